Context: an optimization exercise on an open-source flow, tuned for small area. The choices shown serve that exercise and are no tape-out recipe.
Where RTL was checked, it was by simulation tests only, not by an equivalence proof against the original.
The runs stand in the order in which they began. Some may have run side by side, so a run need not build on the results above it, and the first need not be the original design.
The series may have gaps, and a smaller design here may also do less where the tests do not look.
Only the layout flow was run in runs 8, 9, 12, 14 to 18, 22 and 26; the RTL was not checked for function there.
Power is estimated from default activity; no workload was simulated.

[run.sh]
#!/bin/bash
# synth_recipe.tcl (not shown) runs the flow's synth.tcl, then flattens the netlist and writes it again
# the make line also repeats each setting of config.mk as NAME=value (left out here)
make -C /OpenROAD-flow-scripts/flow DESIGN_CONFIG=/design/flow/config.mk WORK_HOME=/design/flow/orfs CLKGATE_MAP_FILE= SYNTH_SCRIPT=/design/flow/synth_recipe.tcl finish
[config.mk]
export PLATFORM = sky130hd
export DESIGN_NAME = FIR_filter
export DESIGN_NICKNAME = FIR_filter
export VERILOG_FILES = /design/flow/design.v
export SDC_FILE = /design/flow/constraint.sdc
export NUM_CORES = 4
export LEC_CHECK = 0
export CAP_MARGIN = 20
export CORE_MARGIN = 2
export CORE_UTILIZATION = 40
export SLEW_MARGIN = 20
[constraint.sdc]
create_clock -name core_clock -period 10.0 [get_ports {clk}]
set_input_delay 2.0000 -clock core_clock [delete_from_list [all_inputs] [get_ports {clk}]]
set_output_delay 2.0000 -clock core_clock [all_outputs]
set_load 0.01 [all_outputs]
[design.v]
`timescale 1ns/1ps
module mac_mult (
	input logic signed [15:0] a,
	input logic signed [23:0] b,
	output logic signed [39:0] p
);
	assign p = a * b;
endmodule
`timescale 1ns/1ps
`timescale 1ns/1ps
module FIR_filter #(parameter order = 10)(
	input logic clk,
	input logic reset,
	input logic x_valid,
	input logic signed [23:0] x,
	input logic [16*order - 1:0] h,
	output logic signed [39:0] y
);
	logic [23:0] ring [0:order - 1];	 
	logic [23:0] hold;			 
	logic [3:0] age;			 
	logic pend;				 
	logic [3:0] left;			 
	logic [3:0] nvalid;			 
	logic signed [39:0] acc;
	wire accept = x_valid & ~reset;
	wire ins = pend & (age == order - 1);
	wire [23:0] smp = ins ? hold : ring[order - 1];
	wire [3:0] k = ins ? 4'd0 : pend ? age + 4'd1 : age;
	wire use_k = (left != 0) & (k < nvalid);
	logic [15:0] tap;
	always_comb begin
		tap = '0;
		for (int j = 0; j < order; j++)
			if (use_k && k == j) tap = tap | h[16*j +: 16];
	end
	logic signed [39:0] prod;
	mac_mult u_mult (.a(tap), .b(smp), .p(prod));
	always_ff @(posedge clk) begin
		ring[0] <= smp;
		for (int i = 1; i < order; i++) ring[i] <= ring[i - 1];
		if (x_valid) hold <= x;
		acc <= x_valid ? 40'sd0 : acc + prod;
		if (reset) begin
			pend <= 1'b0;
			left <= '0;
			nvalid <= '0;
			age <= order - 1;
		end else begin
			age <= (ins || age == 0) ? order - 1 : age - 4'd1;
			if (accept) begin
				pend <= 1'b1;
				left <= order;
				nvalid <= (nvalid == order) ? nvalid : nvalid + 4'd1;
			end else begin
				if (ins) pend <= 1'b0;
				if (left != 0) left <= left - 4'd1;
			end
		end
	end
	assign y = acc;
endmodule
==> insert_results.sql, run 1 <==
INSERT INTO impl_metrics (metric_group, metric, value, unit) VALUES
('outcome', 'outcome', 'finished clean', ''),
('pwr', 'total_power_density_per_cell_area', '282', 'nW/um2'),
('route', 'post_drt_wl_per_cell', '19.0', 'um'),
('timing', 'final.setup_skew', '0.0237', 'ns'),
('grt', 'global_route_wire_length_before_repair', '101', 'mm'),
('grt', 'globalRouteOverflowTotal', '0', ''),
('floorplan', 'total_die_area', '61100', 'um2'),
('cts', 'cts_tree', 'done', ''),
('layout', 'fillCellCount', '5543', ''),
('timing', 'setup_violation_total_in_the_final_timing_report', '0', ''),
('timing', 'maxSlewHeadroom', '0.382', ''),
('cts', 'path_clk_slew', '0.07', 'ns'),
('yosys', 'netlist_area_before_placement', '23700', 'um2'),
('placement', 'port-buffer-count', '226', ''),
('worst_setup_path', 'worstSetupStartpointType', 'flip-flop', ''),
('timing', 'rsz_0062_raised_after_global_routing', 'no', ''),
('yosys', 'synth_area_per_cell', '10.1', 'um2'),
('layout', 'design_area', '28200', 'um2'),
('layout', 'syn_to_layout_area_delta', '19.2', '%'),
('yosys', 'cell_type_with_the_highest_aggregate_area_in_the_netlist', 'sky130_fd_sc_hd__fa_1', ''),
('timing', 'timing.setup.tns', '0', 'ns'),
('timing', 'post-route-period-util', '0.953', ''),
('yosys', 'yosysTopAreaCellShare', '0.349', ''),
('pwr', 'power.static_leakage', '13.4', 'nW'),
('cts', 'cts_sinks', '317', ''),
('flow_run', 'max-cap-violations', '0', ''),
('grt', 'grt_start_max_net_pins', '39', ''),
('route', 'detail_route.iter0.violations', '951', ''),
('placement', 'detailed_place.area', '27100', 'um2'),
('placement', 'finalWeightedCongestion', '0.952', ''),
('worst_hold_path', 'timing.hold.worst.class', 'flip-flop to flip-flop', ''),
('worst_setup_path', 'worst-setup-path-type', 'flip-flop to flip-flop', ''),
('route', 'routed_wl', '64.4', 'mm'),
('cts', 'cts-root-to-sink-buffers', '3', ''),
('floorplan', 'floorplan.core_area', '58800', 'um2'),
('floorplan', 'die_extent_in_x', '247', 'um'),
('pwr', 'vdd.ir_drop.worst', '0.191', 'mV'),
('yosys', 'synth_top_cells_by_area', 'sky130_fd_sc_hd__fa_1 35%, sky130_fd_sc_hd__dfxtp_1 25%, sky130_fd_sc_hd__inv_1 7.7%', ''),
('route', 'ant_nets', '0', ''),
('worst_setup_path', 'crit_required', '10.47', 'ns'),
('floorplan', 'pin_count', '227', ''),
('timing', 'worst_hold_slack', '0.300', 'ns'),
('worst_setup_path', 'max_stage_delay', '0.84', 'ns'),
('placement', 'dpl.hpwl', '52.1', 'mm'),
('layout', 'num-nets-final', '3315', ''),
('yosys', 'synth_cell_type_count', '77', ''),
('cts', 'ctsHtreeMaxLevel', '1', ''),
('yosys', 'ys_seq_elements', '317', ''),
('worst_setup_path', 'crit_path_top_delay_cell', 'sky130_fd_sc_hd__and4_1', ''),
('pwr', 'total_power', '7.94', 'mW'),
('worst_setup_path', 'cp_max_fo', '16', ''),
('cts', 'cts_made_buffers', '31', ''),
('timing', 'achievable-frequency', '105', 'MHz'),
('worst_setup_path', 'crit_top_cell', 'sky130_fd_sc_hd__fa_1', ''),
('worst_setup_path', 'timing.reg2reg.setup_slack', '0.47', 'ns'),
('yosys', 'synth_edf_count', '24', ''),
('cts', 'clock_insertion_delay_worst_skew', '0.60', 'ns'),
('yosys', 'ys_seq_area_frac', '0.278', ''),
('route', 'vias', '17000', ''),
('grt', 'first_global_vias', '18100', ''),
('floorplan', 'initial_core_utilization', '0.402', ''),
('yosys', 'async_reset_ff_frac', '0', ''),
('timing', 'min_period', '9.53', 'ns'),
('yosys', 'synthFlopType', 'sky130_fd_sc_hd__dfxtp_1', ''),
('timing', 'finalMaxSlewViolations', '0', ''),
('route', 'avgViaCountPerCell', '5.01', ''),
('grt', 'groute.usage.overall', '0.217', ''),
('floorplan', 'die_height', '247', 'um'),
('route', 'detail_route.first_pass.iterations', '8', ''),
('timing', 'worst_pin_slew', '0.902', 'ns'),
('layout', 'final_layout_size_suffix_gt1_frac', '0.0611', ''),
('route', 'drc', '0', ''),
('yosys', 'ys_warn_count', '2', ''),
('timing', 'hold_violations', '0', ''),
('grt', 'antenna_found_initial', '3', ''),
('floorplan', 'site_rows', '89', ''),
('cts', 'clockRootBuffer', 'sky130_fd_sc_hd__clkbuf_16', ''),
('yosys', 'netlist_instances', '2336', ''),
('worst_setup_path', 'worstSetupEndpointType', 'flip-flop', ''),
('worst_setup_path', 'arrival', '10.00', 'ns'),
('cts', 'cts_hold_buffers', '0', '');
## path summary, 6_finish.rpt
check                                         start                   to  depth (start not counted)
worst max-delay path              age[1]$_SDFF_PP0_   acc[37]$_SDFF_PP0_                         31
worst min-delay path            ring[1][13]$_DFF_P_  ring[2][13]$_DFF_P_                          0
worst max register to register    age[1]$_SDFF_PP0_   acc[37]$_SDFF_PP0_                         31
worst min register to register  ring[1][13]$_DFF_P_  ring[2][13]$_DFF_P_                          0
## Yosys cell counts, types with 14 or more instances
| library cell | count |
|---|---|
| sky130_fd_sc_hd__a21oi_1 | 44 |
| sky130_fd_sc_hd__a22o_1 | 14 |
| sky130_fd_sc_hd__a22oi_1 | 32 |
| sky130_fd_sc_hd__and2_1 | 18 |
| sky130_fd_sc_hd__and3_1 | 17 |
| sky130_fd_sc_hd__buf_2 | 38 |
| sky130_fd_sc_hd__clkbuf_1 | 24 |
| sky130_fd_sc_hd__clkinv_1 | 18 |
| sky130_fd_sc_hd__dfxtp_1 | 293 |
| sky130_fd_sc_hd__edfxtp_1 | 24 |
| sky130_fd_sc_hd__fa_1 | 412 |
| sky130_fd_sc_hd__ha_1 | 122 |
| sky130_fd_sc_hd__inv_1 | 485 |
| sky130_fd_sc_hd__mux2i_1 | 37 |
| sky130_fd_sc_hd__nand2_1 | 217 |
| sky130_fd_sc_hd__nand2b_1 | 21 |
| sky130_fd_sc_hd__nor2_1 | 236 |
| sky130_fd_sc_hd__nor3_1 | 20 |
| sky130_fd_sc_hd__o21ai_0 | 31 |
| sky130_fd_sc_hd__xnor2_1 | 30 |
## final cells by class
class	count	area (um2)	area share
well taps	773	967	0.0343
clock buffers	45	921	0.0327
inverters	503	1890	0.0670
clock inverters	12	141	0.00501
multi-input cells	1439	14800	0.526
flip-flops and latches	317	6590	0.234
repair buffers	302	2850	0.101
diodes	3	7.51	0.000266
## kinds of logic after synthesis
family	count (synthesis)	share of synthesized area
AND/OR/NAND/NOR	595	0.110
AO/OA/AOI/OAI	230	0.0702
multiplexers	39	0.0166
flip-flops	317	0.278
XOR/XNOR	41	0.0152
adder cells (fa/ha/maj)	534	0.413
buffers and inverters	580	0.0963
## state kept, by name, indices dropped and copies added (netlist names)
| register | cells |
|---|---|
| acc | 40 |
| age | 4 |
| hold | 24 |
| left | 4 |
| nvalid | 4 |
| pend | 1 |
| ring | 240 |
## critical path, delay by kind of cell, from the launching register on
family,cells,cell delay [ns]
AO/OA/AOI/OAI,9,2.21
multiplexers,1,0.35
AND/OR/NAND/NOR,7,2.00
adder cells (fa/ha/maj),9,3.84
buffers and inverters,5,0.64
flip-flops,1,0.37
## routing by layer
metal | vias up | GRT usage | wire length [um]
li1 | 7693 | - | -
met1 | 8656 | 0.280 | 26800
met2 | 537 | 0.366 | 31300
met3 | 104 | 0.0442 | 4210
met4 | 0 | 0.0682 | 2160
met5 | - | 0 | 0
## through the flow
stage	cells	util	worst slack (ns)
6_report	3394	0.480	0.472
5_1_grt	3394	0.480	0.0136
4_1_cts	3388	0.478	0.127
3_5_place_dp	3331	0.460	0.0693
3_3_place_gp	3331	0.460	0.128
2_1_floorplan	2336	-	1.31
## timing repair
item / 4_1_cts / 5_1_grt
endpoints found under the setup margin: 1 / 13
buffers inserted: 0 / 3
pin swaps: 0 / 2
resized for setup: 1 / 16
hold endpoints to repair: 0 / 0
## power by group
group	leakage [nW]	switching, mW	internal, mW
clock network	0.518	0.501	0.695
registers	2.67	0.164	1.84
logic	10.3	2.90	1.84
## layout by cell type, fill, tap and decap left out, types with 17 or more instances in the layout
cell	netlist	layout
sky130_fd_sc_hd__mux2i_1	37	37
sky130_fd_sc_hd__fa_1	412	412
sky130_fd_sc_hd__nand2b_1	21	21
sky130_fd_sc_hd__and2_1	18	17
sky130_fd_sc_hd__clkbuf_16	0	33
sky130_fd_sc_hd__a21oi_1	44	44
sky130_fd_sc_hd__dfxtp_1	293	293
sky130_fd_sc_hd__buf_4	8	74
sky130_fd_sc_hd__nand2_1	217	217
sky130_fd_sc_hd__edfxtp_1	24	24
sky130_fd_sc_hd__clkinv_1	18	18
sky130_fd_sc_hd__a22oi_1	32	32
sky130_fd_sc_hd__o21ai_0	31	31
sky130_fd_sc_hd__ha_1	122	122
sky130_fd_sc_hd__nor3_1	20	20
sky130_fd_sc_hd__xnor2_1	30	30
sky130_fd_sc_hd__clkdlybuf4s50_1	0	225
sky130_fd_sc_hd__nor2_1	236	236
sky130_fd_sc_hd__inv_1	485	485
==> run 2, diff against run 1 <==
==> design.v (replaced) <==
`timescale 1ns/1ps
module mac_mult (
	input logic [15:0] a,
	input logic [23:0] b,
	input logic [39:0] acc,
	output logic [39:0] p
);
	wire one0 = a[0] ^ 1'b0;
	wire two0 = (a[1] & ~a[0] & ~1'b0) | (~a[1] & a[0] & 1'b0);
	wire neg0 = a[1];
	wire pp0_0;
	booth_sel u_pp0_0 (one0, two0, neg0, b[0], 1'b0, pp0_0);
	wire pp0_1;
	booth_sel u_pp0_1 (one0, two0, neg0, b[1], b[0], pp0_1);
	wire pp0_2;
	booth_sel u_pp0_2 (one0, two0, neg0, b[2], b[1], pp0_2);
	wire pp0_3;
	booth_sel u_pp0_3 (one0, two0, neg0, b[3], b[2], pp0_3);
	wire pp0_4;
	booth_sel u_pp0_4 (one0, two0, neg0, b[4], b[3], pp0_4);
	wire pp0_5;
	booth_sel u_pp0_5 (one0, two0, neg0, b[5], b[4], pp0_5);
	wire pp0_6;
	booth_sel u_pp0_6 (one0, two0, neg0, b[6], b[5], pp0_6);
	wire pp0_7;
	booth_sel u_pp0_7 (one0, two0, neg0, b[7], b[6], pp0_7);
	wire pp0_8;
	booth_sel u_pp0_8 (one0, two0, neg0, b[8], b[7], pp0_8);
	wire pp0_9;
	booth_sel u_pp0_9 (one0, two0, neg0, b[9], b[8], pp0_9);
	wire pp0_10;
	booth_sel u_pp0_10 (one0, two0, neg0, b[10], b[9], pp0_10);
	wire pp0_11;
	booth_sel u_pp0_11 (one0, two0, neg0, b[11], b[10], pp0_11);
	wire pp0_12;
	booth_sel u_pp0_12 (one0, two0, neg0, b[12], b[11], pp0_12);
	wire pp0_13;
	booth_sel u_pp0_13 (one0, two0, neg0, b[13], b[12], pp0_13);
	wire pp0_14;
	booth_sel u_pp0_14 (one0, two0, neg0, b[14], b[13], pp0_14);
	wire pp0_15;
	booth_sel u_pp0_15 (one0, two0, neg0, b[15], b[14], pp0_15);
	wire pp0_16;
	booth_sel u_pp0_16 (one0, two0, neg0, b[16], b[15], pp0_16);
	wire pp0_17;
	booth_sel u_pp0_17 (one0, two0, neg0, b[17], b[16], pp0_17);
	wire pp0_18;
	booth_sel u_pp0_18 (one0, two0, neg0, b[18], b[17], pp0_18);
	wire pp0_19;
	booth_sel u_pp0_19 (one0, two0, neg0, b[19], b[18], pp0_19);
	wire pp0_20;
	booth_sel u_pp0_20 (one0, two0, neg0, b[20], b[19], pp0_20);
	wire pp0_21;
	booth_sel u_pp0_21 (one0, two0, neg0, b[21], b[20], pp0_21);
	wire pp0_22;
	booth_sel u_pp0_22 (one0, two0, neg0, b[22], b[21], pp0_22);
	wire pp0_23;
	booth_sel u_pp0_23 (one0, two0, neg0, b[23], b[22], pp0_23);
	wire pp0_24;
	booth_sel_n u_pp0_24 (one0, two0, neg0, b[23], b[23], pp0_24);
	wire one1 = a[2] ^ a[1];
	wire two1 = (a[3] & ~a[2] & ~a[1]) | (~a[3] & a[2] & a[1]);
	wire neg1 = a[3];
	wire pp1_0;
	booth_sel u_pp1_0 (one1, two1, neg1, b[0], 1'b0, pp1_0);
	wire pp1_1;
	booth_sel u_pp1_1 (one1, two1, neg1, b[1], b[0], pp1_1);
	wire pp1_2;
	booth_sel u_pp1_2 (one1, two1, neg1, b[2], b[1], pp1_2);
	wire pp1_3;
	booth_sel u_pp1_3 (one1, two1, neg1, b[3], b[2], pp1_3);
	wire pp1_4;
	booth_sel u_pp1_4 (one1, two1, neg1, b[4], b[3], pp1_4);
	wire pp1_5;
	booth_sel u_pp1_5 (one1, two1, neg1, b[5], b[4], pp1_5);
	wire pp1_6;
	booth_sel u_pp1_6 (one1, two1, neg1, b[6], b[5], pp1_6);
	wire pp1_7;
	booth_sel u_pp1_7 (one1, two1, neg1, b[7], b[6], pp1_7);
	wire pp1_8;
	booth_sel u_pp1_8 (one1, two1, neg1, b[8], b[7], pp1_8);
	wire pp1_9;
	booth_sel u_pp1_9 (one1, two1, neg1, b[9], b[8], pp1_9);
	wire pp1_10;
	booth_sel u_pp1_10 (one1, two1, neg1, b[10], b[9], pp1_10);
	wire pp1_11;
	booth_sel u_pp1_11 (one1, two1, neg1, b[11], b[10], pp1_11);
	wire pp1_12;
	booth_sel u_pp1_12 (one1, two1, neg1, b[12], b[11], pp1_12);
	wire pp1_13;
	booth_sel u_pp1_13 (one1, two1, neg1, b[13], b[12], pp1_13);
	wire pp1_14;
	booth_sel u_pp1_14 (one1, two1, neg1, b[14], b[13], pp1_14);
	wire pp1_15;
	booth_sel u_pp1_15 (one1, two1, neg1, b[15], b[14], pp1_15);
	wire pp1_16;
	booth_sel u_pp1_16 (one1, two1, neg1, b[16], b[15], pp1_16);
	wire pp1_17;
	booth_sel u_pp1_17 (one1, two1, neg1, b[17], b[16], pp1_17);
	wire pp1_18;
	booth_sel u_pp1_18 (one1, two1, neg1, b[18], b[17], pp1_18);
	wire pp1_19;
	booth_sel u_pp1_19 (one1, two1, neg1, b[19], b[18], pp1_19);
	wire pp1_20;
	booth_sel u_pp1_20 (one1, two1, neg1, b[20], b[19], pp1_20);
	wire pp1_21;
	booth_sel u_pp1_21 (one1, two1, neg1, b[21], b[20], pp1_21);
	wire pp1_22;
	booth_sel u_pp1_22 (one1, two1, neg1, b[22], b[21], pp1_22);
	wire pp1_23;
	booth_sel u_pp1_23 (one1, two1, neg1, b[23], b[22], pp1_23);
	wire pp1_24;
	booth_sel_n u_pp1_24 (one1, two1, neg1, b[23], b[23], pp1_24);
	wire one2 = a[4] ^ a[3];
	wire two2 = (a[5] & ~a[4] & ~a[3]) | (~a[5] & a[4] & a[3]);
	wire neg2 = a[5];
	wire pp2_0;
	booth_sel u_pp2_0 (one2, two2, neg2, b[0], 1'b0, pp2_0);
	wire pp2_1;
	booth_sel u_pp2_1 (one2, two2, neg2, b[1], b[0], pp2_1);
	wire pp2_2;
	booth_sel u_pp2_2 (one2, two2, neg2, b[2], b[1], pp2_2);
	wire pp2_3;
	booth_sel u_pp2_3 (one2, two2, neg2, b[3], b[2], pp2_3);
	wire pp2_4;
	booth_sel u_pp2_4 (one2, two2, neg2, b[4], b[3], pp2_4);
	wire pp2_5;
	booth_sel u_pp2_5 (one2, two2, neg2, b[5], b[4], pp2_5);
	wire pp2_6;
	booth_sel u_pp2_6 (one2, two2, neg2, b[6], b[5], pp2_6);
	wire pp2_7;
	booth_sel u_pp2_7 (one2, two2, neg2, b[7], b[6], pp2_7);
	wire pp2_8;
	booth_sel u_pp2_8 (one2, two2, neg2, b[8], b[7], pp2_8);
	wire pp2_9;
	booth_sel u_pp2_9 (one2, two2, neg2, b[9], b[8], pp2_9);
	wire pp2_10;
	booth_sel u_pp2_10 (one2, two2, neg2, b[10], b[9], pp2_10);
	wire pp2_11;
	booth_sel u_pp2_11 (one2, two2, neg2, b[11], b[10], pp2_11);
	wire pp2_12;
	booth_sel u_pp2_12 (one2, two2, neg2, b[12], b[11], pp2_12);
	wire pp2_13;
	booth_sel u_pp2_13 (one2, two2, neg2, b[13], b[12], pp2_13);
	wire pp2_14;
	booth_sel u_pp2_14 (one2, two2, neg2, b[14], b[13], pp2_14);
	wire pp2_15;
	booth_sel u_pp2_15 (one2, two2, neg2, b[15], b[14], pp2_15);
	wire pp2_16;
	booth_sel u_pp2_16 (one2, two2, neg2, b[16], b[15], pp2_16);
	wire pp2_17;
	booth_sel u_pp2_17 (one2, two2, neg2, b[17], b[16], pp2_17);
	wire pp2_18;
	booth_sel u_pp2_18 (one2, two2, neg2, b[18], b[17], pp2_18);
	wire pp2_19;
	booth_sel u_pp2_19 (one2, two2, neg2, b[19], b[18], pp2_19);
	wire pp2_20;
	booth_sel u_pp2_20 (one2, two2, neg2, b[20], b[19], pp2_20);
	wire pp2_21;
	booth_sel u_pp2_21 (one2, two2, neg2, b[21], b[20], pp2_21);
	wire pp2_22;
	booth_sel u_pp2_22 (one2, two2, neg2, b[22], b[21], pp2_22);
	wire pp2_23;
	booth_sel u_pp2_23 (one2, two2, neg2, b[23], b[22], pp2_23);
	wire pp2_24;
	booth_sel_n u_pp2_24 (one2, two2, neg2, b[23], b[23], pp2_24);
	wire one3 = a[6] ^ a[5];
	wire two3 = (a[7] & ~a[6] & ~a[5]) | (~a[7] & a[6] & a[5]);
	wire neg3 = a[7];
	wire pp3_0;
	booth_sel u_pp3_0 (one3, two3, neg3, b[0], 1'b0, pp3_0);
	wire pp3_1;
	booth_sel u_pp3_1 (one3, two3, neg3, b[1], b[0], pp3_1);
	wire pp3_2;
	booth_sel u_pp3_2 (one3, two3, neg3, b[2], b[1], pp3_2);
	wire pp3_3;
	booth_sel u_pp3_3 (one3, two3, neg3, b[3], b[2], pp3_3);
	wire pp3_4;
	booth_sel u_pp3_4 (one3, two3, neg3, b[4], b[3], pp3_4);
	wire pp3_5;
	booth_sel u_pp3_5 (one3, two3, neg3, b[5], b[4], pp3_5);
	wire pp3_6;
	booth_sel u_pp3_6 (one3, two3, neg3, b[6], b[5], pp3_6);
	wire pp3_7;
	booth_sel u_pp3_7 (one3, two3, neg3, b[7], b[6], pp3_7);
	wire pp3_8;
	booth_sel u_pp3_8 (one3, two3, neg3, b[8], b[7], pp3_8);
	wire pp3_9;
	booth_sel u_pp3_9 (one3, two3, neg3, b[9], b[8], pp3_9);
	wire pp3_10;
	booth_sel u_pp3_10 (one3, two3, neg3, b[10], b[9], pp3_10);
	wire pp3_11;
	booth_sel u_pp3_11 (one3, two3, neg3, b[11], b[10], pp3_11);
	wire pp3_12;
	booth_sel u_pp3_12 (one3, two3, neg3, b[12], b[11], pp3_12);
	wire pp3_13;
	booth_sel u_pp3_13 (one3, two3, neg3, b[13], b[12], pp3_13);
	wire pp3_14;
	booth_sel u_pp3_14 (one3, two3, neg3, b[14], b[13], pp3_14);
	wire pp3_15;
	booth_sel u_pp3_15 (one3, two3, neg3, b[15], b[14], pp3_15);
	wire pp3_16;
	booth_sel u_pp3_16 (one3, two3, neg3, b[16], b[15], pp3_16);
	wire pp3_17;
	booth_sel u_pp3_17 (one3, two3, neg3, b[17], b[16], pp3_17);
	wire pp3_18;
	booth_sel u_pp3_18 (one3, two3, neg3, b[18], b[17], pp3_18);
	wire pp3_19;
	booth_sel u_pp3_19 (one3, two3, neg3, b[19], b[18], pp3_19);
	wire pp3_20;
	booth_sel u_pp3_20 (one3, two3, neg3, b[20], b[19], pp3_20);
	wire pp3_21;
	booth_sel u_pp3_21 (one3, two3, neg3, b[21], b[20], pp3_21);
	wire pp3_22;
	booth_sel u_pp3_22 (one3, two3, neg3, b[22], b[21], pp3_22);
	wire pp3_23;
	booth_sel u_pp3_23 (one3, two3, neg3, b[23], b[22], pp3_23);
	wire pp3_24;
	booth_sel_n u_pp3_24 (one3, two3, neg3, b[23], b[23], pp3_24);
	wire one4 = a[8] ^ a[7];
	wire two4 = (a[9] & ~a[8] & ~a[7]) | (~a[9] & a[8] & a[7]);
	wire neg4 = a[9];
	wire pp4_0;
	booth_sel u_pp4_0 (one4, two4, neg4, b[0], 1'b0, pp4_0);
	wire pp4_1;
	booth_sel u_pp4_1 (one4, two4, neg4, b[1], b[0], pp4_1);
	wire pp4_2;
	booth_sel u_pp4_2 (one4, two4, neg4, b[2], b[1], pp4_2);
	wire pp4_3;
	booth_sel u_pp4_3 (one4, two4, neg4, b[3], b[2], pp4_3);
	wire pp4_4;
	booth_sel u_pp4_4 (one4, two4, neg4, b[4], b[3], pp4_4);
	wire pp4_5;
	booth_sel u_pp4_5 (one4, two4, neg4, b[5], b[4], pp4_5);
	wire pp4_6;
	booth_sel u_pp4_6 (one4, two4, neg4, b[6], b[5], pp4_6);
	wire pp4_7;
	booth_sel u_pp4_7 (one4, two4, neg4, b[7], b[6], pp4_7);
	wire pp4_8;
	booth_sel u_pp4_8 (one4, two4, neg4, b[8], b[7], pp4_8);
	wire pp4_9;
	booth_sel u_pp4_9 (one4, two4, neg4, b[9], b[8], pp4_9);
	wire pp4_10;
	booth_sel u_pp4_10 (one4, two4, neg4, b[10], b[9], pp4_10);
	wire pp4_11;
	booth_sel u_pp4_11 (one4, two4, neg4, b[11], b[10], pp4_11);
	wire pp4_12;
	booth_sel u_pp4_12 (one4, two4, neg4, b[12], b[11], pp4_12);
	wire pp4_13;
	booth_sel u_pp4_13 (one4, two4, neg4, b[13], b[12], pp4_13);
	wire pp4_14;
	booth_sel u_pp4_14 (one4, two4, neg4, b[14], b[13], pp4_14);
	wire pp4_15;
	booth_sel u_pp4_15 (one4, two4, neg4, b[15], b[14], pp4_15);
	wire pp4_16;
	booth_sel u_pp4_16 (one4, two4, neg4, b[16], b[15], pp4_16);
	wire pp4_17;
	booth_sel u_pp4_17 (one4, two4, neg4, b[17], b[16], pp4_17);
	wire pp4_18;
	booth_sel u_pp4_18 (one4, two4, neg4, b[18], b[17], pp4_18);
	wire pp4_19;
	booth_sel u_pp4_19 (one4, two4, neg4, b[19], b[18], pp4_19);
	wire pp4_20;
	booth_sel u_pp4_20 (one4, two4, neg4, b[20], b[19], pp4_20);
	wire pp4_21;
	booth_sel u_pp4_21 (one4, two4, neg4, b[21], b[20], pp4_21);
	wire pp4_22;
	booth_sel u_pp4_22 (one4, two4, neg4, b[22], b[21], pp4_22);
	wire pp4_23;
	booth_sel u_pp4_23 (one4, two4, neg4, b[23], b[22], pp4_23);
	wire pp4_24;
	booth_sel_n u_pp4_24 (one4, two4, neg4, b[23], b[23], pp4_24);
	wire one5 = a[10] ^ a[9];
	wire two5 = (a[11] & ~a[10] & ~a[9]) | (~a[11] & a[10] & a[9]);
	wire neg5 = a[11];
	wire pp5_0;
	booth_sel u_pp5_0 (one5, two5, neg5, b[0], 1'b0, pp5_0);
	wire pp5_1;
	booth_sel u_pp5_1 (one5, two5, neg5, b[1], b[0], pp5_1);
	wire pp5_2;
	booth_sel u_pp5_2 (one5, two5, neg5, b[2], b[1], pp5_2);
	wire pp5_3;
	booth_sel u_pp5_3 (one5, two5, neg5, b[3], b[2], pp5_3);
	wire pp5_4;
	booth_sel u_pp5_4 (one5, two5, neg5, b[4], b[3], pp5_4);
	wire pp5_5;
	booth_sel u_pp5_5 (one5, two5, neg5, b[5], b[4], pp5_5);
	wire pp5_6;
	booth_sel u_pp5_6 (one5, two5, neg5, b[6], b[5], pp5_6);
	wire pp5_7;
	booth_sel u_pp5_7 (one5, two5, neg5, b[7], b[6], pp5_7);
	wire pp5_8;
	booth_sel u_pp5_8 (one5, two5, neg5, b[8], b[7], pp5_8);
	wire pp5_9;
	booth_sel u_pp5_9 (one5, two5, neg5, b[9], b[8], pp5_9);
	wire pp5_10;
	booth_sel u_pp5_10 (one5, two5, neg5, b[10], b[9], pp5_10);
	wire pp5_11;
	booth_sel u_pp5_11 (one5, two5, neg5, b[11], b[10], pp5_11);
	wire pp5_12;
	booth_sel u_pp5_12 (one5, two5, neg5, b[12], b[11], pp5_12);
	wire pp5_13;
	booth_sel u_pp5_13 (one5, two5, neg5, b[13], b[12], pp5_13);
	wire pp5_14;
	booth_sel u_pp5_14 (one5, two5, neg5, b[14], b[13], pp5_14);
	wire pp5_15;
	booth_sel u_pp5_15 (one5, two5, neg5, b[15], b[14], pp5_15);
	wire pp5_16;
	booth_sel u_pp5_16 (one5, two5, neg5, b[16], b[15], pp5_16);
	wire pp5_17;
	booth_sel u_pp5_17 (one5, two5, neg5, b[17], b[16], pp5_17);
	wire pp5_18;
	booth_sel u_pp5_18 (one5, two5, neg5, b[18], b[17], pp5_18);
	wire pp5_19;
	booth_sel u_pp5_19 (one5, two5, neg5, b[19], b[18], pp5_19);
	wire pp5_20;
	booth_sel u_pp5_20 (one5, two5, neg5, b[20], b[19], pp5_20);
	wire pp5_21;
	booth_sel u_pp5_21 (one5, two5, neg5, b[21], b[20], pp5_21);
	wire pp5_22;
	booth_sel u_pp5_22 (one5, two5, neg5, b[22], b[21], pp5_22);
	wire pp5_23;
	booth_sel u_pp5_23 (one5, two5, neg5, b[23], b[22], pp5_23);
	wire pp5_24;
	booth_sel_n u_pp5_24 (one5, two5, neg5, b[23], b[23], pp5_24);
	wire one6 = a[12] ^ a[11];
	wire two6 = (a[13] & ~a[12] & ~a[11]) | (~a[13] & a[12] & a[11]);
	wire neg6 = a[13];
	wire pp6_0;
	booth_sel u_pp6_0 (one6, two6, neg6, b[0], 1'b0, pp6_0);
	wire pp6_1;
	booth_sel u_pp6_1 (one6, two6, neg6, b[1], b[0], pp6_1);
	wire pp6_2;
	booth_sel u_pp6_2 (one6, two6, neg6, b[2], b[1], pp6_2);
	wire pp6_3;
	booth_sel u_pp6_3 (one6, two6, neg6, b[3], b[2], pp6_3);
	wire pp6_4;
	booth_sel u_pp6_4 (one6, two6, neg6, b[4], b[3], pp6_4);
	wire pp6_5;
	booth_sel u_pp6_5 (one6, two6, neg6, b[5], b[4], pp6_5);
	wire pp6_6;
	booth_sel u_pp6_6 (one6, two6, neg6, b[6], b[5], pp6_6);
	wire pp6_7;
	booth_sel u_pp6_7 (one6, two6, neg6, b[7], b[6], pp6_7);
	wire pp6_8;
	booth_sel u_pp6_8 (one6, two6, neg6, b[8], b[7], pp6_8);
	wire pp6_9;
	booth_sel u_pp6_9 (one6, two6, neg6, b[9], b[8], pp6_9);
	wire pp6_10;
	booth_sel u_pp6_10 (one6, two6, neg6, b[10], b[9], pp6_10);
	wire pp6_11;
	booth_sel u_pp6_11 (one6, two6, neg6, b[11], b[10], pp6_11);
	wire pp6_12;
	booth_sel u_pp6_12 (one6, two6, neg6, b[12], b[11], pp6_12);
	wire pp6_13;
	booth_sel u_pp6_13 (one6, two6, neg6, b[13], b[12], pp6_13);
	wire pp6_14;
	booth_sel u_pp6_14 (one6, two6, neg6, b[14], b[13], pp6_14);
	wire pp6_15;
	booth_sel u_pp6_15 (one6, two6, neg6, b[15], b[14], pp6_15);
	wire pp6_16;
	booth_sel u_pp6_16 (one6, two6, neg6, b[16], b[15], pp6_16);
	wire pp6_17;
	booth_sel u_pp6_17 (one6, two6, neg6, b[17], b[16], pp6_17);
	wire pp6_18;
	booth_sel u_pp6_18 (one6, two6, neg6, b[18], b[17], pp6_18);
	wire pp6_19;
	booth_sel u_pp6_19 (one6, two6, neg6, b[19], b[18], pp6_19);
	wire pp6_20;
	booth_sel u_pp6_20 (one6, two6, neg6, b[20], b[19], pp6_20);
	wire pp6_21;
	booth_sel u_pp6_21 (one6, two6, neg6, b[21], b[20], pp6_21);
	wire pp6_22;
	booth_sel u_pp6_22 (one6, two6, neg6, b[22], b[21], pp6_22);
	wire pp6_23;
	booth_sel u_pp6_23 (one6, two6, neg6, b[23], b[22], pp6_23);
	wire pp6_24;
	booth_sel_n u_pp6_24 (one6, two6, neg6, b[23], b[23], pp6_24);
	wire one7 = a[14] ^ a[13];
	wire two7 = (a[15] & ~a[14] & ~a[13]) | (~a[15] & a[14] & a[13]);
	wire neg7 = a[15];
	wire pp7_0;
	booth_sel u_pp7_0 (one7, two7, neg7, b[0], 1'b0, pp7_0);
	wire pp7_1;
	booth_sel u_pp7_1 (one7, two7, neg7, b[1], b[0], pp7_1);
	wire pp7_2;
	booth_sel u_pp7_2 (one7, two7, neg7, b[2], b[1], pp7_2);
	wire pp7_3;
	booth_sel u_pp7_3 (one7, two7, neg7, b[3], b[2], pp7_3);
	wire pp7_4;
	booth_sel u_pp7_4 (one7, two7, neg7, b[4], b[3], pp7_4);
	wire pp7_5;
	booth_sel u_pp7_5 (one7, two7, neg7, b[5], b[4], pp7_5);
	wire pp7_6;
	booth_sel u_pp7_6 (one7, two7, neg7, b[6], b[5], pp7_6);
	wire pp7_7;
	booth_sel u_pp7_7 (one7, two7, neg7, b[7], b[6], pp7_7);
	wire pp7_8;
	booth_sel u_pp7_8 (one7, two7, neg7, b[8], b[7], pp7_8);
	wire pp7_9;
	booth_sel u_pp7_9 (one7, two7, neg7, b[9], b[8], pp7_9);
	wire pp7_10;
	booth_sel u_pp7_10 (one7, two7, neg7, b[10], b[9], pp7_10);
	wire pp7_11;
	booth_sel u_pp7_11 (one7, two7, neg7, b[11], b[10], pp7_11);
	wire pp7_12;
	booth_sel u_pp7_12 (one7, two7, neg7, b[12], b[11], pp7_12);
	wire pp7_13;
	booth_sel u_pp7_13 (one7, two7, neg7, b[13], b[12], pp7_13);
	wire pp7_14;
	booth_sel u_pp7_14 (one7, two7, neg7, b[14], b[13], pp7_14);
	wire pp7_15;
	booth_sel u_pp7_15 (one7, two7, neg7, b[15], b[14], pp7_15);
	wire pp7_16;
	booth_sel u_pp7_16 (one7, two7, neg7, b[16], b[15], pp7_16);
	wire pp7_17;
	booth_sel u_pp7_17 (one7, two7, neg7, b[17], b[16], pp7_17);
	wire pp7_18;
	booth_sel u_pp7_18 (one7, two7, neg7, b[18], b[17], pp7_18);
	wire pp7_19;
	booth_sel u_pp7_19 (one7, two7, neg7, b[19], b[18], pp7_19);
	wire pp7_20;
	booth_sel u_pp7_20 (one7, two7, neg7, b[20], b[19], pp7_20);
	wire pp7_21;
	booth_sel u_pp7_21 (one7, two7, neg7, b[21], b[20], pp7_21);
	wire pp7_22;
	booth_sel u_pp7_22 (one7, two7, neg7, b[22], b[21], pp7_22);
	wire pp7_23;
	booth_sel u_pp7_23 (one7, two7, neg7, b[23], b[22], pp7_23);
	wire pp7_24;
	booth_sel_n u_pp7_24 (one7, two7, neg7, b[23], b[23], pp7_24);
	wire hs0, hc0;
	ha_cell u_hs0 (acc[14], neg7, hs0, hc0);
	wire hs1, hc1;
	ha_cell u_hs1 (acc[15], pp0_15, hs1, hc1);
	wire hs2, hc2;
	ha_cell u_hs2 (acc[16], pp0_16, hs2, hc2);
	wire hs3, hc3;
	ha_cell u_hs3 (acc[17], pp0_17, hs3, hc3);
	wire hs4, hc4;
	ha_cell u_hs4 (acc[18], pp0_18, hs4, hc4);
	wire hs5, hc5;
	ha_cell u_hs5 (acc[19], pp0_19, hs5, hc5);
	wire hs6, hc6;
	ha_cell u_hs6 (acc[20], pp0_20, hs6, hc6);
	wire hs7, hc7;
	ha_cell u_hs7 (acc[21], pp0_21, hs7, hc7);
	wire hs8, hc8;
	ha_cell u_hs8 (acc[22], pp0_22, hs8, hc8);
	wire hs9, hc9;
	ha_cell u_hs9 (acc[23], pp0_23, hs9, hc9);
	wire s0, c0;
	fa_cell u_s0 (acc[24], 1'b1, pp0_24, s0, c0);
	wire hs10, hc10;
	ha_cell u_hs10 (acc[25], 1'b1, hs10, hc10);
	wire hs11, hc11;
	ha_cell u_hs11 (acc[8], neg4, hs11, hc11);
	wire hs12, hc12;
	ha_cell u_hs12 (acc[9], pp0_9, hs12, hc12);
	wire s1, c1;
	fa_cell u_s1 (acc[10], neg5, pp0_10, s1, c1);
	wire hs13, hc13;
	ha_cell u_hs13 (pp1_8, pp2_6, hs13, hc13);
	wire s2, c2;
	fa_cell u_s2 (acc[11], pp0_11, pp1_9, s2, c2);
	wire hs14, hc14;
	ha_cell u_hs14 (pp2_7, pp3_5, hs14, hc14);
	wire s3, c3;
	fa_cell u_s3 (acc[12], neg6, pp0_12, s3, c3);
	wire s4, c4;
	fa_cell u_s4 (pp1_10, pp2_8, pp3_6, s4, c4);
	wire hs15, hc15;
	ha_cell u_hs15 (pp4_4, pp5_2, hs15, hc15);
	wire s5, c5;
	fa_cell u_s5 (acc[13], pp0_13, pp1_11, s5, c5);
	wire s6, c6;
	fa_cell u_s6 (pp2_9, pp3_7, pp4_5, s6, c6);
	wire hs16, hc16;
	ha_cell u_hs16 (pp5_3, pp6_1, hs16, hc16);
	wire s7, c7;
	fa_cell u_s7 (pp0_14, pp1_12, pp2_10, s7, c7);
	wire s8, c8;
	fa_cell u_s8 (pp3_8, pp4_6, pp5_4, s8, c8);
	wire s9, c9;
	fa_cell u_s9 (pp6_2, pp7_0, hs0, s9, c9);
	wire s10, c10;
	fa_cell u_s10 (pp1_13, pp2_11, pp3_9, s10, c10);
	wire s11, c11;
	fa_cell u_s11 (pp4_7, pp5_5, pp6_3, s11, c11);
	wire s12, c12;
	fa_cell u_s12 (pp7_1, hc0, hs1, s12, c12);
	wire s13, c13;
	fa_cell u_s13 (pp1_14, pp2_12, pp3_10, s13, c13);
	wire s14, c14;
	fa_cell u_s14 (pp4_8, pp5_6, pp6_4, s14, c14);
	wire s15, c15;
	fa_cell u_s15 (pp7_2, hc1, hs2, s15, c15);
	wire s16, c16;
	fa_cell u_s16 (pp1_15, pp2_13, pp3_11, s16, c16);
	wire s17, c17;
	fa_cell u_s17 (pp4_9, pp5_7, pp6_5, s17, c17);
	wire s18, c18;
	fa_cell u_s18 (pp7_3, hc2, hs3, s18, c18);
	wire s19, c19;
	fa_cell u_s19 (pp1_16, pp2_14, pp3_12, s19, c19);
	wire s20, c20;
	fa_cell u_s20 (pp4_10, pp5_8, pp6_6, s20, c20);
	wire s21, c21;
	fa_cell u_s21 (pp7_4, hc3, hs4, s21, c21);
	wire s22, c22;
	fa_cell u_s22 (pp1_17, pp2_15, pp3_13, s22, c22);
	wire s23, c23;
	fa_cell u_s23 (pp4_11, pp5_9, pp6_7, s23, c23);
	wire s24, c24;
	fa_cell u_s24 (pp7_5, hc4, hs5, s24, c24);
	wire s25, c25;
	fa_cell u_s25 (pp1_18, pp2_16, pp3_14, s25, c25);
	wire s26, c26;
	fa_cell u_s26 (pp4_12, pp5_10, pp6_8, s26, c26);
	wire s27, c27;
	fa_cell u_s27 (pp7_6, hc5, hs6, s27, c27);
	wire s28, c28;
	fa_cell u_s28 (pp1_19, pp2_17, pp3_15, s28, c28);
	wire s29, c29;
	fa_cell u_s29 (pp4_13, pp5_11, pp6_9, s29, c29);
	wire s30, c30;
	fa_cell u_s30 (pp7_7, hc6, hs7, s30, c30);
	wire s31, c31;
	fa_cell u_s31 (pp1_20, pp2_18, pp3_16, s31, c31);
	wire s32, c32;
	fa_cell u_s32 (pp4_14, pp5_12, pp6_10, s32, c32);
	wire s33, c33;
	fa_cell u_s33 (pp7_8, hc7, hs8, s33, c33);
	wire s34, c34;
	fa_cell u_s34 (pp1_21, pp2_19, pp3_17, s34, c34);
	wire s35, c35;
	fa_cell u_s35 (pp4_15, pp5_13, pp6_11, s35, c35);
	wire s36, c36;
	fa_cell u_s36 (pp7_9, hc8, hs9, s36, c36);
	wire s37, c37;
	fa_cell u_s37 (pp1_22, pp2_20, pp3_18, s37, c37);
	wire s38, c38;
	fa_cell u_s38 (pp4_16, pp5_14, pp6_12, s38, c38);
	wire s39, c39;
	fa_cell u_s39 (pp7_10, hc9, s0, s39, c39);
	wire s40, c40;
	fa_cell u_s40 (hs10, pp1_23, pp2_21, s40, c40);
	wire s41, c41;
	fa_cell u_s41 (pp3_19, pp4_17, pp5_15, s41, c41);
	wire s42, c42;
	fa_cell u_s42 (pp6_13, pp7_11, c0, s42, c42);
	wire s43, c43;
	fa_cell u_s43 (acc[26], hc10, pp1_24, s43, c43);
	wire s44, c44;
	fa_cell u_s44 (pp2_22, pp3_20, pp4_18, s44, c44);
	wire s45, c45;
	fa_cell u_s45 (pp5_16, pp6_14, pp7_12, s45, c45);
	wire s46, c46;
	fa_cell u_s46 (acc[27], 1'b1, pp2_23, s46, c46);
	wire s47, c47;
	fa_cell u_s47 (pp3_21, pp4_19, pp5_17, s47, c47);
	wire hs17, hc17;
	ha_cell u_hs17 (pp6_15, pp7_13, hs17, hc17);
	wire s48, c48;
	fa_cell u_s48 (acc[28], pp2_24, pp3_22, s48, c48);
	wire s49, c49;
	fa_cell u_s49 (pp4_20, pp5_18, pp6_16, s49, c49);
	wire s50, c50;
	fa_cell u_s50 (acc[29], 1'b1, pp3_23, s50, c50);
	wire hs18, hc18;
	ha_cell u_hs18 (pp4_21, pp5_19, hs18, hc18);
	wire s51, c51;
	fa_cell u_s51 (acc[30], pp3_24, pp4_22, s51, c51);
	wire hs19, hc19;
	ha_cell u_hs19 (acc[31], 1'b1, hs19, hc19);
	wire hs20, hc20;
	ha_cell u_hs20 (acc[4], neg2, hs20, hc20);
	wire hs21, hc21;
	ha_cell u_hs21 (acc[5], pp0_5, hs21, hc21);
	wire s52, c52;
	fa_cell u_s52 (acc[6], neg3, pp0_6, s52, c52);
	wire hs22, hc22;
	ha_cell u_hs22 (pp1_4, pp2_2, hs22, hc22);
	wire s53, c53;
	fa_cell u_s53 (acc[7], pp0_7, pp1_5, s53, c53);
	wire hs23, hc23;
	ha_cell u_hs23 (pp2_3, pp3_1, hs23, hc23);
	wire s54, c54;
	fa_cell u_s54 (pp0_8, pp1_6, pp2_4, s54, c54);
	wire s55, c55;
	fa_cell u_s55 (pp3_2, pp4_0, hs11, s55, c55);
	wire s56, c56;
	fa_cell u_s56 (pp1_7, pp2_5, pp3_3, s56, c56);
	wire s57, c57;
	fa_cell u_s57 (pp4_1, hc11, hs12, s57, c57);
	wire s58, c58;
	fa_cell u_s58 (pp3_4, pp4_2, pp5_0, s58, c58);
	wire s59, c59;
	fa_cell u_s59 (hc12, hs13, s1, s59, c59);
	wire s60, c60;
	fa_cell u_s60 (pp4_3, pp5_1, hc13, s60, c60);
	wire s61, c61;
	fa_cell u_s61 (hs14, c1, s2, s61, c61);
	wire s62, c62;
	fa_cell u_s62 (pp6_0, hc14, hs15, s62, c62);
	wire s63, c63;
	fa_cell u_s63 (c2, s3, s4, s63, c63);
	wire s64, c64;
	fa_cell u_s64 (hc15, hs16, c3, s64, c64);
	wire s65, c65;
	fa_cell u_s65 (c4, s5, s6, s65, c65);
	wire s66, c66;
	fa_cell u_s66 (hc16, c5, c6, s66, c66);
	wire s67, c67;
	fa_cell u_s67 (s7, s8, s9, s67, c67);
	wire s68, c68;
	fa_cell u_s68 (c7, c8, c9, s68, c68);
	wire s69, c69;
	fa_cell u_s69 (s10, s11, s12, s69, c69);
	wire s70, c70;
	fa_cell u_s70 (c10, c11, s13, s70, c70);
	wire s71, c71;
	fa_cell u_s71 (s14, c12, s15, s71, c71);
	wire s72, c72;
	fa_cell u_s72 (c13, c14, s16, s72, c72);
	wire s73, c73;
	fa_cell u_s73 (s17, c15, s18, s73, c73);
	wire s74, c74;
	fa_cell u_s74 (c16, c17, s19, s74, c74);
	wire s75, c75;
	fa_cell u_s75 (s20, c18, s21, s75, c75);
	wire s76, c76;
	fa_cell u_s76 (c19, c20, s22, s76, c76);
	wire s77, c77;
	fa_cell u_s77 (s23, c21, s24, s77, c77);
	wire s78, c78;
	fa_cell u_s78 (c22, c23, s25, s78, c78);
	wire s79, c79;
	fa_cell u_s79 (s26, c24, s27, s79, c79);
	wire s80, c80;
	fa_cell u_s80 (c25, c26, s28, s80, c80);
	wire s81, c81;
	fa_cell u_s81 (s29, c27, s30, s81, c81);
	wire s82, c82;
	fa_cell u_s82 (c28, c29, s31, s82, c82);
	wire s83, c83;
	fa_cell u_s83 (s32, c30, s33, s83, c83);
	wire s84, c84;
	fa_cell u_s84 (c31, c32, s34, s84, c84);
	wire s85, c85;
	fa_cell u_s85 (s35, c33, s36, s85, c85);
	wire s86, c86;
	fa_cell u_s86 (c34, c35, s37, s86, c86);
	wire s87, c87;
	fa_cell u_s87 (s38, c36, s39, s87, c87);
	wire s88, c88;
	fa_cell u_s88 (c37, c38, s40, s88, c88);
	wire s89, c89;
	fa_cell u_s89 (s41, c39, s42, s89, c89);
	wire s90, c90;
	fa_cell u_s90 (c40, c41, s43, s90, c90);
	wire s91, c91;
	fa_cell u_s91 (s44, s45, c42, s91, c91);
	wire s92, c92;
	fa_cell u_s92 (hs17, c43, c44, s92, c92);
	wire s93, c93;
	fa_cell u_s93 (c45, s46, s47, s93, c93);
	wire s94, c94;
	fa_cell u_s94 (pp7_14, hc17, c46, s94, c94);
	wire s95, c95;
	fa_cell u_s95 (c47, s48, s49, s95, c95);
	wire s96, c96;
	fa_cell u_s96 (pp6_17, pp7_15, hs18, s96, c96);
	wire s97, c97;
	fa_cell u_s97 (c48, c49, s50, s97, c97);
	wire s98, c98;
	fa_cell u_s98 (pp5_20, pp6_18, pp7_16, s98, c98);
	wire s99, c99;
	fa_cell u_s99 (hc18, c50, s51, s99, c99);
	wire s100, c100;
	fa_cell u_s100 (hs19, pp4_23, pp5_21, s100, c100);
	wire s101, c101;
	fa_cell u_s101 (pp6_19, pp7_17, c51, s101, c101);
	wire s102, c102;
	fa_cell u_s102 (acc[32], hc19, pp4_24, s102, c102);
	wire s103, c103;
	fa_cell u_s103 (pp5_22, pp6_20, pp7_18, s103, c103);
	wire s104, c104;
	fa_cell u_s104 (acc[33], 1'b1, pp5_23, s104, c104);
	wire hs24, hc24;
	ha_cell u_hs24 (pp6_21, pp7_19, hs24, hc24);
	wire s105, c105;
	fa_cell u_s105 (acc[34], pp5_24, pp6_22, s105, c105);
	wire hs25, hc25;
	ha_cell u_hs25 (acc[35], 1'b1, hs25, hc25);
	wire hs26, hc26;
	ha_cell u_hs26 (acc[2], neg1, hs26, hc26);
	wire hs27, hc27;
	ha_cell u_hs27 (acc[3], pp0_3, hs27, hc27);
	wire s106, c106;
	fa_cell u_s106 (pp0_4, pp1_2, pp2_0, s106, c106);
	wire s107, c107;
	fa_cell u_s107 (pp1_3, pp2_1, hc20, s107, c107);
	wire s108, c108;
	fa_cell u_s108 (pp3_0, hc21, hs22, s108, c108);
	wire s109, c109;
	fa_cell u_s109 (hc22, hs23, c52, s109, c109);
	wire s110, c110;
	fa_cell u_s110 (hc23, c53, s54, s110, c110);
	wire s111, c111;
	fa_cell u_s111 (c54, c55, s56, s111, c111);
	wire s112, c112;
	fa_cell u_s112 (c56, s58, c57, s112, c112);
	wire s113, c113;
	fa_cell u_s113 (c58, s60, c59, s113, c113);
	wire s114, c114;
	fa_cell u_s114 (c60, s62, c61, s114, c114);
	wire s115, c115;
	fa_cell u_s115 (c62, c63, s64, s115, c115);
	wire s116, c116;
	fa_cell u_s116 (c64, c65, s66, s116, c116);
	wire s117, c117;
	fa_cell u_s117 (c66, c67, s68, s117, c117);
	wire s118, c118;
	fa_cell u_s118 (c68, s70, c69, s118, c118);
	wire s119, c119;
	fa_cell u_s119 (c70, s72, c71, s119, c119);
	wire s120, c120;
	fa_cell u_s120 (c72, s74, c73, s120, c120);
	wire s121, c121;
	fa_cell u_s121 (c74, s76, c75, s121, c121);
	wire s122, c122;
	fa_cell u_s122 (c76, s78, c77, s122, c122);
	wire s123, c123;
	fa_cell u_s123 (c78, s80, c79, s123, c123);
	wire s124, c124;
	fa_cell u_s124 (c80, s82, c81, s124, c124);
	wire s125, c125;
	fa_cell u_s125 (c82, s84, c83, s125, c125);
	wire s126, c126;
	fa_cell u_s126 (c84, s86, c85, s126, c126);
	wire s127, c127;
	fa_cell u_s127 (c86, s88, s89, s127, c127);
	wire s128, c128;
	fa_cell u_s128 (c88, s90, c89, s128, c128);
	wire s129, c129;
	fa_cell u_s129 (c90, s92, s93, s129, c129);
	wire s130, c130;
	fa_cell u_s130 (c92, c93, s94, s130, c130);
	wire s131, c131;
	fa_cell u_s131 (c94, s96, c95, s131, c131);
	wire s132, c132;
	fa_cell u_s132 (s98, c96, c97, s132, c132);
	wire s133, c133;
	fa_cell u_s133 (c98, s100, c99, s133, c133);
	wire s134, c134;
	fa_cell u_s134 (c100, s102, s103, s134, c134);
	wire s135, c135;
	fa_cell u_s135 (hs24, c102, c103, s135, c135);
	wire s136, c136;
	fa_cell u_s136 (pp7_20, hc24, c104, s136, c136);
	wire s137, c137;
	fa_cell u_s137 (hs25, pp6_23, pp7_21, s137, c137);
	wire s138, c138;
	fa_cell u_s138 (acc[36], hc25, pp6_24, s138, c138);
	wire hs28, hc28;
	ha_cell u_hs28 (acc[37], 1'b1, hs28, hc28);
	wire hs29, hc29;
	ha_cell u_hs29 (acc[0], neg0, hs29, hc29);
	wire hs30, hc30;
	ha_cell u_hs30 (acc[1], pp0_1, hs30, hc30);
	wire s139, c139;
	fa_cell u_s139 (pp0_2, pp1_0, hs26, s139, c139);
	wire s140, c140;
	fa_cell u_s140 (pp1_1, hc26, hs27, s140, c140);
	wire s141, c141;
	fa_cell u_s141 (hs20, hc27, s106, s141, c141);
	wire s142, c142;
	fa_cell u_s142 (hs21, c106, s107, s142, c142);
	wire s143, c143;
	fa_cell u_s143 (c107, s52, s108, s143, c143);
	wire s144, c144;
	fa_cell u_s144 (s53, c108, s109, s144, c144);
	wire s145, c145;
	fa_cell u_s145 (s55, c109, s110, s145, c145);
	wire s146, c146;
	fa_cell u_s146 (s57, c110, s111, s146, c146);
	wire s147, c147;
	fa_cell u_s147 (c111, s59, s112, s147, c147);
	wire s148, c148;
	fa_cell u_s148 (s61, c112, s113, s148, c148);
	wire s149, c149;
	fa_cell u_s149 (s63, c113, s114, s149, c149);
	wire s150, c150;
	fa_cell u_s150 (s65, c114, s115, s150, c150);
	wire s151, c151;
	fa_cell u_s151 (s67, c115, s116, s151, c151);
	wire s152, c152;
	fa_cell u_s152 (c116, s69, s117, s152, c152);
	wire s153, c153;
	fa_cell u_s153 (s71, c117, s118, s153, c153);
	wire s154, c154;
	fa_cell u_s154 (s73, c118, s119, s154, c154);
	wire s155, c155;
	fa_cell u_s155 (s75, c119, s120, s155, c155);
	wire s156, c156;
	fa_cell u_s156 (s77, c120, s121, s156, c156);
	wire s157, c157;
	fa_cell u_s157 (s79, c121, s122, s157, c157);
	wire s158, c158;
	fa_cell u_s158 (s81, c122, s123, s158, c158);
	wire s159, c159;
	fa_cell u_s159 (s83, c123, s124, s159, c159);
	wire s160, c160;
	fa_cell u_s160 (s85, c124, s125, s160, c160);
	wire s161, c161;
	fa_cell u_s161 (s87, c125, s126, s161, c161);
	wire s162, c162;
	fa_cell u_s162 (c87, c126, s127, s162, c162);
	wire s163, c163;
	fa_cell u_s163 (s91, c127, s128, s163, c163);
	wire s164, c164;
	fa_cell u_s164 (c91, s129, c128, s164, c164);
	wire s165, c165;
	fa_cell u_s165 (s95, s130, c129, s165, c165);
	wire s166, c166;
	fa_cell u_s166 (s97, c130, s131, s166, c166);
	wire s167, c167;
	fa_cell u_s167 (s99, c131, s132, s167, c167);
	wire s168, c168;
	fa_cell u_s168 (s101, c132, s133, s168, c168);
	wire s169, c169;
	fa_cell u_s169 (c101, s134, c133, s169, c169);
	wire s170, c170;
	fa_cell u_s170 (s104, c134, s135, s170, c170);
	wire s171, c171;
	fa_cell u_s171 (s105, c135, s136, s171, c171);
	wire s172, c172;
	fa_cell u_s172 (c105, s137, c136, s172, c172);
	wire s173, c173;
	fa_cell u_s173 (pp7_22, c137, s138, s173, c173);
	wire s174, c174;
	fa_cell u_s174 (hs28, pp7_23, c138, s174, c174);
	wire s175, c175;
	fa_cell u_s175 (acc[38], hc28, pp7_24, s175, c175);
	wire hs31, hc31;
	ha_cell u_hs31 (acc[39], 1'b1, hs31, hc31);
	wire hs32, hc32;
	ha_cell u_hs32 (pp0_0, hs29, hs32, hc32);
	assign p[0] = hs32;
	wire s176, c176;
	fa_cell u_s176 (hc29, hs30, hc32, s176, c176);
	assign p[1] = s176;
	wire s177, c177;
	fa_cell u_s177 (hc30, s139, c176, s177, c177);
	assign p[2] = s177;
	wire s178, c178;
	fa_cell u_s178 (c139, s140, c177, s178, c178);
	assign p[3] = s178;
	wire s179, c179;
	fa_cell u_s179 (c140, s141, c178, s179, c179);
	assign p[4] = s179;
	wire s180, c180;
	fa_cell u_s180 (c141, s142, c179, s180, c180);
	assign p[5] = s180;
	wire s181, c181;
	fa_cell u_s181 (c142, s143, c180, s181, c181);
	assign p[6] = s181;
	wire s182, c182;
	fa_cell u_s182 (c143, s144, c181, s182, c182);
	assign p[7] = s182;
	wire g8, p8;
	assign {g8, p8} = c144 + s145;
	wire g9, p9;
	assign {g9, p9} = c145 + s146;
	wire g10, p10;
	assign {g10, p10} = c146 + s147;
	wire g11, p11;
	assign {g11, p11} = c147 + s148;
	wire g12, p12;
	assign {g12, p12} = c148 + s149;
	wire g13, p13;
	assign {g13, p13} = c149 + s150;
	wire g14, p14;
	assign {g14, p14} = c150 + s151;
	wire g15, p15;
	assign {g15, p15} = c151 + s152;
	wire g16, p16;
	assign {g16, p16} = c152 + s153;
	wire g17, p17;
	assign {g17, p17} = c153 + s154;
	wire g18, p18;
	assign {g18, p18} = c154 + s155;
	wire g19, p19;
	assign {g19, p19} = c155 + s156;
	wire g20, p20;
	assign {g20, p20} = c156 + s157;
	wire g21, p21;
	assign {g21, p21} = c157 + s158;
	wire g22, p22;
	assign {g22, p22} = c158 + s159;
	wire g23, p23;
	assign {g23, p23} = c159 + s160;
	wire g24, p24;
	assign {g24, p24} = c160 + s161;
	wire g25, p25;
	assign {g25, p25} = c161 + s162;
	wire g26, p26;
	assign {g26, p26} = c162 + s163;
	wire g27, p27;
	assign {g27, p27} = c163 + s164;
	wire g28, p28;
	assign {g28, p28} = s165 + c164;
	wire g29, p29;
	assign {g29, p29} = c165 + s166;
	wire g30, p30;
	assign {g30, p30} = c166 + s167;
	wire g31, p31;
	assign {g31, p31} = c167 + s168;
	wire g32, p32;
	assign {g32, p32} = c168 + s169;
	wire g33, p33;
	assign {g33, p33} = s170 + c169;
	wire g34, p34;
	assign {g34, p34} = c170 + s171;
	wire g35, p35;
	assign {g35, p35} = c171 + s172;
	wire g36, p36;
	assign {g36, p36} = s173 + c172;
	wire g37, p37;
	assign {g37, p37} = c173 + s174;
	wire g38, p38;
	assign {g38, p38} = s175 + c174;
	wire g39, p39;
	assign {g39, p39} = hs31 + c175;
	wire G0 = g8 | (p8 & c182);
	wire P0 = p8 & 1'b0;
	wire G1 = g10 | (p10 & g9);
	wire P1 = p10 & p9;
	wire G2 = g12 | (p12 & g11);
	wire P2 = p12 & p11;
	wire G3 = g14 | (p14 & g13);
	wire P3 = p14 & p13;
	wire G4 = g16 | (p16 & g15);
	wire P4 = p16 & p15;
	wire G5 = g18 | (p18 & g17);
	wire P5 = p18 & p17;
	wire G6 = g20 | (p20 & g19);
	wire P6 = p20 & p19;
	wire G7 = g22 | (p22 & g21);
	wire P7 = p22 & p21;
	wire G8 = g24 | (p24 & g23);
	wire P8 = p24 & p23;
	wire G9 = g26 | (p26 & g25);
	wire P9 = p26 & p25;
	wire G10 = g28 | (p28 & g27);
	wire P10 = p28 & p27;
	wire G11 = g30 | (p30 & g29);
	wire P11 = p30 & p29;
	wire G12 = g32 | (p32 & g31);
	wire P12 = p32 & p31;
	wire G13 = g34 | (p34 & g33);
	wire P13 = p34 & p33;
	wire G14 = g36 | (p36 & g35);
	wire P14 = p36 & p35;
	wire G15 = g38 | (p38 & g37);
	wire P15 = p38 & p37;
	wire G16 = G1 | (P1 & G0);
	wire P16 = P1 & P0;
	wire G17 = G3 | (P3 & G2);
	wire P17 = P3 & P2;
	wire G18 = G5 | (P5 & G4);
	wire P18 = P5 & P4;
	wire G19 = G7 | (P7 & G6);
	wire P19 = P7 & P6;
	wire G20 = G9 | (P9 & G8);
	wire P20 = P9 & P8;
	wire G21 = G11 | (P11 & G10);
	wire P21 = P11 & P10;
	wire G22 = G13 | (P13 & G12);
	wire P22 = P13 & P12;
	wire G23 = G15 | (P15 & G14);
	wire P23 = P15 & P14;
	wire G24 = G17 | (P17 & G16);
	wire P24 = P17 & P16;
	wire G25 = G19 | (P19 & G18);
	wire P25 = P19 & P18;
	wire G26 = G21 | (P21 & G20);
	wire P26 = P21 & P20;
	wire G27 = G23 | (P23 & G22);
	wire P27 = P23 & P22;
	wire G28 = G25 | (P25 & G24);
	wire P28 = P25 & P24;
	wire G29 = G27 | (P27 & G26);
	wire P29 = P27 & P26;
	wire G30 = G29 | (P29 & G28);
	wire P30 = P29 & P28;
	wire G31 = G26 | (P26 & G28);
	wire P31 = P26 & P28;
	wire G32 = G18 | (P18 & G24);
	wire P32 = P18 & P24;
	wire G33 = G20 | (P20 & G28);
	wire P33 = P20 & P28;
	wire G34 = G22 | (P22 & G31);
	wire P34 = P22 & P31;
	wire G35 = G2 | (P2 & G16);
	wire P35 = P2 & P16;
	wire G36 = G4 | (P4 & G24);
	wire P36 = P4 & P24;
	wire G37 = G6 | (P6 & G32);
	wire P37 = P6 & P32;
	wire G38 = G8 | (P8 & G28);
	wire P38 = P8 & P28;
	wire G39 = G10 | (P10 & G33);
	wire P39 = P10 & P33;
	wire G40 = G12 | (P12 & G31);
	wire P40 = P12 & P31;
	wire G41 = G14 | (P14 & G34);
	wire P41 = P14 & P34;
	wire G42 = g9 | (p9 & G0);
	wire P42 = p9 & P0;
	wire G43 = g11 | (p11 & G16);
	wire P43 = p11 & P16;
	wire G44 = g13 | (p13 & G35);
	wire P44 = p13 & P35;
	wire G45 = g15 | (p15 & G24);
	wire P45 = p15 & P24;
	wire G46 = g17 | (p17 & G36);
	wire P46 = p17 & P36;
	wire G47 = g19 | (p19 & G32);
	wire P47 = p19 & P32;
	wire G48 = g21 | (p21 & G37);
	wire P48 = p21 & P37;
	wire G49 = g23 | (p23 & G28);
	wire P49 = p23 & P28;
	wire G50 = g25 | (p25 & G38);
	wire P50 = p25 & P38;
	wire G51 = g27 | (p27 & G33);
	wire P51 = p27 & P33;
	wire G52 = g29 | (p29 & G39);
	wire P52 = p29 & P39;
	wire G53 = g31 | (p31 & G31);
	wire P53 = p31 & P31;
	wire G54 = g33 | (p33 & G40);
	wire P54 = p33 & P40;
	wire G55 = g35 | (p35 & G34);
	wire P55 = p35 & P34;
	wire G56 = g37 | (p37 & G41);
	wire P56 = p37 & P41;
	wire G57 = g39 | (p39 & G30);
	wire P57 = p39 & P30;
	assign p[8] = p8 ^ c182;
	assign p[9] = p9 ^ G0;
	assign p[10] = p10 ^ G42;
	assign p[11] = p11 ^ G16;
	assign p[12] = p12 ^ G43;
	assign p[13] = p13 ^ G35;
	assign p[14] = p14 ^ G44;
	assign p[15] = p15 ^ G24;
	assign p[16] = p16 ^ G45;
	assign p[17] = p17 ^ G36;
	assign p[18] = p18 ^ G46;
	assign p[19] = p19 ^ G32;
	assign p[20] = p20 ^ G47;
	assign p[21] = p21 ^ G37;
	assign p[22] = p22 ^ G48;
	assign p[23] = p23 ^ G28;
	assign p[24] = p24 ^ G49;
	assign p[25] = p25 ^ G38;
	assign p[26] = p26 ^ G50;
	assign p[27] = p27 ^ G33;
	assign p[28] = p28 ^ G51;
	assign p[29] = p29 ^ G39;
	assign p[30] = p30 ^ G52;
	assign p[31] = p31 ^ G31;
	assign p[32] = p32 ^ G53;
	assign p[33] = p33 ^ G40;
	assign p[34] = p34 ^ G54;
	assign p[35] = p35 ^ G34;
	assign p[36] = p36 ^ G55;
	assign p[37] = p37 ^ G41;
	assign p[38] = p38 ^ G56;
	assign p[39] = p39 ^ G30;
endmodule
`timescale 1ns/1ps
module fa_cell (
	input logic a,
	input logic b,
	input logic c,
	output logic s,
	output logic co
);
	assign {co, s} = a + b + c;
endmodule
module ha_cell (
	input logic a,
	input logic b,
	output logic s,
	output logic co
);
	assign {co, s} = a + b;
endmodule
module booth_sel (
	input logic one,
	input logic two,
	input logic neg,
	input logic b0,
	input logic b1,
	output logic p
);
	assign p = ((one & b0) | (two & b1)) ^ neg;
endmodule
module booth_sel_n (
	input logic one,
	input logic two,
	input logic neg,
	input logic b0,
	input logic b1,
	output logic p
);
	assign p = ~(((one & b0) | (two & b1)) ^ neg);
endmodule
`timescale 1ns/1ps
module FIR_filter #(parameter order = 10)(
	input logic clk,
	input logic reset,
	input logic x_valid,
	input logic signed [23:0] x,
	input logic [16*order - 1:0] h,
	output logic signed [39:0] y
);
	logic [23:0] ring [0:order - 1];	 
	logic [23:0] hold;			 
	logic [3:0] age;			 
	logic pend;				 
	logic [3:0] left;			 
	logic [3:0] nvalid;			 
	logic [15:0] tap;			 
	logic [39:0] acc;
	wire ins = pend & (age == order - 1);
	wire [23:0] smp = ins ? hold : ring[order - 1];
	logic [3:0] age_n, left_n, nvalid_n, k_n;
	logic pend_n, use_n;
	always_comb begin
		if (reset) begin
			pend_n = 1'b0;
			left_n = '0;
			nvalid_n = '0;
			age_n = order - 1;
		end else begin
			age_n = (ins || age == 0) ? order - 1 : age - 4'd1;
			if (x_valid) begin
				pend_n = 1'b1;
				left_n = order;
				nvalid_n = (nvalid == order) ? nvalid : nvalid + 4'd1;
			end else begin
				pend_n = pend & ~ins;
				left_n = (left != 0) ? left - 4'd1 : left;
				nvalid_n = nvalid;
			end
		end
		k_n = (pend_n && age_n == order - 1) ? 4'd0 : pend_n ? age_n + 4'd1 : age_n;
		use_n = (left_n != 0) && (k_n < nvalid_n);
	end
	logic [15:0] tap_n;
	always_comb begin
		tap_n = '0;
		for (int j = 0; j < order; j++)
			if (use_n && k_n == j) tap_n = tap_n | h[16*j +: 16];
	end
	logic [39:0] sum;
	mac_mult u_mult (.a(tap), .b(smp), .acc(acc), .p(sum));
	always_ff @(posedge clk) begin
		ring[0] <= smp;
		for (int i = 1; i < order; i++) ring[i] <= ring[i - 1];
		if (x_valid) hold <= x;
		acc <= x_valid ? 40'd0 : sum;
		tap <= tap_n;
		pend <= pend_n;
		left <= left_n;
		nvalid <= nvalid_n;
		age <= age_n;
	end
	assign y = acc;
endmodule
--- a/config.mk
+++ b/config.mk
@@ -10,2 +10,3 @@
 export CORE_UTILIZATION = 40
 export SLEW_MARGIN = 20
+export SYNTH_HIERARCHICAL = 1
==> insert_results.sql, run 2 <==
INSERT INTO impl_metrics (metric_group, metric, value, unit) VALUES
('outcome', 'outcome', 'finished clean', ''),
('layout', 'syn_to_layout_area_delta', '24.2', '%'),
('timing', 'achievable-frequency', '120', 'MHz'),
('yosys', 'ys_seq_elements', '333', ''),
('worst_hold_path', 'hold-path-cell-count', '0', ''),
('cts', 'clock_insertion_delay_worst_skew', '0.57', 'ns'),
('timing', 'rsz_0062_raised_after_global_routing', 'no', ''),
('layout', 'largest_reg_flops', '240', ''),
('floorplan', 'initial_core_utilization', '0.406', ''),
('cts', 'path_clk_slew', '0.06', 'ns'),
('route', 'avgViaCountPerCell', '5.32', ''),
('worst_setup_path', 'worstSetupStartpointType', 'flip-flop', ''),
('placement', 'finalWeightedCongestion', '0.877', ''),
('worst_setup_path', 'worstSetupEndpointType', 'flip-flop', ''),
('timing', 'setup_violation_total_in_the_final_timing_report', '0', ''),
('timing', 'timing.final.ws_setup', '1.67', 'ns'),
('cts', 'cts_made_buffers', '36', ''),
('yosys', 'synth_edf_count', '24', ''),
('timing', 'worst_pin_slew', '1.11', 'ns'),
('pwr', 'power.static_leakage', '9.51', 'nW'),
('floorplan', 'pin_count', '227', ''),
('route', 'drc', '0', ''),
('layout', 'registers.top_by_ff_count', 'ring', ''),
('layout', 'mostFrequentLayoutCell', 'sky130_fd_sc_hd__dfxtp_1', ''),
('yosys', 'netlist_area_before_placement', '19500', 'um2'),
('timing', 'finalMaxSlewViolations', '0', ''),
('cts', 'cts_sinks', '333', ''),
('pwr', 'vdd.ir_drop.worst', '0.300', 'mV'),
('cts', 'post_cts.resized_instances', '0', ''),
('flow_run', 'max-cap-violations', '0', ''),
('layout', 'final_layout_size_suffix_gt1_frac', '0.194', ''),
('worst_setup_path', 'worst_r2r_path_depth', '24', ''),
('worst_setup_path', 'reg2reg_from', 'age[0]$_DFF_P_', ''),
('cts', 'cts_tree', 'done', ''),
('timing', 'maxSlewHeadroom', '0.260', ''),
('timing', 'final.setup_skew', '0.0319', 'ns'),
('placement', 'dpl.hpwl', '40.4', 'mm'),
('yosys', 'netlist_instances', '1590', ''),
('grt', 'groute.usage.overall', '0.224', ''),
('route', 'ant_nets', '0', ''),
('yosys', 'synth.most_common_cell', 'sky130_fd_sc_hd__dfxtp_1', ''),
('floorplan', 'site_rows', '80', ''),
('yosys', 'synth.top_cells.by_count', '309 x sky130_fd_sc_hd__dfxtp_1, 203 x sky130_fd_sc_hd__xnor2_1, 200 x sky130_fd_sc_hd__a22oi_2, 199 x sky130_fd_sc_hd__fa_1, 139 x sky130_fd_sc_hd__nand2_1', ''),
('cts', 'cts_hold_buffers', '0', ''),
('worst_setup_path', 'worst-setup-path-type', 'flip-flop to flip-flop', ''),
('layout', 'top_library_cells_by_usage_in_the_layout_fill_and_taps_aside', '302 x sky130_fd_sc_hd__dfxtp_1, 225 x sky130_fd_sc_hd__clkdlybuf4s50_1, 203 x sky130_fd_sc_hd__xnor2_1, 200 x sky130_fd_sc_hd__a22oi_2, 199 x sky130_fd_sc_hd__fa_1', ''),
('worst_hold_path', 'hold_path_end', 'ring[8][11]$_DFF_P_', ''),
('timing', 'timing.setup.tns', '0', 'ns'),
('worst_setup_path', 'cp_max_fo', '17', ''),
('worst_hold_path', 'worst_hold_startpoint', 'ring[7][11]$_DFF_P_', ''),
('floorplan', 'die_extent_in_x', '225', 'um'),
('layout', 'num-nets-final', '2346', ''),
('yosys', 'synth_top_cells_by_area', 'sky130_fd_sc_hd__dfxtp_1 32%, sky130_fd_sc_hd__fa_1 20%, sky130_fd_sc_hd__a22oi_2 13%', ''),
('yosys', 'yosysTopAreaCellShare', '0.317', ''),
('route', 'detail_route.first_pass.iterations', '5', ''),
('floorplan', 'die_height', '225', 'um'),
('worst_hold_path', 'timing.hold.worst.class', 'flip-flop to flip-flop', ''),
('grt', 'antenna_found_initial', '0', ''),
('worst_setup_path', 'setup.worst_path.start', 'age[0]$_DFF_P_', ''),
('floorplan', 'floorplan.core_area', '47900', 'um2'),
('grt', 'first_global_vias', '14700', ''),
('placement', 'preCtsSetupSlack', '1.71', 'ns'),
('yosys', 'ys_warn_count', '8', ''),
('cts', 'post_cts.repair.setup_buffers', '0', ''),
('worst_setup_path', 'timing.reg2reg.setup_slack', '1.67', 'ns'),
('timing', 'hold_violations', '0', ''),
('cts', 'ctsHtreeMaxLevel', '2', ''),
('grt', 'global_route_wire_length_before_repair', '85.3', 'mm'),
('yosys', 'synth_cell_type_count', '73', ''),
('placement', 'port-buffer-count', '226', ''),
('route', 'post_drt_wl_per_cell', '21.8', 'um'),
('grt', 'globalRouteOverflowTotal', '0', ''),
('route', 'routed_wl', '55.1', 'mm'),
('layout', 'antenna_cells', '0', ''),
('layout', 'fillCellCount', '4213', ''),
('cts', 'clockRootBuffer', 'sky130_fd_sc_hd__clkbuf_16', ''),
('pwr', 'total_power_density_per_cell_area', '421', 'nW/um2'),
('cts', 'cts-root-to-sink-buffers', '3', ''),
('timing', 'min_period', '8.33', 'ns'),
('route', 'vias', '13500', ''),
('yosys', 'ys_seq_area_frac', '0.354', ''),
('yosys', 'cell_type_with_the_highest_aggregate_area_in_the_netlist', 'sky130_fd_sc_hd__dfxtp_1', ''),
('worst_setup_path', 'crit_required', '10.43', 'ns'),
('worst_setup_path', 'arrival', '8.75', 'ns'),
('grt', 'grt_start_max_net_pins', '59', ''),
('yosys', 'async_reset_ff_frac', '0', ''),
('timing', 'post-route-period-util', '0.833', ''),
('layout', 'largest_registers', 'ring x240, acc x40, hold x24', ''),
('route', 'detail_route.iter0.violations', '545', ''),
('floorplan', 'total_die_area', '50500', 'um2'),
('yosys', 'synthFlopType', 'sky130_fd_sc_hd__dfxtp_1', ''),
('worst_setup_path', 'r2r_path_end', 'acc[38]$_SDFF_PP0_', ''),
('yosys', 'synth_area_per_cell', '12.3', 'um2');
[run 2: worst max-delay path by stage]
stage,endpoint,cells after the start,slack [ns]
6_report,acc[38]$_SDFF_PP0_,24,1.67
2_1_floorplan,acc[26]$_SDFF_PP0_,20,1.26
3_3_place_gp,acc[38]$_SDFF_PP0_,25,1.86
3_5_place_dp,acc[38]$_SDFF_PP0_,24,1.71
4_1_cts,acc[38]$_SDFF_PP0_,24,1.69
5_1_grt,acc[38]$_SDFF_PP0_,25,1.11
[run 2: final cells by class]
cell class | instances | area, um2 | share of cell area
Multi-Input combinational cell | 1198 | 12400 | 0.513
Clock buffer | 41 | 971 | 0.0401
Inverter | 38 | 143 | 0.00590
Tap cell | 615 | 769 | 0.0318
Timing Repair Buffer | 279 | 2680 | 0.111
Sequential cell | 333 | 6920 | 0.286
Clock inverter | 24 | 293 | 0.0121
[run 2: per-module statistics from Yosys, one instance, submodules excluded]
module	flip-flops and latches	times used	cell area, um2
booth_sel	0	192	21.3
FIR_filter	333	1	9600
mac_mult	0	1	1560
ha_cell	0	33	12.5
booth_sel_n	0	8	21.3
fa_cell	0	183	20.0
[run 2: routing by layer]
layer / GRT usage / up-vias / wire length, um
met1: 0.263 / 6712 / 21900
met3: 0.0387 / 104 / 2910
met4: 0.104 / 0 / 2490
met2: 0.397 / 450 / 27800
met5: 0 / - / 0
li1: - / 6195 / -
[run 2: power by group]
part           internal (mW)  leakage (nW)  switching [mW]  total [mW]
clock                  0.798         0.623           0.588        1.39
sequential              1.82          2.80           0.167        1.99
combinational           2.92          6.09            3.89        6.81
total                   5.54          9.51            4.65        10.2
[run 2: logic make-up (layout without fill, tap and decap cells)]
| logic type | after synthesis | in the layout | share of synthesized area |
|---|---|---|---|
| AO/OA/AOI/OAI | 365 | 365 | 0.187 |
| XOR/XNOR | 230 | 230 | 0.103 |
| adder cells (fa/ha/maj) | 273 | 273 | 0.252 |
| buffers and inverters | 74 | 382 | 0.0171 |
| flip-flops | 333 | 333 | 0.354 |
| multiplexers | 15 | 15 | 0.00816 |
| other | 2 | 17 | 0.000385 |
| AND/OR/NAND/NOR | 298 | 298 | 0.0771 |
[run 2: worst max-delay path, cell delays in order (launching register included)]
cell                       delay [ns]
sky130_fd_sc_hd__dfxtp_1         0.39
sky130_fd_sc_hd__ha_1            0.23
sky130_fd_sc_hd__and4b_1         0.61
sky130_fd_sc_hd__nand2_1         0.11
sky130_fd_sc_hd__nand2_1         0.65
sky130_fd_sc_hd__a22oi_2         0.18
sky130_fd_sc_hd__xnor2_1         0.17
sky130_fd_sc_hd__ha_1            0.31
sky130_fd_sc_hd__fa_1            0.41
sky130_fd_sc_hd__fa_1            0.39
sky130_fd_sc_hd__fa_1            0.42
sky130_fd_sc_hd__fa_1            0.43
sky130_fd_sc_hd__fa_1            0.41
sky130_fd_sc_hd__fa_1            0.40
sky130_fd_sc_hd__fa_1            0.39
sky130_fd_sc_hd__fa_1            0.43
sky130_fd_sc_hd__a211oi_1        0.24
sky130_fd_sc_hd__o21ai_1         0.23
sky130_fd_sc_hd__o211ai_1        0.40
sky130_fd_sc_hd__a21oi_1         0.24
sky130_fd_sc_hd__o21ai_0         0.32
sky130_fd_sc_hd__a32oi_1         0.17
sky130_fd_sc_hd__fa_1            0.40
sky130_fd_sc_hd__xor2_1          0.14
sky130_fd_sc_hd__nor2b_1         0.12
[run 2: per-stage QoR]
step,area (um2),total power [mW],util,hold slack [ns],std cells
after global placement,22900,8.69,0.477,0.310,2458
after CTS,24100,10.3,0.504,0.301,2524
after floorplan,19500,7.05,-,0.310,1605
final,24200,10.2,0.505,0.301,2528
after detailed placement,22900,8.85,0.477,0.312,2459
after global routing,24200,11.2,0.505,0.310,2528
==> run 3, diff against run 2 <==
--- a/config.mk
+++ b/config.mk
@@ -9,4 +9,5 @@
 export CORE_MARGIN = 2
 export CORE_UTILIZATION = 40
+export CTS_BUF_LIST = sky130_fd_sc_hd__clkbuf_4
 export SLEW_MARGIN = 20
 export SYNTH_HIERARCHICAL = 1
==> insert_results.sql, run 3 <==
INSERT INTO impl_metrics (metric_group, metric, value, unit) VALUES
('yosys', 'synth.most_common_cell', 'sky130_fd_sc_hd__dfxtp_1', ''),
('worst_hold_path', 'timing.hold.worst.class', 'flip-flop to flip-flop', ''),
('layout', 'registers.top_by_ff_count', 'ring', ''),
('yosys', 'async_reset_ff_frac', '0', ''),
('route', 'post_drt_wl_per_cell', '21.1', 'um'),
('worst_setup_path', 'setup.worst_path.start', 'age[0]$_DFF_P_', ''),
('timing', 'timing.setup.tns', '0', 'ns'),
('placement', 'dpl.hpwl', '40.4', 'mm'),
('layout', 'finalCoreUtilization', '0.501', ''),
('yosys', 'synth_top_cells_by_area', 'sky130_fd_sc_hd__dfxtp_1 32%, sky130_fd_sc_hd__fa_1 20%, sky130_fd_sc_hd__a22oi_2 13%', ''),
('worst_setup_path', 'reg2reg_from', 'age[0]$_DFF_P_', ''),
('worst_setup_path', 'cp.buffers_inverters', '0', ''),
('cts', 'post_cts.repair.setup_buffers', '0', ''),
('layout', 'largest_registers', 'ring x240, acc x40, hold x24', ''),
('worst_setup_path', 'family_with_the_most_delay_on_the_worst_path', 'adder cells', ''),
('yosys', 'netlist_instances', '1590', ''),
('pwr', 'vdd.ir_drop.worst', '0.301', 'mV'),
('grt', 'groute.usage.overall', '0.226', ''),
('cts', 'clock_insertion_delay_worst_skew', '0.83', 'ns'),
('yosys', 'synth.top_cells.by_count', '309 x sky130_fd_sc_hd__dfxtp_1, 203 x sky130_fd_sc_hd__xnor2_1, 200 x sky130_fd_sc_hd__a22oi_2, 199 x sky130_fd_sc_hd__fa_1, 139 x sky130_fd_sc_hd__nand2_1', ''),
('yosys', 'netlist_area_before_placement', '19500', 'um2'),
('timing', 'hold_violations', '0', ''),
('timing', 'finalMaxSlewViolations', '0', ''),
('yosys', 'cell_type_with_the_highest_aggregate_area_in_the_netlist', 'sky130_fd_sc_hd__dfxtp_1', ''),
('route', 'route.top_layer_used', 'met4', ''),
('worst_setup_path', 'timing.reg2reg.setup_slack', '1.69', 'ns'),
('route', 'met2_length', '28.2', 'mm'),
('yosys', 'ys_warn_count', '8', ''),
('pwr', 'power.static_leakage', '9.53', 'nW'),
('cts', 'path_clk_slew', '0.07', 'ns'),
('cts', 'cts_hold_buffers', '0', ''),
('cts', 'cts_sinks', '333', ''),
('timing', 'rsz_0062_raised_after_global_routing', 'no', ''),
('worst_setup_path', 'max_stage_delay', '0.65', 'ns'),
('grt', 'globalRouteOverflowTotal', '0', ''),
('timing', 'achievable-frequency', '120', 'MHz'),
('worst_setup_path', 'cp_max_fo', '17', ''),
('worst_hold_path', 'worst_hold_startpoint', 'ring[7][19]$_DFF_P_', ''),
('floorplan', 'floorplan.core_area', '47900', 'um2'),
('cts', 'cts-root-to-sink-buffers', '3', ''),
('timing', 'min_period', '8.31', 'ns'),
('worst_setup_path', 'worstSetupStartpointType', 'flip-flop', ''),
('layout', 'syn_to_layout_area_delta', '23.4', '%'),
('cts', 'clockRootBuffer', 'sky130_fd_sc_hd__clkbuf_4', ''),
('yosys', 'synthFlopType', 'sky130_fd_sc_hd__dfxtp_1', ''),
('worst_hold_path', 'hold-path-cell-count', '0', ''),
('floorplan', 'die_extent_in_x', '225', 'um'),
('layout', 'num-nets-final', '2394', ''),
('placement', 'port-buffer-count', '226', ''),
('worst_setup_path', 'crit_top_cell', 'sky130_fd_sc_hd__fa_1', ''),
('worst_setup_path', 'worst-setup-path-type', 'flip-flop to flip-flop', ''),
('worst_setup_path', 'worstPathCellList', 'ha_1, and4b_1, nand2_1, nand2_1, a22oi_2, xnor2_1, ha_1, fa_1, fa_1, fa_1, fa_1, fa_1, fa_1, fa_1, fa_1, a211oi_1, o21ai_1, o211ai_1, a21oi_1, o21ai_0, a32oi_1, fa_1, xor2_1, nor2b_1', ''),
('placement', 'preCtsSetupSlack', '1.71', 'ns'),
('grt', 'global_route_wire_length_before_repair', '86.2', 'mm'),
('cts', 'ctsHtreeMaxLevel', '3', ''),
('yosys', 'ys_seq_area_frac', '0.354', ''),
('placement', 'detailed_place.area', '22900', 'um2'),
('worst_setup_path', 'arrival', '8.97', 'ns'),
('cts', 'cts_tree', 'done', ''),
('yosys', 'ys_seq_elements', '333', ''),
('grt', 'antenna_found_initial', '2', ''),
('route', 'detail_route.first_pass.iterations', '5', ''),
('route', 'routed_wl', '55.4', 'mm'),
('cts', 'cts_made_buffers', '85', ''),
('layout', 'largest_reg_flops', '240', ''),
('worst_setup_path', 'worstSetupEndpointType', 'flip-flop', ''),
('timing', 'final.setup_skew', '0.0868', 'ns'),
('layout', 'fillCellCount', '4310', ''),
('floorplan', 'die_height', '225', 'um'),
('layout', 'top_library_cells_by_usage_in_the_layout_fill_and_taps_aside', '302 x sky130_fd_sc_hd__dfxtp_1, 225 x sky130_fd_sc_hd__clkdlybuf4s50_1, 203 x sky130_fd_sc_hd__xnor2_1, 200 x sky130_fd_sc_hd__a22oi_2, 199 x sky130_fd_sc_hd__fa_1', ''),
('route', 'detailroute.wirelength.met3', '2.87', 'mm'),
('route', 'drc', '0', ''),
('worst_setup_path', 'crit_path_top_delay_cell', 'sky130_fd_sc_hd__nand2_1', ''),
('route', 'vias', '13800', ''),
('cts', 'post_cts.resized_instances', '0', ''),
('pwr', 'total_power_density_per_cell_area', '414', 'nW/um2'),
('timing', 'worst_pin_slew', '1.08', 'ns'),
('worst_setup_path', 'crit_required', '10.66', 'ns'),
('outcome', 'outcome', 'finished clean', ''),
('yosys', 'synth_area_per_cell', '12.3', 'um2'),
('grt', 'first_global_vias', '15200', ''),
('layout', 'mostFrequentLayoutCell', 'sky130_fd_sc_hd__dfxtp_1', ''),
('timing', 'maxSlewHeadroom', '0.278', ''),
('grt', 'grt_start_max_net_pins', '59', ''),
('yosys', 'yosysTopAreaCellShare', '0.317', ''),
('timing', 'timing.final.ws_setup', '1.69', 'ns'),
('timing', 'post-route-period-util', '0.831', ''),
('layout', 'design_area', '24000', 'um2'),
('floorplan', 'total_die_area', '50500', 'um2'),
('route', 'detail_route.iter0.violations', '605', ''),
('floorplan', 'pin_count', '227', ''),
('route', 'routedLengthMet1', '22.0', 'mm'),
('route', 'avgViaCountPerCell', '5.26', ''),
('floorplan', 'site_rows', '80', ''),
('layout', 'final_layout_size_suffix_gt1_frac', '0.220', ''),
('placement', 'finalWeightedCongestion', '0.877', ''),
('timing', 'setup_violation_total_in_the_final_timing_report', '0', ''),
('floorplan', 'initial_core_utilization', '0.406', ''),
('yosys', 'synth_cell_type_count', '73', ''),
('worst_setup_path', 'worst_r2r_path_depth', '24', ''),
('flow_run', 'max-cap-violations', '0', ''),
('pwr', 'total_power', '9.96', 'mW'),
('yosys', 'synth_edf_count', '24', ''),
('route', 'ant_nets', '0', ''),
('worst_setup_path', 'cp.depth', '24', '');
run 3: cell counts after synthesis:
Identical to the previous run, type by type.
run 3: final timing paths:
kind / end
worst min-delay path: ring[8][19]$_DFF_P_
worst max register to register: acc[38]$_SDFF_PP0_
worst min register to register: ring[8][19]$_DFF_P_
worst max-delay path: acc[38]$_SDFF_PP0_
run 3: cells by family (layout without fill, tap and decap cells):
logic type | Yosys count | after routing | synth area share
mux | 15 | 15 | 0.00816
fa+ha+maj | 273 | 273 | 0.252
flops | 333 | 333 | 0.354
xor+xnor | 230 | 230 | 0.103
other cells | 2 | 20 | 0.000385
buf+inv | 74 | 472 | 0.0171
simple gates | 298 | 298 | 0.0771
compound gates | 365 | 365 | 0.187
run 3: per-stage QoR:
| step | hold slack [ns] | cells |
|---|---|---|
| 2_1_floorplan | 0.310 | 1605 |
| 3_3_place_gp | 0.310 | 2458 |
| 3_5_place_dp | 0.312 | 2459 |
| 4_1_cts | 0.283 | 2615 |
| 5_1_grt | 0.303 | 2620 |
| 6_report | 0.276 | 2621 |
run 3: area by class of cell:
| type | count | area, um2 | share of cell area |
|---|---|---|---|
| clock buffers | 122 | 916 | 0.0381 |
| clock inverters | 34 | 190 | 0.00791 |
| flip-flops and latches | 333 | 6920 | 0.288 |
| repair buffers | 278 | 2680 | 0.111 |
| well taps | 615 | 769 | 0.0320 |
| inverters | 38 | 143 | 0.00593 |
| diodes | 3 | 7.51 | 0.000312 |
| multi-input cells | 1198 | 12400 | 0.517 |
run 3: Yosys stat by module (local to each module, per instance):
module | cells inside | flip-flops and latches
mac_mult | 192 | 0
fa_cell | 1 | 0
booth_sel_n | 2 | 0
ha_cell | 1 | 0
FIR_filter | 782 | 333
booth_sel | 2 | 0
run 3: power by group:
group / switching, mW / leakage, nW / internal [mW]
Clock: 0.565 / 0.653 / 0.597
Sequential: 0.166 / 2.80 / 1.82
Combinational: 3.90 / 6.08 / 2.91
Total: 4.63 / 9.53 / 5.34
run 3: routing by layer:
layer / global-route usage / vias up
met5: 0 / -
met4: 0.121 / 0
met3: 0.0419 / 110
met2: 0.400 / 452
met1: 0.259 / 6861
li1: - / 6368
==> run 4, diff against run 3 <==
==> flow/run.sh (new file) <==
#!/bin/bash
# The standard layout, with two changes to how it is made:
#  - ports are buffered with the smallest buffer (buf_1) instead of the default choice;
#  - before floorplanning, combinational cells that synthesis upsized are set back to their
#    smallest size (downsize.tcl); the flow's timing repair upsizes again where needed.
# make's full output goes to flow_make.log; each step's log is under orfs/logs/.
set -euo pipefail
here=$(pwd)
bash standard.sh \
  "BUFFER_PORTS_ARGS=-buffer_cell sky130_fd_sc_hd__buf_1" \
  "PRE_FLOORPLAN_TCL=$here/flow/downsize.tcl" \
  finish > "$here/flow_make.log" 2>&1
==> flow/downsize.tcl (new file) <==
# Set every combinational cell that is not a buffer, delay or clock cell to the smallest
# size of its kind (for example a22oi_2 -> a22oi_1). Sequential cells are left alone.
set db [ord::get_db]
set n 0
foreach inst [[ord::get_db_block] getInsts] {
  set master [$inst getMaster]
  set name [$master getName]
  if { ![regexp {^sky130_fd_sc_hd__([a-z0-9]+)_([0-9]+)$} $name -> base drive] } { continue }
  if { [regexp {^(df|edf|sdf|sedf|dl|clk|buf|dly|conb|tap|fill|decap|diode|probe|lpflow)} $base] } { continue }
  set best $master
  foreach d {0 1 2} {
    set cand [$db findMaster "sky130_fd_sc_hd__${base}_$d"]
    if { $cand ne "NULL" && [$cand getWidth] < [[set best] getWidth] } { set best $cand }
  }
  if { $best ne $master } {
    replace_cell [$inst getName] [$best getName]
    incr n
  }
}
puts "downsize.tcl: resized $n instances"
==> standard.sh (new file) <==
#!/bin/bash
# synth_recipe.tcl (not shown) runs the flow's synth.tcl, then flattens the netlist and writes it again
# the make line also repeats each setting of config.mk as NAME=value (left out here)
make -C /OpenROAD-flow-scripts/flow DESIGN_CONFIG=/design/flow/config.mk WORK_HOME=/design/flow/orfs CLKGATE_MAP_FILE= SYNTH_SCRIPT=/design/flow/synth_recipe.tcl "${@:-finish}"
--- a/config.mk
+++ b/config.mk
@@ -9,5 +9,4 @@
 export CORE_MARGIN = 2
 export CORE_UTILIZATION = 40
-export CTS_BUF_LIST = sky130_fd_sc_hd__clkbuf_4
 export SLEW_MARGIN = 20
 export SYNTH_HIERARCHICAL = 1
removed: run.sh
==> insert_results.sql, run 4 <==
INSERT INTO impl_metrics (metric_group, metric, value, unit) VALUES
('outcome', 'outcome', 'finished clean', ''),
('layout', 'largest_registers', 'ring x240, acc x40, hold x24', ''),
('grt', 'global_route_wire_length_before_repair', '83.7', 'mm'),
('cts', 'clock_insertion_delay_worst_skew', '0.56', 'ns'),
('route', 'drc', '0', ''),
('cts', 'ctsHtreeMaxLevel', '2', ''),
('timing', 'worst_pin_slew', '1.09', 'ns'),
('cts', 'cts_tree', 'done', ''),
('worst_setup_path', 'arrival', '8.56', 'ns'),
('route', 'routed_wl', '54.0', 'mm'),
('route', 'detail_route.iter0.violations', '1023', ''),
('timing', 'achievable-frequency', '123', 'MHz'),
('pwr', 'power.static_leakage', '8.72', 'nW'),
('timing', 'min_period', '8.13', 'ns'),
('pwr', 'vdd.ir_drop.worst', '0.252', 'mV'),
('timing', 'rsz_0062_raised_after_global_routing', 'no', ''),
('route', 'ant_nets', '0', ''),
('placement', 'port-buffer-count', '226', ''),
('worst_setup_path', 'worstSetupStartpointType', 'flip-flop', ''),
('floorplan', 'pin_count', '227', ''),
('worst_setup_path', 'worstSetupEndpointType', 'flip-flop', ''),
('grt', 'globalRouteOverflowTotal', '0', ''),
('route', 'avgViaCountPerCell', '5.44', ''),
('timing', 'timing.setup.tns', '0', 'ns'),
('floorplan', 'die_extent_in_x', '218', 'um'),
('worst_hold_path', 'timing.hold.worst.class', 'flip-flop to flip-flop', ''),
('layout', 'largest_reg_flops', '240', ''),
('floorplan', 'initial_core_utilization', '0.405', ''),
('yosys', 'ys_warn_count', '8', ''),
('worst_setup_path', 'worst-setup-path-type', 'flip-flop to flip-flop', ''),
('layout', 'registers.top_by_ff_count', 'ring', ''),
('grt', 'grt_start_max_net_pins', '58', ''),
('cts', 'post_cts.resized_instances', '0', ''),
('floorplan', 'site_rows', '78', ''),
('route', 'post_drt_wl_per_cell', '21.6', 'um'),
('grt', 'groute.usage.overall', '0.232', ''),
('placement', 'dpl.hpwl', '39.1', 'mm'),
('timing', 'setup_violation_total_in_the_final_timing_report', '0', ''),
('timing', 'post-route-period-util', '0.813', ''),
('floorplan', 'total_die_area', '47700', 'um2'),
('layout', 'antenna_cells', '0', ''),
('flow_run', 'max-cap-violations', '0', ''),
('cts', 'cts_hold_buffers', '0', ''),
('timing', 'worst_hold_slack', '0.320', 'ns'),
('cts', 'path_clk_slew', '0.07', 'ns'),
('floorplan', 'die_height', '218', 'um'),
('cts', 'post_cts.repair.setup_buffers', '0', ''),
('cts', 'cts_sinks', '333', ''),
('layout', 'final_layout_size_suffix_gt1_frac', '0.0618', ''),
('worst_setup_path', 'crit_required', '10.44', 'ns'),
('floorplan', 'floorplan.core_area', '45400', 'um2'),
('layout', 'mostFrequentLayoutCell', 'sky130_fd_sc_hd__dfxtp_1', ''),
('grt', 'first_global_vias', '14600', ''),
('grt', 'antenna_found_initial', '0', ''),
('timing', 'final.setup_skew', '0.0159', 'ns'),
('placement', 'finalWeightedCongestion', '0.896', ''),
('cts', 'clockRootBuffer', 'sky130_fd_sc_hd__clkbuf_16', ''),
('worst_setup_path', 'cp_max_fo', '17', ''),
('yosys', 'netlist_instances', '1590', ''),
('timing', 'finalMaxSlewViolations', '0', ''),
('pwr', 'total_power_density_per_cell_area', '448', 'nW/um2'),
('cts', 'cts-root-to-sink-buffers', '3', ''),
('layout', 'top_library_cells_by_usage_in_the_layout_fill_and_taps_aside', '302 x sky130_fd_sc_hd__dfxtp_1, 235 x sky130_fd_sc_hd__a22oi_1, 225 x sky130_fd_sc_hd__buf_1, 203 x sky130_fd_sc_hd__xnor2_1, 199 x sky130_fd_sc_hd__fa_1', ''),
('timing', 'maxSlewHeadroom', '0.271', ''),
('layout', 'num-nets-final', '2324', ''),
('timing', 'hold_violations', '0', ''),
('route', 'vias', '13600', ''),
('cts', 'cts_made_buffers', '37', ''),
('route', 'detail_route.first_pass.iterations', '6', '');
## run 4: layout make-up
class / instances / area [um2]
clock buffer: 53 / 1090
tap: 600 / 751
sequential: 333 / 6920
multi-input combinational: 1198 / 11200
timing repair buffer: 256 / 1080
fill: 4263 / 23900
clock inverter: 15 / 225
inverter: 38 / 143
## run 4: power by group
part	leakage, nW	switching, mW	internal [mW]
Clock	0.636	0.576	0.852
Combinational	5.29	3.55	2.62
Sequential	2.80	0.195	1.82
Total	8.72	4.32	5.29
## run 4: per-layer routing
metal	routed length [um]	part of all wire	track usage
met5	0	0	0
met4	2880	0.053	0.125
met1	20600	0.38	0.274
met2	26600	0.49	0.400
met3	3880	0.072	0.0412
## run 4: worst paths after layout
check	cells after the start	start	end	slack (ns)
worst min register to register	0	ring[8][6]$_DFF_P_	ring[9][6]$_DFF_P_	0.32
worst max register to register	24	age[0]$_DFF_P_	acc[38]$_SDFF_PP0_	1.87
worst min-delay path	0	ring[8][6]$_DFF_P_	ring[9][6]$_DFF_P_	0.32
worst max-delay path	24	age[0]$_DFF_P_	acc[38]$_SDFF_PP0_	1.87
## run 4: metrics by stage
| stage | cell area (um2) | util | setup slack [ns] | power, mW | std cells |
|---|---|---|---|---|---|
| finish | 21400 | 0.473 | 1.87 | 9.61 | 2493 |
| global route | 21400 | 0.473 | 1.35 | 10.6 | 2493 |
| CTS | 21400 | 0.472 | 1.84 | 9.72 | 2493 |
| detailed placement | 20100 | 0.444 | 1.88 | 8.25 | 2425 |
| global placement | 20100 | 0.444 | 1.97 | 8.05 | 2425 |
| floorplan | 18500 | - | 2.27 | 6.67 | 1605 |
## run 4: critical path, cell delays in order (launching register included)
cell	delay, ns
sky130_fd_sc_hd__dfxtp_1	0.40
sky130_fd_sc_hd__ha_1	0.24
sky130_fd_sc_hd__nand4b_1	0.55
sky130_fd_sc_hd__nand2_1	0.24
sky130_fd_sc_hd__nand2_1	0.39
sky130_fd_sc_hd__a22oi_1	0.32
sky130_fd_sc_hd__xnor2_1	0.15
sky130_fd_sc_hd__ha_1	0.26
sky130_fd_sc_hd__fa_1	0.43
sky130_fd_sc_hd__fa_1	0.40
sky130_fd_sc_hd__fa_1	0.41
sky130_fd_sc_hd__fa_1	0.44
sky130_fd_sc_hd__fa_1	0.41
sky130_fd_sc_hd__fa_1	0.41
sky130_fd_sc_hd__fa_1	0.39
sky130_fd_sc_hd__fa_1	0.42
sky130_fd_sc_hd__a211oi_1	0.24
sky130_fd_sc_hd__o21ai_1	0.22
sky130_fd_sc_hd__o211ai_1	0.38
sky130_fd_sc_hd__a21oi_1	0.20
sky130_fd_sc_hd__o21ai_0	0.28
sky130_fd_sc_hd__a32oi_1	0.16
sky130_fd_sc_hd__fa_1	0.39
sky130_fd_sc_hd__xor2_1	0.14
sky130_fd_sc_hd__nor2b_1	0.12
==> run 5, diff against run 4 <==
--- a/config.mk
+++ b/config.mk
@@ -9,4 +9,7 @@
 export CORE_MARGIN = 2
 export CORE_UTILIZATION = 40
+export CTS_BUF_LIST = sky130_fd_sc_hd__clkbuf_8
+export CTS_CLUSTER_DIAMETER = 50
+export CTS_CLUSTER_SIZE = 16
 export SLEW_MARGIN = 20
 export SYNTH_HIERARCHICAL = 1
==> insert_results.sql, run 5 <==
INSERT INTO impl_metrics (metric_group, metric, value, unit) VALUES
('timing', 'timing.setup.tns', '0', 'ns'),
('route', 'post_drt_wl_per_cell', '21.6', 'um'),
('layout', 'registers.top_by_ff_count', 'ring', ''),
('placement', 'dpl.hpwl', '39.1', 'mm'),
('timing', 'rsz_0062_raised_after_global_routing', 'no', ''),
('cts', 'clockRootBuffer', 'sky130_fd_sc_hd__clkbuf_8', ''),
('pwr', 'vdd.ir_drop.worst', '0.259', 'mV'),
('route', 'detail_route.iter0.violations', '1090', ''),
('route', 'detail_route.first_pass.iterations', '6', ''),
('timing', 'maxSlewHeadroom', '0.269', ''),
('worst_setup_path', 'worstSetupStartpointType', 'flip-flop', ''),
('worst_setup_path', 'r2r_path_end', 'acc[38]$_SDFF_PP0_', ''),
('outcome', 'outcome', 'finished clean', ''),
('route', 'avgViaCountPerCell', '5.43', ''),
('worst_setup_path', 'worst_r2r_path_depth', '24', ''),
('layout', 'final_layout_size_suffix_gt1_frac', '0.0604', ''),
('pwr', 'total_power_density_per_cell_area', '437', 'nW/um2'),
('yosys', 'ys_warn_count', '8', ''),
('worst_hold_path', 'hold_path_end', 'ring[3][14]$_DFF_P_', ''),
('worst_setup_path', 'cp.buffers_inverters', '0', ''),
('timing', 'setup_violation_total_in_the_final_timing_report', '0', ''),
('timing', 'hold_violations', '0', ''),
('cts', 'path_clk_slew', '0.09', 'ns'),
('worst_hold_path', 'worst_hold_startpoint', 'ring[2][14]$_DFF_P_', ''),
('floorplan', 'floorplan.core_area', '45400', 'um2'),
('worst_setup_path', 'reg2reg_from', 'age[0]$_DFF_P_', ''),
('timing', 'final.setup_skew', '0.0206', 'ns'),
('worst_setup_path', 'crit_required', '10.47', 'ns'),
('floorplan', 'pin_count', '227', ''),
('flow_run', 'max-cap-violations', '0', ''),
('cts', 'cts_sinks', '333', ''),
('cts', 'post_cts.resized_instances', '0', ''),
('grt', 'first_global_vias', '14400', ''),
('timing', 'worst_pin_slew', '1.10', 'ns'),
('floorplan', 'initial_core_utilization', '0.405', ''),
('placement', 'finalWeightedCongestion', '0.896', ''),
('cts', 'cts_hold_buffers', '0', ''),
('timing', 'min_period', '8.25', 'ns'),
('worst_setup_path', 'arrival', '8.72', 'ns'),
('cts', 'cts-root-to-sink-buffers', '3', ''),
('cts', 'clock_insertion_delay_worst_skew', '0.60', 'ns'),
('worst_setup_path', 'crit_top_cell', 'sky130_fd_sc_hd__fa_1', ''),
('cts', 'cts_tree', 'done', ''),
('route', 'ant_nets', '0', ''),
('worst_hold_path', 'hold-path-cell-count', '0', ''),
('pwr', 'power.static_leakage', '8.48', 'nW'),
('grt', 'groute.usage.overall', '0.230', ''),
('route', 'routed_wl', '53.8', 'mm'),
('layout', 'mostFrequentLayoutCell', 'sky130_fd_sc_hd__dfxtp_1', ''),
('worst_hold_path', 'timing.hold.worst.class', 'flip-flop to flip-flop', ''),
('grt', 'grt_start_max_net_pins', '58', ''),
('worst_setup_path', 'family_with_the_most_delay_on_the_worst_path', 'adder cells', ''),
('yosys', 'netlist_instances', '1590', ''),
('route', 'drc', '0', ''),
('layout', 'largest_registers', 'ring x240, acc x40, hold x24', ''),
('floorplan', 'die_extent_in_x', '218', 'um'),
('worst_setup_path', 'crit_path_top_delay_cell', 'sky130_fd_sc_hd__nand4b_1', ''),
('placement', 'place_inst', '2425', ''),
('layout', 'num-nets-final', '2324', ''),
('worst_setup_path', 'worstPathCellList', 'ha_1, nand4b_1, nand2_1, nand2_1, a22oi_1, xnor2_1, ha_1, fa_1, fa_1, fa_1, fa_1, fa_1, fa_1, fa_1, fa_1, a211oi_1, o21ai_1, o211ai_1, a21oi_1, o21ai_0, a32oi_1, fa_1, xor2_1, nor2b_1', ''),
('grt', 'antenna_found_initial', '0', ''),
('floorplan', 'site_rows', '78', ''),
('layout', 'top_library_cells_by_usage_in_the_layout_fill_and_taps_aside', '302 x sky130_fd_sc_hd__dfxtp_1, 235 x sky130_fd_sc_hd__a22oi_1, 225 x sky130_fd_sc_hd__buf_1, 203 x sky130_fd_sc_hd__xnor2_1, 199 x sky130_fd_sc_hd__fa_1', ''),
('worst_setup_path', 'worst-setup-path-type', 'flip-flop to flip-flop', ''),
('cts', 'cts_made_buffers', '37', ''),
('placement', 'port-buffer-count', '226', ''),
('worst_setup_path', 'cp_max_fo', '17', ''),
('timing', 'finalMaxSlewViolations', '0', ''),
('worst_setup_path', 'timing.reg2reg.setup_slack', '1.75', 'ns'),
('worst_setup_path', 'worstSetupEndpointType', 'flip-flop', ''),
('timing', 'achievable-frequency', '121', 'MHz'),
('grt', 'globalRouteOverflowTotal', '0', ''),
('timing', 'post-route-period-util', '0.825', ''),
('route', 'vias', '13500', ''),
('grt', 'global_route_wire_length_before_repair', '83.0', 'mm'),
('layout', 'final_cell_count_no_fill', '2486', ''),
('layout', 'antenna_cells', '0', ''),
('floorplan', 'total_die_area', '47700', 'um2'),
('cts', 'post_cts.repair.setup_buffers', '0', ''),
('layout', 'largest_reg_flops', '240', ''),
('worst_setup_path', 'max_stage_delay', '0.57', 'ns'),
('cts', 'ctsHtreeMaxLevel', '2', ''),
('floorplan', 'die_height', '218', 'um');
run 5: worst register-to-register path: cells and delay by family, from the launching register on:
kind	cells	cell delay (ns)
xor+xnor	2	0.30
compound gates	7	1.82
fa+ha+maj	11	4.24
flops	1	0.42
simple gates	4	1.33
run 5: power breakdown:
group | total, mW | internal, mW | switching, mW
logic | 6.17 | 2.62 | 3.55
clock network | 0.942 | 0.425 | 0.517
registers | 2.01 | 1.82 | 0.194
run 5: worst max-delay path by stage:
stage                   start                 end  cells after the start
2_1_floorplan  tap[3]$_DFF_P_  acc[26]$_SDFF_PP0_                     20
3_3_place_gp   age[0]$_DFF_P_  acc[38]$_SDFF_PP0_                     24
3_5_place_dp   age[0]$_DFF_P_  acc[38]$_SDFF_PP0_                     24
4_1_cts        age[0]$_DFF_P_  acc[38]$_SDFF_PP0_                     24
5_1_grt        age[0]$_DFF_P_  acc[38]$_SDFF_PP0_                     24
6_report       age[0]$_DFF_P_  acc[38]$_SDFF_PP0_                     24
run 5: area by class of cell:
cell class	count	area, um2
clock buffer	37	509
clock inverter	24	246
fill	4307	24500
inverter	38	143
multi-input combinational	1198	11200
sequential	333	6920
tap	600	751
timing repair buffer	256	1080
run 5: routing by layer:
metal	part of all wire	track usage	vias up
met5	0	0	-
met3	0.075	0.0450	129
met2	0.49	0.399	661
li1	-	-	6146
met4	0.048	0.110	0
met1	0.38	0.273	6573
run 5: stage by stage:
stage | hold slack [ns] | area, um2 | setup WS, ns | total power, mW | util
final | 0.325 | 20900 | 1.75 | 9.13 | 0.460
after global routing | 0.322 | 20900 | 1.30 | 10.1 | 0.460
after CTS | 0.323 | 20900 | 1.77 | 9.23 | 0.460
after detailed placement | 0.312 | 20100 | 1.88 | 8.25 | 0.444
after global placement | 0.310 | 20100 | 1.97 | 8.05 | 0.444
after floorplan | 0.310 | 18500 | 2.27 | 6.67 | -
==> run 6, diff against run 5 <==
--- a/config.mk
+++ b/config.mk
@@ -9,7 +9,7 @@
 export CORE_MARGIN = 2
 export CORE_UTILIZATION = 40
-export CTS_BUF_LIST = sky130_fd_sc_hd__clkbuf_8
-export CTS_CLUSTER_DIAMETER = 50
-export CTS_CLUSTER_SIZE = 16
+export CTS_BUF_LIST = sky130_fd_sc_hd__clkbuf_4
+export CTS_CLUSTER_DIAMETER = 40
+export CTS_CLUSTER_SIZE = 10
 export SLEW_MARGIN = 20
 export SYNTH_HIERARCHICAL = 1
==> insert_results.sql, run 6 <==
INSERT INTO impl_metrics (metric_group, metric, value, unit) VALUES
('layout', 'largest_registers', 'ring x240, acc x40, hold x24', ''),
('floorplan', 'pin_count', '227', ''),
('floorplan', 'floorplan.core_area', '45400', 'um2'),
('layout', 'num-nets-final', '2340', ''),
('pwr', 'power_switching_share', '0.469', ''),
('grt', 'grt_start_max_net_pins', '58', ''),
('timing', 'finalMaxSlewViolations', '0', ''),
('worst_setup_path', 'arrival', '8.84', 'ns'),
('layout', 'top_library_cells_by_usage_in_the_layout_fill_and_taps_aside', '302 x sky130_fd_sc_hd__dfxtp_1, 235 x sky130_fd_sc_hd__a22oi_1, 225 x sky130_fd_sc_hd__buf_1, 203 x sky130_fd_sc_hd__xnor2_1, 199 x sky130_fd_sc_hd__fa_1', ''),
('timing', 'final.setup_skew', '0.0576', 'ns'),
('cts', 'cts-root-to-sink-buffers', '3', ''),
('floorplan', 'die_extent_in_x', '218', 'um'),
('grt', 'groute.usage.overall', '0.231', ''),
('cts', 'cts_tree', 'done', ''),
('worst_setup_path', 'worst_r2r_path_depth', '24', ''),
('route', 'detail_route.first_pass.iterations', '5', ''),
('grt', 'gr-usage-met3', '0.0468', ''),
('placement', 'place_inst', '2425', ''),
('cts', 'ctsHtreeMaxLevel', '2', ''),
('route', 'drc', '0', ''),
('pwr', 'total_power_density_per_cell_area', '436', 'nW/um2'),
('layout', 'final_layout_size_suffix_gt1_frac', '0.0747', ''),
('pwr', 'internal-power', '4.83', 'mW'),
('yosys', 'netlist_instances', '1590', ''),
('pwr', 'power.static_leakage', '8.49', 'nW'),
('worst_setup_path', 'cp_max_fo', '17', ''),
('outcome', 'outcome', 'finished clean', ''),
('layout', 'multiInputGateArea', '11200', 'um2'),
('cts', 'post_cts.resized_instances', '0', ''),
('layout', 'mostFrequentLayoutCell', 'sky130_fd_sc_hd__dfxtp_1', ''),
('grt', 'globalRoute.busiestLayer', 'met2', ''),
('worst_setup_path', 'reg2reg_from', 'age[0]$_DFF_P_', ''),
('worst_setup_path', 'worstSetupStartpointType', 'flip-flop', ''),
('pwr', 'power_switching', '4.28', 'mW'),
('worst_setup_path', 'worstSetupEndpointType', 'flip-flop', ''),
('worst_setup_path', 'worst-setup-path-type', 'flip-flop to flip-flop', ''),
('route', 'avgViaCountPerCell', '5.41', ''),
('worst_setup_path', 'timing.reg2reg.setup_slack', '1.85', 'ns'),
('layout', 'fillCellCount', '4329', ''),
('floorplan', 'site_rows', '78', ''),
('grt', 'global_route_wire_length_before_repair', '83.3', 'mm'),
('timing', 'timing.setup.tns', '0', 'ns'),
('timing', 'rsz_0062_raised_after_global_routing', 'no', ''),
('worst_setup_path', 'setup.worst_path.start', 'age[0]$_DFF_P_', ''),
('timing', 'hold_violations', '0', ''),
('timing', 'setup_violation_total_in_the_final_timing_report', '0', ''),
('cts', 'cts_hold_buffers', '0', ''),
('route', 'ant_nets', '0', ''),
('cts', 'clock_insertion_delay_worst_skew', '0.81', 'ns'),
('cts', 'cts_made_buffers', '53', ''),
('grt', 'groute.layer.met1.usage', '0.271', ''),
('worst_setup_path', 'crit_required', '10.69', 'ns'),
('worst_setup_path', 'r2r_path_end', 'acc[38]$_SDFF_PP0_', ''),
('timing', 'worst_pin_slew', '1.10', 'ns'),
('flow_run', 'max-cap-violations', '0', ''),
('grt', 'antenna_found_initial', '2', ''),
('timing', 'achievable-frequency', '123', 'MHz'),
('cts', 'clockRootBuffer', 'sky130_fd_sc_hd__clkbuf_4', ''),
('timing', 'min_period', '8.15', 'ns'),
('route', 'vias', '13600', ''),
('layout', 'final_cell_count_no_fill', '2516', ''),
('cts', 'cts_sinks', '333', ''),
('timing', 'maxSlewHeadroom', '0.265', ''),
('grt', 'first_global_vias', '14700', ''),
('placement', 'detailed_place.area', '20100', 'um2'),
('placement', 'port-buffer-count', '226', ''),
('route', 'detail_route.iter0.violations', '1059', ''),
('pwr', 'power_frac_clock', '0.101', ''),
('timing', 'worst_hold_slack', '0.292', 'ns'),
('cts', 'path_clk_slew', '0.10', 'ns'),
('layout', 'design_area', '20900', 'um2'),
('route', 'routed_wl', '53.8', 'mm'),
('pwr', 'vdd.ir_drop.worst', '0.260', 'mV'),
('placement', 'dpl.hpwl', '39.1', 'mm'),
('cts', 'post_cts.repair.setup_buffers', '0', ''),
('pwr', 'pwr-share-seq', '0.221', ''),
('grt', 'grt_util_met2', '0.402', ''),
('worst_setup_path', 'critPathCapture', 'acc[38]$_SDFF_PP0_', ''),
('pwr', 'total_power', '9.11', 'mW'),
('yosys', 'ys_warn_count', '8', ''),
('pwr', 'comb_pwr_share', '0.678', ''),
('floorplan', 'initial_core_utilization', '0.405', ''),
('floorplan', 'die_height', '218', 'um'),
('worst_hold_path', 'timing.hold.worst.class', 'flip-flop to flip-flop', ''),
('grt', 'globalRouteOverflowTotal', '0', ''),
('layout', 'largest_reg_flops', '240', ''),
('layout', 'register_area', '6920', 'um2'),
('floorplan', 'total_die_area', '47700', 'um2'),
('layout', 'registers.top_by_ff_count', 'ring', ''),
('timing', 'post-route-period-util', '0.815', ''),
('placement', 'finalWeightedCongestion', '0.896', ''),
('route', 'post_drt_wl_per_cell', '21.4', 'um');
## run 6: cell type report
class,count,share of cell area
clock buffer,61,0.0219
sequential,333,0.331
antenna,2,0.000240
timing repair buffer,256,0.0516
multi-input combinational,1198,0.539
tap,600,0.0360
inverter,38,0.00683
clock inverter,28,0.0132
## run 6: per-stage QoR
stage / utilization / worst slack [ns]
6_report: 0.460 / 1.85
2_1_floorplan: - / 2.27
4_1_cts: 0.460 / 1.83
5_1_grt: 0.460 / 1.32
3_5_place_dp: 0.444 / 1.88
3_3_place_gp: 0.444 / 1.97
## run 6: power groups by stage
stage	Combinational (mW)	Clock, mW	Sequential, mW
5_1_grt	6.99	1.02	2.06
2_1_floorplan	4.62	0	2.05
6_report	6.17	0.923	2.01
4_1_cts	6.22	0.965	2.02
3_5_place_dp	6.19	0	2.05
3_3_place_gp	6.01	0	2.04
## run 6: worst max-delay path, stage by stage, from the launching register on
cell and delay [ns]:
sky130_fd_sc_hd__dfxtp_1 0.42, sky130_fd_sc_hd__ha_1 0.24, sky130_fd_sc_hd__nand4b_1 0.56, sky130_fd_sc_hd__nand2_1 0.24, sky130_fd_sc_hd__nand2_1 0.39, sky130_fd_sc_hd__a22oi_1 0.32
sky130_fd_sc_hd__xnor2_1 0.15, sky130_fd_sc_hd__ha_1 0.26, sky130_fd_sc_hd__fa_1 0.43, sky130_fd_sc_hd__fa_1 0.40, sky130_fd_sc_hd__fa_1 0.41, sky130_fd_sc_hd__fa_1 0.44
sky130_fd_sc_hd__fa_1 0.41, sky130_fd_sc_hd__fa_1 0.41, sky130_fd_sc_hd__fa_1 0.39, sky130_fd_sc_hd__fa_1 0.42, sky130_fd_sc_hd__a211oi_1 0.24, sky130_fd_sc_hd__o21ai_1 0.22
sky130_fd_sc_hd__o211ai_1 0.39, sky130_fd_sc_hd__a21oi_1 0.20, sky130_fd_sc_hd__o21ai_0 0.28, sky130_fd_sc_hd__a32oi_1 0.16, sky130_fd_sc_hd__fa_1 0.39, sky130_fd_sc_hd__xor2_1 0.14
sky130_fd_sc_hd__nor2b_1 0.12
## run 6: how the worst min path moves through the flow
stage                     cells after the start                  end           startpoint
after floorplan                               0   ring[1][0]$_DFF_P_   ring[0][0]$_DFF_P_
after global placement                        0   ring[5][5]$_DFF_P_   ring[4][5]$_DFF_P_
after detailed placement                      0  ring[1][12]$_DFF_P_  ring[0][12]$_DFF_P_
after CTS                                     0   ring[6][2]$_DFF_P_   ring[5][2]$_DFF_P_
after global routing                          0   ring[3][0]$_DFF_P_   ring[2][0]$_DFF_P_
final                                         0   ring[6][2]$_DFF_P_   ring[5][2]$_DFF_P_
## run 6: per-layer routing
layer	vias up	part of all wire
met5	-	0
met4	0	0.049
met3	142	0.073
met2	671	0.50
met1	6604	0.38
li1	6201	-
==> run 7, diff against run 6 <==
--- a/config.mk
+++ b/config.mk
@@ -9,7 +9,7 @@
 export CORE_MARGIN = 2
 export CORE_UTILIZATION = 40
-export CTS_BUF_LIST = sky130_fd_sc_hd__clkbuf_4
-export CTS_CLUSTER_DIAMETER = 40
-export CTS_CLUSTER_SIZE = 10
+export CTS_BUF_LIST = sky130_fd_sc_hd__clkbuf_16 sky130_fd_sc_hd__clkbuf_8 sky130_fd_sc_hd__clkbuf_4
+export CTS_CLUSTER_DIAMETER = 60
+export CTS_CLUSTER_SIZE = 24
 export SLEW_MARGIN = 20
 export SYNTH_HIERARCHICAL = 1
==> insert_results.sql, run 7 <==
INSERT INTO impl_metrics (metric_group, metric, value, unit) VALUES
('worst_setup_path', 'cp_max_fo', '17', ''),
('cts', 'cts_hold_buffers', '0', ''),
('worst_setup_path', 'max_stage_delay', '0.57', 'ns'),
('timing', 'worst_pin_slew', '1.09', 'ns'),
('worst_setup_path', 'arrival', '8.63', 'ns'),
('layout', 'finalCoreUtilization', '0.468', ''),
('route', 'post_drt_wl_per_cell', '21.6', 'um'),
('grt', 'first_global_vias', '14400', ''),
('route', 'detail_route.iter0.violations', '1005', ''),
('cts', 'ctsHtreeMaxLevel', '1', ''),
('worst_hold_path', 'timing.hold.worst.class', 'flip-flop to flip-flop', ''),
('grt', 'grt_start_max_net_pins', '58', ''),
('grt', 'globalRouteOverflowTotal', '0', ''),
('placement', 'dpl.hpwl', '39.1', 'mm'),
('cts', 'clock_insertion_delay_worst_skew', '0.59', 'ns'),
('pwr', 'vdd.ir_drop.worst', '0.253', 'mV'),
('worst_setup_path', 'crit_path_top_delay_cell', 'sky130_fd_sc_hd__nand4b_1', ''),
('worst_setup_path', 'worstPathCellList', 'ha_1, nand4b_1, nand2_1, nand2_1, a22oi_1, xnor2_1, ha_1, fa_1, fa_1, fa_1, fa_1, fa_1, fa_1, fa_1, fa_1, a211oi_1, o21ai_1, o211ai_1, a21oi_1, o21ai_0, a32oi_1, fa_1, xor2_1, nor2b_1', ''),
('timing', 'post-route-period-util', '0.816', ''),
('cts', 'path_clk_slew', '0.08', 'ns'),
('timing', 'worst_hold_slack', '0.308', 'ns'),
('cts', 'cts_tree', 'done', ''),
('floorplan', 'site_rows', '78', ''),
('yosys', 'netlist_instances', '1590', ''),
('timing', 'final.setup_skew', '0.0283', 'ns'),
('layout', 'registers.top_by_ff_count', 'ring', ''),
('cts', 'clockRootBuffer', 'sky130_fd_sc_hd__clkbuf_16', ''),
('route', 'ant_nets', '0', ''),
('cts', 'cts-root-to-sink-buffers', '3', ''),
('pwr', 'total_power_density_per_cell_area', '444', 'nW/um2'),
('timing', 'achievable-frequency', '123', 'MHz'),
('grt', 'global_route_wire_length_before_repair', '82.9', 'mm'),
('route', 'detail_route.first_pass.iterations', '6', ''),
('cts', 'post_cts.repair.setup_buffers', '0', ''),
('pwr', 'total_power', '9.44', 'mW'),
('route', 'avgViaCountPerCell', '5.40', ''),
('outcome', 'outcome', 'finished clean', ''),
('flow_run', 'max-cap-violations', '0', ''),
('grt', 'antenna_found_initial', '0', ''),
('layout', 'mostFrequentLayoutCell', 'sky130_fd_sc_hd__dfxtp_1', ''),
('layout', 'largest_registers', 'ring x240, acc x40, hold x24', ''),
('layout', 'antenna_cells', '0', ''),
('floorplan', 'floorplan.core_area', '45400', 'um2'),
('floorplan', 'initial_core_utilization', '0.405', ''),
('timing', 'rsz_0062_raised_after_global_routing', 'no', ''),
('worst_setup_path', 'timing.reg2reg.setup_slack', '1.84', 'ns'),
('route', 'drc', '0', ''),
('floorplan', 'total_die_area', '47700', 'um2'),
('placement', 'finalWeightedCongestion', '0.896', ''),
('timing', 'hold_violations', '0', ''),
('route', 'routed_wl', '53.6', 'mm'),
('layout', 'final_layout_size_suffix_gt1_frac', '0.0581', ''),
('cts', 'cts_made_buffers', '29', ''),
('grt', 'groute.usage.overall', '0.228', ''),
('layout', 'num-nets-final', '2316', ''),
('floorplan', 'pin_count', '227', ''),
('yosys', 'ys_warn_count', '8', ''),
('worst_setup_path', 'worstSetupStartpointType', 'flip-flop', ''),
('cts', 'post_cts.resized_instances', '0', ''),
('worst_setup_path', 'worst-setup-path-type', 'flip-flop to flip-flop', ''),
('cts', 'cts_sinks', '333', ''),
('timing', 'maxSlewHeadroom', '0.275', ''),
('pwr', 'power.static_leakage', '8.61', 'nW'),
('timing', 'min_period', '8.16', 'ns'),
('layout', 'top_library_cells_by_usage_in_the_layout_fill_and_taps_aside', '302 x sky130_fd_sc_hd__dfxtp_1, 235 x sky130_fd_sc_hd__a22oi_1, 225 x sky130_fd_sc_hd__buf_1, 203 x sky130_fd_sc_hd__xnor2_1, 199 x sky130_fd_sc_hd__fa_1', ''),
('timing', 'finalMaxSlewViolations', '0', ''),
('worst_setup_path', 'worstSetupEndpointType', 'flip-flop', ''),
('worst_setup_path', 'family_with_the_most_delay_on_the_worst_path', 'adder cells', ''),
('timing', 'timing.setup.tns', '0', 'ns'),
('floorplan', 'die_height', '218', 'um'),
('floorplan', 'die_extent_in_x', '218', 'um'),
('timing', 'setup_violation_total_in_the_final_timing_report', '0', ''),
('worst_setup_path', 'crit_required', '10.47', 'ns'),
('worst_setup_path', 'crit_top_cell', 'sky130_fd_sc_hd__fa_1', ''),
('placement', 'port-buffer-count', '226', ''),
('worst_setup_path', 'cp.buffers_inverters', '0', ''),
('layout', 'largest_reg_flops', '240', ''),
('route', 'vias', '13400', '');
==> run 7: cell count changes in the layout (fill, tap and decap cells not counted), sizes merged <==
cell	delta
bufinv	-3
clkbuf	-28
clkinv	-2
clkinvlp	-2
diode	-2
inv	-2
==> run 7: worst paths after layout <==
path,from,to,cells after the start
min,ring[8][20]$_DFF_P_,ring[9][20]$_DFF_P_,0
min reg2reg,ring[8][20]$_DFF_P_,ring[9][20]$_DFF_P_,0
max reg2reg,age[0]$_DFF_P_,acc[38]$_SDFF_PP0_,24
max,age[0]$_DFF_P_,acc[38]$_SDFF_PP0_,24
==> run 7: layout make-up <==
class / instances / area, um2
inverters: 38 / 143
well taps: 600 / 751
repair buffers: 256 / 1080
clock inverters: 19 / 345
multi-input cells: 1198 / 11200
fillers: 4267 / 24100
flip-flops and latches: 333 / 6920
clock buffers: 33 / 762
==> run 7: power by group <==
group / total (mW) / internal, mW / switching, mW
combinational: 6.17 / 2.62 / 3.55
clock: 1.25 / 0.619 / 0.630
sequential: 2.02 / 1.82 / 0.195
==> run 7: per-layer routing <==
layer | GRT usage | part of all wire | vias to the layer above
met3 | 0.0379 | 0.068 | 122
li1 | - | - | 6129
met1 | 0.273 | 0.39 | 6520
met5 | 0 | 0 | -
met4 | 0.105 | 0.047 | 0
met2 | 0.399 | 0.50 | 612
==> run 7: through the flow <==
step	area [um2]	std cells	worst slack (ns)
after floorplan	18500	1605	2.27
after global placement	20100	2425	1.97
after detailed placement	20100	2425	1.88
after CTS	21200	2477	1.83
after global routing	21200	2477	1.34
final	21200	2477	1.84
==> run 8, diff against run 7 <==
--- a/design.v
+++ b/design.v
@@ -451,7 +451,9 @@
 	ha_cell u_hs9 (acc[23], pp0_23, hs9, hc9);
 	wire s0, c0;
-	fa_cell u_s0 (acc[24], 1'b1, pp0_24, s0, c0);
+	assign s0 = ~(acc[24] ^ pp0_24);
+	assign c0 = acc[24] | pp0_24;
 	wire hs10, hc10;
-	ha_cell u_hs10 (acc[25], 1'b1, hs10, hc10);
+	assign hs10 = ~acc[25];
+	assign hc10 = acc[25];
 	wire hs11, hc11;
 	ha_cell u_hs11 (acc[8], neg4, hs11, hc11);
@@ -557,5 +559,6 @@
 	fa_cell u_s45 (pp5_16, pp6_14, pp7_12, s45, c45);
 	wire s46, c46;
-	fa_cell u_s46 (acc[27], 1'b1, pp2_23, s46, c46);
+	assign s46 = ~(acc[27] ^ pp2_23);
+	assign c46 = acc[27] | pp2_23;
 	wire s47, c47;
 	fa_cell u_s47 (pp3_21, pp4_19, pp5_17, s47, c47);
@@ -567,5 +570,6 @@
 	fa_cell u_s49 (pp4_20, pp5_18, pp6_16, s49, c49);
 	wire s50, c50;
-	fa_cell u_s50 (acc[29], 1'b1, pp3_23, s50, c50);
+	assign s50 = ~(acc[29] ^ pp3_23);
+	assign c50 = acc[29] | pp3_23;
 	wire hs18, hc18;
 	ha_cell u_hs18 (pp4_21, pp5_19, hs18, hc18);
@@ -573,5 +577,6 @@
 	fa_cell u_s51 (acc[30], pp3_24, pp4_22, s51, c51);
 	wire hs19, hc19;
-	ha_cell u_hs19 (acc[31], 1'b1, hs19, hc19);
+	assign hs19 = ~acc[31];
+	assign hc19 = acc[31];
 	wire hs20, hc20;
 	ha_cell u_hs20 (acc[4], neg2, hs20, hc20);
@@ -687,5 +692,6 @@
 	fa_cell u_s103 (pp5_22, pp6_20, pp7_18, s103, c103);
 	wire s104, c104;
-	fa_cell u_s104 (acc[33], 1'b1, pp5_23, s104, c104);
+	assign s104 = ~(acc[33] ^ pp5_23);
+	assign c104 = acc[33] | pp5_23;
 	wire hs24, hc24;
 	ha_cell u_hs24 (pp6_21, pp7_19, hs24, hc24);
@@ -693,5 +699,6 @@
 	fa_cell u_s105 (acc[34], pp5_24, pp6_22, s105, c105);
 	wire hs25, hc25;
-	ha_cell u_hs25 (acc[35], 1'b1, hs25, hc25);
+	assign hs25 = ~acc[35];
+	assign hc25 = acc[35];
 	wire hs26, hc26;
 	ha_cell u_hs26 (acc[2], neg1, hs26, hc26);
@@ -765,5 +772,6 @@
 	fa_cell u_s138 (acc[36], hc25, pp6_24, s138, c138);
 	wire hs28, hc28;
-	ha_cell u_hs28 (acc[37], 1'b1, hs28, hc28);
+	assign hs28 = ~acc[37];
+	assign hc28 = acc[37];
 	wire hs29, hc29;
 	ha_cell u_hs29 (acc[0], neg0, hs29, hc29);
@@ -845,5 +853,6 @@
 	fa_cell u_s175 (acc[38], hc28, pp7_24, s175, c175);
 	wire hs31, hc31;
-	ha_cell u_hs31 (acc[39], 1'b1, hs31, hc31);
+	assign hs31 = ~acc[39];
+	assign hc31 = acc[39];
 	wire hs32, hc32;
 	ha_cell u_hs32 (pp0_0, hs29, hs32, hc32);
@@ -1130,14 +1139,17 @@
 	output logic signed [39:0] y
 );
-	logic [23:0] ring [0:order - 1];	 
+	localparam int R = order - 1;		 
+	logic [23:0] ring [0:R - 1];		 
 	logic [23:0] hold;			 
 	logic [3:0] age;			 
 	logic pend;				 
+	logic ins;				 
+	logic last;				 
 	logic [3:0] left;			 
 	logic [3:0] nvalid;			 
 	logic [15:0] tap;			 
 	logic [39:0] acc;
-	wire ins = pend & (age == order - 1);
-	wire [23:0] smp = ins ? hold : ring[order - 1];
+	wire [23:0] tail = ring[R - 1];
+	wire [23:0] smp = last ? hold : tail;
 	logic [3:0] age_n, left_n, nvalid_n, k_n;
 	logic pend_n, use_n;
@@ -1147,18 +1159,20 @@
 			left_n = '0;
 			nvalid_n = '0;
-			age_n = order - 1;
+			age_n = R - 1;
+		end else if (x_valid) begin
+			pend_n = 1'b1;
+			left_n = order;
+			nvalid_n = (nvalid == order) ? nvalid : nvalid + 4'd1;
+			age_n = (age == 0) ? R : age;
 		end else begin
-			age_n = (ins || age == 0) ? order - 1 : age - 4'd1;
-			if (x_valid) begin
-				pend_n = 1'b1;
-				left_n = order;
-				nvalid_n = (nvalid == order) ? nvalid : nvalid + 4'd1;
-			end else begin
-				pend_n = pend & ~ins;
-				left_n = (left != 0) ? left - 4'd1 : left;
-				nvalid_n = nvalid;
-			end
+			pend_n = pend & ~ins;
+			left_n = (left != 0) ? left - 4'd1 : left;
+			nvalid_n = nvalid;
+			if (pend && !ins)
+				age_n = (age == 1) ? R : age - 4'd1;	 
+			else
+				age_n = (age == 0) ? R - 1 : age - 4'd1;	 
 		end
-		k_n = (pend_n && age_n == order - 1) ? 4'd0 : pend_n ? age_n + 4'd1 : age_n;
+		k_n = (left_n == 1) ? 4'd0 : age_n;
 		use_n = (left_n != 0) && (k_n < nvalid_n);
 	end
@@ -1172,10 +1186,12 @@
 	mac_mult u_mult (.a(tap), .b(smp), .acc(acc), .p(sum));
 	always_ff @(posedge clk) begin
-		ring[0] <= smp;
-		for (int i = 1; i < order; i++) ring[i] <= ring[i - 1];
+		ring[0] <= ins ? hold : tail;
+		for (int i = 1; i < R; i++) ring[i] <= ring[i - 1];
 		if (x_valid) hold <= x;
 		acc <= x_valid ? 40'd0 : sum;
 		tap <= tap_n;
 		pend <= pend_n;
+		ins <= pend_n && age_n == R;
+		last <= left_n == 1;
 		left <= left_n;
 		nvalid <= nvalid_n;
--- a/config.mk
+++ b/config.mk
@@ -9,7 +9,7 @@
 export CORE_MARGIN = 2
 export CORE_UTILIZATION = 40
-export CTS_BUF_LIST = sky130_fd_sc_hd__clkbuf_16 sky130_fd_sc_hd__clkbuf_8 sky130_fd_sc_hd__clkbuf_4
-export CTS_CLUSTER_DIAMETER = 60
-export CTS_CLUSTER_SIZE = 24
+export CTS_BUF_LIST = sky130_fd_sc_hd__clkbuf_8
+export CTS_CLUSTER_DIAMETER = 50
+export CTS_CLUSTER_SIZE = 16
 export SLEW_MARGIN = 20
 export SYNTH_HIERARCHICAL = 1
==> insert_results.sql, run 8 <==
INSERT INTO impl_metrics (metric_group, metric, value, unit) VALUES
('flow_run', 'max-cap-violations', '0', ''),
('layout', 'register_area', '6470', 'um2'),
('placement', 'dpl.hpwl', '38.5', 'mm'),
('worst_setup_path', 'cp_max_fo', '24', ''),
('worst_setup_path', 'arrival', '8.18', 'ns'),
('pwr', 'power_switching', '2.05', 'mW'),
('cts', 'clockRootBuffer', 'sky130_fd_sc_hd__clkbuf_8', ''),
('cts', 'clock_insertion_delay_worst_skew', '0.63', 'ns'),
('cts', 'cts-root-to-sink-buffers', '3', ''),
('timing', 'timing.setup.tns', '0', 'ns'),
('route', 'detail_route.iter0.violations', '967', ''),
('layout', 'fillCellCount', '4314', ''),
('placement', 'finalWeightedCongestion', '0.936', ''),
('grt', 'first_global_vias', '14200', ''),
('cts', 'cts_sinks', '311', ''),
('worst_hold_path', 'hold_path_end', 'ring[7][2]$_DFF_P_', ''),
('route', 'detail_route.first_pass.iterations', '6', ''),
('grt', 'globalRouteOverflowTotal', '0', ''),
('layout', 'top_library_cells_by_usage_in_the_layout_fill_and_taps_aside', '280 x sky130_fd_sc_hd__dfxtp_1, 232 x sky130_fd_sc_hd__a22oi_1, 225 x sky130_fd_sc_hd__buf_1, 202 x sky130_fd_sc_hd__xnor2_1, 195 x sky130_fd_sc_hd__fa_1', ''),
('floorplan', 'initial_core_utilization', '0.404', ''),
('cts', 'post_cts.repair.setup_buffers', '0', ''),
('worst_setup_path', 'cp.buffers_inverters', '2', ''),
('yosys', 'netlist_instances', '1567', ''),
('pwr', 'total_power_density_per_cell_area', '243', 'nW/um2'),
('route', 'met2_length', '24.6', 'mm'),
('outcome', 'outcome', 'finished clean', ''),
('grt', 'grt_start_max_net_pins', '48', ''),
('timing', 'post-route-period-util', '0.768', ''),
('route', 'vias', '13300', ''),
('worst_setup_path', 'worst_r2r_path_depth', '23', ''),
('route', 'route.top_layer_used', 'met4', ''),
('yosys', 'ys_warn_count', '8', ''),
('layout', 'registers.top_by_ff_count', 'ring', ''),
('cts', 'ctsHtreeMaxLevel', '2', ''),
('pwr', 'power_frac_clock', '0.200', ''),
('timing', 'worst_hold_slack', '0.299', 'ns'),
('route', 'avgViaCountPerCell', '5.41', ''),
('layout', 'num-nets-final', '2281', ''),
('worst_setup_path', 'worstSetupEndpointType', 'flip-flop', ''),
('grt', 'groute.usage.overall', '0.221', ''),
('grt', 'antenna_found_initial', '0', ''),
('floorplan', 'die_height', '218', 'um'),
('cts', 'cts_hold_buffers', '0', ''),
('pwr', 'pwr-share-seq', '0.312', ''),
('worst_setup_path', 'worstPathCellList', 'buf_4, mux2_2, a22oi_1, xnor2_1, ha_1, fa_1, fa_1, fa_1, fa_1, fa_1, fa_1, fa_1, fa_1, a211oi_1, o21ai_0, buf_4, o211ai_1, nand2_1, a21oi_1, o21ai_0, fa_1, xor2_1, nor2b_1', ''),
('worst_setup_path', 'crit_required', '10.50', 'ns'),
('layout', 'largest_registers', 'ring x216, acc x40, hold x24', ''),
('worst_hold_path', 'worst_hold_startpoint', 'ring[6][2]$_DFF_P_', ''),
('worst_setup_path', 'r2r_path_end', 'acc[30]$_SDFF_PP0_', ''),
('cts', 'cts_tree', 'done', ''),
('grt', 'global_route_wire_length_before_repair', '80.4', 'mm'),
('worst_setup_path', 'crit_top_cell', 'sky130_fd_sc_hd__fa_1', ''),
('worst_setup_path', 'worstSetupStartpointType', 'flip-flop', ''),
('pwr', 'power.static_leakage', '8.28', 'nW'),
('layout', 'mostFrequentLayoutCell', 'sky130_fd_sc_hd__dfxtp_1', ''),
('pwr', 'total_power', '5.06', 'mW'),
('timing', 'timing.final.ws_setup', '2.32', 'ns'),
('layout', 'final_layout_size_suffix_gt1_frac', '0.0920', ''),
('layout', 'final_cell_count_no_fill', '2458', ''),
('worst_setup_path', 'family_with_the_most_delay_on_the_worst_path', 'adder cells', ''),
('placement', 'detailed_place.area', '20000', 'um2'),
('timing', 'achievable-frequency', '130', 'MHz'),
('route', 'routed_wl', '51.3', 'mm'),
('floorplan', 'total_die_area', '47400', 'um2'),
('route', 'drc', '0', ''),
('route', 'ant_nets', '0', ''),
('pwr', 'comb_pwr_share', '0.489', ''),
('timing', 'worst_pin_slew', '1.15', 'ns'),
('worst_hold_path', 'timing.hold.worst.class', 'flip-flop to flip-flop', ''),
('timing', 'setup_violation_total_in_the_final_timing_report', '0', ''),
('layout', 'multiInputGateArea', '11400', 'um2'),
('placement', 'preCtsSetupSlack', '2.42', 'ns'),
('timing', 'hold_violations', '0', ''),
('pwr', 'internal-power', '3.01', 'mW'),
('worst_setup_path', 'worst-setup-path-type', 'flip-flop to flip-flop', ''),
('route', 'post_drt_wl_per_cell', '20.9', 'um'),
('worst_setup_path', 'crit_path_top_delay_cell', 'sky130_fd_sc_hd__mux2_2', ''),
('placement', 'place_inst', '2389', ''),
('layout', 'antenna_cells', '0', ''),
('worst_hold_path', 'hold-path-cell-count', '0', ''),
('route', 'detailroute.wirelength.met3', '3.48', 'mm'),
('worst_setup_path', 'reg2reg_from', 'last$_DFF_P_', ''),
('worst_setup_path', 'max_stage_delay', '0.54', 'ns'),
('timing', 'final.setup_skew', '0.0524', 'ns'),
('pwr', 'power_switching_share', '0.406', ''),
('placement', 'port-buffer-count', '226', ''),
('timing', 'min_period', '7.68', 'ns'),
('layout', 'design_area', '20800', 'um2'),
('floorplan', 'pin_count', '227', ''),
('worst_setup_path', 'timing.reg2reg.setup_slack', '2.32', 'ns'),
('cts', 'post_cts.resized_instances', '0', ''),
('floorplan', 'floorplan.core_area', '45300', 'um2'),
('timing', 'finalMaxSlewViolations', '0', ''),
('layout', 'finalCoreUtilization', '0.460', ''),
('floorplan', 'die_extent_in_x', '218', 'um'),
('layout', 'largest_reg_flops', '216', ''),
('cts', 'cts_made_buffers', '38', ''),
('cts', 'path_clk_slew', '0.09', 'ns'),
('route', 'routedLengthMet1', '20.8', 'mm'),
('timing', 'maxSlewHeadroom', '0.229', ''),
('floorplan', 'site_rows', '78', ''),
('timing', 'rsz_0062_raised_after_global_routing', 'no', ''),
('pwr', 'vdd.ir_drop.worst', '0.124', 'mV');
## run 8: worst max-delay path by stage
stage                    from                 end  slack, ns  cells past startpoint
2_1_floorplan  tap[3]$_DFF_P_  acc[26]$_SDFF_PP0_       2.15                     20
3_3_place_gp     last$_DFF_P_  acc[30]$_SDFF_PP0_       2.48                     23
3_5_place_dp     last$_DFF_P_  acc[30]$_SDFF_PP0_       2.42                     23
4_1_cts          last$_DFF_P_  acc[30]$_SDFF_PP0_       2.37                     23
5_1_grt          last$_DFF_P_  acc[30]$_SDFF_PP0_       2.08                     23
6_report         last$_DFF_P_  acc[30]$_SDFF_PP0_       2.32                     23
## run 8: power groups by stage
stage	Combinational [mW]	Clock [mW]	Sequential, mW
2_1_floorplan	1.84	0	1.60
3_3_place_gp	2.40	0	1.61
3_5_place_dp	2.47	0	1.61
4_1_cts	2.49	1.05	1.58
5_1_grt	2.81	1.10	1.60
6_report	2.47	1.01	1.58
## run 8: area by class of cell
type | count | area share
clock buffers | 38 | 0.0251
clock inverters | 31 | 0.0169
inverters | 54 | 0.00973
multi-input cells | 1165 | 0.549
flip-flops and latches | 311 | 0.311
well taps | 600 | 0.0360
repair buffers | 259 | 0.0528
## run 8: per-layer routing
layer / vias to the layer above / track usage
li1: 6094 / -
met1: 6516 / 0.271
met2: 565 / 0.376
met3: 128 / 0.0384
met4: 0 / 0.107
met5: - / 0
==> run 9, diff against run 8 <==
--- a/config.mk
+++ b/config.mk
@@ -6,5 +6,5 @@
 export NUM_CORES = 4
 export LEC_CHECK = 0
-export CAP_MARGIN = 20
+export CAP_MARGIN = 0
 export CORE_MARGIN = 2
 export CORE_UTILIZATION = 40
@@ -12,4 +12,4 @@
 export CTS_CLUSTER_DIAMETER = 50
 export CTS_CLUSTER_SIZE = 16
-export SLEW_MARGIN = 20
+export SLEW_MARGIN = 0
 export SYNTH_HIERARCHICAL = 1
==> insert_results.sql, run 9 <==
INSERT INTO impl_metrics (metric_group, metric, value, unit) VALUES
('outcome', 'outcome', 'finished clean', ''),
('worst_setup_path', 'reg2reg_from', 'tap[0]$_DFF_P_', ''),
('grt', 'first_global_vias', '14100', ''),
('worst_hold_path', 'hold-path-cell-count', '0', ''),
('flow_run', 'max-cap-violations', '0', ''),
('cts', 'path_clk_slew', '0.10', 'ns'),
('layout', 'antenna_cells', '0', ''),
('worst_setup_path', 'max_stage_delay', '0.91', 'ns'),
('yosys', 'netlist_instances', '1567', ''),
('floorplan', 'pin_count', '227', ''),
('cts', 'cts_tree', 'done', ''),
('layout', 'largest_reg_flops', '216', ''),
('cts', 'clock_insertion_delay_worst_skew', '0.62', 'ns'),
('pwr', 'total_power_density_per_cell_area', '241', 'nW/um2'),
('timing', 'min_period', '7.65', 'ns'),
('placement', 'finalWeightedCongestion', '0.936', ''),
('timing', 'setup_violation_total_in_the_final_timing_report', '0', ''),
('cts', 'cts_sinks', '311', ''),
('worst_setup_path', 'worst-setup-path-type', 'flip-flop to flip-flop', ''),
('layout', 'largest_registers', 'ring x216, acc x40, hold x24', ''),
('worst_setup_path', 'crit_path_top_delay_cell', 'sky130_fd_sc_hd__dfxtp_1', ''),
('worst_setup_path', 'worstSetupStartpointType', 'flip-flop', ''),
('grt', 'grt_start_max_net_pins', '48', ''),
('floorplan', 'die_extent_in_x', '218', 'um'),
('worst_hold_path', 'timing.hold.worst.class', 'flip-flop to flip-flop', ''),
('layout', 'design_area', '20800', 'um2'),
('grt', 'groute.usage.overall', '0.220', ''),
('route', 'vias', '13200', ''),
('grt', 'antenna_found_initial', '0', ''),
('timing', 'achievable-frequency', '131', 'MHz'),
('placement', 'port-buffer-count', '226', ''),
('worst_setup_path', 'crit_required', '10.47', 'ns'),
('cts', 'cts-root-to-sink-buffers', '3', ''),
('route', 'avgViaCountPerCell', '5.38', ''),
('layout', 'registers.top_by_ff_count', 'ring', ''),
('route', 'post_drt_wl_per_cell', '20.9', 'um'),
('cts', 'ctsHtreeMaxLevel', '2', ''),
('timing', 'worst_hold_slack', '0.306', 'ns'),
('placement', 'detailed_place.area', '19900', 'um2'),
('worst_setup_path', 'r2r_path_end', 'acc[30]$_SDFF_PP0_', ''),
('layout', 'top_library_cells_by_usage_in_the_layout_fill_and_taps_aside', '280 x sky130_fd_sc_hd__dfxtp_1, 232 x sky130_fd_sc_hd__a22oi_1, 225 x sky130_fd_sc_hd__buf_1, 202 x sky130_fd_sc_hd__xnor2_1, 195 x sky130_fd_sc_hd__fa_1', ''),
('cts', 'post_cts.repair.setup_buffers', '0', ''),
('route', 'ant_nets', '0', ''),
('worst_setup_path', 'cp_max_fo', '26', ''),
('worst_setup_path', 'timing.reg2reg.setup_slack', '2.35', 'ns'),
('timing', 'timing.setup.tns', '0', 'ns'),
('layout', 'finalCoreUtilization', '0.459', ''),
('pwr', 'vdd.ir_drop.worst', '0.123', 'mV'),
('timing', 'finalMaxSlewViolations', '0', ''),
('placement', 'dpl.hpwl', '38.5', 'mm'),
('pwr', 'total_power', '5.01', 'mW'),
('timing', 'post-route-period-util', '0.765', ''),
('floorplan', 'site_rows', '78', ''),
('worst_setup_path', 'crit_top_cell', 'sky130_fd_sc_hd__fa_1', ''),
('timing', 'worst_pin_slew', '1.19', 'ns'),
('cts', 'cts_made_buffers', '37', ''),
('timing', 'rsz_0062_raised_after_global_routing', 'no', ''),
('worst_setup_path', 'worstSetupEndpointType', 'flip-flop', ''),
('layout', 'num-nets-final', '2280', ''),
('floorplan', 'initial_core_utilization', '0.404', ''),
('pwr', 'power.static_leakage', '8.26', 'nW'),
('worst_hold_path', 'worst_hold_startpoint', 'ring[3][3]$_DFF_P_', ''),
('worst_setup_path', 'worst_r2r_path_depth', '22', ''),
('grt', 'globalRouteOverflowTotal', '0', ''),
('yosys', 'ys_warn_count', '8', ''),
('floorplan', 'floorplan.core_area', '45300', 'um2'),
('timing', 'maxSlewHeadroom', '0.206', ''),
('worst_setup_path', 'arrival', '8.12', 'ns'),
('route', 'detail_route.iter0.violations', '963', ''),
('worst_setup_path', 'worstPathCellList', 'nor2b_1, buf_4, a22oi_1, xnor2_1, fa_1, fa_1, fa_1, fa_1, fa_1, fa_1, fa_1, fa_1, a211oi_1, o21ai_0, buf_4, o211ai_1, nand2_1, a21oi_1, o21ai_0, fa_1, xor2_1, nor2b_1', ''),
('route', 'drc', '0', ''),
('timing', 'final.setup_skew', '0.0469', 'ns'),
('cts', 'clockRootBuffer', 'sky130_fd_sc_hd__clkbuf_8', ''),
('timing', 'hold_violations', '0', ''),
('layout', 'final_layout_size_suffix_gt1_frac', '0.0899', ''),
('floorplan', 'total_die_area', '47400', 'um2'),
('grt', 'global_route_wire_length_before_repair', '80.3', 'mm'),
('worst_hold_path', 'hold_path_end', 'ring[4][3]$_DFF_P_', ''),
('layout', 'mostFrequentLayoutCell', 'sky130_fd_sc_hd__dfxtp_1', ''),
('cts', 'post_cts.resized_instances', '0', ''),
('cts', 'cts_hold_buffers', '0', ''),
('floorplan', 'die_height', '218', 'um'),
('route', 'routed_wl', '51.4', 'mm'),
('route', 'detail_route.first_pass.iterations', '6', '');
## run 9: cell type report
type	count	area, um2
Clock buffer	41	564
Tap cell	600	751
Timing Repair Buffer	259	1100
Inverter	54	203
Clock inverter	27	259
Fill cell	4269	24500
Multi-Input combinational cell	1165	11400
Sequential cell	311	6470
## run 9: through the flow
stage                     worst slack [ns]  instances
final                                 2.35       2457
after detailed placement              2.43       2389
after floorplan                       2.15       1574
after CTS                             2.39       2457
after global routing                  2.07       2457
after global placement                2.48       2389
## run 9: worst max path at each step
| stage | start | end | cells after the start |
|---|---|---|---|
| floorplan | tap[3]$_DFF_P_ | acc[26]$_SDFF_PP0_ | 20 |
| detailed placement | tap[0]$_DFF_P_ | acc[30]$_SDFF_PP0_ | 22 |
| finish | tap[0]$_DFF_P_ | acc[30]$_SDFF_PP0_ | 22 |
| CTS | last$_DFF_P_ | acc[30]$_SDFF_PP0_ | 23 |
| global route | tap[0]$_DFF_P_ | acc[30]$_SDFF_PP0_ | 22 |
| global placement | last$_DFF_P_ | acc[30]$_SDFF_PP0_ | 23 |
## run 9: power breakdown
part	internal (mW)	leakage, nW	switching [mW]
Combinational	1.11	5.24	1.37
Clock	0.439	0.443	0.523
Sequential	1.46	2.58	0.117
## run 9: critical path, delay by kind of cell, from the launching register on
family	cells	cell delay, ns
buf+inv	2	0.43
fa+ha+maj	9	3.91
simple gates	3	0.51
flops	1	0.91
compound gates	6	1.45
xor+xnor	2	0.30
## run 9: layer usage
metal	part of all wire	track usage	up-vias
li1	-	-	6085
met2	0.49	0.383	564
met5	0	0	-
met4	0.035	0.0828	0
met1	0.41	0.273	6467
met3	0.065	0.0391	96
==> run 10, diff against run 9 <==
--- a/design.v
+++ b/design.v
@@ -1148,5 +1148,6 @@
 	logic [3:0] left;			 
 	logic [3:0] nvalid;			 
-	logic [15:0] tap;			 
+	logic [3:0] k;				 
+	logic use_k;				 
 	logic [39:0] acc;
 	wire [23:0] tail = ring[R - 1];
@@ -1177,9 +1178,9 @@
 		use_n = (left_n != 0) && (k_n < nvalid_n);
 	end
-	logic [15:0] tap_n;
+	logic [15:0] tap;
 	always_comb begin
-		tap_n = '0;
+		tap = '0;
 		for (int j = 0; j < order; j++)
-			if (use_n && k_n == j) tap_n = tap_n | h[16*j +: 16];
+			if (use_k && k == j) tap = tap | h[16*j +: 16];
 	end
 	logic [39:0] sum;
@@ -1190,5 +1191,6 @@
 		if (x_valid) hold <= x;
 		acc <= x_valid ? 40'd0 : sum;
-		tap <= tap_n;
+		k <= k_n;
+		use_k <= use_n;
 		pend <= pend_n;
 		ins <= pend_n && age_n == R;
--- a/config.mk
+++ b/config.mk
@@ -6,5 +6,5 @@
 export NUM_CORES = 4
 export LEC_CHECK = 0
-export CAP_MARGIN = 0
+export CAP_MARGIN = 20
 export CORE_MARGIN = 2
 export CORE_UTILIZATION = 40
@@ -12,4 +12,4 @@
 export CTS_CLUSTER_DIAMETER = 50
 export CTS_CLUSTER_SIZE = 16
-export SLEW_MARGIN = 0
+export SLEW_MARGIN = 20
 export SYNTH_HIERARCHICAL = 1
==> insert_results.sql, run 10 <==
INSERT INTO impl_metrics (metric_group, metric, value, unit) VALUES
('outcome', 'outcome', 'finished clean', ''),
('route', 'avgViaCountPerCell', '5.37', ''),
('grt', 'global_route_wire_length_before_repair', '75.6', 'mm'),
('grt', 'grt_util_met2', '0.375', ''),
('pwr', 'power_switching_share', '0.394', ''),
('cts', 'clock_insertion_delay_worst_skew', '0.66', 'ns'),
('pwr', 'power_frac_clock', '0.182', ''),
('grt', 'groute.layer.met1.usage', '0.287', ''),
('timing', 'min_period', '8.57', 'ns'),
('route', 'post_drt_wl_per_cell', '20.7', 'um'),
('floorplan', 'pin_count', '227', ''),
('cts', 'cts_made_buffers', '31', ''),
('worst_setup_path', 'crit_top_cell', 'sky130_fd_sc_hd__fa_2', ''),
('route', 'vias', '12500', ''),
('timing', 'worst_pin_slew', '1.09', 'ns'),
('pwr', 'power.static_leakage', '7.94', 'nW'),
('cts', 'cts_hold_buffers', '0', ''),
('pwr', 'pwr-share-seq', '0.332', ''),
('placement', 'finalWeightedCongestion', '0.914', ''),
('worst_setup_path', 'cp.buffers_inverters', '2', ''),
('worst_setup_path', 'crit_path_top_delay_cell', 'sky130_fd_sc_hd__o211ai_1', ''),
('grt', 'groute.usage.overall', '0.217', ''),
('worst_setup_path', 'cp_max_fo', '15', ''),
('floorplan', 'die_extent_in_x', '213', 'um'),
('timing', 'timing.setup.tns', '0', 'ns'),
('cts', 'post_cts.resized_instances', '0', ''),
('route', 'drc', '0', ''),
('pwr', 'internal-power', '2.86', 'mW'),
('pwr', 'total_power', '4.73', 'mW'),
('worst_setup_path', 'worstSetupStartpointType', 'input pin', ''),
('floorplan', 'site_rows', '76', ''),
('route', 'ant_nets', '0', ''),
('route', 'detail_route.first_pass.iterations', '8', ''),
('route', 'routed_wl', '48.2', 'mm'),
('layout', 'multiInputGateArea', '11000', 'um2'),
('timing', 'hold_violations', '0', ''),
('placement', 'port-buffer-count', '226', ''),
('layout', 'largest_registers', 'ring x216, acc x40, hold x24', ''),
('grt', 'gr-usage-met3', '0.0279', ''),
('floorplan', 'floorplan.core_area', '43100', 'um2'),
('layout', 'num-nets-final', '2173', ''),
('cts', 'ctsHtreeMaxLevel', '1', ''),
('pwr', 'vdd.ir_drop.worst', '0.136', 'mV'),
('floorplan', 'initial_core_utilization', '0.405', ''),
('layout', 'largest_reg_flops', '216', ''),
('route', 'detail_route.iter0.violations', '920', ''),
('grt', 'antenna_found_initial', '0', ''),
('grt', 'first_global_vias', '13200', ''),
('floorplan', 'total_die_area', '45300', 'um2'),
('layout', 'registers.top_by_ff_count', 'ring', ''),
('layout', 'fillCellCount', '3957', ''),
('worst_hold_path', 'timing.hold.worst.class', 'flip-flop to flip-flop', ''),
('grt', 'grt_start_max_net_pins', '46', ''),
('worst_setup_path', 'family_with_the_most_delay_on_the_worst_path', 'adder cells', ''),
('timing', 'setup_violation_total_in_the_final_timing_report', '0', ''),
('worst_setup_path', 'worst-setup-path-type', 'input pin to flip-flop', ''),
('cts', 'clockRootBuffer', 'sky130_fd_sc_hd__clkbuf_8', ''),
('layout', 'register_area', '6250', 'um2'),
('floorplan', 'die_height', '213', 'um'),
('worst_setup_path', 'max_stage_delay', '0.51', 'ns'),
('placement', 'dpl.hpwl', '36.3', 'mm'),
('cts', 'cts_sinks', '300', ''),
('timing', 'finalMaxSlewViolations', '0', ''),
('worst_setup_path', 'arrival', '9.11', 'ns'),
('flow_run', 'max-cap-violations', '0', ''),
('pwr', 'total_power_density_per_cell_area', '235', 'nW/um2'),
('timing', 'maxSlewHeadroom', '0.266', ''),
('timing', 'rsz_0062_raised_after_global_routing', 'no', ''),
('worst_setup_path', 'worstSetupEndpointType', 'flip-flop', ''),
('pwr', 'power_switching', '1.86', 'mW'),
('grt', 'globalRouteOverflowTotal', '0', ''),
('timing', 'final.setup_skew', '0.0698', 'ns'),
('cts', 'cts_tree', 'done', ''),
('pwr', 'comb_pwr_share', '0.486', ''),
('yosys', 'netlist_instances', '1441', ''),
('cts', 'path_clk_slew', '0.10', 'ns'),
('layout', 'final_layout_size_suffix_gt1_frac', '0.104', ''),
('layout', 'top_library_cells_by_usage_in_the_layout_fill_and_taps_aside', '276 x sky130_fd_sc_hd__dfxtp_1, 244 x sky130_fd_sc_hd__a22oi_1, 225 x sky130_fd_sc_hd__buf_1, 202 x sky130_fd_sc_hd__xnor2_1, 186 x sky130_fd_sc_hd__fa_1', ''),
('cts', 'cts-root-to-sink-buffers', '3', ''),
('timing', 'post-route-period-util', '0.857', ''),
('grt', 'globalRoute.busiestLayer', 'met2', ''),
('timing', 'achievable-frequency', '117', 'MHz'),
('cts', 'post_cts.repair.setup_buffers', '0', ''),
('layout', 'antenna_cells', '0', ''),
('yosys', 'ys_warn_count', '8', ''),
('worst_setup_path', 'crit_required', '10.53', 'ns'),
('layout', 'mostFrequentLayoutCell', 'sky130_fd_sc_hd__dfxtp_1', '');
==> run 10: path summary, 6_finish.rpt <==
path                    endpoint                start  cells after the start  slack [ns]
min          ring[4][16]$_DFF_P_  ring[3][16]$_DFF_P_                      0        0.27
min reg2reg  ring[4][16]$_DFF_P_  ring[3][16]$_DFF_P_                      0        0.27
max           acc[26]$_SDFF_PP0_               h[128]                     26        1.43
max reg2reg   acc[26]$_SDFF_PP0_         k[1]$_DFF_P_                     28        1.73
==> run 10: layer usage <==
| layer | vias to the layer above | wire length, um |
|---|---|---|
| met3 | 77 | 2770 |
| li1 | 5728 | - |
| met2 | 436 | 23900 |
| met5 | - | 0 |
| met4 | 0 | 1100 |
| met1 | 6276 | 20400 |
==> run 10: layout make-up <==
type / instances / share of cell area
inverter: 53 / 0.00990
timing repair buffer: 273 / 0.0600
sequential: 300 / 0.311
clock buffer: 31 / 0.0212
clock inverter: 26 / 0.0141
tap: 585 / 0.0364
multi-input combinational: 1062 / 0.548
==> run 10: per-stage QoR <==
step                 util  instances  hold WS (ns)  area (um2)  setup slack [ns]
floorplan               -       1448         0.310       17500            -0.362
global placement    0.450       2273         0.310       19400             0.885
detailed placement  0.450       2273         0.312       19400             0.758
CTS                 0.467       2330         0.287       20100              1.43
global route        0.467       2330         0.313       20100              1.12
finish              0.467       2330         0.274       20100              1.43
==> run 10: worst register-to-register path, delay by kind of cell, from the launching register on <==
family | cells | cell delay (ns)
compound gates | 8 | 2.16
xor+xnor | 2 | 0.32
fa+ha+maj | 10 | 3.74
buf+inv | 2 | 0.45
flops | 1 | 0.56
simple gates | 6 | 0.90
==> run 10: power by group through the flow <==
| stage | Clock [mW] | Sequential [mW] | Combinational (mW) |
|---|---|---|---|
| after floorplan | 0 | 1.57 | 1.76 |
| after global placement | 0 | 1.60 | 2.25 |
| after detailed placement | 0 | 1.60 | 2.31 |
| after CTS | 0.887 | 1.58 | 2.32 |
| after global routing | 0.934 | 1.60 | 2.63 |
| final | 0.861 | 1.57 | 2.30 |
==> run 11, diff against run 10 <==
--- a/design.v
+++ b/design.v
@@ -10,5 +10,5 @@
 	wire neg0 = a[1];
 	wire pp0_0;
-	booth_sel u_pp0_0 (one0, two0, neg0, b[0], 1'b0, pp0_0);
+	booth_sel0 u_pp0_0 (one0, neg0, b[0], pp0_0);
 	wire pp0_1;
 	booth_sel u_pp0_1 (one0, two0, neg0, b[1], b[0], pp0_1);
@@ -63,5 +63,5 @@
 	wire neg1 = a[3];
 	wire pp1_0;
-	booth_sel u_pp1_0 (one1, two1, neg1, b[0], 1'b0, pp1_0);
+	booth_sel0 u_pp1_0 (one1, neg1, b[0], pp1_0);
 	wire pp1_1;
 	booth_sel u_pp1_1 (one1, two1, neg1, b[1], b[0], pp1_1);
@@ -116,5 +116,5 @@
 	wire neg2 = a[5];
 	wire pp2_0;
-	booth_sel u_pp2_0 (one2, two2, neg2, b[0], 1'b0, pp2_0);
+	booth_sel0 u_pp2_0 (one2, neg2, b[0], pp2_0);
 	wire pp2_1;
 	booth_sel u_pp2_1 (one2, two2, neg2, b[1], b[0], pp2_1);
@@ -169,5 +169,5 @@
 	wire neg3 = a[7];
 	wire pp3_0;
-	booth_sel u_pp3_0 (one3, two3, neg3, b[0], 1'b0, pp3_0);
+	booth_sel0 u_pp3_0 (one3, neg3, b[0], pp3_0);
 	wire pp3_1;
 	booth_sel u_pp3_1 (one3, two3, neg3, b[1], b[0], pp3_1);
@@ -222,5 +222,5 @@
 	wire neg4 = a[9];
 	wire pp4_0;
-	booth_sel u_pp4_0 (one4, two4, neg4, b[0], 1'b0, pp4_0);
+	booth_sel0 u_pp4_0 (one4, neg4, b[0], pp4_0);
 	wire pp4_1;
 	booth_sel u_pp4_1 (one4, two4, neg4, b[1], b[0], pp4_1);
@@ -275,5 +275,5 @@
 	wire neg5 = a[11];
 	wire pp5_0;
-	booth_sel u_pp5_0 (one5, two5, neg5, b[0], 1'b0, pp5_0);
+	booth_sel0 u_pp5_0 (one5, neg5, b[0], pp5_0);
 	wire pp5_1;
 	booth_sel u_pp5_1 (one5, two5, neg5, b[1], b[0], pp5_1);
@@ -328,5 +328,5 @@
 	wire neg6 = a[13];
 	wire pp6_0;
-	booth_sel u_pp6_0 (one6, two6, neg6, b[0], 1'b0, pp6_0);
+	booth_sel0 u_pp6_0 (one6, neg6, b[0], pp6_0);
 	wire pp6_1;
 	booth_sel u_pp6_1 (one6, two6, neg6, b[1], b[0], pp6_1);
@@ -381,5 +381,5 @@
 	wire neg7 = a[15];
 	wire pp7_0;
-	booth_sel u_pp7_0 (one7, two7, neg7, b[0], 1'b0, pp7_0);
+	booth_sel0 u_pp7_0 (one7, neg7, b[0], pp7_0);
 	wire pp7_1;
 	booth_sel u_pp7_1 (one7, two7, neg7, b[1], b[0], pp7_1);
@@ -1130,4 +1130,12 @@
 	assign p = ~(((one & b0) | (two & b1)) ^ neg);
 endmodule
+module booth_sel0 (
+	input logic one,
+	input logic neg,
+	input logic b0,
+	output logic p
+);
+	assign p = (one & b0) ^ neg;
+endmodule
 `timescale 1ns/1ps
 module FIR_filter #(parameter order = 10)(
--- a/config.mk
+++ b/config.mk
@@ -6,5 +6,5 @@
 export NUM_CORES = 4
 export LEC_CHECK = 0
-export CAP_MARGIN = 20
+export CAP_MARGIN = 0
 export CORE_MARGIN = 2
 export CORE_UTILIZATION = 40
@@ -12,4 +12,4 @@
 export CTS_CLUSTER_DIAMETER = 50
 export CTS_CLUSTER_SIZE = 16
-export SLEW_MARGIN = 20
+export SLEW_MARGIN = 0
 export SYNTH_HIERARCHICAL = 1
==> insert_results.sql, run 11 <==
INSERT INTO impl_metrics (metric_group, metric, value, unit) VALUES
('pwr', 'total_power_density_per_cell_area', '231', 'nW/um2'),
('cts', 'cts_tree', 'done', ''),
('layout', 'largest_registers', 'ring x216, acc x40, hold x24', ''),
('cts', 'post_cts.repair.setup_buffers', '0', ''),
('timing', 'achievable-frequency', '117', 'MHz'),
('pwr', 'power.static_leakage', '7.85', 'nW'),
('cts', 'clockRootBuffer', 'sky130_fd_sc_hd__clkbuf_8', ''),
('floorplan', 'initial_core_utilization', '0.405', ''),
('cts', 'cts-root-to-sink-buffers', '3', ''),
('timing', 'rsz_0062_raised_after_global_routing', 'no', ''),
('placement', 'preCtsSetupSlack', '0.826', 'ns'),
('cts', 'cts_sinks', '300', ''),
('layout', 'top_library_cells_by_usage_in_the_layout_fill_and_taps_aside', '275 x sky130_fd_sc_hd__dfxtp_1, 236 x sky130_fd_sc_hd__a22oi_1, 225 x sky130_fd_sc_hd__buf_1, 202 x sky130_fd_sc_hd__xnor2_1, 186 x sky130_fd_sc_hd__fa_1', ''),
('worst_setup_path', 'arrival', '9.06', 'ns'),
('grt', 'global_route_wire_length_before_repair', '73.1', 'mm'),
('layout', 'mostFrequentLayoutCell', 'sky130_fd_sc_hd__dfxtp_1', ''),
('worst_setup_path', 'worstSetupStartpointType', 'input pin', ''),
('route', 'post_drt_wl_per_cell', '20.3', 'um'),
('floorplan', 'pin_count', '227', ''),
('timing', 'timing.final.ws_setup', '1.42', 'ns'),
('timing', 'setup_violation_total_in_the_final_timing_report', '0', ''),
('worst_hold_path', 'timing.hold.worst.class', 'flip-flop to flip-flop', ''),
('cts', 'path_clk_slew', '0.10', 'ns'),
('route', 'drc', '0', ''),
('timing', 'timing.setup.tns', '0', 'ns'),
('pwr', 'total_power', '4.59', 'mW'),
('worst_setup_path', 'crit_required', '10.48', 'ns'),
('timing', 'min_period', '8.58', 'ns'),
('route', 'ant_nets', '0', ''),
('cts', 'cts_made_buffers', '28', ''),
('placement', 'port-buffer-count', '226', ''),
('grt', 'globalRouteOverflowTotal', '0', ''),
('grt', 'grt_start_max_net_pins', '72', ''),
('timing', 'worst_pin_slew', '1.33', 'ns'),
('route', 'detail_route.first_pass.iterations', '6', ''),
('layout', 'registers.top_by_ff_count', 'ring', ''),
('floorplan', 'site_rows', '76', ''),
('floorplan', 'total_die_area', '45200', 'um2'),
('floorplan', 'die_height', '213', 'um'),
('cts', 'ctsHtreeMaxLevel', '1', ''),
('cts', 'cts_hold_buffers', '0', ''),
('grt', 'first_global_vias', '13000', ''),
('layout', 'num-nets-final', '2156', ''),
('timing', 'final.setup_skew', '0.0488', 'ns'),
('outcome', 'outcome', 'finished clean', ''),
('yosys', 'ys_warn_count', '8', ''),
('placement', 'dpl.hpwl', '35.5', 'mm'),
('floorplan', 'floorplan.core_area', '43000', 'um2'),
('yosys', 'netlist_instances', '1438', ''),
('floorplan', 'die_extent_in_x', '213', 'um'),
('route', 'vias', '12400', ''),
('layout', 'largest_reg_flops', '216', ''),
('cts', 'clock_insertion_delay_worst_skew', '0.64', 'ns'),
('worst_setup_path', 'cp_max_fo', '25', ''),
('timing', 'maxSlewHeadroom', '0.109', ''),
('route', 'routed_wl', '46.9', 'mm'),
('timing', 'hold_violations', '0', ''),
('route', 'detail_route.iter0.violations', '903', ''),
('layout', 'final_layout_size_suffix_gt1_frac', '0.0963', ''),
('timing', 'post-route-period-util', '0.858', ''),
('timing', 'finalMaxSlewViolations', '0', ''),
('worst_setup_path', 'worst-setup-path-type', 'input pin to flip-flop', ''),
('flow_run', 'max-cap-violations', '0', ''),
('route', 'avgViaCountPerCell', '5.36', ''),
('pwr', 'vdd.ir_drop.worst', '0.121', 'mV'),
('grt', 'antenna_found_initial', '0', ''),
('cts', 'post_cts.resized_instances', '0', ''),
('worst_setup_path', 'worstSetupEndpointType', 'flip-flop', ''),
('placement', 'finalWeightedCongestion', '0.911', ''),
('grt', 'groute.usage.overall', '0.211', '');
## run 11: layout make-up
class | count | area (um2)
fill | 4059 | 23100
multi-input combinational | 1053 | 10900
sequential | 300 | 6250
timing repair buffer | 269 | 1170
tap | 585 | 732
clock buffer | 30 | 413
inverter | 52 | 195
clock inverter | 20 | 178
antenna | 1 | 2.50
## run 11: per-stage QoR
step                      instances  area (um2)  hold WS [ns]   util
after CTS                      2309       19900         0.326  0.462
final                          2310       19900         0.326  0.462
after global placement         2259       19300         0.311  0.449
after global routing           2309       19900         0.334  0.462
after detailed placement       2259       19300         0.312  0.449
after floorplan                1438       17500         0.310      -
## run 11: worst paths after layout
path,start,to,slack [ns],depth (start not counted)
setup / recovery,h[32],acc[36]$_SDFF_PP0_,1.42,27
hold / removal,ring[2][21]$_DFF_P_,ring[3][21]$_DFF_P_,0.33,0
setup reg to reg,k[1]$_DFF_P_,acc[36]$_SDFF_PP0_,1.77,27
hold reg to reg,ring[2][21]$_DFF_P_,ring[3][21]$_DFF_P_,0.33,0
## run 11: layer usage
metal	wire [um]	GRT usage
met5	0	0
met2	23000	0.368
met3	2660	0.0287
met1	20000	0.277
met4	1140	0.0559
## run 11: where the power goes
part | internal [mW] | total, mW | switching [mW]
Clock | 0.300 | 0.742 | 0.442
Combinational | 1.03 | 2.27 | 1.24
Sequential | 1.45 | 1.58 | 0.125
Total | 2.78 | 4.59 | 1.81
## run 11: critical path: stages
cell and delay (ns):
sky130_fd_sc_hd__buf_1 0.09, sky130_fd_sc_hd__mux2i_1 0.13, sky130_fd_sc_hd__nor4_1 0.06, sky130_fd_sc_hd__a21oi_1 0.13, sky130_fd_sc_hd__nand3_1 0.10, sky130_fd_sc_hd__a221o_1 0.40
sky130_fd_sc_hd__buf_4 0.27, sky130_fd_sc_hd__a22oi_1 0.23, sky130_fd_sc_hd__xnor2_1 0.15, sky130_fd_sc_hd__ha_1 0.26, sky130_fd_sc_hd__fa_1 0.43, sky130_fd_sc_hd__fa_1 0.41
sky130_fd_sc_hd__fa_1 0.41, sky130_fd_sc_hd__fa_2 0.38, sky130_fd_sc_hd__fa_2 0.38, sky130_fd_sc_hd__fa_2 0.39, sky130_fd_sc_hd__fa_2 0.41, sky130_fd_sc_hd__fa_2 0.41
sky130_fd_sc_hd__a211oi_2 0.26, sky130_fd_sc_hd__o21ai_2 0.15, sky130_fd_sc_hd__o2111ai_2 0.45, sky130_fd_sc_hd__a21oi_1 0.16, sky130_fd_sc_hd__o21ai_1 0.21, sky130_fd_sc_hd__nand2b_1 0.10
sky130_fd_sc_hd__fa_1 0.38, sky130_fd_sc_hd__xor2_1 0.17, sky130_fd_sc_hd__nor2b_1 0.13
==> run 12, diff against run 11 <==
--- a/design.v
+++ b/design.v
@@ -1156,11 +1156,9 @@
 	logic [3:0] left;			 
 	logic [3:0] nvalid;			 
-	logic [3:0] k;				 
-	logic use_k;				 
 	logic [39:0] acc;
 	wire [23:0] tail = ring[R - 1];
 	wire [23:0] smp = last ? hold : tail;
-	logic [3:0] age_n, left_n, nvalid_n, k_n;
-	logic pend_n, use_n;
+	logic [3:0] age_n, left_n, nvalid_n;
+	logic pend_n;
 	always_comb begin
 		if (reset) begin
@@ -1183,7 +1181,7 @@
 				age_n = (age == 0) ? R - 1 : age - 4'd1;	 
 		end
-		k_n = (left_n == 1) ? 4'd0 : age_n;
-		use_n = (left_n != 0) && (k_n < nvalid_n);
 	end
+	wire [3:0] k = last ? 4'd0 : age;
+	wire use_k = (left != 0) && (k < nvalid);
 	logic [15:0] tap;
 	always_comb begin
@@ -1199,6 +1197,4 @@
 		if (x_valid) hold <= x;
 		acc <= x_valid ? 40'd0 : sum;
-		k <= k_n;
-		use_k <= use_n;
 		pend <= pend_n;
 		ins <= pend_n && age_n == R;
==> flow/run.sh (replaced) <==
#!/bin/bash
# The standard layout, with three changes to how it is made:
#  - ports are buffered with the smallest buffer (buf_1) instead of the default choice;
#  - before floorplanning, combinational cells that synthesis upsized are set back to their
#    smallest size (downsize.tcl); the flow's timing repair upsizes again where needed;
#  - clock tree synthesis adds no dummy load cells.
# make's full output goes to flow_make.log; each step's log is under orfs/logs/.
set -euo pipefail
here=$(pwd)
bash standard.sh \
  "BUFFER_PORTS_ARGS=-buffer_cell sky130_fd_sc_hd__buf_1" \
  "PRE_FLOORPLAN_TCL=$here/flow/downsize.tcl" \
  "CTS_ARGS=-sink_clustering_enable -repair_clock_nets -sink_clustering_size 16 -sink_clustering_max_diameter 50 -buf_list sky130_fd_sc_hd__clkbuf_8 -dont_use_dummy_load" \
  finish > "$here/flow_make.log" 2>&1
==> insert_results.sql, run 12 <==
INSERT INTO impl_metrics (metric_group, metric, value, unit) VALUES
('outcome', 'outcome', 'finished clean', ''),
('grt', 'grt_util_met2', '0.361', ''),
('cts', 'clockRootBuffer', 'sky130_fd_sc_hd__clkbuf_8', ''),
('cts', 'post_cts.repair.setup_buffers', '0', ''),
('pwr', 'power_switching', '2.28', 'mW'),
('grt', 'groute.usage.overall', '0.223', ''),
('worst_setup_path', 'crit_top_cell', 'sky130_fd_sc_hd__fa_2', ''),
('floorplan', 'die_height', '215', 'um'),
('cts', 'cts_hold_buffers', '0', ''),
('pwr', 'vdd.ir_drop.worst', '0.178', 'mV'),
('layout', 'final_cell_count_no_fill', '2385', ''),
('layout', 'largest_registers', 'ring x216, acc x40, hold x24', ''),
('floorplan', 'total_die_area', '46400', 'um2'),
('grt', 'first_global_vias', '13500', ''),
('layout', 'design_area', '20200', 'um2'),
('timing', 'min_period', '8.86', 'ns'),
('yosys', 'ys_warn_count', '8', ''),
('grt', 'globalRouteOverflowTotal', '0', ''),
('worst_hold_path', 'timing.hold.worst.class', 'flip-flop to flip-flop', ''),
('timing', 'setup_violation_total_in_the_final_timing_report', '0', ''),
('floorplan', 'pin_count', '227', ''),
('worst_setup_path', 'cp_max_fo', '29', ''),
('route', 'detail_route.first_pass.iterations', '7', ''),
('layout', 'largest_reg_flops', '216', ''),
('worst_setup_path', 'arrival', '9.32', 'ns'),
('placement', 'detailed_place.area', '19700', 'um2'),
('pwr', 'total_power_density_per_cell_area', '271', 'nW/um2'),
('floorplan', 'floorplan.core_area', '44100', 'um2'),
('route', 'post_drt_wl_per_cell', '21.6', 'um'),
('pwr', 'power.static_leakage', '7.84', 'nW'),
('timing', 'achievable-frequency', '113', 'MHz'),
('route', 'drc', '0', ''),
('placement', 'port-buffer-count', '226', ''),
('cts', 'cts_sinks', '295', ''),
('flow_run', 'max-cap-violations', '0', ''),
('placement', 'finalWeightedCongestion', '0.937', ''),
('worst_setup_path', 'crit_required', '10.47', 'ns'),
('pwr', 'pwr-share-seq', '0.282', ''),
('cts', 'cts_tree', 'done', ''),
('grt', 'gr-usage-met3', '0.0397', ''),
('grt', 'antenna_found_initial', '2', ''),
('route', 'ant_nets', '0', ''),
('pwr', 'internal-power', '3.19', 'mW'),
('cts', 'clock_insertion_delay_worst_skew', '0.64', 'ns'),
('yosys', 'netlist_instances', '1525', ''),
('layout', 'num-nets-final', '2244', ''),
('layout', 'top_library_cells_by_usage_in_the_layout_fill_and_taps_aside', '269 x sky130_fd_sc_hd__dfxtp_1, 225 x sky130_fd_sc_hd__buf_1, 204 x sky130_fd_sc_hd__a22oi_1, 203 x sky130_fd_sc_hd__xnor2_1, 188 x sky130_fd_sc_hd__fa_1', ''),
('timing', 'worst_pin_slew', '1.21', 'ns'),
('layout', 'registers.top_by_ff_count', 'ring', ''),
('grt', 'global_route_wire_length_before_repair', '80.4', 'mm'),
('route', 'vias', '13100', ''),
('worst_setup_path', 'worst-setup-path-type', 'flip-flop to flip-flop', ''),
('cts', 'cts_made_buffers', '31', ''),
('floorplan', 'die_extent_in_x', '215', 'um'),
('worst_setup_path', 'worstSetupEndpointType', 'flip-flop', ''),
('worst_setup_path', 'crit_path_top_delay_cell', 'sky130_fd_sc_hd__or4b_1', ''),
('floorplan', 'site_rows', '77', ''),
('placement', 'place_inst', '2352', ''),
('layout', 'mostFrequentLayoutCell', 'sky130_fd_sc_hd__dfxtp_1', ''),
('timing', 'maxSlewHeadroom', '0.193', ''),
('grt', 'globalRoute.busiestLayer', 'met2', ''),
('timing', 'rsz_0062_raised_after_global_routing', 'no', ''),
('cts', 'cts-root-to-sink-buffers', '3', ''),
('cts', 'path_clk_slew', '0.09', 'ns'),
('cts', 'ctsHtreeMaxLevel', '1', ''),
('layout', 'final_layout_size_suffix_gt1_frac', '0.0893', ''),
('placement', 'dpl.hpwl', '38.8', 'mm'),
('route', 'avgViaCountPerCell', '5.49', ''),
('floorplan', 'initial_core_utilization', '0.405', ''),
('layout', 'finalCoreUtilization', '0.457', ''),
('pwr', 'power_switching_share', '0.417', ''),
('pwr', 'comb_pwr_share', '0.600', ''),
('timing', 'worst_hold_slack', '0.297', 'ns'),
('grt', 'grt_start_max_net_pins', '59', ''),
('timing', 'finalMaxSlewViolations', '0', ''),
('pwr', 'power_frac_clock', '0.118', ''),
('timing', 'hold_violations', '0', ''),
('grt', 'groute.layer.met1.usage', '0.311', ''),
('route', 'detail_route.iter0.violations', '981', ''),
('worst_setup_path', 'worstSetupStartpointType', 'flip-flop', ''),
('timing', 'final.setup_skew', '0.0633', 'ns'),
('timing', 'post-route-period-util', '0.886', ''),
('route', 'routed_wl', '51.5', 'mm'),
('worst_setup_path', 'max_stage_delay', '0.60', 'ns'),
('cts', 'post_cts.resized_instances', '0', '');
==> run 12: metal layers <==
metal / share of wire / vias to the layer above
met5: 0 / -
met4: 0.021 / 0
met3: 0.067 / 89
met2: 0.47 / 456
met1: 0.44 / 6596
li1: - / 5956
==> run 12: through the flow <==
| stage | setup TNS [ns] | total power [mW] | worst slack, ns |
|---|---|---|---|
| 5_1_grt | 0 | 6.05 | 0.662 |
| 3_5_place_dp | 0 | 4.86 | 0.983 |
| 2_1_floorplan | -2.82 | 4.07 | -0.362 |
| 4_1_cts | 0 | 5.54 | 1.14 |
| 3_3_place_gp | 0 | 4.80 | 1.08 |
| 6_report | 0 | 5.46 | 1.14 |
==> run 12: area by class of cell <==
cell class | instances | area (um2)
multi-input combinational | 1135 | 11400
inverter | 53 | 199
fill | 4300 | 24000
timing repair buffer | 277 | 1230
antenna | 2 | 5.00
tap | 592 | 741
clock buffer | 31 | 427
sequential | 295 | 6150
==> run 12: power by group through the flow <==
stage / logic (mW) / clock network [mW] / registers, mW
2_1_floorplan: 2.52 / 0 / 1.55
3_3_place_gp: 3.23 / 0 / 1.57
3_5_place_dp: 3.28 / 0 / 1.57
4_1_cts: 3.31 / 0.678 / 1.55
5_1_grt: 3.76 / 0.717 / 1.57
6_report: 3.28 / 0.644 / 1.54
==> run 12: final timing paths <==
kind | from | end | slack (ns) | cells after the start
worst max-delay path | age[3]$_DFF_P_ | acc[30]$_SDFF_PP0_ | 1.14 | 29
worst min-delay path | ring[4][17]$_DFF_P_ | ring[5][17]$_DFF_P_ | 0.30 | 0
worst max register to register | age[3]$_DFF_P_ | acc[30]$_SDFF_PP0_ | 1.14 | 29
worst min register to register | ring[4][17]$_DFF_P_ | ring[5][17]$_DFF_P_ | 0.30 | 0
==> run 12: critical path, delay by kind of cell, from the launching register on <==
| kind | cells | cell delay, ns |
|---|---|---|
| AOI/OAI and AO/OA | 6 | 1.35 |
| adders and majority gates | 10 | 3.85 |
| buffers and inverters | 2 | 0.59 |
| DFF | 1 | 0.45 |
| xor gates and xnor gates | 3 | 0.58 |
| and+or+nand+nor | 8 | 1.88 |
==> run 13, diff against run 12 <==
--- a/design.v
+++ b/design.v
@@ -1156,9 +1156,11 @@
 	logic [3:0] left;			 
 	logic [3:0] nvalid;			 
+	logic [3:0] k;				 
+	logic use_k;				 
 	logic [39:0] acc;
 	wire [23:0] tail = ring[R - 1];
 	wire [23:0] smp = last ? hold : tail;
-	logic [3:0] age_n, left_n, nvalid_n;
-	logic pend_n;
+	logic [3:0] age_n, left_n, nvalid_n, k_n;
+	logic pend_n, use_n;
 	always_comb begin
 		if (reset) begin
@@ -1181,7 +1183,7 @@
 				age_n = (age == 0) ? R - 1 : age - 4'd1;	 
 		end
+		k_n = (left_n == 1) ? 4'd0 : age_n;
+		use_n = (left_n != 0) && (k_n < nvalid_n);
 	end
-	wire [3:0] k = last ? 4'd0 : age;
-	wire use_k = (left != 0) && (k < nvalid);
 	logic [15:0] tap;
 	always_comb begin
@@ -1197,4 +1199,6 @@
 		if (x_valid) hold <= x;
 		acc <= x_valid ? 40'd0 : sum;
+		k <= k_n;
+		use_k <= use_n;
 		pend <= pend_n;
 		ins <= pend_n && age_n == R;
==> insert_results.sql, run 13 <==
INSERT INTO impl_metrics (metric_group, metric, value, unit) VALUES
('outcome', 'outcome', 'finished clean', ''),
('cts', 'cts_tree', 'done', ''),
('layout', 'mostFrequentLayoutCell', 'sky130_fd_sc_hd__dfxtp_1', ''),
('worst_hold_path', 'hold_path_end', 'ring[3][21]$_DFF_P_', ''),
('pwr', 'vdd.ir_drop.worst', '0.123', 'mV'),
('timing', 'worst_hold_slack', '0.292', 'ns'),
('route', 'detail_route.iter0.violations', '893', ''),
('layout', 'largest_registers', 'ring x216, acc x40, hold x24', ''),
('cts', 'cts_made_buffers', '28', ''),
('placement', 'finalWeightedCongestion', '0.911', ''),
('timing', 'timing.final.ws_setup', '1.38', 'ns'),
('yosys', 'ys_warn_count', '8', ''),
('worst_setup_path', 'max_stage_delay', '0.45', 'ns'),
('layout', 'largest_reg_flops', '216', ''),
('route', 'detail_route.first_pass.iterations', '8', ''),
('worst_setup_path', 'worstSetupEndpointType', 'flip-flop', ''),
('floorplan', 'pin_count', '227', ''),
('grt', 'groute.usage.overall', '0.212', ''),
('grt', 'grt_start_max_net_pins', '72', ''),
('yosys', 'netlist_instances', '1438', ''),
('timing', 'worst_pin_slew', '1.31', 'ns'),
('pwr', 'power.static_leakage', '7.72', 'nW'),
('worst_setup_path', 'arrival', '9.06', 'ns'),
('worst_hold_path', 'timing.hold.worst.class', 'flip-flop to flip-flop', ''),
('cts', 'cts-root-to-sink-buffers', '3', ''),
('cts', 'cts_hold_buffers', '0', ''),
('timing', 'hold_violations', '0', ''),
('cts', 'clockRootBuffer', 'sky130_fd_sc_hd__clkbuf_8', ''),
('worst_setup_path', 'cp_max_fo', '25', ''),
('placement', 'place_inst', '2259', ''),
('placement', 'preCtsSetupSlack', '0.826', 'ns'),
('layout', 'num-nets-final', '2156', ''),
('worst_setup_path', 'crit_required', '10.44', 'ns'),
('timing', 'finalMaxSlewViolations', '0', ''),
('grt', 'globalRouteOverflowTotal', '0', ''),
('pwr', 'total_power', '4.46', 'mW'),
('worst_setup_path', 'crit_path_top_delay_cell', 'sky130_fd_sc_hd__o2111ai_2', ''),
('layout', 'top_library_cells_by_usage_in_the_layout_fill_and_taps_aside', '275 x sky130_fd_sc_hd__dfxtp_1, 236 x sky130_fd_sc_hd__a22oi_1, 225 x sky130_fd_sc_hd__buf_1, 202 x sky130_fd_sc_hd__xnor2_1, 186 x sky130_fd_sc_hd__fa_1', ''),
('worst_setup_path', 'worstSetupStartpointType', 'input pin', ''),
('layout', 'final_layout_size_suffix_gt1_frac', '0.0905', ''),
('worst_hold_path', 'worst_hold_startpoint', 'ring[2][21]$_DFF_P_', ''),
('route', 'routed_wl', '46.8', 'mm'),
('timing', 'rsz_0062_raised_after_global_routing', 'no', ''),
('floorplan', 'floorplan.core_area', '43000', 'um2'),
('floorplan', 'total_die_area', '45200', 'um2'),
('worst_setup_path', 'crit_top_cell', 'sky130_fd_sc_hd__fa_2', ''),
('route', 'vias', '12300', ''),
('route', 'drc', '0', ''),
('floorplan', 'die_extent_in_x', '213', 'um'),
('floorplan', 'initial_core_utilization', '0.405', ''),
('route', 'ant_nets', '0', ''),
('layout', 'final_cell_count_no_fill', '2288', ''),
('placement', 'dpl.hpwl', '35.5', 'mm'),
('timing', 'final.setup_skew', '0.115', 'ns'),
('route', 'avgViaCountPerCell', '5.39', ''),
('cts', 'clock_insertion_delay_worst_skew', '0.63', 'ns'),
('floorplan', 'die_height', '213', 'um'),
('layout', 'registers.top_by_ff_count', 'ring', ''),
('grt', 'global_route_wire_length_before_repair', '73.1', 'mm'),
('timing', 'maxSlewHeadroom', '0.119', ''),
('cts', 'post_cts.repair.setup_buffers', '0', ''),
('cts', 'post_cts.resized_instances', '0', ''),
('layout', 'fillCellCount', '4086', ''),
('worst_hold_path', 'hold-path-cell-count', '0', ''),
('grt', 'antenna_found_initial', '0', ''),
('worst_setup_path', 'timing.reg2reg.setup_slack', '1.75', 'ns'),
('timing', 'min_period', '8.62', 'ns'),
('worst_setup_path', 'reg2reg_from', 'k[1]$_DFF_P_', ''),
('cts', 'cts_sinks', '300', ''),
('grt', 'first_global_vias', '13000', ''),
('floorplan', 'site_rows', '76', ''),
('cts', 'ctsHtreeMaxLevel', '1', ''),
('placement', 'port-buffer-count', '226', ''),
('pwr', 'total_power_density_per_cell_area', '227', 'nW/um2'),
('worst_setup_path', 'worst-setup-path-type', 'input pin to flip-flop', ''),
('timing', 'achievable-frequency', '116', 'MHz'),
('worst_setup_path', 'r2r_path_end', 'acc[36]$_SDFF_PP0_', ''),
('timing', 'post-route-period-util', '0.862', ''),
('route', 'post_drt_wl_per_cell', '20.5', 'um'),
('worst_setup_path', 'worst_r2r_path_depth', '27', ''),
('worst_setup_path', 'setup.worst_path.start', 'h[32]', ''),
('timing', 'timing.setup.tns', '0', 'ns'),
('timing', 'setup_violation_total_in_the_final_timing_report', '0', ''),
('flow_run', 'max-cap-violations', '0', ''),
('cts', 'path_clk_slew', '0.09', 'ns');
[run 13: report_power, final]
part / switching (mW) / leakage (nW) / internal [mW]
sequential: 0.125 / 2.51 / 1.45
combinational: 1.24 / 5.02 / 1.03
clock: 0.366 / 0.201 / 0.247
[run 13: worst max-delay path, delay by kind of cell]
family | cells | cell delay [ns]
multiplexers | 1 | 0.13
AO/OA/AOI/OAI | 8 | 2.00
AND/OR/NAND/NOR | 4 | 0.39
adder cells (fa/ha/maj) | 10 | 3.86
buffers and inverters | 2 | 0.35
XOR/XNOR | 2 | 0.32
[run 13: layout make-up]
class                      instances  area (um2)  area share
multi-input combinational       1053       10900       0.556
tap                              585         732      0.0372
timing repair buffer             269        1170      0.0597
antenna                            1        2.50    0.000127
sequential                       300        6250       0.318
clock buffer                      28         385      0.0196
inverter                          52         195     0.00992
[run 13: routing by layer]
| metal | vias to the layer above | share of wire | track usage |
|---|---|---|---|
| met5 | - | 0 | 0 |
| li1 | 5652 | - | - |
| met2 | 428 | 0.49 | 0.367 |
| met1 | 6189 | 0.43 | 0.277 |
| met4 | 0 | 0.026 | 0.0552 |
| met3 | 68 | 0.055 | 0.0287 |
[run 13: metrics by stage]
stage          area [um2]  utilization
3_3_place_gp        19300        0.449
3_5_place_dp        19300        0.449
2_1_floorplan       17500            -
5_1_grt             19700        0.458
4_1_cts             19700        0.458
6_report            19700        0.458
[run 13: worst max path at each step]
stage and end:
2_1_floorplan acc[26]$_SDFF_PP0_, 3_3_place_gp acc[26]$_SDFF_PP0_, 3_5_place_dp acc[38]$_SDFF_PP0_, 4_1_cts acc[36]$_SDFF_PP0_
5_1_grt acc[36]$_SDFF_PP0_, 6_report acc[36]$_SDFF_PP0_
==> run 14, diff against run 13 <==
--- a/design.v
+++ b/design.v
@@ -2,432 +2,432 @@
 module mac_mult (
 	input logic [15:0] a,
-	input logic [23:0] b,
+	input logic [23:0] bn,
 	input logic [39:0] acc,
 	output logic [39:0] p
 );
-	wire one0 = a[0] ^ 1'b0;
-	wire two0 = (a[1] & ~a[0] & ~1'b0) | (~a[1] & a[0] & 1'b0);
+	wire one0 = ~(a[0] ^ 1'b0);
+	wire two0 = ~((a[1] & ~a[0] & ~1'b0) | (~a[1] & a[0] & 1'b0));
 	wire neg0 = a[1];
 	wire pp0_0;
-	booth_sel0 u_pp0_0 (one0, neg0, b[0], pp0_0);
+	booth_sel0 u_pp0_0 (one0, neg0, bn[0], pp0_0);
 	wire pp0_1;
-	booth_sel u_pp0_1 (one0, two0, neg0, b[1], b[0], pp0_1);
+	booth_sel u_pp0_1 (one0, two0, neg0, bn[1], bn[0], pp0_1);
 	wire pp0_2;
-	booth_sel u_pp0_2 (one0, two0, neg0, b[2], b[1], pp0_2);
+	booth_sel u_pp0_2 (one0, two0, neg0, bn[2], bn[1], pp0_2);
 	wire pp0_3;
-	booth_sel u_pp0_3 (one0, two0, neg0, b[3], b[2], pp0_3);
+	booth_sel u_pp0_3 (one0, two0, neg0, bn[3], bn[2], pp0_3);
 	wire pp0_4;
-	booth_sel u_pp0_4 (one0, two0, neg0, b[4], b[3], pp0_4);
+	booth_sel u_pp0_4 (one0, two0, neg0, bn[4], bn[3], pp0_4);
 	wire pp0_5;
-	booth_sel u_pp0_5 (one0, two0, neg0, b[5], b[4], pp0_5);
+	booth_sel u_pp0_5 (one0, two0, neg0, bn[5], bn[4], pp0_5);
 	wire pp0_6;
-	booth_sel u_pp0_6 (one0, two0, neg0, b[6], b[5], pp0_6);
+	booth_sel u_pp0_6 (one0, two0, neg0, bn[6], bn[5], pp0_6);
 	wire pp0_7;
-	booth_sel u_pp0_7 (one0, two0, neg0, b[7], b[6], pp0_7);
+	booth_sel u_pp0_7 (one0, two0, neg0, bn[7], bn[6], pp0_7);
 	wire pp0_8;
-	booth_sel u_pp0_8 (one0, two0, neg0, b[8], b[7], pp0_8);
+	booth_sel u_pp0_8 (one0, two0, neg0, bn[8], bn[7], pp0_8);
 	wire pp0_9;
-	booth_sel u_pp0_9 (one0, two0, neg0, b[9], b[8], pp0_9);
+	booth_sel u_pp0_9 (one0, two0, neg0, bn[9], bn[8], pp0_9);
 	wire pp0_10;
-	booth_sel u_pp0_10 (one0, two0, neg0, b[10], b[9], pp0_10);
+	booth_sel u_pp0_10 (one0, two0, neg0, bn[10], bn[9], pp0_10);
 	wire pp0_11;
-	booth_sel u_pp0_11 (one0, two0, neg0, b[11], b[10], pp0_11);
+	booth_sel u_pp0_11 (one0, two0, neg0, bn[11], bn[10], pp0_11);
 	wire pp0_12;
-	booth_sel u_pp0_12 (one0, two0, neg0, b[12], b[11], pp0_12);
+	booth_sel u_pp0_12 (one0, two0, neg0, bn[12], bn[11], pp0_12);
 	wire pp0_13;
-	booth_sel u_pp0_13 (one0, two0, neg0, b[13], b[12], pp0_13);
+	booth_sel u_pp0_13 (one0, two0, neg0, bn[13], bn[12], pp0_13);
 	wire pp0_14;
-	booth_sel u_pp0_14 (one0, two0, neg0, b[14], b[13], pp0_14);
+	booth_sel u_pp0_14 (one0, two0, neg0, bn[14], bn[13], pp0_14);
 	wire pp0_15;
-	booth_sel u_pp0_15 (one0, two0, neg0, b[15], b[14], pp0_15);
+	booth_sel u_pp0_15 (one0, two0, neg0, bn[15], bn[14], pp0_15);
 	wire pp0_16;
-	booth_sel u_pp0_16 (one0, two0, neg0, b[16], b[15], pp0_16);
+	booth_sel u_pp0_16 (one0, two0, neg0, bn[16], bn[15], pp0_16);
 	wire pp0_17;
-	booth_sel u_pp0_17 (one0, two0, neg0, b[17], b[16], pp0_17);
+	booth_sel u_pp0_17 (one0, two0, neg0, bn[17], bn[16], pp0_17);
 	wire pp0_18;
-	booth_sel u_pp0_18 (one0, two0, neg0, b[18], b[17], pp0_18);
+	booth_sel u_pp0_18 (one0, two0, neg0, bn[18], bn[17], pp0_18);
 	wire pp0_19;
-	booth_sel u_pp0_19 (one0, two0, neg0, b[19], b[18], pp0_19);
+	booth_sel u_pp0_19 (one0, two0, neg0, bn[19], bn[18], pp0_19);
 	wire pp0_20;
-	booth_sel u_pp0_20 (one0, two0, neg0, b[20], b[19], pp0_20);
+	booth_sel u_pp0_20 (one0, two0, neg0, bn[20], bn[19], pp0_20);
 	wire pp0_21;
-	booth_sel u_pp0_21 (one0, two0, neg0, b[21], b[20], pp0_21);
+	booth_sel u_pp0_21 (one0, two0, neg0, bn[21], bn[20], pp0_21);
 	wire pp0_22;
-	booth_sel u_pp0_22 (one0, two0, neg0, b[22], b[21], pp0_22);
+	booth_sel u_pp0_22 (one0, two0, neg0, bn[22], bn[21], pp0_22);
 	wire pp0_23;
-	booth_sel u_pp0_23 (one0, two0, neg0, b[23], b[22], pp0_23);
+	booth_sel u_pp0_23 (one0, two0, neg0, bn[23], bn[22], pp0_23);
 	wire pp0_24;
-	booth_sel_n u_pp0_24 (one0, two0, neg0, b[23], b[23], pp0_24);
-	wire one1 = a[2] ^ a[1];
-	wire two1 = (a[3] & ~a[2] & ~a[1]) | (~a[3] & a[2] & a[1]);
+	booth_sel_n u_pp0_24 (one0, two0, neg0, bn[23], bn[23], pp0_24);
+	wire one1 = ~(a[2] ^ a[1]);
+	wire two1 = ~((a[3] & ~a[2] & ~a[1]) | (~a[3] & a[2] & a[1]));
 	wire neg1 = a[3];
 	wire pp1_0;
-	booth_sel0 u_pp1_0 (one1, neg1, b[0], pp1_0);
+	booth_sel0 u_pp1_0 (one1, neg1, bn[0], pp1_0);
 	wire pp1_1;
-	booth_sel u_pp1_1 (one1, two1, neg1, b[1], b[0], pp1_1);
+	booth_sel u_pp1_1 (one1, two1, neg1, bn[1], bn[0], pp1_1);
 	wire pp1_2;
-	booth_sel u_pp1_2 (one1, two1, neg1, b[2], b[1], pp1_2);
+	booth_sel u_pp1_2 (one1, two1, neg1, bn[2], bn[1], pp1_2);
 	wire pp1_3;
-	booth_sel u_pp1_3 (one1, two1, neg1, b[3], b[2], pp1_3);
+	booth_sel u_pp1_3 (one1, two1, neg1, bn[3], bn[2], pp1_3);
 	wire pp1_4;
-	booth_sel u_pp1_4 (one1, two1, neg1, b[4], b[3], pp1_4);
+	booth_sel u_pp1_4 (one1, two1, neg1, bn[4], bn[3], pp1_4);
 	wire pp1_5;
-	booth_sel u_pp1_5 (one1, two1, neg1, b[5], b[4], pp1_5);
+	booth_sel u_pp1_5 (one1, two1, neg1, bn[5], bn[4], pp1_5);
 	wire pp1_6;
-	booth_sel u_pp1_6 (one1, two1, neg1, b[6], b[5], pp1_6);
+	booth_sel u_pp1_6 (one1, two1, neg1, bn[6], bn[5], pp1_6);
 	wire pp1_7;
-	booth_sel u_pp1_7 (one1, two1, neg1, b[7], b[6], pp1_7);
+	booth_sel u_pp1_7 (one1, two1, neg1, bn[7], bn[6], pp1_7);
 	wire pp1_8;
-	booth_sel u_pp1_8 (one1, two1, neg1, b[8], b[7], pp1_8);
+	booth_sel u_pp1_8 (one1, two1, neg1, bn[8], bn[7], pp1_8);
 	wire pp1_9;
-	booth_sel u_pp1_9 (one1, two1, neg1, b[9], b[8], pp1_9);
+	booth_sel u_pp1_9 (one1, two1, neg1, bn[9], bn[8], pp1_9);
 	wire pp1_10;
-	booth_sel u_pp1_10 (one1, two1, neg1, b[10], b[9], pp1_10);
+	booth_sel u_pp1_10 (one1, two1, neg1, bn[10], bn[9], pp1_10);
 	wire pp1_11;
-	booth_sel u_pp1_11 (one1, two1, neg1, b[11], b[10], pp1_11);
+	booth_sel u_pp1_11 (one1, two1, neg1, bn[11], bn[10], pp1_11);
 	wire pp1_12;
-	booth_sel u_pp1_12 (one1, two1, neg1, b[12], b[11], pp1_12);
+	booth_sel u_pp1_12 (one1, two1, neg1, bn[12], bn[11], pp1_12);
 	wire pp1_13;
-	booth_sel u_pp1_13 (one1, two1, neg1, b[13], b[12], pp1_13);
+	booth_sel u_pp1_13 (one1, two1, neg1, bn[13], bn[12], pp1_13);
 	wire pp1_14;
-	booth_sel u_pp1_14 (one1, two1, neg1, b[14], b[13], pp1_14);
+	booth_sel u_pp1_14 (one1, two1, neg1, bn[14], bn[13], pp1_14);
 	wire pp1_15;
-	booth_sel u_pp1_15 (one1, two1, neg1, b[15], b[14], pp1_15);
+	booth_sel u_pp1_15 (one1, two1, neg1, bn[15], bn[14], pp1_15);
 	wire pp1_16;
-	booth_sel u_pp1_16 (one1, two1, neg1, b[16], b[15], pp1_16);
+	booth_sel u_pp1_16 (one1, two1, neg1, bn[16], bn[15], pp1_16);
 	wire pp1_17;
-	booth_sel u_pp1_17 (one1, two1, neg1, b[17], b[16], pp1_17);
+	booth_sel u_pp1_17 (one1, two1, neg1, bn[17], bn[16], pp1_17);
 	wire pp1_18;
-	booth_sel u_pp1_18 (one1, two1, neg1, b[18], b[17], pp1_18);
+	booth_sel u_pp1_18 (one1, two1, neg1, bn[18], bn[17], pp1_18);
 	wire pp1_19;
-	booth_sel u_pp1_19 (one1, two1, neg1, b[19], b[18], pp1_19);
+	booth_sel u_pp1_19 (one1, two1, neg1, bn[19], bn[18], pp1_19);
 	wire pp1_20;
-	booth_sel u_pp1_20 (one1, two1, neg1, b[20], b[19], pp1_20);
+	booth_sel u_pp1_20 (one1, two1, neg1, bn[20], bn[19], pp1_20);
 	wire pp1_21;
-	booth_sel u_pp1_21 (one1, two1, neg1, b[21], b[20], pp1_21);
+	booth_sel u_pp1_21 (one1, two1, neg1, bn[21], bn[20], pp1_21);
 	wire pp1_22;
-	booth_sel u_pp1_22 (one1, two1, neg1, b[22], b[21], pp1_22);
+	booth_sel u_pp1_22 (one1, two1, neg1, bn[22], bn[21], pp1_22);
 	wire pp1_23;
-	booth_sel u_pp1_23 (one1, two1, neg1, b[23], b[22], pp1_23);
+	booth_sel u_pp1_23 (one1, two1, neg1, bn[23], bn[22], pp1_23);
 	wire pp1_24;
-	booth_sel_n u_pp1_24 (one1, two1, neg1, b[23], b[23], pp1_24);
-	wire one2 = a[4] ^ a[3];
-	wire two2 = (a[5] & ~a[4] & ~a[3]) | (~a[5] & a[4] & a[3]);
+	booth_sel_n u_pp1_24 (one1, two1, neg1, bn[23], bn[23], pp1_24);
+	wire one2 = ~(a[4] ^ a[3]);
+	wire two2 = ~((a[5] & ~a[4] & ~a[3]) | (~a[5] & a[4] & a[3]));
 	wire neg2 = a[5];
 	wire pp2_0;
-	booth_sel0 u_pp2_0 (one2, neg2, b[0], pp2_0);
+	booth_sel0 u_pp2_0 (one2, neg2, bn[0], pp2_0);
 	wire pp2_1;
-	booth_sel u_pp2_1 (one2, two2, neg2, b[1], b[0], pp2_1);
+	booth_sel u_pp2_1 (one2, two2, neg2, bn[1], bn[0], pp2_1);
 	wire pp2_2;
-	booth_sel u_pp2_2 (one2, two2, neg2, b[2], b[1], pp2_2);
+	booth_sel u_pp2_2 (one2, two2, neg2, bn[2], bn[1], pp2_2);
 	wire pp2_3;
-	booth_sel u_pp2_3 (one2, two2, neg2, b[3], b[2], pp2_3);
+	booth_sel u_pp2_3 (one2, two2, neg2, bn[3], bn[2], pp2_3);
 	wire pp2_4;
-	booth_sel u_pp2_4 (one2, two2, neg2, b[4], b[3], pp2_4);
+	booth_sel u_pp2_4 (one2, two2, neg2, bn[4], bn[3], pp2_4);
 	wire pp2_5;
-	booth_sel u_pp2_5 (one2, two2, neg2, b[5], b[4], pp2_5);
+	booth_sel u_pp2_5 (one2, two2, neg2, bn[5], bn[4], pp2_5);
 	wire pp2_6;
-	booth_sel u_pp2_6 (one2, two2, neg2, b[6], b[5], pp2_6);
+	booth_sel u_pp2_6 (one2, two2, neg2, bn[6], bn[5], pp2_6);
 	wire pp2_7;
-	booth_sel u_pp2_7 (one2, two2, neg2, b[7], b[6], pp2_7);
+	booth_sel u_pp2_7 (one2, two2, neg2, bn[7], bn[6], pp2_7);
 	wire pp2_8;
-	booth_sel u_pp2_8 (one2, two2, neg2, b[8], b[7], pp2_8);
+	booth_sel u_pp2_8 (one2, two2, neg2, bn[8], bn[7], pp2_8);
 	wire pp2_9;
-	booth_sel u_pp2_9 (one2, two2, neg2, b[9], b[8], pp2_9);
+	booth_sel u_pp2_9 (one2, two2, neg2, bn[9], bn[8], pp2_9);
 	wire pp2_10;
-	booth_sel u_pp2_10 (one2, two2, neg2, b[10], b[9], pp2_10);
+	booth_sel u_pp2_10 (one2, two2, neg2, bn[10], bn[9], pp2_10);
 	wire pp2_11;
-	booth_sel u_pp2_11 (one2, two2, neg2, b[11], b[10], pp2_11);
+	booth_sel u_pp2_11 (one2, two2, neg2, bn[11], bn[10], pp2_11);
 	wire pp2_12;
-	booth_sel u_pp2_12 (one2, two2, neg2, b[12], b[11], pp2_12);
+	booth_sel u_pp2_12 (one2, two2, neg2, bn[12], bn[11], pp2_12);
 	wire pp2_13;
-	booth_sel u_pp2_13 (one2, two2, neg2, b[13], b[12], pp2_13);
+	booth_sel u_pp2_13 (one2, two2, neg2, bn[13], bn[12], pp2_13);
 	wire pp2_14;
-	booth_sel u_pp2_14 (one2, two2, neg2, b[14], b[13], pp2_14);
+	booth_sel u_pp2_14 (one2, two2, neg2, bn[14], bn[13], pp2_14);
 	wire pp2_15;
-	booth_sel u_pp2_15 (one2, two2, neg2, b[15], b[14], pp2_15);
+	booth_sel u_pp2_15 (one2, two2, neg2, bn[15], bn[14], pp2_15);
 	wire pp2_16;
-	booth_sel u_pp2_16 (one2, two2, neg2, b[16], b[15], pp2_16);
+	booth_sel u_pp2_16 (one2, two2, neg2, bn[16], bn[15], pp2_16);
 	wire pp2_17;
-	booth_sel u_pp2_17 (one2, two2, neg2, b[17], b[16], pp2_17);
+	booth_sel u_pp2_17 (one2, two2, neg2, bn[17], bn[16], pp2_17);
 	wire pp2_18;
-	booth_sel u_pp2_18 (one2, two2, neg2, b[18], b[17], pp2_18);
+	booth_sel u_pp2_18 (one2, two2, neg2, bn[18], bn[17], pp2_18);
 	wire pp2_19;
-	booth_sel u_pp2_19 (one2, two2, neg2, b[19], b[18], pp2_19);
+	booth_sel u_pp2_19 (one2, two2, neg2, bn[19], bn[18], pp2_19);
 	wire pp2_20;
-	booth_sel u_pp2_20 (one2, two2, neg2, b[20], b[19], pp2_20);
+	booth_sel u_pp2_20 (one2, two2, neg2, bn[20], bn[19], pp2_20);
 	wire pp2_21;
-	booth_sel u_pp2_21 (one2, two2, neg2, b[21], b[20], pp2_21);
+	booth_sel u_pp2_21 (one2, two2, neg2, bn[21], bn[20], pp2_21);
 	wire pp2_22;
-	booth_sel u_pp2_22 (one2, two2, neg2, b[22], b[21], pp2_22);
+	booth_sel u_pp2_22 (one2, two2, neg2, bn[22], bn[21], pp2_22);
 	wire pp2_23;
-	booth_sel u_pp2_23 (one2, two2, neg2, b[23], b[22], pp2_23);
+	booth_sel u_pp2_23 (one2, two2, neg2, bn[23], bn[22], pp2_23);
 	wire pp2_24;
-	booth_sel_n u_pp2_24 (one2, two2, neg2, b[23], b[23], pp2_24);
-	wire one3 = a[6] ^ a[5];
-	wire two3 = (a[7] & ~a[6] & ~a[5]) | (~a[7] & a[6] & a[5]);
+	booth_sel_n u_pp2_24 (one2, two2, neg2, bn[23], bn[23], pp2_24);
+	wire one3 = ~(a[6] ^ a[5]);
+	wire two3 = ~((a[7] & ~a[6] & ~a[5]) | (~a[7] & a[6] & a[5]));
 	wire neg3 = a[7];
 	wire pp3_0;
-	booth_sel0 u_pp3_0 (one3, neg3, b[0], pp3_0);
+	booth_sel0 u_pp3_0 (one3, neg3, bn[0], pp3_0);
 	wire pp3_1;
-	booth_sel u_pp3_1 (one3, two3, neg3, b[1], b[0], pp3_1);
+	booth_sel u_pp3_1 (one3, two3, neg3, bn[1], bn[0], pp3_1);
 	wire pp3_2;
-	booth_sel u_pp3_2 (one3, two3, neg3, b[2], b[1], pp3_2);
+	booth_sel u_pp3_2 (one3, two3, neg3, bn[2], bn[1], pp3_2);
 	wire pp3_3;
-	booth_sel u_pp3_3 (one3, two3, neg3, b[3], b[2], pp3_3);
+	booth_sel u_pp3_3 (one3, two3, neg3, bn[3], bn[2], pp3_3);
 	wire pp3_4;
-	booth_sel u_pp3_4 (one3, two3, neg3, b[4], b[3], pp3_4);
+	booth_sel u_pp3_4 (one3, two3, neg3, bn[4], bn[3], pp3_4);
 	wire pp3_5;
-	booth_sel u_pp3_5 (one3, two3, neg3, b[5], b[4], pp3_5);
+	booth_sel u_pp3_5 (one3, two3, neg3, bn[5], bn[4], pp3_5);
 	wire pp3_6;
-	booth_sel u_pp3_6 (one3, two3, neg3, b[6], b[5], pp3_6);
+	booth_sel u_pp3_6 (one3, two3, neg3, bn[6], bn[5], pp3_6);
 	wire pp3_7;
-	booth_sel u_pp3_7 (one3, two3, neg3, b[7], b[6], pp3_7);
+	booth_sel u_pp3_7 (one3, two3, neg3, bn[7], bn[6], pp3_7);
 	wire pp3_8;
-	booth_sel u_pp3_8 (one3, two3, neg3, b[8], b[7], pp3_8);
+	booth_sel u_pp3_8 (one3, two3, neg3, bn[8], bn[7], pp3_8);
 	wire pp3_9;
-	booth_sel u_pp3_9 (one3, two3, neg3, b[9], b[8], pp3_9);
+	booth_sel u_pp3_9 (one3, two3, neg3, bn[9], bn[8], pp3_9);
 	wire pp3_10;
-	booth_sel u_pp3_10 (one3, two3, neg3, b[10], b[9], pp3_10);
+	booth_sel u_pp3_10 (one3, two3, neg3, bn[10], bn[9], pp3_10);
 	wire pp3_11;
-	booth_sel u_pp3_11 (one3, two3, neg3, b[11], b[10], pp3_11);
+	booth_sel u_pp3_11 (one3, two3, neg3, bn[11], bn[10], pp3_11);
 	wire pp3_12;
-	booth_sel u_pp3_12 (one3, two3, neg3, b[12], b[11], pp3_12);
+	booth_sel u_pp3_12 (one3, two3, neg3, bn[12], bn[11], pp3_12);
 	wire pp3_13;
-	booth_sel u_pp3_13 (one3, two3, neg3, b[13], b[12], pp3_13);
+	booth_sel u_pp3_13 (one3, two3, neg3, bn[13], bn[12], pp3_13);
 	wire pp3_14;
-	booth_sel u_pp3_14 (one3, two3, neg3, b[14], b[13], pp3_14);
+	booth_sel u_pp3_14 (one3, two3, neg3, bn[14], bn[13], pp3_14);
 	wire pp3_15;
-	booth_sel u_pp3_15 (one3, two3, neg3, b[15], b[14], pp3_15);
+	booth_sel u_pp3_15 (one3, two3, neg3, bn[15], bn[14], pp3_15);
 	wire pp3_16;
-	booth_sel u_pp3_16 (one3, two3, neg3, b[16], b[15], pp3_16);
+	booth_sel u_pp3_16 (one3, two3, neg3, bn[16], bn[15], pp3_16);
 	wire pp3_17;
-	booth_sel u_pp3_17 (one3, two3, neg3, b[17], b[16], pp3_17);
+	booth_sel u_pp3_17 (one3, two3, neg3, bn[17], bn[16], pp3_17);
 	wire pp3_18;
-	booth_sel u_pp3_18 (one3, two3, neg3, b[18], b[17], pp3_18);
+	booth_sel u_pp3_18 (one3, two3, neg3, bn[18], bn[17], pp3_18);
 	wire pp3_19;
-	booth_sel u_pp3_19 (one3, two3, neg3, b[19], b[18], pp3_19);
+	booth_sel u_pp3_19 (one3, two3, neg3, bn[19], bn[18], pp3_19);
 	wire pp3_20;
-	booth_sel u_pp3_20 (one3, two3, neg3, b[20], b[19], pp3_20);
+	booth_sel u_pp3_20 (one3, two3, neg3, bn[20], bn[19], pp3_20);
 	wire pp3_21;
-	booth_sel u_pp3_21 (one3, two3, neg3, b[21], b[20], pp3_21);
+	booth_sel u_pp3_21 (one3, two3, neg3, bn[21], bn[20], pp3_21);
 	wire pp3_22;
-	booth_sel u_pp3_22 (one3, two3, neg3, b[22], b[21], pp3_22);
+	booth_sel u_pp3_22 (one3, two3, neg3, bn[22], bn[21], pp3_22);
 	wire pp3_23;
-	booth_sel u_pp3_23 (one3, two3, neg3, b[23], b[22], pp3_23);
+	booth_sel u_pp3_23 (one3, two3, neg3, bn[23], bn[22], pp3_23);
 	wire pp3_24;
-	booth_sel_n u_pp3_24 (one3, two3, neg3, b[23], b[23], pp3_24);
-	wire one4 = a[8] ^ a[7];
-	wire two4 = (a[9] & ~a[8] & ~a[7]) | (~a[9] & a[8] & a[7]);
+	booth_sel_n u_pp3_24 (one3, two3, neg3, bn[23], bn[23], pp3_24);
+	wire one4 = ~(a[8] ^ a[7]);
+	wire two4 = ~((a[9] & ~a[8] & ~a[7]) | (~a[9] & a[8] & a[7]));
 	wire neg4 = a[9];
 	wire pp4_0;
-	booth_sel0 u_pp4_0 (one4, neg4, b[0], pp4_0);
+	booth_sel0 u_pp4_0 (one4, neg4, bn[0], pp4_0);
 	wire pp4_1;
-	booth_sel u_pp4_1 (one4, two4, neg4, b[1], b[0], pp4_1);
+	booth_sel u_pp4_1 (one4, two4, neg4, bn[1], bn[0], pp4_1);
 	wire pp4_2;
-	booth_sel u_pp4_2 (one4, two4, neg4, b[2], b[1], pp4_2);
+	booth_sel u_pp4_2 (one4, two4, neg4, bn[2], bn[1], pp4_2);
 	wire pp4_3;
-	booth_sel u_pp4_3 (one4, two4, neg4, b[3], b[2], pp4_3);
+	booth_sel u_pp4_3 (one4, two4, neg4, bn[3], bn[2], pp4_3);
 	wire pp4_4;
-	booth_sel u_pp4_4 (one4, two4, neg4, b[4], b[3], pp4_4);
+	booth_sel u_pp4_4 (one4, two4, neg4, bn[4], bn[3], pp4_4);
 	wire pp4_5;
-	booth_sel u_pp4_5 (one4, two4, neg4, b[5], b[4], pp4_5);
+	booth_sel u_pp4_5 (one4, two4, neg4, bn[5], bn[4], pp4_5);
 	wire pp4_6;
-	booth_sel u_pp4_6 (one4, two4, neg4, b[6], b[5], pp4_6);
+	booth_sel u_pp4_6 (one4, two4, neg4, bn[6], bn[5], pp4_6);
 	wire pp4_7;
-	booth_sel u_pp4_7 (one4, two4, neg4, b[7], b[6], pp4_7);
+	booth_sel u_pp4_7 (one4, two4, neg4, bn[7], bn[6], pp4_7);
 	wire pp4_8;
-	booth_sel u_pp4_8 (one4, two4, neg4, b[8], b[7], pp4_8);
+	booth_sel u_pp4_8 (one4, two4, neg4, bn[8], bn[7], pp4_8);
 	wire pp4_9;
-	booth_sel u_pp4_9 (one4, two4, neg4, b[9], b[8], pp4_9);
+	booth_sel u_pp4_9 (one4, two4, neg4, bn[9], bn[8], pp4_9);
 	wire pp4_10;
-	booth_sel u_pp4_10 (one4, two4, neg4, b[10], b[9], pp4_10);
+	booth_sel u_pp4_10 (one4, two4, neg4, bn[10], bn[9], pp4_10);
 	wire pp4_11;
-	booth_sel u_pp4_11 (one4, two4, neg4, b[11], b[10], pp4_11);
+	booth_sel u_pp4_11 (one4, two4, neg4, bn[11], bn[10], pp4_11);
 	wire pp4_12;
-	booth_sel u_pp4_12 (one4, two4, neg4, b[12], b[11], pp4_12);
+	booth_sel u_pp4_12 (one4, two4, neg4, bn[12], bn[11], pp4_12);
 	wire pp4_13;
-	booth_sel u_pp4_13 (one4, two4, neg4, b[13], b[12], pp4_13);
+	booth_sel u_pp4_13 (one4, two4, neg4, bn[13], bn[12], pp4_13);
 	wire pp4_14;
-	booth_sel u_pp4_14 (one4, two4, neg4, b[14], b[13], pp4_14);
+	booth_sel u_pp4_14 (one4, two4, neg4, bn[14], bn[13], pp4_14);
 	wire pp4_15;
-	booth_sel u_pp4_15 (one4, two4, neg4, b[15], b[14], pp4_15);
+	booth_sel u_pp4_15 (one4, two4, neg4, bn[15], bn[14], pp4_15);
 	wire pp4_16;
-	booth_sel u_pp4_16 (one4, two4, neg4, b[16], b[15], pp4_16);
+	booth_sel u_pp4_16 (one4, two4, neg4, bn[16], bn[15], pp4_16);
 	wire pp4_17;
-	booth_sel u_pp4_17 (one4, two4, neg4, b[17], b[16], pp4_17);
+	booth_sel u_pp4_17 (one4, two4, neg4, bn[17], bn[16], pp4_17);
 	wire pp4_18;
-	booth_sel u_pp4_18 (one4, two4, neg4, b[18], b[17], pp4_18);
+	booth_sel u_pp4_18 (one4, two4, neg4, bn[18], bn[17], pp4_18);
 	wire pp4_19;
-	booth_sel u_pp4_19 (one4, two4, neg4, b[19], b[18], pp4_19);
+	booth_sel u_pp4_19 (one4, two4, neg4, bn[19], bn[18], pp4_19);
 	wire pp4_20;
-	booth_sel u_pp4_20 (one4, two4, neg4, b[20], b[19], pp4_20);
+	booth_sel u_pp4_20 (one4, two4, neg4, bn[20], bn[19], pp4_20);
 	wire pp4_21;
-	booth_sel u_pp4_21 (one4, two4, neg4, b[21], b[20], pp4_21);
+	booth_sel u_pp4_21 (one4, two4, neg4, bn[21], bn[20], pp4_21);
 	wire pp4_22;
-	booth_sel u_pp4_22 (one4, two4, neg4, b[22], b[21], pp4_22);
+	booth_sel u_pp4_22 (one4, two4, neg4, bn[22], bn[21], pp4_22);
 	wire pp4_23;
-	booth_sel u_pp4_23 (one4, two4, neg4, b[23], b[22], pp4_23);
+	booth_sel u_pp4_23 (one4, two4, neg4, bn[23], bn[22], pp4_23);
 	wire pp4_24;
-	booth_sel_n u_pp4_24 (one4, two4, neg4, b[23], b[23], pp4_24);
-	wire one5 = a[10] ^ a[9];
-	wire two5 = (a[11] & ~a[10] & ~a[9]) | (~a[11] & a[10] & a[9]);
+	booth_sel_n u_pp4_24 (one4, two4, neg4, bn[23], bn[23], pp4_24);
+	wire one5 = ~(a[10] ^ a[9]);
+	wire two5 = ~((a[11] & ~a[10] & ~a[9]) | (~a[11] & a[10] & a[9]));
 	wire neg5 = a[11];
 	wire pp5_0;
-	booth_sel0 u_pp5_0 (one5, neg5, b[0], pp5_0);
+	booth_sel0 u_pp5_0 (one5, neg5, bn[0], pp5_0);
 	wire pp5_1;
-	booth_sel u_pp5_1 (one5, two5, neg5, b[1], b[0], pp5_1);
+	booth_sel u_pp5_1 (one5, two5, neg5, bn[1], bn[0], pp5_1);
 	wire pp5_2;
-	booth_sel u_pp5_2 (one5, two5, neg5, b[2], b[1], pp5_2);
+	booth_sel u_pp5_2 (one5, two5, neg5, bn[2], bn[1], pp5_2);
 	wire pp5_3;
-	booth_sel u_pp5_3 (one5, two5, neg5, b[3], b[2], pp5_3);
+	booth_sel u_pp5_3 (one5, two5, neg5, bn[3], bn[2], pp5_3);
 	wire pp5_4;
-	booth_sel u_pp5_4 (one5, two5, neg5, b[4], b[3], pp5_4);
+	booth_sel u_pp5_4 (one5, two5, neg5, bn[4], bn[3], pp5_4);
 	wire pp5_5;
-	booth_sel u_pp5_5 (one5, two5, neg5, b[5], b[4], pp5_5);
+	booth_sel u_pp5_5 (one5, two5, neg5, bn[5], bn[4], pp5_5);
 	wire pp5_6;
-	booth_sel u_pp5_6 (one5, two5, neg5, b[6], b[5], pp5_6);
+	booth_sel u_pp5_6 (one5, two5, neg5, bn[6], bn[5], pp5_6);
 	wire pp5_7;
-	booth_sel u_pp5_7 (one5, two5, neg5, b[7], b[6], pp5_7);
+	booth_sel u_pp5_7 (one5, two5, neg5, bn[7], bn[6], pp5_7);
 	wire pp5_8;
-	booth_sel u_pp5_8 (one5, two5, neg5, b[8], b[7], pp5_8);
+	booth_sel u_pp5_8 (one5, two5, neg5, bn[8], bn[7], pp5_8);
 	wire pp5_9;
-	booth_sel u_pp5_9 (one5, two5, neg5, b[9], b[8], pp5_9);
+	booth_sel u_pp5_9 (one5, two5, neg5, bn[9], bn[8], pp5_9);
 	wire pp5_10;
-	booth_sel u_pp5_10 (one5, two5, neg5, b[10], b[9], pp5_10);
+	booth_sel u_pp5_10 (one5, two5, neg5, bn[10], bn[9], pp5_10);
 	wire pp5_11;
-	booth_sel u_pp5_11 (one5, two5, neg5, b[11], b[10], pp5_11);
+	booth_sel u_pp5_11 (one5, two5, neg5, bn[11], bn[10], pp5_11);
 	wire pp5_12;
-	booth_sel u_pp5_12 (one5, two5, neg5, b[12], b[11], pp5_12);
+	booth_sel u_pp5_12 (one5, two5, neg5, bn[12], bn[11], pp5_12);
 	wire pp5_13;
-	booth_sel u_pp5_13 (one5, two5, neg5, b[13], b[12], pp5_13);
+	booth_sel u_pp5_13 (one5, two5, neg5, bn[13], bn[12], pp5_13);
 	wire pp5_14;
-	booth_sel u_pp5_14 (one5, two5, neg5, b[14], b[13], pp5_14);
+	booth_sel u_pp5_14 (one5, two5, neg5, bn[14], bn[13], pp5_14);
 	wire pp5_15;
-	booth_sel u_pp5_15 (one5, two5, neg5, b[15], b[14], pp5_15);
+	booth_sel u_pp5_15 (one5, two5, neg5, bn[15], bn[14], pp5_15);
 	wire pp5_16;
-	booth_sel u_pp5_16 (one5, two5, neg5, b[16], b[15], pp5_16);
+	booth_sel u_pp5_16 (one5, two5, neg5, bn[16], bn[15], pp5_16);
 	wire pp5_17;
-	booth_sel u_pp5_17 (one5, two5, neg5, b[17], b[16], pp5_17);
+	booth_sel u_pp5_17 (one5, two5, neg5, bn[17], bn[16], pp5_17);
 	wire pp5_18;
-	booth_sel u_pp5_18 (one5, two5, neg5, b[18], b[17], pp5_18);
+	booth_sel u_pp5_18 (one5, two5, neg5, bn[18], bn[17], pp5_18);
 	wire pp5_19;
-	booth_sel u_pp5_19 (one5, two5, neg5, b[19], b[18], pp5_19);
+	booth_sel u_pp5_19 (one5, two5, neg5, bn[19], bn[18], pp5_19);
 	wire pp5_20;
-	booth_sel u_pp5_20 (one5, two5, neg5, b[20], b[19], pp5_20);
+	booth_sel u_pp5_20 (one5, two5, neg5, bn[20], bn[19], pp5_20);
 	wire pp5_21;
-	booth_sel u_pp5_21 (one5, two5, neg5, b[21], b[20], pp5_21);
+	booth_sel u_pp5_21 (one5, two5, neg5, bn[21], bn[20], pp5_21);
 	wire pp5_22;
-	booth_sel u_pp5_22 (one5, two5, neg5, b[22], b[21], pp5_22);
+	booth_sel u_pp5_22 (one5, two5, neg5, bn[22], bn[21], pp5_22);
 	wire pp5_23;
-	booth_sel u_pp5_23 (one5, two5, neg5, b[23], b[22], pp5_23);
+	booth_sel u_pp5_23 (one5, two5, neg5, bn[23], bn[22], pp5_23);
 	wire pp5_24;
-	booth_sel_n u_pp5_24 (one5, two5, neg5, b[23], b[23], pp5_24);
-	wire one6 = a[12] ^ a[11];
-	wire two6 = (a[13] & ~a[12] & ~a[11]) | (~a[13] & a[12] & a[11]);
+	booth_sel_n u_pp5_24 (one5, two5, neg5, bn[23], bn[23], pp5_24);
+	wire one6 = ~(a[12] ^ a[11]);
+	wire two6 = ~((a[13] & ~a[12] & ~a[11]) | (~a[13] & a[12] & a[11]));
 	wire neg6 = a[13];
 	wire pp6_0;
-	booth_sel0 u_pp6_0 (one6, neg6, b[0], pp6_0);
+	booth_sel0 u_pp6_0 (one6, neg6, bn[0], pp6_0);
 	wire pp6_1;
-	booth_sel u_pp6_1 (one6, two6, neg6, b[1], b[0], pp6_1);
+	booth_sel u_pp6_1 (one6, two6, neg6, bn[1], bn[0], pp6_1);
 	wire pp6_2;
-	booth_sel u_pp6_2 (one6, two6, neg6, b[2], b[1], pp6_2);
+	booth_sel u_pp6_2 (one6, two6, neg6, bn[2], bn[1], pp6_2);
 	wire pp6_3;
-	booth_sel u_pp6_3 (one6, two6, neg6, b[3], b[2], pp6_3);
+	booth_sel u_pp6_3 (one6, two6, neg6, bn[3], bn[2], pp6_3);
 	wire pp6_4;
-	booth_sel u_pp6_4 (one6, two6, neg6, b[4], b[3], pp6_4);
+	booth_sel u_pp6_4 (one6, two6, neg6, bn[4], bn[3], pp6_4);
 	wire pp6_5;
-	booth_sel u_pp6_5 (one6, two6, neg6, b[5], b[4], pp6_5);
+	booth_sel u_pp6_5 (one6, two6, neg6, bn[5], bn[4], pp6_5);
 	wire pp6_6;
-	booth_sel u_pp6_6 (one6, two6, neg6, b[6], b[5], pp6_6);
+	booth_sel u_pp6_6 (one6, two6, neg6, bn[6], bn[5], pp6_6);
 	wire pp6_7;
-	booth_sel u_pp6_7 (one6, two6, neg6, b[7], b[6], pp6_7);
+	booth_sel u_pp6_7 (one6, two6, neg6, bn[7], bn[6], pp6_7);
 	wire pp6_8;
-	booth_sel u_pp6_8 (one6, two6, neg6, b[8], b[7], pp6_8);
+	booth_sel u_pp6_8 (one6, two6, neg6, bn[8], bn[7], pp6_8);
 	wire pp6_9;
-	booth_sel u_pp6_9 (one6, two6, neg6, b[9], b[8], pp6_9);
+	booth_sel u_pp6_9 (one6, two6, neg6, bn[9], bn[8], pp6_9);
 	wire pp6_10;
-	booth_sel u_pp6_10 (one6, two6, neg6, b[10], b[9], pp6_10);
+	booth_sel u_pp6_10 (one6, two6, neg6, bn[10], bn[9], pp6_10);
 	wire pp6_11;
-	booth_sel u_pp6_11 (one6, two6, neg6, b[11], b[10], pp6_11);
+	booth_sel u_pp6_11 (one6, two6, neg6, bn[11], bn[10], pp6_11);
 	wire pp6_12;
-	booth_sel u_pp6_12 (one6, two6, neg6, b[12], b[11], pp6_12);
+	booth_sel u_pp6_12 (one6, two6, neg6, bn[12], bn[11], pp6_12);
 	wire pp6_13;
-	booth_sel u_pp6_13 (one6, two6, neg6, b[13], b[12], pp6_13);
+	booth_sel u_pp6_13 (one6, two6, neg6, bn[13], bn[12], pp6_13);
 	wire pp6_14;
-	booth_sel u_pp6_14 (one6, two6, neg6, b[14], b[13], pp6_14);
+	booth_sel u_pp6_14 (one6, two6, neg6, bn[14], bn[13], pp6_14);
 	wire pp6_15;
-	booth_sel u_pp6_15 (one6, two6, neg6, b[15], b[14], pp6_15);
+	booth_sel u_pp6_15 (one6, two6, neg6, bn[15], bn[14], pp6_15);
 	wire pp6_16;
-	booth_sel u_pp6_16 (one6, two6, neg6, b[16], b[15], pp6_16);
+	booth_sel u_pp6_16 (one6, two6, neg6, bn[16], bn[15], pp6_16);
 	wire pp6_17;
-	booth_sel u_pp6_17 (one6, two6, neg6, b[17], b[16], pp6_17);
+	booth_sel u_pp6_17 (one6, two6, neg6, bn[17], bn[16], pp6_17);
 	wire pp6_18;
-	booth_sel u_pp6_18 (one6, two6, neg6, b[18], b[17], pp6_18);
+	booth_sel u_pp6_18 (one6, two6, neg6, bn[18], bn[17], pp6_18);
 	wire pp6_19;
-	booth_sel u_pp6_19 (one6, two6, neg6, b[19], b[18], pp6_19);
+	booth_sel u_pp6_19 (one6, two6, neg6, bn[19], bn[18], pp6_19);
 	wire pp6_20;
-	booth_sel u_pp6_20 (one6, two6, neg6, b[20], b[19], pp6_20);
+	booth_sel u_pp6_20 (one6, two6, neg6, bn[20], bn[19], pp6_20);
 	wire pp6_21;
-	booth_sel u_pp6_21 (one6, two6, neg6, b[21], b[20], pp6_21);
+	booth_sel u_pp6_21 (one6, two6, neg6, bn[21], bn[20], pp6_21);
 	wire pp6_22;
-	booth_sel u_pp6_22 (one6, two6, neg6, b[22], b[21], pp6_22);
+	booth_sel u_pp6_22 (one6, two6, neg6, bn[22], bn[21], pp6_22);
 	wire pp6_23;
-	booth_sel u_pp6_23 (one6, two6, neg6, b[23], b[22], pp6_23);
+	booth_sel u_pp6_23 (one6, two6, neg6, bn[23], bn[22], pp6_23);
 	wire pp6_24;
-	booth_sel_n u_pp6_24 (one6, two6, neg6, b[23], b[23], pp6_24);
-	wire one7 = a[14] ^ a[13];
-	wire two7 = (a[15] & ~a[14] & ~a[13]) | (~a[15] & a[14] & a[13]);
+	booth_sel_n u_pp6_24 (one6, two6, neg6, bn[23], bn[23], pp6_24);
+	wire one7 = ~(a[14] ^ a[13]);
+	wire two7 = ~((a[15] & ~a[14] & ~a[13]) | (~a[15] & a[14] & a[13]));
 	wire neg7 = a[15];
 	wire pp7_0;
-	booth_sel0 u_pp7_0 (one7, neg7, b[0], pp7_0);
+	booth_sel0 u_pp7_0 (one7, neg7, bn[0], pp7_0);
 	wire pp7_1;
-	booth_sel u_pp7_1 (one7, two7, neg7, b[1], b[0], pp7_1);
+	booth_sel u_pp7_1 (one7, two7, neg7, bn[1], bn[0], pp7_1);
 	wire pp7_2;
-	booth_sel u_pp7_2 (one7, two7, neg7, b[2], b[1], pp7_2);
+	booth_sel u_pp7_2 (one7, two7, neg7, bn[2], bn[1], pp7_2);
 	wire pp7_3;
-	booth_sel u_pp7_3 (one7, two7, neg7, b[3], b[2], pp7_3);
+	booth_sel u_pp7_3 (one7, two7, neg7, bn[3], bn[2], pp7_3);
 	wire pp7_4;
-	booth_sel u_pp7_4 (one7, two7, neg7, b[4], b[3], pp7_4);
+	booth_sel u_pp7_4 (one7, two7, neg7, bn[4], bn[3], pp7_4);
 	wire pp7_5;
-	booth_sel u_pp7_5 (one7, two7, neg7, b[5], b[4], pp7_5);
+	booth_sel u_pp7_5 (one7, two7, neg7, bn[5], bn[4], pp7_5);
 	wire pp7_6;
-	booth_sel u_pp7_6 (one7, two7, neg7, b[6], b[5], pp7_6);
+	booth_sel u_pp7_6 (one7, two7, neg7, bn[6], bn[5], pp7_6);
 	wire pp7_7;
-	booth_sel u_pp7_7 (one7, two7, neg7, b[7], b[6], pp7_7);
+	booth_sel u_pp7_7 (one7, two7, neg7, bn[7], bn[6], pp7_7);
 	wire pp7_8;
-	booth_sel u_pp7_8 (one7, two7, neg7, b[8], b[7], pp7_8);
+	booth_sel u_pp7_8 (one7, two7, neg7, bn[8], bn[7], pp7_8);
 	wire pp7_9;
-	booth_sel u_pp7_9 (one7, two7, neg7, b[9], b[8], pp7_9);
+	booth_sel u_pp7_9 (one7, two7, neg7, bn[9], bn[8], pp7_9);
 	wire pp7_10;
-	booth_sel u_pp7_10 (one7, two7, neg7, b[10], b[9], pp7_10);
+	booth_sel u_pp7_10 (one7, two7, neg7, bn[10], bn[9], pp7_10);
 	wire pp7_11;
-	booth_sel u_pp7_11 (one7, two7, neg7, b[11], b[10], pp7_11);
+	booth_sel u_pp7_11 (one7, two7, neg7, bn[11], bn[10], pp7_11);
 	wire pp7_12;
-	booth_sel u_pp7_12 (one7, two7, neg7, b[12], b[11], pp7_12);
+	booth_sel u_pp7_12 (one7, two7, neg7, bn[12], bn[11], pp7_12);
 	wire pp7_13;
-	booth_sel u_pp7_13 (one7, two7, neg7, b[13], b[12], pp7_13);
+	booth_sel u_pp7_13 (one7, two7, neg7, bn[13], bn[12], pp7_13);
 	wire pp7_14;
-	booth_sel u_pp7_14 (one7, two7, neg7, b[14], b[13], pp7_14);
+	booth_sel u_pp7_14 (one7, two7, neg7, bn[14], bn[13], pp7_14);
 	wire pp7_15;
-	booth_sel u_pp7_15 (one7, two7, neg7, b[15], b[14], pp7_15);
+	booth_sel u_pp7_15 (one7, two7, neg7, bn[15], bn[14], pp7_15);
 	wire pp7_16;
-	booth_sel u_pp7_16 (one7, two7, neg7, b[16], b[15], pp7_16);
+	booth_sel u_pp7_16 (one7, two7, neg7, bn[16], bn[15], pp7_16);
 	wire pp7_17;
-	booth_sel u_pp7_17 (one7, two7, neg7, b[17], b[16], pp7_17);
+	booth_sel u_pp7_17 (one7, two7, neg7, bn[17], bn[16], pp7_17);
 	wire pp7_18;
-	booth_sel u_pp7_18 (one7, two7, neg7, b[18], b[17], pp7_18);
+	booth_sel u_pp7_18 (one7, two7, neg7, bn[18], bn[17], pp7_18);
 	wire pp7_19;
-	booth_sel u_pp7_19 (one7, two7, neg7, b[19], b[18], pp7_19);
+	booth_sel u_pp7_19 (one7, two7, neg7, bn[19], bn[18], pp7_19);
 	wire pp7_20;
-	booth_sel u_pp7_20 (one7, two7, neg7, b[20], b[19], pp7_20);
+	booth_sel u_pp7_20 (one7, two7, neg7, bn[20], bn[19], pp7_20);
 	wire pp7_21;
-	booth_sel u_pp7_21 (one7, two7, neg7, b[21], b[20], pp7_21);
+	booth_sel u_pp7_21 (one7, two7, neg7, bn[21], bn[20], pp7_21);
 	wire pp7_22;
-	booth_sel u_pp7_22 (one7, two7, neg7, b[22], b[21], pp7_22);
+	booth_sel u_pp7_22 (one7, two7, neg7, bn[22], bn[21], pp7_22);
 	wire pp7_23;
-	booth_sel u_pp7_23 (one7, two7, neg7, b[23], b[22], pp7_23);
+	booth_sel u_pp7_23 (one7, two7, neg7, bn[23], bn[22], pp7_23);
 	wire pp7_24;
-	booth_sel_n u_pp7_24 (one7, two7, neg7, b[23], b[23], pp7_24);
+	booth_sel_n u_pp7_24 (one7, two7, neg7, bn[23], bn[23], pp7_24);
 	wire hs0, hc0;
 	ha_cell u_hs0 (acc[14], neg7, hs0, hc0);
@@ -1111,30 +1111,30 @@
 endmodule
 module booth_sel (
-	input logic one,
-	input logic two,
+	input logic one_n,
+	input logic two_n,
 	input logic neg,
-	input logic b0,
-	input logic b1,
+	input logic b0_n,
+	input logic b1_n,
 	output logic p
 );
-	assign p = ((one & b0) | (two & b1)) ^ neg;
+	assign p = ((~one_n & ~b0_n) | (~two_n & ~b1_n)) ^ neg;
 endmodule
 module booth_sel_n (
-	input logic one,
-	input logic two,
+	input logic one_n,
+	input logic two_n,
 	input logic neg,
-	input logic b0,
-	input logic b1,
+	input logic b0_n,
+	input logic b1_n,
 	output logic p
 );
-	assign p = ~(((one & b0) | (two & b1)) ^ neg);
+	assign p = ~(((~one_n & ~b0_n) | (~two_n & ~b1_n)) ^ neg);
 endmodule
 module booth_sel0 (
-	input logic one,
+	input logic one_n,
 	input logic neg,
-	input logic b0,
+	input logic b0_n,
 	output logic p
 );
-	assign p = (one & b0) ^ neg;
+	assign p = (~one_n & ~b0_n) ^ neg;
 endmodule
 `timescale 1ns/1ps
@@ -1160,5 +1160,5 @@
 	logic [39:0] acc;
 	wire [23:0] tail = ring[R - 1];
-	wire [23:0] smp = last ? hold : tail;
+	wire [23:0] smp_n = ~(last ? hold : tail);	 
 	logic [3:0] age_n, left_n, nvalid_n, k_n;
 	logic pend_n, use_n;
@@ -1193,5 +1193,5 @@
 	end
 	logic [39:0] sum;
-	mac_mult u_mult (.a(tap), .b(smp), .acc(acc), .p(sum));
+	mac_mult u_mult (.a(tap), .bn(smp_n), .acc(acc), .p(sum));
 	always_ff @(posedge clk) begin
 		ring[0] <= ins ? hold : tail;
==> insert_results.sql, run 14 <==
INSERT INTO impl_metrics (metric_group, metric, value, unit) VALUES
('cts', 'clock_insertion_delay_worst_skew', '0.62', 'ns'),
('worst_setup_path', 'crit_required', '10.49', 'ns'),
('flow_run', 'max-cap-violations', '0', ''),
('layout', 'final_layout_size_suffix_gt1_frac', '0.0874', ''),
('timing', 'finalMaxSlewViolations', '0', ''),
('cts', 'post_cts.resized_instances', '0', ''),
('cts', 'post_cts.repair.setup_buffers', '0', ''),
('cts', 'cts_sinks', '300', ''),
('worst_setup_path', 'worst-setup-path-type', 'input pin to flip-flop', ''),
('worst_setup_path', 'crit_top_cell', 'sky130_fd_sc_hd__fa_2', ''),
('route', 'detail_route.iter0.violations', '818', ''),
('worst_setup_path', 'arrival', '9.33', 'ns'),
('cts', 'cts_tree', 'done', ''),
('route', 'ant_nets', '0', ''),
('worst_setup_path', 'cp.buffers_inverters', '2', ''),
('layout', 'design_area', '19500', 'um2'),
('worst_setup_path', 'crit_path_top_delay_cell', 'sky130_fd_sc_hd__nand4_1', ''),
('layout', 'finalCoreUtilization', '0.464', ''),
('worst_setup_path', 'timing.reg2reg.setup_slack', '1.57', 'ns'),
('grt', 'gr-usage-met3', '0.0569', ''),
('worst_setup_path', 'worst_r2r_path_depth', '27', ''),
('layout', 'top_library_cells_by_usage_in_the_layout_fill_and_taps_aside', '276 x sky130_fd_sc_hd__dfxtp_1, 225 x sky130_fd_sc_hd__buf_1, 204 x sky130_fd_sc_hd__xor2_1, 192 x sky130_fd_sc_hd__o22ai_1, 188 x sky130_fd_sc_hd__fa_1', ''),
('worst_setup_path', 'r2r_path_end', 'acc[38]$_SDFF_PP0_', ''),
('layout', 'num-nets-final', '2194', ''),
('layout', 'largest_registers', 'ring x216, acc x40, hold x24', ''),
('pwr', 'power.static_leakage', '9.02', 'nW'),
('grt', 'global_route_wire_length_before_repair', '77.0', 'mm'),
('placement', 'place_inst', '2251', ''),
('floorplan', 'floorplan.core_area', '42100', 'um2'),
('worst_setup_path', 'family_with_the_most_delay_on_the_worst_path', 'adder cells', ''),
('floorplan', 'initial_core_utilization', '0.408', ''),
('layout', 'mostFrequentLayoutCell', 'sky130_fd_sc_hd__dfxtp_1', ''),
('pwr', 'total_power', '4.40', 'mW'),
('layout', 'final_cell_count_no_fill', '2282', ''),
('worst_setup_path', 'max_stage_delay', '0.54', 'ns'),
('cts', 'cts_hold_buffers', '0', ''),
('timing', 'rsz_0062_raised_after_global_routing', 'no', ''),
('grt', 'globalRouteOverflowTotal', '0', ''),
('cts', 'path_clk_slew', '0.09', 'ns'),
('cts', 'ctsHtreeMaxLevel', '1', ''),
('grt', 'first_global_vias', '13100', ''),
('placement', 'port-buffer-count', '226', ''),
('worst_setup_path', 'worstSetupEndpointType', 'flip-flop', ''),
('route', 'post_drt_wl_per_cell', '21.7', 'um'),
('grt', 'antenna_found_initial', '3', ''),
('placement', 'dpl.hpwl', '38.0', 'mm'),
('outcome', 'outcome', 'finished clean', ''),
('placement', 'finalWeightedCongestion', '0.974', ''),
('placement', 'detailed_place.area', '19200', 'um2'),
('timing', 'hold_violations', '0', ''),
('grt', 'groute.layer.met1.usage', '0.314', ''),
('route', 'vias', '12700', ''),
('yosys', 'ys_warn_count', '8', ''),
('cts', 'cts-root-to-sink-buffers', '3', ''),
('yosys', 'netlist_instances', '1454', ''),
('cts', 'cts_made_buffers', '28', ''),
('floorplan', 'site_rows', '75', ''),
('timing', 'timing.setup.tns', '0', 'ns'),
('timing', 'worst_hold_slack', '0.278', 'ns'),
('cts', 'clockRootBuffer', 'sky130_fd_sc_hd__clkbuf_8', ''),
('floorplan', 'die_extent_in_x', '211', 'um'),
('timing', 'setup_violation_total_in_the_final_timing_report', '0', ''),
('route', 'detail_route.first_pass.iterations', '6', ''),
('placement', 'preCtsSetupSlack', '0.646', 'ns'),
('worst_setup_path', 'reg2reg_from', 'k[3]$_DFF_P_', ''),
('worst_hold_path', 'hold_path_end', 'ring[8][1]$_DFF_P_', ''),
('timing', 'achievable-frequency', '113', 'MHz'),
('route', 'routed_wl', '49.6', 'mm'),
('worst_setup_path', 'cp_max_fo', '23', ''),
('worst_hold_path', 'hold-path-cell-count', '0', ''),
('route', 'drc', '0', ''),
('floorplan', 'total_die_area', '44600', 'um2'),
('timing', 'post-route-period-util', '0.884', ''),
('worst_hold_path', 'timing.hold.worst.class', 'flip-flop to flip-flop', ''),
('grt', 'groute.usage.overall', '0.225', ''),
('pwr', 'vdd.ir_drop.worst', '0.164', 'mV'),
('grt', 'grt_util_met2', '0.342', ''),
('floorplan', 'pin_count', '227', ''),
('grt', 'grt_start_max_net_pins', '61', ''),
('layout', 'registers.top_by_ff_count', 'ring', ''),
('worst_hold_path', 'worst_hold_startpoint', 'ring[7][1]$_DFF_P_', ''),
('timing', 'timing.final.ws_setup', '1.16', 'ns'),
('pwr', 'total_power_density_per_cell_area', '225', 'nW/um2'),
('layout', 'largest_reg_flops', '216', ''),
('timing', 'final.setup_skew', '0.0903', 'ns'),
('timing', 'maxSlewHeadroom', '0.298', ''),
('floorplan', 'die_height', '211', 'um'),
('timing', 'worst_pin_slew', '1.05', 'ns'),
('route', 'avgViaCountPerCell', '5.55', ''),
('timing', 'min_period', '8.84', 'ns'),
('worst_setup_path', 'worstSetupStartpointType', 'input pin', ''),
('grt', 'globalRoute.busiestLayer', 'met2', '');
## run 14: how the worst max path moves through the flow
| stage | start | slack (ns) | cells after the start | endpoint |
|---|---|---|---|---|
| 2_1_floorplan | h[81] | -0.05 | 23 | acc[26]$_SDFF_PP0_ |
| 3_3_place_gp | h[81] | 0.70 | 25 | acc[38]$_SDFF_PP0_ |
| 3_5_place_dp | h[81] | 0.65 | 25 | acc[38]$_SDFF_PP0_ |
| 4_1_cts | h[81] | 1.29 | 25 | acc[38]$_SDFF_PP0_ |
| 5_1_grt | h[113] | 0.79 | 25 | acc[38]$_SDFF_PP0_ |
| 6_report | h[81] | 1.16 | 25 | acc[38]$_SDFF_PP0_ |
## run 14: worst reg2reg max path, stage by stage (launching register included)
cell and delay [ns]:
sky130_fd_sc_hd__dfxtp_1 0.48, sky130_fd_sc_hd__nand2b_1 0.28, sky130_fd_sc_hd__nor2_1 0.08, sky130_fd_sc_hd__buf_4 0.21, sky130_fd_sc_hd__a22o_1 0.22, sky130_fd_sc_hd__a221oi_1 0.36, sky130_fd_sc_hd__nand4_1 0.54, sky130_fd_sc_hd__nand2_1 0.27
sky130_fd_sc_hd__buf_4 0.28, sky130_fd_sc_hd__o22ai_1 0.12, sky130_fd_sc_hd__xor2_1 0.17, sky130_fd_sc_hd__fa_1 0.53, sky130_fd_sc_hd__fa_2 0.38, sky130_fd_sc_hd__fa_2 0.36, sky130_fd_sc_hd__fa_2 0.35, sky130_fd_sc_hd__fa_2 0.37
sky130_fd_sc_hd__fa_2 0.36, sky130_fd_sc_hd__fa_2 0.36, sky130_fd_sc_hd__fa_2 0.40, sky130_fd_sc_hd__a211oi_2 0.22, sky130_fd_sc_hd__o211ai_1 0.22, sky130_fd_sc_hd__nand4b_1 0.47, sky130_fd_sc_hd__a21boi_0 0.25, sky130_fd_sc_hd__o21ai_1 0.24
sky130_fd_sc_hd__a21oi_1 0.11, sky130_fd_sc_hd__fa_1 0.39, sky130_fd_sc_hd__xor2_1 0.17, sky130_fd_sc_hd__nor2b_1 0.13
## run 14: area by class of cell
cell class | count | area (um2)
diodes | 3 | 7.51
clock buffers | 28 | 385
fillers | 3923 | 22600
inverters | 54 | 203
multi-input cells | 1065 | 10700
flip-flops and latches | 300 | 6250
well taps | 539 | 674
repair buffers | 293 | 1360
## run 14: power breakdown
| part | leakage [nW] | internal (mW) | total, mW | switching, mW |
|---|---|---|---|---|
| logic | 6.31 | 0.993 | 2.24 | 1.24 |
| clock network | 0.201 | 0.247 | 0.614 | 0.366 |
| registers | 2.50 | 1.44 | 1.55 | 0.107 |
## run 14: routing by layer
metal,up-vias,part of all wire
met5,-,0
met4,0,0.032
met3,94,0.077
met2,421,0.45
met1,6372,0.45
li1,5782,-
==> run 15, diff against run 14 <==
--- a/config.mk
+++ b/config.mk
@@ -12,4 +12,5 @@
 export CTS_CLUSTER_DIAMETER = 50
 export CTS_CLUSTER_SIZE = 16
+export GPL_TIMING_DRIVEN = 0
 export SLEW_MARGIN = 0
 export SYNTH_HIERARCHICAL = 1
==> insert_results.sql, run 15 <==
INSERT INTO impl_metrics (metric_group, metric, value, unit) VALUES
('outcome', 'outcome', 'finished clean', ''),
('layout', 'final_cell_count_no_fill', '2307', ''),
('route', 'drc', '0', ''),
('pwr', 'power.static_leakage', '9.27', 'nW'),
('cts', 'clock_insertion_delay_worst_skew', '0.64', 'ns'),
('layout', 'finalCoreUtilization', '0.478', ''),
('layout', 'mostFrequentLayoutCell', 'sky130_fd_sc_hd__dfxtp_1', ''),
('timing', 'hold_violations', '0', ''),
('worst_setup_path', 'cp.buffers_inverters', '2', ''),
('cts', 'cts-root-to-sink-buffers', '3', ''),
('timing', 'finalMaxSlewViolations', '0', ''),
('worst_setup_path', 'worst-setup-path-type', 'input pin to flip-flop', ''),
('timing', 'achievable-frequency', '102', 'MHz'),
('cts', 'cts_sinks', '300', ''),
('grt', 'globalRouteOverflowTotal', '0', ''),
('layout', 'final_layout_size_suffix_gt1_frac', '0.102', ''),
('layout', 'design_area', '20100', 'um2'),
('floorplan', 'total_die_area', '44600', 'um2'),
('timing', 'rsz_0062_raised_after_global_routing', 'no', ''),
('floorplan', 'die_height', '211', 'um'),
('worst_setup_path', 'critPathCapture', 'acc[34]$_SDFF_PP0_', ''),
('worst_hold_path', 'hold-path-cell-count', '0', ''),
('worst_setup_path', 'crit_required', '10.48', 'ns'),
('worst_setup_path', 'crit_path_top_delay_cell', 'sky130_fd_sc_hd__nand2_1', ''),
('timing', 'final.setup_skew', '0.0934', 'ns'),
('grt', 'global_route_wire_length_before_repair', '80.7', 'mm'),
('worst_setup_path', 'worst_r2r_path_depth', '26', ''),
('route', 'avgViaCountPerCell', '5.57', ''),
('timing', 'setup_violation_total_in_the_final_timing_report', '0', ''),
('yosys', 'ys_warn_count', '8', ''),
('placement', 'preCtsSetupSlack', '-0.306', 'ns'),
('worst_setup_path', 'setup.worst_path.start', 'h[81]', ''),
('placement', 'detailed_place.area', '19700', 'um2'),
('worst_setup_path', 'cp_max_fo', '24', ''),
('cts', 'cts_tree', 'done', ''),
('layout', 'registers.top_by_ff_count', 'ring', ''),
('grt', 'first_global_vias', '13300', ''),
('cts', 'cts_made_buffers', '30', ''),
('yosys', 'netlist_instances', '1454', ''),
('route', 'detail_route.first_pass.iterations', '5', ''),
('placement', 'place_inst', '2275', ''),
('layout', 'largest_reg_flops', '216', ''),
('route', 'ant_nets', '0', ''),
('cts', 'cts_hold_buffers', '0', ''),
('placement', 'port-buffer-count', '225', ''),
('worst_setup_path', 'worstSetupStartpointType', 'input pin', ''),
('layout', 'multiInputGateArea', '10700', 'um2'),
('worst_setup_path', 'reg2reg_from', 'k[2]$_DFF_P_', ''),
('layout', 'register_area', '6250', 'um2'),
('cts', 'path_clk_slew', '0.07', 'ns'),
('pwr', 'total_power', '4.52', 'mW'),
('timing', 'post-route-period-util', '0.978', ''),
('floorplan', 'initial_core_utilization', '0.408', ''),
('timing', 'worst_pin_slew', '1.32', 'ns'),
('layout', 'top_library_cells_by_usage_in_the_layout_fill_and_taps_aside', '276 x sky130_fd_sc_hd__dfxtp_1, 226 x sky130_fd_sc_hd__buf_1, 204 x sky130_fd_sc_hd__xor2_1, 192 x sky130_fd_sc_hd__o22ai_1, 188 x sky130_fd_sc_hd__fa_1', ''),
('route', 'routed_wl', '52.1', 'mm'),
('timing', 'timing.final.ws_setup', '0.218', 'ns'),
('route', 'post_drt_wl_per_cell', '22.6', 'um'),
('worst_setup_path', 'arrival', '10.26', 'ns'),
('placement', 'finalWeightedCongestion', '0.950', ''),
('layout', 'fillCellCount', '3845', ''),
('grt', 'antenna_found_initial', '1', ''),
('pwr', 'total_power_density_per_cell_area', '224', 'nW/um2'),
('layout', 'num-nets-final', '2220', ''),
('worst_setup_path', 'timing.reg2reg.setup_slack', '0.65', 'ns'),
('placement', 'dpl.hpwl', '40.7', 'mm'),
('route', 'vias', '12800', ''),
('grt', 'groute.usage.overall', '0.236', ''),
('timing', 'min_period', '9.78', 'ns'),
('worst_setup_path', 'crit_top_cell', 'sky130_fd_sc_hd__fa_2', ''),
('worst_setup_path', 'cp.depth', '26', ''),
('worst_setup_path', 'family_with_the_most_delay_on_the_worst_path', 'adder cells', ''),
('worst_setup_path', 'max_stage_delay', '0.74', 'ns'),
('floorplan', 'pin_count', '227', ''),
('layout', 'largest_registers', 'ring x216, acc x40, hold x24', ''),
('floorplan', 'site_rows', '75', ''),
('cts', 'ctsHtreeMaxLevel', '1', ''),
('flow_run', 'max-cap-violations', '0', ''),
('cts', 'clockRootBuffer', 'sky130_fd_sc_hd__clkbuf_8', ''),
('floorplan', 'floorplan.core_area', '42100', 'um2'),
('worst_setup_path', 'worstSetupEndpointType', 'flip-flop', ''),
('worst_setup_path', 'r2r_path_end', 'acc[34]$_SDFF_PP0_', ''),
('grt', 'grt_start_max_net_pins', '30', ''),
('timing', 'maxSlewHeadroom', '0.112', ''),
('floorplan', 'die_extent_in_x', '211', 'um'),
('cts', 'post_cts.resized_instances', '0', ''),
('cts', 'post_cts.repair.setup_buffers', '0', ''),
('pwr', 'vdd.ir_drop.worst', '0.124', 'mV'),
('route', 'detail_route.iter0.violations', '1127', ''),
('worst_hold_path', 'timing.hold.worst.class', 'flip-flop to flip-flop', '');
==> run 15: cell count changes in the layout (fill, tap and decap cells not counted), sizes merged <==
cell / change
buf: +10
clkbuf: +16
diode: -1
==> run 15: metal layers <==
metal  share of wire  track usage
met4           0.024       0.0566
met1            0.46        0.339
met3           0.067       0.0480
met2            0.45        0.367
met5               0            0
==> run 15: worst min-delay path by stage <==
stage	startpoint	end
after global placement	ring[0][4]$_DFF_P_	ring[1][4]$_DFF_P_
after floorplan	ring[0][0]$_DFF_P_	ring[1][0]$_DFF_P_
after global routing	ring[3][1]$_DFF_P_	ring[4][1]$_DFF_P_
final	ring[3][1]$_DFF_P_	ring[4][1]$_DFF_P_
after CTS	ring[3][1]$_DFF_P_	ring[4][1]$_DFF_P_
after detailed placement	ring[2][21]$_DFF_P_	ring[3][21]$_DFF_P_
==> run 15: cell type report <==
class                   count  share of cell area
multi-input cells        1065               0.533
flip-flops and latches    300               0.310
repair buffers            282              0.0833
well taps                 539              0.0335
clock buffers              30              0.0205
inverters                  54              0.0101
plain buffers              35             0.00938
diodes                      2            0.000248
==> run 15: per-stage QoR <==
step,TNS [ns],hold slack [ns]
after floorplan,-0.0485,0.310
after global placement,-70.25,0.310
after detailed placement,-2.28,0.312
after CTS,0,0.245
after global routing,0,0.243
final,0,0.258
==> run 15: power breakdown <==
part	switching, mW	internal [mW]
clock	0.368	0.264
combinational	1.27	1.06
sequential	0.107	1.44
==> run 16, diff against run 15 <==
--- a/config.mk
+++ b/config.mk
@@ -8,9 +8,8 @@
 export CAP_MARGIN = 0
 export CORE_MARGIN = 2
-export CORE_UTILIZATION = 40
+export CORE_UTILIZATION = 60
 export CTS_BUF_LIST = sky130_fd_sc_hd__clkbuf_8
 export CTS_CLUSTER_DIAMETER = 50
 export CTS_CLUSTER_SIZE = 16
-export GPL_TIMING_DRIVEN = 0
 export SLEW_MARGIN = 0
 export SYNTH_HIERARCHICAL = 1
==> insert_results.sql, run 16 <==
INSERT INTO impl_metrics (metric_group, metric, value, unit) VALUES
('yosys', 'netlist_instances', '1454', ''),
('grt', 'globalRouteOverflowTotal', '0', ''),
('worst_setup_path', 'cp.buffers_inverters', '2', ''),
('layout', 'largest_registers', 'ring x216, acc x40, hold x24', ''),
('worst_setup_path', 'timing.reg2reg.setup_slack', '1.64', 'ns'),
('route', 'drc', '0', ''),
('flow_run', 'max-cap-violations', '0', ''),
('worst_setup_path', 'crit_path_top_delay_cell', 'sky130_fd_sc_hd__fa_1', ''),
('worst_setup_path', 'cp_max_fo', '24', ''),
('layout', 'finalCoreUtilization', '0.688', ''),
('layout', 'antenna_cells', '0', ''),
('floorplan', 'floorplan.core_area', '28000', 'um2'),
('floorplan', 'total_die_area', '30000', 'um2'),
('timing', 'maxSlewHeadroom', '0.190', ''),
('timing', 'rsz_0062_raised_after_global_routing', 'no', ''),
('yosys', 'ys_warn_count', '8', ''),
('floorplan', 'die_extent_in_x', '173', 'um'),
('layout', 'fillCellCount', '2177', ''),
('layout', 'largest_reg_flops', '216', ''),
('route', 'detail_route.iter0.violations', '1190', ''),
('worst_setup_path', 'arrival', '8.84', 'ns'),
('worst_setup_path', 'worst-setup-path-type', 'input pin to flip-flop', ''),
('route', 'vias', '12700', ''),
('timing', 'setup_violation_total_in_the_final_timing_report', '0', ''),
('cts', 'post_cts.repair.setup_buffers', '0', ''),
('timing', 'worst_pin_slew', '1.21', 'ns'),
('cts', 'ctsHtreeMaxLevel', '1', ''),
('grt', 'grt_util_met2', '0.460', ''),
('route', 'post_drt_wl_per_cell', '21.4', 'um'),
('worst_setup_path', 'worstSetupStartpointType', 'input pin', ''),
('placement', 'dpl.hpwl', '33.2', 'mm'),
('grt', 'first_global_vias', '13200', ''),
('worst_hold_path', 'timing.hold.worst.class', 'flip-flop to flip-flop', ''),
('timing', 'final.setup_skew', '0.105', 'ns'),
('route', 'detail_route.first_pass.iterations', '6', ''),
('grt', 'antenna_found_initial', '0', ''),
('worst_setup_path', 'crit_top_cell', 'sky130_fd_sc_hd__fa_2', ''),
('layout', 'registers.top_by_ff_count', 'ring', ''),
('worst_setup_path', 'worstSetupEndpointType', 'flip-flop', ''),
('worst_setup_path', 'crit_required', '10.42', 'ns'),
('floorplan', 'die_height', '173', 'um'),
('grt', 'groute.layer.met1.usage', '0.425', ''),
('outcome', 'outcome', 'finished clean', ''),
('cts', 'cts-root-to-sink-buffers', '3', ''),
('worst_setup_path', 'max_stage_delay', '0.42', 'ns'),
('grt', 'globalRoute.busiestLayer', 'met2', ''),
('pwr', 'power.static_leakage', '8.98', 'nW'),
('layout', 'num-nets-final', '2186', ''),
('grt', 'global_route_wire_length_before_repair', '71.9', 'mm'),
('timing', 'min_period', '8.42', 'ns'),
('timing', 'worst_hold_slack', '0.273', 'ns'),
('placement', 'port-buffer-count', '226', ''),
('cts', 'cts_sinks', '300', ''),
('grt', 'groute.usage.overall', '0.304', ''),
('cts', 'cts_made_buffers', '28', ''),
('cts', 'clockRootBuffer', 'sky130_fd_sc_hd__clkbuf_8', ''),
('cts', 'clock_insertion_delay_worst_skew', '0.63', 'ns'),
('worst_setup_path', 'family_with_the_most_delay_on_the_worst_path', 'adder cells', ''),
('cts', 'post_cts.resized_instances', '0', ''),
('floorplan', 'initial_core_utilization', '0.613', ''),
('route', 'routed_wl', '45.1', 'mm'),
('route', 'avgViaCountPerCell', '6.02', ''),
('placement', 'finalWeightedCongestion', '1.07', ''),
('timing', 'finalMaxSlewViolations', '0', ''),
('pwr', 'vdd.ir_drop.worst', '0.189', 'mV'),
('layout', 'top_library_cells_by_usage_in_the_layout_fill_and_taps_aside', '276 x sky130_fd_sc_hd__dfxtp_1, 225 x sky130_fd_sc_hd__buf_1, 204 x sky130_fd_sc_hd__xor2_1, 192 x sky130_fd_sc_hd__o22ai_1, 188 x sky130_fd_sc_hd__fa_1', ''),
('cts', 'path_clk_slew', '0.09', 'ns'),
('timing', 'hold_violations', '0', ''),
('timing', 'post-route-period-util', '0.842', ''),
('pwr', 'total_power_density_per_cell_area', '228', 'nW/um2'),
('grt', 'grt_start_max_net_pins', '84', ''),
('floorplan', 'site_rows', '61', ''),
('layout', 'mostFrequentLayoutCell', 'sky130_fd_sc_hd__dfxtp_1', ''),
('layout', 'final_layout_size_suffix_gt1_frac', '0.0837', ''),
('cts', 'cts_tree', 'done', ''),
('timing', 'achievable-frequency', '119', 'MHz'),
('route', 'ant_nets', '0', ''),
('cts', 'cts_hold_buffers', '0', ''),
('floorplan', 'pin_count', '227', ''),
('grt', 'gr-usage-met3', '0.0844', '');
run 16: per-layer routing:
layer | up-vias | share of wire
li1 | 5754 | -
met1 | 6222 | 0.42
met2 | 614 | 0.45
met3 | 118 | 0.093
met4 | 2 | 0.034
met5 | - | 0.0014
run 16: final cells by class:
type | instances | area [um2] | area share
flip-flops and latches | 300 | 6250 | 0.324
well taps | 378 | 473 | 0.0245
clock buffers | 28 | 385 | 0.0200
multi-input cells | 1065 | 10700 | 0.554
repair buffers | 285 | 1290 | 0.0672
inverters | 54 | 203 | 0.0105
run 16: worst paths after layout:
check,from,end,cells after the start
hold reg to reg,ring[6][15]$_DFF_P_,ring[7][15]$_DFF_P_,0
hold / removal,ring[6][15]$_DFF_P_,ring[7][15]$_DFF_P_,0
setup / recovery,h[81],acc[34]$_SDFF_PP0_,26
setup reg to reg,k[2]$_DFF_P_,acc[34]$_SDFF_PP0_,26
run 16: stage by stage:
| stage | instances | cell area (um2) | setup WS, ns | power, mW | setup TNS [ns] |
|---|---|---|---|---|---|
| after floorplan | 1454 | 17200 | -0.0485 | 3.20 | -0.0485 |
| after global placement | 2082 | 18900 | 1.16 | 3.74 | 0 |
| after detailed placement | 2082 | 18900 | 1.08 | 3.79 | 0 |
| after CTS | 2110 | 19300 | 1.67 | 4.42 | 0 |
| after global routing | 2110 | 19300 | 1.17 | 4.78 | 0 |
| final | 2110 | 19300 | 1.58 | 4.39 | 0 |
run 16: report_power, final:
part / internal (mW) / switching [mW] / total (mW)
Clock: 0.247 / 0.358 / 0.604
Sequential: 1.44 / 0.102 / 1.55
Combinational: 0.995 / 1.25 / 2.24
==> run 17, diff against run 16 <==
--- a/flow/run.sh
+++ b/flow/run.sh
@@ -11,4 +11,4 @@
   "BUFFER_PORTS_ARGS=-buffer_cell sky130_fd_sc_hd__buf_1" \
   "PRE_FLOORPLAN_TCL=$here/flow/downsize.tcl" \
-  "CTS_ARGS=-sink_clustering_enable -repair_clock_nets -sink_clustering_size 16 -sink_clustering_max_diameter 50 -buf_list sky130_fd_sc_hd__clkbuf_8 -dont_use_dummy_load" \
+  "CTS_ARGS=-sink_clustering_enable -repair_clock_nets -sink_clustering_size 20 -sink_clustering_max_diameter 70 -buf_list sky130_fd_sc_hd__clkbuf_8 -dont_use_dummy_load" \
   finish > "$here/flow_make.log" 2>&1
==> insert_results.sql, run 17 <==
INSERT INTO impl_metrics (metric_group, metric, value, unit) VALUES
('outcome', 'outcome', 'finished clean', ''),
('timing', 'final.setup_skew', '0.0960', 'ns'),
('cts', 'post_cts.repair.setup_buffers', '0', ''),
('worst_setup_path', 'max_stage_delay', '0.63', 'ns'),
('cts', 'cts_made_buffers', '22', ''),
('layout', 'top_library_cells_by_usage_in_the_layout_fill_and_taps_aside', '276 x sky130_fd_sc_hd__dfxtp_1, 225 x sky130_fd_sc_hd__buf_1, 204 x sky130_fd_sc_hd__xor2_1, 192 x sky130_fd_sc_hd__o22ai_1, 188 x sky130_fd_sc_hd__fa_1', ''),
('floorplan', 'total_die_area', '30000', 'um2'),
('timing', 'timing.setup.tns', '0', 'ns'),
('timing', 'hold_violations', '0', ''),
('worst_setup_path', 'worst-setup-path-type', 'input pin to flip-flop', ''),
('pwr', 'comb_pwr_share', '0.518', ''),
('timing', 'maxSlewHeadroom', '0.166', ''),
('cts', 'cts_tree', 'done', ''),
('pwr', 'internal-power', '2.63', 'mW'),
('cts', 'clockRootBuffer', 'sky130_fd_sc_hd__clkbuf_8', ''),
('worst_setup_path', 'reg2reg_from', 'k[2]$_DFF_P_', ''),
('layout', 'antenna_cells', '0', ''),
('layout', 'design_area', '19200', 'um2'),
('pwr', 'power_frac_clock', '0.126', ''),
('cts', 'clock_insertion_delay_worst_skew', '0.59', 'ns'),
('grt', 'grt_start_max_net_pins', '84', ''),
('worst_hold_path', 'hold_path_end', 'ring[7][1]$_DFF_P_', ''),
('layout', 'registers.top_by_ff_count', 'ring', ''),
('worst_setup_path', 'worstPathCellList', 'buf_1, a22o_1, a221oi_1, nand4_1, nor3b_1, a21oi_1, buf_4, o22ai_1, xor2_1, fa_1, fa_1, fa_2, fa_2, fa_2, fa_2, a211oi_2, o211ai_1, nand4b_1, a21boi_0, nor2_1, o21ai_1, fa_1, xor2_1, nor2b_1', ''),
('route', 'avgViaCountPerCell', '6.05', ''),
('route', 'routed_wl', '45.3', 'mm'),
('pwr', 'power.static_leakage', '8.94', 'nW'),
('route', 'ant_nets', '0', ''),
('timing', 'worst_hold_slack', '0.283', 'ns'),
('worst_hold_path', 'timing.hold.worst.class', 'flip-flop to flip-flop', ''),
('cts', 'path_clk_slew', '0.11', 'ns'),
('flow_run', 'max-cap-violations', '0', ''),
('grt', 'groute.usage.overall', '0.303', ''),
('worst_setup_path', 'family_with_the_most_delay_on_the_worst_path', 'adder cells', ''),
('route', 'detail_route.first_pass.iterations', '5', ''),
('yosys', 'netlist_instances', '1454', ''),
('timing', 'finalMaxSlewViolations', '0', ''),
('worst_setup_path', 'cp.buffers_inverters', '2', ''),
('timing', 'achievable-frequency', '118', 'MHz'),
('worst_setup_path', 'setup.worst_path.start', 'h[85]', ''),
('pwr', 'total_power', '4.34', 'mW'),
('worst_setup_path', 'arrival', '8.86', 'ns'),
('placement', 'dpl.hpwl', '33.2', 'mm'),
('pwr', 'power_switching', '1.70', 'mW'),
('placement', 'detailed_place.area', '18900', 'um2'),
('route', 'post_drt_wl_per_cell', '21.5', 'um'),
('route', 'vias', '12700', ''),
('worst_setup_path', 'crit_path_top_delay_cell', 'sky130_fd_sc_hd__nand4_1', ''),
('layout', 'finalCoreUtilization', '0.685', ''),
('layout', 'largest_registers', 'ring x216, acc x40, hold x24', ''),
('timing', 'post-route-period-util', '0.846', ''),
('floorplan', 'initial_core_utilization', '0.613', ''),
('pwr', 'vdd.ir_drop.worst', '0.183', 'mV'),
('worst_setup_path', 'timing.reg2reg.setup_slack', '1.55', 'ns'),
('grt', 'first_global_vias', '13100', ''),
('worst_setup_path', 'worstSetupEndpointType', 'flip-flop', ''),
('floorplan', 'floorplan.core_area', '28000', 'um2'),
('placement', 'finalWeightedCongestion', '1.07', ''),
('grt', 'antenna_found_initial', '0', ''),
('placement', 'preCtsSetupSlack', '1.08', 'ns'),
('route', 'drc', '0', ''),
('layout', 'num-nets-final', '2180', ''),
('layout', 'final_cell_count_no_fill', '2104', ''),
('cts', 'cts_sinks', '300', ''),
('worst_setup_path', 'worstSetupStartpointType', 'input pin', ''),
('worst_hold_path', 'hold-path-cell-count', '0', ''),
('worst_hold_path', 'worst_hold_startpoint', 'ring[6][1]$_DFF_P_', ''),
('pwr', 'pwr-share-seq', '0.357', ''),
('timing', 'setup_violation_total_in_the_final_timing_report', '0', ''),
('worst_setup_path', 'r2r_path_end', 'acc[34]$_SDFF_PP0_', ''),
('timing', 'min_period', '8.46', 'ns'),
('grt', 'globalRouteOverflowTotal', '0', ''),
('worst_setup_path', 'worst_r2r_path_depth', '26', ''),
('cts', 'post_cts.resized_instances', '0', ''),
('layout', 'final_layout_size_suffix_gt1_frac', '0.0805', ''),
('grt', 'global_route_wire_length_before_repair', '72.0', 'mm'),
('floorplan', 'site_rows', '61', ''),
('layout', 'mostFrequentLayoutCell', 'sky130_fd_sc_hd__dfxtp_1', ''),
('pwr', 'power_switching_share', '0.392', ''),
('yosys', 'ys_warn_count', '8', ''),
('timing', 'worst_pin_slew', '1.24', 'ns'),
('floorplan', 'pin_count', '227', ''),
('placement', 'port-buffer-count', '226', ''),
('pwr', 'total_power_density_per_cell_area', '226', 'nW/um2'),
('placement', 'place_inst', '2082', ''),
('worst_setup_path', 'cp_max_fo', '24', ''),
('floorplan', 'die_height', '173', 'um'),
('timing', 'timing.final.ws_setup', '1.54', 'ns'),
('cts', 'cts-root-to-sink-buffers', '3', ''),
('worst_setup_path', 'crit_required', '10.40', 'ns'),
('timing', 'rsz_0062_raised_after_global_routing', 'no', ''),
('cts', 'ctsHtreeMaxLevel', '1', ''),
('worst_setup_path', 'crit_top_cell', 'sky130_fd_sc_hd__fa_2', ''),
('floorplan', 'die_extent_in_x', '173', 'um'),
('layout', 'largest_reg_flops', '216', ''),
('route', 'detail_route.iter0.violations', '1107', ''),
('cts', 'cts_hold_buffers', '0', '');
==> run 17: cell type report <==
class / instances / area [um2]
Multi-Input combinational cell: 1065 / 10700
Timing Repair Buffer: 285 / 1290
Sequential cell: 300 / 6250
Fill cell: 2174 / 8810
Inverter: 54 / 203
Clock buffer: 22 / 303
Tap cell: 378 / 473
==> run 17: power by group through the flow <==
| stage | logic (mW) | registers [mW] | clock network [mW] |
|---|---|---|---|
| 3_5_place_dp | 2.22 | 1.58 | 0 |
| 3_3_place_gp | 2.18 | 1.56 | 0 |
| 6_report | 2.25 | 1.55 | 0.546 |
| 2_1_floorplan | 1.64 | 1.56 | 0 |
| 4_1_cts | 2.24 | 1.55 | 0.564 |
| 5_1_grt | 2.54 | 1.57 | 0.601 |
==> run 17: how the worst max path moves through the flow <==
stage	endpoint	cells past startpoint
after global routing	acc[34]$_SDFF_PP0_	26
after CTS	acc[34]$_SDFF_PP0_	26
final	acc[34]$_SDFF_PP0_	24
after global placement	acc[34]$_SDFF_PP0_	26
after detailed placement	acc[34]$_SDFF_PP0_	26
after floorplan	acc[26]$_SDFF_PP0_	23
==> run 17: routing by layer <==
| metal | wire (um) | global-route usage | up-vias |
|---|---|---|---|
| met5 | 63 | 0.0160 | - |
| met3 | 3840 | 0.0655 | 108 |
| met4 | 1330 | 0.0865 | 2 |
| met1 | 19400 | 0.434 | 6291 |
| met2 | 20600 | 0.466 | 580 |
| li1 | - | - | 5738 |
==> run 18, diff against run 17 <==
--- a/flow/run.sh
+++ b/flow/run.sh
@@ -11,4 +11,4 @@
   "BUFFER_PORTS_ARGS=-buffer_cell sky130_fd_sc_hd__buf_1" \
   "PRE_FLOORPLAN_TCL=$here/flow/downsize.tcl" \
-  "CTS_ARGS=-sink_clustering_enable -repair_clock_nets -sink_clustering_size 20 -sink_clustering_max_diameter 70 -buf_list sky130_fd_sc_hd__clkbuf_8 -dont_use_dummy_load" \
+  "CTS_ARGS=-sink_clustering_enable -repair_clock_nets -sink_clustering_size 16 -sink_clustering_max_diameter 50 -buf_list sky130_fd_sc_hd__clkbuf_8 -dont_use_dummy_load" \
   finish > "$here/flow_make.log" 2>&1
--- a/config.mk
+++ b/config.mk
@@ -8,5 +8,5 @@
 export CAP_MARGIN = 0
 export CORE_MARGIN = 2
-export CORE_UTILIZATION = 60
+export CORE_UTILIZATION = 75
 export CTS_BUF_LIST = sky130_fd_sc_hd__clkbuf_8
 export CTS_CLUSTER_DIAMETER = 50
==> insert_results.sql, run 18 <==
INSERT INTO impl_metrics (metric_group, metric, value, unit) VALUES
('grt', 'globalRouteOverflowTotal', '0', ''),
('floorplan', 'site_rows', '55', ''),
('layout', 'num-nets-final', '2189', ''),
('cts', 'clock_insertion_delay_worst_skew', '0.62', 'ns'),
('timing', 'timing.final.ws_setup', '-0.0192', 'ns'),
('layout', 'mostFrequentLayoutCell', 'sky130_fd_sc_hd__dfxtp_1', ''),
('worst_setup_path', 'worstPathCellList', 'buf_1, a22o_1, a221oi_1, nand4_1, nor2_1, a21oi_1, buf_4, o22ai_1, xor2_1, fa_1, fa_1, fa_1, fa_1, ha_1, nand4_1, nor2_1, a21boi_1, nor2_1, fa_1, xnor2_1, nor2b_1', ''),
('yosys', 'ys_warn_count', '8', ''),
('pwr', 'total_power_density_per_cell_area', '265', 'nW/um2'),
('worst_setup_path', 'crit_top_cell', 'sky130_fd_sc_hd__fa_1', ''),
('route', 'ant_nets', '0', ''),
('worst_setup_path', 'reg2reg_from', 'k[3]$_DFF_P_', ''),
('layout', 'registers.top_by_ff_count', 'ring', ''),
('placement', 'port-buffer-count', '226', ''),
('layout', 'largest_registers', 'ring x216, acc x40, hold x24', ''),
('route', 'detail_route.first_pass.iterations', '14', ''),
('route', 'post_drt_wl_per_cell', '30.8', 'um'),
('grt', 'global_route_wire_length_before_repair', '93.2', 'mm'),
('floorplan', 'pin_count', '227', ''),
('layout', 'fillCellCount', '1037', ''),
('timing', 'rsz_0062_raised_after_global_routing', 'no', ''),
('placement', 'dpl.hpwl', '42.6', 'mm'),
('cts', 'cts-root-to-sink-buffers', '3', ''),
('route', 'detailroute.wirelength.met3', '8.31', 'mm'),
('pwr', 'vdd.ir_drop.worst', '0.267', 'mV'),
('floorplan', 'initial_core_utilization', '0.761', ''),
('yosys', 'netlist_instances', '1454', ''),
('worst_setup_path', 'max_stage_delay', '0.80', 'ns'),
('worst_setup_path', 'r2r_path_end', 'acc[32]$_SDFF_PP0_', ''),
('pwr', 'power.static_leakage', '8.98', 'nW'),
('worst_setup_path', 'crit_path_top_delay_cell', 'sky130_fd_sc_hd__a21boi_1', ''),
('layout', 'final_layout_size_suffix_gt1_frac', '0.0813', ''),
('worst_setup_path', 'cp.buffers_inverters', '2', ''),
('route', 'drc', '0', ''),
('cts', 'path_clk_slew', '0.10', 'ns'),
('timing', 'hold_violations', '0', ''),
('timing', 'post-route-period-util', '1.00', ''),
('worst_setup_path', 'worstSetupStartpointType', 'input pin', ''),
('grt', 'first_global_vias', '15800', ''),
('timing', 'final.setup_skew', '0.0887', 'ns'),
('timing', 'setup_violation_total_in_the_final_timing_report', '1', ''),
('worst_setup_path', 'critPathCapture', 'acc[32]$_SDFF_PP0_', ''),
('route', 'met2_length', '27.6', 'mm'),
('timing', 'achievable-frequency', '99.8', 'MHz'),
('worst_setup_path', 'setup.worst_path.start', 'h[89]', ''),
('grt', 'groute.usage.overall', '0.521', ''),
('worst_setup_path', 'family_with_the_most_delay_on_the_worst_path', 'adder cells', ''),
('worst_hold_path', 'worst_hold_startpoint', 'ring[6][18]$_DFF_P_', ''),
('worst_setup_path', 'worst_r2r_path_depth', '23', ''),
('worst_setup_path', 'timing.reg2reg.setup_slack', '0.30', 'ns'),
('grt', 'grt_start_max_net_pins', '84', ''),
('layout', 'finalCoreUtilization', '0.849', ''),
('timing', 'min_period', '10.02', 'ns'),
('floorplan', 'total_die_area', '24100', 'um2'),
('route', 'vias', '15000', ''),
('timing', 'maxSlewHeadroom', '0.182', ''),
('cts', 'clockRootBuffer', 'sky130_fd_sc_hd__clkbuf_8', ''),
('floorplan', 'die_height', '155', 'um'),
('layout', 'largest_reg_flops', '216', ''),
('route', 'routed_wl', '62.3', 'mm'),
('timing', 'finalMaxSlewViolations', '0', ''),
('route', 'detail_route.iter0.violations', '2483', ''),
('worst_setup_path', 'crit_required', '10.46', 'ns'),
('worst_setup_path', 'worstSetupEndpointType', 'flip-flop', ''),
('placement', 'detailed_place.area', '18800', 'um2'),
('placement', 'finalWeightedCongestion', '0.970', ''),
('layout', 'design_area', '19200', 'um2'),
('route', 'routedLengthMet1', '20.7', 'mm'),
('worst_setup_path', 'worst-setup-path-type', 'input pin to flip-flop', ''),
('worst_setup_path', 'cp_max_fo', '24', ''),
('outcome', 'so.violations', 'negative setup slack', ''),
('flow_run', 'max-cap-violations', '0', ''),
('timing', 'worst_pin_slew', '1.22', 'ns'),
('cts', 'post_cts.repair.setup_buffers', '0', ''),
('cts', 'cts_sinks', '300', ''),
('outcome', 'outcome', 'complete, but fails checks', ''),
('worst_hold_path', 'timing.hold.worst.class', 'flip-flop to flip-flop', ''),
('floorplan', 'floorplan.core_area', '22600', 'um2'),
('worst_setup_path', 'cp.depth', '21', ''),
('route', 'route.top_layer_used', 'met5', ''),
('cts', 'ctsHtreeMaxLevel', '1', ''),
('layout', 'top_library_cells_by_usage_in_the_layout_fill_and_taps_aside', '276 x sky130_fd_sc_hd__dfxtp_1, 225 x sky130_fd_sc_hd__buf_1, 204 x sky130_fd_sc_hd__xor2_1, 192 x sky130_fd_sc_hd__o22ai_1, 188 x sky130_fd_sc_hd__fa_1', ''),
('floorplan', 'die_extent_in_x', '155', 'um'),
('cts', 'cts_tree', 'done', ''),
('worst_setup_path', 'arrival', '10.48', 'ns'),
('cts', 'cts_made_buffers', '26', ''),
('route', 'avgViaCountPerCell', '7.44', ''),
('grt', 'antenna_found_initial', '3', '');
[run 18: layer usage]
layer	vias to the layer above	global-route usage
li1	5759	-
met1	7099	0.617
met2	1575	0.800
met3	609	0.190
met4	4	0.356
met5	-	0
[run 18: layout make-up]
type | instances | area, um2 | area share
Multi-Input combinational cell | 1065 | 10700 | 0.556
Timing Repair Buffer | 290 | 1330 | 0.0696
Tap cell | 285 | 357 | 0.0186
Clock buffer | 26 | 358 | 0.0187
Inverter | 54 | 203 | 0.0106
Antenna cell | 3 | 7.51 | 0.000392
Sequential cell | 300 | 6250 | 0.326
[run 18: worst min path at each step]
stage                                     end  slack (ns)  depth (start not counted)
after global routing       ring[6][3]$_DFF_P_        0.28                          0
final                     ring[7][18]$_DFF_P_        0.29                          0
after detailed placement  ring[3][16]$_DFF_P_        0.31                          0
after floorplan            ring[1][0]$_DFF_P_        0.31                          0
after global placement    ring[7][17]$_DFF_P_        0.31                          0
after CTS                 ring[7][18]$_DFF_P_        0.29                          0
[run 18: metrics by stage]
step           TNS, ns  instances  power (mW)  setup WS, ns  hold WS (ns)
3_5_place_dp         0       1994        4.09         0.590         0.312
4_1_cts              0       2020        4.82          1.09         0.286
3_3_place_gp         0       1994        3.67          1.07         0.310
5_1_grt              0       2020        5.20        0.0318         0.283
6_report       -0.0192       2023        5.09       -0.0192         0.286
2_1_floorplan  -0.0485       1454        3.20       -0.0485         0.310
[run 18: repair_timing]
action	CTS	global route
resized for setup	0	1
hold buffers	0	0
endpoints found under the setup margin	0	4
[run 18: where the power goes]
group	leakage, nW	internal [mW]	total, mW	switching [mW]
combinational	6.29	1.10	2.88	1.77
sequential	2.50	1.44	1.59	0.144
clock	0.187	0.231	0.618	0.387
total	8.98	2.78	5.09	2.31
==> run 19, diff against run 18 <==
--- a/design.v
+++ b/design.v
@@ -1,4 +1,5 @@
 `timescale 1ns/1ps
 module mac_mult (
+	input logic act,
 	input logic [15:0] a,
 	input logic [23:0] bn,
@@ -58,5 +59,5 @@
 	booth_sel u_pp0_23 (one0, two0, neg0, bn[23], bn[22], pp0_23);
 	wire pp0_24;
-	booth_sel_n u_pp0_24 (one0, two0, neg0, bn[23], bn[23], pp0_24);
+	booth_sel_n u_pp0_24 (act, one0, two0, neg0, bn[23], bn[23], pp0_24);
 	wire one1 = ~(a[2] ^ a[1]);
 	wire two1 = ~((a[3] & ~a[2] & ~a[1]) | (~a[3] & a[2] & a[1]));
@@ -111,5 +112,5 @@
 	booth_sel u_pp1_23 (one1, two1, neg1, bn[23], bn[22], pp1_23);
 	wire pp1_24;
-	booth_sel_n u_pp1_24 (one1, two1, neg1, bn[23], bn[23], pp1_24);
+	booth_sel_n u_pp1_24 (act, one1, two1, neg1, bn[23], bn[23], pp1_24);
 	wire one2 = ~(a[4] ^ a[3]);
 	wire two2 = ~((a[5] & ~a[4] & ~a[3]) | (~a[5] & a[4] & a[3]));
@@ -164,5 +165,5 @@
 	booth_sel u_pp2_23 (one2, two2, neg2, bn[23], bn[22], pp2_23);
 	wire pp2_24;
-	booth_sel_n u_pp2_24 (one2, two2, neg2, bn[23], bn[23], pp2_24);
+	booth_sel_n u_pp2_24 (act, one2, two2, neg2, bn[23], bn[23], pp2_24);
 	wire one3 = ~(a[6] ^ a[5]);
 	wire two3 = ~((a[7] & ~a[6] & ~a[5]) | (~a[7] & a[6] & a[5]));
@@ -217,5 +218,5 @@
 	booth_sel u_pp3_23 (one3, two3, neg3, bn[23], bn[22], pp3_23);
 	wire pp3_24;
-	booth_sel_n u_pp3_24 (one3, two3, neg3, bn[23], bn[23], pp3_24);
+	booth_sel_n u_pp3_24 (act, one3, two3, neg3, bn[23], bn[23], pp3_24);
 	wire one4 = ~(a[8] ^ a[7]);
 	wire two4 = ~((a[9] & ~a[8] & ~a[7]) | (~a[9] & a[8] & a[7]));
@@ -270,5 +271,5 @@
 	booth_sel u_pp4_23 (one4, two4, neg4, bn[23], bn[22], pp4_23);
 	wire pp4_24;
-	booth_sel_n u_pp4_24 (one4, two4, neg4, bn[23], bn[23], pp4_24);
+	booth_sel_n u_pp4_24 (act, one4, two4, neg4, bn[23], bn[23], pp4_24);
 	wire one5 = ~(a[10] ^ a[9]);
 	wire two5 = ~((a[11] & ~a[10] & ~a[9]) | (~a[11] & a[10] & a[9]));
@@ -323,5 +324,5 @@
 	booth_sel u_pp5_23 (one5, two5, neg5, bn[23], bn[22], pp5_23);
 	wire pp5_24;
-	booth_sel_n u_pp5_24 (one5, two5, neg5, bn[23], bn[23], pp5_24);
+	booth_sel_n u_pp5_24 (act, one5, two5, neg5, bn[23], bn[23], pp5_24);
 	wire one6 = ~(a[12] ^ a[11]);
 	wire two6 = ~((a[13] & ~a[12] & ~a[11]) | (~a[13] & a[12] & a[11]));
@@ -376,5 +377,5 @@
 	booth_sel u_pp6_23 (one6, two6, neg6, bn[23], bn[22], pp6_23);
 	wire pp6_24;
-	booth_sel_n u_pp6_24 (one6, two6, neg6, bn[23], bn[23], pp6_24);
+	booth_sel_n u_pp6_24 (act, one6, two6, neg6, bn[23], bn[23], pp6_24);
 	wire one7 = ~(a[14] ^ a[13]);
 	wire two7 = ~((a[15] & ~a[14] & ~a[13]) | (~a[15] & a[14] & a[13]));
@@ -429,5 +430,5 @@
 	booth_sel u_pp7_23 (one7, two7, neg7, bn[23], bn[22], pp7_23);
 	wire pp7_24;
-	booth_sel_n u_pp7_24 (one7, two7, neg7, bn[23], bn[23], pp7_24);
+	booth_sel_n u_pp7_24 (act, one7, two7, neg7, bn[23], bn[23], pp7_24);
 	wire hs0, hc0;
 	ha_cell u_hs0 (acc[14], neg7, hs0, hc0);
@@ -450,498 +451,473 @@
 	wire hs9, hc9;
 	ha_cell u_hs9 (acc[23], pp0_23, hs9, hc9);
-	wire s0, c0;
-	assign s0 = ~(acc[24] ^ pp0_24);
-	assign c0 = acc[24] | pp0_24;
 	wire hs10, hc10;
-	assign hs10 = ~acc[25];
-	assign hc10 = acc[25];
+	ha_cell u_hs10 (acc[24], pp0_24, hs10, hc10);
 	wire hs11, hc11;
 	ha_cell u_hs11 (acc[8], neg4, hs11, hc11);
 	wire hs12, hc12;
 	ha_cell u_hs12 (acc[9], pp0_9, hs12, hc12);
-	wire s1, c1;
-	fa_cell u_s1 (acc[10], neg5, pp0_10, s1, c1);
+	wire s0, c0;
+	fa_cell u_s0 (acc[10], neg5, pp0_10, s0, c0);
 	wire hs13, hc13;
 	ha_cell u_hs13 (pp1_8, pp2_6, hs13, hc13);
-	wire s2, c2;
-	fa_cell u_s2 (acc[11], pp0_11, pp1_9, s2, c2);
+	wire s1, c1;
+	fa_cell u_s1 (acc[11], pp0_11, pp1_9, s1, c1);
 	wire hs14, hc14;
 	ha_cell u_hs14 (pp2_7, pp3_5, hs14, hc14);
+	wire s2, c2;
+	fa_cell u_s2 (acc[12], neg6, pp0_12, s2, c2);
 	wire s3, c3;
-	fa_cell u_s3 (acc[12], neg6, pp0_12, s3, c3);
-	wire s4, c4;
-	fa_cell u_s4 (pp1_10, pp2_8, pp3_6, s4, c4);
+	fa_cell u_s3 (pp1_10, pp2_8, pp3_6, s3, c3);
 	wire hs15, hc15;
 	ha_cell u_hs15 (pp4_4, pp5_2, hs15, hc15);
+	wire s4, c4;
+	fa_cell u_s4 (acc[13], pp0_13, pp1_11, s4, c4);
 	wire s5, c5;
-	fa_cell u_s5 (acc[13], pp0_13, pp1_11, s5, c5);
-	wire s6, c6;
-	fa_cell u_s6 (pp2_9, pp3_7, pp4_5, s6, c6);
+	fa_cell u_s5 (pp2_9, pp3_7, pp4_5, s5, c5);
 	wire hs16, hc16;
 	ha_cell u_hs16 (pp5_3, pp6_1, hs16, hc16);
+	wire s6, c6;
+	fa_cell u_s6 (pp0_14, pp1_12, pp2_10, s6, c6);
 	wire s7, c7;
-	fa_cell u_s7 (pp0_14, pp1_12, pp2_10, s7, c7);
+	fa_cell u_s7 (pp3_8, pp4_6, pp5_4, s7, c7);
 	wire s8, c8;
-	fa_cell u_s8 (pp3_8, pp4_6, pp5_4, s8, c8);
+	fa_cell u_s8 (pp6_2, pp7_0, hs0, s8, c8);
 	wire s9, c9;
-	fa_cell u_s9 (pp6_2, pp7_0, hs0, s9, c9);
+	fa_cell u_s9 (pp1_13, pp2_11, pp3_9, s9, c9);
 	wire s10, c10;
-	fa_cell u_s10 (pp1_13, pp2_11, pp3_9, s10, c10);
+	fa_cell u_s10 (pp4_7, pp5_5, pp6_3, s10, c10);
 	wire s11, c11;
-	fa_cell u_s11 (pp4_7, pp5_5, pp6_3, s11, c11);
+	fa_cell u_s11 (pp7_1, hc0, hs1, s11, c11);
 	wire s12, c12;
-	fa_cell u_s12 (pp7_1, hc0, hs1, s12, c12);
+	fa_cell u_s12 (pp1_14, pp2_12, pp3_10, s12, c12);
 	wire s13, c13;
-	fa_cell u_s13 (pp1_14, pp2_12, pp3_10, s13, c13);
+	fa_cell u_s13 (pp4_8, pp5_6, pp6_4, s13, c13);
 	wire s14, c14;
-	fa_cell u_s14 (pp4_8, pp5_6, pp6_4, s14, c14);
+	fa_cell u_s14 (pp7_2, hc1, hs2, s14, c14);
 	wire s15, c15;
-	fa_cell u_s15 (pp7_2, hc1, hs2, s15, c15);
+	fa_cell u_s15 (pp1_15, pp2_13, pp3_11, s15, c15);
 	wire s16, c16;
-	fa_cell u_s16 (pp1_15, pp2_13, pp3_11, s16, c16);
+	fa_cell u_s16 (pp4_9, pp5_7, pp6_5, s16, c16);
 	wire s17, c17;
-	fa_cell u_s17 (pp4_9, pp5_7, pp6_5, s17, c17);
+	fa_cell u_s17 (pp7_3, hc2, hs3, s17, c17);
 	wire s18, c18;
-	fa_cell u_s18 (pp7_3, hc2, hs3, s18, c18);
+	fa_cell u_s18 (pp1_16, pp2_14, pp3_12, s18, c18);
 	wire s19, c19;
-	fa_cell u_s19 (pp1_16, pp2_14, pp3_12, s19, c19);
+	fa_cell u_s19 (pp4_10, pp5_8, pp6_6, s19, c19);
 	wire s20, c20;
-	fa_cell u_s20 (pp4_10, pp5_8, pp6_6, s20, c20);
+	fa_cell u_s20 (pp7_4, hc3, hs4, s20, c20);
 	wire s21, c21;
-	fa_cell u_s21 (pp7_4, hc3, hs4, s21, c21);
+	fa_cell u_s21 (pp1_17, pp2_15, pp3_13, s21, c21);
 	wire s22, c22;
-	fa_cell u_s22 (pp1_17, pp2_15, pp3_13, s22, c22);
+	fa_cell u_s22 (pp4_11, pp5_9, pp6_7, s22, c22);
 	wire s23, c23;
-	fa_cell u_s23 (pp4_11, pp5_9, pp6_7, s23, c23);
+	fa_cell u_s23 (pp7_5, hc4, hs5, s23, c23);
 	wire s24, c24;
-	fa_cell u_s24 (pp7_5, hc4, hs5, s24, c24);
+	fa_cell u_s24 (pp1_18, pp2_16, pp3_14, s24, c24);
 	wire s25, c25;
-	fa_cell u_s25 (pp1_18, pp2_16, pp3_14, s25, c25);
+	fa_cell u_s25 (pp4_12, pp5_10, pp6_8, s25, c25);
 	wire s26, c26;
-	fa_cell u_s26 (pp4_12, pp5_10, pp6_8, s26, c26);
+	fa_cell u_s26 (pp7_6, hc5, hs6, s26, c26);
 	wire s27, c27;
-	fa_cell u_s27 (pp7_6, hc5, hs6, s27, c27);
+	fa_cell u_s27 (pp1_19, pp2_17, pp3_15, s27, c27);
 	wire s28, c28;
-	fa_cell u_s28 (pp1_19, pp2_17, pp3_15, s28, c28);
+	fa_cell u_s28 (pp4_13, pp5_11, pp6_9, s28, c28);
 	wire s29, c29;
-	fa_cell u_s29 (pp4_13, pp5_11, pp6_9, s29, c29);
+	fa_cell u_s29 (pp7_7, hc6, hs7, s29, c29);
 	wire s30, c30;
-	fa_cell u_s30 (pp7_7, hc6, hs7, s30, c30);
+	fa_cell u_s30 (pp1_20, pp2_18, pp3_16, s30, c30);
 	wire s31, c31;
-	fa_cell u_s31 (pp1_20, pp2_18, pp3_16, s31, c31);
+	fa_cell u_s31 (pp4_14, pp5_12, pp6_10, s31, c31);
 	wire s32, c32;
-	fa_cell u_s32 (pp4_14, pp5_12, pp6_10, s32, c32);
+	fa_cell u_s32 (pp7_8, hc7, hs8, s32, c32);
 	wire s33, c33;
-	fa_cell u_s33 (pp7_8, hc7, hs8, s33, c33);
+	fa_cell u_s33 (pp1_21, pp2_19, pp3_17, s33, c33);
 	wire s34, c34;
-	fa_cell u_s34 (pp1_21, pp2_19, pp3_17, s34, c34);
+	fa_cell u_s34 (pp4_15, pp5_13, pp6_11, s34, c34);
 	wire s35, c35;
-	fa_cell u_s35 (pp4_15, pp5_13, pp6_11, s35, c35);
+	fa_cell u_s35 (pp7_9, hc8, hs9, s35, c35);
 	wire s36, c36;
-	fa_cell u_s36 (pp7_9, hc8, hs9, s36, c36);
+	fa_cell u_s36 (pp1_22, pp2_20, pp3_18, s36, c36);
 	wire s37, c37;
-	fa_cell u_s37 (pp1_22, pp2_20, pp3_18, s37, c37);
+	fa_cell u_s37 (pp4_16, pp5_14, pp6_12, s37, c37);
 	wire s38, c38;
-	fa_cell u_s38 (pp4_16, pp5_14, pp6_12, s38, c38);
+	fa_cell u_s38 (pp7_10, hc9, hs10, s38, c38);
 	wire s39, c39;
-	fa_cell u_s39 (pp7_10, hc9, s0, s39, c39);
+	fa_cell u_s39 (acc[25], pp1_23, pp2_21, s39, c39);
 	wire s40, c40;
-	fa_cell u_s40 (hs10, pp1_23, pp2_21, s40, c40);
+	fa_cell u_s40 (pp3_19, pp4_17, pp5_15, s40, c40);
 	wire s41, c41;
-	fa_cell u_s41 (pp3_19, pp4_17, pp5_15, s41, c41);
+	fa_cell u_s41 (pp6_13, pp7_11, hc10, s41, c41);
 	wire s42, c42;
-	fa_cell u_s42 (pp6_13, pp7_11, c0, s42, c42);
+	fa_cell u_s42 (acc[26], pp1_24, pp2_22, s42, c42);
 	wire s43, c43;
-	fa_cell u_s43 (acc[26], hc10, pp1_24, s43, c43);
+	fa_cell u_s43 (pp3_20, pp4_18, pp5_16, s43, c43);
+	wire hs17, hc17;
+	ha_cell u_hs17 (pp6_14, pp7_12, hs17, hc17);
 	wire s44, c44;
-	fa_cell u_s44 (pp2_22, pp3_20, pp4_18, s44, c44);
+	fa_cell u_s44 (acc[27], pp2_23, pp3_21, s44, c44);
 	wire s45, c45;
-	fa_cell u_s45 (pp5_16, pp6_14, pp7_12, s45, c45);
+	fa_cell u_s45 (pp4_19, pp5_17, pp6_15, s45, c45);
 	wire s46, c46;
-	assign s46 = ~(acc[27] ^ pp2_23);
-	assign c46 = acc[27] | pp2_23;
-	wire s47, c47;
-	fa_cell u_s47 (pp3_21, pp4_19, pp5_17, s47, c47);
-	wire hs17, hc17;
-	ha_cell u_hs17 (pp6_15, pp7_13, hs17, hc17);
-	wire s48, c48;
-	fa_cell u_s48 (acc[28], pp2_24, pp3_22, s48, c48);
-	wire s49, c49;
-	fa_cell u_s49 (pp4_20, pp5_18, pp6_16, s49, c49);
-	wire s50, c50;
-	assign s50 = ~(acc[29] ^ pp3_23);
-	assign c50 = acc[29] | pp3_23;
+	fa_cell u_s46 (acc[28], pp2_24, pp3_22, s46, c46);
 	wire hs18, hc18;
-	ha_cell u_hs18 (pp4_21, pp5_19, hs18, hc18);
-	wire s51, c51;
-	fa_cell u_s51 (acc[30], pp3_24, pp4_22, s51, c51);
+	ha_cell u_hs18 (pp4_20, pp5_18, hs18, hc18);
+	wire s47, c47;
+	fa_cell u_s47 (acc[29], pp3_23, pp4_21, s47, c47);
 	wire hs19, hc19;
-	assign hs19 = ~acc[31];
-	assign hc19 = acc[31];
+	ha_cell u_hs19 (acc[30], pp3_24, hs19, hc19);
 	wire hs20, hc20;
 	ha_cell u_hs20 (acc[4], neg2, hs20, hc20);
 	wire hs21, hc21;
 	ha_cell u_hs21 (acc[5], pp0_5, hs21, hc21);
-	wire s52, c52;
-	fa_cell u_s52 (acc[6], neg3, pp0_6, s52, c52);
+	wire s48, c48;
+	fa_cell u_s48 (acc[6], neg3, pp0_6, s48, c48);
 	wire hs22, hc22;
 	ha_cell u_hs22 (pp1_4, pp2_2, hs22, hc22);
-	wire s53, c53;
-	fa_cell u_s53 (acc[7], pp0_7, pp1_5, s53, c53);
+	wire s49, c49;
+	fa_cell u_s49 (acc[7], pp0_7, pp1_5, s49, c49);
 	wire hs23, hc23;
 	ha_cell u_hs23 (pp2_3, pp3_1, hs23, hc23);
+	wire s50, c50;
+	fa_cell u_s50 (pp0_8, pp1_6, pp2_4, s50, c50);
+	wire s51, c51;
+	fa_cell u_s51 (pp3_2, pp4_0, hs11, s51, c51);
+	wire s52, c52;
+	fa_cell u_s52 (pp1_7, pp2_5, pp3_3, s52, c52);
+	wire s53, c53;
+	fa_cell u_s53 (pp4_1, hc11, hs12, s53, c53);
 	wire s54, c54;
-	fa_cell u_s54 (pp0_8, pp1_6, pp2_4, s54, c54);
+	fa_cell u_s54 (pp3_4, pp4_2, pp5_0, s54, c54);
 	wire s55, c55;
-	fa_cell u_s55 (pp3_2, pp4_0, hs11, s55, c55);
+	fa_cell u_s55 (hc12, hs13, s0, s55, c55);
 	wire s56, c56;
-	fa_cell u_s56 (pp1_7, pp2_5, pp3_3, s56, c56);
+	fa_cell u_s56 (pp4_3, pp5_1, hc13, s56, c56);
 	wire s57, c57;
-	fa_cell u_s57 (pp4_1, hc11, hs12, s57, c57);
+	fa_cell u_s57 (hs14, c0, s1, s57, c57);
 	wire s58, c58;
-	fa_cell u_s58 (pp3_4, pp4_2, pp5_0, s58, c58);
+	fa_cell u_s58 (pp6_0, hc14, hs15, s58, c58);
 	wire s59, c59;
-	fa_cell u_s59 (hc12, hs13, s1, s59, c59);
+	fa_cell u_s59 (c1, s2, s3, s59, c59);
 	wire s60, c60;
-	fa_cell u_s60 (pp4_3, pp5_1, hc13, s60, c60);
+	fa_cell u_s60 (hc15, hs16, c2, s60, c60);
 	wire s61, c61;
-	fa_cell u_s61 (hs14, c1, s2, s61, c61);
+	fa_cell u_s61 (c3, s4, s5, s61, c61);
 	wire s62, c62;
-	fa_cell u_s62 (pp6_0, hc14, hs15, s62, c62);
+	fa_cell u_s62 (hc16, c4, c5, s62, c62);
 	wire s63, c63;
-	fa_cell u_s63 (c2, s3, s4, s63, c63);
+	fa_cell u_s63 (s6, s7, s8, s63, c63);
 	wire s64, c64;
-	fa_cell u_s64 (hc15, hs16, c3, s64, c64);
+	fa_cell u_s64 (c6, c7, c8, s64, c64);
 	wire s65, c65;
-	fa_cell u_s65 (c4, s5, s6, s65, c65);
+	fa_cell u_s65 (s9, s10, s11, s65, c65);
 	wire s66, c66;
-	fa_cell u_s66 (hc16, c5, c6, s66, c66);
+	fa_cell u_s66 (c9, c10, s12, s66, c66);
 	wire s67, c67;
-	fa_cell u_s67 (s7, s8, s9, s67, c67);
+	fa_cell u_s67 (s13, c11, s14, s67, c67);
 	wire s68, c68;
-	fa_cell u_s68 (c7, c8, c9, s68, c68);
+	fa_cell u_s68 (c12, c13, s15, s68, c68);
 	wire s69, c69;
-	fa_cell u_s69 (s10, s11, s12, s69, c69);
+	fa_cell u_s69 (s16, c14, s17, s69, c69);
 	wire s70, c70;
-	fa_cell u_s70 (c10, c11, s13, s70, c70);
+	fa_cell u_s70 (c15, c16, s18, s70, c70);
 	wire s71, c71;
-	fa_cell u_s71 (s14, c12, s15, s71, c71);
+	fa_cell u_s71 (s19, c17, s20, s71, c71);
 	wire s72, c72;
-	fa_cell u_s72 (c13, c14, s16, s72, c72);
+	fa_cell u_s72 (c18, c19, s21, s72, c72);
 	wire s73, c73;
-	fa_cell u_s73 (s17, c15, s18, s73, c73);
+	fa_cell u_s73 (s22, c20, s23, s73, c73);
 	wire s74, c74;
-	fa_cell u_s74 (c16, c17, s19, s74, c74);
+	fa_cell u_s74 (c21, c22, s24, s74, c74);
 	wire s75, c75;
-	fa_cell u_s75 (s20, c18, s21, s75, c75);
+	fa_cell u_s75 (s25, c23, s26, s75, c75);
 	wire s76, c76;
-	fa_cell u_s76 (c19, c20, s22, s76, c76);
+	fa_cell u_s76 (c24, c25, s27, s76, c76);
 	wire s77, c77;
-	fa_cell u_s77 (s23, c21, s24, s77, c77);
+	fa_cell u_s77 (s28, c26, s29, s77, c77);
 	wire s78, c78;
-	fa_cell u_s78 (c22, c23, s25, s78, c78);
+	fa_cell u_s78 (c27, c28, s30, s78, c78);
 	wire s79, c79;
-	fa_cell u_s79 (s26, c24, s27, s79, c79);
+	fa_cell u_s79 (s31, c29, s32, s79, c79);
 	wire s80, c80;
-	fa_cell u_s80 (c25, c26, s28, s80, c80);
+	fa_cell u_s80 (c30, c31, s33, s80, c80);
 	wire s81, c81;
-	fa_cell u_s81 (s29, c27, s30, s81, c81);
+	fa_cell u_s81 (s34, c32, s35, s81, c81);
 	wire s82, c82;
-	fa_cell u_s82 (c28, c29, s31, s82, c82);
+	fa_cell u_s82 (c33, c34, s36, s82, c82);
 	wire s83, c83;
-	fa_cell u_s83 (s32, c30, s33, s83, c83);
+	fa_cell u_s83 (s37, c35, s38, s83, c83);
 	wire s84, c84;
-	fa_cell u_s84 (c31, c32, s34, s84, c84);
+	fa_cell u_s84 (c36, c37, s39, s84, c84);
 	wire s85, c85;
-	fa_cell u_s85 (s35, c33, s36, s85, c85);
+	fa_cell u_s85 (s40, c38, s41, s85, c85);
 	wire s86, c86;
-	fa_cell u_s86 (c34, c35, s37, s86, c86);
+	fa_cell u_s86 (hs17, c39, c40, s86, c86);
 	wire s87, c87;
-	fa_cell u_s87 (s38, c36, s39, s87, c87);
+	fa_cell u_s87 (s42, s43, c41, s87, c87);
 	wire s88, c88;
-	fa_cell u_s88 (c37, c38, s40, s88, c88);
+	fa_cell u_s88 (pp7_13, hc17, c42, s88, c88);
 	wire s89, c89;
-	fa_cell u_s89 (s41, c39, s42, s89, c89);
+	fa_cell u_s89 (c43, s44, s45, s89, c89);
 	wire s90, c90;
-	fa_cell u_s90 (c40, c41, s43, s90, c90);
+	fa_cell u_s90 (pp6_16, pp7_14, hs18, s90, c90);
 	wire s91, c91;
-	fa_cell u_s91 (s44, s45, c42, s91, c91);
+	fa_cell u_s91 (c44, c45, s46, s91, c91);
 	wire s92, c92;
-	fa_cell u_s92 (hs17, c43, c44, s92, c92);
+	fa_cell u_s92 (pp5_19, pp6_17, pp7_15, s92, c92);
 	wire s93, c93;
-	fa_cell u_s93 (c45, s46, s47, s93, c93);
+	fa_cell u_s93 (hc18, c46, s47, s93, c93);
 	wire s94, c94;
-	fa_cell u_s94 (pp7_14, hc17, c46, s94, c94);
+	fa_cell u_s94 (pp4_22, pp5_20, pp6_18, s94, c94);
 	wire s95, c95;
-	fa_cell u_s95 (c47, s48, s49, s95, c95);
+	fa_cell u_s95 (pp7_16, hs19, c47, s95, c95);
 	wire s96, c96;
-	fa_cell u_s96 (pp6_17, pp7_15, hs18, s96, c96);
+	fa_cell u_s96 (acc[31], pp4_23, pp5_21, s96, c96);
 	wire s97, c97;
-	fa_cell u_s97 (c48, c49, s50, s97, c97);
+	fa_cell u_s97 (pp6_19, pp7_17, hc19, s97, c97);
 	wire s98, c98;
-	fa_cell u_s98 (pp5_20, pp6_18, pp7_16, s98, c98);
+	fa_cell u_s98 (acc[32], pp4_24, pp5_22, s98, c98);
+	wire hs24, hc24;
+	ha_cell u_hs24 (pp6_20, pp7_18, hs24, hc24);
 	wire s99, c99;
-	fa_cell u_s99 (hc18, c50, s51, s99, c99);
+	fa_cell u_s99 (acc[33], pp5_23, pp6_21, s99, c99);
+	wire hs25, hc25;
+	ha_cell u_hs25 (acc[34], pp5_24, hs25, hc25);
+	wire hs26, hc26;
+	ha_cell u_hs26 (acc[2], neg1, hs26, hc26);
+	wire hs27, hc27;
+	ha_cell u_hs27 (acc[3], pp0_3, hs27, hc27);
 	wire s100, c100;
-	fa_cell u_s100 (hs19, pp4_23, pp5_21, s100, c100);
+	fa_cell u_s100 (pp0_4, pp1_2, pp2_0, s100, c100);
 	wire s101, c101;
-	fa_cell u_s101 (pp6_19, pp7_17, c51, s101, c101);
+	fa_cell u_s101 (pp1_3, pp2_1, hc20, s101, c101);
 	wire s102, c102;
-	fa_cell u_s102 (acc[32], hc19, pp4_24, s102, c102);
+	fa_cell u_s102 (pp3_0, hc21, hs22, s102, c102);
 	wire s103, c103;
-	fa_cell u_s103 (pp5_22, pp6_20, pp7_18, s103, c103);
+	fa_cell u_s103 (hc22, hs23, c48, s103, c103);
 	wire s104, c104;
-	assign s104 = ~(acc[33] ^ pp5_23);
-	assign c104 = acc[33] | pp5_23;
-	wire hs24, hc24;
-	ha_cell u_hs24 (pp6_21, pp7_19, hs24, hc24);
+	fa_cell u_s104 (hc23, c49, s50, s104, c104);
 	wire s105, c105;
-	fa_cell u_s105 (acc[34], pp5_24, pp6_22, s105, c105);
-	wire hs25, hc25;
-	assign hs25 = ~acc[35];
-	assign hc25 = acc[35];
-	wire hs26, hc26;
-	ha_cell u_hs26 (acc[2], neg1, hs26, hc26);
-	wire hs27, hc27;
-	ha_cell u_hs27 (acc[3], pp0_3, hs27, hc27);
+	fa_cell u_s105 (c50, c51, s52, s105, c105);
 	wire s106, c106;
-	fa_cell u_s106 (pp0_4, pp1_2, pp2_0, s106, c106);
+	fa_cell u_s106 (c52, s54, c53, s106, c106);
 	wire s107, c107;
-	fa_cell u_s107 (pp1_3, pp2_1, hc20, s107, c107);
+	fa_cell u_s107 (c54, s56, c55, s107, c107);
 	wire s108, c108;
-	fa_cell u_s108 (pp3_0, hc21, hs22, s108, c108);
+	fa_cell u_s108 (c56, s58, c57, s108, c108);
 	wire s109, c109;
-	fa_cell u_s109 (hc22, hs23, c52, s109, c109);
+	fa_cell u_s109 (c58, c59, s60, s109, c109);
 	wire s110, c110;
-	fa_cell u_s110 (hc23, c53, s54, s110, c110);
+	fa_cell u_s110 (c60, c61, s62, s110, c110);
 	wire s111, c111;
-	fa_cell u_s111 (c54, c55, s56, s111, c111);
+	fa_cell u_s111 (c62, c63, s64, s111, c111);
 	wire s112, c112;
-	fa_cell u_s112 (c56, s58, c57, s112, c112);
+	fa_cell u_s112 (c64, s66, c65, s112, c112);
 	wire s113, c113;
-	fa_cell u_s113 (c58, s60, c59, s113, c113);
+	fa_cell u_s113 (c66, s68, c67, s113, c113);
 	wire s114, c114;
-	fa_cell u_s114 (c60, s62, c61, s114, c114);
+	fa_cell u_s114 (c68, s70, c69, s114, c114);
 	wire s115, c115;
-	fa_cell u_s115 (c62, c63, s64, s115, c115);
+	fa_cell u_s115 (c70, s72, c71, s115, c115);
 	wire s116, c116;
-	fa_cell u_s116 (c64, c65, s66, s116, c116);
+	fa_cell u_s116 (c72, s74, c73, s116, c116);
 	wire s117, c117;
-	fa_cell u_s117 (c66, c67, s68, s117, c117);
+	fa_cell u_s117 (c74, s76, c75, s117, c117);
 	wire s118, c118;
-	fa_cell u_s118 (c68, s70, c69, s118, c118);
+	fa_cell u_s118 (c76, s78, c77, s118, c118);
 	wire s119, c119;
-	fa_cell u_s119 (c70, s72, c71, s119, c119);
+	fa_cell u_s119 (c78, s80, c79, s119, c119);
 	wire s120, c120;
-	fa_cell u_s120 (c72, s74, c73, s120, c120);
+	fa_cell u_s120 (c80, s82, c81, s120, c120);
 	wire s121, c121;
-	fa_cell u_s121 (c74, s76, c75, s121, c121);
+	fa_cell u_s121 (c82, s84, c83, s121, c121);
 	wire s122, c122;
-	fa_cell u_s122 (c76, s78, c77, s122, c122);
+	fa_cell u_s122 (c84, s86, c85, s122, c122);
 	wire s123, c123;
-	fa_cell u_s123 (c78, s80, c79, s123, c123);
+	fa_cell u_s123 (c86, s88, s89, s123, c123);
 	wire s124, c124;
-	fa_cell u_s124 (c80, s82, c81, s124, c124);
+	fa_cell u_s124 (c88, s90, c89, s124, c124);
 	wire s125, c125;
-	fa_cell u_s125 (c82, s84, c83, s125, c125);
+	fa_cell u_s125 (s92, c90, c91, s125, c125);
 	wire s126, c126;
-	fa_cell u_s126 (c84, s86, c85, s126, c126);
+	fa_cell u_s126 (c92, s94, c93, s126, c126);
 	wire s127, c127;
-	fa_cell u_s127 (c86, s88, s89, s127, c127);
+	fa_cell u_s127 (c94, s96, s97, s127, c127);
 	wire s128, c128;
-	fa_cell u_s128 (c88, s90, c89, s128, c128);
+	fa_cell u_s128 (hs24, c96, s98, s128, c128);
 	wire s129, c129;
-	fa_cell u_s129 (c90, s92, s93, s129, c129);
+	fa_cell u_s129 (pp7_19, hc24, c98, s129, c129);
 	wire s130, c130;
-	fa_cell u_s130 (c92, c93, s94, s130, c130);
+	fa_cell u_s130 (pp6_22, pp7_20, hs25, s130, c130);
 	wire s131, c131;
-	fa_cell u_s131 (c94, s96, c95, s131, c131);
+	fa_cell u_s131 (acc[35], pp6_23, pp7_21, s131, c131);
+	wire hs28, hc28;
+	ha_cell u_hs28 (acc[36], pp6_24, hs28, hc28);
+	wire hs29, hc29;
+	ha_cell u_hs29 (acc[0], neg0, hs29, hc29);
+	wire hs30, hc30;
+	ha_cell u_hs30 (acc[1], pp0_1, hs30, hc30);
 	wire s132, c132;
-	fa_cell u_s132 (s98, c96, c97, s132, c132);
+	fa_cell u_s132 (pp0_2, pp1_0, hs26, s132, c132);
 	wire s133, c133;
-	fa_cell u_s133 (c98, s100, c99, s133, c133);
+	fa_cell u_s133 (pp1_1, hc26, hs27, s133, c133);
 	wire s134, c134;
-	fa_cell u_s134 (c100, s102, s103, s134, c134);
+	fa_cell u_s134 (hs20, hc27, s100, s134, c134);
 	wire s135, c135;
-	fa_cell u_s135 (hs24, c102, c103, s135, c135);
+	fa_cell u_s135 (hs21, c100, s101, s135, c135);
 	wire s136, c136;
-	fa_cell u_s136 (pp7_20, hc24, c104, s136, c136);
+	fa_cell u_s136 (c101, s48, s102, s136, c136);
 	wire s137, c137;
-	fa_cell u_s137 (hs25, pp6_23, pp7_21, s137, c137);
+	fa_cell u_s137 (s49, c102, s103, s137, c137);
 	wire s138, c138;
-	fa_cell u_s138 (acc[36], hc25, pp6_24, s138, c138);
-	wire hs28, hc28;
-	assign hs28 = ~acc[37];
-	assign hc28 = acc[37];
-	wire hs29, hc29;
-	ha_cell u_hs29 (acc[0], neg0, hs29, hc29);
-	wire hs30, hc30;
-	ha_cell u_hs30 (acc[1], pp0_1, hs30, hc30);
+	fa_cell u_s138 (s51, c103, s104, s138, c138);
 	wire s139, c139;
-	fa_cell u_s139 (pp0_2, pp1_0, hs26, s139, c139);
+	fa_cell u_s139 (s53, c104, s105, s139, c139);
 	wire s140, c140;
-	fa_cell u_s140 (pp1_1, hc26, hs27, s140, c140);
+	fa_cell u_s140 (c105, s55, s106, s140, c140);
 	wire s141, c141;
-	fa_cell u_s141 (hs20, hc27, s106, s141, c141);
+	fa_cell u_s141 (s57, c106, s107, s141, c141);
 	wire s142, c142;
-	fa_cell u_s142 (hs21, c106, s107, s142, c142);
+	fa_cell u_s142 (s59, c107, s108, s142, c142);
 	wire s143, c143;
-	fa_cell u_s143 (c107, s52, s108, s143, c143);
+	fa_cell u_s143 (s61, c108, s109, s143, c143);
 	wire s144, c144;
-	fa_cell u_s144 (s53, c108, s109, s144, c144);
+	fa_cell u_s144 (s63, c109, s110, s144, c144);
 	wire s145, c145;
-	fa_cell u_s145 (s55, c109, s110, s145, c145);
+	fa_cell u_s145 (c110, s65, s111, s145, c145);
 	wire s146, c146;
-	fa_cell u_s146 (s57, c110, s111, s146, c146);
+	fa_cell u_s146 (s67, c111, s112, s146, c146);
 	wire s147, c147;
-	fa_cell u_s147 (c111, s59, s112, s147, c147);
+	fa_cell u_s147 (s69, c112, s113, s147, c147);
 	wire s148, c148;
-	fa_cell u_s148 (s61, c112, s113, s148, c148);
+	fa_cell u_s148 (s71, c113, s114, s148, c148);
 	wire s149, c149;
-	fa_cell u_s149 (s63, c113, s114, s149, c149);
+	fa_cell u_s149 (s73, c114, s115, s149, c149);
 	wire s150, c150;
-	fa_cell u_s150 (s65, c114, s115, s150, c150);
+	fa_cell u_s150 (s75, c115, s116, s150, c150);
 	wire s151, c151;
-	fa_cell u_s151 (s67, c115, s116, s151, c151);
+	fa_cell u_s151 (s77, c116, s117, s151, c151);
 	wire s152, c152;
-	fa_cell u_s152 (c116, s69, s117, s152, c152);
+	fa_cell u_s152 (s79, c117, s118, s152, c152);
 	wire s153, c153;
-	fa_cell u_s153 (s71, c117, s118, s153, c153);
+	fa_cell u_s153 (s81, c118, s119, s153, c153);
 	wire s154, c154;
-	fa_cell u_s154 (s73, c118, s119, s154, c154);
+	fa_cell u_s154 (s83, c119, s120, s154, c154);
 	wire s155, c155;
-	fa_cell u_s155 (s75, c119, s120, s155, c155);
+	fa_cell u_s155 (s85, c120, s121, s155, c155);
 	wire s156, c156;
-	fa_cell u_s156 (s77, c120, s121, s156, c156);
+	fa_cell u_s156 (s87, c121, s122, s156, c156);
 	wire s157, c157;
-	fa_cell u_s157 (s79, c121, s122, s157, c157);
+	fa_cell u_s157 (c87, s123, c122, s157, c157);
 	wire s158, c158;
-	fa_cell u_s158 (s81, c122, s123, s158, c158);
+	fa_cell u_s158 (s91, s124, c123, s158, c158);
 	wire s159, c159;
-	fa_cell u_s159 (s83, c123, s124, s159, c159);
+	fa_cell u_s159 (s93, c124, s125, s159, c159);
 	wire s160, c160;
-	fa_cell u_s160 (s85, c124, s125, s160, c160);
+	fa_cell u_s160 (s95, c125, s126, s160, c160);
 	wire s161, c161;
-	fa_cell u_s161 (s87, c125, s126, s161, c161);
+	fa_cell u_s161 (c95, s127, c126, s161, c161);
 	wire s162, c162;
-	fa_cell u_s162 (c87, c126, s127, s162, c162);
+	fa_cell u_s162 (c97, s128, c127, s162, c162);
 	wire s163, c163;
-	fa_cell u_s163 (s91, c127, s128, s163, c163);
+	fa_cell u_s163 (s99, c128, s129, s163, c163);
 	wire s164, c164;
-	fa_cell u_s164 (c91, s129, c128, s164, c164);
+	fa_cell u_s164 (c99, c129, s130, s164, c164);
 	wire s165, c165;
-	fa_cell u_s165 (s95, s130, c129, s165, c165);
+	fa_cell u_s165 (hc25, s131, c130, s165, c165);
 	wire s166, c166;
-	fa_cell u_s166 (s97, c130, s131, s166, c166);
+	fa_cell u_s166 (pp7_22, hs28, c131, s166, c166);
 	wire s167, c167;
-	fa_cell u_s167 (s99, c131, s132, s167, c167);
+	fa_cell u_s167 (acc[37], pp7_23, hc28, s167, c167);
+	wire hs31, hc31;
+	ha_cell u_hs31 (acc[38], pp7_24, hs31, hc31);
+	wire hs32, hc32;
+	ha_cell u_hs32 (pp0_0, hs29, hs32, hc32);
+	assign p[0] = hs32;
 	wire s168, c168;
-	fa_cell u_s168 (s101, c132, s133, s168, c168);
+	fa_cell u_s168 (hc29, hs30, hc32, s168, c168);
+	assign p[1] = s168;
 	wire s169, c169;
-	fa_cell u_s169 (c101, s134, c133, s169, c169);
+	fa_cell u_s169 (hc30, s132, c168, s169, c169);
+	assign p[2] = s169;
 	wire s170, c170;
-	fa_cell u_s170 (s104, c134, s135, s170, c170);
+	fa_cell u_s170 (c132, s133, c169, s170, c170);
+	assign p[3] = s170;
 	wire s171, c171;
-	fa_cell u_s171 (s105, c135, s136, s171, c171);
+	fa_cell u_s171 (c133, s134, c170, s171, c171);
+	assign p[4] = s171;
 	wire s172, c172;
-	fa_cell u_s172 (c105, s137, c136, s172, c172);
+	fa_cell u_s172 (c134, s135, c171, s172, c172);
+	assign p[5] = s172;
 	wire s173, c173;
-	fa_cell u_s173 (pp7_22, c137, s138, s173, c173);
+	fa_cell u_s173 (c135, s136, c172, s173, c173);
+	assign p[6] = s173;
 	wire s174, c174;
-	fa_cell u_s174 (hs28, pp7_23, c138, s174, c174);
-	wire s175, c175;
-	fa_cell u_s175 (acc[38], hc28, pp7_24, s175, c175);
-	wire hs31, hc31;
-	assign hs31 = ~acc[39];
-	assign hc31 = acc[39];
-	wire hs32, hc32;
-	ha_cell u_hs32 (pp0_0, hs29, hs32, hc32);
-	assign p[0] = hs32;
-	wire s176, c176;
-	fa_cell u_s176 (hc29, hs30, hc32, s176, c176);
-	assign p[1] = s176;
-	wire s177, c177;
-	fa_cell u_s177 (hc30, s139, c176, s177, c177);
-	assign p[2] = s177;
-	wire s178, c178;
-	fa_cell u_s178 (c139, s140, c177, s178, c178);
-	assign p[3] = s178;
-	wire s179, c179;
-	fa_cell u_s179 (c140, s141, c178, s179, c179);
-	assign p[4] = s179;
-	wire s180, c180;
-	fa_cell u_s180 (c141, s142, c179, s180, c180);
-	assign p[5] = s180;
-	wire s181, c181;
-	fa_cell u_s181 (c142, s143, c180, s181, c181);
-	assign p[6] = s181;
-	wire s182, c182;
-	fa_cell u_s182 (c143, s144, c181, s182, c182);
-	assign p[7] = s182;
+	fa_cell u_s174 (c136, s137, c173, s174, c174);
+	assign p[7] = s174;
 	wire g8, p8;
-	assign {g8, p8} = c144 + s145;
+	assign {g8, p8} = c137 + s138;
 	wire g9, p9;
-	assign {g9, p9} = c145 + s146;
+	assign {g9, p9} = c138 + s139;
 	wire g10, p10;
-	assign {g10, p10} = c146 + s147;
+	assign {g10, p10} = c139 + s140;
 	wire g11, p11;
-	assign {g11, p11} = c147 + s148;
+	assign {g11, p11} = c140 + s141;
 	wire g12, p12;
-	assign {g12, p12} = c148 + s149;
+	assign {g12, p12} = c141 + s142;
 	wire g13, p13;
-	assign {g13, p13} = c149 + s150;
+	assign {g13, p13} = c142 + s143;
 	wire g14, p14;
-	assign {g14, p14} = c150 + s151;
+	assign {g14, p14} = c143 + s144;
 	wire g15, p15;
-	assign {g15, p15} = c151 + s152;
+	assign {g15, p15} = c144 + s145;
 	wire g16, p16;
-	assign {g16, p16} = c152 + s153;
+	assign {g16, p16} = c145 + s146;
 	wire g17, p17;
-	assign {g17, p17} = c153 + s154;
+	assign {g17, p17} = c146 + s147;
 	wire g18, p18;
-	assign {g18, p18} = c154 + s155;
+	assign {g18, p18} = c147 + s148;
 	wire g19, p19;
-	assign {g19, p19} = c155 + s156;
+	assign {g19, p19} = c148 + s149;
 	wire g20, p20;
-	assign {g20, p20} = c156 + s157;
+	assign {g20, p20} = c149 + s150;
 	wire g21, p21;
-	assign {g21, p21} = c157 + s158;
+	assign {g21, p21} = c150 + s151;
 	wire g22, p22;
-	assign {g22, p22} = c158 + s159;
+	assign {g22, p22} = c151 + s152;
 	wire g23, p23;
-	assign {g23, p23} = c159 + s160;
+	assign {g23, p23} = c152 + s153;
 	wire g24, p24;
-	assign {g24, p24} = c160 + s161;
+	assign {g24, p24} = c153 + s154;
 	wire g25, p25;
-	assign {g25, p25} = c161 + s162;
+	assign {g25, p25} = c154 + s155;
 	wire g26, p26;
-	assign {g26, p26} = c162 + s163;
+	assign {g26, p26} = c155 + s156;
 	wire g27, p27;
-	assign {g27, p27} = c163 + s164;
+	assign {g27, p27} = s157 + c156;
 	wire g28, p28;
-	assign {g28, p28} = s165 + c164;
+	assign {g28, p28} = s158 + c157;
 	wire g29, p29;
-	assign {g29, p29} = c165 + s166;
+	assign {g29, p29} = c158 + s159;
 	wire g30, p30;
-	assign {g30, p30} = c166 + s167;
+	assign {g30, p30} = c159 + s160;
 	wire g31, p31;
-	assign {g31, p31} = c167 + s168;
+	assign {g31, p31} = c160 + s161;
 	wire g32, p32;
-	assign {g32, p32} = c168 + s169;
+	assign {g32, p32} = s162 + c161;
 	wire g33, p33;
-	assign {g33, p33} = s170 + c169;
+	assign {g33, p33} = s163 + c162;
 	wire g34, p34;
-	assign {g34, p34} = c170 + s171;
+	assign {g34, p34} = c163 + s164;
 	wire g35, p35;
-	assign {g35, p35} = c171 + s172;
+	assign {g35, p35} = c164 + s165;
 	wire g36, p36;
-	assign {g36, p36} = s173 + c172;
+	assign {g36, p36} = s166 + c165;
 	wire g37, p37;
-	assign {g37, p37} = c173 + s174;
+	assign {g37, p37} = s167 + c166;
 	wire g38, p38;
-	assign {g38, p38} = s175 + c174;
+	assign {g38, p38} = hs31 + c167;
 	wire g39, p39;
-	assign {g39, p39} = hs31 + c175;
-	wire G0 = g8 | (p8 & c182);
+	assign {g39, p39} = acc[39] + hc31;
+	wire G0 = g8 | (p8 & c174);
 	wire P0 = p8 & 1'b0;
 	wire G1 = g10 | (p10 & g9);
@@ -1059,5 +1035,5 @@
 	wire G57 = g39 | (p39 & G30);
 	wire P57 = p39 & P30;
-	assign p[8] = p8 ^ c182;
+	assign p[8] = p8 ^ c174;
 	assign p[9] = p9 ^ G0;
 	assign p[10] = p10 ^ G42;
@@ -1121,4 +1097,5 @@
 endmodule
 module booth_sel_n (
+	input logic act,
 	input logic one_n,
 	input logic two_n,
@@ -1128,5 +1105,5 @@
 	output logic p
 );
-	assign p = ~(((~one_n & ~b0_n) | (~two_n & ~b1_n)) ^ neg);
+	assign p = act & ~(((~one_n & ~b0_n) | (~two_n & ~b1_n)) ^ neg);
 endmodule
 module booth_sel0 (
@@ -1193,10 +1170,10 @@
 	end
 	logic [39:0] sum;
-	mac_mult u_mult (.a(tap), .bn(smp_n), .acc(acc), .p(sum));
+	mac_mult u_mult (.act(left != 0), .a(tap), .bn(smp_n), .acc(acc), .p(sum));
 	always_ff @(posedge clk) begin
 		ring[0] <= ins ? hold : tail;
 		for (int i = 1; i < R; i++) ring[i] <= ring[i - 1];
 		if (x_valid) hold <= x;
-		acc <= x_valid ? 40'd0 : sum;
+		acc <= x_valid ? 40'hAAAE000000 : sum;
 		k <= k_n;
 		use_k <= use_n;
--- a/flow/run.sh
+++ b/flow/run.sh
@@ -11,4 +11,4 @@
   "BUFFER_PORTS_ARGS=-buffer_cell sky130_fd_sc_hd__buf_1" \
   "PRE_FLOORPLAN_TCL=$here/flow/downsize.tcl" \
-  "CTS_ARGS=-sink_clustering_enable -repair_clock_nets -sink_clustering_size 16 -sink_clustering_max_diameter 50 -buf_list sky130_fd_sc_hd__clkbuf_8 -dont_use_dummy_load" \
+  "CTS_ARGS=-sink_clustering_enable -repair_clock_nets -sink_clustering_size 20 -sink_clustering_max_diameter 70 -buf_list sky130_fd_sc_hd__clkbuf_8 -dont_use_dummy_load" \
   finish > "$here/flow_make.log" 2>&1
--- a/config.mk
+++ b/config.mk
@@ -8,5 +8,5 @@
 export CAP_MARGIN = 0
 export CORE_MARGIN = 2
-export CORE_UTILIZATION = 75
+export CORE_UTILIZATION = 60
 export CTS_BUF_LIST = sky130_fd_sc_hd__clkbuf_8
 export CTS_CLUSTER_DIAMETER = 50
==> insert_results.sql, run 19 <==
INSERT INTO impl_metrics (metric_group, metric, value, unit) VALUES
('route', 'post_drt_wl_per_cell', '21.2', 'um'),
('pwr', 'power_frac_clock', '0.143', ''),
('worst_setup_path', 'max_stage_delay', '0.53', 'ns'),
('worst_setup_path', 'crit_path_top_delay_cell', 'sky130_fd_sc_hd__o211ai_1', ''),
('flow_run', 'max-cap-violations', '0', ''),
('layout', 'registers.top_by_ff_count', 'ring', ''),
('floorplan', 'initial_core_utilization', '0.611', ''),
('outcome', 'outcome', 'finished clean', ''),
('route', 'avgViaCountPerCell', '6.08', ''),
('route', 'drc', '0', ''),
('pwr', 'power_switching', '1.45', 'mW'),
('floorplan', 'floorplan.core_area', '27900', 'um2'),
('layout', 'mostFrequentLayoutCell', 'sky130_fd_sc_hd__dfxtp_1', ''),
('worst_hold_path', 'timing.hold.worst.class', 'flip-flop to flip-flop', ''),
('cts', 'post_cts.repair.setup_buffers', '0', ''),
('placement', 'port-buffer-count', '226', ''),
('worst_setup_path', 'family_with_the_most_delay_on_the_worst_path', 'adder cells', ''),
('cts', 'ctsHtreeMaxLevel', '1', ''),
('timing', 'setup_violation_total_in_the_final_timing_report', '0', ''),
('timing', 'final.setup_skew', '0.103', 'ns'),
('timing', 'rsz_0062_raised_after_global_routing', 'no', ''),
('cts', 'clock_insertion_delay_worst_skew', '0.59', 'ns'),
('timing', 'timing.setup.tns', '0', 'ns'),
('placement', 'detailed_place.area', '18900', 'um2'),
('timing', 'timing.final.ws_setup', '1.23', 'ns'),
('grt', 'groute.usage.overall', '0.302', ''),
('pwr', 'total_power_density_per_cell_area', '201', 'nW/um2'),
('pwr', 'power.static_leakage', '8.96', 'nW'),
('grt', 'antenna_found_initial', '0', ''),
('floorplan', 'die_height', '173', 'um'),
('cts', 'path_clk_slew', '0.12', 'ns'),
('pwr', 'power_switching_share', '0.376', ''),
('floorplan', 'site_rows', '61', ''),
('layout', 'antenna_cells', '0', ''),
('worst_setup_path', 'cp.buffers_inverters', '2', ''),
('timing', 'post-route-period-util', '0.877', ''),
('pwr', 'comb_pwr_share', '0.458', ''),
('placement', 'place_inst', '2079', ''),
('cts', 'post_cts.resized_instances', '0', ''),
('placement', 'finalWeightedCongestion', '1.03', ''),
('layout', 'num-nets-final', '2174', ''),
('cts', 'cts_made_buffers', '22', ''),
('grt', 'globalRouteOverflowTotal', '0', ''),
('pwr', 'pwr-share-seq', '0.399', ''),
('floorplan', 'total_die_area', '29800', 'um2'),
('layout', 'largest_reg_flops', '216', ''),
('placement', 'preCtsSetupSlack', '0.766', 'ns'),
('layout', 'largest_registers', 'ring x216, acc x40, hold x24', ''),
('grt', 'grt_start_max_net_pins', '82', ''),
('floorplan', 'pin_count', '227', ''),
('layout', 'final_cell_count_no_fill', '2101', ''),
('placement', 'dpl.hpwl', '33.0', 'mm'),
('worst_setup_path', 'worstSetupEndpointType', 'flip-flop', ''),
('cts', 'cts_sinks', '300', ''),
('cts', 'cts_tree', 'done', ''),
('timing', 'maxSlewHeadroom', '0.202', ''),
('layout', 'top_library_cells_by_usage_in_the_layout_fill_and_taps_aside', '276 x sky130_fd_sc_hd__dfxtp_1, 225 x sky130_fd_sc_hd__buf_1, 204 x sky130_fd_sc_hd__xor2_1, 192 x sky130_fd_sc_hd__o22ai_1, 184 x sky130_fd_sc_hd__fa_1', ''),
('pwr', 'vdd.ir_drop.worst', '0.184', 'mV'),
('cts', 'clockRootBuffer', 'sky130_fd_sc_hd__clkbuf_8', ''),
('pwr', 'total_power', '3.85', 'mW'),
('timing', 'finalMaxSlewViolations', '0', ''),
('floorplan', 'die_extent_in_x', '173', 'um'),
('grt', 'global_route_wire_length_before_repair', '71.7', 'mm'),
('timing', 'min_period', '8.77', 'ns'),
('route', 'detail_route.first_pass.iterations', '6', ''),
('worst_setup_path', 'crit_top_cell', 'sky130_fd_sc_hd__fa_2', ''),
('route', 'ant_nets', '0', ''),
('worst_setup_path', 'arrival', '9.22', 'ns'),
('layout', 'final_layout_size_suffix_gt1_frac', '0.0894', ''),
('worst_setup_path', 'crit_required', '10.45', 'ns'),
('worst_setup_path', 'worst-setup-path-type', 'input pin to flip-flop', ''),
('layout', 'design_area', '19200', 'um2'),
('worst_setup_path', 'cp_max_fo', '24', ''),
('grt', 'first_global_vias', '13100', ''),
('yosys', 'ys_warn_count', '8', ''),
('pwr', 'internal-power', '2.40', 'mW'),
('worst_setup_path', 'worstSetupStartpointType', 'input pin', ''),
('yosys', 'netlist_instances', '1443', ''),
('layout', 'fillCellCount', '2234', ''),
('cts', 'cts_hold_buffers', '0', ''),
('timing', 'achievable-frequency', '114', 'MHz'),
('route', 'vias', '12800', ''),
('route', 'detail_route.iter0.violations', '1115', ''),
('timing', 'worst_pin_slew', '1.17', 'ns'),
('worst_setup_path', 'timing.reg2reg.setup_slack', '1.73', 'ns'),
('cts', 'cts-root-to-sink-buffers', '3', ''),
('route', 'routed_wl', '44.6', 'mm'),
('timing', 'hold_violations', '0', '');
run 19: changes by cell type in the layout (fill, tap and decap cells not counted), sizes merged, moves of 5 or more:
cell,previous run,this run
or2,2,11
nand2,25,35
o21ai,13,20
mux2i,24,35
nor2b,45,32
xnor2,25,15
a211oi,2,7
inv,54,37
nand4,22,17
nand2b,6,14
run 19: worst paths after layout:
kind,startpoint,endpoint,depth (start not counted)
max,h[17],acc[26]$_SDFF_PP1_,26
min,ring[5][20]$_DFF_P_,ring[6][20]$_DFF_P_,0
min reg2reg,ring[5][20]$_DFF_P_,ring[6][20]$_DFF_P_,0
max reg2reg,k[3]$_DFF_P_,acc[26]$_SDFF_PP1_,27
run 19: metal layers:
layer / track usage / share of wire
met1: 0.442 / 0.44
met2: 0.470 / 0.46
met3: 0.0512 / 0.081
met4: 0.0780 / 0.023
met5: 0 / 0
run 19: power groups by stage:
stage	Clock, mW	Sequential, mW	Combinational (mW)
2_1_floorplan	0	1.54	1.27
3_3_place_gp	0	1.56	1.67
3_5_place_dp	0	1.56	1.74
4_1_cts	0.569	1.54	1.76
5_1_grt	0.610	1.56	1.97
6_report	0.551	1.53	1.76
run 19: layout make-up:
class	count	area, um2	area share
repair buffers	290	1330	0.0695
multi-input cells	1074	10700	0.557
inverters	37	139	0.00725
well taps	378	473	0.0247
flip-flops and latches	300	6250	0.326
clock buffers	22	303	0.0158
run 19: through the flow:
step	util	hold slack, ns
detailed placement	0.675	0.312
CTS	0.686	0.306
finish	0.686	0.303
global route	0.686	0.316
global placement	0.675	0.310
floorplan	-	0.310
==> run 20, diff against run 19 <==
--- a/config.mk
+++ b/config.mk
@@ -9,7 +9,4 @@
 export CORE_MARGIN = 2
 export CORE_UTILIZATION = 60
-export CTS_BUF_LIST = sky130_fd_sc_hd__clkbuf_8
-export CTS_CLUSTER_DIAMETER = 50
-export CTS_CLUSTER_SIZE = 16
 export SLEW_MARGIN = 0
 export SYNTH_HIERARCHICAL = 1
==> insert_results.sql, run 20 <==
INSERT INTO impl_metrics (metric_group, metric, value, unit) VALUES
('flow_run', 'max-cap-violations', '0', ''),
('cts', 'path_clk_slew', '0.12', 'ns'),
('grt', 'groute.usage.overall', '0.302', ''),
('timing', 'post-route-period-util', '0.877', ''),
('layout', 'multiInputGateArea', '10700', 'um2'),
('placement', 'place_inst', '2079', ''),
('pwr', 'total_power_density_per_cell_area', '201', 'nW/um2'),
('cts', 'cts-root-to-sink-buffers', '3', ''),
('route', 'detail_route.first_pass.iterations', '6', ''),
('timing', 'worst_hold_slack', '0.303', 'ns'),
('pwr', 'power.static_leakage', '8.96', 'nW'),
('grt', 'globalRouteOverflowTotal', '0', ''),
('grt', 'antenna_found_initial', '0', ''),
('cts', 'cts_made_buffers', '22', ''),
('cts', 'clock_insertion_delay_worst_skew', '0.59', 'ns'),
('layout', 'fillCellCount', '2234', ''),
('grt', 'first_global_vias', '13100', ''),
('placement', 'dpl.hpwl', '33.0', 'mm'),
('layout', 'top_library_cells_by_usage_in_the_layout_fill_and_taps_aside', '276 x sky130_fd_sc_hd__dfxtp_1, 225 x sky130_fd_sc_hd__buf_1, 204 x sky130_fd_sc_hd__xor2_1, 192 x sky130_fd_sc_hd__o22ai_1, 184 x sky130_fd_sc_hd__fa_1', ''),
('route', 'ant_nets', '0', ''),
('yosys', 'netlist_instances', '1443', ''),
('timing', 'finalMaxSlewViolations', '0', ''),
('layout', 'registers.top_by_ff_count', 'ring', ''),
('floorplan', 'die_height', '173', 'um'),
('timing', 'setup_violation_total_in_the_final_timing_report', '0', ''),
('cts', 'post_cts.repair.setup_buffers', '0', ''),
('outcome', 'outcome', 'finished clean', ''),
('grt', 'grt_start_max_net_pins', '82', ''),
('layout', 'register_area', '6250', 'um2'),
('worst_setup_path', 'arrival', '9.22', 'ns'),
('route', 'detail_route.iter0.violations', '1115', ''),
('pwr', 'vdd.ir_drop.worst', '0.184', 'mV'),
('floorplan', 'site_rows', '61', ''),
('layout', 'mostFrequentLayoutCell', 'sky130_fd_sc_hd__dfxtp_1', ''),
('layout', 'num-nets-final', '2174', ''),
('cts', 'post_cts.resized_instances', '0', ''),
('cts', 'cts_sinks', '300', ''),
('route', 'vias', '12800', ''),
('cts', 'cts_hold_buffers', '0', ''),
('route', 'post_drt_wl_per_cell', '21.2', 'um'),
('worst_setup_path', 'worstSetupEndpointType', 'flip-flop', ''),
('worst_setup_path', 'crit_required', '10.45', 'ns'),
('timing', 'rsz_0062_raised_after_global_routing', 'no', ''),
('worst_hold_path', 'timing.hold.worst.class', 'flip-flop to flip-flop', ''),
('layout', 'largest_registers', 'ring x216, acc x40, hold x24', ''),
('timing', 'achievable-frequency', '114', 'MHz'),
('floorplan', 'floorplan.core_area', '27900', 'um2'),
('placement', 'finalWeightedCongestion', '1.03', ''),
('layout', 'final_cell_count_no_fill', '2101', ''),
('timing', 'maxSlewHeadroom', '0.202', ''),
('worst_setup_path', 'worstSetupStartpointType', 'input pin', ''),
('cts', 'ctsHtreeMaxLevel', '1', ''),
('timing', 'hold_violations', '0', ''),
('placement', 'port-buffer-count', '226', ''),
('yosys', 'ys_warn_count', '8', ''),
('worst_setup_path', 'worst-setup-path-type', 'input pin to flip-flop', ''),
('route', 'avgViaCountPerCell', '6.08', ''),
('route', 'routed_wl', '44.6', 'mm'),
('worst_setup_path', 'cp_max_fo', '24', ''),
('floorplan', 'die_extent_in_x', '173', 'um'),
('floorplan', 'total_die_area', '29800', 'um2'),
('cts', 'clockRootBuffer', 'sky130_fd_sc_hd__clkbuf_8', ''),
('grt', 'global_route_wire_length_before_repair', '71.7', 'mm'),
('timing', 'final.setup_skew', '0.103', 'ns'),
('layout', 'final_layout_size_suffix_gt1_frac', '0.0894', ''),
('layout', 'antenna_cells', '0', ''),
('timing', 'worst_pin_slew', '1.17', 'ns'),
('timing', 'min_period', '8.77', 'ns'),
('floorplan', 'initial_core_utilization', '0.611', ''),
('floorplan', 'pin_count', '227', ''),
('route', 'drc', '0', ''),
('layout', 'largest_reg_flops', '216', ''),
('cts', 'cts_tree', 'done', '');
==> run 20: area by class of cell <==
cell class | count | area share
Inverter | 37 | 0.00725
Multi-Input combinational cell | 1074 | 0.557
Timing Repair Buffer | 290 | 0.0695
Sequential cell | 300 | 0.326
Tap cell | 378 | 0.0247
Clock buffer | 22 | 0.0158
==> run 20: where the power goes <==
part / internal [mW] / leakage [nW] / switching (mW)
sequential: 1.43 / 2.51 / 0.105
clock: 0.197 / 0.158 / 0.354
combinational: 0.775 / 6.30 / 0.986
total: 2.40 / 8.96 / 1.45
==> run 20: per-layer routing <==
metal  track usage  wire length (um)  up-vias  part of all wire
li1              -                 -     5749                 -
met1         0.442             19500     6369              0.44
met2         0.470             20400      572              0.46
met3        0.0512              3620       89             0.081
met4        0.0780              1010        0             0.023
met5             0                 0        -                 0
==> run 20: worst max-delay path, cell delays in order <==
cell	delay [ns]
sky130_fd_sc_hd__buf_1	0.07
sky130_fd_sc_hd__a22o_1	0.21
sky130_fd_sc_hd__a221oi_2	0.19
sky130_fd_sc_hd__nand4_1	0.41
sky130_fd_sc_hd__nand2_1	0.19
sky130_fd_sc_hd__buf_4	0.27
sky130_fd_sc_hd__o22ai_1	0.12
sky130_fd_sc_hd__xor2_1	0.17
sky130_fd_sc_hd__ha_1	0.31
sky130_fd_sc_hd__fa_1	0.43
sky130_fd_sc_hd__fa_2	0.36
sky130_fd_sc_hd__fa_2	0.36
sky130_fd_sc_hd__fa_2	0.35
sky130_fd_sc_hd__fa_2	0.37
sky130_fd_sc_hd__fa_2	0.35
sky130_fd_sc_hd__fa_2	0.36
sky130_fd_sc_hd__fa_2	0.37
sky130_fd_sc_hd__a211oi_2	0.22
sky130_fd_sc_hd__o21ai_2	0.14
sky130_fd_sc_hd__o211ai_1	0.53
sky130_fd_sc_hd__nand2_1	0.22
sky130_fd_sc_hd__a21o_1	0.22
sky130_fd_sc_hd__a21o_1	0.18
sky130_fd_sc_hd__fa_1	0.37
sky130_fd_sc_hd__xor2_1	0.16
sky130_fd_sc_hd__or2_2	0.27
==> run 20: path summary, 6_finish.rpt <==
path	start	cells past startpoint	endpoint	slack, ns
hold / removal	ring[5][20]$_DFF_P_	0	ring[6][20]$_DFF_P_	0.30
hold reg to reg	ring[5][20]$_DFF_P_	0	ring[6][20]$_DFF_P_	0.30
setup / recovery	h[17]	26	acc[26]$_SDFF_PP1_	1.23
setup reg to reg	k[3]$_DFF_P_	27	acc[26]$_SDFF_PP1_	1.73
==> run 20: metrics by stage <==
| step | utilization | TNS [ns] | power, mW | setup WS (ns) | area [um2] |
|---|---|---|---|---|---|
| after floorplan | - | -0.372 | 2.81 | -0.203 | 17100 |
| after global placement | 0.675 | 0 | 3.23 | 0.833 | 18900 |
| after detailed placement | 0.675 | 0 | 3.30 | 0.766 | 18900 |
| after CTS | 0.686 | 0 | 3.86 | 1.34 | 19200 |
| after global routing | 0.686 | 0 | 4.14 | 0.934 | 19200 |
| final | 0.686 | 0 | 3.85 | 1.23 | 19200 |
==> run 21, diff against run 20 <==
--- a/flow/run.sh
+++ b/flow/run.sh
@@ -3,5 +3,5 @@
 #  - ports are buffered with the smallest buffer (buf_1) instead of the default choice;
 #  - before floorplanning, combinational cells that synthesis upsized are set back to their
-#    smallest size (downsize.tcl); the flow's timing repair upsizes again where needed;
+#    smallest size, or size 2 for high fanout (downsize.tcl); timing repair resizes again as needed;
 #  - clock tree synthesis adds no dummy load cells.
 # make's full output goes to flow_make.log; each step's log is under orfs/logs/.
==> flow/downsize.tcl (replaced) <==
# Size every combinational cell that is not a buffer, delay or clock cell by its fanout: the
# smallest size of its kind (for example a22oi_2 -> a22oi_1), or size 2 when its output drives
# FANOUT_BIG or more pins. Sequential cells are left alone. The flow's timing repair resizes
# again where needed.
set FANOUT_BIG 10
set db [ord::get_db]
set n 0
foreach inst [[ord::get_db_block] getInsts] {
  set master [$inst getMaster]
  set name [$master getName]
  if { ![regexp {^sky130_fd_sc_hd__([a-z0-9]+)_([0-9]+)$} $name -> base drive] } { continue }
  if { [regexp {^(df|edf|sdf|sedf|dl|clk|buf|dly|conb|tap|fill|decap|diode|probe|lpflow)} $base] } { continue }
  set fanout 0
  foreach it [$inst getITerms] {
    if { [$it isOutputSignal] && [$it getNet] ne "NULL" } {
      set fanout [expr { $fanout + [llength [[$it getNet] getITerms]] - 1 + [llength [[$it getNet] getBTerms]] }]
    }
  }
  set best $master
  if { $fanout >= $FANOUT_BIG } {
    set cand [$db findMaster "sky130_fd_sc_hd__${base}_2"]
    if { $cand ne "NULL" } { set best $cand }
  } else {
    foreach d {0 1 2} {
      set cand [$db findMaster "sky130_fd_sc_hd__${base}_$d"]
      if { $cand ne "NULL" && [$cand getWidth] < [[set best] getWidth] } { set best $cand }
    }
  }
  if { $best ne $master } {
    replace_cell [$inst getName] [$best getName]
    incr n
  }
}
puts "downsize.tcl: resized $n instances"
==> insert_results.sql, run 21 <==
INSERT INTO impl_metrics (metric_group, metric, value, unit) VALUES
('pwr', 'power.static_leakage', '8.99', 'nW'),
('yosys', 'netlist_instances', '1443', ''),
('pwr', 'vdd.ir_drop.worst', '0.188', 'mV'),
('layout', 'design_area', '19300', 'um2'),
('placement', 'dpl.hpwl', '34.0', 'mm'),
('route', 'routedLengthMet1', '19.3', 'mm'),
('floorplan', 'site_rows', '62', ''),
('timing', 'timing.setup.tns', '0', 'ns'),
('route', 'avgViaCountPerCell', '6.00', ''),
('worst_setup_path', 'worstSetupStartpointType', 'input pin', ''),
('worst_setup_path', 'arrival', '9.56', 'ns'),
('timing', 'worst_hold_slack', '0.302', 'ns'),
('placement', 'finalWeightedCongestion', '0.994', ''),
('route', 'detailroute.wirelength.met3', '3.24', 'mm'),
('worst_setup_path', 'crit_top_cell', 'sky130_fd_sc_hd__fa_1', ''),
('worst_setup_path', 'max_stage_delay', '0.62', 'ns'),
('layout', 'final_layout_size_suffix_gt1_frac', '0.105', ''),
('outcome', 'outcome', 'finished clean', ''),
('timing', 'final.setup_skew', '0.117', 'ns'),
('layout', 'top_library_cells_by_usage_in_the_layout_fill_and_taps_aside', '275 x sky130_fd_sc_hd__dfxtp_1, 225 x sky130_fd_sc_hd__buf_1, 204 x sky130_fd_sc_hd__xor2_1, 192 x sky130_fd_sc_hd__o22ai_1, 191 x sky130_fd_sc_hd__fa_1', ''),
('worst_hold_path', 'timing.hold.worst.class', 'flip-flop to flip-flop', ''),
('layout', 'antenna_cells', '0', ''),
('route', 'route.top_layer_used', 'met4', ''),
('floorplan', 'total_die_area', '30200', 'um2'),
('route', 'ant_nets', '0', ''),
('cts', 'clock_insertion_delay_worst_skew', '0.59', 'ns'),
('placement', 'detailed_place.area', '19000', 'um2'),
('grt', 'global_route_wire_length_before_repair', '71.7', 'mm'),
('grt', 'antenna_found_initial', '0', ''),
('cts', 'clockRootBuffer', 'sky130_fd_sc_hd__clkbuf_8', ''),
('timing', 'achievable-frequency', '110', 'MHz'),
('route', 'detail_route.iter0.violations', '1024', ''),
('timing', 'post-route-period-util', '0.911', ''),
('timing', 'finalMaxSlewViolations', '0', ''),
('layout', 'num-nets-final', '2171', ''),
('cts', 'post_cts.repair.setup_buffers', '0', ''),
('timing', 'rsz_0062_raised_after_global_routing', 'no', ''),
('cts', 'path_clk_slew', '0.11', 'ns'),
('cts', 'cts_tree', 'done', ''),
('cts', 'cts_made_buffers', '22', ''),
('timing', 'worst_pin_slew', '1.08', 'ns'),
('layout', 'registers.top_by_ff_count', 'ring', ''),
('layout', 'largest_registers', 'ring x216, acc x40, hold x24', ''),
('grt', 'globalRouteOverflowTotal', '0', ''),
('layout', 'multiInputGateArea', '10800', 'um2'),
('grt', 'grt_start_max_net_pins', '55', ''),
('worst_setup_path', 'crit_path_top_delay_cell', 'sky130_fd_sc_hd__o211ai_1', ''),
('route', 'vias', '12600', ''),
('cts', 'cts_hold_buffers', '0', ''),
('pwr', 'total_power_density_per_cell_area', '199', 'nW/um2'),
('timing', 'min_period', '9.11', 'ns'),
('grt', 'groute.usage.overall', '0.302', ''),
('route', 'routed_wl', '44.8', 'mm'),
('route', 'post_drt_wl_per_cell', '21.3', 'um'),
('timing', 'hold_violations', '0', ''),
('layout', 'register_area', '6250', 'um2'),
('route', 'met2_length', '20.7', 'mm'),
('floorplan', 'die_height', '174', 'um'),
('floorplan', 'pin_count', '227', ''),
('placement', 'port-buffer-count', '226', ''),
('route', 'drc', '0', ''),
('layout', 'mostFrequentLayoutCell', 'sky130_fd_sc_hd__dfxtp_1', ''),
('floorplan', 'die_extent_in_x', '174', 'um'),
('worst_setup_path', 'worst-setup-path-type', 'input pin to flip-flop', ''),
('timing', 'setup_violation_total_in_the_final_timing_report', '0', ''),
('cts', 'ctsHtreeMaxLevel', '1', ''),
('layout', 'fillCellCount', '2284', ''),
('route', 'detail_route.first_pass.iterations', '5', ''),
('layout', 'largest_reg_flops', '216', ''),
('grt', 'first_global_vias', '13200', ''),
('cts', 'cts-root-to-sink-buffers', '3', ''),
('cts', 'post_cts.resized_instances', '0', ''),
('worst_setup_path', 'worstSetupEndpointType', 'flip-flop', ''),
('cts', 'cts_sinks', '300', ''),
('yosys', 'ys_warn_count', '8', ''),
('worst_setup_path', 'cp_max_fo', '30', ''),
('layout', 'finalCoreUtilization', '0.675', ''),
('timing', 'maxSlewHeadroom', '0.266', ''),
('worst_setup_path', 'crit_required', '10.45', 'ns'),
('flow_run', 'max-cap-violations', '0', ''),
('worst_setup_path', 'timing.reg2reg.setup_slack', '1.29', 'ns'),
('floorplan', 'initial_core_utilization', '0.606', ''),
('floorplan', 'floorplan.core_area', '28500', 'um2');
==> run 21: changes by cell type in the layout (fill, tap and decap cells not counted), sizes merged <==
| cell | delta |
|---|---|
| buf | -3 |
==> run 21: cell type report <==
type,instances,area share
Clock buffer,22,0.0157
Inverter,37,0.00721
Multi-Input combinational cell,1074,0.560
Sequential cell,300,0.324
Tap cell,384,0.0249
Timing Repair Buffer,287,0.0680
==> run 21: through the flow <==
stage                     total power, mW  instances  setup slack (ns)
after floorplan                      2.82       1443             0.342
after global placement               3.24       2082             0.605
after detailed placement             3.30       2082             0.469
after CTS                            3.86       2104              1.09
after global routing                 4.13       2104             0.631
final                                3.83       2104             0.888
==> run 21: where the power goes <==
part,internal [mW],leakage [nW],switching (mW)
logic,0.769,6.32,0.974
clock network,0.197,0.158,0.345
registers,1.43,2.51,0.112
total,2.39,8.99,1.43
==> run 21: final timing paths <==
path	startpoint	to	cells after the start
max	h[17]	acc[26]$_SDFF_PP1_	25
min	ring[5][6]$_DFF_P_	ring[6][6]$_DFF_P_	0
max reg2reg	k[2]$_DFF_P_	acc[26]$_SDFF_PP1_	26
min reg2reg	ring[5][6]$_DFF_P_	ring[6][6]$_DFF_P_	0
==> run 21: routing by layer <==
layer  up-vias  track usage
met5         -            0
met4         0       0.0984
met3        95       0.0476
met2       499        0.482
met1      6294        0.425
li1       5744            -
==> run 21: worst max-delay path, delay by kind of cell <==
family	cells	cell delay (ns)
adders and majority gates	9	3.78
buffers and inverters	2	0.37
AOI/OAI and AO/OA	7	2.02
xor gates and xnor gates	3	0.58
and+or+nand+nor	4	0.79
==> run 22, diff against run 21 <==
--- a/design.v
+++ b/design.v
@@ -1115,4 +1115,27 @@
 	assign p = (~one_n & ~b0_n) ^ neg;
 endmodule
+module sel_or10 (
+	input logic [9:0] sel,
+	input logic [9:0] d,
+	output logic y
+);
+	logic n0, n1, n2, n3;
+	aoi222_cell u_a0 (sel[0], d[0], sel[1], d[1], sel[2], d[2], n0);
+	aoi222_cell u_a1 (sel[3], d[3], sel[4], d[4], sel[5], d[5], n1);
+	aoi222_cell u_a2 (sel[6], d[6], sel[7], d[7], sel[8], d[8], n2);
+	assign n3 = ~(sel[9] & d[9]);
+	assign y = ~(n0 & n1 & n2 & n3);
+endmodule
+module aoi222_cell (
+	input logic a1,
+	input logic a2,
+	input logic b1,
+	input logic b2,
+	input logic c1,
+	input logic c2,
+	output logic y
+);
+	assign y = ~((a1 & a2) | (b1 & b2) | (c1 & c2));
+endmodule
 `timescale 1ns/1ps
 module FIR_filter #(parameter order = 10)(
@@ -1163,10 +1186,15 @@
 		use_n = (left_n != 0) && (k_n < nvalid_n);
 	end
+	logic [order - 1:0] sel;		 
+	always_comb
+		for (int j = 0; j < order; j++) sel[j] = use_k && k == j;
 	logic [15:0] tap;
-	always_comb begin
-		tap = '0;
-		for (int j = 0; j < order; j++)
-			if (use_k && k == j) tap = tap | h[16*j +: 16];
+	genvar b;
+	generate
+	for (b = 0; b < 16; b++) begin : tap_mux
+		sel_or10 u_mux (.sel(sel), .d({h[144 + b], h[128 + b], h[112 + b], h[96 + b], h[80 + b],
+			h[64 + b], h[48 + b], h[32 + b], h[16 + b], h[b]}), .y(tap[b]));
 	end
+	endgenerate
 	logic [39:0] sum;
 	mac_mult u_mult (.act(left != 0), .a(tap), .bn(smp_n), .acc(acc), .p(sum));
--- a/flow/run.sh
+++ b/flow/run.sh
@@ -3,5 +3,5 @@
 #  - ports are buffered with the smallest buffer (buf_1) instead of the default choice;
 #  - before floorplanning, combinational cells that synthesis upsized are set back to their
-#    smallest size, or size 2 for high fanout (downsize.tcl); timing repair resizes again as needed;
+#    smallest size (downsize.tcl); the flow's timing repair upsizes again where needed;
 #  - clock tree synthesis adds no dummy load cells.
 # make's full output goes to flow_make.log; each step's log is under orfs/logs/.
==> flow/downsize.tcl (replaced) <==
# Set every combinational cell that is not a buffer, delay or clock cell to the smallest
# size of its kind (for example a22oi_2 -> a22oi_1). Sequential cells are left alone.
set db [ord::get_db]
set n 0
foreach inst [[ord::get_db_block] getInsts] {
  set master [$inst getMaster]
  set name [$master getName]
  if { ![regexp {^sky130_fd_sc_hd__([a-z0-9]+)_([0-9]+)$} $name -> base drive] } { continue }
  if { [regexp {^(df|edf|sdf|sedf|dl|clk|buf|dly|conb|tap|fill|decap|diode|probe|lpflow)} $base] } { continue }
  set best $master
  foreach d {0 1 2} {
    set cand [$db findMaster "sky130_fd_sc_hd__${base}_$d"]
    if { $cand ne "NULL" && [$cand getWidth] < [[set best] getWidth] } { set best $cand }
  }
  if { $best ne $master } {
    replace_cell [$inst getName] [$best getName]
    incr n
  }
}
puts "downsize.tcl: resized $n instances"
==> insert_results.sql, run 22 <==
INSERT INTO impl_metrics (metric_group, metric, value, unit) VALUES
('outcome', 'outcome', 'finished clean', ''),
('layout', 'final_layout_size_suffix_gt1_frac', '0.0882', ''),
('cts', 'clock_insertion_delay_worst_skew', '0.55', 'ns'),
('pwr', 'total_power', '4.21', 'mW'),
('cts', 'path_clk_slew', '0.11', 'ns'),
('timing', 'post-route-period-util', '0.850', ''),
('cts', 'ctsHtreeMaxLevel', '1', ''),
('worst_setup_path', 'crit_required', '10.45', 'ns'),
('route', 'drc', '0', ''),
('cts', 'cts_sinks', '300', ''),
('layout', 'largest_reg_flops', '216', ''),
('worst_hold_path', 'timing.hold.worst.class', 'flip-flop to flip-flop', ''),
('route', 'routed_wl', '44.3', 'mm'),
('cts', 'clockRootBuffer', 'sky130_fd_sc_hd__clkbuf_8', ''),
('grt', 'globalRouteOverflowTotal', '0', ''),
('layout', 'largest_registers', 'ring x216, acc x40, hold x24', ''),
('pwr', 'total_power_density_per_cell_area', '222', 'nW/um2'),
('worst_setup_path', 'max_stage_delay', '0.48', 'ns'),
('layout', 'register_area', '6250', 'um2'),
('cts', 'cts_tree', 'done', ''),
('timing', 'finalMaxSlewViolations', '0', ''),
('timing', 'min_period', '8.50', 'ns'),
('timing', 'hold_violations', '0', ''),
('placement', 'finalWeightedCongestion', '0.998', ''),
('cts', 'post_cts.resized_instances', '0', ''),
('floorplan', 'die_height', '172', 'um'),
('layout', 'fillCellCount', '2161', ''),
('flow_run', 'max-cap-violations', '0', ''),
('route', 'avgViaCountPerCell', '6.04', ''),
('layout', 'antenna_cells', '0', ''),
('route', 'ant_nets', '0', ''),
('worst_setup_path', 'family_with_the_most_delay_on_the_worst_path', 'adder cells', ''),
('worst_setup_path', 'cp.buffers_inverters', '3', ''),
('yosys', 'ys_warn_count', '8', ''),
('timing', 'timing.final.ws_setup', '1.50', 'ns'),
('timing', 'final.setup_skew', '0.0616', 'ns'),
('grt', 'groute.usage.overall', '0.303', ''),
('timing', 'achievable-frequency', '118', 'MHz'),
('route', 'vias', '12500', ''),
('layout', 'mostFrequentLayoutCell', 'sky130_fd_sc_hd__dfxtp_1', ''),
('worst_setup_path', 'worst-setup-path-type', 'input pin to flip-flop', ''),
('floorplan', 'die_extent_in_x', '172', 'um'),
('route', 'detail_route.iter0.violations', '1283', ''),
('floorplan', 'total_die_area', '29600', 'um2'),
('floorplan', 'initial_core_utilization', '0.610', ''),
('pwr', 'power.static_leakage', '8.90', 'nW'),
('worst_setup_path', 'worstSetupEndpointType', 'flip-flop', ''),
('timing', 'worst_pin_slew', '1.07', 'ns'),
('placement', 'preCtsSetupSlack', '0.977', 'ns'),
('worst_setup_path', 'arrival', '8.95', 'ns'),
('layout', 'registers.top_by_ff_count', 'ring', ''),
('pwr', 'vdd.ir_drop.worst', '0.193', 'mV'),
('grt', 'antenna_found_initial', '0', ''),
('placement', 'dpl.hpwl', '32.2', 'mm'),
('route', 'post_drt_wl_per_cell', '21.4', 'um'),
('grt', 'first_global_vias', '12500', ''),
('worst_setup_path', 'worstPathCellList', 'buf_1, a222oi_1, nand4_1, buf_4, nor2_1, a21oi_1, buf_4, o22ai_1, xor2_1, fa_1, fa_1, fa_2, fa_2, fa_2, fa_2, fa_2, a211oi_2, o211a_1, nor3_1, nor3_2, o21ai_1, a21o_1, fa_1, or2_2', ''),
('layout', 'top_library_cells_by_usage_in_the_layout_fill_and_taps_aside', '275 x sky130_fd_sc_hd__dfxtp_1, 225 x sky130_fd_sc_hd__buf_1, 204 x sky130_fd_sc_hd__xor2_1, 193 x sky130_fd_sc_hd__o22ai_1, 182 x sky130_fd_sc_hd__fa_1', ''),
('timing', 'setup_violation_total_in_the_final_timing_report', '0', ''),
('layout', 'num-nets-final', '2141', ''),
('cts', 'cts_hold_buffers', '0', ''),
('placement', 'port-buffer-count', '226', ''),
('timing', 'worst_hold_slack', '0.253', 'ns'),
('cts', 'post_cts.repair.setup_buffers', '0', ''),
('worst_setup_path', 'crit_path_top_delay_cell', 'sky130_fd_sc_hd__fa_1', ''),
('timing', 'rsz_0062_raised_after_global_routing', 'no', ''),
('cts', 'cts_made_buffers', '21', ''),
('layout', 'finalCoreUtilization', '0.685', ''),
('yosys', 'netlist_instances', '1406', ''),
('layout', 'final_cell_count_no_fill', '2068', ''),
('worst_setup_path', 'crit_top_cell', 'sky130_fd_sc_hd__fa_2', ''),
('timing', 'maxSlewHeadroom', '0.274', ''),
('floorplan', 'site_rows', '61', ''),
('cts', 'cts-root-to-sink-buffers', '3', ''),
('worst_setup_path', 'worstSetupStartpointType', 'input pin', ''),
('layout', 'multiInputGateArea', '10600', 'um2'),
('route', 'detail_route.first_pass.iterations', '8', ''),
('grt', 'global_route_wire_length_before_repair', '69.2', 'mm'),
('placement', 'place_inst', '2047', ''),
('grt', 'grt_start_max_net_pins', '54', ''),
('worst_setup_path', 'cp_max_fo', '29', ''),
('floorplan', 'pin_count', '227', ''),
('floorplan', 'floorplan.core_area', '27800', 'um2');
==> run 22: where the power goes <==
group | internal (mW) | switching, mW | total [mW]
clock network | 0.189 | 0.347 | 0.535
logic | 0.935 | 1.19 | 2.12
registers | 1.44 | 0.111 | 1.56
==> run 22: path summary, 6_finish.rpt <==
check,endpoint,slack [ns],cells after the start,startpoint
worst max-delay path,acc[35]$_SDFF_PP1_,1.50,24,h[3]
worst max register to register,acc[35]$_SDFF_PP1_,1.72,26,use_k$_DFF_P_
worst min register to register,ring[2][19]$_DFF_P_,0.25,0,ring[1][19]$_DFF_P_
worst min-delay path,ring[2][19]$_DFF_P_,0.25,0,ring[1][19]$_DFF_P_
==> run 22: final cells by class <==
| type | count | area share |
|---|---|---|
| Inverter | 33 | 0.00651 |
| Timing Repair Buffer | 286 | 0.0683 |
| Tap cell | 378 | 0.0249 |
| Sequential cell | 300 | 0.328 |
| Multi-Input combinational cell | 1050 | 0.557 |
| Clock buffer | 21 | 0.0152 |
==> run 22: layer usage <==
metal,share of wire,wire (um),GRT usage
met4,0.026,1140,0.0807
met1,0.44,19400,0.433
met3,0.082,3630,0.0602
met2,0.45,20100,0.478
met5,0,0,0
==> run 22: per-stage QoR <==
stage               setup TNS [ns]  instance area [um2]
floorplan                   -0.256                17000
global placement                 0                18700
detailed placement               0                18700
CTS                              0                19000
global route                     0                19000
finish                           0                19000
==> run 23, diff against run 22 <==
--- a/design.v
+++ b/design.v
@@ -1160,5 +1160,5 @@
 	logic [39:0] acc;
 	wire [23:0] tail = ring[R - 1];
-	wire [23:0] smp_n = ~(last ? hold : tail);	 
+	wire [23:0] smp_n = last ? hold : tail;
 	logic [3:0] age_n, left_n, nvalid_n, k_n;
 	logic pend_n, use_n;
@@ -1202,5 +1202,5 @@
 		ring[0] <= ins ? hold : tail;
 		for (int i = 1; i < R; i++) ring[i] <= ring[i - 1];
-		if (x_valid) hold <= x;
+		if (x_valid) hold <= ~x;
 		acc <= x_valid ? 40'hAAAE000000 : sum;
 		k <= k_n;
==> insert_results.sql, run 23 <==
INSERT INTO impl_metrics (metric_group, metric, value, unit) VALUES
('layout', 'largest_reg_flops', '216', ''),
('pwr', 'vdd.ir_drop.worst', '0.201', 'mV'),
('timing', 'worst_hold_slack', '0.269', 'ns'),
('placement', 'dpl.hpwl', '33.2', 'mm'),
('layout', 'registers.top_by_ff_count', 'ring', ''),
('worst_setup_path', 'crit_required', '10.39', 'ns'),
('yosys', 'ys_warn_count', '8', ''),
('cts', 'cts_hold_buffers', '0', ''),
('placement', 'detailed_place.area', '18700', 'um2'),
('route', 'ant_nets', '0', ''),
('layout', 'final_layout_size_suffix_gt1_frac', '0.0857', ''),
('route', 'post_drt_wl_per_cell', '21.6', 'um'),
('worst_setup_path', 'worstSetupEndpointType', 'flip-flop', ''),
('pwr', 'total_power_density_per_cell_area', '292', 'nW/um2'),
('grt', 'antenna_found_initial', '0', ''),
('cts', 'path_clk_slew', '0.11', 'ns'),
('route', 'avgViaCountPerCell', '6.10', ''),
('grt', 'global_route_wire_length_before_repair', '71.7', 'mm'),
('cts', 'cts-root-to-sink-buffers', '3', ''),
('floorplan', 'floorplan.core_area', '27900', 'um2'),
('layout', 'num-nets-final', '2154', ''),
('cts', 'post_cts.resized_instances', '0', ''),
('floorplan', 'initial_core_utilization', '0.612', ''),
('flow_run', 'max-cap-violations', '0', ''),
('timing', 'finalMaxSlewViolations', '0', ''),
('layout', 'top_library_cells_by_usage_in_the_layout_fill_and_taps_aside', '276 x sky130_fd_sc_hd__dfxtp_1, 225 x sky130_fd_sc_hd__buf_1, 204 x sky130_fd_sc_hd__xor2_1, 192 x sky130_fd_sc_hd__o22ai_1, 184 x sky130_fd_sc_hd__fa_1', ''),
('floorplan', 'site_rows', '61', ''),
('route', 'drc', '0', ''),
('timing', 'rsz_0062_raised_after_global_routing', 'no', ''),
('outcome', 'outcome', 'finished clean', ''),
('worst_setup_path', 'worstSetupStartpointType', 'input pin', ''),
('grt', 'first_global_vias', '13000', ''),
('worst_setup_path', 'worst-setup-path-type', 'input pin to flip-flop', ''),
('floorplan', 'total_die_area', '29800', 'um2'),
('cts', 'cts_tree', 'done', ''),
('grt', 'grt_start_max_net_pins', '62', ''),
('placement', 'port-buffer-count', '226', ''),
('grt', 'globalRouteOverflowTotal', '0', ''),
('cts', 'cts_sinks', '300', ''),
('cts', 'cts_made_buffers', '23', ''),
('worst_setup_path', 'cp_max_fo', '12', ''),
('timing', 'achievable-frequency', '109', 'MHz'),
('route', 'detail_route.first_pass.iterations', '12', ''),
('worst_setup_path', 'r2r_path_end', 'acc[33]$_SDFF_PP1_', ''),
('layout', 'design_area', '19000', 'um2'),
('pwr', 'power.static_leakage', '9.22', 'nW'),
('timing', 'setup_violation_total_in_the_final_timing_report', '0', ''),
('floorplan', 'die_extent_in_x', '173', 'um'),
('layout', 'antenna_cells', '0', ''),
('worst_setup_path', 'worst_r2r_path_depth', '22', ''),
('placement', 'finalWeightedCongestion', '1.16', ''),
('route', 'vias', '12700', ''),
('timing', 'worst_pin_slew', '1.16', 'ns'),
('timing', 'maxSlewHeadroom', '0.203', ''),
('worst_hold_path', 'timing.hold.worst.class', 'flip-flop to flip-flop', ''),
('worst_hold_path', 'worst_hold_startpoint', 'ring[5][17]$_DFF_P_', ''),
('floorplan', 'die_height', '173', 'um'),
('worst_setup_path', 'timing.reg2reg.setup_slack', '1.41', 'ns'),
('route', 'routed_wl', '44.9', 'mm'),
('timing', 'final.setup_skew', '0.0670', 'ns'),
('timing', 'hold_violations', '0', ''),
('placement', 'place_inst', '2058', ''),
('layout', 'final_cell_count_no_fill', '2081', ''),
('yosys', 'netlist_instances', '1434', ''),
('grt', 'groute.usage.overall', '0.302', ''),
('worst_hold_path', 'hold_path_end', 'ring[6][17]$_DFF_P_', ''),
('cts', 'clock_insertion_delay_worst_skew', '0.57', 'ns'),
('floorplan', 'pin_count', '227', ''),
('layout', 'mostFrequentLayoutCell', 'sky130_fd_sc_hd__dfxtp_1', ''),
('timing', 'min_period', '9.20', 'ns'),
('layout', 'fillCellCount', '2165', ''),
('worst_setup_path', 'arrival', '9.59', 'ns'),
('layout', 'largest_registers', 'ring x216, acc x40, hold x24', ''),
('pwr', 'total_power', '5.54', 'mW'),
('timing', 'post-route-period-util', '0.920', ''),
('route', 'detail_route.iter0.violations', '1323', ''),
('cts', 'clockRootBuffer', 'sky130_fd_sc_hd__clkbuf_8', ''),
('layout', 'finalCoreUtilization', '0.681', ''),
('cts', 'ctsHtreeMaxLevel', '1', ''),
('worst_setup_path', 'reg2reg_from', 'k[0]$_DFF_P_', ''),
('cts', 'post_cts.repair.setup_buffers', '0', ''),
('worst_hold_path', 'hold-path-cell-count', '0', '');
run 23: cell types whose count changed in the layout (fill, tap and decap cells not counted), moves of 5 or more:
cell	change
sky130_fd_sc_hd__mux2i_2	-8
sky130_fd_sc_hd__mux2_2	+24
sky130_fd_sc_hd__nor3_1	-5
sky130_fd_sc_hd__mux2i_1	-19
sky130_fd_sc_hd__inv_1	+25
sky130_fd_sc_hd__buf_4	-18
run 23: worst max-delay path by stage:
stage	startpoint	to	slack, ns	cells past startpoint
CTS	h[5]	acc[33]$_SDFF_PP1_	0.92	20
global placement	h[97]	acc[37]$_SDFF_PP1_	0.43	20
global route	h[101]	acc[33]$_SDFF_PP1_	0.63	20
detailed placement	h[5]	acc[35]$_SDFF_PP1_	0.38	20
finish	h[101]	acc[33]$_SDFF_PP1_	0.80	20
floorplan	h[97]	acc[26]$_SDFF_PP1_	-0.006	22
run 23: cell type report:
cell class	instances	area [um2]	area share
timing repair buffer	268	1160	0.0614
sequential	300	6250	0.329
tap	378	473	0.0249
multi-input combinational	1053	10600	0.556
clock buffer	23	317	0.0167
inverter	59	221	0.0117
run 23: layer usage:
| layer | routed length [um] | part of all wire | vias to the layer above | track usage |
|---|---|---|---|---|
| met5 | 0 | 0 | - | 0 |
| met4 | 929 | 0.021 | 0 | 0.0751 |
| met3 | 4740 | 0.11 | 84 | 0.0820 |
| met2 | 19600 | 0.44 | 685 | 0.449 |
| met1 | 19600 | 0.44 | 6230 | 0.440 |
| li1 | - | - | 5704 | - |
run 23: report_power, final:
part / leakage, nW / switching, mW / internal [mW]
combinational: 6.55 / 1.86 / 1.57
clock: 0.165 / 0.357 / 0.206
sequential: 2.51 / 0.103 / 1.45
run 23: through the flow:
step                      setup slack [ns]  TNS [ns]
after floorplan                   -0.00595  -0.00595
after global placement               0.434         0
after global routing                 0.626         0
after detailed placement             0.381         0
final                                0.796         0
after CTS                            0.922         0
run 23: worst max-delay path, cell delays in order:
cell	delay [ns]
sky130_fd_sc_hd__buf_1	0.09
sky130_fd_sc_hd__a222oi_1	0.39
sky130_fd_sc_hd__nand4_1	0.48
sky130_fd_sc_hd__xnor2_2	0.83
sky130_fd_sc_hd__buf_4	0.34
sky130_fd_sc_hd__o22ai_1	0.11
sky130_fd_sc_hd__xor2_1	0.18
sky130_fd_sc_hd__fa_1	0.43
sky130_fd_sc_hd__fa_1	0.48
sky130_fd_sc_hd__fa_1	0.50
sky130_fd_sc_hd__fa_1	0.54
sky130_fd_sc_hd__ha_1	0.33
sky130_fd_sc_hd__nand4_1	0.24
sky130_fd_sc_hd__a2111oi_0	1.04
sky130_fd_sc_hd__nand3_1	0.29
sky130_fd_sc_hd__nand3_1	0.35
sky130_fd_sc_hd__a21o_1	0.16
sky130_fd_sc_hd__a21o_1	0.12
sky130_fd_sc_hd__fa_1	0.39
sky130_fd_sc_hd__or2_2	0.27
==> run 24, diff against run 23 <==
--- a/flow/run.sh
+++ b/flow/run.sh
@@ -11,4 +11,4 @@
   "BUFFER_PORTS_ARGS=-buffer_cell sky130_fd_sc_hd__buf_1" \
   "PRE_FLOORPLAN_TCL=$here/flow/downsize.tcl" \
-  "CTS_ARGS=-sink_clustering_enable -repair_clock_nets -sink_clustering_size 20 -sink_clustering_max_diameter 70 -buf_list sky130_fd_sc_hd__clkbuf_8 -dont_use_dummy_load" \
+  "CTS_ARGS=-sink_clustering_enable -repair_clock_nets -sink_clustering_size 30 -sink_clustering_max_diameter 100 -buf_list sky130_fd_sc_hd__clkbuf_16 -dont_use_dummy_load" \
   finish > "$here/flow_make.log" 2>&1
==> insert_results.sql, run 24 <==
INSERT INTO impl_metrics (metric_group, metric, value, unit) VALUES
('timing', 'finalMaxSlewViolations', '0', ''),
('grt', 'first_global_vias', '13000', ''),
('grt', 'groute.usage.overall', '0.301', ''),
('worst_setup_path', 'worstPathCellList', 'buf_1, a222oi_1, nand4_1, xnor2_2, buf_4, o22ai_1, xor2_1, fa_1, fa_1, fa_1, fa_1, ha_1, nand4_1, a2111oi_0, nand3_1, nand3_1, a21o_1, a21o_1, fa_1, or2_2', ''),
('pwr', 'power_switching_share', '0.413', ''),
('worst_setup_path', 'crit_top_cell', 'sky130_fd_sc_hd__fa_1', ''),
('layout', 'largest_registers', 'ring x216, acc x40, hold x24', ''),
('route', 'drc', '0', ''),
('pwr', 'pwr-share-seq', '0.277', ''),
('cts', 'ctsHtreeMaxLevel', '1', ''),
('floorplan', 'floorplan.core_area', '27900', 'um2'),
('route', 'ant_nets', '0', ''),
('worst_setup_path', 'cp.buffers_inverters', '2', ''),
('timing', 'min_period', '9.19', 'ns'),
('layout', 'final_layout_size_suffix_gt1_frac', '0.0814', ''),
('floorplan', 'die_extent_in_x', '173', 'um'),
('route', 'post_drt_wl_per_cell', '21.7', 'um'),
('grt', 'globalRouteOverflowTotal', '0', ''),
('placement', 'finalWeightedCongestion', '1.16', ''),
('floorplan', 'initial_core_utilization', '0.612', ''),
('timing', 'maxSlewHeadroom', '0.207', ''),
('layout', 'mostFrequentLayoutCell', 'sky130_fd_sc_hd__dfxtp_1', ''),
('cts', 'clock_insertion_delay_worst_skew', '0.52', 'ns'),
('timing', 'hold_violations', '0', ''),
('cts', 'post_cts.resized_instances', '0', ''),
('floorplan', 'die_height', '173', 'um'),
('placement', 'port-buffer-count', '226', ''),
('yosys', 'netlist_instances', '1434', ''),
('route', 'routed_wl', '45.0', 'mm'),
('worst_setup_path', 'family_with_the_most_delay_on_the_worst_path', 'adder cells', ''),
('layout', 'top_library_cells_by_usage_in_the_layout_fill_and_taps_aside', '276 x sky130_fd_sc_hd__dfxtp_1, 225 x sky130_fd_sc_hd__buf_1, 204 x sky130_fd_sc_hd__xor2_1, 192 x sky130_fd_sc_hd__o22ai_1, 184 x sky130_fd_sc_hd__fa_1', ''),
('layout', 'register_area', '6250', 'um2'),
('worst_setup_path', 'arrival', '9.55', 'ns'),
('worst_setup_path', 'cp_max_fo', '12', ''),
('worst_setup_path', 'crit_required', '10.36', 'ns'),
('placement', 'detailed_place.area', '18700', 'um2'),
('timing', 'final.setup_skew', '0.0659', 'ns'),
('pwr', 'power_switching', '2.32', 'mW'),
('route', 'detail_route.first_pass.iterations', '10', ''),
('cts', 'cts_sinks', '300', ''),
('layout', 'largest_reg_flops', '216', ''),
('floorplan', 'pin_count', '227', ''),
('worst_setup_path', 'worstSetupEndpointType', 'flip-flop', ''),
('cts', 'cts-root-to-sink-buffers', '3', ''),
('worst_setup_path', 'crit_path_top_delay_cell', 'sky130_fd_sc_hd__a2111oi_0', ''),
('floorplan', 'total_die_area', '29800', 'um2'),
('cts', 'clockRootBuffer', 'sky130_fd_sc_hd__clkbuf_16', ''),
('worst_setup_path', 'worst-setup-path-type', 'input pin to flip-flop', ''),
('cts', 'cts_tree', 'done', ''),
('layout', 'fillCellCount', '2155', ''),
('worst_setup_path', 'worstSetupStartpointType', 'input pin', ''),
('layout', 'multiInputGateArea', '10600', 'um2'),
('layout', 'finalCoreUtilization', '0.683', ''),
('layout', 'num-nets-final', '2146', ''),
('pwr', 'power.static_leakage', '9.24', 'nW'),
('cts', 'path_clk_slew', '0.11', 'ns'),
('pwr', 'comb_pwr_share', '0.612', ''),
('route', 'vias', '12600', ''),
('pwr', 'internal-power', '3.29', 'mW'),
('worst_hold_path', 'timing.hold.worst.class', 'flip-flop to flip-flop', ''),
('flow_run', 'max-cap-violations', '0', ''),
('timing', 'achievable-frequency', '109', 'MHz'),
('cts', 'post_cts.repair.setup_buffers', '0', ''),
('timing', 'setup_violation_total_in_the_final_timing_report', '0', ''),
('cts', 'cts_hold_buffers', '0', ''),
('timing', 'worst_pin_slew', '1.16', 'ns'),
('pwr', 'power_frac_clock', '0.111', ''),
('worst_setup_path', 'max_stage_delay', '1.04', 'ns'),
('timing', 'rsz_0062_raised_after_global_routing', 'no', ''),
('floorplan', 'site_rows', '61', ''),
('outcome', 'outcome', 'finished clean', ''),
('timing', 'worst_hold_slack', '0.293', 'ns'),
('grt', 'antenna_found_initial', '0', ''),
('pwr', 'total_power_density_per_cell_area', '295', 'nW/um2'),
('layout', 'antenna_cells', '0', ''),
('route', 'avgViaCountPerCell', '6.10', ''),
('cts', 'cts_made_buffers', '15', ''),
('timing', 'post-route-period-util', '0.919', ''),
('route', 'detail_route.iter0.violations', '1384', ''),
('grt', 'grt_start_max_net_pins', '62', ''),
('layout', 'registers.top_by_ff_count', 'ring', ''),
('pwr', 'vdd.ir_drop.worst', '0.205', 'mV'),
('placement', 'dpl.hpwl', '33.2', 'mm'),
('yosys', 'ys_warn_count', '8', ''),
('grt', 'global_route_wire_length_before_repair', '71.5', 'mm'),
('layout', 'design_area', '19000', 'um2');
==> run 24: stage by stage <==
stage | power [mW] | instances | setup TNS [ns] | setup slack [ns]
after floorplan | 4.20 | 1434 | -0.00595 | -0.00595
after global routing | 6.15 | 2073 | 0 | 0.586
after detailed placement | 4.99 | 2058 | 0 | 0.381
after CTS | 5.63 | 2073 | 0 | 0.883
final | 5.61 | 2073 | 0 | 0.813
after global placement | 4.90 | 2058 | 0 | 0.434
==> run 24: power by group through the flow <==
stage | Combinational (mW) | Clock [mW] | Sequential (mW)
after floorplan | 2.63 | 0 | 1.57
after global placement | 3.33 | 0 | 1.57
after detailed placement | 3.41 | 0 | 1.58
after CTS | 3.44 | 0.643 | 1.55
after global routing | 3.90 | 0.677 | 1.57
final | 3.43 | 0.625 | 1.55
==> run 24: cell type report <==
class,count,area share
Clock buffer,15,0.0197
Inverter,59,0.0116
Multi-Input combinational cell,1053,0.555
Sequential cell,300,0.328
Tap cell,378,0.0248
Timing Repair Buffer,268,0.0612
==> run 24: metal layers <==
layer	up-vias	GRT usage	wire length (um)	share of wire
met5	-	0	0	0
met4	0	0.0780	1160	0.026
li1	5692	-	-	-
met2	638	0.451	19500	0.43
met3	104	0.0796	4280	0.095
met1	6213	0.439	20100	0.45
==> run 24: worst paths after layout <==
path | start | to | slack (ns) | cells after the start
max | h[101] | acc[33]$_SDFF_PP1_ | 0.81 | 20
max reg2reg | k[1]$_DFF_P_ | acc[33]$_SDFF_PP1_ | 1.46 | 22
min | ring[5][17]$_DFF_P_ | ring[6][17]$_DFF_P_ | 0.29 | 0
min reg2reg | ring[5][17]$_DFF_P_ | ring[6][17]$_DFF_P_ | 0.29 | 0
==> run 24: worst reg2reg max path, stage by stage, from the launching register on <==
cell                        delay [ns]
sky130_fd_sc_hd__dfxtp_1          0.45
sky130_fd_sc_hd__nand2b_1         0.19
sky130_fd_sc_hd__nor2_1           0.06
sky130_fd_sc_hd__buf_4            0.21
sky130_fd_sc_hd__a222oi_1         0.46
sky130_fd_sc_hd__nand4_1          0.42
sky130_fd_sc_hd__xnor2_2          0.77
sky130_fd_sc_hd__buf_4            0.34
sky130_fd_sc_hd__o22ai_1          0.12
sky130_fd_sc_hd__xor2_1           0.19
sky130_fd_sc_hd__fa_1             0.43
sky130_fd_sc_hd__fa_1             0.48
sky130_fd_sc_hd__fa_1             0.50
sky130_fd_sc_hd__fa_1             0.54
sky130_fd_sc_hd__ha_1             0.33
sky130_fd_sc_hd__nand4_1          0.25
sky130_fd_sc_hd__a2111oi_0        1.04
sky130_fd_sc_hd__nand3_1          0.29
sky130_fd_sc_hd__nand3_1          0.36
sky130_fd_sc_hd__a21o_1           0.17
sky130_fd_sc_hd__a21o_1           0.12
sky130_fd_sc_hd__fa_1             0.39
sky130_fd_sc_hd__or2_2            0.27
==> run 25, diff against run 24 <==
--- a/flow/run.sh
+++ b/flow/run.sh
@@ -11,4 +11,4 @@
   "BUFFER_PORTS_ARGS=-buffer_cell sky130_fd_sc_hd__buf_1" \
   "PRE_FLOORPLAN_TCL=$here/flow/downsize.tcl" \
-  "CTS_ARGS=-sink_clustering_enable -repair_clock_nets -sink_clustering_size 30 -sink_clustering_max_diameter 100 -buf_list sky130_fd_sc_hd__clkbuf_16 -dont_use_dummy_load" \
+  "CTS_ARGS=-sink_clustering_enable -repair_clock_nets -sink_clustering_size 20 -sink_clustering_max_diameter 70 -buf_list sky130_fd_sc_hd__clkbuf_8 -dont_use_dummy_load" \
   finish > "$here/flow_make.log" 2>&1
--- a/config.mk
+++ b/config.mk
@@ -8,5 +8,5 @@
 export CAP_MARGIN = 0
 export CORE_MARGIN = 2
-export CORE_UTILIZATION = 60
+export CORE_UTILIZATION = 55
 export SLEW_MARGIN = 0
 export SYNTH_HIERARCHICAL = 1
==> insert_results.sql, run 25 <==
INSERT INTO impl_metrics (metric_group, metric, value, unit) VALUES
('timing', 'maxSlewHeadroom', '0.224', ''),
('grt', 'groute.usage.overall', '0.298', ''),
('grt', 'first_global_vias', '13600', ''),
('floorplan', 'initial_core_utilization', '0.557', ''),
('route', 'detail_route.iter0.violations', '1499', ''),
('grt', 'global_route_wire_length_before_repair', '76.4', 'mm'),
('route', 'route.top_layer_used', 'met4', ''),
('route', 'ant_nets', '0', ''),
('layout', 'mostFrequentLayoutCell', 'sky130_fd_sc_hd__dfxtp_1', ''),
('cts', 'post_cts.resized_instances', '0', ''),
('timing', 'timing.setup.tns', '0', 'ns'),
('placement', 'port-buffer-count', '226', ''),
('route', 'avgViaCountPerCell', '6.13', ''),
('pwr', 'power.static_leakage', '9.22', 'nW'),
('timing', 'timing.final.ws_setup', '1.42', 'ns'),
('worst_setup_path', 'crit_path_top_delay_cell', 'sky130_fd_sc_hd__nor2_1', ''),
('cts', 'ctsHtreeMaxLevel', '1', ''),
('timing', 'setup_violation_total_in_the_final_timing_report', '0', ''),
('timing', 'post-route-period-util', '0.858', ''),
('cts', 'cts_sinks', '300', ''),
('grt', 'globalRouteOverflowTotal', '0', ''),
('worst_setup_path', 'reg2reg_from', 'use_k$_DFF_P_', ''),
('worst_setup_path', 'worst-setup-path-type', 'flip-flop to flip-flop', ''),
('timing', 'final.setup_skew', '0.0872', 'ns'),
('route', 'met2_length', '21.2', 'mm'),
('worst_setup_path', 'arrival', '9.00', 'ns'),
('floorplan', 'site_rows', '64', ''),
('timing', 'hold_violations', '0', ''),
('route', 'detailroute.wirelength.met3', '4.65', 'mm'),
('layout', 'final_layout_size_suffix_gt1_frac', '0.0858', ''),
('worst_setup_path', 'timing.reg2reg.setup_slack', '1.42', 'ns'),
('cts', 'clockRootBuffer', 'sky130_fd_sc_hd__clkbuf_8', ''),
('worst_setup_path', 'crit_top_cell', 'sky130_fd_sc_hd__fa_1', ''),
('worst_hold_path', 'hold-path-cell-count', '0', ''),
('placement', 'dpl.hpwl', '34.8', 'mm'),
('worst_setup_path', 'crit_required', '10.42', 'ns'),
('floorplan', 'total_die_area', '32400', 'um2'),
('layout', 'num-nets-final', '2153', ''),
('timing', 'worst_pin_slew', '1.16', 'ns'),
('route', 'drc', '0', ''),
('floorplan', 'floorplan.core_area', '30600', 'um2'),
('pwr', 'total_power_density_per_cell_area', '293', 'nW/um2'),
('timing', 'rsz_0062_raised_after_global_routing', 'no', ''),
('placement', 'finalWeightedCongestion', '0.973', ''),
('cts', 'path_clk_slew', '0.11', 'ns'),
('cts', 'post_cts.repair.setup_buffers', '0', ''),
('floorplan', 'pin_count', '227', ''),
('worst_setup_path', 'worstSetupEndpointType', 'flip-flop', ''),
('route', 'post_drt_wl_per_cell', '23.0', 'um'),
('worst_setup_path', 'max_stage_delay', '0.78', 'ns'),
('route', 'detail_route.first_pass.iterations', '8', ''),
('layout', 'largest_registers', 'ring x216, acc x40, hold x24', ''),
('layout', 'largest_reg_flops', '216', ''),
('worst_setup_path', 'worstPathCellList', 'or3b_2, nor2_1, a222oi_1, nand4_1, buf_4, nor2_1, a21oi_2, buf_4, o22ai_1, xor2_1, fa_1, fa_1, fa_1, fa_1, ha_1, nand4_1, a2111oi_0, nand3_1, nand3_1, a21o_1, a21o_1, fa_1, or2_2', ''),
('worst_setup_path', 'worstSetupStartpointType', 'flip-flop', ''),
('yosys', 'netlist_instances', '1434', ''),
('floorplan', 'die_extent_in_x', '180', 'um'),
('layout', 'registers.top_by_ff_count', 'ring', ''),
('route', 'vias', '12900', ''),
('layout', 'fillCellCount', '2528', ''),
('worst_setup_path', 'r2r_path_end', 'acc[33]$_SDFF_PP1_', ''),
('grt', 'antenna_found_initial', '1', ''),
('cts', 'cts_hold_buffers', '0', ''),
('cts', 'cts-root-to-sink-buffers', '3', ''),
('worst_setup_path', 'worst_r2r_path_depth', '23', ''),
('timing', 'finalMaxSlewViolations', '0', ''),
('cts', 'clock_insertion_delay_worst_skew', '0.59', 'ns'),
('worst_hold_path', 'worst_hold_startpoint', 'ring[6][3]$_DFF_P_', ''),
('route', 'routed_wl', '48.2', 'mm'),
('cts', 'cts_tree', 'done', ''),
('cts', 'cts_made_buffers', '23', ''),
('worst_setup_path', 'cp_max_fo', '31', ''),
('timing', 'achievable-frequency', '117', 'MHz'),
('yosys', 'ys_warn_count', '8', ''),
('route', 'routedLengthMet1', '21.2', 'mm'),
('outcome', 'outcome', 'finished clean', ''),
('worst_hold_path', 'timing.hold.worst.class', 'flip-flop to flip-flop', ''),
('worst_hold_path', 'hold_path_end', 'ring[7][3]$_DFF_P_', ''),
('timing', 'min_period', '8.58', 'ns'),
('grt', 'grt_start_max_net_pins', '81', ''),
('pwr', 'vdd.ir_drop.worst', '0.194', 'mV'),
('floorplan', 'die_height', '180', 'um'),
('placement', 'preCtsSetupSlack', '1.10', 'ns'),
('flow_run', 'max-cap-violations', '0', ''),
('layout', 'top_library_cells_by_usage_in_the_layout_fill_and_taps_aside', '276 x sky130_fd_sc_hd__dfxtp_1, 225 x sky130_fd_sc_hd__buf_1, 204 x sky130_fd_sc_hd__xor2_1, 192 x sky130_fd_sc_hd__o22ai_1, 184 x sky130_fd_sc_hd__fa_1', '');
==> run 25: layer usage <==
| layer | vias to the layer above | track usage |
|---|---|---|
| li1 | 5704 | - |
| met1 | 6332 | 0.435 |
| met2 | 710 | 0.458 |
| met3 | 115 | 0.0584 |
| met4 | 0 | 0.0800 |
| met5 | - | 0 |
==> run 25: final cells by class <==
class,instances,area [um2],area share
Inverter,59,221,0.0117
Timing Repair Buffer,267,1160,0.0609
Sequential cell,300,6250,0.329
Multi-Input combinational cell,1053,10600,0.556
Antenna cell,1,2.50,0.000132
Tap cell,396,495,0.0261
Clock buffer,23,317,0.0167
==> run 25: worst max-delay path, delay by kind of cell, from the launching register on <==
kind            cells  cell delay, ns
simple gates        8            2.62
xor+xnor            1            0.19
flops               1            0.37
compound gates      6            1.73
fa+ha+maj           6            2.72
buf+inv             2            0.78
==> run 25: report_power, final <==
group	internal, mW	total [mW]	switching [mW]
registers	1.45	1.55	0.101
logic	1.57	3.45	1.88
clock network	0.206	0.560	0.354
==> run 25: worst max path at each step <==
stage,end,start,depth (start not counted),slack (ns)
2_1_floorplan,acc[26]$_SDFF_PP1_,h[97],22,-0.006
3_3_place_gp,acc[37]$_SDFF_PP1_,h[62],19,1.20
3_5_place_dp,acc[36]$_SDFF_PP0_,h[96],25,1.10
4_1_cts,acc[29]$_SDFF_PP1_,use_k$_DFF_P_,23,1.60
5_1_grt,acc[33]$_SDFF_PP1_,use_k$_DFF_P_,23,1.05
6_report,acc[33]$_SDFF_PP1_,use_k$_DFF_P_,23,1.42
==> run 25: per-stage QoR <==
stage	power (mW)	cells	cell area [um2]	hold slack [ns]	utilization
after detailed placement	5.00	2075	18700	0.312	0.611
final	5.56	2099	19000	0.306	0.621
after global routing	6.13	2099	19000	0.305	0.621
after CTS	5.57	2098	19000	0.311	0.621
after global placement	4.90	2075	18700	0.310	0.611
after floorplan	4.20	1434	17100	0.310	-
==> run 26, diff against run 25 <==
--- a/design.v
+++ b/design.v
@@ -1157,10 +1157,9 @@
 	logic [3:0] nvalid;			 
 	logic [3:0] k;				 
-	logic use_k;				 
 	logic [39:0] acc;
 	wire [23:0] tail = ring[R - 1];
 	wire [23:0] smp_n = last ? hold : tail;
 	logic [3:0] age_n, left_n, nvalid_n, k_n;
-	logic pend_n, use_n;
+	logic pend_n;
 	always_comb begin
 		if (reset) begin
@@ -1184,9 +1183,9 @@
 		end
 		k_n = (left_n == 1) ? 4'd0 : age_n;
-		use_n = (left_n != 0) && (k_n < nvalid_n);
+		if (left_n == 0 || k_n >= nvalid_n) k_n = 4'd15;	 
 	end
 	logic [order - 1:0] sel;		 
 	always_comb
-		for (int j = 0; j < order; j++) sel[j] = use_k && k == j;
+		for (int j = 0; j < order; j++) sel[j] = k == j;
 	logic [15:0] tap;
 	genvar b;
@@ -1205,5 +1204,4 @@
 		acc <= x_valid ? 40'hAAAE000000 : sum;
 		k <= k_n;
-		use_k <= use_n;
 		pend <= pend_n;
 		ins <= pend_n && age_n == R;
==> insert_results.sql, run 26 <==
INSERT INTO impl_metrics (metric_group, metric, value, unit) VALUES
('timing', 'final.setup_skew', '0.109', 'ns'),
('layout', 'final_cell_count_no_fill', '2105', ''),
('worst_setup_path', 'worstSetupEndpointType', 'flip-flop', ''),
('timing', 'hold_violations', '0', ''),
('timing', 'maxSlewHeadroom', '0.282', ''),
('timing', 'timing.setup.tns', '0', 'ns'),
('worst_setup_path', 'worstSetupStartpointType', 'input pin', ''),
('yosys', 'netlist_instances', '1440', ''),
('cts', 'clock_insertion_delay_worst_skew', '0.59', 'ns'),
('grt', 'gr-usage-met3', '0.0477', ''),
('route', 'drc', '0', ''),
('pwr', 'total_power', '3.49', 'mW'),
('grt', 'globalRoute.busiestLayer', 'met2', ''),
('cts', 'cts_sinks', '299', ''),
('layout', 'mostFrequentLayoutCell', 'sky130_fd_sc_hd__dfxtp_1', ''),
('layout', 'fillCellCount', '2563', ''),
('timing', 'worst_hold_slack', '0.292', 'ns'),
('cts', 'post_cts.repair.setup_buffers', '0', ''),
('floorplan', 'initial_core_utilization', '0.559', ''),
('pwr', 'vdd.ir_drop.worst', '0.165', 'mV'),
('cts', 'path_clk_slew', '0.11', 'ns'),
('layout', 'largest_registers', 'ring x216, acc x40, hold x24', ''),
('grt', 'groute.layer.met1.usage', '0.365', ''),
('route', 'routed_wl', '44.1', 'mm'),
('floorplan', 'pin_count', '227', ''),
('cts', 'post_cts.resized_instances', '0', ''),
('timing', 'worst_pin_slew', '1.07', 'ns'),
('cts', 'cts_made_buffers', '22', ''),
('timing', 'setup_violation_total_in_the_final_timing_report', '0', ''),
('yosys', 'ys_warn_count', '8', ''),
('grt', 'first_global_vias', '13000', ''),
('cts', 'cts-root-to-sink-buffers', '3', ''),
('route', 'ant_nets', '0', ''),
('placement', 'finalWeightedCongestion', '0.883', ''),
('layout', 'top_library_cells_by_usage_in_the_layout_fill_and_taps_aside', '274 x sky130_fd_sc_hd__dfxtp_1, 225 x sky130_fd_sc_hd__buf_1, 205 x sky130_fd_sc_hd__xor2_1, 192 x sky130_fd_sc_hd__o22ai_1, 184 x sky130_fd_sc_hd__fa_1', ''),
('cts', 'clockRootBuffer', 'sky130_fd_sc_hd__clkbuf_8', ''),
('worst_setup_path', 'crit_required', '10.39', 'ns'),
('cts', 'cts_hold_buffers', '0', ''),
('route', 'detail_route.first_pass.iterations', '8', ''),
('placement', 'port-buffer-count', '226', ''),
('grt', 'grt_start_max_net_pins', '81', ''),
('layout', 'num-nets-final', '2160', ''),
('cts', 'cts_tree', 'done', ''),
('floorplan', 'die_height', '180', 'um'),
('floorplan', 'total_die_area', '32500', 'um2'),
('floorplan', 'site_rows', '64', ''),
('grt', 'antenna_found_initial', '1', ''),
('timing', 'rsz_0062_raised_after_global_routing', 'no', ''),
('placement', 'place_inst', '2082', ''),
('floorplan', 'die_extent_in_x', '180', 'um'),
('grt', 'global_route_wire_length_before_repair', '70.6', 'mm'),
('worst_setup_path', 'arrival', '9.18', 'ns'),
('outcome', 'outcome', 'finished clean', ''),
('route', 'vias', '12400', ''),
('worst_setup_path', 'worst-setup-path-type', 'input pin to flip-flop', ''),
('route', 'detail_route.iter0.violations', '1012', ''),
('grt', 'grt_util_met2', '0.449', ''),
('timing', 'post-route-period-util', '0.879', ''),
('timing', 'achievable-frequency', '114', 'MHz'),
('layout', 'registers.top_by_ff_count', 'ring', ''),
('timing', 'finalMaxSlewViolations', '0', ''),
('worst_setup_path', 'cp_max_fo', '23', ''),
('cts', 'ctsHtreeMaxLevel', '1', ''),
('layout', 'design_area', '19100', 'um2'),
('worst_hold_path', 'timing.hold.worst.class', 'flip-flop to flip-flop', ''),
('layout', 'largest_reg_flops', '216', ''),
('floorplan', 'floorplan.core_area', '30600', 'um2'),
('placement', 'detailed_place.area', '18700', 'um2'),
('pwr', 'total_power_density_per_cell_area', '183', 'nW/um2'),
('grt', 'groute.usage.overall', '0.273', ''),
('layout', 'final_layout_size_suffix_gt1_frac', '0.0878', ''),
('grt', 'globalRouteOverflowTotal', '0', ''),
('route', 'avgViaCountPerCell', '5.88', ''),
('route', 'post_drt_wl_per_cell', '20.9', 'um'),
('flow_run', 'max-cap-violations', '0', ''),
('placement', 'dpl.hpwl', '32.9', 'mm'),
('timing', 'min_period', '8.79', 'ns'),
('pwr', 'power.static_leakage', '9.43', 'nW');
run 26: final timing paths:
kind / startpoint / end / slack [ns] / cells past startpoint
worst max-delay path: h[49] / acc[38]$_SDFF_PP0_ / 1.21 / 25
worst min-delay path: ring[6][14]$_DFF_P_ / ring[7][14]$_DFF_P_ / 0.29 / 0
worst max register to register: k[2]$_SDFF_PP1_ / acc[38]$_SDFF_PP0_ / 1.57 / 27
worst min register to register: ring[6][14]$_DFF_P_ / ring[7][14]$_DFF_P_ / 0.29 / 0
run 26: cell type report:
cell class                 count  area [um2]  area share
timing repair buffer         268        1160      0.0611
tap                          396         495      0.0260
inverter                      56         210      0.0110
clock buffer                  22         303      0.0159
multi-input combinational   1063       10600       0.559
sequential                   299        6230       0.327
antenna                        1        2.50    0.000131
run 26: layer usage:
layer | vias up | part of all wire
met5 | - | 0
met2 | 488 | 0.47
li1 | 5725 | -
met1 | 6082 | 0.42
met3 | 88 | 0.071
met4 | 0 | 0.035
run 26: metrics by stage:
step,worst slack (ns),util
5_1_grt,0.787,0.623
6_report,1.21,0.623
2_1_floorplan,-0.312,-
4_1_cts,1.26,0.623
3_3_place_gp,0.775,0.613
3_5_place_dp,0.682,0.613
run 26: power breakdown:
part           leakage (nW)  total, mW  switching (mW)  internal, mW
Combinational          6.78       1.43           0.785         0.640
Clock                 0.158      0.548           0.351         0.197
Sequential             2.50       1.51          0.0978          1.42
Total                  9.43       3.49            1.23          2.25
run 26: critical path, stage by stage:
cell	delay (ns)
sky130_fd_sc_hd__buf_1	0.07
sky130_fd_sc_hd__a222oi_1	0.34
sky130_fd_sc_hd__nand4_1	0.46
sky130_fd_sc_hd__nand2_1	0.24
sky130_fd_sc_hd__buf_4	0.28
sky130_fd_sc_hd__o22ai_1	0.12
sky130_fd_sc_hd__xor2_1	0.18
sky130_fd_sc_hd__fa_1	0.54
sky130_fd_sc_hd__fa_2	0.38
sky130_fd_sc_hd__fa_2	0.36
sky130_fd_sc_hd__fa_2	0.36
sky130_fd_sc_hd__fa_2	0.35
sky130_fd_sc_hd__fa_2	0.36
sky130_fd_sc_hd__fa_2	0.38
sky130_fd_sc_hd__fa_2	0.40
sky130_fd_sc_hd__a211oi_2	0.25
sky130_fd_sc_hd__o211ai_1	0.22
sky130_fd_sc_hd__a21oi_2	0.31
sky130_fd_sc_hd__nor4_1	0.16
sky130_fd_sc_hd__o21ai_1	0.41
sky130_fd_sc_hd__nor2_1	0.07
sky130_fd_sc_hd__a41o_1	0.26
sky130_fd_sc_hd__fa_1	0.37
sky130_fd_sc_hd__xor2_1	0.16
sky130_fd_sc_hd__nor2b_1	0.13
==> run 27, diff against run 26 <==
--- a/design.v
+++ b/design.v
@@ -1157,9 +1157,10 @@
 	logic [3:0] nvalid;			 
 	logic [3:0] k;				 
+	logic use_k;				 
 	logic [39:0] acc;
 	wire [23:0] tail = ring[R - 1];
 	wire [23:0] smp_n = last ? hold : tail;
 	logic [3:0] age_n, left_n, nvalid_n, k_n;
-	logic pend_n;
+	logic pend_n, use_n;
 	always_comb begin
 		if (reset) begin
@@ -1183,9 +1184,9 @@
 		end
 		k_n = (left_n == 1) ? 4'd0 : age_n;
-		if (left_n == 0 || k_n >= nvalid_n) k_n = 4'd15;	 
+		use_n = (left_n != 0) && (k_n < nvalid_n);
 	end
 	logic [order - 1:0] sel;		 
 	always_comb
-		for (int j = 0; j < order; j++) sel[j] = k == j;
+		for (int j = 0; j < order; j++) sel[j] = use_k && k == j;
 	logic [15:0] tap;
 	genvar b;
@@ -1204,4 +1205,5 @@
 		acc <= x_valid ? 40'hAAAE000000 : sum;
 		k <= k_n;
+		use_k <= use_n;
 		pend <= pend_n;
 		ins <= pend_n && age_n == R;
--- a/config.mk
+++ b/config.mk
@@ -8,5 +8,5 @@
 export CAP_MARGIN = 0
 export CORE_MARGIN = 2
-export CORE_UTILIZATION = 55
+export CORE_UTILIZATION = 65
 export SLEW_MARGIN = 0
 export SYNTH_HIERARCHICAL = 1
==> insert_results.sql, run 27 <==
INSERT INTO impl_metrics (metric_group, metric, value, unit) VALUES
('layout', 'multiInputGateArea', '10600', 'um2'),
('layout', 'top_library_cells_by_usage_in_the_layout_fill_and_taps_aside', '276 x sky130_fd_sc_hd__dfxtp_1, 225 x sky130_fd_sc_hd__buf_1, 204 x sky130_fd_sc_hd__xor2_1, 192 x sky130_fd_sc_hd__o22ai_1, 184 x sky130_fd_sc_hd__fa_1', ''),
('worst_setup_path', 'arrival', '9.76', 'ns'),
('worst_setup_path', 'crit_required', '10.45', 'ns'),
('timing', 'timing.final.ws_setup', '0.686', 'ns'),
('placement', 'port-buffer-count', '226', ''),
('yosys', 'ys_warn_count', '8', ''),
('worst_hold_path', 'hold_path_end', 'ring[6][0]$_DFF_P_', ''),
('layout', 'fillCellCount', '1876', ''),
('layout', 'registers.top_by_ff_count', 'ring', ''),
('layout', 'num-nets-final', '2146', ''),
('route', 'detail_route.first_pass.iterations', '15', ''),
('grt', 'grt_start_max_net_pins', '52', ''),
('grt', 'first_global_vias', '13400', ''),
('cts', 'cts-root-to-sink-buffers', '3', ''),
('cts', 'ctsHtreeMaxLevel', '1', ''),
('layout', 'largest_registers', 'ring x216, acc x40, hold x24', ''),
('cts', 'cts_sinks', '300', ''),
('grt', 'antenna_found_initial', '0', ''),
('layout', 'mostFrequentLayoutCell', 'sky130_fd_sc_hd__dfxtp_1', ''),
('timing', 'worst_pin_slew', '1.35', 'ns'),
('timing', 'post-route-period-util', '0.931', ''),
('layout', 'register_area', '6250', 'um2'),
('route', 'drc', '0', ''),
('timing', 'worst_hold_slack', '0.275', 'ns'),
('outcome', 'outcome', 'finished clean', ''),
('floorplan', 'pin_count', '227', ''),
('grt', 'groute.usage.overall', '0.333', ''),
('worst_setup_path', 'reg2reg_from', 'use_k$_DFF_P_', ''),
('floorplan', 'die_extent_in_x', '166', 'um'),
('worst_setup_path', 'r2r_path_end', 'acc[37]$_SDFF_PP1_', ''),
('timing', 'achievable-frequency', '107', 'MHz'),
('worst_hold_path', 'timing.hold.worst.class', 'flip-flop to flip-flop', ''),
('placement', 'finalWeightedCongestion', '1.14', '');
==> run 27: layout make-up <==
cell class | count | share of cell area
Inverter | 59 | 0.0117
Tap cell | 335 | 0.0222
Multi-Input combinational cell | 1053 | 0.560
Sequential cell | 300 | 0.331
Clock buffer | 21 | 0.0153
Timing Repair Buffer | 262 | 0.0594
==> run 27: power breakdown <==
part	total [mW]	leakage (nW)	internal, mW	switching [mW]
Combinational	3.46	6.51	1.58	1.88
Clock	0.541	0.151	0.189	0.352
Sequential	1.55	2.51	1.45	0.102
Total	5.55	9.17	3.22	2.33
==> run 27: layer usage <==
metal  share of wire  track usage  vias up
met4           0.027       0.0957        0
met2            0.45        0.504      776
met1            0.42        0.475     6315
li1                -            -     5687
met3            0.11       0.0925      127
met5               0            0        -
==> run 27: stage by stage <==
step / power (mW) / std cells / area (um2)
2_1_floorplan: 4.20 / 1434 / 17100
3_3_place_gp: 4.87 / 2009 / 18600
3_5_place_dp: 5.00 / 2009 / 18600
4_1_cts: 5.56 / 2030 / 18900
5_1_grt: 6.12 / 2030 / 18900
6_report: 5.55 / 2030 / 18900
==> run 27: worst max-delay path by stage <==
stage / from / to / slack, ns / depth (start not counted)
floorplan: h[97] / acc[26]$_SDFF_PP1_ / -0.006 / 22
global placement: h[3] / acc[37]$_SDFF_PP1_ / 0.60 / 20
detailed placement: h[3] / acc[37]$_SDFF_PP1_ / 0.50 / 20
CTS: h[3] / acc[37]$_SDFF_PP1_ / 1.08 / 20
global route: h[3] / acc[37]$_SDFF_PP1_ / 0.52 / 20
finish: h[3] / acc[37]$_SDFF_PP1_ / 0.69 / 20
==> run 27: critical path, cell delays in order <==
cell and delay [ns]:
sky130_fd_sc_hd__buf_1 0.08, sky130_fd_sc_hd__a222oi_1 0.72, sky130_fd_sc_hd__nand4_1 0.48, sky130_fd_sc_hd__xnor2_2 0.83
sky130_fd_sc_hd__buf_4 0.35, sky130_fd_sc_hd__o22ai_1 0.12, sky130_fd_sc_hd__xor2_1 0.19, sky130_fd_sc_hd__fa_1 0.47
sky130_fd_sc_hd__fa_1 0.61, sky130_fd_sc_hd__fa_1 0.45, sky130_fd_sc_hd__fa_1 0.51, sky130_fd_sc_hd__ha_1 0.32
sky130_fd_sc_hd__nand4_1 0.22, sky130_fd_sc_hd__a2111oi_0 0.83, sky130_fd_sc_hd__nand3_1 0.28, sky130_fd_sc_hd__nand3_1 0.31
sky130_fd_sc_hd__nand2_1 0.09, sky130_fd_sc_hd__o21ai_1 0.19, sky130_fd_sc_hd__fa_1 0.44, sky130_fd_sc_hd__or2_2 0.27

==> separate check: timing with driven ports <==
The results above use ideal ports. As a check the final layouts listed here were re-extracted and re-timed, cells and wires unchanged.
Step 1 (the two cells are an assumption about what drives the block):
set clk [get_ports {clk}]
set_driving_cell -lib_cell sky130_fd_sc_hd__clkbuf_16 $clk
set_driving_cell -lib_cell sky130_fd_sc_hd__buf_2 [delete_from_list [all_inputs] $clk]
Step 2 also shifts input and output timing later by t, the mid clock arrival at the registers, as if the neighbouring blocks saw the same clock.
Slacks: no drivers / after step 1 / after step 2; pairs: no drivers / after step 1.
| run | t, ns | setup WS [ns] | hold slack, ns | worst register clock-pin slew, ns | worst slew at a driven data input, ns |
|---|---|---|---|---|---|
| run 1 | 0.645 | 0.472 / 0.472 / 0.286 | 0.300 / 0.300 / 0.300 | 0.07 / 0.07 | 0.09 |
| run 2 | 0.618 | 1.675 / 1.675 / 1.675 | 0.301 / 0.301 / 0.301 | 0.07 / 0.07 | 0.06 |
| run 3 | 0.846 | 1.692 / 1.692 / 1.692 | 0.276 / 0.276 / 0.276 | 0.08 / 0.08 | 0.06 |
| run 4 | 0.606 | 1.872 / 1.872 / 1.872 | 0.320 / 0.320 / 0.320 | 0.07 / 0.07 | 0.08 |
| run 5 | 0.643 | 1.749 / 1.749 / 1.749 | 0.325 / 0.325 / 0.325 | 0.10 / 0.10 | 0.08 |
| run 6 | 0.841 | 1.851 / 1.851 / 1.851 | 0.292 / 0.292 / 0.292 | 0.11 / 0.11 | 0.09 |
| run 7 | 0.637 | 1.843 / 1.843 / 1.843 | 0.308 / 0.308 / 0.308 | 0.09 / 0.09 | 0.09 |
| run 8 | 0.655 | 2.317 / 2.317 / 2.317 | 0.299 / 0.299 / 0.299 | 0.10 / 0.10 | 0.07 |
| run 9 | 0.645 | 2.351 / 2.351 / 2.351 | 0.306 / 0.306 / 0.306 | 0.10 / 0.10 | 0.07 |
| run 10 | 0.680 | 1.429 / 1.456 / 0.775 | 0.274 / 0.274 / 0.274 | 0.10 / 0.10 | 0.08 |
| run 11 | 0.669 | 1.422 / 1.452 / 0.782 | 0.326 / 0.326 / 0.326 | 0.10 / 0.10 | 0.05 |
| run 12 | 0.660 | 1.144 / 1.144 / 0.988 | 0.297 / 0.297 / 0.297 | 0.09 / 0.09 | 0.08 |
| run 13 | 0.628 | 1.377 / 1.407 / 0.779 | 0.292 / 0.292 / 0.292 | 0.09 / 0.09 | 0.05 |
| run 14 | 0.625 | 1.160 / 1.184 / 0.558 | 0.278 / 0.278 / 0.278 | 0.09 / 0.09 | 0.16 |
| run 15 | 0.637 | 0.218 / 0.232 / -0.405 | 0.258 / 0.258 / 0.258 | 0.09 / 0.09 | 0.08 |
| run 16 | 0.624 | 1.580 / 1.601 / 0.977 | 0.273 / 0.273 / 0.273 | 0.10 / 0.10 | 0.05 |
| run 17 | 0.588 | 1.541 / 1.554 / 0.972 | 0.283 / 0.283 / 0.283 | 0.11 / 0.11 | 0.05 |
| run 18 | 0.625 | -0.019 / 0.009 / -0.617 | 0.286 / 0.286 / 0.286 | 0.10 / 0.10 | 0.10 |
| run 19 | 0.590 | 1.234 / 1.263 / 0.673 | 0.303 / 0.303 / 0.303 | 0.12 / 0.12 | 0.06 |
| run 20 | 0.590 | 1.234 / 1.263 / 0.673 | 0.303 / 0.303 / 0.303 | 0.12 / 0.12 | 0.06 |
| run 21 | 0.577 | 0.888 / 0.912 / 0.336 | 0.302 / 0.302 / 0.302 | 0.11 / 0.11 | 0.11 |
| run 22 | 0.579 | 1.500 / 1.525 / 0.946 | 0.253 / 0.253 / 0.253 | 0.11 / 0.11 | 0.06 |
| run 23 | 0.587 | 0.796 / 0.823 / 0.237 | 0.269 / 0.269 / 0.269 | 0.11 / 0.11 | 0.08 |
| run 24 | 0.536 | 0.813 / 0.845 / 0.309 | 0.293 / 0.293 / 0.293 | 0.11 / 0.11 | 0.09 |
| run 25 | 0.590 | 1.423 / 1.423 / 0.949 | 0.306 / 0.306 / 0.306 | 0.12 / 0.12 | 0.08 |
| run 26 | 0.584 | 1.211 / 1.238 / 0.654 | 0.292 / 0.292 / 0.292 | 0.12 / 0.12 | 0.11 |
| run 27 | 0.601 | 0.686 / 0.711 / 0.109 | 0.275 / 0.275 / 0.275 | 0.12 / 0.12 | 0.05 |
Met with ideal ports but missed after step 2: setup timing in run 15. The setup slack of run 10, which loses most, moves by +0.027 ns with the drivers and by -0.654 ns with both steps.
